This design comes from an exercise in tuning for small area and a short achievable clock period on the open sky130 flow, not from production work.
Where RTL was checked, it was by simulation tests only, not by an equivalence proof against the original.
The runs stand in the order in which they began. Some may have run side by side, so a run need not build on the results above it, and the first need not be the original design.
Some runs may be left out. An edit can pass the tests and still lose a function that they never use.
Only the layout flow was run in runs 3, 4, 11 to 13, 20, 21, 24 to 26, 29 and 31 to 36; the RTL was not checked for function there.

## run.sh

```bash
#!/bin/bash
# synth_recipe.tcl (not shown) runs the flow's synth.tcl, then flattens the netlist and writes it again
# the make line also repeats each setting of config.mk as NAME=value (left out here)
make -C /OpenROAD-flow-scripts/flow DESIGN_CONFIG=/design/flow/config.mk WORK_HOME=/design/flow/orfs CLKGATE_MAP_FILE= SYNTH_SCRIPT=/design/flow/synth_recipe.tcl finish
```

## constraint.sdc

```tcl
create_clock -name core_clock -period 56.0 [get_ports {clk}]
set_input_delay 11.2000 -clock core_clock [delete_from_list [all_inputs] [get_ports {clk}]]
set_output_delay 11.2000 -clock core_clock [all_outputs]
set_load 0.01 [all_outputs]
```

## design.v

```verilog
module HarmonicMean (
    input wire clk,
    input wire reset,
    input wire [15:0] data1,
    input wire [15:0] data2,
    input wire [15:0] data3,
    input wire [15:0] data4,
    input wire data_valid1,
    input wire data_valid2,
    input wire data_valid3,
    input wire data_valid4,
    output reg [15:0] harmonic_mean,
    output reg data_ready
);
wire [15:0] hm_num = data1 * data2 * data3 * data4;
wire [15:0] hm_den = data1 + data2 + data3 + data4;
always @(posedge clk or posedge reset) begin
    if (reset) begin
        harmonic_mean <= 0;
        data_ready <= 0;
    end else if (data_valid1 && data_valid2 && data_valid3 && data_valid4) begin
        harmonic_mean <= (hm_den == 16'd0) ? 16'hFFFF : hm_num / hm_den;
        data_ready <= 1;
    end else begin
        data_ready <= 0;
    end
end
endmodule
```

## config.mk

```make
export PLATFORM = sky130hd
export DESIGN_NAME = HarmonicMean
export DESIGN_NICKNAME = HarmonicMean
export VERILOG_FILES = /design/flow/design.v
export SDC_FILE = /design/flow/constraint.sdc
export NUM_CORES = 4
export LEC_CHECK = 0
export CAP_MARGIN = 20
export CORE_MARGIN = 2
export CORE_UTILIZATION = 40
export SLEW_MARGIN = 20
```

==> flow_results.xml, run 1 <==
<?xml version="1.0" encoding="UTF-8"?>
<metrics>
  <group name="outcome">
    <metric name="run_status" unit="">finished clean</metric>
  </group>
  <group name="floorplanning">
    <metric name="die_height" unit="um">231</metric>
    <metric name="fp.coreArea" unit="mm2">0.0512</metric>
    <metric name="die_area" unit="mm2">0.0535</metric>
    <metric name="die_width" unit="um">231</metric>
    <metric name="io_pins" unit="">87</metric>
    <metric name="placement_rows" unit="">83</metric>
    <metric name="starting_density_of_the_core" unit="">0.404</metric>
  </group>
  <group name="setup_path">
    <metric name="crit_slowest_cell" unit="">fa_1</metric>
    <metric name="cp_data_arrival_time" unit="ns">54.17</metric>
    <metric name="timing.critical_path.fanout_max" unit="">7</metric>
    <metric name="setup.worst_path.start_class" unit="">primary input</metric>
    <metric name="worst_setup_path_end_kind" unit="">register</metric>
    <metric name="required" unit="ns">56.11</metric>
    <metric name="sum_of_buffers_and_inverters_on_the_critical_path" unit="">18</metric>
    <metric name="worst-setup-path-type" unit="">primary input to register</metric>
    <metric name="path_delay_family" unit="">compound AO/OA/AOI/OAI gates</metric>
    <metric name="critical-path-max-stage-delay" unit="ns">0.56</metric>
    <metric name="critPathMostFrequentCell" unit="">o21a_1</metric>
  </group>
  <group name="global_routing">
    <metric name="first_pass_grt_wire_length" unit="um">101000</metric>
    <metric name="pin_count_of_the_biggest_net_entering_global_routing" unit="">33</metric>
    <metric name="total_overflow_reported_by_the_global_router" unit="">0</metric>
    <metric name="vias_in_the_first_global_route" unit="">19400</metric>
    <metric name="grt_antenna_before_repair" unit="">0</metric>
    <metric name="gr-usage-all-layers" unit="">0.237</metric>
  </group>
  <group name="clock_network">
    <metric name="ctsHoldBuffers" unit="">0</metric>
    <metric name="clock_insertion_delay_at_the_later_pin_of_the_skew_report" unit="ns">0.25</metric>
    <metric name="clockRootBuffer" unit="">clkbuf_16</metric>
    <metric name="cts_tree" unit="">yes</metric>
    <metric name="htree_num_levels" unit="">1</metric>
    <metric name="clkTransAtPathRegs" unit="ns">0.05</metric>
    <metric name="tritoncts_num_sinks" unit="">17</metric>
    <metric name="cts_inserted_buffers" unit="">3</metric>
    <metric name="cts-root-to-sink-buffers" unit="">2</metric>
  </group>
  <group name="synthesis">
    <metric name="synth.ff_latch_count" unit="">17</metric>
    <metric name="synth-warning-count" unit="">1</metric>
    <metric name="yosysUniqueCellTypes" unit="">88</metric>
    <metric name="asyncSetResetFlopFracSynth" unit="">1.00</metric>
    <metric name="average_instance_area_after_synthesis" unit="um2">8.06</metric>
    <metric name="synth.yosys.seq_area_share" unit="">0.0206</metric>
    <metric name="mappedNetlistNets" unit="">3212</metric>
    <metric name="postSynth.topFlopCell" unit="">dfrtp_1</metric>
    <metric name="synth_cells" unit="">2565</metric>
    <metric name="synth.cell_area" unit="mm2">0.0207</metric>
    <metric name="synth_enable_flop_cells" unit="">0</metric>
  </group>
  <group name="timing">
    <metric name="final_critical_path_time_including_i_o_delays_and_setup" unit="ns">54.07</metric>
    <metric name="hold_viol" unit="">0</metric>
    <metric name="final.setup.worst_slack" unit="ns">1.93</metric>
    <metric name="rel_slew_slack" unit="">0.424</metric>
    <metric name="max_clock_freq" unit="MHz">18.5</metric>
    <metric name="finalHoldWorstSlack" unit="ns">0.512</metric>
    <metric name="setup_violations" unit="">0</metric>
    <metric name="finalMaxSlewViolations" unit="">0</metric>
    <metric name="timing.final.crit_share" unit="">0.966</metric>
    <metric name="slew_worst_pin" unit="ns">0.858</metric>
    <metric name="fin_worst_skew" unit="ns">0</metric>
  </group>
  <group name="min_path">
    <metric name="worstHoldPathType" unit="">register to register</metric>
  </group>
  <group name="drt">
    <metric name="detailroute.via_count" unit="">18900</metric>
    <metric name="number_of_detailed_route_iterations_in_the_first_pass" unit="">5</metric>
    <metric name="postRouteAntennaNets" unit="">0</metric>
    <metric name="route.detailed.wl_per_inst" unit="um">18.6</metric>
    <metric name="drc" unit="">0</metric>
    <metric name="initialDrtViolationCount" unit="">1242</metric>
    <metric name="detail_route.wirelength" unit="um">64400</metric>
    <metric name="drt-vias-per-instance" unit="">5.45</metric>
  </group>
  <group name="finish">
    <metric name="syn2layout_area_growth" unit="%">18.5</metric>
    <metric name="fin_area" unit="mm2">0.0245</metric>
    <metric name="share_of_final_layout_standard_cells_stronger_than_drive_strength_1" unit="">0.139</metric>
    <metric name="most_common_cell_after_layout_fill_and_taps_aside" unit="">inv_1</metric>
    <metric name="final_cell_mix" unit="">397 x inv_1, 290 x ha_1, 268 x fa_1, 239 x nand2_1, 219 x and2_1</metric>
    <metric name="layout.nets" unit="">3431</metric>
    <metric name="share_of_the_core_filled_with_cells" unit="">0.479</metric>
  </group>
  <group name="job">
    <metric name="max_cap_violations" unit="">0</metric>
  </group>
  <group name="placement">
    <metric name="globalplace.congestion" unit="">0.979</metric>
    <metric name="preCtsSetupSlack" unit="ns">-1.11</metric>
    <metric name="port_buffers" unit="">86</metric>
    <metric name="placed_instance_area" unit="mm2">0.0231</metric>
    <metric name="dpl.hpwl" unit="um">52000</metric>
  </group>
</metrics>
==> synth_stat cells (32+ instances only) <==
cell | count | share of area
nand2_1 | 245 | 0.044
clkbuf_1 | 68 | 0.012
fa_1 | 270 | 0.26
and2_1 | 223 | 0.067
xnor2_1 | 129 | 0.055
nor2_1 | 164 | 0.030
o21a_1 | 66 | 0.024
xor2_1 | 32 | 0.014
nor3_1 | 73 | 0.018
a21oi_1 | 100 | 0.024
inv_1 | 397 | 0.072
ha_1 | 307 | 0.19
o21ai_0 | 76 | 0.018
==> metrics by stage <==
stage,std cells,TNS (ns)
global route,3463,-0.428
detailed placement,3391,-1.11
finish,3465,0
global placement,3391,0
CTS,3396,0
floorplan,2565,0
==> timing repair <==
action                                  CTS  global route
buffers inserted                          1            66
resized for setup                        15           178
pin swaps                                 1           125
cloned                                    0             1
endpoints found under the setup margin    1             2
endpoints found under the hold margin     0             0
==> metal layers <==
| metal | vias to the layer above | track usage | routed length (um) |
|---|---|---|---|
| li1 | 8896 | - | - |
| met5 | - | 0 | 0 |
| met2 | 664 | 0.412 | 30800 |
| met1 | 9216 | 0.309 | 27900 |
| met4 | 0 | 0.0645 | 1880 |
| met3 | 120 | 0.0277 | 3900 |
==> flip-flops by register name, indices dropped and copies added (netlist names) <==
register	flops
harmonic_mean	16
data_ready	1
==> kinds of logic after synthesis <==
kind of cell    synth area share
xor+xnor                  0.0744
simple gates               0.207
fa+ha+maj                  0.447
mux                       0.0226
buf+inv                   0.0860
compound gates             0.142
flops                     0.0206
==> area by class of cell <==
| type | count | area [um2] |
|---|---|---|
| multi-input cells | 2080 | 19200 |
| fillers | 5016 | 26700 |
| diodes | 2 | 5.00 |
| flip-flops and latches | 17 | 425 |
| well taps | 680 | 851 |
| inverters | 397 | 1490 |
| clock buffers | 4 | 78.8 |
| repair buffers | 285 | 2460 |
==> worst paths after layout <==
kind	slack, ns	cells after the start	endpoint	startpoint
setup / recovery	1.93	210	harmonic_mean[0]	data1[9]
hold / removal	0.51	1	harmonic_mean[8]	harmonic_mean[8]
setup reg to reg	55.20	2	harmonic_mean[5]	harmonic_mean[5]
hold reg to reg	0.51	1	harmonic_mean[8]	harmonic_mean[8]
max in group asynchronous	44.19	2	harmonic_mean[0]	reset
min in group asynchronous	11.36	2	harmonic_mean[13]	reset
Power of run 1 is left out: the tool's default activity adds up to more than one toggle a clock period on the data nets, which glitch-free logic cannot reach.
==> run 2: changes to the inputs <==
==> design.v (replaced) <==
module HarmonicMean (
    input wire clk,
    input wire reset,
    input wire [15:0] data1,
    input wire [15:0] data2,
    input wire [15:0] data3,
    input wire [15:0] data4,
    input wire data_valid1,
    input wire data_valid2,
    input wire data_valid3,
    input wire data_valid4,
    output wire [15:0] harmonic_mean,
    output reg data_ready
);
wire [15:0] p12, p34, hm_num;
hm_mul16lo u_m12 (.a(data1), .b(data2), .p(p12));
hm_mul16lo u_m34 (.a(data3), .b(data4), .p(p34));
hm_mul16lo u_mn (.a(p12), .b(p34), .p(hm_num));
wire [15:0] hm_den = data1 + data2 + data3 + data4;
wire all_valid = data_valid1 & data_valid2 & data_valid3 & data_valid4;
wire [15:0] ra [9:16];
wire [15:9] qa;
assign ra[16] = hm_num;
genvar i;
generate
    for (i = 15; i >= 9; i = i - 1) begin : rowa
        hm_divrow #(.I(i)) u (.r(ra[i+1]), .d(hm_den), .q(qa[i]), .rn(ra[i]));
    end
endgenerate
reg [15:0] rem_q;
reg [15:0] den_q;
reg [15:9] qhi_q;
always @(posedge clk or posedge reset) begin
    if (reset) begin
        rem_q <= 16'd0;
        den_q <= 16'd1;
        qhi_q <= 0;
        data_ready <= 1'b0;
    end else begin
        if (all_valid) begin
            rem_q <= ra[9];
            den_q <= hm_den;
            qhi_q <= qa;
        end
        data_ready <= all_valid;
    end
end
wire [15:0] rb [0:9];
wire [8:0] qb;
assign rb[9] = rem_q;
generate
    for (i = 8; i >= 0; i = i - 1) begin : rowb
        hm_divrow #(.I(i)) u (.r(rb[i+1]), .d(den_q), .q(qb[i]), .rn(rb[i]));
    end
endgenerate
assign harmonic_mean = {qhi_q, qb};
endmodule
module hm_divrow #(parameter I = 0) (
    input wire [15:0] r,
    input wire [15:0] d,
    output wire q,
    output wire [15:0] rn
);
    wire hz;
    wire [16-I:0] diff = {1'b0, r[15:I]} - {1'b0, d[15-I:0]};
    generate
        if (I == 0) begin : g0
            assign hz = 1'b1;
            assign rn = q ? diff[15:0] : r;
        end else begin : gn
            assign hz = ~|d[15:16-I];
            assign rn = q ? {diff[15-I:0], r[I-1:0]} : r;
        end
    endgenerate
    assign q = hz & ~diff[16-I];
endmodule
module hm_mul16lo (input wire [15:0] a, input wire [15:0] b, output wire [15:0] p);
    wire pp_0_0 = a[0] & b[0];
    wire pp_0_1 = a[0] & b[1];
    wire pp_0_2 = a[0] & b[2];
    wire pp_0_3 = a[0] & b[3];
    wire pp_0_4 = a[0] & b[4];
    wire pp_0_5 = a[0] & b[5];
    wire pp_0_6 = a[0] & b[6];
    wire pp_0_7 = a[0] & b[7];
    wire pp_0_8 = a[0] & b[8];
    wire pp_0_9 = a[0] & b[9];
    wire pp_0_10 = a[0] & b[10];
    wire pp_0_11 = a[0] & b[11];
    wire pp_0_12 = a[0] & b[12];
    wire pp_0_13 = a[0] & b[13];
    wire pp_0_14 = a[0] & b[14];
    wire pp_0_15 = a[0] & b[15];
    wire pp_1_0 = a[1] & b[0];
    wire pp_1_1 = a[1] & b[1];
    wire pp_1_2 = a[1] & b[2];
    wire pp_1_3 = a[1] & b[3];
    wire pp_1_4 = a[1] & b[4];
    wire pp_1_5 = a[1] & b[5];
    wire pp_1_6 = a[1] & b[6];
    wire pp_1_7 = a[1] & b[7];
    wire pp_1_8 = a[1] & b[8];
    wire pp_1_9 = a[1] & b[9];
    wire pp_1_10 = a[1] & b[10];
    wire pp_1_11 = a[1] & b[11];
    wire pp_1_12 = a[1] & b[12];
    wire pp_1_13 = a[1] & b[13];
    wire pp_1_14 = a[1] & b[14];
    wire pp_2_0 = a[2] & b[0];
    wire pp_2_1 = a[2] & b[1];
    wire pp_2_2 = a[2] & b[2];
    wire pp_2_3 = a[2] & b[3];
    wire pp_2_4 = a[2] & b[4];
    wire pp_2_5 = a[2] & b[5];
    wire pp_2_6 = a[2] & b[6];
    wire pp_2_7 = a[2] & b[7];
    wire pp_2_8 = a[2] & b[8];
    wire pp_2_9 = a[2] & b[9];
    wire pp_2_10 = a[2] & b[10];
    wire pp_2_11 = a[2] & b[11];
    wire pp_2_12 = a[2] & b[12];
    wire pp_2_13 = a[2] & b[13];
    wire pp_3_0 = a[3] & b[0];
    wire pp_3_1 = a[3] & b[1];
    wire pp_3_2 = a[3] & b[2];
    wire pp_3_3 = a[3] & b[3];
    wire pp_3_4 = a[3] & b[4];
    wire pp_3_5 = a[3] & b[5];
    wire pp_3_6 = a[3] & b[6];
    wire pp_3_7 = a[3] & b[7];
    wire pp_3_8 = a[3] & b[8];
    wire pp_3_9 = a[3] & b[9];
    wire pp_3_10 = a[3] & b[10];
    wire pp_3_11 = a[3] & b[11];
    wire pp_3_12 = a[3] & b[12];
    wire pp_4_0 = a[4] & b[0];
    wire pp_4_1 = a[4] & b[1];
    wire pp_4_2 = a[4] & b[2];
    wire pp_4_3 = a[4] & b[3];
    wire pp_4_4 = a[4] & b[4];
    wire pp_4_5 = a[4] & b[5];
    wire pp_4_6 = a[4] & b[6];
    wire pp_4_7 = a[4] & b[7];
    wire pp_4_8 = a[4] & b[8];
    wire pp_4_9 = a[4] & b[9];
    wire pp_4_10 = a[4] & b[10];
    wire pp_4_11 = a[4] & b[11];
    wire pp_5_0 = a[5] & b[0];
    wire pp_5_1 = a[5] & b[1];
    wire pp_5_2 = a[5] & b[2];
    wire pp_5_3 = a[5] & b[3];
    wire pp_5_4 = a[5] & b[4];
    wire pp_5_5 = a[5] & b[5];
    wire pp_5_6 = a[5] & b[6];
    wire pp_5_7 = a[5] & b[7];
    wire pp_5_8 = a[5] & b[8];
    wire pp_5_9 = a[5] & b[9];
    wire pp_5_10 = a[5] & b[10];
    wire pp_6_0 = a[6] & b[0];
    wire pp_6_1 = a[6] & b[1];
    wire pp_6_2 = a[6] & b[2];
    wire pp_6_3 = a[6] & b[3];
    wire pp_6_4 = a[6] & b[4];
    wire pp_6_5 = a[6] & b[5];
    wire pp_6_6 = a[6] & b[6];
    wire pp_6_7 = a[6] & b[7];
    wire pp_6_8 = a[6] & b[8];
    wire pp_6_9 = a[6] & b[9];
    wire pp_7_0 = a[7] & b[0];
    wire pp_7_1 = a[7] & b[1];
    wire pp_7_2 = a[7] & b[2];
    wire pp_7_3 = a[7] & b[3];
    wire pp_7_4 = a[7] & b[4];
    wire pp_7_5 = a[7] & b[5];
    wire pp_7_6 = a[7] & b[6];
    wire pp_7_7 = a[7] & b[7];
    wire pp_7_8 = a[7] & b[8];
    wire pp_8_0 = a[8] & b[0];
    wire pp_8_1 = a[8] & b[1];
    wire pp_8_2 = a[8] & b[2];
    wire pp_8_3 = a[8] & b[3];
    wire pp_8_4 = a[8] & b[4];
    wire pp_8_5 = a[8] & b[5];
    wire pp_8_6 = a[8] & b[6];
    wire pp_8_7 = a[8] & b[7];
    wire pp_9_0 = a[9] & b[0];
    wire pp_9_1 = a[9] & b[1];
    wire pp_9_2 = a[9] & b[2];
    wire pp_9_3 = a[9] & b[3];
    wire pp_9_4 = a[9] & b[4];
    wire pp_9_5 = a[9] & b[5];
    wire pp_9_6 = a[9] & b[6];
    wire pp_10_0 = a[10] & b[0];
    wire pp_10_1 = a[10] & b[1];
    wire pp_10_2 = a[10] & b[2];
    wire pp_10_3 = a[10] & b[3];
    wire pp_10_4 = a[10] & b[4];
    wire pp_10_5 = a[10] & b[5];
    wire pp_11_0 = a[11] & b[0];
    wire pp_11_1 = a[11] & b[1];
    wire pp_11_2 = a[11] & b[2];
    wire pp_11_3 = a[11] & b[3];
    wire pp_11_4 = a[11] & b[4];
    wire pp_12_0 = a[12] & b[0];
    wire pp_12_1 = a[12] & b[1];
    wire pp_12_2 = a[12] & b[2];
    wire pp_12_3 = a[12] & b[3];
    wire pp_13_0 = a[13] & b[0];
    wire pp_13_1 = a[13] & b[1];
    wire pp_13_2 = a[13] & b[2];
    wire pp_14_0 = a[14] & b[0];
    wire pp_14_1 = a[14] & b[1];
    wire pp_15_0 = a[15] & b[0];
    wire s1 = pp_0_2 ^ pp_1_1 ^ pp_2_0;
    wire c2 = (pp_0_2 & pp_1_1) | (pp_2_0 & (pp_0_2 ^ pp_1_1));
    wire s3 = pp_0_3 ^ pp_1_2 ^ pp_2_1;
    wire c4 = (pp_0_3 & pp_1_2) | (pp_2_1 & (pp_0_3 ^ pp_1_2));
    wire s5 = pp_3_0 ^ c2 ^ s3;
    wire c6 = (pp_3_0 & c2) | (s3 & (pp_3_0 ^ c2));
    wire s7 = pp_0_4 ^ pp_1_3 ^ pp_2_2;
    wire c8 = (pp_0_4 & pp_1_3) | (pp_2_2 & (pp_0_4 ^ pp_1_3));
    wire s9 = pp_3_1 ^ pp_4_0 ^ c4;
    wire c10 = (pp_3_1 & pp_4_0) | (c4 & (pp_3_1 ^ pp_4_0));
    wire s11 = s7 ^ c6 ^ s9;
    wire c12 = (s7 & c6) | (s9 & (s7 ^ c6));
    wire s13 = pp_0_5 ^ pp_1_4 ^ pp_2_3;
    wire c14 = (pp_0_5 & pp_1_4) | (pp_2_3 & (pp_0_5 ^ pp_1_4));
    wire s15 = pp_3_2 ^ pp_4_1 ^ pp_5_0;
    wire c16 = (pp_3_2 & pp_4_1) | (pp_5_0 & (pp_3_2 ^ pp_4_1));
    wire s17 = c8 ^ s13 ^ s15;
    wire c18 = (c8 & s13) | (s15 & (c8 ^ s13));
    wire s19 = c10 ^ s17 ^ c12;
    wire c20 = (c10 & s17) | (c12 & (c10 ^ s17));
    wire s21 = pp_0_6 ^ pp_1_5 ^ pp_2_4;
    wire c22 = (pp_0_6 & pp_1_5) | (pp_2_4 & (pp_0_6 ^ pp_1_5));
    wire s23 = pp_3_3 ^ pp_4_2 ^ pp_5_1;
    wire c24 = (pp_3_3 & pp_4_2) | (pp_5_1 & (pp_3_3 ^ pp_4_2));
    wire s25 = pp_6_0 ^ c14 ^ c16;
    wire c26 = (pp_6_0 & c14) | (c16 & (pp_6_0 ^ c14));
    wire s27 = s21 ^ s23 ^ c18;
    wire c28 = (s21 & s23) | (c18 & (s21 ^ s23));
    wire s29 = s25 ^ s27 ^ c20;
    wire c30 = (s25 & s27) | (c20 & (s25 ^ s27));
    wire s31 = pp_0_7 ^ pp_1_6 ^ pp_2_5;
    wire c32 = (pp_0_7 & pp_1_6) | (pp_2_5 & (pp_0_7 ^ pp_1_6));
    wire s33 = pp_3_4 ^ pp_4_3 ^ pp_5_2;
    wire c34 = (pp_3_4 & pp_4_3) | (pp_5_2 & (pp_3_4 ^ pp_4_3));
    wire s35 = pp_6_1 ^ pp_7_0 ^ c22;
    wire c36 = (pp_6_1 & pp_7_0) | (c22 & (pp_6_1 ^ pp_7_0));
    wire s37 = c24 ^ s31 ^ s33;
    wire c38 = (c24 & s31) | (s33 & (c24 ^ s31));
    wire s39 = c26 ^ s35 ^ s37;
    wire c40 = (c26 & s35) | (s37 & (c26 ^ s35));
    wire s41 = c28 ^ s39 ^ c30;
    wire c42 = (c28 & s39) | (c30 & (c28 ^ s39));
    wire s43 = pp_0_8 ^ pp_1_7 ^ pp_2_6;
    wire c44 = (pp_0_8 & pp_1_7) | (pp_2_6 & (pp_0_8 ^ pp_1_7));
    wire s45 = pp_3_5 ^ pp_4_4 ^ pp_5_3;
    wire c46 = (pp_3_5 & pp_4_4) | (pp_5_3 & (pp_3_5 ^ pp_4_4));
    wire s47 = pp_6_2 ^ pp_7_1 ^ pp_8_0;
    wire c48 = (pp_6_2 & pp_7_1) | (pp_8_0 & (pp_6_2 ^ pp_7_1));
    wire s49 = c32 ^ c34 ^ s43;
    wire c50 = (c32 & c34) | (s43 & (c32 ^ c34));
    wire s51 = s45 ^ s47 ^ c36;
    wire c52 = (s45 & s47) | (c36 & (s45 ^ s47));
    wire s53 = c38 ^ s49 ^ s51;
    wire c54 = (c38 & s49) | (s51 & (c38 ^ s49));
    wire s55 = c40 ^ s53 ^ c42;
    wire c56 = (c40 & s53) | (c42 & (c40 ^ s53));
    wire s57 = pp_0_9 ^ pp_1_8 ^ pp_2_7;
    wire c58 = (pp_0_9 & pp_1_8) | (pp_2_7 & (pp_0_9 ^ pp_1_8));
    wire s59 = pp_3_6 ^ pp_4_5 ^ pp_5_4;
    wire c60 = (pp_3_6 & pp_4_5) | (pp_5_4 & (pp_3_6 ^ pp_4_5));
    wire s61 = pp_6_3 ^ pp_7_2 ^ pp_8_1;
    wire c62 = (pp_6_3 & pp_7_2) | (pp_8_1 & (pp_6_3 ^ pp_7_2));
    wire s63 = pp_9_0 ^ c44 ^ c46;
    wire c64 = (pp_9_0 & c44) | (c46 & (pp_9_0 ^ c44));
    wire s65 = c48 ^ s57 ^ s59;
    wire c66 = (c48 & s57) | (s59 & (c48 ^ s57));
    wire s67 = s61 ^ c50 ^ s63;
    wire c68 = (s61 & c50) | (s63 & (s61 ^ c50));
    wire s69 = s65 ^ c52 ^ s67;
    wire c70 = (s65 & c52) | (s67 & (s65 ^ c52));
    wire s71 = c54 ^ s69 ^ c56;
    wire c72 = (c54 & s69) | (c56 & (c54 ^ s69));
    wire s73 = pp_0_10 ^ pp_10_0 ^ pp_1_9;
    wire c74 = (pp_0_10 & pp_10_0) | (pp_1_9 & (pp_0_10 ^ pp_10_0));
    wire s75 = pp_2_8 ^ pp_3_7 ^ pp_4_6;
    wire c76 = (pp_2_8 & pp_3_7) | (pp_4_6 & (pp_2_8 ^ pp_3_7));
    wire s77 = pp_5_5 ^ pp_6_4 ^ pp_7_3;
    wire c78 = (pp_5_5 & pp_6_4) | (pp_7_3 & (pp_5_5 ^ pp_6_4));
    wire s79 = pp_8_2 ^ pp_9_1 ^ c58;
    wire c80 = (pp_8_2 & pp_9_1) | (c58 & (pp_8_2 ^ pp_9_1));
    wire s81 = c60 ^ c62 ^ s73;
    wire c82 = (c60 & c62) | (s73 & (c60 ^ c62));
    wire s83 = s75 ^ s77 ^ c64;
    wire c84 = (s75 & s77) | (c64 & (s75 ^ s77));
    wire s85 = c66 ^ s79 ^ s81;
    wire c86 = (c66 & s79) | (s81 & (c66 ^ s79));
    wire s87 = s83 ^ c68 ^ s85;
    wire c88 = (s83 & c68) | (s85 & (s83 ^ c68));
    wire s89 = c70 ^ s87 ^ c72;
    wire c90 = (c70 & s87) | (c72 & (c70 ^ s87));
    wire s91 = pp_0_11 ^ pp_10_1 ^ pp_11_0;
    wire c92 = (pp_0_11 & pp_10_1) | (pp_11_0 & (pp_0_11 ^ pp_10_1));
    wire s93 = pp_1_10 ^ pp_2_9 ^ pp_3_8;
    wire c94 = (pp_1_10 & pp_2_9) | (pp_3_8 & (pp_1_10 ^ pp_2_9));
    wire s95 = pp_4_7 ^ pp_5_6 ^ pp_6_5;
    wire c96 = (pp_4_7 & pp_5_6) | (pp_6_5 & (pp_4_7 ^ pp_5_6));
    wire s97 = pp_7_4 ^ pp_8_3 ^ pp_9_2;
    wire c98 = (pp_7_4 & pp_8_3) | (pp_9_2 & (pp_7_4 ^ pp_8_3));
    wire s99 = c74 ^ c76 ^ c78;
    wire c100 = (c74 & c76) | (c78 & (c74 ^ c76));
    wire s101 = s91 ^ s93 ^ s95;
    wire c102 = (s91 & s93) | (s95 & (s91 ^ s93));
    wire s103 = s97 ^ c80 ^ c82;
    wire c104 = (s97 & c80) | (c82 & (s97 ^ c80));
    wire s105 = s99 ^ s101 ^ c84;
    wire c106 = (s99 & s101) | (c84 & (s99 ^ s101));
    wire s107 = c86 ^ s103 ^ s105;
    wire c108 = (c86 & s103) | (s105 & (c86 ^ s103));
    wire s109 = c88 ^ s107 ^ c90;
    wire c110 = (c88 & s107) | (c90 & (c88 ^ s107));
    wire s111 = pp_0_12 ^ pp_10_2 ^ pp_11_1;
    wire c112 = (pp_0_12 & pp_10_2) | (pp_11_1 & (pp_0_12 ^ pp_10_2));
    wire s113 = pp_12_0 ^ pp_1_11 ^ pp_2_10;
    wire c114 = (pp_12_0 & pp_1_11) | (pp_2_10 & (pp_12_0 ^ pp_1_11));
    wire s115 = pp_3_9 ^ pp_4_8 ^ pp_5_7;
    wire c116 = (pp_3_9 & pp_4_8) | (pp_5_7 & (pp_3_9 ^ pp_4_8));
    wire s117 = pp_6_6 ^ pp_7_5 ^ pp_8_4;
    wire c118 = (pp_6_6 & pp_7_5) | (pp_8_4 & (pp_6_6 ^ pp_7_5));
    wire s119 = pp_9_3 ^ c92 ^ c94;
    wire c120 = (pp_9_3 & c92) | (c94 & (pp_9_3 ^ c92));
    wire s121 = c96 ^ c98 ^ s111;
    wire c122 = (c96 & c98) | (s111 & (c96 ^ c98));
    wire s123 = s113 ^ s115 ^ s117;
    wire c124 = (s113 & s115) | (s117 & (s113 ^ s115));
    wire s125 = c100 ^ c102 ^ s119;
    wire c126 = (c100 & c102) | (s119 & (c100 ^ c102));
    wire s127 = s121 ^ s123 ^ c104;
    wire c128 = (s121 & s123) | (c104 & (s121 ^ s123));
    wire s129 = s125 ^ c106 ^ s127;
    wire c130 = (s125 & c106) | (s127 & (s125 ^ c106));
    wire s131 = c108 ^ s129 ^ c110;
    wire c132 = (c108 & s129) | (c110 & (c108 ^ s129));
    wire s133 = pp_0_13 ^ pp_10_3 ^ pp_11_2;
    wire c134 = (pp_0_13 & pp_10_3) | (pp_11_2 & (pp_0_13 ^ pp_10_3));
    wire s135 = pp_12_1 ^ pp_13_0 ^ pp_1_12;
    wire c136 = (pp_12_1 & pp_13_0) | (pp_1_12 & (pp_12_1 ^ pp_13_0));
    wire s137 = pp_2_11 ^ pp_3_10 ^ pp_4_9;
    wire c138 = (pp_2_11 & pp_3_10) | (pp_4_9 & (pp_2_11 ^ pp_3_10));
    wire s139 = pp_5_8 ^ pp_6_7 ^ pp_7_6;
    wire c140 = (pp_5_8 & pp_6_7) | (pp_7_6 & (pp_5_8 ^ pp_6_7));
    wire s141 = pp_8_5 ^ pp_9_4 ^ c112;
    wire c142 = (pp_8_5 & pp_9_4) | (c112 & (pp_8_5 ^ pp_9_4));
    wire s143 = c114 ^ c116 ^ c118;
    wire c144 = (c114 & c116) | (c118 & (c114 ^ c116));
    wire s145 = s133 ^ s135 ^ s137;
    wire c146 = (s133 & s135) | (s137 & (s133 ^ s135));
    wire s147 = s139 ^ c120 ^ c122;
    wire c148 = (s139 & c120) | (c122 & (s139 ^ c120));
    wire s149 = c124 ^ s141 ^ s143;
    wire c150 = (c124 & s141) | (s143 & (c124 ^ s141));
    wire s151 = s145 ^ c126 ^ s147;
    wire c152 = (s145 & c126) | (s147 & (s145 ^ c126));
    wire s153 = s149 ^ c128 ^ s151;
    wire c154 = (s149 & c128) | (s151 & (s149 ^ c128));
    wire s155 = c130 ^ s153 ^ c132;
    wire c156 = (c130 & s153) | (c132 & (c130 ^ s153));
    wire s157 = pp_0_14 ^ pp_10_4 ^ pp_11_3;
    wire c158 = (pp_0_14 & pp_10_4) | (pp_11_3 & (pp_0_14 ^ pp_10_4));
    wire s159 = pp_12_2 ^ pp_13_1 ^ pp_14_0;
    wire c160 = (pp_12_2 & pp_13_1) | (pp_14_0 & (pp_12_2 ^ pp_13_1));
    wire s161 = pp_1_13 ^ pp_2_12 ^ pp_3_11;
    wire c162 = (pp_1_13 & pp_2_12) | (pp_3_11 & (pp_1_13 ^ pp_2_12));
    wire s163 = pp_4_10 ^ pp_5_9 ^ pp_6_8;
    wire c164 = (pp_4_10 & pp_5_9) | (pp_6_8 & (pp_4_10 ^ pp_5_9));
    wire s165 = pp_7_7 ^ pp_8_6 ^ pp_9_5;
    wire c166 = (pp_7_7 & pp_8_6) | (pp_9_5 & (pp_7_7 ^ pp_8_6));
    wire s167 = c134 ^ c136 ^ c138;
    wire c168 = (c134 & c136) | (c138 & (c134 ^ c136));
    wire s169 = c140 ^ s157 ^ s159;
    wire c170 = (c140 & s157) | (s159 & (c140 ^ s157));
    wire s171 = s161 ^ s163 ^ s165;
    wire c172 = (s161 & s163) | (s165 & (s161 ^ s163));
    wire s173 = c142 ^ c144 ^ c146;
    wire c174 = (c142 & c144) | (c146 & (c142 ^ c144));
    wire s175 = s167 ^ s169 ^ s171;
    wire c176 = (s167 & s169) | (s171 & (s167 ^ s169));
    wire s177 = c148 ^ c150 ^ s173;
    wire c178 = (c148 & c150) | (s173 & (c148 ^ c150));
    wire s179 = s175 ^ c152 ^ s177;
    wire c180 = (s175 & c152) | (s177 & (s175 ^ c152));
    wire s181 = c154 ^ s179 ^ c156;
    wire c182 = (c154 & s179) | (c156 & (c154 ^ s179));
    wire s183 = pp_0_15 ^ pp_10_5 ^ pp_11_4;
    wire s184 = pp_12_3 ^ pp_13_2 ^ pp_14_1;
    wire s185 = pp_15_0 ^ pp_1_14 ^ pp_2_13;
    wire s186 = pp_3_12 ^ pp_4_11 ^ pp_5_10;
    wire s187 = pp_6_9 ^ pp_7_8 ^ pp_8_7;
    wire s188 = pp_9_6 ^ c158 ^ c160;
    wire s189 = c162 ^ c164 ^ c166;
    wire s190 = s183 ^ s184 ^ s185;
    wire s191 = s186 ^ s187 ^ c168;
    wire s192 = c170 ^ c172 ^ s188;
    wire s193 = s189 ^ s190 ^ s191;
    wire s194 = c174 ^ c176 ^ s192;
    wire s195 = c178 ^ s193 ^ s194;
    wire s196 = c180 ^ s195 ^ c182;
    wire [15:0] ra = {s196, s181, s155, s131, s109, s89, s71, s55, s41, s29, s19, s11, s5, s1, pp_0_1, pp_0_0};
    wire [15:0] rb = {1'b0, 1'b0, 1'b0, 1'b0, 1'b0, 1'b0, 1'b0, 1'b0, 1'b0, 1'b0, 1'b0, 1'b0, 1'b0, 1'b0, pp_1_0, 1'b0};
    assign p = ra + rb;
endmodule
--- a/config.mk
+++ b/config.mk
@@ -7,2 +7,3 @@
 export LEC_CHECK = 0
+export ABC_AREA = 1
 export CAP_MARGIN = 20
==> flow_results.xml, run 2 <==
<?xml version="1.0" encoding="UTF-8"?>
<metrics>
  <group name="synthesis">
    <metric name="synth.cell_area" unit="mm2">0.0204</metric>
    <metric name="yosysUniqueCellTypes" unit="">53</metric>
    <metric name="postSynth.topFlopCell" unit="">dfrtp_1</metric>
    <metric name="average_instance_area_after_synthesis" unit="um2">6.95</metric>
    <metric name="synth-warning-count" unit="">1</metric>
    <metric name="ys_top_cells_by_area" unit="">fa_1 31%, nand2_1 16%, inv_1 12%</metric>
    <metric name="mappedNetlistNets" unit="">3486</metric>
    <metric name="synth_cells" unit="">2936</metric>
    <metric name="synth_top_cells_by_count" unit="">850 x nand2_1, 655 x inv_1, 317 x fa_1, 163 x ha_1, 144 x nand3_1</metric>
    <metric name="yosysMostFrequentCell" unit="">nand2_1</metric>
    <metric name="yosysTopAreaCellShare" unit="">0.311</metric>
    <metric name="synth.ff_latch_count" unit="">40</metric>
    <metric name="synth_area_leader_cell" unit="">fa_1</metric>
    <metric name="asyncSetResetFlopFracSynth" unit="">1.00</metric>
    <metric name="synth_enable_flop_cells" unit="">0</metric>
    <metric name="synth.yosys.seq_area_share" unit="">0.0492</metric>
  </group>
  <group name="global_routing">
    <metric name="gr-usage-all-layers" unit="">0.221</metric>
    <metric name="grt_antenna_before_repair" unit="">0</metric>
    <metric name="total_overflow_reported_by_the_global_router" unit="">0</metric>
    <metric name="vias_in_the_first_global_route" unit="">19200</metric>
    <metric name="pin_count_of_the_biggest_net_entering_global_routing" unit="">41</metric>
    <metric name="first_pass_grt_wire_length" unit="um">94500</metric>
  </group>
  <group name="clock_network">
    <metric name="clkTransAtPathRegs" unit="ns">0.06</metric>
    <metric name="cts_inserted_buffers" unit="">5</metric>
    <metric name="htree_num_levels" unit="">2</metric>
    <metric name="clock_insertion_delay_at_the_later_pin_of_the_skew_report" unit="ns">0.29</metric>
    <metric name="cts-root-to-sink-buffers" unit="">2</metric>
    <metric name="cts.repair.resized" unit="">0</metric>
    <metric name="post_cts.repair.setup_buffers" unit="">0</metric>
    <metric name="ctsHoldBuffers" unit="">0</metric>
    <metric name="clockRootBuffer" unit="">clkbuf_16</metric>
    <metric name="tritoncts_num_sinks" unit="">40</metric>
    <metric name="cts_tree" unit="">yes</metric>
  </group>
  <group name="setup_path">
    <metric name="crit_slowest_cell" unit="">fa_1</metric>
    <metric name="sum_of_buffers_and_inverters_on_the_critical_path" unit="">9</metric>
    <metric name="worst_setup_path_end_kind" unit="">output port</metric>
    <metric name="cp_data_arrival_time" unit="ns">22.00</metric>
    <metric name="path_delay_family" unit="">compound AO/OA/AOI/OAI gates</metric>
    <metric name="critPathMostFrequentCell" unit="">nand2_1</metric>
    <metric name="worst-setup-path-type" unit="">register to output port</metric>
    <metric name="setup.worst_path.start_class" unit="">register</metric>
    <metric name="timing.critical_path.fanout_max" unit="">27</metric>
    <metric name="critical-path-max-stage-delay" unit="ns">0.57</metric>
    <metric name="required" unit="ns">44.80</metric>
  </group>
  <group name="floorplanning">
    <metric name="die_area" unit="mm2">0.0528</metric>
    <metric name="die_height" unit="um">230</metric>
    <metric name="starting_density_of_the_core" unit="">0.406</metric>
    <metric name="fp.coreArea" unit="mm2">0.0503</metric>
    <metric name="io_pins" unit="">87</metric>
    <metric name="die_width" unit="um">230</metric>
    <metric name="placement_rows" unit="">82</metric>
  </group>
  <group name="placement">
    <metric name="globalplace.congestion" unit="">0.871</metric>
    <metric name="port_buffers" unit="">86</metric>
    <metric name="dpl.hpwl" unit="um">47300</metric>
    <metric name="preCtsSetupSlack" unit="ns">23.25</metric>
  </group>
  <group name="finish">
    <metric name="fill_cells" unit="">5284</metric>
    <metric name="most_common_cell_after_layout_fill_and_taps_aside" unit="">nand2_1</metric>
    <metric name="final_cell_mix" unit="">850 x nand2_1, 654 x inv_1, 317 x fa_1, 163 x ha_1, 144 x nand3_1</metric>
    <metric name="layout_top_registers" unit="">den_q: 16 flops, rem_q: 16 flops, qhi_q: 7 flops</metric>
    <metric name="syn2layout_area_growth" unit="%">7.83</metric>
    <metric name="diodes" unit="">0</metric>
    <metric name="layout.nets" unit="">3521</metric>
    <metric name="share_of_final_layout_standard_cells_stronger_than_drive_strength_1" unit="">0.0464</metric>
  </group>
  <group name="timing">
    <metric name="setup_violations" unit="">0</metric>
    <metric name="rsz0062_at_grt" unit="">false</metric>
    <metric name="finalHoldWorstSlack" unit="ns">0.485</metric>
    <metric name="final_critical_path_time_including_i_o_delays_and_setup" unit="ns">33.20</metric>
    <metric name="timing.final.crit_share" unit="">0.593</metric>
    <metric name="fin_setup_tns" unit="ns">0</metric>
    <metric name="finalMaxSlewViolations" unit="">0</metric>
    <metric name="max_clock_freq" unit="MHz">30.1</metric>
    <metric name="fin_worst_skew" unit="ns">0</metric>
    <metric name="slew_worst_pin" unit="ns">0.927</metric>
    <metric name="hold_viol" unit="">0</metric>
    <metric name="rel_slew_slack" unit="">0.380</metric>
    <metric name="final.setup.worst_slack" unit="ns">22.80</metric>
  </group>
  <group name="drt">
    <metric name="number_of_detailed_route_iterations_in_the_first_pass" unit="">5</metric>
    <metric name="drc" unit="">0</metric>
    <metric name="detailroute.via_count" unit="">18200</metric>
    <metric name="drt-vias-per-instance" unit="">5.00</metric>
    <metric name="route.detailed.wl_per_inst" unit="um">15.8</metric>
    <metric name="detail_route.wirelength" unit="um">57400</metric>
    <metric name="initialDrtViolationCount" unit="">1009</metric>
    <metric name="postRouteAntennaNets" unit="">0</metric>
  </group>
  <group name="outcome">
    <metric name="run_status" unit="">finished clean</metric>
  </group>
  <group name="job">
    <metric name="max_cap_violations" unit="">0</metric>
  </group>
  <group name="min_path">
    <metric name="worstHoldPathType" unit="">register to register</metric>
  </group>
</metrics>
## run 2: layer usage
| metal | track usage | vias up | wire length [um] |
|---|---|---|---|
| met5 | 0 | - | 0 |
| met4 | 0.0665 | 0 | 1650 |
| met1 | 0.270 | 8788 | 24100 |
| met3 | 0.00955 | 99 | 2100 |
| met2 | 0.419 | 406 | 29600 |
| li1 | - | 8909 | - |
## run 2: final timing paths
path	from	endpoint	slack (ns)	cells after the start
worst max-delay path	den_q[1]	harmonic_mean[0]	22.80	121
worst min-delay path	qhi_q[10]	qhi_q[10]	0.49	2
worst max register to register	den_q[8]	den_q[8]	54.85	2
worst min register to register	qhi_q[10]	qhi_q[10]	0.49	2
max in group asynchronous	reset	den_q[13]	44.03	2
min in group asynchronous	reset	qhi_q[10]	11.43	2
## run 2: worst reg2reg max path, stage by stage, from the launching register on
cell,delay (ns)
dfrtp_1,0.36
inv_1,0.47
o21ai_0,0.18
## run 2: cell type report
cell class | count | area (um2) | share of cell area
tap | 672 | 841 | 0.0382
inverter | 671 | 2520 | 0.115
timing repair buffer | 100 | 966 | 0.0439
clock buffer | 7 | 133 | 0.00603
sequential | 40 | 1000 | 0.0456
multi-input combinational | 2153 | 16500 | 0.751
clock inverter | 1 | 5.00 | 0.000228
## run 2: per-stage QoR
stage,instances,area (um2),utilization
after global placement,3636,21800,0.435
after global routing,3644,22000,0.437
final,3644,22000,0.437
after floorplan,2936,20400,-
after detailed placement,3636,21800,0.435
after CTS,3644,22000,0.437
## run 2: kinds of logic after synthesis
kind of cell,synth area share
AOI/OAI and AO/OA,0.0902
xor gates and xnor gates,0.0471
adders and majority gates,0.411
buffers and inverters,0.141
DFF,0.0492
and+or+nand+nor,0.262
Power of run 2 is left out for the same reason.
## Run 3: large edit since run 2, in outline
design.v: 413 -> 1169 lines; modules unchanged: 1
  hm_divrow: edited, 19 -> 694 lines, shown in part
  hm_mul16lo: edited, 337 -> 418 lines, not shown
==> module hm_divrow, changes in run 3, first 43 of 693 lines <==
@@ -7,3 +7,678 @@
     wire hz;
-    wire [16-I:0] diff = {1'b0, r[15:I]} - {1'b0, d[15-I:0]};
+    wire [15-I:0] df;
+    wire bo;
+    generate
+        if (I == 0) begin : w16
+            wire [15:0] a = r[15:0];
+            wire [15:0] b = d[15:0];
+            wire [15:0] g0 = ~a & b;
+            wire [15:0] p0 = ~(a ^ b);
+            wire g1_1 = g0[1] | (p0[1] & g0[0]);
+            wire p1_1 = p0[1] & p0[0];
+            wire g1_3 = g0[3] | (p0[3] & g0[2]);
+            wire p1_3 = p0[3] & p0[2];
+            wire g1_5 = g0[5] | (p0[5] & g0[4]);
+            wire p1_5 = p0[5] & p0[4];
+            wire g1_7 = g0[7] | (p0[7] & g0[6]);
+            wire p1_7 = p0[7] & p0[6];
+            wire g1_9 = g0[9] | (p0[9] & g0[8]);
+            wire p1_9 = p0[9] & p0[8];
+            wire g1_11 = g0[11] | (p0[11] & g0[10]);
+            wire p1_11 = p0[11] & p0[10];
+            wire g1_13 = g0[13] | (p0[13] & g0[12]);
+            wire p1_13 = p0[13] & p0[12];
+            wire g1_15 = g0[15] | (p0[15] & g0[14]);
+            wire p1_15 = p0[15] & p0[14];
+            wire g2_2 = g0[2] | (p0[2] & g1_1);
+            wire p2_2 = p0[2] & p1_1;
+            wire g2_3 = g1_3 | (p1_3 & g1_1);
+            wire p2_3 = p1_3 & p1_1;
+            wire g2_6 = g0[6] | (p0[6] & g1_5);
+            wire p2_6 = p0[6] & p1_5;
+            wire g2_7 = g1_7 | (p1_7 & g1_5);
+            wire p2_7 = p1_7 & p1_5;
+            wire g2_10 = g0[10] | (p0[10] & g1_9);
+            wire p2_10 = p0[10] & p1_9;
+            wire g2_11 = g1_11 | (p1_11 & g1_9);
+            wire p2_11 = p1_11 & p1_9;
+            wire g2_14 = g0[14] | (p0[14] & g1_13);
+            wire p2_14 = p0[14] & p1_13;
+            wire g2_15 = g1_15 | (p1_15 & g1_13);
+            wire p2_15 = p1_15 & p1_13;
--- a/config.mk
+++ b/config.mk
@@ -8,5 +8,5 @@
 export ABC_AREA = 1
-export CAP_MARGIN = 20
+export CAP_MARGIN = 70
 export CORE_MARGIN = 2
 export CORE_UTILIZATION = 40
-export SLEW_MARGIN = 20
+export SLEW_MARGIN = 70
==> flow_results.xml, run 3 <==
<?xml version="1.0" encoding="UTF-8"?>
<metrics>
  <group name="job">
    <metric name="max_cap_violations" unit="">0</metric>
  </group>
  <group name="synthesis">
    <metric name="synth-warning-count" unit="">1</metric>
    <metric name="synth_top_family_by_area" unit="">adder cells</metric>
    <metric name="synth_top_cells_by_count" unit="">822 x nand2_1, 590 x inv_1, 348 x fa_1, 153 x ha_1, 122 x nand3_1</metric>
    <metric name="yosysMostFrequentCell" unit="">nand2_1</metric>
    <metric name="yosysUniqueCellTypes" unit="">55</metric>
    <metric name="simple_logic_cell_fraction_of_the_synthesized_area" unit="">0.239</metric>
    <metric name="yosysTopAreaCellShare" unit="">0.360</metric>
    <metric name="synth_compound_area_frac" unit="">0.0698</metric>
    <metric name="synth.ff_latch_count" unit="">40</metric>
    <metric name="synth_mux_area_frac" unit="">0.00395</metric>
    <metric name="synth_enable_flop_cells" unit="">0</metric>
    <metric name="synth.cell_area" unit="mm2">0.0193</metric>
    <metric name="asyncSetResetFlopFracSynth" unit="">1.00</metric>
    <metric name="arithmetic_cell_share_of_the_synthesized_area_counting_full_adders_half_adders_and_majority_gates" unit="">0.459</metric>
    <metric name="synth_area_leader_cell" unit="">fa_1</metric>
    <metric name="ys_top_cells_by_area" unit="">fa_1 36%, nand2_1 16%, inv_1 11%</metric>
    <metric name="postSynth.topFlopCell" unit="">dfrtp_1</metric>
    <metric name="synth.yosys.seq_area_share" unit="">0.0519</metric>
    <metric name="synth_cells" unit="">2665</metric>
    <metric name="average_instance_area_after_synthesis" unit="um2">7.25</metric>
    <metric name="post_synth_xor_area_fraction" unit="">0.0408</metric>
    <metric name="mappedNetlistNets" unit="">3236</metric>
  </group>
  <group name="setup_path">
    <metric name="critical-path-max-stage-delay" unit="ns">0.65</metric>
    <metric name="crit_slowest_cell" unit="">dfstp_2</metric>
    <metric name="worstSetupStartpoint" unit="">den_q[0]</metric>
    <metric name="r2r_start" unit="">den_q[8]</metric>
    <metric name="worst-setup-path-type" unit="">register to output port</metric>
    <metric name="setup.worst_path.start_class" unit="">register</metric>
    <metric name="critPathMostFrequentCell" unit="">nand2_1</metric>
    <metric name="sum_of_buffers_and_inverters_on_the_critical_path" unit="">20</metric>
    <metric name="path_delay_family" unit="">compound AO/OA/AOI/OAI gates</metric>
    <metric name="cp_data_arrival_time" unit="ns">21.04</metric>
    <metric name="worst_setup_path_end_kind" unit="">output port</metric>
    <metric name="required" unit="ns">44.80</metric>
    <metric name="timing.critical_path.fanout_max" unit="">25</metric>
  </group>
  <group name="drt">
    <metric name="detail_route.wirelength" unit="um">53800</metric>
    <metric name="drt-vias-per-instance" unit="">5.04</metric>
    <metric name="detailroute.via_count" unit="">16800</metric>
    <metric name="drc" unit="">0</metric>
    <metric name="initialDrtViolationCount" unit="">1002</metric>
    <metric name="number_of_detailed_route_iterations_in_the_first_pass" unit="">5</metric>
    <metric name="route.detailed.wl_per_inst" unit="um">16.2</metric>
    <metric name="postRouteAntennaNets" unit="">0</metric>
  </group>
  <group name="timing">
    <metric name="slew_worst_pin" unit="ns">0.440</metric>
    <metric name="finalMaxSlewViolations" unit="">0</metric>
    <metric name="final_critical_path_time_including_i_o_delays_and_setup" unit="ns">32.24</metric>
    <metric name="final.setup.worst_slack" unit="ns">23.76</metric>
    <metric name="fin_worst_skew" unit="ns">0</metric>
    <metric name="finalHoldWorstSlack" unit="ns">0.493</metric>
    <metric name="max_clock_freq" unit="MHz">31.0</metric>
    <metric name="rsz0062_at_grt" unit="">false</metric>
    <metric name="fin_setup_tns" unit="ns">0</metric>
    <metric name="rel_slew_slack" unit="">0.705</metric>
    <metric name="setup_violations" unit="">0</metric>
    <metric name="timing.final.crit_share" unit="">0.576</metric>
    <metric name="hold_viol" unit="">0</metric>
  </group>
  <group name="placement">
    <metric name="port_buffers" unit="">86</metric>
    <metric name="globalplace.congestion" unit="">0.884</metric>
    <metric name="preCtsSetupSlack" unit="ns">23.96</metric>
    <metric name="dpl.hpwl" unit="um">44200</metric>
  </group>
  <group name="global_routing">
    <metric name="pin_count_of_the_biggest_net_entering_global_routing" unit="">42</metric>
    <metric name="vias_in_the_first_global_route" unit="">17600</metric>
    <metric name="gr-usage-all-layers" unit="">0.223</metric>
    <metric name="first_pass_grt_wire_length" unit="um">89300</metric>
    <metric name="total_overflow_reported_by_the_global_router" unit="">0</metric>
    <metric name="grt_antenna_before_repair" unit="">0</metric>
  </group>
  <group name="clock_network">
    <metric name="post_cts.repair.setup_buffers" unit="">0</metric>
    <metric name="clock_insertion_delay_at_the_later_pin_of_the_skew_report" unit="ns">0.28</metric>
    <metric name="cts_tree" unit="">yes</metric>
    <metric name="ctsHoldBuffers" unit="">0</metric>
    <metric name="clkTransAtPathRegs" unit="ns">0.06</metric>
    <metric name="clockRootBuffer" unit="">clkbuf_16</metric>
    <metric name="cts_inserted_buffers" unit="">5</metric>
    <metric name="htree_num_levels" unit="">2</metric>
    <metric name="cts.repair.resized" unit="">0</metric>
    <metric name="tritoncts_num_sinks" unit="">40</metric>
    <metric name="cts-root-to-sink-buffers" unit="">2</metric>
  </group>
  <group name="finish">
    <metric name="final_cell_mix" unit="">821 x nand2_1, 587 x inv_1, 347 x fa_1, 144 x ha_1, 121 x nand3_1</metric>
    <metric name="share_of_final_layout_standard_cells_stronger_than_drive_strength_1" unit="">0.0598</metric>
    <metric name="syn2layout_area_growth" unit="%">8.54</metric>
    <metric name="diodes" unit="">0</metric>
    <metric name="fill_cells" unit="">4806</metric>
    <metric name="layout_top_registers" unit="">den_q: 16 flops, rem_q: 16 flops, qhi_q: 7 flops</metric>
    <metric name="most_common_cell_after_layout_fill_and_taps_aside" unit="">nand2_1</metric>
    <metric name="share_of_the_core_filled_with_cells" unit="">0.439</metric>
    <metric name="layout.nets" unit="">3280</metric>
  </group>
  <group name="floorplanning">
    <metric name="starting_density_of_the_core" unit="">0.405</metric>
    <metric name="io_pins" unit="">87</metric>
    <metric name="placement_rows" unit="">80</metric>
    <metric name="fp.coreArea" unit="mm2">0.0477</metric>
    <metric name="die_height" unit="um">224</metric>
    <metric name="die_width" unit="um">224</metric>
    <metric name="die_area" unit="mm2">0.0501</metric>
  </group>
  <group name="min_path">
    <metric name="hold_start" unit="">rem_q[0]</metric>
    <metric name="worstHoldPathType" unit="">register to register</metric>
  </group>
  <group name="outcome">
    <metric name="run_status" unit="">finished clean</metric>
  </group>
</metrics>
## run 3: cells by family after synthesis
group                      count (synthesis)
and+or+nand+nor                         1127
buffers and inverters                    676
adders and majority gates                501
AOI/OAI and AO/OA                        225
xor gates and xnor gates                  90
DFF                                       40
muxes                                      6
## run 3: worst register-to-register path: cells and delay by family (launching register included)
family	cells	cell delay [ns]
compound gates	1	0.14
buf+inv	2	0.49
flops	1	0.36
## run 3: cell type report
| class | count | area [um2] | share of cell area |
|---|---|---|---|
| Tap cell | 615 | 769 | 0.0367 |
| Timing Repair Buffer | 115 | 953 | 0.0454 |
| Clock inverter | 3 | 42.5 | 0.00203 |
| Sequential cell | 40 | 1010 | 0.0483 |
| Inverter | 598 | 2240 | 0.107 |
| Multi-Input combinational cell | 1949 | 15800 | 0.755 |
| Clock buffer | 5 | 125 | 0.00596 |
## run 3: final timing paths
path                                     to  slack [ns]  cells past startpoint
hold / removal                     rem_q[0]        0.49                      2
setup reg to reg                   den_q[8]       54.90                      3
setup / recovery           harmonic_mean[0]       23.76                    128
max in group asynchronous          den_q[0]       44.40                      3
hold reg to reg                    rem_q[0]        0.49                      2
min in group asynchronous        data_ready       11.28                      3
## run 3: per-layer routing
metal	vias up	wire length (um)	share of wire	global-route usage
li1	8051	-	-	-
met1	8113	23500	0.44	0.296
met2	526	26000	0.48	0.392
met3	77	2820	0.052	0.0198
met4	0	1440	0.027	0.0613
met5	-	0	0	0
## run 3: per-stage QoR
step / cells / instance area [um2]
3_3_place_gp: 3315 / 20800
6_report: 3325 / 21000
2_1_floorplan: 2665 / 19300
5_1_grt: 3325 / 21000
3_5_place_dp: 3316 / 20800
4_1_cts: 3324 / 21000
Power of run 3 is left out for the same reason.
==> run 4: changes to the inputs <==
--- a/config.mk
+++ b/config.mk
@@ -8,5 +8,5 @@
 export ABC_AREA = 1
-export CAP_MARGIN = 70
+export CAP_MARGIN = 20
 export CORE_MARGIN = 2
 export CORE_UTILIZATION = 40
-export SLEW_MARGIN = 70
+export SLEW_MARGIN = 20
==> flow_results.xml, run 4 <==
<?xml version="1.0" encoding="UTF-8"?>
<metrics>
  <group name="setup_path">
    <metric name="reg2reg_slack" unit="ns">54.72</metric>
    <metric name="worstSetupStartpoint" unit="">den_q[2]</metric>
    <metric name="timing.critical_path.fanout_max" unit="">25</metric>
    <metric name="critPathMostFrequentCell" unit="">nand2_1</metric>
    <metric name="critical-path-max-stage-delay" unit="ns">0.93</metric>
    <metric name="worst_setup_path_end_kind" unit="">output port</metric>
    <metric name="regToRegEndpoint" unit="">den_q[8]</metric>
    <metric name="r2r_start" unit="">den_q[8]</metric>
    <metric name="timing.reg2reg.worst_path_depth" unit="">3</metric>
    <metric name="cp_data_arrival_time" unit="ns">21.73</metric>
    <metric name="setup.worst_path.start_class" unit="">register</metric>
    <metric name="critPathCapture" unit="">harmonic_mean[0]</metric>
    <metric name="crit_slowest_cell" unit="">dfrtp_1</metric>
    <metric name="worst-setup-path-type" unit="">register to output port</metric>
    <metric name="required" unit="ns">44.80</metric>
  </group>
  <group name="job">
    <metric name="max_cap_violations" unit="">0</metric>
  </group>
  <group name="clock_network">
    <metric name="clkTransAtPathRegs" unit="ns">0.07</metric>
    <metric name="tritoncts_num_sinks" unit="">40</metric>
    <metric name="clockRootBuffer" unit="">clkbuf_16</metric>
    <metric name="cts_tree" unit="">yes</metric>
    <metric name="ctsHoldBuffers" unit="">0</metric>
    <metric name="cts_inserted_buffers" unit="">5</metric>
    <metric name="post_cts.repair.setup_buffers" unit="">0</metric>
    <metric name="htree_num_levels" unit="">2</metric>
    <metric name="clock_insertion_delay_at_the_later_pin_of_the_skew_report" unit="ns">0.28</metric>
    <metric name="cts.repair.resized" unit="">0</metric>
    <metric name="cts-root-to-sink-buffers" unit="">2</metric>
  </group>
  <group name="synthesis">
    <metric name="synth_enable_flop_cells" unit="">0</metric>
    <metric name="yosysTopAreaCellShare" unit="">0.360</metric>
    <metric name="synth_top_cells_by_count" unit="">822 x nand2_1, 590 x inv_1, 348 x fa_1, 153 x ha_1, 122 x nand3_1</metric>
    <metric name="synth_cells" unit="">2665</metric>
    <metric name="synth.ff_latch_count" unit="">40</metric>
    <metric name="mappedNetlistNets" unit="">3236</metric>
    <metric name="ys_top_cells_by_area" unit="">fa_1 36%, nand2_1 16%, inv_1 11%</metric>
    <metric name="synth-warning-count" unit="">1</metric>
    <metric name="asyncSetResetFlopFracSynth" unit="">1.00</metric>
    <metric name="synth.cell_area" unit="mm2">0.0193</metric>
    <metric name="postSynth.topFlopCell" unit="">dfrtp_1</metric>
    <metric name="synth_area_leader_cell" unit="">fa_1</metric>
    <metric name="average_instance_area_after_synthesis" unit="um2">7.25</metric>
    <metric name="yosysMostFrequentCell" unit="">nand2_1</metric>
    <metric name="yosysUniqueCellTypes" unit="">55</metric>
    <metric name="synth.yosys.seq_area_share" unit="">0.0519</metric>
  </group>
  <group name="placement">
    <metric name="place_inst" unit="">3315</metric>
    <metric name="dpl.hpwl" unit="um">44200</metric>
    <metric name="globalplace.congestion" unit="">0.884</metric>
    <metric name="port_buffers" unit="">86</metric>
  </group>
  <group name="drt">
    <metric name="initialDrtViolationCount" unit="">981</metric>
    <metric name="detailroute.via_count" unit="">16700</metric>
    <metric name="drt-vias-per-instance" unit="">5.03</metric>
    <metric name="detail_route.wirelength" unit="um">53600</metric>
    <metric name="route.detailed.wl_per_inst" unit="um">16.1</metric>
    <metric name="number_of_detailed_route_iterations_in_the_first_pass" unit="">8</metric>
    <metric name="drc" unit="">0</metric>
    <metric name="postRouteAntennaNets" unit="">0</metric>
  </group>
  <group name="global_routing">
    <metric name="gr-usage-all-layers" unit="">0.223</metric>
    <metric name="total_overflow_reported_by_the_global_router" unit="">0</metric>
    <metric name="pin_count_of_the_biggest_net_entering_global_routing" unit="">42</metric>
    <metric name="grt_antenna_before_repair" unit="">0</metric>
    <metric name="first_pass_grt_wire_length" unit="um">89600</metric>
    <metric name="vias_in_the_first_global_route" unit="">17500</metric>
  </group>
  <group name="floorplanning">
    <metric name="starting_density_of_the_core" unit="">0.405</metric>
    <metric name="fp.coreArea" unit="mm2">0.0477</metric>
    <metric name="die_width" unit="um">224</metric>
    <metric name="die_area" unit="mm2">0.0501</metric>
    <metric name="placement_rows" unit="">80</metric>
    <metric name="die_height" unit="um">224</metric>
    <metric name="io_pins" unit="">87</metric>
  </group>
  <group name="timing">
    <metric name="finalMaxSlewViolations" unit="">0</metric>
    <metric name="timing.final.crit_share" unit="">0.588</metric>
    <metric name="rsz0062_at_grt" unit="">false</metric>
    <metric name="rel_slew_slack" unit="">0.295</metric>
    <metric name="hold_viol" unit="">0</metric>
    <metric name="slew_worst_pin" unit="ns">1.05</metric>
    <metric name="fin_setup_tns" unit="ns">0</metric>
    <metric name="max_clock_freq" unit="MHz">30.4</metric>
    <metric name="fin_worst_skew" unit="ns">0</metric>
    <metric name="setup_violations" unit="">0</metric>
    <metric name="final_critical_path_time_including_i_o_delays_and_setup" unit="ns">32.93</metric>
    <metric name="finalHoldWorstSlack" unit="ns">0.490</metric>
  </group>
  <group name="min_path">
    <metric name="holdPathStages" unit="">2</metric>
    <metric name="worstHoldPathType" unit="">register to register</metric>
  </group>
  <group name="finish">
    <metric name="layout.cells.non_filler" unit="">3323</metric>
    <metric name="most_common_cell_after_layout_fill_and_taps_aside" unit="">nand2_1</metric>
    <metric name="layout.nets" unit="">3278</metric>
    <metric name="final_cell_mix" unit="">822 x nand2_1, 589 x inv_1, 348 x fa_1, 153 x ha_1, 122 x nand3_1</metric>
    <metric name="layout_top_registers" unit="">den_q: 16 flops, rem_q: 16 flops, qhi_q: 7 flops</metric>
    <metric name="share_of_final_layout_standard_cells_stronger_than_drive_strength_1" unit="">0.0377</metric>
    <metric name="syn2layout_area_growth" unit="%">8.53</metric>
    <metric name="diodes" unit="">0</metric>
  </group>
  <group name="outcome">
    <metric name="run_status" unit="">finished clean</metric>
  </group>
</metrics>
run 4: cell counts after synthesis:
Identical to the previous run, type by type.
run 4: cell families (layout without fill, tap and decap cells):
kind of cell / Yosys count / after routing / synth area share
and+or+nand+nor: 1127 / 1127 / 0.239
buffers and inverters: 676 / 719 / 0.135
adders and majority gates: 501 / 501 / 0.459
AOI/OAI and AO/OA: 225 / 225 / 0.0698
xor gates and xnor gates: 90 / 90 / 0.0408
DFF: 40 / 40 / 0.0519
muxes: 6 / 6 / 0.00395
run 4: how the worst min path moves through the flow:
stage                   from       end  slack, ns
finish              rem_q[0]  rem_q[0]       0.49
global route        rem_q[0]  rem_q[0]       0.53
CTS                 rem_q[0]  rem_q[0]       0.49
detailed placement  rem_q[0]  rem_q[0]       0.48
global placement    rem_q[0]  rem_q[0]       0.48
floorplan           rem_q[0]  rem_q[0]       0.45
run 4: cell type report:
class	count	area, um2
Clock buffer	5	125
Clock inverter	3	42.5
Fill cell	4818	26800
Inverter	598	2240
Multi-Input combinational cell	1949	15700
Sequential cell	40	1000
Tap cell	615	769
Timing Repair Buffer	113	1060
run 4: per-stage QoR:
step | cell area, um2 | util | setup WS (ns)
after detailed placement | 20800 | 0.436 | 23.30
after floorplan | 19300 | - | 26.91
final | 21000 | 0.439 | 23.07
after global placement | 20800 | 0.436 | 23.71
after CTS | 21000 | 0.439 | 22.96
after global routing | 21000 | 0.439 | 20.59
run 4: per-layer routing:
layer  GRT usage  wire length, um
met5           0                0
met2       0.397            26100
met4      0.0561             1340
met1       0.293            23400
met3      0.0184             2770
run 4: critical path, delay by kind of cell (launching register included):
family	cells	cell delay, ns
and+or+nand+nor	53	6.18
AOI/OAI and AO/OA	43	7.48
adders and majority gates	10	3.29
muxes	1	0.24
buffers and inverters	16	3.28
DFF	1	0.93
Power of run 4 is left out for the same reason.
==> run 5: changes to the inputs <==
--- a/design.v
+++ b/design.v
@@ -14,3 +14,3 @@
 );
-wire [15:0] p12, p34, hm_num;
+wire [15:0] p12, p34, hm_num, hm_den;
 hm_mul16lo u_m12 (.a(data1), .b(data2), .p(p12));
@@ -18,3 +18,3 @@
 hm_mul16lo u_mn (.a(p12), .b(p34), .p(hm_num));
-wire [15:0] hm_den = data1 + data2 + data3 + data4;
+hm_sum4 u_sum (.a(data1), .b(data2), .c(data3), .d(data4), .s(hm_den));
 wire all_valid = data_valid1 & data_valid2 & data_valid3 & data_valid4;
@@ -889,183 +889,183 @@
     wire s1 = pp_0_2 ^ pp_1_1 ^ pp_2_0;
-    wire c2 = (pp_0_2 & pp_1_1) | (pp_2_0 & (pp_0_2 ^ pp_1_1));
+    wire c2 = ~((~pp_0_2 & ~pp_1_1) | (~pp_2_0 & (pp_0_2 ^ pp_1_1)));
     wire s3 = pp_0_3 ^ pp_1_2 ^ pp_2_1;
-    wire c4 = (pp_0_3 & pp_1_2) | (pp_2_1 & (pp_0_3 ^ pp_1_2));
+    wire c4 = ~((~pp_0_3 & ~pp_1_2) | (~pp_2_1 & (pp_0_3 ^ pp_1_2)));
     wire s5 = pp_3_0 ^ c2 ^ s3;
-    wire c6 = (pp_3_0 & c2) | (s3 & (pp_3_0 ^ c2));
+    wire c6 = ~((~pp_3_0 & ~c2) | (~s3 & (pp_3_0 ^ c2)));
     wire s7 = pp_0_4 ^ pp_1_3 ^ pp_2_2;
-    wire c8 = (pp_0_4 & pp_1_3) | (pp_2_2 & (pp_0_4 ^ pp_1_3));
+    wire c8 = ~((~pp_0_4 & ~pp_1_3) | (~pp_2_2 & (pp_0_4 ^ pp_1_3)));
     wire s9 = pp_3_1 ^ pp_4_0 ^ c4;
-    wire c10 = (pp_3_1 & pp_4_0) | (c4 & (pp_3_1 ^ pp_4_0));
+    wire c10 = ~((~pp_3_1 & ~pp_4_0) | (~c4 & (pp_3_1 ^ pp_4_0)));
     wire s11 = s7 ^ c6 ^ s9;
-    wire c12 = (s7 & c6) | (s9 & (s7 ^ c6));
+    wire c12 = ~((~s7 & ~c6) | (~s9 & (s7 ^ c6)));
     wire s13 = pp_0_5 ^ pp_1_4 ^ pp_2_3;
-    wire c14 = (pp_0_5 & pp_1_4) | (pp_2_3 & (pp_0_5 ^ pp_1_4));
+    wire c14 = ~((~pp_0_5 & ~pp_1_4) | (~pp_2_3 & (pp_0_5 ^ pp_1_4)));
     wire s15 = pp_3_2 ^ pp_4_1 ^ pp_5_0;
-    wire c16 = (pp_3_2 & pp_4_1) | (pp_5_0 & (pp_3_2 ^ pp_4_1));
+    wire c16 = ~((~pp_3_2 & ~pp_4_1) | (~pp_5_0 & (pp_3_2 ^ pp_4_1)));
     wire s17 = c8 ^ s13 ^ s15;
-    wire c18 = (c8 & s13) | (s15 & (c8 ^ s13));
+    wire c18 = ~((~c8 & ~s13) | (~s15 & (c8 ^ s13)));
     wire s19 = c10 ^ s17 ^ c12;
-    wire c20 = (c10 & s17) | (c12 & (c10 ^ s17));
+    wire c20 = ~((~c10 & ~s17) | (~c12 & (c10 ^ s17)));
     wire s21 = pp_0_6 ^ pp_1_5 ^ pp_2_4;
-    wire c22 = (pp_0_6 & pp_1_5) | (pp_2_4 & (pp_0_6 ^ pp_1_5));
+    wire c22 = ~((~pp_0_6 & ~pp_1_5) | (~pp_2_4 & (pp_0_6 ^ pp_1_5)));
     wire s23 = pp_3_3 ^ pp_4_2 ^ pp_5_1;
-    wire c24 = (pp_3_3 & pp_4_2) | (pp_5_1 & (pp_3_3 ^ pp_4_2));
+    wire c24 = ~((~pp_3_3 & ~pp_4_2) | (~pp_5_1 & (pp_3_3 ^ pp_4_2)));
     wire s25 = pp_6_0 ^ c14 ^ c16;
-    wire c26 = (pp_6_0 & c14) | (c16 & (pp_6_0 ^ c14));
+    wire c26 = ~((~pp_6_0 & ~c14) | (~c16 & (pp_6_0 ^ c14)));
     wire s27 = s21 ^ s23 ^ c18;
-    wire c28 = (s21 & s23) | (c18 & (s21 ^ s23));
+    wire c28 = ~((~s21 & ~s23) | (~c18 & (s21 ^ s23)));
     wire s29 = s25 ^ s27 ^ c20;
-    wire c30 = (s25 & s27) | (c20 & (s25 ^ s27));
+    wire c30 = ~((~s25 & ~s27) | (~c20 & (s25 ^ s27)));
     wire s31 = pp_0_7 ^ pp_1_6 ^ pp_2_5;
-    wire c32 = (pp_0_7 & pp_1_6) | (pp_2_5 & (pp_0_7 ^ pp_1_6));
+    wire c32 = ~((~pp_0_7 & ~pp_1_6) | (~pp_2_5 & (pp_0_7 ^ pp_1_6)));
     wire s33 = pp_3_4 ^ pp_4_3 ^ pp_5_2;
-    wire c34 = (pp_3_4 & pp_4_3) | (pp_5_2 & (pp_3_4 ^ pp_4_3));
+    wire c34 = ~((~pp_3_4 & ~pp_4_3) | (~pp_5_2 & (pp_3_4 ^ pp_4_3)));
     wire s35 = pp_6_1 ^ pp_7_0 ^ c22;
-    wire c36 = (pp_6_1 & pp_7_0) | (c22 & (pp_6_1 ^ pp_7_0));
+    wire c36 = ~((~pp_6_1 & ~pp_7_0) | (~c22 & (pp_6_1 ^ pp_7_0)));
     wire s37 = c24 ^ s31 ^ s33;
-    wire c38 = (c24 & s31) | (s33 & (c24 ^ s31));
+    wire c38 = ~((~c24 & ~s31) | (~s33 & (c24 ^ s31)));
     wire s39 = c26 ^ s35 ^ s37;
-    wire c40 = (c26 & s35) | (s37 & (c26 ^ s35));
+    wire c40 = ~((~c26 & ~s35) | (~s37 & (c26 ^ s35)));
     wire s41 = c28 ^ s39 ^ c30;
-    wire c42 = (c28 & s39) | (c30 & (c28 ^ s39));
+    wire c42 = ~((~c28 & ~s39) | (~c30 & (c28 ^ s39)));
     wire s43 = pp_0_8 ^ pp_1_7 ^ pp_2_6;
-    wire c44 = (pp_0_8 & pp_1_7) | (pp_2_6 & (pp_0_8 ^ pp_1_7));
+    wire c44 = ~((~pp_0_8 & ~pp_1_7) | (~pp_2_6 & (pp_0_8 ^ pp_1_7)));
     wire s45 = pp_3_5 ^ pp_4_4 ^ pp_5_3;
-    wire c46 = (pp_3_5 & pp_4_4) | (pp_5_3 & (pp_3_5 ^ pp_4_4));
+    wire c46 = ~((~pp_3_5 & ~pp_4_4) | (~pp_5_3 & (pp_3_5 ^ pp_4_4)));
     wire s47 = pp_6_2 ^ pp_7_1 ^ pp_8_0;
-    wire c48 = (pp_6_2 & pp_7_1) | (pp_8_0 & (pp_6_2 ^ pp_7_1));
+    wire c48 = ~((~pp_6_2 & ~pp_7_1) | (~pp_8_0 & (pp_6_2 ^ pp_7_1)));
     wire s49 = c32 ^ c34 ^ s43;
-    wire c50 = (c32 & c34) | (s43 & (c32 ^ c34));
+    wire c50 = ~((~c32 & ~c34) | (~s43 & (c32 ^ c34)));
     wire s51 = s45 ^ s47 ^ c36;
-    wire c52 = (s45 & s47) | (c36 & (s45 ^ s47));
+    wire c52 = ~((~s45 & ~s47) | (~c36 & (s45 ^ s47)));
     wire s53 = c38 ^ s49 ^ s51;
-    wire c54 = (c38 & s49) | (s51 & (c38 ^ s49));
+    wire c54 = ~((~c38 & ~s49) | (~s51 & (c38 ^ s49)));
     wire s55 = c40 ^ s53 ^ c42;
-    wire c56 = (c40 & s53) | (c42 & (c40 ^ s53));
+    wire c56 = ~((~c40 & ~s53) | (~c42 & (c40 ^ s53)));
     wire s57 = pp_0_9 ^ pp_1_8 ^ pp_2_7;
-    wire c58 = (pp_0_9 & pp_1_8) | (pp_2_7 & (pp_0_9 ^ pp_1_8));
+    wire c58 = ~((~pp_0_9 & ~pp_1_8) | (~pp_2_7 & (pp_0_9 ^ pp_1_8)));
     wire s59 = pp_3_6 ^ pp_4_5 ^ pp_5_4;
-    wire c60 = (pp_3_6 & pp_4_5) | (pp_5_4 & (pp_3_6 ^ pp_4_5));
+    wire c60 = ~((~pp_3_6 & ~pp_4_5) | (~pp_5_4 & (pp_3_6 ^ pp_4_5)));
     wire s61 = pp_6_3 ^ pp_7_2 ^ pp_8_1;
-    wire c62 = (pp_6_3 & pp_7_2) | (pp_8_1 & (pp_6_3 ^ pp_7_2));
+    wire c62 = ~((~pp_6_3 & ~pp_7_2) | (~pp_8_1 & (pp_6_3 ^ pp_7_2)));
     wire s63 = pp_9_0 ^ c44 ^ c46;
-    wire c64 = (pp_9_0 & c44) | (c46 & (pp_9_0 ^ c44));
+    wire c64 = ~((~pp_9_0 & ~c44) | (~c46 & (pp_9_0 ^ c44)));
     wire s65 = c48 ^ s57 ^ s59;
-    wire c66 = (c48 & s57) | (s59 & (c48 ^ s57));
+    wire c66 = ~((~c48 & ~s57) | (~s59 & (c48 ^ s57)));
     wire s67 = s61 ^ c50 ^ s63;
-    wire c68 = (s61 & c50) | (s63 & (s61 ^ c50));
+    wire c68 = ~((~s61 & ~c50) | (~s63 & (s61 ^ c50)));
     wire s69 = s65 ^ c52 ^ s67;
-    wire c70 = (s65 & c52) | (s67 & (s65 ^ c52));
+    wire c70 = ~((~s65 & ~c52) | (~s67 & (s65 ^ c52)));
     wire s71 = c54 ^ s69 ^ c56;
-    wire c72 = (c54 & s69) | (c56 & (c54 ^ s69));
+    wire c72 = ~((~c54 & ~s69) | (~c56 & (c54 ^ s69)));
     wire s73 = pp_0_10 ^ pp_10_0 ^ pp_1_9;
-    wire c74 = (pp_0_10 & pp_10_0) | (pp_1_9 & (pp_0_10 ^ pp_10_0));
+    wire c74 = ~((~pp_0_10 & ~pp_10_0) | (~pp_1_9 & (pp_0_10 ^ pp_10_0)));
     wire s75 = pp_2_8 ^ pp_3_7 ^ pp_4_6;
-    wire c76 = (pp_2_8 & pp_3_7) | (pp_4_6 & (pp_2_8 ^ pp_3_7));
+    wire c76 = ~((~pp_2_8 & ~pp_3_7) | (~pp_4_6 & (pp_2_8 ^ pp_3_7)));
     wire s77 = pp_5_5 ^ pp_6_4 ^ pp_7_3;
-    wire c78 = (pp_5_5 & pp_6_4) | (pp_7_3 & (pp_5_5 ^ pp_6_4));
+    wire c78 = ~((~pp_5_5 & ~pp_6_4) | (~pp_7_3 & (pp_5_5 ^ pp_6_4)));
     wire s79 = pp_8_2 ^ pp_9_1 ^ c58;
-    wire c80 = (pp_8_2 & pp_9_1) | (c58 & (pp_8_2 ^ pp_9_1));
+    wire c80 = ~((~pp_8_2 & ~pp_9_1) | (~c58 & (pp_8_2 ^ pp_9_1)));
     wire s81 = c60 ^ c62 ^ s73;
-    wire c82 = (c60 & c62) | (s73 & (c60 ^ c62));
+    wire c82 = ~((~c60 & ~c62) | (~s73 & (c60 ^ c62)));
     wire s83 = s75 ^ s77 ^ c64;
-    wire c84 = (s75 & s77) | (c64 & (s75 ^ s77));
+    wire c84 = ~((~s75 & ~s77) | (~c64 & (s75 ^ s77)));
     wire s85 = c66 ^ s79 ^ s81;
-    wire c86 = (c66 & s79) | (s81 & (c66 ^ s79));
+    wire c86 = ~((~c66 & ~s79) | (~s81 & (c66 ^ s79)));
     wire s87 = s83 ^ c68 ^ s85;
-    wire c88 = (s83 & c68) | (s85 & (s83 ^ c68));
+    wire c88 = ~((~s83 & ~c68) | (~s85 & (s83 ^ c68)));
     wire s89 = c70 ^ s87 ^ c72;
-    wire c90 = (c70 & s87) | (c72 & (c70 ^ s87));
+    wire c90 = ~((~c70 & ~s87) | (~c72 & (c70 ^ s87)));
     wire s91 = pp_0_11 ^ pp_10_1 ^ pp_11_0;
-    wire c92 = (pp_0_11 & pp_10_1) | (pp_11_0 & (pp_0_11 ^ pp_10_1));
+    wire c92 = ~((~pp_0_11 & ~pp_10_1) | (~pp_11_0 & (pp_0_11 ^ pp_10_1)));
     wire s93 = pp_1_10 ^ pp_2_9 ^ pp_3_8;
-    wire c94 = (pp_1_10 & pp_2_9) | (pp_3_8 & (pp_1_10 ^ pp_2_9));
+    wire c94 = ~((~pp_1_10 & ~pp_2_9) | (~pp_3_8 & (pp_1_10 ^ pp_2_9)));
     wire s95 = pp_4_7 ^ pp_5_6 ^ pp_6_5;
-    wire c96 = (pp_4_7 & pp_5_6) | (pp_6_5 & (pp_4_7 ^ pp_5_6));
+    wire c96 = ~((~pp_4_7 & ~pp_5_6) | (~pp_6_5 & (pp_4_7 ^ pp_5_6)));
     wire s97 = pp_7_4 ^ pp_8_3 ^ pp_9_2;
-    wire c98 = (pp_7_4 & pp_8_3) | (pp_9_2 & (pp_7_4 ^ pp_8_3));
+    wire c98 = ~((~pp_7_4 & ~pp_8_3) | (~pp_9_2 & (pp_7_4 ^ pp_8_3)));
     wire s99 = c74 ^ c76 ^ c78;
-    wire c100 = (c74 & c76) | (c78 & (c74 ^ c76));
+    wire c100 = ~((~c74 & ~c76) | (~c78 & (c74 ^ c76)));
     wire s101 = s91 ^ s93 ^ s95;
-    wire c102 = (s91 & s93) | (s95 & (s91 ^ s93));
+    wire c102 = ~((~s91 & ~s93) | (~s95 & (s91 ^ s93)));
     wire s103 = s97 ^ c80 ^ c82;
-    wire c104 = (s97 & c80) | (c82 & (s97 ^ c80));
+    wire c104 = ~((~s97 & ~c80) | (~c82 & (s97 ^ c80)));
     wire s105 = s99 ^ s101 ^ c84;
-    wire c106 = (s99 & s101) | (c84 & (s99 ^ s101));
+    wire c106 = ~((~s99 & ~s101) | (~c84 & (s99 ^ s101)));
     wire s107 = c86 ^ s103 ^ s105;
-    wire c108 = (c86 & s103) | (s105 & (c86 ^ s103));
+    wire c108 = ~((~c86 & ~s103) | (~s105 & (c86 ^ s103)));
     wire s109 = c88 ^ s107 ^ c90;
-    wire c110 = (c88 & s107) | (c90 & (c88 ^ s107));
+    wire c110 = ~((~c88 & ~s107) | (~c90 & (c88 ^ s107)));
     wire s111 = pp_0_12 ^ pp_10_2 ^ pp_11_1;
-    wire c112 = (pp_0_12 & pp_10_2) | (pp_11_1 & (pp_0_12 ^ pp_10_2));
+    wire c112 = ~((~pp_0_12 & ~pp_10_2) | (~pp_11_1 & (pp_0_12 ^ pp_10_2)));
     wire s113 = pp_12_0 ^ pp_1_11 ^ pp_2_10;
-    wire c114 = (pp_12_0 & pp_1_11) | (pp_2_10 & (pp_12_0 ^ pp_1_11));
+    wire c114 = ~((~pp_12_0 & ~pp_1_11) | (~pp_2_10 & (pp_12_0 ^ pp_1_11)));
     wire s115 = pp_3_9 ^ pp_4_8 ^ pp_5_7;
-    wire c116 = (pp_3_9 & pp_4_8) | (pp_5_7 & (pp_3_9 ^ pp_4_8));
+    wire c116 = ~((~pp_3_9 & ~pp_4_8) | (~pp_5_7 & (pp_3_9 ^ pp_4_8)));
     wire s117 = pp_6_6 ^ pp_7_5 ^ pp_8_4;
-    wire c118 = (pp_6_6 & pp_7_5) | (pp_8_4 & (pp_6_6 ^ pp_7_5));
+    wire c118 = ~((~pp_6_6 & ~pp_7_5) | (~pp_8_4 & (pp_6_6 ^ pp_7_5)));
     wire s119 = pp_9_3 ^ c92 ^ c94;
-    wire c120 = (pp_9_3 & c92) | (c94 & (pp_9_3 ^ c92));
+    wire c120 = ~((~pp_9_3 & ~c92) | (~c94 & (pp_9_3 ^ c92)));
     wire s121 = c96 ^ c98 ^ s111;
-    wire c122 = (c96 & c98) | (s111 & (c96 ^ c98));
+    wire c122 = ~((~c96 & ~c98) | (~s111 & (c96 ^ c98)));
     wire s123 = s113 ^ s115 ^ s117;
-    wire c124 = (s113 & s115) | (s117 & (s113 ^ s115));
+    wire c124 = ~((~s113 & ~s115) | (~s117 & (s113 ^ s115)));
     wire s125 = c100 ^ c102 ^ s119;
-    wire c126 = (c100 & c102) | (s119 & (c100 ^ c102));
+    wire c126 = ~((~c100 & ~c102) | (~s119 & (c100 ^ c102)));
     wire s127 = s121 ^ s123 ^ c104;
-    wire c128 = (s121 & s123) | (c104 & (s121 ^ s123));
+    wire c128 = ~((~s121 & ~s123) | (~c104 & (s121 ^ s123)));
     wire s129 = s125 ^ c106 ^ s127;
-    wire c130 = (s125 & c106) | (s127 & (s125 ^ c106));
+    wire c130 = ~((~s125 & ~c106) | (~s127 & (s125 ^ c106)));
     wire s131 = c108 ^ s129 ^ c110;
-    wire c132 = (c108 & s129) | (c110 & (c108 ^ s129));
+    wire c132 = ~((~c108 & ~s129) | (~c110 & (c108 ^ s129)));
     wire s133 = pp_0_13 ^ pp_10_3 ^ pp_11_2;
-    wire c134 = (pp_0_13 & pp_10_3) | (pp_11_2 & (pp_0_13 ^ pp_10_3));
+    wire c134 = ~((~pp_0_13 & ~pp_10_3) | (~pp_11_2 & (pp_0_13 ^ pp_10_3)));
     wire s135 = pp_12_1 ^ pp_13_0 ^ pp_1_12;
-    wire c136 = (pp_12_1 & pp_13_0) | (pp_1_12 & (pp_12_1 ^ pp_13_0));
+    wire c136 = ~((~pp_12_1 & ~pp_13_0) | (~pp_1_12 & (pp_12_1 ^ pp_13_0)));
     wire s137 = pp_2_11 ^ pp_3_10 ^ pp_4_9;
-    wire c138 = (pp_2_11 & pp_3_10) | (pp_4_9 & (pp_2_11 ^ pp_3_10));
+    wire c138 = ~((~pp_2_11 & ~pp_3_10) | (~pp_4_9 & (pp_2_11 ^ pp_3_10)));
     wire s139 = pp_5_8 ^ pp_6_7 ^ pp_7_6;
-    wire c140 = (pp_5_8 & pp_6_7) | (pp_7_6 & (pp_5_8 ^ pp_6_7));
+    wire c140 = ~((~pp_5_8 & ~pp_6_7) | (~pp_7_6 & (pp_5_8 ^ pp_6_7)));
     wire s141 = pp_8_5 ^ pp_9_4 ^ c112;
-    wire c142 = (pp_8_5 & pp_9_4) | (c112 & (pp_8_5 ^ pp_9_4));
+    wire c142 = ~((~pp_8_5 & ~pp_9_4) | (~c112 & (pp_8_5 ^ pp_9_4)));
     wire s143 = c114 ^ c116 ^ c118;
-    wire c144 = (c114 & c116) | (c118 & (c114 ^ c116));
+    wire c144 = ~((~c114 & ~c116) | (~c118 & (c114 ^ c116)));
     wire s145 = s133 ^ s135 ^ s137;
-    wire c146 = (s133 & s135) | (s137 & (s133 ^ s135));
+    wire c146 = ~((~s133 & ~s135) | (~s137 & (s133 ^ s135)));
     wire s147 = s139 ^ c120 ^ c122;
-    wire c148 = (s139 & c120) | (c122 & (s139 ^ c120));
+    wire c148 = ~((~s139 & ~c120) | (~c122 & (s139 ^ c120)));
     wire s149 = c124 ^ s141 ^ s143;
-    wire c150 = (c124 & s141) | (s143 & (c124 ^ s141));
+    wire c150 = ~((~c124 & ~s141) | (~s143 & (c124 ^ s141)));
     wire s151 = s145 ^ c126 ^ s147;
-    wire c152 = (s145 & c126) | (s147 & (s145 ^ c126));
+    wire c152 = ~((~s145 & ~c126) | (~s147 & (s145 ^ c126)));
     wire s153 = s149 ^ c128 ^ s151;
-    wire c154 = (s149 & c128) | (s151 & (s149 ^ c128));
+    wire c154 = ~((~s149 & ~c128) | (~s151 & (s149 ^ c128)));
     wire s155 = c130 ^ s153 ^ c132;
-    wire c156 = (c130 & s153) | (c132 & (c130 ^ s153));
+    wire c156 = ~((~c130 & ~s153) | (~c132 & (c130 ^ s153)));
     wire s157 = pp_0_14 ^ pp_10_4 ^ pp_11_3;
-    wire c158 = (pp_0_14 & pp_10_4) | (pp_11_3 & (pp_0_14 ^ pp_10_4));
+    wire c158 = ~((~pp_0_14 & ~pp_10_4) | (~pp_11_3 & (pp_0_14 ^ pp_10_4)));
     wire s159 = pp_12_2 ^ pp_13_1 ^ pp_14_0;
-    wire c160 = (pp_12_2 & pp_13_1) | (pp_14_0 & (pp_12_2 ^ pp_13_1));
+    wire c160 = ~((~pp_12_2 & ~pp_13_1) | (~pp_14_0 & (pp_12_2 ^ pp_13_1)));
     wire s161 = pp_1_13 ^ pp_2_12 ^ pp_3_11;
-    wire c162 = (pp_1_13 & pp_2_12) | (pp_3_11 & (pp_1_13 ^ pp_2_12));
+    wire c162 = ~((~pp_1_13 & ~pp_2_12) | (~pp_3_11 & (pp_1_13 ^ pp_2_12)));
     wire s163 = pp_4_10 ^ pp_5_9 ^ pp_6_8;
-    wire c164 = (pp_4_10 & pp_5_9) | (pp_6_8 & (pp_4_10 ^ pp_5_9));
+    wire c164 = ~((~pp_4_10 & ~pp_5_9) | (~pp_6_8 & (pp_4_10 ^ pp_5_9)));
     wire s165 = pp_7_7 ^ pp_8_6 ^ pp_9_5;
-    wire c166 = (pp_7_7 & pp_8_6) | (pp_9_5 & (pp_7_7 ^ pp_8_6));
+    wire c166 = ~((~pp_7_7 & ~pp_8_6) | (~pp_9_5 & (pp_7_7 ^ pp_8_6)));
     wire s167 = c134 ^ c136 ^ c138;
-    wire c168 = (c134 & c136) | (c138 & (c134 ^ c136));
+    wire c168 = ~((~c134 & ~c136) | (~c138 & (c134 ^ c136)));
     wire s169 = c140 ^ s157 ^ s159;
-    wire c170 = (c140 & s157) | (s159 & (c140 ^ s157));
+    wire c170 = ~((~c140 & ~s157) | (~s159 & (c140 ^ s157)));
     wire s171 = s161 ^ s163 ^ s165;
-    wire c172 = (s161 & s163) | (s165 & (s161 ^ s163));
+    wire c172 = ~((~s161 & ~s163) | (~s165 & (s161 ^ s163)));
     wire s173 = c142 ^ c144 ^ c146;
-    wire c174 = (c142 & c144) | (c146 & (c142 ^ c144));
+    wire c174 = ~((~c142 & ~c144) | (~c146 & (c142 ^ c144)));
     wire s175 = s167 ^ s169 ^ s171;
-    wire c176 = (s167 & s169) | (s171 & (s167 ^ s169));
+    wire c176 = ~((~s167 & ~s169) | (~s171 & (s167 ^ s169)));
     wire s177 = c148 ^ c150 ^ s173;
-    wire c178 = (c148 & c150) | (s173 & (c148 ^ c150));
+    wire c178 = ~((~c148 & ~c150) | (~s173 & (c148 ^ c150)));
     wire s179 = s175 ^ c152 ^ s177;
-    wire c180 = (s175 & c152) | (s177 & (s175 ^ c152));
+    wire c180 = ~((~s175 & ~c152) | (~s177 & (s175 ^ c152)));
     wire s181 = c154 ^ s179 ^ c156;
-    wire c182 = (c154 & s179) | (c156 & (c154 ^ s179));
+    wire c182 = ~((~c154 & ~s179) | (~c156 & (c154 ^ s179)));
     wire s183 = pp_0_15 ^ pp_10_5 ^ pp_11_4;
@@ -1169 +1169,16 @@
 endmodule
+module hm_sum4 (input wire [15:0] a, input wire [15:0] b, input wire [15:0] c, input wire [15:0] d, output wire [15:0] s);
+    wire [15:0] s1 = a ^ b ^ c;
+    wire [15:0] c1 = {(a[14:0] & b[14:0]) | (c[14:0] & (a[14:0] ^ b[14:0])), 1'b0};
+    wire [15:0] s2 = s1 ^ c1 ^ d;
+    wire [15:0] c2 = {(s1[14:0] & c1[14:0]) | (d[14:0] & (s1[14:0] ^ c1[14:0])), 1'b0};
+    wire [16:0] cy;
+    assign cy[0] = 1'b0;
+    genvar i;
+    generate
+        for (i = 0; i < 16; i = i + 1) begin : rc
+            assign s[i] = s2[i] ^ c2[i] ^ cy[i];
+            assign cy[i+1] = (s2[i] & c2[i]) | (cy[i] & (s2[i] ^ c2[i]));
+        end
+    endgenerate
+endmodule
--- a/config.mk
+++ b/config.mk
@@ -8,5 +8,5 @@
 export ABC_AREA = 1
-export CAP_MARGIN = 20
+export CAP_MARGIN = 70
 export CORE_MARGIN = 2
 export CORE_UTILIZATION = 40
-export SLEW_MARGIN = 20
+export SLEW_MARGIN = 70
==> flow_results.xml, run 5 <==
<?xml version="1.0" encoding="UTF-8"?>
<metrics>
  <group name="global_routing">
    <metric name="first_pass_grt_wire_length" unit="um">88500</metric>
    <metric name="vias_in_the_first_global_route" unit="">17600</metric>
    <metric name="grt_antenna_before_repair" unit="">0</metric>
    <metric name="pin_count_of_the_biggest_net_entering_global_routing" unit="">44</metric>
    <metric name="gr-usage-all-layers" unit="">0.220</metric>
    <metric name="total_overflow_reported_by_the_global_router" unit="">0</metric>
  </group>
  <group name="timing">
    <metric name="rel_slew_slack" unit="">0.709</metric>
    <metric name="finalMaxSlewViolations" unit="">0</metric>
    <metric name="final_critical_path_time_including_i_o_delays_and_setup" unit="ns">31.45</metric>
    <metric name="hold_viol" unit="">0</metric>
    <metric name="rsz0062_at_grt" unit="">false</metric>
    <metric name="timing.final.crit_share" unit="">0.562</metric>
    <metric name="slew_worst_pin" unit="ns">0.437</metric>
    <metric name="final.setup.worst_slack" unit="ns">24.55</metric>
    <metric name="fin_setup_tns" unit="ns">0</metric>
    <metric name="setup_violations" unit="">0</metric>
    <metric name="max_clock_freq" unit="MHz">31.8</metric>
    <metric name="fin_worst_skew" unit="ns">0</metric>
  </group>
  <group name="clock_network">
    <metric name="htree_num_levels" unit="">2</metric>
    <metric name="tritoncts_num_sinks" unit="">40</metric>
    <metric name="cts.repair.resized" unit="">0</metric>
    <metric name="cts_tree" unit="">yes</metric>
    <metric name="cts-root-to-sink-buffers" unit="">2</metric>
    <metric name="post_cts.repair.setup_buffers" unit="">0</metric>
    <metric name="clock_insertion_delay_at_the_later_pin_of_the_skew_report" unit="ns">0.28</metric>
    <metric name="clockRootBuffer" unit="">clkbuf_16</metric>
    <metric name="clkTransAtPathRegs" unit="ns">0.06</metric>
    <metric name="ctsHoldBuffers" unit="">0</metric>
    <metric name="cts_inserted_buffers" unit="">5</metric>
  </group>
  <group name="finish">
    <metric name="layout.cells.non_filler" unit="">3342</metric>
    <metric name="multi_input_comb_area" unit="mm2">0.0156</metric>
    <metric name="syn2layout_area_growth" unit="%">7.77</metric>
    <metric name="sequential_cell_area" unit="mm2">0.00101</metric>
    <metric name="layout.nets" unit="">3296</metric>
    <metric name="share_of_final_layout_standard_cells_stronger_than_drive_strength_1" unit="">0.0572</metric>
    <metric name="layout_top_registers" unit="">den_q: 16 flops, rem_q: 16 flops, qhi_q: 7 flops</metric>
    <metric name="diodes" unit="">0</metric>
    <metric name="most_common_cell_after_layout_fill_and_taps_aside" unit="">nand2_1</metric>
    <metric name="fill_cells" unit="">4806</metric>
    <metric name="final_cell_mix" unit="">786 x nand2_1, 660 x inv_1, 358 x fa_1, 138 x ha_1, 137 x nor2_1</metric>
    <metric name="fin_area" unit="mm2">0.0210</metric>
  </group>
  <group name="drt">
    <metric name="detail_route.wirelength" unit="um">53200</metric>
    <metric name="initialDrtViolationCount" unit="">939</metric>
    <metric name="number_of_detailed_route_iterations_in_the_first_pass" unit="">5</metric>
    <metric name="detailroute.via_count" unit="">16500</metric>
    <metric name="drc" unit="">0</metric>
    <metric name="drt-vias-per-instance" unit="">4.95</metric>
    <metric name="route.detailed.wl_per_inst" unit="um">15.9</metric>
    <metric name="postRouteAntennaNets" unit="">0</metric>
  </group>
  <group name="setup_path">
    <metric name="cp_data_arrival_time" unit="ns">20.25</metric>
    <metric name="setup.worst_path.start_class" unit="">register</metric>
    <metric name="required" unit="ns">44.80</metric>
    <metric name="worst-setup-path-type" unit="">register to output port</metric>
    <metric name="critical-path-max-stage-delay" unit="ns">0.65</metric>
    <metric name="critPathMostFrequentCell" unit="">nand2_1</metric>
    <metric name="crit_slowest_cell" unit="">dfstp_2</metric>
    <metric name="timing.critical_path.fanout_max" unit="">23</metric>
    <metric name="worst_setup_path_end_kind" unit="">output port</metric>
  </group>
  <group name="synthesis">
    <metric name="post_synth_xor_area_fraction" unit="">0.0396</metric>
    <metric name="synth_enable_flop_cells" unit="">0</metric>
    <metric name="arithmetic_cell_share_of_the_synthesized_area_counting_full_adders_half_adders_and_majority_gates" unit="">0.460</metric>
    <metric name="average_instance_area_after_synthesis" unit="um2">7.26</metric>
    <metric name="synth.cell_area" unit="mm2">0.0195</metric>
    <metric name="asyncSetResetFlopFracSynth" unit="">1.00</metric>
    <metric name="synth_top_family_by_area" unit="">adder cells</metric>
    <metric name="simple_logic_cell_fraction_of_the_synthesized_area" unit="">0.229</metric>
    <metric name="postSynth.topFlopCell" unit="">dfrtp_1</metric>
    <metric name="yosysMostFrequentCell" unit="">nand2_1</metric>
    <metric name="synth.yosys.seq_area_share" unit="">0.0514</metric>
    <metric name="synth_top_cells_by_count" unit="">788 x nand2_1, 664 x inv_1, 360 x fa_1, 140 x ha_1, 137 x nor2_1</metric>
    <metric name="synth_compound_area_frac" unit="">0.0658</metric>
    <metric name="yosysTopAreaCellShare" unit="">0.370</metric>
    <metric name="ys_top_cells_by_area" unit="">fa_1 37%, nand2_1 15%, inv_1 13%</metric>
    <metric name="synth_mux_area_frac" unit="">0.00340</metric>
    <metric name="mappedNetlistNets" unit="">3254</metric>
    <metric name="synth.ff_latch_count" unit="">40</metric>
    <metric name="synth-warning-count" unit="">1</metric>
    <metric name="synth_cells" unit="">2684</metric>
    <metric name="yosysUniqueCellTypes" unit="">58</metric>
    <metric name="synth_area_leader_cell" unit="">fa_1</metric>
  </group>
  <group name="placement">
    <metric name="globalplace.congestion" unit="">0.874</metric>
    <metric name="place_inst" unit="">3331</metric>
    <metric name="preCtsSetupSlack" unit="ns">24.92</metric>
    <metric name="port_buffers" unit="">86</metric>
    <metric name="placed_instance_area" unit="mm2">0.0208</metric>
    <metric name="dpl.hpwl" unit="um">44000</metric>
  </group>
  <group name="min_path">
    <metric name="worstHoldPathType" unit="">register to register</metric>
  </group>
  <group name="floorplanning">
    <metric name="io_pins" unit="">87</metric>
    <metric name="die_area" unit="mm2">0.0505</metric>
    <metric name="fp.coreArea" unit="mm2">0.0479</metric>
    <metric name="die_width" unit="um">225</metric>
    <metric name="die_height" unit="um">225</metric>
    <metric name="placement_rows" unit="">80</metric>
    <metric name="starting_density_of_the_core" unit="">0.406</metric>
  </group>
  <group name="outcome">
    <metric name="run_status" unit="">finished clean</metric>
  </group>
  <group name="job">
    <metric name="max_cap_violations" unit="">0</metric>
  </group>
</metrics>
run 5: cell types whose count changed after synthesis, sizes merged, moves of 13 or more:
| cell | previous run | this run |
|---|---|---|
| inv | 595 | 670 |
| nand2 | 826 | 790 |
| nor2 | 108 | 143 |
| a21oi | 63 | 45 |
| nand3 | 125 | 111 |
| ha | 153 | 140 |
run 5: layer usage:
layer | GRT usage | wire [um]
met1 | 0.278 | 22400
met2 | 0.402 | 26700
met3 | 0.0121 | 2260
met4 | 0.0728 | 1910
met5 | 0 | 0
run 5: worst max-delay path, delay by kind of cell, from the launching register on:
kind	cells	cell delay, ns
AOI/OAI and AO/OA	37	6.33
and+or+nand+nor	53	5.34
adders and majority gates	11	3.58
buffers and inverters	22	3.34
muxes	2	0.67
DFF	1	0.65
run 5: cell families (layout without fill, tap and decap cells):
kind of cell | count (synthesis) | in the layout
fa+ha+maj | 500 | 500
simple gates | 1097 | 1097
compound gates | 203 | 203
buf+inv | 751 | 794
flops | 40 | 40
xor+xnor | 88 | 88
mux | 5 | 5
run 5: layout make-up:
type | instances | area share
multi-input combinational | 1893 | 0.744
inverter | 673 | 0.121
clock inverter | 3 | 0.00203
timing repair buffer | 113 | 0.0421
clock buffer | 5 | 0.00596
tap | 615 | 0.0367
sequential | 40 | 0.0481
run 5: worst paths after layout:
check	startpoint	endpoint	slack [ns]	cells after the start
worst min register to register	qhi_q[9]	qhi_q[9]	0.49	1
worst max-delay path	den_q[0]	harmonic_mean[0]	24.55	125
worst min-delay path	qhi_q[9]	qhi_q[9]	0.49	1
min in group asynchronous	reset	data_ready	11.29	3
max in group asynchronous	reset	den_q[0]	44.40	3
worst max register to register	den_q[8]	den_q[8]	54.87	3
run 5: per-stage QoR:
stage	utilization	hold WS, ns
2_1_floorplan	-	0.475
3_3_place_gp	0.435	0.482
3_5_place_dp	0.434	0.483
4_1_cts	0.437	0.496
5_1_grt	0.438	0.534
6_report	0.438	0.492
Power of run 5 is left out for the same reason.
==> run 6: changes to the inputs <==
--- a/config.mk
+++ b/config.mk
@@ -10,3 +10,4 @@
 export CORE_MARGIN = 2
-export CORE_UTILIZATION = 40
+export CORE_UTILIZATION = 65
+export PLACE_DENSITY = 0.75
 export SLEW_MARGIN = 70
==> flow_results.xml, run 6 <==
<?xml version="1.0" encoding="UTF-8"?>
<metrics>
  <group name="floorplanning">
    <metric name="placement_rows" unit="">63</metric>
    <metric name="fp.coreArea" unit="mm2">0.0296</metric>
    <metric name="io_pins" unit="">87</metric>
    <metric name="die_area" unit="mm2">0.0314</metric>
    <metric name="starting_density_of_the_core" unit="">0.659</metric>
    <metric name="die_width" unit="um">177</metric>
    <metric name="die_height" unit="um">177</metric>
  </group>
  <group name="global_routing">
    <metric name="total_overflow_reported_by_the_global_router" unit="">0</metric>
    <metric name="grt_antenna_before_repair" unit="">0</metric>
    <metric name="gr-usage-all-layers" unit="">0.356</metric>
    <metric name="first_pass_grt_wire_length" unit="um">87700</metric>
    <metric name="vias_in_the_first_global_route" unit="">18000</metric>
    <metric name="pin_count_of_the_biggest_net_entering_global_routing" unit="">44</metric>
  </group>
  <group name="synthesis">
    <metric name="yosysUniqueCellTypes" unit="">58</metric>
    <metric name="yosysTopAreaCellShare" unit="">0.370</metric>
    <metric name="ys_top_cells_by_area" unit="">fa_1 37%, nand2_1 15%, inv_1 13%</metric>
    <metric name="synth_top_cells_by_count" unit="">788 x nand2_1, 664 x inv_1, 360 x fa_1, 140 x ha_1, 137 x nor2_1</metric>
    <metric name="yosysMostFrequentCell" unit="">nand2_1</metric>
    <metric name="postSynth.topFlopCell" unit="">dfrtp_1</metric>
    <metric name="synth_area_leader_cell" unit="">fa_1</metric>
    <metric name="synth_enable_flop_cells" unit="">0</metric>
    <metric name="synth.ff_latch_count" unit="">40</metric>
    <metric name="synth_cells" unit="">2684</metric>
    <metric name="synth.yosys.seq_area_share" unit="">0.0514</metric>
    <metric name="asyncSetResetFlopFracSynth" unit="">1.00</metric>
    <metric name="average_instance_area_after_synthesis" unit="um2">7.26</metric>
    <metric name="mappedNetlistNets" unit="">3254</metric>
    <metric name="synth-warning-count" unit="">1</metric>
    <metric name="synth.cell_area" unit="mm2">0.0195</metric>
  </group>
  <group name="placement">
    <metric name="dpl.hpwl" unit="um">43000</metric>
    <metric name="port_buffers" unit="">86</metric>
    <metric name="placed_instance_area" unit="mm2">0.0205</metric>
    <metric name="preCtsSetupSlack" unit="ns">24.53</metric>
    <metric name="globalplace.congestion" unit="">0.969</metric>
  </group>
  <group name="setup_path">
    <metric name="r2r_start" unit="">den_q[8]</metric>
    <metric name="worst-setup-path-type" unit="">register to output port</metric>
    <metric name="setup.worst_path.start_class" unit="">register</metric>
    <metric name="critical-path-max-stage-delay" unit="ns">0.68</metric>
    <metric name="cp_data_arrival_time" unit="ns">20.76</metric>
    <metric name="worst_setup_path_end_kind" unit="">output port</metric>
    <metric name="critPathMostFrequentCell" unit="">nand2_1</metric>
    <metric name="required" unit="ns">44.80</metric>
    <metric name="worstSetupStartpoint" unit="">den_q[0]</metric>
    <metric name="timing.critical_path.fanout_max" unit="">23</metric>
    <metric name="crit_slowest_cell" unit="">dfstp_2</metric>
  </group>
  <group name="timing">
    <metric name="max_clock_freq" unit="MHz">31.3</metric>
    <metric name="final_critical_path_time_including_i_o_delays_and_setup" unit="ns">31.96</metric>
    <metric name="finalMaxSlewViolations" unit="">0</metric>
    <metric name="slew_worst_pin" unit="ns">0.452</metric>
    <metric name="timing.final.crit_share" unit="">0.571</metric>
    <metric name="rel_slew_slack" unit="">0.699</metric>
    <metric name="setup_violations" unit="">0</metric>
    <metric name="final.setup.worst_slack" unit="ns">24.04</metric>
    <metric name="hold_viol" unit="">0</metric>
    <metric name="fin_setup_tns" unit="ns">0</metric>
    <metric name="rsz0062_at_grt" unit="">false</metric>
    <metric name="fin_worst_skew" unit="ns">0</metric>
  </group>
  <group name="clock_network">
    <metric name="post_cts.repair.setup_buffers" unit="">0</metric>
    <metric name="cts_tree" unit="">yes</metric>
    <metric name="cts.repair.resized" unit="">0</metric>
    <metric name="cts_inserted_buffers" unit="">5</metric>
    <metric name="ctsHoldBuffers" unit="">0</metric>
    <metric name="htree_num_levels" unit="">2</metric>
    <metric name="cts-root-to-sink-buffers" unit="">2</metric>
    <metric name="clkTransAtPathRegs" unit="ns">0.06</metric>
    <metric name="clock_insertion_delay_at_the_later_pin_of_the_skew_report" unit="ns">0.28</metric>
    <metric name="clockRootBuffer" unit="">clkbuf_16</metric>
    <metric name="tritoncts_num_sinks" unit="">40</metric>
  </group>
  <group name="finish">
    <metric name="most_common_cell_after_layout_fill_and_taps_aside" unit="">nand2_1</metric>
    <metric name="final_cell_mix" unit="">784 x nand2_1, 661 x inv_1, 358 x fa_1, 137 x nor2_1, 136 x ha_1</metric>
    <metric name="syn2layout_area_growth" unit="%">6.12</metric>
    <metric name="layout.nets" unit="">3284</metric>
    <metric name="layout_top_registers" unit="">den_q: 16 flops, rem_q: 16 flops, qhi_q: 7 flops</metric>
    <metric name="sequential_cell_area" unit="mm2">0.00101</metric>
    <metric name="multi_input_comb_area" unit="mm2">0.0157</metric>
    <metric name="fin_area" unit="mm2">0.0207</metric>
    <metric name="share_of_final_layout_standard_cells_stronger_than_drive_strength_1" unit="">0.0586</metric>
    <metric name="fill_cells" unit="">2517</metric>
    <metric name="share_of_the_core_filled_with_cells" unit="">0.699</metric>
    <metric name="diodes" unit="">0</metric>
  </group>
  <group name="drt">
    <metric name="detail_route.wirelength" unit="um">52500</metric>
    <metric name="initialDrtViolationCount" unit="">1189</metric>
    <metric name="detailroute.via_count" unit="">17000</metric>
    <metric name="number_of_detailed_route_iterations_in_the_first_pass" unit="">5</metric>
    <metric name="route.detailed.wl_per_inst" unit="um">16.9</metric>
    <metric name="postRouteAntennaNets" unit="">0</metric>
    <metric name="drc" unit="">0</metric>
    <metric name="drt-vias-per-instance" unit="">5.48</metric>
  </group>
  <group name="min_path">
    <metric name="worstHoldPathType" unit="">register to register</metric>
    <metric name="hold_start" unit="">qhi_q[13]</metric>
  </group>
  <group name="job">
    <metric name="max_cap_violations" unit="">0</metric>
  </group>
  <group name="outcome">
    <metric name="run_status" unit="">finished clean</metric>
  </group>
</metrics>
## run 6: critical path: cells and delay by family, from the launching register on
family,cells,cell delay (ns)
muxes,1,0.40
AOI/OAI and AO/OA,38,7.00
DFF,1,0.68
buffers and inverters,22,3.45
and+or+nand+nor,54,5.48
adders and majority gates,11,3.45
## run 6: cell type report
class | instances | share of cell area
multi-input combinational | 1893 | 0.758
inverter | 673 | 0.123
sequential | 40 | 0.0490
timing repair buffer | 101 | 0.0383
tap | 390 | 0.0236
clock buffer | 6 | 0.00672
clock inverter | 2 | 0.00188
## run 6: per-stage QoR
stage               cells  hold slack, ns
floorplan            2684           0.475
global placement     3093           0.465
finish               3105           0.494
detailed placement   3097           0.482
CTS                  3105           0.497
global route         3105           0.528
## run 6: final timing paths
path | to | slack, ns | depth (start not counted)
setup reg to reg | den_q[8] | 54.83 | 2
min in group asynchronous | data_ready | 11.31 | 3
hold reg to reg | qhi_q[13] | 0.49 | 2
hold / removal | qhi_q[13] | 0.49 | 2
max in group asynchronous | den_q[0] | 44.38 | 3
setup / recovery | harmonic_mean[0] | 24.04 | 126
## run 6: kinds of logic after synthesis
kind of cell | count (synthesis) | share of synthesized area
buffers and inverters | 751 | 0.151
flip-flops | 40 | 0.0514
adder cells (fa/ha/maj) | 500 | 0.460
multiplexers | 5 | 0.00340
XOR/XNOR | 88 | 0.0396
AND/OR/NAND/NOR | 1097 | 0.229
AO/OA/AOI/OAI | 203 | 0.0658
## run 6: metal layers
layer	GRT usage	wire [um]
met1	0.454	20700
met4	0.158	2630
met2	0.617	25300
met3	0.0335	3860
met5	0	0
Power of run 6 is left out for the same reason.
==> run 7: changes to the inputs <==
==> flow/run.sh (new file) <==
#!/bin/bash
# Standard synthesis, then full-adder polarity clean-up on its netlist, then the
# standard layout from that netlist. Each tool's output goes to its own log here.
set -euo pipefail
R=orfs/results/$FLOW_PLATFORM/HarmonicMean/base
bash standard.sh synth > synth.log 2>&1
cp $R/1_2_yosys.v 1_2_yosys.standard.v
python3 flow/fapol.py 1_2_yosys.standard.v $R/1_2_yosys.v > fapol.log 2>&1
bash standard.sh finish > layout.log 2>&1
==> flow/fapol.py (new file) <==
#!/usr/bin/env python3
"""Flips the polarity of full-adder cells in a Yosys netlist to remove inverters.

A full adder is self-dual: fa(~a, ~b, ~c) = (~cout, ~sum). Flipping one takes the
complements of its inputs (reusing inverters already there) and complements its
outputs (absorbing the inverters on them). A flip is kept when it lowers the
inverter count. usage: fapol.py in.v out.v
"""
import re, sys
from collections import defaultdict

src = open(sys.argv[1]).read()
mod_m = re.search(r'^module\s+(\w+)\s*\((.*?)\);', src, re.S | re.M)
body_start = mod_m.end()
end_idx = src.rindex('endmodule')
body = src[body_start:end_idx]

inst_re = re.compile(r'^\s*(sky130_fd_sc_hd__\w+)\s+(\S+)\s*\((.*?)\);', re.S | re.M)
pin_re = re.compile(r'\.(\w+)\(([^()]*)\)')
insts = {}
order = []
for m in inst_re.finditer(body):
    typ, name, pins = m.group(1), m.group(2), m.group(3)
    insts[name] = {'type': typ, 'pins': {p: n.strip() for p, n in pin_re.findall(pins)}}
    order.append(name)
other = inst_re.sub('', body)  # declarations and assigns
assert 'assign' not in other or True
ports_out = set()
for m in re.finditer(r'^\s*output\s+(\[\d+:\d+\]\s+)?(\S+)\s*;', body, re.M):
    rng, nm = m.group(1), m.group(2)
    if rng:
        a, b = map(int, re.findall(r'\d+', rng))
        for i in range(min(a, b), max(a, b) + 1):
            ports_out.add(f'{nm}[{i}]')
    else:
        ports_out.add(nm)
assigns = re.findall(r'^\s*assign\s+(.*?)\s*=\s*(.*?);', other, re.M)
assign_nets = set()
for l, r in assigns:
    assign_nets.add(l.strip()); assign_nets.add(r.strip())

def is_inv(t): return re.fullmatch(r'sky130_fd_sc_hd__(clk)?inv_\d+', t) is not None
def is_fa(t): return re.fullmatch(r'sky130_fd_sc_hd__fa_\d+', t) is not None
OUTPINS = {'X', 'Y', 'Q', 'Q_N', 'COUT', 'SUM', 'HI', 'LO'}

def norm(n):
    return n.replace(' ', '')

def maps():
    drv, loads = {}, defaultdict(list)
    for nm, ins in insts.items():
        for p, n in ins['pins'].items():
            if not n: continue
            k = norm(n)
            if p in OUTPINS: drv[k] = (nm, p)
            else: loads[k].append((nm, p))
    return drv, loads

cnt = [0]
newwires = []
def fresh():
    cnt[0] += 1
    w = f'fapol_n{cnt[0]}'
    newwires.append(w)
    return w
def new_inv(a, y):
    cnt[0] += 1
    nm = f'fapol_i{cnt[0]}'
    insts[nm] = {'type': 'sky130_fd_sc_hd__inv_1', 'pins': {'A': a, 'Y': y}}
    return nm

def protected(n):
    return norm(n) in ports_out or norm(n) in assign_nets

def delta(f, drv, loads):
    ins = insts[f]['pins']
    d = 0
    seen = set()
    for p in ('A', 'B', 'CIN'):
        n = norm(ins[p])
        if n in seen: continue
        seen.add(n)
        dv = drv.get(n)
        if dv and is_inv(insts[dv[0]]['type']):
            ld = loads[n]
            if all(x[0] == f for x in ld) and not protected(n): d -= 1
        elif any(is_inv(insts[x[0]]['type']) for x in loads[n]):
            pass
        else:
            d += 1
    for p in ('SUM', 'COUT'):
        n = norm(ins.get(p, ''))
        if not n: continue
        ld = loads[n]
        k = [x for x in ld if is_inv(insts[x[0]]['type'])]
        rest = [x for x in ld if not is_inv(insts[x[0]]['type'])]
        d -= len([x for x in k if not protected(insts[x[0]]['pins']['Y'])])
        if rest or protected(n): d += 1
    return d

def flip(f, drv, loads):
    ins = insts[f]['pins']
    comp = {}
    for p in ('A', 'B', 'CIN'):
        n = norm(ins[p])
        if n in comp:
            ins[p] = comp[n]; continue
        dv = drv.get(n)
        if dv and is_inv(insts[dv[0]]['type']):
            c = insts[dv[0]]['pins']['A']
        else:
            invs = [x for x in loads[n] if is_inv(insts[x[0]]['type'])]
            if invs:
                c = insts[invs[0][0]]['pins']['Y']
            else:
                c = fresh(); new_inv(ins[p], c)
        comp[n] = c
        ins[p] = c
    for p in ('SUM', 'COUT'):
        n = ins.get(p, '')
        if not n or not n.strip(): continue
        nn = fresh()
        ins[p] = nn
        new_inv(nn, n)

def cleanup():
    changed = True
    while changed:
        changed = False
        drv, loads = maps()
        for nm in list(insts):
            ins = insts.get(nm)
            if ins is None or not is_inv(ins['type']): continue
            y = norm(ins['pins']['Y'])
            if not loads[y] and not protected(y):
                del insts[nm]; changed = True; continue
            a = norm(ins['pins']['A'])
            dv = drv.get(a)
            if dv and is_inv(insts[dv[0]]['type']) and not protected(y):
                m = insts[dv[0]]['pins']['A']
                for (ln, lp) in loads[y]:
                    insts[ln]['pins'][lp] = m
                del insts[nm]; changed = True
        if changed: continue
        # merge inverters on the same input
        byin = defaultdict(list)
        for nm, ins in insts.items():
            if is_inv(ins['type']): byin[norm(ins['pins']['A'])].append(nm)
        for a, lst in byin.items():
            if len(lst) < 2: continue
            keep = lst[0]
            ky = insts[keep]['pins']['Y']
            for nm in lst[1:]:
                y = norm(insts[nm]['pins']['Y'])
                if protected(y): continue
                for (ln, lp) in loads[y]:
                    insts[ln]['pins'][lp] = ky
                del insts[nm]; changed = True
            if changed: break

def ninv():
    return sum(1 for i in insts.values() if is_inv(i['type']))

cleanup()
before = ninv()
it = 0
while True:
    drv, loads = maps()
    best, bd = None, 0
    for nm, ins in insts.items():
        if is_fa(ins['type']):
            d = delta(nm, drv, loads)
            if d < bd: best, bd = nm, d
    if best is None: break
    flip(best, drv, loads)
    cleanup()
    it += 1
after = ninv()
print(f'fapol: {it} flips, inverters {before} -> {after}', file=sys.stderr)

# write out
def fmt(n):
    n = n.strip()
    return n + ' ' if n.startswith('\\') else n
used = set()
for ins in insts.values():
    for n in ins['pins'].values(): used.add(norm(n))
lines = []
decl = other
wires = ''.join(f'  wire {w};\n' for w in newwires if w in used)
out = src[:body_start] + decl.rstrip('\n') + '\n' + wires
for nm, ins in insts.items():
    pins = ',\n'.join(f'    .{p}({fmt(n)})' for p, n in ins['pins'].items())
    out += f'  {ins["type"]} {nm} (\n{pins}\n  );\n'
out += 'endmodule\n' + src[end_idx + len('endmodule'):].lstrip('\n')
open(sys.argv[2], 'w').write(out)
==> standard.sh (new file) <==
#!/bin/bash
# synth_recipe.tcl (not shown) runs the flow's synth.tcl, then flattens the netlist and writes it again
# the make line also repeats each setting of config.mk as NAME=value (left out here)
make -C /OpenROAD-flow-scripts/flow DESIGN_CONFIG=/design/flow/config.mk WORK_HOME=/design/flow/orfs CLKGATE_MAP_FILE= SYNTH_SCRIPT=/design/flow/synth_recipe.tcl "${@:-finish}"
--- a/config.mk
+++ b/config.mk
@@ -10,4 +10,3 @@
 export CORE_MARGIN = 2
-export CORE_UTILIZATION = 65
-export PLACE_DENSITY = 0.75
+export CORE_UTILIZATION = 40
 export SLEW_MARGIN = 70
removed: run.sh
==> flow_results.xml, run 7 <==
<?xml version="1.0" encoding="UTF-8"?>
<metrics>
  <group name="timing">
    <metric name="fin_setup_tns" unit="ns">0</metric>
    <metric name="max_clock_freq" unit="MHz">31.4</metric>
    <metric name="fin_worst_skew" unit="ns">0</metric>
    <metric name="slew_worst_pin" unit="ns">0.433</metric>
    <metric name="final.setup.worst_slack" unit="ns">24.18</metric>
    <metric name="finalMaxSlewViolations" unit="">0</metric>
    <metric name="final_critical_path_time_including_i_o_delays_and_setup" unit="ns">31.82</metric>
    <metric name="rel_slew_slack" unit="">0.711</metric>
    <metric name="hold_viol" unit="">0</metric>
    <metric name="setup_violations" unit="">0</metric>
    <metric name="timing.final.crit_share" unit="">0.568</metric>
    <metric name="rsz0062_at_grt" unit="">false</metric>
  </group>
  <group name="floorplanning">
    <metric name="starting_density_of_the_core" unit="">0.407</metric>
    <metric name="die_width" unit="um">216</metric>
    <metric name="placement_rows" unit="">77</metric>
    <metric name="die_area" unit="mm2">0.0468</metric>
    <metric name="fp.coreArea" unit="mm2">0.0443</metric>
    <metric name="io_pins" unit="">87</metric>
    <metric name="die_height" unit="um">216</metric>
  </group>
  <group name="setup_path">
    <metric name="regToRegEndpoint" unit="">den_q[8]</metric>
    <metric name="critical-path-max-stage-delay" unit="ns">0.66</metric>
    <metric name="cp_data_arrival_time" unit="ns">20.62</metric>
    <metric name="setup.worst_path.start_class" unit="">register</metric>
    <metric name="timing.reg2reg.worst_path_depth" unit="">3</metric>
    <metric name="timing.critical_path.fanout_max" unit="">23</metric>
    <metric name="crit_slowest_cell" unit="">dfstp_2</metric>
    <metric name="required" unit="ns">44.80</metric>
    <metric name="worst_setup_path_end_kind" unit="">output port</metric>
    <metric name="reg2reg_slack" unit="ns">54.89</metric>
    <metric name="r2r_start" unit="">den_q[8]</metric>
    <metric name="critPathMostFrequentCell" unit="">nand2_1</metric>
    <metric name="worst-setup-path-type" unit="">register to output port</metric>
  </group>
  <group name="clock_network">
    <metric name="clockRootBuffer" unit="">clkbuf_16</metric>
    <metric name="tritoncts_num_sinks" unit="">40</metric>
    <metric name="clock_insertion_delay_at_the_later_pin_of_the_skew_report" unit="ns">0.28</metric>
    <metric name="cts.repair.resized" unit="">0</metric>
    <metric name="cts-root-to-sink-buffers" unit="">2</metric>
    <metric name="post_cts.repair.setup_buffers" unit="">0</metric>
    <metric name="htree_num_levels" unit="">2</metric>
    <metric name="cts_inserted_buffers" unit="">5</metric>
    <metric name="clkTransAtPathRegs" unit="ns">0.06</metric>
    <metric name="ctsHoldBuffers" unit="">0</metric>
    <metric name="cts_tree" unit="">yes</metric>
  </group>
  <group name="finish">
    <metric name="share_of_the_core_filled_with_cells" unit="">0.441</metric>
    <metric name="fill_cells" unit="">4468</metric>
    <metric name="diodes" unit="">0</metric>
    <metric name="share_of_final_layout_standard_cells_stronger_than_drive_strength_1" unit="">0.0654</metric>
    <metric name="final_cell_mix" unit="">785 x nand2_1, 358 x fa_1, 275 x inv_1, 137 x nor2_1, 136 x ha_1</metric>
    <metric name="syn2layout_area_growth" unit="%">8.45</metric>
    <metric name="most_common_cell_after_layout_fill_and_taps_aside" unit="">nand2_1</metric>
    <metric name="layout.nets" unit="">2908</metric>
    <metric name="layout_top_registers" unit="">den_q: 16 flops, rem_q: 16 flops, qhi_q: 7 flops</metric>
  </group>
  <group name="global_routing">
    <metric name="total_overflow_reported_by_the_global_router" unit="">0</metric>
    <metric name="first_pass_grt_wire_length" unit="um">85200</metric>
    <metric name="pin_count_of_the_biggest_net_entering_global_routing" unit="">44</metric>
    <metric name="grt_antenna_before_repair" unit="">0</metric>
    <metric name="vias_in_the_first_global_route" unit="">16500</metric>
    <metric name="gr-usage-all-layers" unit="">0.228</metric>
  </group>
  <group name="outcome">
    <metric name="run_status" unit="">finished clean</metric>
  </group>
  <group name="drt">
    <metric name="route.detailed.wl_per_inst" unit="um">17.5</metric>
    <metric name="drt-vias-per-instance" unit="">5.25</metric>
    <metric name="drc" unit="">0</metric>
    <metric name="initialDrtViolationCount" unit="">928</metric>
    <metric name="number_of_detailed_route_iterations_in_the_first_pass" unit="">5</metric>
    <metric name="detail_route.wirelength" unit="um">51200</metric>
    <metric name="postRouteAntennaNets" unit="">0</metric>
    <metric name="detailroute.via_count" unit="">15400</metric>
  </group>
  <group name="synthesis">
    <metric name="mappedNetlistNets" unit="">2868</metric>
    <metric name="synth_cells" unit="">2298</metric>
    <metric name="synth-warning-count" unit="">1</metric>
    <metric name="synth.cell_area" unit="mm2">0.0180</metric>
    <metric name="average_instance_area_after_synthesis" unit="um2">7.85</metric>
  </group>
  <group name="placement">
    <metric name="globalplace.congestion" unit="">0.919</metric>
    <metric name="preCtsSetupSlack" unit="ns">24.56</metric>
    <metric name="dpl.hpwl" unit="um">42400</metric>
    <metric name="port_buffers" unit="">86</metric>
  </group>
  <group name="min_path">
    <metric name="holdPathStages" unit="">1</metric>
    <metric name="worstHoldPathType" unit="">register to register</metric>
    <metric name="hold_start" unit="">qhi_q[9]</metric>
    <metric name="worstHoldEndpoint" unit="">qhi_q[9]</metric>
  </group>
  <group name="job">
    <metric name="max_cap_violations" unit="">0</metric>
  </group>
</metrics>
run 7: layout make-up:
cell class                 instances  area [um2]  area share
inverter                         287        1090      0.0555
clock inverter                     2        15.0    0.000768
timing repair buffer             111         911      0.0466
tap                              592         741      0.0379
multi-input combinational       1893       15700       0.800
clock buffer                       6         139     0.00710
sequential                        40        1010      0.0518
run 7: worst max-delay path by stage:
stage          startpoint                to  depth (start not counted)  slack (ns)
2_1_floorplan    data3[0]         rem_q[11]                         88       26.61
3_3_place_gp     den_q[4]  harmonic_mean[0]                        112       23.26
3_5_place_dp     den_q[0]  harmonic_mean[0]                        122       24.56
4_1_cts          den_q[0]  harmonic_mean[0]                        121       24.21
5_1_grt          den_q[0]  harmonic_mean[0]                        125       21.92
6_report         den_q[0]  harmonic_mean[0]                        126       24.18
run 7: worst max-delay path, delay by kind of cell, from the launching register on:
family	cells	cell delay, ns
mux	1	0.38
simple gates	55	5.86
flops	1	0.66
fa+ha+maj	11	3.46
compound gates	38	6.46
buf+inv	21	3.45
run 7: layer usage:
| layer | wire (um) | vias to the layer above | global-route usage |
|---|---|---|---|
| met2 | 26100 | 451 | 0.414 |
| met1 | 21800 | 7644 | 0.294 |
| met4 | 1410 | 0 | 0.0669 |
| met3 | 2020 | 88 | 0.0121 |
| met5 | 0 | - | 0 |
| li1 | - | 7207 | - |
run 7: metrics by stage:
stage	instance area, um2	instances	hold WS [ns]
final	19600	2931	0.507
after detailed placement	19400	2923	0.502
after CTS	19500	2931	0.517
after global routing	19600	2931	0.518
after global placement	19400	2919	0.491
after floorplan	18000	2298	0.475
Power of run 7 is left out for the same reason.
==> run 8: changes to the inputs <==
--- a/flow/run.sh
+++ b/flow/run.sh
@@ -8,2 +8,2 @@
 python3 flow/fapol.py 1_2_yosys.standard.v $R/1_2_yosys.v > fapol.log 2>&1
-bash standard.sh finish > layout.log 2>&1
+bash standard.sh finish SETUP_SLACK_MARGIN=31 > layout.log 2>&1
==> flow_results.xml, run 8 <==
<?xml version="1.0" encoding="UTF-8"?>
<metrics>
  <group name="setup_path">
    <metric name="worst_setup_path_end_kind" unit="">register</metric>
    <metric name="timing.reg2reg.worst_path_depth" unit="">3</metric>
    <metric name="worst-setup-path-type" unit="">primary input to register</metric>
    <metric name="setup.worst_path.start_class" unit="">primary input</metric>
    <metric name="critical-path-max-stage-delay" unit="ns">0.61</metric>
    <metric name="reg2reg_slack" unit="ns">54.83</metric>
    <metric name="timing.critical_path.fanout_max" unit="">12</metric>
    <metric name="crit_slowest_cell" unit="">fa_2</metric>
    <metric name="critPathMostFrequentCell" unit="">fa_2</metric>
    <metric name="cp_data_arrival_time" unit="ns">27.99</metric>
    <metric name="required" unit="ns">56.17</metric>
  </group>
  <group name="timing">
    <metric name="setup_violations" unit="">0</metric>
    <metric name="timing.final.crit_share" unit="">0.497</metric>
    <metric name="slew_worst_pin" unit="ns">0.498</metric>
    <metric name="max_clock_freq" unit="MHz">35.9</metric>
    <metric name="fin_worst_skew" unit="ns">0</metric>
    <metric name="finalMaxSlewViolations" unit="">0</metric>
    <metric name="rsz0062_at_grt" unit="">true</metric>
    <metric name="final_critical_path_time_including_i_o_delays_and_setup" unit="ns">27.82</metric>
    <metric name="finalHoldWorstSlack" unit="ns">0.520</metric>
    <metric name="fin_setup_tns" unit="ns">0</metric>
    <metric name="rel_slew_slack" unit="">0.665</metric>
    <metric name="hold_viol" unit="">0</metric>
  </group>
  <group name="clock_network">
    <metric name="tritoncts_num_sinks" unit="">40</metric>
    <metric name="clkTransAtPathRegs" unit="ns">0.06</metric>
    <metric name="clockRootBuffer" unit="">clkbuf_16</metric>
    <metric name="cts-root-to-sink-buffers" unit="">2</metric>
    <metric name="cts_inserted_buffers" unit="">5</metric>
    <metric name="clock_insertion_delay_at_the_later_pin_of_the_skew_report" unit="ns">0.28</metric>
    <metric name="htree_num_levels" unit="">2</metric>
    <metric name="cts_tree" unit="">yes</metric>
  </group>
  <group name="finish">
    <metric name="final_cell_mix" unit="">717 x nand2_1, 305 x fa_1, 247 x inv_1, 213 x buf_4, 120 x nor2_1</metric>
    <metric name="layout_top_registers" unit="">den_q: 16 flops, rem_q: 16 flops, qhi_q: 7 flops</metric>
    <metric name="sequential_cell_area" unit="mm2">0.00102</metric>
    <metric name="syn2layout_area_growth" unit="%">25.9</metric>
    <metric name="share_of_final_layout_standard_cells_stronger_than_drive_strength_1" unit="">0.261</metric>
    <metric name="multi_input_comb_area" unit="mm2">0.0170</metric>
    <metric name="most_common_cell_after_layout_fill_and_taps_aside" unit="">nand2_1</metric>
    <metric name="diodes" unit="">0</metric>
    <metric name="fill_cells" unit="">4133</metric>
    <metric name="layout.nets" unit="">3118</metric>
  </group>
  <group name="drt">
    <metric name="detailroute.via_count" unit="">16600</metric>
    <metric name="drt-vias-per-instance" unit="">5.27</metric>
    <metric name="detail_route.wirelength" unit="um">56500</metric>
    <metric name="route.detailed.wl_per_inst" unit="um">18.0</metric>
    <metric name="initialDrtViolationCount" unit="">1024</metric>
    <metric name="drc" unit="">0</metric>
    <metric name="number_of_detailed_route_iterations_in_the_first_pass" unit="">5</metric>
    <metric name="postRouteAntennaNets" unit="">0</metric>
  </group>
  <group name="global_routing">
    <metric name="gr-usage-all-layers" unit="">0.240</metric>
    <metric name="pin_count_of_the_biggest_net_entering_global_routing" unit="">44</metric>
    <metric name="total_overflow_reported_by_the_global_router" unit="">0</metric>
    <metric name="grt_antenna_before_repair" unit="">0</metric>
    <metric name="first_pass_grt_wire_length" unit="um">89300</metric>
    <metric name="vias_in_the_first_global_route" unit="">17400</metric>
  </group>
  <group name="synthesis">
    <metric name="average_instance_area_after_synthesis" unit="um2">7.85</metric>
    <metric name="synth-warning-count" unit="">1</metric>
    <metric name="synth.cell_area" unit="mm2">0.0180</metric>
    <metric name="mappedNetlistNets" unit="">2868</metric>
    <metric name="synth_cells" unit="">2298</metric>
  </group>
  <group name="min_path">
    <metric name="holdPathStages" unit="">2</metric>
    <metric name="worstHoldPathType" unit="">register to register</metric>
  </group>
  <group name="placement">
    <metric name="dpl.hpwl" unit="um">42200</metric>
    <metric name="port_buffers" unit="">86</metric>
    <metric name="globalplace.congestion" unit="">0.889</metric>
  </group>
  <group name="outcome">
    <metric name="run_status" unit="">finished clean</metric>
  </group>
  <group name="floorplanning">
    <metric name="die_area" unit="mm2">0.0468</metric>
    <metric name="die_width" unit="um">216</metric>
    <metric name="starting_density_of_the_core" unit="">0.407</metric>
    <metric name="placement_rows" unit="">77</metric>
    <metric name="fp.coreArea" unit="mm2">0.0443</metric>
    <metric name="die_height" unit="um">216</metric>
    <metric name="io_pins" unit="">87</metric>
  </group>
  <group name="job">
    <metric name="max_cap_violations" unit="">0</metric>
  </group>
</metrics>
run 8: cell type report:
cell class	instances	area share
Clock buffer	5	0.00551
Multi-Input combinational cell	1895	0.751
Timing Repair inverter	3	0.000827
Timing Repair Buffer	316	0.114
Tap cell	592	0.0326
Sequential cell	40	0.0451
Inverter	287	0.0499
Clock inverter	3	0.00105
run 8: path summary, 6_finish.rpt:
kind,endpoint,from
max,rem_q[14],data4[5]
min,rem_q[15],rem_q[15]
max reg2reg,den_q[8],den_q[8]
min reg2reg,rem_q[15],rem_q[15]
max in group asynchronous,den_q[0],reset
min in group asynchronous,qhi_q[9],reset
run 8: critical path: cells and delay by family:
family                   cells  cell delay [ns]
AO/OA/AOI/OAI               10             1.44
buffers and inverters       14             1.42
XOR/XNOR                     3             0.54
adder cells (fa/ha/maj)     26            10.16
AND/OR/NAND/NOR             30             3.19
run 8: metal layers:
metal  track usage  wire (um)  vias to the layer above
met1         0.293      22000                     8210
met5             0          0                        -
met4        0.0863       2190                        0
li1              -          -                     7633
met3        0.0175       2910                      157
met2         0.443      29400                      559
run 8: stage by stage:
stage	utilization	cells	cell area, um2	setup WS, ns
2_1_floorplan	-	2298	18600	28.61
3_3_place_gp	0.447	2913	19800	25.44
3_5_place_dp	0.446	2916	19800	25.60
4_1_cts	0.489	3080	21700	28.21
5_1_grt	0.512	3141	22700	27.45
6_report	0.512	3141	22700	28.18
run 8: repair_timing:
action | CTS | global route
gates resized for setup | 189 | 124
pin swaps | 135 | 119
hold endpoints to repair | 0 | 0
cloned | 5 | 0
hold buffers | 0 | 0
setup buffers | 151 | 60
setup endpoints to repair | 13 | 13
Power of run 8 is left out for the same reason.
==> run 9: changes to the inputs <==
--- a/flow/run.sh
+++ b/flow/run.sh
@@ -8,2 +8,2 @@
 python3 flow/fapol.py 1_2_yosys.standard.v $R/1_2_yosys.v > fapol.log 2>&1
-bash standard.sh finish SETUP_SLACK_MARGIN=31 > layout.log 2>&1
+bash standard.sh finish SETUP_SLACK_MARGIN=28 > layout.log 2>&1
==> flow_results.xml, run 9 <==
<?xml version="1.0" encoding="UTF-8"?>
<metrics>
  <group name="outcome">
    <metric name="run_status" unit="">finished clean</metric>
  </group>
  <group name="finish">
    <metric name="layout_top_registers" unit="">den_q: 16 flops, rem_q: 16 flops, qhi_q: 7 flops</metric>
    <metric name="syn2layout_area_growth" unit="%">21.4</metric>
    <metric name="share_of_final_layout_standard_cells_stronger_than_drive_strength_1" unit="">0.214</metric>
    <metric name="fill_cells" unit="">4219</metric>
    <metric name="diodes" unit="">0</metric>
    <metric name="most_common_cell_after_layout_fill_and_taps_aside" unit="">nand2_1</metric>
    <metric name="final_cell_mix" unit="">739 x nand2_1, 308 x fa_1, 259 x inv_1, 152 x buf_4, 123 x ha_1</metric>
    <metric name="layout.nets" unit="">3060</metric>
  </group>
  <group name="setup_path">
    <metric name="required" unit="ns">56.16</metric>
    <metric name="worst_setup_path_end_kind" unit="">register</metric>
    <metric name="cp_data_arrival_time" unit="ns">28.33</metric>
    <metric name="crit_slowest_cell" unit="">fa_2</metric>
    <metric name="r2r_start" unit="">den_q[8]</metric>
    <metric name="path_delay_family" unit="">adder cells</metric>
    <metric name="setup.worst_path.start_class" unit="">primary input</metric>
    <metric name="worstSetupStartpoint" unit="">data4[3]</metric>
    <metric name="sum_of_buffers_and_inverters_on_the_critical_path" unit="">14</metric>
    <metric name="worst-setup-path-type" unit="">primary input to register</metric>
    <metric name="critPathMostFrequentCell" unit="">fa_2</metric>
    <metric name="critical-path-max-stage-delay" unit="ns">0.62</metric>
    <metric name="timing.critical_path.fanout_max" unit="">8</metric>
  </group>
  <group name="timing">
    <metric name="rel_slew_slack" unit="">0.695</metric>
    <metric name="timing.final.crit_share" unit="">0.503</metric>
    <metric name="setup_violations" unit="">0</metric>
    <metric name="slew_worst_pin" unit="ns">0.456</metric>
    <metric name="fin_setup_tns" unit="ns">0</metric>
    <metric name="max_clock_freq" unit="MHz">35.5</metric>
    <metric name="final_critical_path_time_including_i_o_delays_and_setup" unit="ns">28.17</metric>
    <metric name="hold_viol" unit="">0</metric>
    <metric name="finalMaxSlewViolations" unit="">0</metric>
    <metric name="rsz0062_at_grt" unit="">true</metric>
    <metric name="fin_worst_skew" unit="ns">0</metric>
  </group>
  <group name="synthesis">
    <metric name="synth.cell_area" unit="mm2">0.0180</metric>
    <metric name="average_instance_area_after_synthesis" unit="um2">7.85</metric>
    <metric name="mappedNetlistNets" unit="">2868</metric>
    <metric name="synth-warning-count" unit="">1</metric>
    <metric name="synth_cells" unit="">2298</metric>
  </group>
  <group name="placement">
    <metric name="port_buffers" unit="">86</metric>
    <metric name="dpl.hpwl" unit="um">41500</metric>
    <metric name="globalplace.congestion" unit="">0.887</metric>
  </group>
  <group name="global_routing">
    <metric name="vias_in_the_first_global_route" unit="">17300</metric>
    <metric name="first_pass_grt_wire_length" unit="um">90000</metric>
    <metric name="gr-usage-all-layers" unit="">0.242</metric>
    <metric name="pin_count_of_the_biggest_net_entering_global_routing" unit="">44</metric>
    <metric name="total_overflow_reported_by_the_global_router" unit="">0</metric>
    <metric name="grt_antenna_before_repair" unit="">0</metric>
  </group>
  <group name="drt">
    <metric name="number_of_detailed_route_iterations_in_the_first_pass" unit="">5</metric>
    <metric name="drt-vias-per-instance" unit="">5.28</metric>
    <metric name="drc" unit="">0</metric>
    <metric name="route.detailed.wl_per_inst" unit="um">18.0</metric>
    <metric name="postRouteAntennaNets" unit="">0</metric>
    <metric name="detailroute.via_count" unit="">16300</metric>
    <metric name="detail_route.wirelength" unit="um">55500</metric>
    <metric name="initialDrtViolationCount" unit="">922</metric>
  </group>
  <group name="clock_network">
    <metric name="clkTransAtPathRegs" unit="ns">0.06</metric>
    <metric name="cts_tree" unit="">yes</metric>
    <metric name="ctsHoldBuffers" unit="">0</metric>
    <metric name="clock_insertion_delay_at_the_later_pin_of_the_skew_report" unit="ns">0.29</metric>
    <metric name="tritoncts_num_sinks" unit="">40</metric>
    <metric name="clockRootBuffer" unit="">clkbuf_16</metric>
    <metric name="htree_num_levels" unit="">2</metric>
    <metric name="cts_inserted_buffers" unit="">5</metric>
    <metric name="cts-root-to-sink-buffers" unit="">2</metric>
  </group>
  <group name="floorplanning">
    <metric name="placement_rows" unit="">77</metric>
    <metric name="starting_density_of_the_core" unit="">0.407</metric>
    <metric name="die_area" unit="mm2">0.0468</metric>
    <metric name="fp.coreArea" unit="mm2">0.0443</metric>
    <metric name="io_pins" unit="">87</metric>
    <metric name="die_width" unit="um">216</metric>
    <metric name="die_height" unit="um">216</metric>
  </group>
  <group name="min_path">
    <metric name="hold_start" unit="">qhi_q[11]</metric>
    <metric name="worstHoldPathType" unit="">register to register</metric>
  </group>
  <group name="job">
    <metric name="max_cap_violations" unit="">0</metric>
  </group>
</metrics>
## run 9: repair_timing
action | 4_1_cts | 5_1_grt
setup endpoints to repair | 11 | 10
pin swaps | 142 | 81
setup buffers | 120 | 33
gates cloned | 5 | 0
resized for setup | 244 | 95
## run 9: final cells by class
class / count / area, um2 / share of cell area
inverter: 287 / 1110 / 0.0508
tap: 592 / 741 / 0.0338
clock buffer: 5 / 125 / 0.00571
multi-input combinational: 1896 / 16700 / 0.761
sequential: 40 / 1020 / 0.0465
timing repair buffer: 259 / 2190 / 0.0998
timing repair inverter: 1 / 8.76 / 0.000400
clock inverter: 3 / 46.3 / 0.00211
## run 9: worst register-to-register path: stages (launching register included)
cell,delay (ns)
dfrtp_1,0.41
buf_4,0.30
inv_2,0.19
o21ai_0,0.19
## run 9: metal layers
| metal | wire [um] | part of all wire | GRT usage |
|---|---|---|---|
| met1 | 22600 | 0.41 | 0.305 |
| met2 | 28300 | 0.51 | 0.445 |
| met3 | 2870 | 0.052 | 0.0164 |
| met4 | 1740 | 0.031 | 0.0696 |
| met5 | 0 | 0 | 0 |
## run 9: worst paths after layout
check / endpoint / slack, ns / cells after the start
worst max-delay path: rem_q[13] / 27.83 / 82
worst min-delay path: qhi_q[11] / 0.49 / 2
worst max register to register: den_q[8] / 54.84 / 3
worst min register to register: qhi_q[11] / 0.49 / 2
max in group asynchronous: den_q[0] / 44.41 / 3
min in group asynchronous: qhi_q[10] / 11.29 / 3
## run 9: through the flow
stage | std cells | instance area (um2) | util | hold slack, ns | setup WS, ns
global placement | 2917 | 19400 | 0.439 | 0.467 | 24.57
finish | 3083 | 21900 | 0.494 | 0.493 | 27.83
global route | 3083 | 21900 | 0.494 | 0.526 | 26.73
detailed placement | 2917 | 19300 | 0.436 | 0.476 | 25.18
floorplan | 2298 | 18100 | - | 0.475 | 28.00
CTS | 3050 | 21200 | 0.478 | 0.491 | 27.76
Power of run 9 is left out for the same reason.
==> run 10: changes to the inputs <==
--- a/flow/run.sh
+++ b/flow/run.sh
@@ -8,2 +8,2 @@
 python3 flow/fapol.py 1_2_yosys.standard.v $R/1_2_yosys.v > fapol.log 2>&1
-bash standard.sh finish SETUP_SLACK_MARGIN=28 > layout.log 2>&1
+bash standard.sh finish SETUP_SLACK_MARGIN=26 > layout.log 2>&1
--- a/config.mk
+++ b/config.mk
@@ -8,5 +8,5 @@
 export ABC_AREA = 1
-export CAP_MARGIN = 70
+export CAP_MARGIN = 20
 export CORE_MARGIN = 2
 export CORE_UTILIZATION = 40
-export SLEW_MARGIN = 70
+export SLEW_MARGIN = 20
==> flow_results.xml, run 10 <==
<?xml version="1.0" encoding="UTF-8"?>
<metrics>
  <group name="timing">
    <metric name="rel_slew_slack" unit="">0.399</metric>
    <metric name="timing.final.crit_share" unit="">0.521</metric>
    <metric name="finalHoldWorstSlack" unit="ns">0.504</metric>
    <metric name="fin_setup_tns" unit="ns">0</metric>
    <metric name="hold_viol" unit="">0</metric>
    <metric name="rsz0062_at_grt" unit="">false</metric>
    <metric name="finalMaxSlewViolations" unit="">0</metric>
    <metric name="fin_worst_skew" unit="ns">0</metric>
    <metric name="slew_worst_pin" unit="ns">0.896</metric>
    <metric name="setup_violations" unit="">0</metric>
    <metric name="max_clock_freq" unit="MHz">34.3</metric>
    <metric name="final_critical_path_time_including_i_o_delays_and_setup" unit="ns">29.18</metric>
  </group>
  <group name="drt">
    <metric name="route.detailed.wl_per_inst" unit="um">17.6</metric>
    <metric name="drt-vias-per-instance" unit="">5.24</metric>
    <metric name="postRouteAntennaNets" unit="">0</metric>
    <metric name="detail_route.wirelength" unit="um">52800</metric>
    <metric name="initialDrtViolationCount" unit="">884</metric>
    <metric name="number_of_detailed_route_iterations_in_the_first_pass" unit="">6</metric>
    <metric name="detailroute.via_count" unit="">15700</metric>
    <metric name="drc" unit="">0</metric>
  </group>
  <group name="clock_network">
    <metric name="tritoncts_num_sinks" unit="">40</metric>
    <metric name="clockRootBuffer" unit="">clkbuf_16</metric>
    <metric name="cts_inserted_buffers" unit="">5</metric>
    <metric name="ctsHoldBuffers" unit="">0</metric>
    <metric name="cts_tree" unit="">yes</metric>
    <metric name="clkTransAtPathRegs" unit="ns">0.06</metric>
    <metric name="htree_num_levels" unit="">2</metric>
    <metric name="cts-root-to-sink-buffers" unit="">2</metric>
    <metric name="clock_insertion_delay_at_the_later_pin_of_the_skew_report" unit="ns">0.28</metric>
  </group>
  <group name="synthesis">
    <metric name="synth.cell_area" unit="mm2">0.0180</metric>
    <metric name="average_instance_area_after_synthesis" unit="um2">7.85</metric>
    <metric name="synth-warning-count" unit="">1</metric>
    <metric name="synth_cells" unit="">2298</metric>
    <metric name="mappedNetlistNets" unit="">2868</metric>
  </group>
  <group name="setup_path">
    <metric name="critPathCapture" unit="">rem_q[15]</metric>
    <metric name="critical_path_stages" unit="">88</metric>
    <metric name="timing.critical_path.fanout_max" unit="">7</metric>
    <metric name="crit_slowest_cell" unit="">fa_1</metric>
    <metric name="worst-setup-path-type" unit="">primary input to register</metric>
    <metric name="worst_setup_path_end_kind" unit="">register</metric>
    <metric name="timing.reg2reg.worst_path_depth" unit="">3</metric>
    <metric name="setup.worst_path.start_class" unit="">primary input</metric>
    <metric name="critPathMostFrequentCell" unit="">fa_1</metric>
    <metric name="r2r_start" unit="">den_q[8]</metric>
    <metric name="regToRegEndpoint" unit="">den_q[8]</metric>
    <metric name="required" unit="ns">56.22</metric>
    <metric name="critical-path-max-stage-delay" unit="ns">0.62</metric>
    <metric name="path_delay_family" unit="">adder cells</metric>
    <metric name="worstSetupStartpoint" unit="">data4[3]</metric>
    <metric name="sum_of_buffers_and_inverters_on_the_critical_path" unit="">15</metric>
    <metric name="reg2reg_slack" unit="ns">54.66</metric>
    <metric name="cp_data_arrival_time" unit="ns">29.40</metric>
  </group>
  <group name="floorplanning">
    <metric name="fp.coreArea" unit="mm2">0.0443</metric>
    <metric name="die_area" unit="mm2">0.0468</metric>
    <metric name="placement_rows" unit="">77</metric>
    <metric name="die_width" unit="um">216</metric>
    <metric name="die_height" unit="um">216</metric>
    <metric name="starting_density_of_the_core" unit="">0.407</metric>
    <metric name="io_pins" unit="">87</metric>
  </group>
  <group name="finish">
    <metric name="syn2layout_area_growth" unit="%">14.6</metric>
    <metric name="share_of_final_layout_standard_cells_stronger_than_drive_strength_1" unit="">0.114</metric>
    <metric name="diodes" unit="">0</metric>
    <metric name="layout_top_registers" unit="">den_q: 16 flops, rem_q: 16 flops, qhi_q: 7 flops</metric>
    <metric name="fill_cells" unit="">4314</metric>
    <metric name="layout.nets" unit="">2983</metric>
    <metric name="layout.cells.non_filler" unit="">3005</metric>
    <metric name="most_common_cell_after_layout_fill_and_taps_aside" unit="">nand2_1</metric>
    <metric name="final_cell_mix" unit="">778 x nand2_1, 333 x fa_1, 268 x inv_1, 139 x ha_1, 127 x nor2_1</metric>
  </group>
  <group name="placement">
    <metric name="globalplace.congestion" unit="">0.919</metric>
    <metric name="place_inst" unit="">2919</metric>
    <metric name="dpl.hpwl" unit="um">42300</metric>
    <metric name="port_buffers" unit="">86</metric>
  </group>
  <group name="outcome">
    <metric name="run_status" unit="">finished clean</metric>
  </group>
  <group name="global_routing">
    <metric name="first_pass_grt_wire_length" unit="um">85100</metric>
    <metric name="pin_count_of_the_biggest_net_entering_global_routing" unit="">44</metric>
    <metric name="gr-usage-all-layers" unit="">0.228</metric>
    <metric name="vias_in_the_first_global_route" unit="">16200</metric>
    <metric name="grt_antenna_before_repair" unit="">0</metric>
    <metric name="total_overflow_reported_by_the_global_router" unit="">0</metric>
  </group>
  <group name="job">
    <metric name="max_cap_violations" unit="">0</metric>
  </group>
  <group name="min_path">
    <metric name="worstHoldPathType" unit="">register to register</metric>
  </group>
</metrics>
## run 10: how the worst min path moves through the flow
| stage | from | to | cells past startpoint |
|---|---|---|---|
| 2_1_floorplan | rem_q[3] | rem_q[3] | 2 |
| 3_3_place_gp | qhi_q[9] | qhi_q[9] | 1 |
| 3_5_place_dp | qhi_q[9] | qhi_q[9] | 1 |
| 4_1_cts | qhi_q[9] | qhi_q[9] | 1 |
| 5_1_grt | qhi_q[9] | qhi_q[9] | 1 |
| 6_report | den_q[0] | den_q[0] | 2 |
## run 10: layout make-up
cell class | instances | area [um2] | area share
clock buffers | 5 | 125 | 0.00606
clock inverters | 2 | 60.1 | 0.00291
inverters | 287 | 1100 | 0.0534
multi-input cells | 1899 | 16000 | 0.772
flip-flops and latches | 40 | 1010 | 0.0487
well taps | 592 | 741 | 0.0358
repair buffers | 177 | 1650 | 0.0797
repair inverters | 3 | 17.5 | 0.000848
## run 10: worst reg2reg max path, stage by stage, from the launching register on
cell	delay, ns
dfrtp_1	0.40
buf_4	0.22
inv_1	0.40
o21ai_0	0.17
## run 10: metal layers
layer,share of wire,track usage,routed length [um],up-vias
met5,0,0,0,-
met4,0.033,0.0703,1760,0
met3,0.053,0.0146,2780,111
met2,0.51,0.414,26700,526
met1,0.41,0.291,21600,7736
li1,-,-,-,7359
## run 10: timing repair
action | CTS | global route
cloned | 3 | 6
buffers inserted | 12 | 58
pin swaps | 7 | 35
resized for setup | 40 | 134
endpoints found under the setup margin | 10 | 9
## run 10: stage by stage
step / utilization / setup slack (ns) / instance area, um2
2_1_floorplan: - / 26.61 / 18000
3_3_place_gp: 0.437 / 23.26 / 19400
3_5_place_dp: 0.437 / 22.95 / 19400
4_1_cts: 0.447 / 26.00 / 19800
5_1_grt: 0.466 / 25.82 / 20700
6_report: 0.466 / 26.82 / 20700
Power of run 10 is left out for the same reason.
==> run 11: changes to the inputs <==
--- a/design.v
+++ b/design.v
@@ -20,4 +20,4 @@
 wire all_valid = data_valid1 & data_valid2 & data_valid3 & data_valid4;
-wire [15:0] ra [9:16];
-wire [15:9] qa;
+wire [15:0] ra [10:16];
+wire [15:10] qa;
 assign ra[16] = hm_num;
@@ -25,3 +25,3 @@
 generate
-    for (i = 15; i >= 9; i = i - 1) begin : rowa
+    for (i = 15; i >= 10; i = i - 1) begin : rowa
         hm_divrow #(.I(i)) u (.r(ra[i+1]), .d(hm_den), .q(qa[i]), .rn(ra[i]));
@@ -31,3 +31,3 @@
 reg [15:0] den_q;
-reg [15:9] qhi_q;
+reg [15:10] qhi_q;
 always @(posedge clk or posedge reset) begin
@@ -40,3 +40,3 @@
         if (all_valid) begin
-            rem_q <= ra[9];
+            rem_q <= ra[10];
             den_q <= hm_den;
@@ -47,7 +47,7 @@
 end
-wire [15:0] rb [0:9];
-wire [8:0] qb;
-assign rb[9] = rem_q;
+wire [15:0] rb [0:10];
+wire [9:0] qb;
+assign rb[10] = rem_q;
 generate
-    for (i = 8; i >= 0; i = i - 1) begin : rowb
+    for (i = 9; i >= 0; i = i - 1) begin : rowb
         hm_divrow #(.I(i)) u (.r(rb[i+1]), .d(den_q), .q(qb[i]), .rn(rb[i]));
--- a/config.mk
+++ b/config.mk
@@ -8,5 +8,5 @@
 export ABC_AREA = 1
-export CAP_MARGIN = 20
+export CAP_MARGIN = 70
 export CORE_MARGIN = 2
 export CORE_UTILIZATION = 40
-export SLEW_MARGIN = 20
+export SLEW_MARGIN = 70
==> flow_results.xml, run 11 <==
<?xml version="1.0" encoding="UTF-8"?>
<metrics>
  <group name="clock_network">
    <metric name="tritoncts_num_sinks" unit="">39</metric>
    <metric name="clock_insertion_delay_at_the_later_pin_of_the_skew_report" unit="ns">0.29</metric>
    <metric name="clockRootBuffer" unit="">clkbuf_16</metric>
    <metric name="cts-root-to-sink-buffers" unit="">2</metric>
    <metric name="clkTransAtPathRegs" unit="ns">0.06</metric>
    <metric name="cts_inserted_buffers" unit="">5</metric>
    <metric name="cts_tree" unit="">yes</metric>
    <metric name="ctsHoldBuffers" unit="">0</metric>
    <metric name="htree_num_levels" unit="">2</metric>
  </group>
  <group name="timing">
    <metric name="timing.final.crit_share" unit="">0.523</metric>
    <metric name="slew_worst_pin" unit="ns">0.515</metric>
    <metric name="hold_viol" unit="">0</metric>
    <metric name="fin_worst_skew" unit="ns">0</metric>
    <metric name="finalMaxSlewViolations" unit="">0</metric>
    <metric name="fin_setup_tns" unit="ns">0</metric>
    <metric name="setup_violations" unit="">0</metric>
    <metric name="max_clock_freq" unit="MHz">34.1</metric>
    <metric name="finalHoldWorstSlack" unit="ns">0.488</metric>
    <metric name="rsz0062_at_grt" unit="">true</metric>
    <metric name="rel_slew_slack" unit="">0.657</metric>
    <metric name="final_critical_path_time_including_i_o_delays_and_setup" unit="ns">29.31</metric>
  </group>
  <group name="floorplanning">
    <metric name="die_area" unit="mm2">0.0471</metric>
    <metric name="die_height" unit="um">217</metric>
    <metric name="fp.coreArea" unit="mm2">0.0451</metric>
    <metric name="placement_rows" unit="">78</metric>
    <metric name="io_pins" unit="">87</metric>
    <metric name="starting_density_of_the_core" unit="">0.403</metric>
    <metric name="die_width" unit="um">217</metric>
  </group>
  <group name="setup_path">
    <metric name="regToRegEndpoint" unit="">den_q[8]</metric>
    <metric name="worst_setup_path_end_kind" unit="">output port</metric>
    <metric name="critical-path-max-stage-delay" unit="ns">0.55</metric>
    <metric name="worst-setup-path-type" unit="">register to output port</metric>
    <metric name="critPathMostFrequentCell" unit="">nand2_2</metric>
    <metric name="required" unit="ns">44.80</metric>
    <metric name="reg2reg_slack" unit="ns">54.83</metric>
    <metric name="worstSetupStartpoint" unit="">den_q[0]</metric>
    <metric name="path_delay_family" unit="">compound AO/OA/AOI/OAI gates</metric>
    <metric name="setup.worst_path.start_class" unit="">register</metric>
    <metric name="r2r_start" unit="">den_q[8]</metric>
    <metric name="cp_data_arrival_time" unit="ns">18.11</metric>
    <metric name="timing.critical_path.fanout_max" unit="">7</metric>
    <metric name="critPathCapture" unit="">harmonic_mean[0]</metric>
    <metric name="timing.reg2reg.worst_path_depth" unit="">3</metric>
    <metric name="critical_path_stages" unit="">130</metric>
    <metric name="sum_of_buffers_and_inverters_on_the_critical_path" unit="">18</metric>
    <metric name="crit_slowest_cell" unit="">dfstp_2</metric>
  </group>
  <group name="placement">
    <metric name="port_buffers" unit="">86</metric>
    <metric name="dpl.hpwl" unit="um">41900</metric>
    <metric name="globalplace.congestion" unit="">0.906</metric>
  </group>
  <group name="global_routing">
    <metric name="total_overflow_reported_by_the_global_router" unit="">0</metric>
    <metric name="pin_count_of_the_biggest_net_entering_global_routing" unit="">49</metric>
    <metric name="gr-usage-all-layers" unit="">0.227</metric>
    <metric name="first_pass_grt_wire_length" unit="um">84500</metric>
    <metric name="vias_in_the_first_global_route" unit="">16500</metric>
    <metric name="grt_antenna_before_repair" unit="">0</metric>
  </group>
  <group name="drt">
    <metric name="drc" unit="">0</metric>
    <metric name="route.detailed.wl_per_inst" unit="um">17.6</metric>
    <metric name="detail_route.wirelength" unit="um">54100</metric>
    <metric name="number_of_detailed_route_iterations_in_the_first_pass" unit="">5</metric>
    <metric name="drt-vias-per-instance" unit="">5.22</metric>
    <metric name="detailroute.via_count" unit="">16000</metric>
    <metric name="initialDrtViolationCount" unit="">892</metric>
    <metric name="postRouteAntennaNets" unit="">0</metric>
  </group>
  <group name="synthesis">
    <metric name="synth-warning-count" unit="">1</metric>
    <metric name="synth_cells" unit="">2333</metric>
    <metric name="synth.cell_area" unit="mm2">0.0182</metric>
    <metric name="mappedNetlistNets" unit="">2903</metric>
    <metric name="average_instance_area_after_synthesis" unit="um2">7.78</metric>
  </group>
  <group name="job">
    <metric name="max_cap_violations" unit="">0</metric>
  </group>
  <group name="finish">
    <metric name="share_of_final_layout_standard_cells_stronger_than_drive_strength_1" unit="">0.168</metric>
    <metric name="layout_top_registers" unit="">den_q: 16 flops, rem_q: 16 flops, qhi_q: 6 flops</metric>
    <metric name="layout.nets" unit="">3040</metric>
    <metric name="final_cell_mix" unit="">727 x nand2_1, 349 x fa_1, 286 x inv_1, 149 x nor2_1, 126 x ha_1</metric>
    <metric name="most_common_cell_after_layout_fill_and_taps_aside" unit="">nand2_1</metric>
    <metric name="diodes" unit="">0</metric>
    <metric name="syn2layout_area_growth" unit="%">16.6</metric>
  </group>
  <group name="outcome">
    <metric name="run_status" unit="">finished clean</metric>
  </group>
  <group name="min_path">
    <metric name="worstHoldPathType" unit="">register to register</metric>
  </group>
</metrics>
run 11: worst min-delay path by stage:
stage | startpoint | to | slack (ns) | cells past startpoint
floorplan | rem_q[15] | rem_q[15] | 0.45 | 2
global placement | rem_q[15] | rem_q[15] | 0.47 | 2
detailed placement | rem_q[15] | rem_q[15] | 0.48 | 2
CTS | rem_q[15] | rem_q[15] | 0.49 | 2
global route | rem_q[0] | rem_q[0] | 0.57 | 2
finish | rem_q[15] | rem_q[15] | 0.49 | 2
run 11: metal layers:
metal	track usage	share of wire
met1	0.286	0.41
met2	0.404	0.50
met3	0.0200	0.047
met4	0.0881	0.042
met5	0	0
run 11: worst min-delay path, cell delays in order (launching register included):
cell,delay (ns)
dfrtp_1,0.35
nand2_1,0.05
nand2_1,0.06
run 11: layout make-up:
cell class	count	area, um2
fill	4420	23900
timing repair inverter	1	6.26
multi-input combinational	1902	16400
clock inverter	3	46.3
tap	600	751
sequential	39	985
timing repair buffer	206	1660
inverter	315	1200
clock buffer	5	125
run 11: timing repair:
action,CTS,global route
pin swaps,11,88
buffers inserted,26,71
setup endpoints to repair,2,9
gates cloned,2,4
resized for setup,33,150
run 11: through the flow:
stage                     utilization  std cells  worst slack [ns]  cell area (um2)
after floorplan                     -       2333             26.97            18200
after global placement          0.433       2956             22.66            19500
after detailed placement        0.431       2959             23.97            19400
after CTS                       0.442       2995             26.02            19900
after global routing            0.469       3071             25.61            21200
final                           0.469       3071             26.69            21200
Power of run 11 is left out for the same reason.
==> run 12: changes to the inputs <==
--- a/design.v
+++ b/design.v
@@ -20,4 +20,4 @@
 wire all_valid = data_valid1 & data_valid2 & data_valid3 & data_valid4;
-wire [15:0] ra [10:16];
-wire [15:10] qa;
+wire [15:0] ra [11:16];
+wire [15:11] qa;
 assign ra[16] = hm_num;
@@ -25,3 +25,3 @@
 generate
-    for (i = 15; i >= 10; i = i - 1) begin : rowa
+    for (i = 15; i >= 11; i = i - 1) begin : rowa
         hm_divrow #(.I(i)) u (.r(ra[i+1]), .d(hm_den), .q(qa[i]), .rn(ra[i]));
@@ -31,3 +31,3 @@
 reg [15:0] den_q;
-reg [15:10] qhi_q;
+reg [15:11] qhi_q;
 always @(posedge clk or posedge reset) begin
@@ -40,3 +40,3 @@
         if (all_valid) begin
-            rem_q <= ra[10];
+            rem_q <= ra[11];
             den_q <= hm_den;
@@ -47,7 +47,7 @@
 end
-wire [15:0] rb [0:10];
-wire [9:0] qb;
-assign rb[10] = rem_q;
+wire [15:0] rb [0:11];
+wire [10:0] qb;
+assign rb[11] = rem_q;
 generate
-    for (i = 9; i >= 0; i = i - 1) begin : rowb
+    for (i = 10; i >= 0; i = i - 1) begin : rowb
         hm_divrow #(.I(i)) u (.r(rb[i+1]), .d(den_q), .q(qb[i]), .rn(rb[i]));
@@ -888,200 +888,200 @@
     wire pp_15_0 = a[15] & b[0];
-    wire s1 = pp_0_2 ^ pp_1_1 ^ pp_2_0;
-    wire c2 = ~((~pp_0_2 & ~pp_1_1) | (~pp_2_0 & (pp_0_2 ^ pp_1_1)));
-    wire s3 = pp_0_3 ^ pp_1_2 ^ pp_2_1;
-    wire c4 = ~((~pp_0_3 & ~pp_1_2) | (~pp_2_1 & (pp_0_3 ^ pp_1_2)));
-    wire s5 = pp_3_0 ^ c2 ^ s3;
-    wire c6 = ~((~pp_3_0 & ~c2) | (~s3 & (pp_3_0 ^ c2)));
-    wire s7 = pp_0_4 ^ pp_1_3 ^ pp_2_2;
-    wire c8 = ~((~pp_0_4 & ~pp_1_3) | (~pp_2_2 & (pp_0_4 ^ pp_1_3)));
-    wire s9 = pp_3_1 ^ pp_4_0 ^ c4;
-    wire c10 = ~((~pp_3_1 & ~pp_4_0) | (~c4 & (pp_3_1 ^ pp_4_0)));
-    wire s11 = s7 ^ c6 ^ s9;
-    wire c12 = ~((~s7 & ~c6) | (~s9 & (s7 ^ c6)));
-    wire s13 = pp_0_5 ^ pp_1_4 ^ pp_2_3;
-    wire c14 = ~((~pp_0_5 & ~pp_1_4) | (~pp_2_3 & (pp_0_5 ^ pp_1_4)));
-    wire s15 = pp_3_2 ^ pp_4_1 ^ pp_5_0;
-    wire c16 = ~((~pp_3_2 & ~pp_4_1) | (~pp_5_0 & (pp_3_2 ^ pp_4_1)));
-    wire s17 = c8 ^ s13 ^ s15;
-    wire c18 = ~((~c8 & ~s13) | (~s15 & (c8 ^ s13)));
-    wire s19 = c10 ^ s17 ^ c12;
-    wire c20 = ~((~c10 & ~s17) | (~c12 & (c10 ^ s17)));
-    wire s21 = pp_0_6 ^ pp_1_5 ^ pp_2_4;
-    wire c22 = ~((~pp_0_6 & ~pp_1_5) | (~pp_2_4 & (pp_0_6 ^ pp_1_5)));
-    wire s23 = pp_3_3 ^ pp_4_2 ^ pp_5_1;
-    wire c24 = ~((~pp_3_3 & ~pp_4_2) | (~pp_5_1 & (pp_3_3 ^ pp_4_2)));
-    wire s25 = pp_6_0 ^ c14 ^ c16;
-    wire c26 = ~((~pp_6_0 & ~c14) | (~c16 & (pp_6_0 ^ c14)));
-    wire s27 = s21 ^ s23 ^ c18;
-    wire c28 = ~((~s21 & ~s23) | (~c18 & (s21 ^ s23)));
-    wire s29 = s25 ^ s27 ^ c20;
-    wire c30 = ~((~s25 & ~s27) | (~c20 & (s25 ^ s27)));
-    wire s31 = pp_0_7 ^ pp_1_6 ^ pp_2_5;
-    wire c32 = ~((~pp_0_7 & ~pp_1_6) | (~pp_2_5 & (pp_0_7 ^ pp_1_6)));
-    wire s33 = pp_3_4 ^ pp_4_3 ^ pp_5_2;
-    wire c34 = ~((~pp_3_4 & ~pp_4_3) | (~pp_5_2 & (pp_3_4 ^ pp_4_3)));
-    wire s35 = pp_6_1 ^ pp_7_0 ^ c22;
-    wire c36 = ~((~pp_6_1 & ~pp_7_0) | (~c22 & (pp_6_1 ^ pp_7_0)));
-    wire s37 = c24 ^ s31 ^ s33;
-    wire c38 = ~((~c24 & ~s31) | (~s33 & (c24 ^ s31)));
-    wire s39 = c26 ^ s35 ^ s37;
-    wire c40 = ~((~c26 & ~s35) | (~s37 & (c26 ^ s35)));
-    wire s41 = c28 ^ s39 ^ c30;
-    wire c42 = ~((~c28 & ~s39) | (~c30 & (c28 ^ s39)));
-    wire s43 = pp_0_8 ^ pp_1_7 ^ pp_2_6;
-    wire c44 = ~((~pp_0_8 & ~pp_1_7) | (~pp_2_6 & (pp_0_8 ^ pp_1_7)));
-    wire s45 = pp_3_5 ^ pp_4_4 ^ pp_5_3;
-    wire c46 = ~((~pp_3_5 & ~pp_4_4) | (~pp_5_3 & (pp_3_5 ^ pp_4_4)));
-    wire s47 = pp_6_2 ^ pp_7_1 ^ pp_8_0;
-    wire c48 = ~((~pp_6_2 & ~pp_7_1) | (~pp_8_0 & (pp_6_2 ^ pp_7_1)));
-    wire s49 = c32 ^ c34 ^ s43;
-    wire c50 = ~((~c32 & ~c34) | (~s43 & (c32 ^ c34)));
-    wire s51 = s45 ^ s47 ^ c36;
-    wire c52 = ~((~s45 & ~s47) | (~c36 & (s45 ^ s47)));
-    wire s53 = c38 ^ s49 ^ s51;
-    wire c54 = ~((~c38 & ~s49) | (~s51 & (c38 ^ s49)));
-    wire s55 = c40 ^ s53 ^ c42;
-    wire c56 = ~((~c40 & ~s53) | (~c42 & (c40 ^ s53)));
-    wire s57 = pp_0_9 ^ pp_1_8 ^ pp_2_7;
-    wire c58 = ~((~pp_0_9 & ~pp_1_8) | (~pp_2_7 & (pp_0_9 ^ pp_1_8)));
-    wire s59 = pp_3_6 ^ pp_4_5 ^ pp_5_4;
-    wire c60 = ~((~pp_3_6 & ~pp_4_5) | (~pp_5_4 & (pp_3_6 ^ pp_4_5)));
-    wire s61 = pp_6_3 ^ pp_7_2 ^ pp_8_1;
-    wire c62 = ~((~pp_6_3 & ~pp_7_2) | (~pp_8_1 & (pp_6_3 ^ pp_7_2)));
-    wire s63 = pp_9_0 ^ c44 ^ c46;
-    wire c64 = ~((~pp_9_0 & ~c44) | (~c46 & (pp_9_0 ^ c44)));
-    wire s65 = c48 ^ s57 ^ s59;
-    wire c66 = ~((~c48 & ~s57) | (~s59 & (c48 ^ s57)));
-    wire s67 = s61 ^ c50 ^ s63;
-    wire c68 = ~((~s61 & ~c50) | (~s63 & (s61 ^ c50)));
-    wire s69 = s65 ^ c52 ^ s67;
-    wire c70 = ~((~s65 & ~c52) | (~s67 & (s65 ^ c52)));
-    wire s71 = c54 ^ s69 ^ c56;
-    wire c72 = ~((~c54 & ~s69) | (~c56 & (c54 ^ s69)));
-    wire s73 = pp_0_10 ^ pp_10_0 ^ pp_1_9;
-    wire c74 = ~((~pp_0_10 & ~pp_10_0) | (~pp_1_9 & (pp_0_10 ^ pp_10_0)));
-    wire s75 = pp_2_8 ^ pp_3_7 ^ pp_4_6;
-    wire c76 = ~((~pp_2_8 & ~pp_3_7) | (~pp_4_6 & (pp_2_8 ^ pp_3_7)));
-    wire s77 = pp_5_5 ^ pp_6_4 ^ pp_7_3;
-    wire c78 = ~((~pp_5_5 & ~pp_6_4) | (~pp_7_3 & (pp_5_5 ^ pp_6_4)));
-    wire s79 = pp_8_2 ^ pp_9_1 ^ c58;
-    wire c80 = ~((~pp_8_2 & ~pp_9_1) | (~c58 & (pp_8_2 ^ pp_9_1)));
-    wire s81 = c60 ^ c62 ^ s73;
-    wire c82 = ~((~c60 & ~c62) | (~s73 & (c60 ^ c62)));
-    wire s83 = s75 ^ s77 ^ c64;
-    wire c84 = ~((~s75 & ~s77) | (~c64 & (s75 ^ s77)));
-    wire s85 = c66 ^ s79 ^ s81;
-    wire c86 = ~((~c66 & ~s79) | (~s81 & (c66 ^ s79)));
-    wire s87 = s83 ^ c68 ^ s85;
-    wire c88 = ~((~s83 & ~c68) | (~s85 & (s83 ^ c68)));
-    wire s89 = c70 ^ s87 ^ c72;
-    wire c90 = ~((~c70 & ~s87) | (~c72 & (c70 ^ s87)));
-    wire s91 = pp_0_11 ^ pp_10_1 ^ pp_11_0;
-    wire c92 = ~((~pp_0_11 & ~pp_10_1) | (~pp_11_0 & (pp_0_11 ^ pp_10_1)));
-    wire s93 = pp_1_10 ^ pp_2_9 ^ pp_3_8;
-    wire c94 = ~((~pp_1_10 & ~pp_2_9) | (~pp_3_8 & (pp_1_10 ^ pp_2_9)));
-    wire s95 = pp_4_7 ^ pp_5_6 ^ pp_6_5;
-    wire c96 = ~((~pp_4_7 & ~pp_5_6) | (~pp_6_5 & (pp_4_7 ^ pp_5_6)));
-    wire s97 = pp_7_4 ^ pp_8_3 ^ pp_9_2;
-    wire c98 = ~((~pp_7_4 & ~pp_8_3) | (~pp_9_2 & (pp_7_4 ^ pp_8_3)));
-    wire s99 = c74 ^ c76 ^ c78;
-    wire c100 = ~((~c74 & ~c76) | (~c78 & (c74 ^ c76)));
-    wire s101 = s91 ^ s93 ^ s95;
-    wire c102 = ~((~s91 & ~s93) | (~s95 & (s91 ^ s93)));
-    wire s103 = s97 ^ c80 ^ c82;
-    wire c104 = ~((~s97 & ~c80) | (~c82 & (s97 ^ c80)));
-    wire s105 = s99 ^ s101 ^ c84;
-    wire c106 = ~((~s99 & ~s101) | (~c84 & (s99 ^ s101)));
-    wire s107 = c86 ^ s103 ^ s105;
-    wire c108 = ~((~c86 & ~s103) | (~s105 & (c86 ^ s103)));
-    wire s109 = c88 ^ s107 ^ c90;
-    wire c110 = ~((~c88 & ~s107) | (~c90 & (c88 ^ s107)));
-    wire s111 = pp_0_12 ^ pp_10_2 ^ pp_11_1;
-    wire c112 = ~((~pp_0_12 & ~pp_10_2) | (~pp_11_1 & (pp_0_12 ^ pp_10_2)));
-    wire s113 = pp_12_0 ^ pp_1_11 ^ pp_2_10;
-    wire c114 = ~((~pp_12_0 & ~pp_1_11) | (~pp_2_10 & (pp_12_0 ^ pp_1_11)));
-    wire s115 = pp_3_9 ^ pp_4_8 ^ pp_5_7;
-    wire c116 = ~((~pp_3_9 & ~pp_4_8) | (~pp_5_7 & (pp_3_9 ^ pp_4_8)));
-    wire s117 = pp_6_6 ^ pp_7_5 ^ pp_8_4;
-    wire c118 = ~((~pp_6_6 & ~pp_7_5) | (~pp_8_4 & (pp_6_6 ^ pp_7_5)));
-    wire s119 = pp_9_3 ^ c92 ^ c94;
-    wire c120 = ~((~pp_9_3 & ~c92) | (~c94 & (pp_9_3 ^ c92)));
-    wire s121 = c96 ^ c98 ^ s111;
-    wire c122 = ~((~c96 & ~c98) | (~s111 & (c96 ^ c98)));
-    wire s123 = s113 ^ s115 ^ s117;
-    wire c124 = ~((~s113 & ~s115) | (~s117 & (s113 ^ s115)));
-    wire s125 = c100 ^ c102 ^ s119;
-    wire c126 = ~((~c100 & ~c102) | (~s119 & (c100 ^ c102)));
-    wire s127 = s121 ^ s123 ^ c104;
-    wire c128 = ~((~s121 & ~s123) | (~c104 & (s121 ^ s123)));
-    wire s129 = s125 ^ c106 ^ s127;
-    wire c130 = ~((~s125 & ~c106) | (~s127 & (s125 ^ c106)));
-    wire s131 = c108 ^ s129 ^ c110;
-    wire c132 = ~((~c108 & ~s129) | (~c110 & (c108 ^ s129)));
-    wire s133 = pp_0_13 ^ pp_10_3 ^ pp_11_2;
-    wire c134 = ~((~pp_0_13 & ~pp_10_3) | (~pp_11_2 & (pp_0_13 ^ pp_10_3)));
-    wire s135 = pp_12_1 ^ pp_13_0 ^ pp_1_12;
-    wire c136 = ~((~pp_12_1 & ~pp_13_0) | (~pp_1_12 & (pp_12_1 ^ pp_13_0)));
-    wire s137 = pp_2_11 ^ pp_3_10 ^ pp_4_9;
-    wire c138 = ~((~pp_2_11 & ~pp_3_10) | (~pp_4_9 & (pp_2_11 ^ pp_3_10)));
-    wire s139 = pp_5_8 ^ pp_6_7 ^ pp_7_6;
-    wire c140 = ~((~pp_5_8 & ~pp_6_7) | (~pp_7_6 & (pp_5_8 ^ pp_6_7)));
-    wire s141 = pp_8_5 ^ pp_9_4 ^ c112;
-    wire c142 = ~((~pp_8_5 & ~pp_9_4) | (~c112 & (pp_8_5 ^ pp_9_4)));
-    wire s143 = c114 ^ c116 ^ c118;
-    wire c144 = ~((~c114 & ~c116) | (~c118 & (c114 ^ c116)));
-    wire s145 = s133 ^ s135 ^ s137;
-    wire c146 = ~((~s133 & ~s135) | (~s137 & (s133 ^ s135)));
-    wire s147 = s139 ^ c120 ^ c122;
-    wire c148 = ~((~s139 & ~c120) | (~c122 & (s139 ^ c120)));
-    wire s149 = c124 ^ s141 ^ s143;
-    wire c150 = ~((~c124 & ~s141) | (~s143 & (c124 ^ s141)));
-    wire s151 = s145 ^ c126 ^ s147;
-    wire c152 = ~((~s145 & ~c126) | (~s147 & (s145 ^ c126)));
-    wire s153 = s149 ^ c128 ^ s151;
-    wire c154 = ~((~s149 & ~c128) | (~s151 & (s149 ^ c128)));
-    wire s155 = c130 ^ s153 ^ c132;
-    wire c156 = ~((~c130 & ~s153) | (~c132 & (c130 ^ s153)));
-    wire s157 = pp_0_14 ^ pp_10_4 ^ pp_11_3;
-    wire c158 = ~((~pp_0_14 & ~pp_10_4) | (~pp_11_3 & (pp_0_14 ^ pp_10_4)));
-    wire s159 = pp_12_2 ^ pp_13_1 ^ pp_14_0;
-    wire c160 = ~((~pp_12_2 & ~pp_13_1) | (~pp_14_0 & (pp_12_2 ^ pp_13_1)));
-    wire s161 = pp_1_13 ^ pp_2_12 ^ pp_3_11;
-    wire c162 = ~((~pp_1_13 & ~pp_2_12) | (~pp_3_11 & (pp_1_13 ^ pp_2_12)));
-    wire s163 = pp_4_10 ^ pp_5_9 ^ pp_6_8;
-    wire c164 = ~((~pp_4_10 & ~pp_5_9) | (~pp_6_8 & (pp_4_10 ^ pp_5_9)));
-    wire s165 = pp_7_7 ^ pp_8_6 ^ pp_9_5;
-    wire c166 = ~((~pp_7_7 & ~pp_8_6) | (~pp_9_5 & (pp_7_7 ^ pp_8_6)));
-    wire s167 = c134 ^ c136 ^ c138;
-    wire c168 = ~((~c134 & ~c136) | (~c138 & (c134 ^ c136)));
-    wire s169 = c140 ^ s157 ^ s159;
-    wire c170 = ~((~c140 & ~s157) | (~s159 & (c140 ^ s157)));
-    wire s171 = s161 ^ s163 ^ s165;
-    wire c172 = ~((~s161 & ~s163) | (~s165 & (s161 ^ s163)));
-    wire s173 = c142 ^ c144 ^ c146;
-    wire c174 = ~((~c142 & ~c144) | (~c146 & (c142 ^ c144)));
-    wire s175 = s167 ^ s169 ^ s171;
-    wire c176 = ~((~s167 & ~s169) | (~s171 & (s167 ^ s169)));
-    wire s177 = c148 ^ c150 ^ s173;
-    wire c178 = ~((~c148 & ~c150) | (~s173 & (c148 ^ c150)));
-    wire s179 = s175 ^ c152 ^ s177;
-    wire c180 = ~((~s175 & ~c152) | (~s177 & (s175 ^ c152)));
-    wire s181 = c154 ^ s179 ^ c156;
-    wire c182 = ~((~c154 & ~s179) | (~c156 & (c154 ^ s179)));
-    wire s183 = pp_0_15 ^ pp_10_5 ^ pp_11_4;
-    wire s184 = pp_12_3 ^ pp_13_2 ^ pp_14_1;
-    wire s185 = pp_15_0 ^ pp_1_14 ^ pp_2_13;
-    wire s186 = pp_3_12 ^ pp_4_11 ^ pp_5_10;
-    wire s187 = pp_6_9 ^ pp_7_8 ^ pp_8_7;
-    wire s188 = pp_9_6 ^ c158 ^ c160;
-    wire s189 = c162 ^ c164 ^ c166;
-    wire s190 = s183 ^ s184 ^ s185;
-    wire s191 = s186 ^ s187 ^ c168;
-    wire s192 = c170 ^ c172 ^ s188;
-    wire s193 = s189 ^ s190 ^ s191;
-    wire s194 = c174 ^ c176 ^ s192;
-    wire s195 = c178 ^ s193 ^ s194;
-    wire s196 = c180 ^ s195 ^ c182;
-    wire [15:0] ra = {s196, s181, s155, s131, s109, s89, s71, s55, s41, s29, s19, s11, s5, s1, pp_0_1, pp_0_0};
-    wire [15:0] rb = {1'b0, 1'b0, 1'b0, 1'b0, 1'b0, 1'b0, 1'b0, 1'b0, 1'b0, 1'b0, 1'b0, 1'b0, 1'b0, 1'b0, pp_1_0, 1'b0};
+    wire s1 = pp_0_13 ^ pp_1_12;
+    wire c2 = pp_0_13 & pp_1_12;
+    wire s3 = pp_0_14 ^ pp_1_13 ^ pp_2_12;
+    wire c4 = ~((~pp_0_14 & ~pp_1_13) | (~pp_2_12 & (pp_0_14 ^ pp_1_13)));
+    wire s5 = pp_3_11 ^ pp_4_10;
+    wire c6 = pp_3_11 & pp_4_10;
+    wire s7 = pp_0_15 ^ pp_1_14 ^ pp_2_13;
+    wire s8 = pp_3_12 ^ pp_4_11 ^ pp_5_10;
+    wire s9 = pp_6_9 ^ pp_7_8;
+    wire s10 = pp_0_9 ^ pp_1_8;
+    wire c11 = pp_0_9 & pp_1_8;
+    wire s12 = pp_0_10 ^ pp_1_9 ^ pp_2_8;
+    wire c13 = ~((~pp_0_10 & ~pp_1_9) | (~pp_2_8 & (pp_0_10 ^ pp_1_9)));
+    wire s14 = pp_3_7 ^ pp_4_6;
+    wire c15 = pp_3_7 & pp_4_6;
+    wire s16 = pp_0_11 ^ pp_1_10 ^ pp_2_9;
+    wire c17 = ~((~pp_0_11 & ~pp_1_10) | (~pp_2_9 & (pp_0_11 ^ pp_1_10)));
+    wire s18 = pp_3_8 ^ pp_4_7 ^ pp_5_6;
+    wire c19 = ~((~pp_3_8 & ~pp_4_7) | (~pp_5_6 & (pp_3_8 ^ pp_4_7)));
+    wire s20 = pp_6_5 ^ pp_7_4;
+    wire c21 = pp_6_5 & pp_7_4;
+    wire s22 = pp_0_12 ^ pp_1_11 ^ pp_2_10;
+    wire c23 = ~((~pp_0_12 & ~pp_1_11) | (~pp_2_10 & (pp_0_12 ^ pp_1_11)));
+    wire s24 = pp_3_9 ^ pp_4_8 ^ pp_5_7;
+    wire c25 = ~((~pp_3_9 & ~pp_4_8) | (~pp_5_7 & (pp_3_9 ^ pp_4_8)));
+    wire s26 = pp_6_6 ^ pp_7_5 ^ pp_8_4;
+    wire c27 = ~((~pp_6_6 & ~pp_7_5) | (~pp_8_4 & (pp_6_6 ^ pp_7_5)));
+    wire s28 = pp_9_3 ^ pp_10_2;
+    wire c29 = pp_9_3 & pp_10_2;
+    wire s30 = pp_2_11 ^ pp_3_10 ^ pp_4_9;
+    wire c31 = ~((~pp_2_11 & ~pp_3_10) | (~pp_4_9 & (pp_2_11 ^ pp_3_10)));
+    wire s32 = pp_5_8 ^ pp_6_7 ^ pp_7_6;
+    wire c33 = ~((~pp_5_8 & ~pp_6_7) | (~pp_7_6 & (pp_5_8 ^ pp_6_7)));
+    wire s34 = pp_8_5 ^ pp_9_4 ^ pp_10_3;
+    wire c35 = ~((~pp_8_5 & ~pp_9_4) | (~pp_10_3 & (pp_8_5 ^ pp_9_4)));
+    wire s36 = pp_11_2 ^ pp_12_1 ^ pp_13_0;
+    wire c37 = ~((~pp_11_2 & ~pp_12_1) | (~pp_13_0 & (pp_11_2 ^ pp_12_1)));
+    wire s38 = c2 ^ pp_5_9 ^ pp_6_8;
+    wire c39 = ~((~c2 & ~pp_5_9) | (~pp_6_8 & (c2 ^ pp_5_9)));
+    wire s40 = pp_7_7 ^ pp_8_6 ^ pp_9_5;
+    wire c41 = ~((~pp_7_7 & ~pp_8_6) | (~pp_9_5 & (pp_7_7 ^ pp_8_6)));
+    wire s42 = pp_10_4 ^ pp_11_3 ^ pp_12_2;
+    wire c43 = ~((~pp_10_4 & ~pp_11_3) | (~pp_12_2 & (pp_10_4 ^ pp_11_3)));
+    wire s44 = pp_13_1 ^ pp_14_0 ^ s3;
+    wire c45 = ~((~pp_13_1 & ~pp_14_0) | (~s3 & (pp_13_1 ^ pp_14_0)));
+    wire s46 = c4 ^ c6 ^ pp_8_7;
+    wire s47 = pp_9_6 ^ pp_10_5 ^ pp_11_4;
+    wire s48 = pp_12_3 ^ pp_13_2 ^ pp_14_1;
+    wire s49 = pp_15_0 ^ s7 ^ s8;
+    wire s50 = pp_0_6 ^ pp_1_5;
+    wire c51 = pp_0_6 & pp_1_5;
+    wire s52 = pp_0_7 ^ pp_1_6 ^ pp_2_5;
+    wire c53 = ~((~pp_0_7 & ~pp_1_6) | (~pp_2_5 & (pp_0_7 ^ pp_1_6)));
+    wire s54 = pp_3_4 ^ pp_4_3;
+    wire c55 = pp_3_4 & pp_4_3;
+    wire s56 = pp_0_8 ^ pp_1_7 ^ pp_2_6;
+    wire c57 = ~((~pp_0_8 & ~pp_1_7) | (~pp_2_6 & (pp_0_8 ^ pp_1_7)));
+    wire s58 = pp_3_5 ^ pp_4_4 ^ pp_5_3;
+    wire c59 = ~((~pp_3_5 & ~pp_4_4) | (~pp_5_3 & (pp_3_5 ^ pp_4_4)));
+    wire s60 = pp_6_2 ^ pp_7_1;
+    wire c61 = pp_6_2 & pp_7_1;
+    wire s62 = pp_2_7 ^ pp_3_6 ^ pp_4_5;
+    wire c63 = ~((~pp_2_7 & ~pp_3_6) | (~pp_4_5 & (pp_2_7 ^ pp_3_6)));
+    wire s64 = pp_5_4 ^ pp_6_3 ^ pp_7_2;
+    wire c65 = ~((~pp_5_4 & ~pp_6_3) | (~pp_7_2 & (pp_5_4 ^ pp_6_3)));
+    wire s66 = pp_8_1 ^ pp_9_0 ^ s10;
+    wire c67 = ~((~pp_8_1 & ~pp_9_0) | (~s10 & (pp_8_1 ^ pp_9_0)));
+    wire s68 = c11 ^ pp_5_5 ^ pp_6_4;
+    wire c69 = ~((~c11 & ~pp_5_5) | (~pp_6_4 & (c11 ^ pp_5_5)));
+    wire s70 = pp_7_3 ^ pp_8_2 ^ pp_9_1;
+    wire c71 = ~((~pp_7_3 & ~pp_8_2) | (~pp_9_1 & (pp_7_3 ^ pp_8_2)));
+    wire s72 = pp_10_0 ^ s12 ^ s14;
+    wire c73 = ~((~pp_10_0 & ~s12) | (~s14 & (pp_10_0 ^ s12)));
+    wire s74 = c13 ^ c15 ^ pp_8_3;
+    wire c75 = ~((~c13 & ~c15) | (~pp_8_3 & (c13 ^ c15)));
+    wire s76 = pp_9_2 ^ pp_10_1 ^ pp_11_0;
+    wire c77 = ~((~pp_9_2 & ~pp_10_1) | (~pp_11_0 & (pp_9_2 ^ pp_10_1)));
+    wire s78 = s16 ^ s18 ^ s20;
+    wire c79 = ~((~s16 & ~s18) | (~s20 & (s16 ^ s18)));
+    wire s80 = c17 ^ c19 ^ c21;
+    wire c81 = ~((~c17 & ~c19) | (~c21 & (c17 ^ c19)));
+    wire s82 = pp_11_1 ^ pp_12_0 ^ s22;
+    wire c83 = ~((~pp_11_1 & ~pp_12_0) | (~s22 & (pp_11_1 ^ pp_12_0)));
+    wire s84 = s24 ^ s26 ^ s28;
+    wire c85 = ~((~s24 & ~s26) | (~s28 & (s24 ^ s26)));
+    wire s86 = c23 ^ c25 ^ c27;
+    wire c87 = ~((~c23 & ~c25) | (~c27 & (c23 ^ c25)));
+    wire s88 = c29 ^ s1 ^ s30;
+    wire c89 = ~((~c29 & ~s1) | (~s30 & (c29 ^ s1)));
+    wire s90 = s32 ^ s34 ^ s36;
+    wire c91 = ~((~s32 & ~s34) | (~s36 & (s32 ^ s34)));
+    wire s92 = c31 ^ c33 ^ c35;
+    wire c93 = ~((~c31 & ~c33) | (~c35 & (c31 ^ c33)));
+    wire s94 = c37 ^ s5 ^ s38;
+    wire c95 = ~((~c37 & ~s5) | (~s38 & (c37 ^ s5)));
+    wire s96 = s40 ^ s42 ^ s44;
+    wire c97 = ~((~s40 & ~s42) | (~s44 & (s40 ^ s42)));
+    wire s98 = c39 ^ c41 ^ c43;
+    wire s99 = c45 ^ s9 ^ s46;
+    wire s100 = s47 ^ s48 ^ s49;
+    wire s101 = pp_0_4 ^ pp_1_3;
+    wire c102 = pp_0_4 & pp_1_3;
+    wire s103 = pp_0_5 ^ pp_1_4 ^ pp_2_3;
+    wire c104 = ~((~pp_0_5 & ~pp_1_4) | (~pp_2_3 & (pp_0_5 ^ pp_1_4)));
+    wire s105 = pp_3_2 ^ pp_4_1;
+    wire c106 = pp_3_2 & pp_4_1;
+    wire s107 = pp_2_4 ^ pp_3_3 ^ pp_4_2;
+    wire c108 = ~((~pp_2_4 & ~pp_3_3) | (~pp_4_2 & (pp_2_4 ^ pp_3_3)));
+    wire s109 = pp_5_1 ^ pp_6_0 ^ s50;
+    wire c110 = ~((~pp_5_1 & ~pp_6_0) | (~s50 & (pp_5_1 ^ pp_6_0)));
+    wire s111 = c51 ^ pp_5_2 ^ pp_6_1;
+    wire c112 = ~((~c51 & ~pp_5_2) | (~pp_6_1 & (c51 ^ pp_5_2)));
+    wire s113 = pp_7_0 ^ s52 ^ s54;
+    wire c114 = ~((~pp_7_0 & ~s52) | (~s54 & (pp_7_0 ^ s52)));
+    wire s115 = c53 ^ c55 ^ pp_8_0;
+    wire c116 = ~((~c53 & ~c55) | (~pp_8_0 & (c53 ^ c55)));
+    wire s117 = s56 ^ s58 ^ s60;
+    wire c118 = ~((~s56 & ~s58) | (~s60 & (s56 ^ s58)));
+    wire s119 = c57 ^ c59 ^ c61;
+    wire c120 = ~((~c57 & ~c59) | (~c61 & (c57 ^ c59)));
+    wire s121 = s62 ^ s64 ^ s66;
+    wire c122 = ~((~s62 & ~s64) | (~s66 & (s62 ^ s64)));
+    wire s123 = c63 ^ c65 ^ c67;
+    wire c124 = ~((~c63 & ~c65) | (~c67 & (c63 ^ c65)));
+    wire s125 = s68 ^ s70 ^ s72;
+    wire c126 = ~((~s68 & ~s70) | (~s72 & (s68 ^ s70)));
+    wire s127 = c69 ^ c71 ^ c73;
+    wire c128 = ~((~c69 & ~c71) | (~c73 & (c69 ^ c71)));
+    wire s129 = s74 ^ s76 ^ s78;
+    wire c130 = ~((~s74 & ~s76) | (~s78 & (s74 ^ s76)));
+    wire s131 = c75 ^ c77 ^ c79;
+    wire c132 = ~((~c75 & ~c77) | (~c79 & (c75 ^ c77)));
+    wire s133 = s80 ^ s82 ^ s84;
+    wire c134 = ~((~s80 & ~s82) | (~s84 & (s80 ^ s82)));
+    wire s135 = c81 ^ c83 ^ c85;
+    wire c136 = ~((~c81 & ~c83) | (~c85 & (c81 ^ c83)));
+    wire s137 = s86 ^ s88 ^ s90;
+    wire c138 = ~((~s86 & ~s88) | (~s90 & (s86 ^ s88)));
+    wire s139 = c87 ^ c89 ^ c91;
+    wire c140 = ~((~c87 & ~c89) | (~c91 & (c87 ^ c89)));
+    wire s141 = s92 ^ s94 ^ s96;
+    wire c142 = ~((~s92 & ~s94) | (~s96 & (s92 ^ s94)));
+    wire s143 = c93 ^ c95 ^ c97;
+    wire s144 = s98 ^ s99 ^ s100;
+    wire s145 = pp_0_3 ^ pp_1_2;
+    wire c146 = pp_0_3 & pp_1_2;
+    wire s147 = pp_2_2 ^ pp_3_1 ^ pp_4_0;
+    wire c148 = ~((~pp_2_2 & ~pp_3_1) | (~pp_4_0 & (pp_2_2 ^ pp_3_1)));
+    wire s149 = c102 ^ pp_5_0 ^ s103;
+    wire c150 = ~((~c102 & ~pp_5_0) | (~s103 & (c102 ^ pp_5_0)));
+    wire s151 = c104 ^ c106 ^ s107;
+    wire c152 = ~((~c104 & ~c106) | (~s107 & (c104 ^ c106)));
+    wire s153 = c108 ^ c110 ^ s111;
+    wire c154 = ~((~c108 & ~c110) | (~s111 & (c108 ^ c110)));
+    wire s155 = c112 ^ c114 ^ s115;
+    wire c156 = ~((~c112 & ~c114) | (~s115 & (c112 ^ c114)));
+    wire s157 = c116 ^ c118 ^ s119;
+    wire c158 = ~((~c116 & ~c118) | (~s119 & (c116 ^ c118)));
+    wire s159 = c120 ^ c122 ^ s123;
+    wire c160 = ~((~c120 & ~c122) | (~s123 & (c120 ^ c122)));
+    wire s161 = c124 ^ c126 ^ s127;
+    wire c162 = ~((~c124 & ~c126) | (~s127 & (c124 ^ c126)));
+    wire s163 = c128 ^ c130 ^ s131;
+    wire c164 = ~((~c128 & ~c130) | (~s131 & (c128 ^ c130)));
+    wire s165 = c132 ^ c134 ^ s135;
+    wire c166 = ~((~c132 & ~c134) | (~s135 & (c132 ^ c134)));
+    wire s167 = c136 ^ c138 ^ s139;
+    wire c168 = ~((~c136 & ~c138) | (~s139 & (c136 ^ c138)));
+    wire s169 = c140 ^ c142 ^ s143;
+    wire s170 = pp_0_2 ^ pp_1_1;
+    wire c171 = pp_0_2 & pp_1_1;
+    wire s172 = pp_2_1 ^ pp_3_0 ^ s145;
+    wire c173 = ~((~pp_2_1 & ~pp_3_0) | (~s145 & (pp_2_1 ^ pp_3_0)));
+    wire s174 = c146 ^ s101 ^ s147;
+    wire c175 = ~((~c146 & ~s101) | (~s147 & (c146 ^ s101)));
+    wire s176 = c148 ^ s105 ^ s149;
+    wire c177 = ~((~c148 & ~s105) | (~s149 & (c148 ^ s105)));
+    wire s178 = c150 ^ s109 ^ s151;
+    wire c179 = ~((~c150 & ~s109) | (~s151 & (c150 ^ s109)));
+    wire s180 = c152 ^ s113 ^ s153;
+    wire c181 = ~((~c152 & ~s113) | (~s153 & (c152 ^ s113)));
+    wire s182 = c154 ^ s117 ^ s155;
+    wire c183 = ~((~c154 & ~s117) | (~s155 & (c154 ^ s117)));
+    wire s184 = c156 ^ s121 ^ s157;
+    wire c185 = ~((~c156 & ~s121) | (~s157 & (c156 ^ s121)));
+    wire s186 = c158 ^ s125 ^ s159;
+    wire c187 = ~((~c158 & ~s125) | (~s159 & (c158 ^ s125)));
+    wire s188 = c160 ^ s129 ^ s161;
+    wire c189 = ~((~c160 & ~s129) | (~s161 & (c160 ^ s129)));
+    wire s190 = c162 ^ s133 ^ s163;
+    wire c191 = ~((~c162 & ~s133) | (~s163 & (c162 ^ s133)));
+    wire s192 = c164 ^ s137 ^ s165;
+    wire c193 = ~((~c164 & ~s137) | (~s165 & (c164 ^ s137)));
+    wire s194 = c166 ^ s141 ^ s167;
+    wire c195 = ~((~c166 & ~s141) | (~s167 & (c166 ^ s141)));
+    wire s196 = c168 ^ s144 ^ s169;
+    wire [15:0] ra = {c195, c193, c191, c189, c187, c185, c183, c181, c179, c177, c175, c173, c171, pp_2_0, pp_0_1, pp_0_0};
+    wire [15:0] rb = {s196, s194, s192, s190, s188, s186, s184, s182, s180, s178, s176, s174, s172, s170, pp_1_0, 1'b0};
     wire [15:0] fg0 = ra & rb;
==> flow_results.xml, run 12 <==
<?xml version="1.0" encoding="UTF-8"?>
<metrics>
  <group name="finish">
    <metric name="final_cell_mix" unit="">739 x nand2_1, 392 x inv_1, 317 x fa_1, 186 x ha_1, 141 x nor2_1</metric>
    <metric name="syn2layout_area_growth" unit="%">17.2</metric>
    <metric name="most_common_cell_after_layout_fill_and_taps_aside" unit="">nand2_1</metric>
    <metric name="fill_cells" unit="">4618</metric>
    <metric name="share_of_final_layout_standard_cells_stronger_than_drive_strength_1" unit="">0.163</metric>
    <metric name="share_of_the_core_filled_with_cells" unit="">0.473</metric>
    <metric name="layout.nets" unit="">3297</metric>
    <metric name="layout_top_registers" unit="">den_q: 16 flops, rem_q: 16 flops, qhi_q: 5 flops</metric>
  </group>
  <group name="clock_network">
    <metric name="clock_insertion_delay_at_the_later_pin_of_the_skew_report" unit="ns">0.27</metric>
    <metric name="htree_num_levels" unit="">2</metric>
    <metric name="cts_inserted_buffers" unit="">5</metric>
    <metric name="cts-root-to-sink-buffers" unit="">2</metric>
    <metric name="tritoncts_num_sinks" unit="">38</metric>
    <metric name="clockRootBuffer" unit="">clkbuf_16</metric>
    <metric name="cts_tree" unit="">yes</metric>
    <metric name="clkTransAtPathRegs" unit="ns">0.06</metric>
  </group>
  <group name="floorplanning">
    <metric name="die_area" unit="mm2">0.0499</metric>
    <metric name="die_width" unit="um">223</metric>
    <metric name="starting_density_of_the_core" unit="">0.404</metric>
    <metric name="placement_rows" unit="">80</metric>
    <metric name="die_height" unit="um">223</metric>
    <metric name="io_pins" unit="">87</metric>
    <metric name="fp.coreArea" unit="mm2">0.0476</metric>
  </group>
  <group name="drt">
    <metric name="route.detailed.wl_per_inst" unit="um">17.1</metric>
    <metric name="initialDrtViolationCount" unit="">967</metric>
    <metric name="drc" unit="">0</metric>
    <metric name="number_of_detailed_route_iterations_in_the_first_pass" unit="">5</metric>
    <metric name="detailroute.via_count" unit="">17200</metric>
    <metric name="postRouteAntennaNets" unit="">0</metric>
    <metric name="drt-vias-per-instance" unit="">5.21</metric>
    <metric name="detail_route.wirelength" unit="um">56500</metric>
  </group>
  <group name="placement">
    <metric name="preCtsSetupSlack" unit="ns">22.81</metric>
    <metric name="dpl.hpwl" unit="um">43400</metric>
    <metric name="globalplace.congestion" unit="">0.866</metric>
    <metric name="port_buffers" unit="">86</metric>
  </group>
  <group name="min_path">
    <metric name="hold_start" unit="">qhi_q[14]</metric>
    <metric name="holdPathStages" unit="">2</metric>
    <metric name="worstHoldPathType" unit="">register to register</metric>
    <metric name="worstHoldEndpoint" unit="">qhi_q[14]</metric>
  </group>
  <group name="setup_path">
    <metric name="required" unit="ns">44.80</metric>
    <metric name="cp_data_arrival_time" unit="ns">18.14</metric>
    <metric name="timing.critical_path.fanout_max" unit="">8</metric>
    <metric name="r2r_start" unit="">den_q[8]</metric>
    <metric name="timing.reg2reg.worst_path_depth" unit="">2</metric>
    <metric name="setup.worst_path.start_class" unit="">register</metric>
    <metric name="worst_setup_path_end_kind" unit="">output port</metric>
    <metric name="regToRegEndpoint" unit="">den_q[8]</metric>
    <metric name="worst-setup-path-type" unit="">register to output port</metric>
    <metric name="critical-path-max-stage-delay" unit="ns">0.56</metric>
    <metric name="reg2reg_slack" unit="ns">54.78</metric>
    <metric name="crit_slowest_cell" unit="">dfstp_2</metric>
  </group>
  <group name="synthesis">
    <metric name="mappedNetlistNets" unit="">3155</metric>
    <metric name="synth-warning-count" unit="">1</metric>
    <metric name="synth_cells" unit="">2546</metric>
    <metric name="synth.cell_area" unit="mm2">0.0192</metric>
    <metric name="average_instance_area_after_synthesis" unit="um2">7.55</metric>
  </group>
  <group name="timing">
    <metric name="slew_worst_pin" unit="ns">0.466</metric>
    <metric name="rsz0062_at_grt" unit="">false</metric>
    <metric name="max_clock_freq" unit="MHz">34.1</metric>
    <metric name="fin_worst_skew" unit="ns">0</metric>
    <metric name="rel_slew_slack" unit="">0.689</metric>
    <metric name="setup_violations" unit="">0</metric>
    <metric name="fin_setup_tns" unit="ns">0</metric>
    <metric name="final_critical_path_time_including_i_o_delays_and_setup" unit="ns">29.34</metric>
    <metric name="hold_viol" unit="">0</metric>
    <metric name="finalMaxSlewViolations" unit="">0</metric>
    <metric name="final.setup.worst_slack" unit="ns">26.66</metric>
    <metric name="timing.final.crit_share" unit="">0.524</metric>
  </group>
  <group name="outcome">
    <metric name="run_status" unit="">finished clean</metric>
  </group>
  <group name="global_routing">
    <metric name="gr-usage-all-layers" unit="">0.225</metric>
    <metric name="pin_count_of_the_biggest_net_entering_global_routing" unit="">43</metric>
    <metric name="vias_in_the_first_global_route" unit="">17900</metric>
    <metric name="grt_antenna_before_repair" unit="">1</metric>
    <metric name="total_overflow_reported_by_the_global_router" unit="">0</metric>
    <metric name="first_pass_grt_wire_length" unit="um">90400</metric>
  </group>
  <group name="job">
    <metric name="max_cap_violations" unit="">0</metric>
  </group>
</metrics>
run 12: cell types whose count changed in the layout (fill, tap and decap cells not counted), moves of 12 or more:
cell and change:
or2_2 +12, inv_1 +106, a21oi_1 +20, o21ai_2 -18, nand2_1 +12, fa_1 -32
nand3_1 +19, ha_1 +60, xor2_1 +20
run 12: final cells by class:
class	instances	area (um2)	share of cell area
diodes	1	2.50	0.000111
multi-input cells	2012	17400	0.770
repair inverters	1	5.00	0.000222
flip-flops and latches	38	970	0.0430
well taps	615	769	0.0341
clock inverters	2	13.8	0.000610
clock buffers	6	129	0.00572
repair buffers	210	1690	0.0751
inverters	420	1610	0.0713
run 12: critical path: cells and delay by family, from the launching register on:
kind | cells | cell delay, ns
compound gates | 41 | 6.40
simple gates | 49 | 4.58
fa+ha+maj | 13 | 3.97
buf+inv | 18 | 1.78
flops | 1 | 0.56
mux | 2 | 0.52
run 12: how the worst max path moves through the flow:
stage | from | to | slack [ns] | cells past startpoint
finish | den_q[0] | harmonic_mean[0] | 26.66 | 123
global route | rem_q[10] | harmonic_mean[0] | 25.62 | 131
CTS | rem_q[10] | harmonic_mean[0] | 26.02 | 135
detailed placement | den_q[0] | harmonic_mean[0] | 22.81 | 134
global placement | den_q[1] | harmonic_mean[0] | 22.47 | 134
floorplan | den_q[2] | harmonic_mean[0] | 26.43 | 132
run 12: layer usage:
layer	vias to the layer above	track usage	wire length [um]
li1	8104	-	-
met1	8459	0.295	24000
met2	531	0.405	28200
met3	113	0.0100	2580
met4	0	0.0632	1640
met5	-	0	0
run 12: per-stage QoR:
step                area (um2)  hold slack, ns  cells
floorplan                19200           0.475   2546
global placement         20600           0.516   3182
detailed placement       20500           0.509   3185
CTS                      21500           0.524   3256
global route             22500           0.536   3305
finish                   22500           0.521   3305
run 12: what timing repair did:
item | 4_1_cts | 5_1_grt
hold buffers | 0 | 0
setup buffers | 58 | 44
pin swaps | 41 | 83
gates cloned | 5 | 3
resized for setup | 93 | 129
endpoints found under the setup margin | 2 | 2
Power of run 12 is left out for the same reason.
==> run 13: changes to the inputs <==
--- a/design.v
+++ b/design.v
@@ -20,4 +20,4 @@
 wire all_valid = data_valid1 & data_valid2 & data_valid3 & data_valid4;
-wire [15:0] ra [11:16];
-wire [15:11] qa;
+wire [15:0] ra [12:16];
+wire [15:12] qa;
 assign ra[16] = hm_num;
@@ -25,3 +25,3 @@
 generate
-    for (i = 15; i >= 11; i = i - 1) begin : rowa
+    for (i = 15; i >= 12; i = i - 1) begin : rowa
         hm_divrow #(.I(i)) u (.r(ra[i+1]), .d(hm_den), .q(qa[i]), .rn(ra[i]));
@@ -31,3 +31,3 @@
 reg [15:0] den_q;
-reg [15:11] qhi_q;
+reg [15:12] qhi_q;
 always @(posedge clk or posedge reset) begin
@@ -40,3 +40,3 @@
         if (all_valid) begin
-            rem_q <= ra[11];
+            rem_q <= ra[12];
             den_q <= hm_den;
@@ -47,7 +47,7 @@
 end
-wire [15:0] rb [0:11];
-wire [10:0] qb;
-assign rb[11] = rem_q;
+wire [15:0] rb [0:12];
+wire [11:0] qb;
+assign rb[12] = rem_q;
 generate
-    for (i = 10; i >= 0; i = i - 1) begin : rowb
+    for (i = 11; i >= 0; i = i - 1) begin : rowb
         hm_divrow #(.I(i)) u (.r(rb[i+1]), .d(den_q), .q(qb[i]), .rn(rb[i]));
==> flow_results.xml, run 13 <==
<?xml version="1.0" encoding="UTF-8"?>
<metrics>
  <group name="drt">
    <metric name="detail_route.wirelength" unit="um">60500</metric>
    <metric name="number_of_detailed_route_iterations_in_the_first_pass" unit="">7</metric>
    <metric name="postRouteAntennaNets" unit="">0</metric>
    <metric name="route.detailed.wl_per_inst" unit="um">18.1</metric>
    <metric name="initialDrtViolationCount" unit="">1154</metric>
    <metric name="detailroute.via_count" unit="">17400</metric>
    <metric name="drc" unit="">0</metric>
    <metric name="drt-vias-per-instance" unit="">5.23</metric>
  </group>
  <group name="finish">
    <metric name="diodes" unit="">0</metric>
    <metric name="layout.nets" unit="">3334</metric>
    <metric name="syn2layout_area_growth" unit="%">23.2</metric>
    <metric name="layout_top_registers" unit="">den_q: 16 flops, rem_q: 16 flops, qhi_q: 4 flops</metric>
    <metric name="final_cell_mix" unit="">674 x nand2_1, 376 x inv_1, 314 x fa_1, 197 x buf_4, 175 x ha_1</metric>
    <metric name="most_common_cell_after_layout_fill_and_taps_aside" unit="">nand2_1</metric>
    <metric name="fill_cells" unit="">4273</metric>
    <metric name="sequential_cell_area" unit="um2">950</metric>
    <metric name="share_of_final_layout_standard_cells_stronger_than_drive_strength_1" unit="">0.218</metric>
    <metric name="multi_input_comb_area" unit="mm2">0.0175</metric>
  </group>
  <group name="setup_path">
    <metric name="setup.worst_path.start_class" unit="">register</metric>
    <metric name="worst-setup-path-type" unit="">register to output port</metric>
    <metric name="path_delay_family" unit="">compound AO/OA/AOI/OAI gates</metric>
    <metric name="critPathMostFrequentCell" unit="">buf_4</metric>
    <metric name="timing.critical_path.fanout_max" unit="">8</metric>
    <metric name="sum_of_buffers_and_inverters_on_the_critical_path" unit="">37</metric>
    <metric name="required" unit="ns">44.80</metric>
    <metric name="crit_slowest_cell" unit="">dfstp_2</metric>
    <metric name="critical-path-max-stage-delay" unit="ns">0.55</metric>
    <metric name="reg2reg_slack" unit="ns">54.30</metric>
    <metric name="cp_data_arrival_time" unit="ns">19.79</metric>
    <metric name="worst_setup_path_end_kind" unit="">output port</metric>
  </group>
  <group name="floorplanning">
    <metric name="placement_rows" unit="">79</metric>
    <metric name="starting_density_of_the_core" unit="">0.407</metric>
    <metric name="io_pins" unit="">87</metric>
    <metric name="die_height" unit="um">222</metric>
    <metric name="die_width" unit="um">222</metric>
    <metric name="die_area" unit="mm2">0.0494</metric>
    <metric name="fp.coreArea" unit="mm2">0.0468</metric>
  </group>
  <group name="timing">
    <metric name="timing.final.crit_share" unit="">0.553</metric>
    <metric name="final_critical_path_time_including_i_o_delays_and_setup" unit="ns">30.99</metric>
    <metric name="rsz0062_at_grt" unit="">true</metric>
    <metric name="max_clock_freq" unit="MHz">32.3</metric>
    <metric name="hold_viol" unit="">0</metric>
    <metric name="fin_setup_tns" unit="ns">0</metric>
    <metric name="slew_worst_pin" unit="ns">0.464</metric>
    <metric name="finalMaxSlewViolations" unit="">0</metric>
    <metric name="rel_slew_slack" unit="">0.688</metric>
    <metric name="fin_worst_skew" unit="ns">0</metric>
    <metric name="setup_violations" unit="">0</metric>
  </group>
  <group name="global_routing">
    <metric name="total_overflow_reported_by_the_global_router" unit="">0</metric>
    <metric name="vias_in_the_first_global_route" unit="">18500</metric>
    <metric name="pin_count_of_the_biggest_net_entering_global_routing" unit="">42</metric>
    <metric name="grt_antenna_before_repair" unit="">0</metric>
    <metric name="gr-usage-all-layers" unit="">0.237</metric>
    <metric name="first_pass_grt_wire_length" unit="um">93500</metric>
  </group>
  <group name="clock_network">
    <metric name="cts-root-to-sink-buffers" unit="">2</metric>
    <metric name="clockRootBuffer" unit="">clkbuf_16</metric>
    <metric name="cts_inserted_buffers" unit="">5</metric>
    <metric name="tritoncts_num_sinks" unit="">37</metric>
    <metric name="clock_insertion_delay_at_the_later_pin_of_the_skew_report" unit="ns">0.28</metric>
    <metric name="clkTransAtPathRegs" unit="ns">0.06</metric>
    <metric name="htree_num_levels" unit="">2</metric>
    <metric name="cts_tree" unit="">yes</metric>
  </group>
  <group name="outcome">
    <metric name="run_status" unit="">finished clean</metric>
  </group>
  <group name="placement">
    <metric name="dpl.hpwl" unit="um">43100</metric>
    <metric name="port_buffers" unit="">86</metric>
    <metric name="globalplace.congestion" unit="">0.854</metric>
  </group>
  <group name="synthesis">
    <metric name="average_instance_area_after_synthesis" unit="um2">7.63</metric>
    <metric name="synth-warning-count" unit="">1</metric>
    <metric name="mappedNetlistNets" unit="">3104</metric>
    <metric name="synth.cell_area" unit="mm2">0.0190</metric>
    <metric name="synth_cells" unit="">2495</metric>
  </group>
  <group name="job">
    <metric name="max_cap_violations" unit="">0</metric>
  </group>
  <group name="min_path">
    <metric name="worstHoldPathType" unit="">register to register</metric>
  </group>
</metrics>
## run 13: metal layers
metal  global-route usage  part of all wire  vias up
met2                0.429              0.50      615
met4               0.0942             0.044        0
li1                     -                 -     8103
met5                    0                 0        -
met1                0.290              0.40     8561
met3               0.0209             0.051      169
## run 13: worst paths after layout
check                           cells past startpoint  startpoint               end
worst max register to register                      3    den_q[4]          den_q[4]
max in group asynchronous                           3       reset          den_q[0]
min in group asynchronous                           3       reset         den_q[15]
worst min register to register                      2   rem_q[15]         rem_q[15]
worst min-delay path                                2   rem_q[15]         rem_q[15]
worst max-delay path                              141    den_q[0]  harmonic_mean[0]
## run 13: layout make-up
cell class / count / share of cell area
repair buffers: 303 / 0.104
repair inverters: 2 / 0.000640
flip-flops and latches: 37 / 0.0405
clock buffers: 5 / 0.00533
well taps: 607 / 0.0324
multi-input cells: 1957 / 0.747
inverters: 419 / 0.0695
clock inverters: 3 / 0.000747
## run 13: tightest hold or removal path, cell delays in order (launching register included)
cell and delay (ns):
dfrtp_1 0.36, nand2_1 0.06, nand2_1 0.06
## run 13: stage by stage
step	util	cells	setup WS (ns)	hold WS (ns)	cell area, um2
finish	0.502	3333	25.01	0.516	23500
global route	0.502	3333	23.93	0.554	23500
CTS	0.484	3288	25.48	0.516	22600
detailed placement	0.435	3121	21.90	0.488	20400
global placement	0.437	3118	22.44	0.471	20400
floorplan	-	2495	26.01	0.449	19100
## run 13: what timing repair did
action                                  in CTS  in global routing
gates resized for setup                    194                107
endpoints found under the hold margin        0                  0
buffers inserted                           154                 44
hold buffers                                 0                  0
endpoints found under the setup margin       3                  2
gates cloned                                 5                  1
pin swaps                                  113                115
Power of run 13 is left out for the same reason.
==> run 14: changes to the inputs <==
==> design.v: back to that of run 5 <==
==> flow_results.xml, run 14 <==
<?xml version="1.0" encoding="UTF-8"?>
<metrics>
  <group name="setup_path">
    <metric name="reg2reg_slack" unit="ns">54.89</metric>
    <metric name="crit_slowest_cell" unit="">fa_2</metric>
    <metric name="worst-setup-path-type" unit="">primary input to register</metric>
    <metric name="cp_data_arrival_time" unit="ns">29.26</metric>
    <metric name="regToRegEndpoint" unit="">den_q[8]</metric>
    <metric name="critPathMostFrequentCell" unit="">nand2_1</metric>
    <metric name="critPathCapture" unit="">rem_q[15]</metric>
    <metric name="required" unit="ns">56.22</metric>
    <metric name="worstSetupStartpoint" unit="">data2[3]</metric>
    <metric name="timing.reg2reg.worst_path_depth" unit="">3</metric>
    <metric name="r2r_start" unit="">den_q[8]</metric>
    <metric name="worst_setup_path_end_kind" unit="">register</metric>
    <metric name="setup.worst_path.start_class" unit="">primary input</metric>
    <metric name="critical-path-max-stage-delay" unit="ns">0.61</metric>
    <metric name="timing.critical_path.fanout_max" unit="">14</metric>
  </group>
  <group name="placement">
    <metric name="port_buffers" unit="">86</metric>
    <metric name="dpl.hpwl" unit="um">42400</metric>
    <metric name="globalplace.congestion" unit="">0.919</metric>
  </group>
  <group name="outcome">
    <metric name="run_status" unit="">finished clean</metric>
  </group>
  <group name="synthesis">
    <metric name="synth-warning-count" unit="">1</metric>
    <metric name="average_instance_area_after_synthesis" unit="um2">7.85</metric>
    <metric name="mappedNetlistNets" unit="">2868</metric>
    <metric name="synth_cells" unit="">2298</metric>
    <metric name="synth.cell_area" unit="mm2">0.0180</metric>
  </group>
  <group name="timing">
    <metric name="rsz0062_at_grt" unit="">true</metric>
    <metric name="fin_setup_tns" unit="ns">0</metric>
    <metric name="max_clock_freq" unit="MHz">34.4</metric>
    <metric name="fin_worst_skew" unit="ns">0</metric>
    <metric name="hold_viol" unit="">0</metric>
    <metric name="setup_violations" unit="">0</metric>
    <metric name="finalMaxSlewViolations" unit="">0</metric>
    <metric name="final_critical_path_time_including_i_o_delays_and_setup" unit="ns">29.05</metric>
    <metric name="rel_slew_slack" unit="">0.659</metric>
    <metric name="slew_worst_pin" unit="ns">0.510</metric>
    <metric name="timing.final.crit_share" unit="">0.519</metric>
  </group>
  <group name="drt">
    <metric name="number_of_detailed_route_iterations_in_the_first_pass" unit="">5</metric>
    <metric name="drt-vias-per-instance" unit="">5.26</metric>
    <metric name="initialDrtViolationCount" unit="">926</metric>
    <metric name="detail_route.wirelength" unit="um">52800</metric>
    <metric name="drc" unit="">0</metric>
    <metric name="postRouteAntennaNets" unit="">0</metric>
    <metric name="route.detailed.wl_per_inst" unit="um">17.6</metric>
    <metric name="detailroute.via_count" unit="">15800</metric>
  </group>
  <group name="clock_network">
    <metric name="clkTransAtPathRegs" unit="ns">0.06</metric>
    <metric name="clockRootBuffer" unit="">clkbuf_16</metric>
    <metric name="tritoncts_num_sinks" unit="">40</metric>
    <metric name="htree_num_levels" unit="">2</metric>
    <metric name="clock_insertion_delay_at_the_later_pin_of_the_skew_report" unit="ns">0.28</metric>
    <metric name="cts_tree" unit="">yes</metric>
    <metric name="cts-root-to-sink-buffers" unit="">2</metric>
    <metric name="cts_inserted_buffers" unit="">5</metric>
  </group>
  <group name="global_routing">
    <metric name="pin_count_of_the_biggest_net_entering_global_routing" unit="">44</metric>
    <metric name="gr-usage-all-layers" unit="">0.229</metric>
    <metric name="grt_antenna_before_repair" unit="">0</metric>
    <metric name="total_overflow_reported_by_the_global_router" unit="">0</metric>
    <metric name="first_pass_grt_wire_length" unit="um">85700</metric>
    <metric name="vias_in_the_first_global_route" unit="">16600</metric>
  </group>
  <group name="finish">
    <metric name="fill_cells" unit="">4398</metric>
    <metric name="syn2layout_area_growth" unit="%">13.8</metric>
    <metric name="most_common_cell_after_layout_fill_and_taps_aside" unit="">nand2_1</metric>
    <metric name="layout_top_registers" unit="">den_q: 16 flops, rem_q: 16 flops, qhi_q: 7 flops</metric>
    <metric name="diodes" unit="">0</metric>
    <metric name="share_of_final_layout_standard_cells_stronger_than_drive_strength_1" unit="">0.128</metric>
    <metric name="final_cell_mix" unit="">775 x nand2_1, 331 x fa_1, 268 x inv_1, 133 x ha_1, 129 x nor2_1</metric>
    <metric name="layout.nets" unit="">2972</metric>
  </group>
  <group name="floorplanning">
    <metric name="die_area" unit="mm2">0.0468</metric>
    <metric name="fp.coreArea" unit="mm2">0.0443</metric>
    <metric name="io_pins" unit="">87</metric>
    <metric name="starting_density_of_the_core" unit="">0.407</metric>
    <metric name="die_width" unit="um">216</metric>
    <metric name="placement_rows" unit="">77</metric>
    <metric name="die_height" unit="um">216</metric>
  </group>
  <group name="job">
    <metric name="max_cap_violations" unit="">0</metric>
  </group>
  <group name="min_path">
    <metric name="holdPathStages" unit="">1</metric>
    <metric name="worstHoldPathType" unit="">register to register</metric>
  </group>
</metrics>
==> run 14: cell types whose count changed in the layout (fill, tap and decap cells not counted), moves of 15 or more <==
cell / delta
buf_4: -129
fa_1: +17
ha_1: -42
ha_4: -28
inv_1: -108
inv_2: -20
nand2_1: +101
nand2_2: -47
nand2_4: -15
nand3_2: -15
nor2_1: -15
o21ai_2: +24
o21ai_4: -20
xor2_1: -21
==> run 14: critical path, delay by kind of cell <==
kind	cells	cell delay (ns)
buffers and inverters	14	1.60
AND/OR/NAND/NOR	34	3.57
adder cells (fa/ha/maj)	27	10.77
AO/OA/AOI/OAI	10	1.58
XOR/XNOR	3	0.51
==> run 14: worst min-delay path by stage <==
stage / startpoint / to
6_report: qhi_q[9] / qhi_q[9]
5_1_grt: qhi_q[9] / qhi_q[9]
4_1_cts: qhi_q[9] / qhi_q[9]
3_5_place_dp: qhi_q[9] / qhi_q[9]
3_3_place_gp: qhi_q[9] / qhi_q[9]
2_1_floorplan: rem_q[3] / rem_q[3]
==> run 14: cell type report <==
type	instances	area, um2	share of cell area
Multi-Input combinational cell	1896	16100	0.782
Clock buffer	6	139	0.00677
Sequential cell	40	1010	0.0494
Timing Repair Buffer	171	1450	0.0706
Timing Repair inverter	1	5.00	0.000244
Inverter	287	1110	0.0540
Clock inverter	2	15.0	0.000732
Tap cell	592	741	0.0361
==> run 14: timing repair <==
item                       CTS  global route
pin swaps                    5            38
gates resized for setup     30           121
setup endpoints to repair   10            10
buffers inserted            11            49
gates cloned                 2             2
hold buffers                 0             0
==> run 14: metal layers <==
| layer | vias to the layer above | GRT usage | wire length [um] |
|---|---|---|---|
| met4 | 0 | 0.0705 | 1770 |
| met1 | 7762 | 0.295 | 21600 |
| li1 | 7337 | - | - |
| met5 | - | 0 | 0 |
| met3 | 114 | 0.0122 | 2650 |
| met2 | 543 | 0.414 | 26700 |
==> run 14: stage by stage <==
step	utilization	hold WS [ns]	setup slack (ns)	instance area, um2	std cells
4_1_cts	0.445	0.517	26.03	19700	2944
5_1_grt	0.463	0.518	25.83	20500	2995
3_3_place_gp	0.437	0.491	23.26	19400	2919
3_5_place_dp	0.437	0.502	24.56	19400	2923
2_1_floorplan	-	0.475	26.61	18000	2298
6_report	0.463	0.510	26.95	20500	2995
Power of run 14 is left out for the same reason.
==> run 15: changes to the inputs <==
--- a/config.mk
+++ b/config.mk
@@ -7,3 +7,3 @@
 export LEC_CHECK = 0
-export ABC_AREA = 1
+export ABC_AREA = 0
 export CAP_MARGIN = 70
==> flow_results.xml, run 15 <==
<?xml version="1.0" encoding="UTF-8"?>
<metrics>
  <group name="setup_path">
    <metric name="crit_slowest_cell" unit="">or4_2</metric>
    <metric name="cp_data_arrival_time" unit="ns">19.13</metric>
    <metric name="path_delay_family" unit="">compound AO/OA/AOI/OAI gates</metric>
    <metric name="sum_of_buffers_and_inverters_on_the_critical_path" unit="">28</metric>
    <metric name="timing.reg2reg.worst_path_depth" unit="">3</metric>
    <metric name="timing.critical_path.fanout_max" unit="">6</metric>
    <metric name="critical-path-max-stage-delay" unit="ns">0.67</metric>
    <metric name="worst_setup_path_end_kind" unit="">output port</metric>
    <metric name="worst-setup-path-type" unit="">register to output port</metric>
    <metric name="r2r_start" unit="">den_q[8]</metric>
    <metric name="critPathMostFrequentCell" unit="">buf_6</metric>
    <metric name="critical_path_stages" unit="">114</metric>
    <metric name="reg2reg_slack" unit="ns">54.75</metric>
    <metric name="regToRegEndpoint" unit="">den_q[8]</metric>
    <metric name="setup.worst_path.start_class" unit="">register</metric>
    <metric name="required" unit="ns">44.80</metric>
  </group>
  <group name="timing">
    <metric name="setup_violations" unit="">0</metric>
    <metric name="timing.final.crit_share" unit="">0.542</metric>
    <metric name="hold_viol" unit="">0</metric>
    <metric name="rel_slew_slack" unit="">0.665</metric>
    <metric name="max_clock_freq" unit="MHz">33.0</metric>
    <metric name="slew_worst_pin" unit="ns">0.502</metric>
    <metric name="final_critical_path_time_including_i_o_delays_and_setup" unit="ns">30.33</metric>
    <metric name="fin_worst_skew" unit="ns">0</metric>
    <metric name="fin_setup_tns" unit="ns">0</metric>
    <metric name="rsz0062_at_grt" unit="">true</metric>
    <metric name="finalMaxSlewViolations" unit="">0</metric>
    <metric name="finalHoldWorstSlack" unit="ns">0.476</metric>
  </group>
  <group name="floorplanning">
    <metric name="die_width" unit="um">216</metric>
    <metric name="fp.coreArea" unit="mm2">0.0443</metric>
    <metric name="io_pins" unit="">87</metric>
    <metric name="placement_rows" unit="">77</metric>
    <metric name="die_height" unit="um">216</metric>
    <metric name="die_area" unit="mm2">0.0466</metric>
    <metric name="starting_density_of_the_core" unit="">0.405</metric>
  </group>
  <group name="drt">
    <metric name="detailroute.via_count" unit="">14500</metric>
    <metric name="number_of_detailed_route_iterations_in_the_first_pass" unit="">5</metric>
    <metric name="drt-vias-per-instance" unit="">5.34</metric>
    <metric name="route.detailed.wl_per_inst" unit="um">19.0</metric>
    <metric name="detail_route.wirelength" unit="um">51600</metric>
    <metric name="postRouteAntennaNets" unit="">0</metric>
    <metric name="initialDrtViolationCount" unit="">717</metric>
    <metric name="drc" unit="">0</metric>
  </group>
  <group name="finish">
    <metric name="layout_top_registers" unit="">den_q: 16 flops, rem_q: 16 flops, qhi_q: 7 flops</metric>
    <metric name="most_common_cell_after_layout_fill_and_taps_aside" unit="">fa_1</metric>
    <metric name="final_cell_mix" unit="">317 x fa_1, 263 x and2_1, 199 x nand2_1, 182 x buf_4, 135 x inv_1</metric>
    <metric name="diodes" unit="">0</metric>
    <metric name="share_of_the_core_filled_with_cells" unit="">0.502</metric>
    <metric name="fill_cells" unit="">4034</metric>
    <metric name="layout.nets" unit="">2690</metric>
    <metric name="syn2layout_area_growth" unit="%">23.9</metric>
    <metric name="share_of_final_layout_standard_cells_stronger_than_drive_strength_1" unit="">0.252</metric>
    <metric name="layout.cells.non_filler" unit="">2713</metric>
  </group>
  <group name="global_routing">
    <metric name="total_overflow_reported_by_the_global_router" unit="">0</metric>
    <metric name="first_pass_grt_wire_length" unit="um">82300</metric>
    <metric name="gr-usage-all-layers" unit="">0.221</metric>
    <metric name="pin_count_of_the_biggest_net_entering_global_routing" unit="">43</metric>
    <metric name="grt_antenna_before_repair" unit="">0</metric>
    <metric name="vias_in_the_first_global_route" unit="">15700</metric>
  </group>
  <group name="min_path">
    <metric name="hold_start" unit="">qhi_q[12]</metric>
    <metric name="worstHoldPathType" unit="">register to register</metric>
    <metric name="worstHoldEndpoint" unit="">qhi_q[12]</metric>
    <metric name="holdPathStages" unit="">2</metric>
  </group>
  <group name="clock_network">
    <metric name="tritoncts_num_sinks" unit="">40</metric>
    <metric name="ctsHoldBuffers" unit="">0</metric>
    <metric name="htree_num_levels" unit="">2</metric>
    <metric name="cts-root-to-sink-buffers" unit="">2</metric>
    <metric name="clkTransAtPathRegs" unit="ns">0.06</metric>
    <metric name="cts_inserted_buffers" unit="">5</metric>
    <metric name="clock_insertion_delay_at_the_later_pin_of_the_skew_report" unit="ns">0.29</metric>
    <metric name="clockRootBuffer" unit="">clkbuf_16</metric>
    <metric name="cts_tree" unit="">yes</metric>
  </group>
  <group name="synthesis">
    <metric name="mappedNetlistNets" unit="">2448</metric>
    <metric name="synth_cells" unit="">1878</metric>
    <metric name="synth.cell_area" unit="mm2">0.0180</metric>
    <metric name="average_instance_area_after_synthesis" unit="um2">9.56</metric>
    <metric name="synth-warning-count" unit="">1</metric>
  </group>
  <group name="placement">
    <metric name="place_inst" unit="">2511</metric>
    <metric name="dpl.hpwl" unit="um">38700</metric>
    <metric name="globalplace.congestion" unit="">0.877</metric>
    <metric name="port_buffers" unit="">86</metric>
  </group>
  <group name="outcome">
    <metric name="run_status" unit="">finished clean</metric>
  </group>
  <group name="job">
    <metric name="max_cap_violations" unit="">0</metric>
  </group>
</metrics>
[run 15: timing repair]
item,in CTS,in global routing
resized for setup,142,154
setup buffers,133,58
setup endpoints to repair,10,10
cloned,1,2
pin swaps,97,143
[run 15: area by class of cell]
class | instances | area [um2] | area share
clock inverter | 3 | 46.3 | 0.00208
tap | 592 | 741 | 0.0333
inverter | 152 | 598 | 0.0269
clock buffer | 5 | 125 | 0.00562
timing repair buffer | 297 | 2500 | 0.112
sequential | 40 | 1020 | 0.0458
multi-input combinational | 1624 | 17200 | 0.774
[run 15: worst max path at each step]
stage / from / to / slack (ns)
3_3_place_gp: den_q[15] / harmonic_mean[0] / 21.85
6_report: den_q[12] / harmonic_mean[0] / 25.67
2_1_floorplan: den_q[15] / harmonic_mean[0] / 25.98
4_1_cts: den_q[14] / harmonic_mean[0] / 25.31
5_1_grt: den_q[12] / harmonic_mean[0] / 24.72
3_5_place_dp: den_q[15] / harmonic_mean[0] / 21.80
[run 15: worst register-to-register path, delay by kind of cell, from the launching register on]
kind                   cells  cell delay [ns]
buffers and inverters      2             0.54
flip-flops                 1             0.44
AO/OA/AOI/OAI              1             0.14
[run 15: routing by layer]
metal,track usage,vias up,share of wire,routed length (um)
met5,0,-,0,0
met4,0.0578,0,0.025,1290
met3,0.0258,87,0.047,2450
met2,0.384,418,0.50,25600
met1,0.292,7429,0.43,22300
li1,-,6552,-,-
[run 15: through the flow]
stage | instance area, um2 | setup WS [ns]
after floorplan | 18100 | 25.98
after global placement | 19500 | 21.85
after detailed placement | 19600 | 21.80
after CTS | 21100 | 25.31
after global routing | 22300 | 24.72
final | 22300 | 25.67
Power of run 15 is left out for the same reason.
==> run 16: changes to the inputs <==
--- a/flow/run.sh
+++ b/flow/run.sh
@@ -8,2 +8,2 @@
 python3 flow/fapol.py 1_2_yosys.standard.v $R/1_2_yosys.v > fapol.log 2>&1
-bash standard.sh finish SETUP_SLACK_MARGIN=26 > layout.log 2>&1
+bash standard.sh finish SETUP_SLACK_MARGIN=26 "BUFFER_PORTS_ARGS=-buffer_cell sky130_fd_sc_hd__buf_2" > layout.log 2>&1
--- a/config.mk
+++ b/config.mk
@@ -7,3 +7,3 @@
 export LEC_CHECK = 0
-export ABC_AREA = 0
+export ABC_AREA = 1
 export CAP_MARGIN = 70
==> flow_results.xml, run 16 <==
<?xml version="1.0" encoding="UTF-8"?>
<metrics>
  <group name="floorplanning">
    <metric name="die_area" unit="mm2">0.0468</metric>
    <metric name="die_width" unit="um">216</metric>
    <metric name="placement_rows" unit="">77</metric>
    <metric name="io_pins" unit="">87</metric>
    <metric name="fp.coreArea" unit="mm2">0.0443</metric>
    <metric name="starting_density_of_the_core" unit="">0.407</metric>
    <metric name="die_height" unit="um">216</metric>
  </group>
  <group name="clock_network">
    <metric name="tritoncts_num_sinks" unit="">40</metric>
    <metric name="cts_inserted_buffers" unit="">5</metric>
    <metric name="clock_insertion_delay_at_the_later_pin_of_the_skew_report" unit="ns">0.28</metric>
    <metric name="clkTransAtPathRegs" unit="ns">0.06</metric>
    <metric name="cts_tree" unit="">yes</metric>
    <metric name="cts-root-to-sink-buffers" unit="">2</metric>
    <metric name="clockRootBuffer" unit="">clkbuf_16</metric>
    <metric name="htree_num_levels" unit="">2</metric>
    <metric name="ctsHoldBuffers" unit="">0</metric>
  </group>
  <group name="global_routing">
    <metric name="first_pass_grt_wire_length" unit="um">82300</metric>
    <metric name="total_overflow_reported_by_the_global_router" unit="">0</metric>
    <metric name="vias_in_the_first_global_route" unit="">16000</metric>
    <metric name="pin_count_of_the_biggest_net_entering_global_routing" unit="">44</metric>
    <metric name="gr-usage-all-layers" unit="">0.220</metric>
    <metric name="grt_antenna_before_repair" unit="">0</metric>
  </group>
  <group name="timing">
    <metric name="slew_worst_pin" unit="ns">0.520</metric>
    <metric name="rel_slew_slack" unit="">0.652</metric>
    <metric name="setup_violations" unit="">0</metric>
    <metric name="hold_viol" unit="">0</metric>
    <metric name="fin_setup_tns" unit="ns">0</metric>
    <metric name="fin_worst_skew" unit="ns">0</metric>
    <metric name="rsz0062_at_grt" unit="">true</metric>
    <metric name="max_clock_freq" unit="MHz">34.3</metric>
    <metric name="timing.final.crit_share" unit="">0.520</metric>
    <metric name="final_critical_path_time_including_i_o_delays_and_setup" unit="ns">29.11</metric>
    <metric name="finalMaxSlewViolations" unit="">0</metric>
  </group>
  <group name="finish">
    <metric name="sequential_cell_area" unit="mm2">0.00102</metric>
    <metric name="fill_cells" unit="">4398</metric>
    <metric name="layout.cells.non_filler" unit="">2998</metric>
    <metric name="diodes" unit="">0</metric>
    <metric name="layout_top_registers" unit="">den_q: 16 flops, rem_q: 16 flops, qhi_q: 7 flops</metric>
    <metric name="most_common_cell_after_layout_fill_and_taps_aside" unit="">nand2_1</metric>
    <metric name="layout.nets" unit="">2975</metric>
    <metric name="multi_input_comb_area" unit="mm2">0.0161</metric>
    <metric name="share_of_final_layout_standard_cells_stronger_than_drive_strength_1" unit="">0.147</metric>
    <metric name="syn2layout_area_growth" unit="%">12.6</metric>
    <metric name="final_cell_mix" unit="">776 x nand2_1, 342 x fa_1, 269 x inv_1, 131 x ha_1, 129 x nor2_1</metric>
  </group>
  <group name="setup_path">
    <metric name="required" unit="ns">56.16</metric>
    <metric name="path_delay_family" unit="">adder cells</metric>
    <metric name="critical-path-max-stage-delay" unit="ns">0.56</metric>
    <metric name="crit_slowest_cell" unit="">fa_1</metric>
    <metric name="timing.critical_path.fanout_max" unit="">14</metric>
    <metric name="cp_data_arrival_time" unit="ns">29.28</metric>
    <metric name="worst-setup-path-type" unit="">primary input to register</metric>
    <metric name="sum_of_buffers_and_inverters_on_the_critical_path" unit="">13</metric>
    <metric name="setup.worst_path.start_class" unit="">primary input</metric>
    <metric name="worst_setup_path_end_kind" unit="">register</metric>
    <metric name="critPathMostFrequentCell" unit="">fa_1</metric>
  </group>
  <group name="placement">
    <metric name="dpl.hpwl" unit="um">41200</metric>
    <metric name="port_buffers" unit="">86</metric>
    <metric name="globalplace.congestion" unit="">0.924</metric>
    <metric name="place_inst" unit="">2910</metric>
  </group>
  <group name="drt">
    <metric name="detailroute.via_count" unit="">15700</metric>
    <metric name="drt-vias-per-instance" unit="">5.23</metric>
    <metric name="route.detailed.wl_per_inst" unit="um">17.3</metric>
    <metric name="number_of_detailed_route_iterations_in_the_first_pass" unit="">5</metric>
    <metric name="drc" unit="">0</metric>
    <metric name="initialDrtViolationCount" unit="">958</metric>
    <metric name="postRouteAntennaNets" unit="">0</metric>
    <metric name="detail_route.wirelength" unit="um">51700</metric>
  </group>
  <group name="synthesis">
    <metric name="synth.cell_area" unit="mm2">0.0180</metric>
    <metric name="mappedNetlistNets" unit="">2868</metric>
    <metric name="synth_cells" unit="">2298</metric>
    <metric name="average_instance_area_after_synthesis" unit="um2">7.85</metric>
    <metric name="synth-warning-count" unit="">1</metric>
  </group>
  <group name="min_path">
    <metric name="worstHoldPathType" unit="">register to register</metric>
  </group>
  <group name="job">
    <metric name="max_cap_violations" unit="">0</metric>
  </group>
  <group name="outcome">
    <metric name="run_status" unit="">finished clean</metric>
  </group>
</metrics>
[run 16: changes by cell type in the layout (fill, tap and decap cells not counted), sizes merged, moves of 38 or more]
cell	change
nand2	+585
and2	-268
inv	+133
nand3	+96
buf	-75
nor2	+55
clkdlybuf4s50	-47
xnor2	-38
[run 16: layer usage]
metal	up-vias	track usage	part of all wire
li1	7348	-	-
met1	7731	0.289	0.42
met2	511	0.390	0.50
met3	100	0.00968	0.047
met4	0	0.0696	0.032
met5	-	0	0
[run 16: area by class of cell]
class                      count  share of cell area
inverter                     287              0.0546
timing repair inverter         2            0.000493
clock buffer                   6             0.00635
clock inverter                 2            0.000801
timing repair buffer         171              0.0601
tap                          592              0.0365
sequential                    40              0.0502
multi-input combinational   1898               0.791
[run 16: worst paths after layout]
| kind | startpoint | depth (start not counted) | endpoint | slack (ns) |
|---|---|---|---|---|
| max | data4[3] | 86 | rem_q[14] | 26.89 |
| min | den_q[0] | 2 | den_q[0] | 0.48 |
| max reg2reg | den_q[8] | 3 | den_q[8] | 54.87 |
| min reg2reg | den_q[0] | 2 | den_q[0] | 0.48 |
| max in group asynchronous | reset | 3 | den_q[0] | 44.72 |
| min in group asynchronous | reset | 3 | qhi_q[9] | 10.96 |
[run 16: timing repair]
action | CTS | global route
setup endpoints to repair | 9 | 10
gates cloned | 1 | 7
setup buffers | 2 | 69
resized for setup | 17 | 141
pin swaps | 3 | 29
[run 16: worst reg2reg max path, cell delays in order (launching register included)]
cell and delay (ns):
dfrtp_1 0.40, buf_4 0.22, inv_2 0.26, o21ai_0 0.13
[run 16: stage by stage]
step,cell area [um2],setup WS (ns),utilization,hold WS [ns]
after floorplan,18000,26.61,-,0.475
after global placement,18900,24.08,0.426,0.493
after detailed placement,19000,25.27,0.428,0.493
after CTS,19200,26.02,0.433,0.507
after global routing,20300,25.79,0.458,0.498
final,20300,26.89,0.458,0.483
Power of run 16 is left out for the same reason.
==> run 17: changes to the inputs <==
--- a/flow/run.sh
+++ b/flow/run.sh
@@ -8,2 +8,2 @@
 python3 flow/fapol.py 1_2_yosys.standard.v $R/1_2_yosys.v > fapol.log 2>&1
-bash standard.sh finish SETUP_SLACK_MARGIN=26 "BUFFER_PORTS_ARGS=-buffer_cell sky130_fd_sc_hd__buf_2" > layout.log 2>&1
+bash standard.sh finish SETUP_SLACK_MARGIN=24 > layout.log 2>&1
==> flow_results.xml, run 17 <==
<?xml version="1.0" encoding="UTF-8"?>
<metrics>
  <group name="global_routing">
    <metric name="total_overflow_reported_by_the_global_router" unit="">0</metric>
    <metric name="pin_count_of_the_biggest_net_entering_global_routing" unit="">44</metric>
    <metric name="first_pass_grt_wire_length" unit="um">85200</metric>
    <metric name="vias_in_the_first_global_route" unit="">16500</metric>
    <metric name="grt_antenna_before_repair" unit="">0</metric>
    <metric name="gr-usage-all-layers" unit="">0.228</metric>
  </group>
  <group name="timing">
    <metric name="final.setup.worst_slack" unit="ns">25.56</metric>
    <metric name="setup_violations" unit="">0</metric>
    <metric name="hold_viol" unit="">0</metric>
    <metric name="timing.final.crit_share" unit="">0.544</metric>
    <metric name="fin_worst_skew" unit="ns">0</metric>
    <metric name="slew_worst_pin" unit="ns">0.554</metric>
    <metric name="rsz0062_at_grt" unit="">true</metric>
    <metric name="max_clock_freq" unit="MHz">32.8</metric>
    <metric name="final_critical_path_time_including_i_o_delays_and_setup" unit="ns">30.45</metric>
    <metric name="rel_slew_slack" unit="">0.630</metric>
    <metric name="finalMaxSlewViolations" unit="">0</metric>
    <metric name="fin_setup_tns" unit="ns">0</metric>
  </group>
  <group name="finish">
    <metric name="share_of_final_layout_standard_cells_stronger_than_drive_strength_1" unit="">0.0809</metric>
    <metric name="diodes" unit="">0</metric>
    <metric name="layout.nets" unit="">2930</metric>
    <metric name="layout_top_registers" unit="">den_q: 16 flops, rem_q: 16 flops, qhi_q: 7 flops</metric>
    <metric name="final_cell_mix" unit="">784 x nand2_1, 358 x fa_1, 274 x inv_1, 136 x ha_1, 135 x nor2_1</metric>
    <metric name="most_common_cell_after_layout_fill_and_taps_aside" unit="">nand2_1</metric>
    <metric name="syn2layout_area_growth" unit="%">9.80</metric>
  </group>
  <group name="setup_path">
    <metric name="worst-setup-path-type" unit="">primary input to register</metric>
    <metric name="worst_setup_path_end_kind" unit="">register</metric>
    <metric name="critPathMostFrequentCell" unit="">fa_1</metric>
    <metric name="crit_slowest_cell" unit="">fa_1</metric>
    <metric name="timing.critical_path.fanout_max" unit="">17</metric>
    <metric name="critical-path-max-stage-delay" unit="ns">0.55</metric>
    <metric name="setup.worst_path.start_class" unit="">primary input</metric>
    <metric name="cp_data_arrival_time" unit="ns">30.61</metric>
    <metric name="required" unit="ns">56.16</metric>
  </group>
  <group name="clock_network">
    <metric name="cts-root-to-sink-buffers" unit="">2</metric>
    <metric name="clock_insertion_delay_at_the_later_pin_of_the_skew_report" unit="ns">0.28</metric>
    <metric name="clockRootBuffer" unit="">clkbuf_16</metric>
    <metric name="htree_num_levels" unit="">2</metric>
    <metric name="clkTransAtPathRegs" unit="ns">0.06</metric>
    <metric name="tritoncts_num_sinks" unit="">40</metric>
    <metric name="cts_tree" unit="">yes</metric>
    <metric name="cts_inserted_buffers" unit="">5</metric>
  </group>
  <group name="placement">
    <metric name="preCtsSetupSlack" unit="ns">24.56</metric>
    <metric name="globalplace.congestion" unit="">0.919</metric>
    <metric name="dpl.hpwl" unit="um">42400</metric>
    <metric name="port_buffers" unit="">86</metric>
  </group>
  <group name="floorplanning">
    <metric name="fp.coreArea" unit="mm2">0.0443</metric>
    <metric name="die_area" unit="mm2">0.0468</metric>
    <metric name="starting_density_of_the_core" unit="">0.407</metric>
    <metric name="io_pins" unit="">87</metric>
    <metric name="placement_rows" unit="">77</metric>
    <metric name="die_height" unit="um">216</metric>
    <metric name="die_width" unit="um">216</metric>
  </group>
  <group name="synthesis">
    <metric name="synth.cell_area" unit="mm2">0.0180</metric>
    <metric name="synth_cells" unit="">2298</metric>
    <metric name="synth-warning-count" unit="">1</metric>
    <metric name="average_instance_area_after_synthesis" unit="um2">7.85</metric>
    <metric name="mappedNetlistNets" unit="">2868</metric>
  </group>
  <group name="drt">
    <metric name="m1WireLength" unit="um">21600</metric>
    <metric name="met2WireLength" unit="um">26300</metric>
    <metric name="drt-vias-per-instance" unit="">5.25</metric>
    <metric name="initialDrtViolationCount" unit="">896</metric>
    <metric name="postRouteAntennaNets" unit="">0</metric>
    <metric name="detail_route.wirelength" unit="um">51800</metric>
    <metric name="number_of_detailed_route_iterations_in_the_first_pass" unit="">6</metric>
    <metric name="topRoutingLayerUsed" unit="">met4</metric>
    <metric name="route.met3.wl" unit="um">2430</metric>
    <metric name="route.detailed.wl_per_inst" unit="um">17.5</metric>
    <metric name="detailroute.via_count" unit="">15500</metric>
    <metric name="drc" unit="">0</metric>
  </group>
  <group name="min_path">
    <metric name="worstHoldPathType" unit="">register to register</metric>
  </group>
  <group name="job">
    <metric name="max_cap_violations" unit="">0</metric>
  </group>
  <group name="outcome">
    <metric name="run_status" unit="">finished clean</metric>
  </group>
</metrics>
-- run 17: cell types whose count changed in the layout (fill, tap and decap cells not counted), sizes merged --
cell / change
clkdlybuf4s50: +57
clkbuf: -4
dlymetal6s2s: -1
clkinvlp: +1
nand2: -2
inv: +3
nand3: -1
clkinv: -6
buf: -92
-- run 17: final timing paths --
path	from	to	slack, ns	depth (start not counted)
worst max-delay path	data2[1]	rem_q[14]	25.56	85
worst min-delay path	den_q[0]	den_q[0]	0.49	2
worst max register to register	den_q[8]	den_q[8]	54.90	3
worst min register to register	den_q[0]	den_q[0]	0.49	2
max in group asynchronous	reset	den_q[0]	44.40	3
min in group asynchronous	reset	rem_q[14]	11.29	3
-- run 17: repair_timing --
item / CTS / global route
hold buffers: 0 / 0
endpoints found under the setup margin: 0 / 9
buffers inserted: 0 / 20
resized for setup: 0 / 27
-- run 17: routing by layer --
layer | GRT usage | up-vias
li1 | - | 7249
met4 | 0.0669 | 0
met5 | 0 | -
met3 | 0.0121 | 103
met1 | 0.294 | 7626
met2 | 0.414 | 512
-- run 17: critical path, delay by kind of cell --
kind,cells,cell delay (ns)
buffers and inverters,13,1.76
and+or+nand+nor,30,3.95
adders and majority gates,28,11.30
AOI/OAI and AO/OA,11,1.86
xor gates and xnor gates,3,0.53
-- run 17: layout make-up --
type / instances / area (um2)
fill: 4469 / 24500
timing repair buffer: 131 / 1060
clock buffer: 6 / 139
clock inverter: 2 / 15.0
inverter: 287 / 1090
sequential: 40 / 1010
tap: 592 / 741
multi-input combinational: 1895 / 15700
-- run 17: stage by stage --
stage          area (um2)   util  hold WS (ns)  instances
3_5_place_dp        19400  0.437         0.502       2923
6_report            19800  0.447         0.487       2953
5_1_grt             19800  0.447         0.518       2953
4_1_cts             19500  0.441         0.517       2931
3_3_place_gp        19400  0.437         0.491       2919
2_1_floorplan       18000      -         0.475       2298
Power of run 17 is left out for the same reason.
==> run 18: changes to the inputs <==
--- a/flow/run.sh
+++ b/flow/run.sh
@@ -8,2 +8,2 @@
 python3 flow/fapol.py 1_2_yosys.standard.v $R/1_2_yosys.v > fapol.log 2>&1
-bash standard.sh finish SETUP_SLACK_MARGIN=24 > layout.log 2>&1
+bash standard.sh finish SETUP_SLACK_MARGIN=26 "BUFFER_PORTS_ARGS=-buffer_cell sky130_fd_sc_hd__buf_2" > layout.log 2>&1
--- a/config.mk
+++ b/config.mk
@@ -8,5 +8,5 @@
 export ABC_AREA = 1
-export CAP_MARGIN = 70
+export CAP_MARGIN = 20
 export CORE_MARGIN = 2
 export CORE_UTILIZATION = 40
-export SLEW_MARGIN = 70
+export SLEW_MARGIN = 20
==> flow_results.xml, run 18 <==
<?xml version="1.0" encoding="UTF-8"?>
<metrics>
  <group name="synthesis">
    <metric name="mappedNetlistNets" unit="">2868</metric>
    <metric name="synth_cells" unit="">2298</metric>
    <metric name="synth-warning-count" unit="">1</metric>
    <metric name="average_instance_area_after_synthesis" unit="um2">7.85</metric>
    <metric name="synth.cell_area" unit="mm2">0.0180</metric>
  </group>
  <group name="drt">
    <metric name="postRouteAntennaNets" unit="">0</metric>
    <metric name="number_of_detailed_route_iterations_in_the_first_pass" unit="">6</metric>
    <metric name="route.detailed.wl_per_inst" unit="um">17.2</metric>
    <metric name="detailroute.via_count" unit="">15600</metric>
    <metric name="initialDrtViolationCount" unit="">954</metric>
    <metric name="drt-vias-per-instance" unit="">5.24</metric>
    <metric name="detail_route.wirelength" unit="um">51100</metric>
    <metric name="drc" unit="">0</metric>
  </group>
  <group name="global_routing">
    <metric name="gr-usage-all-layers" unit="">0.221</metric>
    <metric name="first_pass_grt_wire_length" unit="um">82800</metric>
    <metric name="grt_use_met1" unit="">0.286</metric>
    <metric name="gr-usage-met3" unit="">0.0147</metric>
    <metric name="grt_antenna_before_repair" unit="">0</metric>
    <metric name="total_overflow_reported_by_the_global_router" unit="">0</metric>
    <metric name="pin_count_of_the_biggest_net_entering_global_routing" unit="">44</metric>
    <metric name="grt-busiest-layer" unit="">met2</metric>
    <metric name="global_route.usage.met2" unit="">0.392</metric>
    <metric name="vias_in_the_first_global_route" unit="">16000</metric>
  </group>
  <group name="setup_path">
    <metric name="timing.critical_path.fanout_max" unit="">18</metric>
    <metric name="critPathMostFrequentCell" unit="">fa_1</metric>
    <metric name="crit_slowest_cell" unit="">fa_1</metric>
    <metric name="cp_data_arrival_time" unit="ns">29.25</metric>
    <metric name="worst-setup-path-type" unit="">primary input to register</metric>
    <metric name="worst_setup_path_end_kind" unit="">register</metric>
    <metric name="required" unit="ns">56.15</metric>
    <metric name="critical-path-max-stage-delay" unit="ns">0.54</metric>
    <metric name="setup.worst_path.start_class" unit="">primary input</metric>
  </group>
  <group name="floorplanning">
    <metric name="fp.coreArea" unit="mm2">0.0443</metric>
    <metric name="die_height" unit="um">216</metric>
    <metric name="die_area" unit="mm2">0.0468</metric>
    <metric name="starting_density_of_the_core" unit="">0.407</metric>
    <metric name="io_pins" unit="">87</metric>
    <metric name="die_width" unit="um">216</metric>
    <metric name="placement_rows" unit="">77</metric>
  </group>
  <group name="finish">
    <metric name="layout.nets" unit="">2947</metric>
    <metric name="most_common_cell_after_layout_fill_and_taps_aside" unit="">nand2_1</metric>
    <metric name="diodes" unit="">0</metric>
    <metric name="layout.cells.non_filler" unit="">2970</metric>
    <metric name="syn2layout_area_growth" unit="%">10.2</metric>
    <metric name="sequential_cell_area" unit="mm2">0.00101</metric>
    <metric name="layout_top_registers" unit="">den_q: 16 flops, rem_q: 16 flops, qhi_q: 7 flops</metric>
    <metric name="multi_input_comb_area" unit="mm2">0.0159</metric>
    <metric name="fill_cells" unit="">4412</metric>
    <metric name="final_cell_mix" unit="">779 x nand2_1, 343 x fa_1, 269 x inv_1, 139 x ha_1, 127 x nor2_1</metric>
    <metric name="share_of_the_core_filled_with_cells" unit="">0.448</metric>
    <metric name="share_of_final_layout_standard_cells_stronger_than_drive_strength_1" unit="">0.127</metric>
  </group>
  <group name="placement">
    <metric name="globalplace.congestion" unit="">0.924</metric>
    <metric name="port_buffers" unit="">86</metric>
    <metric name="place_inst" unit="">2908</metric>
    <metric name="dpl.hpwl" unit="um">41100</metric>
  </group>
  <group name="clock_network">
    <metric name="cts_inserted_buffers" unit="">5</metric>
    <metric name="clkTransAtPathRegs" unit="ns">0.06</metric>
    <metric name="tritoncts_num_sinks" unit="">40</metric>
    <metric name="htree_num_levels" unit="">2</metric>
    <metric name="clockRootBuffer" unit="">clkbuf_16</metric>
    <metric name="clock_insertion_delay_at_the_later_pin_of_the_skew_report" unit="ns">0.28</metric>
    <metric name="cts-root-to-sink-buffers" unit="">2</metric>
    <metric name="ctsHoldBuffers" unit="">0</metric>
    <metric name="cts_tree" unit="">yes</metric>
  </group>
  <group name="timing">
    <metric name="hold_viol" unit="">0</metric>
    <metric name="rel_slew_slack" unit="">0.379</metric>
    <metric name="slew_worst_pin" unit="ns">0.926</metric>
    <metric name="timing.final.crit_share" unit="">0.520</metric>
    <metric name="finalMaxSlewViolations" unit="">0</metric>
    <metric name="fin_worst_skew" unit="ns">0</metric>
    <metric name="rsz0062_at_grt" unit="">true</metric>
    <metric name="setup_violations" unit="">0</metric>
    <metric name="fin_setup_tns" unit="ns">0</metric>
    <metric name="max_clock_freq" unit="MHz">34.4</metric>
    <metric name="finalHoldWorstSlack" unit="ns">0.483</metric>
    <metric name="final_critical_path_time_including_i_o_delays_and_setup" unit="ns">29.10</metric>
  </group>
  <group name="outcome">
    <metric name="run_status" unit="">finished clean</metric>
  </group>
  <group name="min_path">
    <metric name="worstHoldPathType" unit="">register to register</metric>
  </group>
  <group name="job">
    <metric name="max_cap_violations" unit="">0</metric>
  </group>
</metrics>
-- run 18: worst max-delay path: cells and delay by family --
kind            cells  cell delay, ns
fa+ha+maj          27           11.04
simple gates       33            3.73
compound gates     10            1.64
buf+inv            13            1.14
xor+xnor            3            0.52
-- run 18: layout make-up --
type                    instances  area share
clock buffers                   6     0.00649
clock inverters                 2    0.000819
inverters                     287      0.0554
multi-input cells            1897       0.799
flip-flops and latches         40      0.0508
well taps                     592      0.0373
repair buffers                145      0.0493
repair inverters                1    0.000378
-- run 18: per-stage QoR --
step                      setup WS [ns]  instance area (um2)
after floorplan                   26.61                18000
after global placement            24.08                18900
after detailed placement          23.86                18900
after CTS                         25.97                19200
after global routing              25.83                19900
final                             26.90                19900
-- run 18: worst paths after layout --
path | from | to | cells past startpoint | slack (ns)
hold reg to reg | den_q[0] | den_q[0] | 2 | 0.48
min in group asynchronous | reset | data_ready | 3 | 11.01
hold / removal | den_q[0] | den_q[0] | 2 | 0.48
max in group asynchronous | reset | den_q[2] | 3 | 44.58
setup / recovery | data1[0] | rem_q[14] | 86 | 26.90
setup reg to reg | den_q[8] | den_q[8] | 3 | 54.71
-- run 18: metal layers --
layer | part of all wire | vias up
met5 | 0 | -
met4 | 0.033 | 0
met3 | 0.048 | 98
met2 | 0.50 | 507
met1 | 0.42 | 7670
li1 | - | 7291
-- run 18: timing repair --
| item | 4_1_cts | 5_1_grt |
|---|---|---|
| cloned | 1 | 5 |
| pin swaps | 3 | 33 |
| resized for setup | 33 | 104 |
| buffers inserted | 8 | 40 |
| endpoints found under the setup margin | 10 | 10 |
Power of run 18 is left out for the same reason.
==> run 19: changes to the inputs <==
--- a/config.mk
+++ b/config.mk
@@ -8,5 +8,6 @@
 export ABC_AREA = 1
-export CAP_MARGIN = 20
+export CAP_MARGIN = 70
 export CORE_MARGIN = 2
-export CORE_UTILIZATION = 40
-export SLEW_MARGIN = 20
+export CORE_UTILIZATION = 60
+export PLACE_DENSITY = 0.7
+export SLEW_MARGIN = 70
==> flow_results.xml, run 19 <==
<?xml version="1.0" encoding="UTF-8"?>
<metrics>
  <group name="outcome">
    <metric name="run_status" unit="">finished clean</metric>
  </group>
  <group name="timing">
    <metric name="fin_worst_skew" unit="ns">0</metric>
    <metric name="fin_setup_tns" unit="ns">0</metric>
    <metric name="setup_violations" unit="">0</metric>
    <metric name="final_critical_path_time_including_i_o_delays_and_setup" unit="ns">29.21</metric>
    <metric name="hold_viol" unit="">0</metric>
    <metric name="rsz0062_at_grt" unit="">true</metric>
    <metric name="max_clock_freq" unit="MHz">34.2</metric>
    <metric name="final.setup.worst_slack" unit="ns">26.79</metric>
    <metric name="slew_worst_pin" unit="ns">0.640</metric>
    <metric name="finalMaxSlewViolations" unit="">0</metric>
    <metric name="rel_slew_slack" unit="">0.571</metric>
    <metric name="timing.final.crit_share" unit="">0.522</metric>
  </group>
  <group name="global_routing">
    <metric name="vias_in_the_first_global_route" unit="">16100</metric>
    <metric name="grt_antenna_before_repair" unit="">0</metric>
    <metric name="global_route.usage.met2" unit="">0.587</metric>
    <metric name="total_overflow_reported_by_the_global_router" unit="">0</metric>
    <metric name="grt_use_met1" unit="">0.394</metric>
    <metric name="pin_count_of_the_biggest_net_entering_global_routing" unit="">44</metric>
    <metric name="gr-usage-met3" unit="">0.0360</metric>
    <metric name="grt-busiest-layer" unit="">met2</metric>
    <metric name="first_pass_grt_wire_length" unit="um">80500</metric>
    <metric name="gr-usage-all-layers" unit="">0.327</metric>
  </group>
  <group name="setup_path">
    <metric name="critical-path-max-stage-delay" unit="ns">0.63</metric>
    <metric name="regToRegEndpoint" unit="">den_q[8]</metric>
    <metric name="timing.reg2reg.worst_path_depth" unit="">2</metric>
    <metric name="reg2reg_slack" unit="ns">54.84</metric>
    <metric name="cp_data_arrival_time" unit="ns">29.41</metric>
    <metric name="timing.critical_path.fanout_max" unit="">14</metric>
    <metric name="crit_slowest_cell" unit="">fa_1</metric>
    <metric name="sum_of_buffers_and_inverters_on_the_critical_path" unit="">13</metric>
    <metric name="setup.worst_path.start_class" unit="">primary input</metric>
    <metric name="r2r_start" unit="">den_q[8]</metric>
    <metric name="worst-setup-path-type" unit="">primary input to register</metric>
    <metric name="critPathMostFrequentCell" unit="">fa_1</metric>
    <metric name="path_delay_family" unit="">adder cells</metric>
    <metric name="required" unit="ns">56.20</metric>
    <metric name="worst_setup_path_end_kind" unit="">register</metric>
  </group>
  <group name="min_path">
    <metric name="holdPathStages" unit="">1</metric>
    <metric name="hold_start" unit="">qhi_q[9]</metric>
    <metric name="worstHoldEndpoint" unit="">qhi_q[9]</metric>
    <metric name="worstHoldPathType" unit="">register to register</metric>
  </group>
  <group name="floorplanning">
    <metric name="die_height" unit="um">177</metric>
    <metric name="die_width" unit="um">177</metric>
    <metric name="starting_density_of_the_core" unit="">0.608</metric>
    <metric name="die_area" unit="mm2">0.0315</metric>
    <metric name="fp.coreArea" unit="mm2">0.0296</metric>
    <metric name="placement_rows" unit="">63</metric>
    <metric name="io_pins" unit="">87</metric>
  </group>
  <group name="finish">
    <metric name="final_cell_mix" unit="">777 x nand2_1, 343 x fa_1, 270 x inv_1, 136 x ha_1, 131 x nor2_1</metric>
    <metric name="syn2layout_area_growth" unit="%">8.79</metric>
    <metric name="share_of_final_layout_standard_cells_stronger_than_drive_strength_1" unit="">0.133</metric>
    <metric name="layout.nets" unit="">2941</metric>
    <metric name="layout.cells.non_filler" unit="">2762</metric>
    <metric name="most_common_cell_after_layout_fill_and_taps_aside" unit="">nand2_1</metric>
    <metric name="diodes" unit="">0</metric>
    <metric name="fin_area" unit="mm2">0.0196</metric>
    <metric name="layout_top_registers" unit="">den_q: 16 flops, rem_q: 16 flops, qhi_q: 7 flops</metric>
  </group>
  <group name="drt">
    <metric name="route.detailed.wl_per_inst" unit="um">18.1</metric>
    <metric name="initialDrtViolationCount" unit="">1067</metric>
    <metric name="number_of_detailed_route_iterations_in_the_first_pass" unit="">5</metric>
    <metric name="drt-vias-per-instance" unit="">5.73</metric>
    <metric name="postRouteAntennaNets" unit="">0</metric>
    <metric name="drc" unit="">0</metric>
    <metric name="detailroute.via_count" unit="">15800</metric>
    <metric name="detail_route.wirelength" unit="um">49900</metric>
  </group>
  <group name="placement">
    <metric name="globalplace.congestion" unit="">0.914</metric>
    <metric name="placed_instance_area" unit="mm2">0.0187</metric>
    <metric name="place_inst" unit="">2704</metric>
    <metric name="dpl.hpwl" unit="um">40100</metric>
    <metric name="port_buffers" unit="">86</metric>
    <metric name="preCtsSetupSlack" unit="ns">25.25</metric>
  </group>
  <group name="clock_network">
    <metric name="clockRootBuffer" unit="">clkbuf_16</metric>
    <metric name="cts_tree" unit="">yes</metric>
    <metric name="clkTransAtPathRegs" unit="ns">0.06</metric>
    <metric name="cts-root-to-sink-buffers" unit="">2</metric>
    <metric name="cts_inserted_buffers" unit="">5</metric>
    <metric name="htree_num_levels" unit="">2</metric>
    <metric name="clock_insertion_delay_at_the_later_pin_of_the_skew_report" unit="ns">0.28</metric>
    <metric name="tritoncts_num_sinks" unit="">40</metric>
  </group>
  <group name="synthesis">
    <metric name="synth.cell_area" unit="mm2">0.0180</metric>
    <metric name="synth-warning-count" unit="">1</metric>
    <metric name="average_instance_area_after_synthesis" unit="um2">7.85</metric>
    <metric name="synth_cells" unit="">2298</metric>
    <metric name="mappedNetlistNets" unit="">2868</metric>
  </group>
  <group name="job">
    <metric name="max_cap_violations" unit="">0</metric>
  </group>
</metrics>
## run 19: cell count changes in the layout (fill, tap and decap cells not counted), sizes merged
cell,previous run,this run
buf,142,134
clkbuf,9,10
clkinv,5,7
clkinvlp,4,0
inv,281,284
## run 19: routing by layer
layer	vias up	routed length [um]
met5	-	0
met4	0	2620
met3	185	3230
met2	666	25200
met1	7694	18800
li1	7290	-
## run 19: worst max path at each step
stage / start / endpoint / slack [ns] / cells after the start
final: data4[3] / rem_q[15] / 26.79 / 86
after global routing: den_q[0] / harmonic_mean[0] / 25.82 / 124
after CTS: den_q[0] / harmonic_mean[0] / 25.95 / 123
after detailed placement: den_q[0] / harmonic_mean[0] / 25.25 / 122
after global placement: den_q[2] / harmonic_mean[0] / 23.82 / 118
after floorplan: data3[0] / rem_q[11] / 26.61 / 88
## run 19: worst reg2reg max path: stages, from the launching register on
cell and delay, ns:
dfrtp_2 0.62, inv_2 0.23, o21ai_0 0.22
## run 19: repair_timing
item / 4_1_cts / 5_1_grt
pin swaps: 2 / 21
gates cloned: 0 / 5
setup buffers: 4 / 40
hold buffers: 0 / 0
resized for setup: 26 / 99
setup endpoints to repair: 9 / 10
## run 19: cell type report
| type | instances | area, um2 |
|---|---|---|
| clock buffers | 5 | 125 |
| clock inverters | 3 | 18.8 |
| fillers | 2594 | 10000 |
| inverters | 287 | 1100 |
| multi-input cells | 1897 | 15900 |
| flip-flops and latches | 40 | 1020 |
| well taps | 390 | 488 |
| repair buffers | 139 | 917 |
| repair inverters | 1 | 5.00 |
## run 19: metrics by stage
step | hold WS, ns | utilization
after CTS | 0.489 | 0.639
after global placement | 0.474 | 0.627
after floorplan | 0.475 | -
final | 0.488 | 0.662
after global routing | 0.531 | 0.662
after detailed placement | 0.476 | 0.631
Power of run 19 is left out for the same reason.
==> run 20: too many edits to list; what changed since run 19 <==
design.v: 1184 -> 2295 lines; modules unchanged: 3
  HarmonicMean: edited, 57 -> 64 lines, not shown
  hm_divpair0: new, 262 lines, shown in part
  hm_divpair2: new, 216 lines, not shown
  hm_divpair4: new, 180 lines, not shown
  hm_divpair6: new, 146 lines, not shown
  hm_divpair8: new, 120 lines, not shown
  hm_divpair10: new, 86 lines, not shown
  hm_times3: new, 94 lines, not shown
==> module hm_divpair0 as of run 20, first 50 of 262 lines <==
module hm_divpair0 (
    input wire [15:0] r,
    input wire [15:0] d,
    input wire [17:0] d3,
    output wire q1,
    output wire q0,
    output wire [15:0] rn
);
    wire [15:0] a = r[15:0];
    wire [15:0] b1 = d[15:0];
    wire [14:0] a2 = r[15:1];
    wire [14:0] b2 = d[14:0];
    wire [15:0] b3 = d3[15:0];
    wire [15:0] xg0 = ~a & b1;
    wire [15:0] xp0 = ~(a ^ b1);
    wire xg1_1 = xg0[1] | (xp0[1] & xg0[0]);
    wire xp1_1 = xp0[1] & xp0[0];
    wire xg1_3 = xg0[3] | (xp0[3] & xg0[2]);
    wire xp1_3 = xp0[3] & xp0[2];
    wire xg1_5 = xg0[5] | (xp0[5] & xg0[4]);
    wire xp1_5 = xp0[5] & xp0[4];
    wire xg1_7 = xg0[7] | (xp0[7] & xg0[6]);
    wire xp1_7 = xp0[7] & xp0[6];
    wire xg1_9 = xg0[9] | (xp0[9] & xg0[8]);
    wire xp1_9 = xp0[9] & xp0[8];
    wire xg1_11 = xg0[11] | (xp0[11] & xg0[10]);
    wire xp1_11 = xp0[11] & xp0[10];
    wire xg1_13 = xg0[13] | (xp0[13] & xg0[12]);
    wire xp1_13 = xp0[13] & xp0[12];
    wire xg1_15 = xg0[15] | (xp0[15] & xg0[14]);
    wire xp1_15 = xp0[15] & xp0[14];
    wire xg2_2 = xg0[2] | (xp0[2] & xg1_1);
    wire xp2_2 = xp0[2] & xp1_1;
    wire xg2_3 = xg1_3 | (xp1_3 & xg1_1);
    wire xp2_3 = xp1_3 & xp1_1;
    wire xg2_6 = xg0[6] | (xp0[6] & xg1_5);
    wire xp2_6 = xp0[6] & xp1_5;
    wire xg2_7 = xg1_7 | (xp1_7 & xg1_5);
    wire xp2_7 = xp1_7 & xp1_5;
    wire xg2_10 = xg0[10] | (xp0[10] & xg1_9);
    wire xp2_10 = xp0[10] & xp1_9;
    wire xg2_11 = xg1_11 | (xp1_11 & xg1_9);
    wire xp2_11 = xp1_11 & xp1_9;
    wire xg2_14 = xg0[14] | (xp0[14] & xg1_13);
    wire xp2_14 = xp0[14] & xp1_13;
    wire xg2_15 = xg1_15 | (xp1_15 & xg1_13);
    wire xp2_15 = xp1_15 & xp1_13;
    wire xg3_4 = xg0[4] | (xp0[4] & xg2_3);
    wire xp3_4 = xp0[4] & xp2_3;
    wire xg3_5 = xg1_5 | (xp1_5 & xg2_3);
--- a/flow/run.sh
+++ b/flow/run.sh
@@ -8,2 +8,2 @@
 python3 flow/fapol.py 1_2_yosys.standard.v $R/1_2_yosys.v > fapol.log 2>&1
-bash standard.sh finish SETUP_SLACK_MARGIN=26 "BUFFER_PORTS_ARGS=-buffer_cell sky130_fd_sc_hd__buf_2" > layout.log 2>&1
+bash standard.sh finish SETUP_SLACK_MARGIN=28 "BUFFER_PORTS_ARGS=-buffer_cell sky130_fd_sc_hd__buf_2" > layout.log 2>&1
--- a/config.mk
+++ b/config.mk
@@ -8,6 +8,5 @@
 export ABC_AREA = 1
-export CAP_MARGIN = 70
+export CAP_MARGIN = 20
 export CORE_MARGIN = 2
-export CORE_UTILIZATION = 60
-export PLACE_DENSITY = 0.7
-export SLEW_MARGIN = 70
+export CORE_UTILIZATION = 40
+export SLEW_MARGIN = 20
==> flow_results.xml, run 20 <==
<?xml version="1.0" encoding="UTF-8"?>
<metrics>
  <group name="global_routing">
    <metric name="vias_in_the_first_global_route" unit="">19100</metric>
    <metric name="pin_count_of_the_biggest_net_entering_global_routing" unit="">38</metric>
    <metric name="first_pass_grt_wire_length" unit="um">102000</metric>
    <metric name="gr-usage-all-layers" unit="">0.242</metric>
    <metric name="grt_antenna_before_repair" unit="">0</metric>
    <metric name="total_overflow_reported_by_the_global_router" unit="">0</metric>
  </group>
  <group name="clock_network">
    <metric name="cts_inserted_buffers" unit="">5</metric>
    <metric name="cts_tree" unit="">yes</metric>
    <metric name="cts-root-to-sink-buffers" unit="">2</metric>
    <metric name="clock_insertion_delay_at_the_later_pin_of_the_skew_report" unit="ns">0.28</metric>
    <metric name="ctsHoldBuffers" unit="">0</metric>
    <metric name="clockRootBuffer" unit="">clkbuf_16</metric>
    <metric name="clkTransAtPathRegs" unit="ns">0.06</metric>
    <metric name="tritoncts_num_sinks" unit="">37</metric>
    <metric name="htree_num_levels" unit="">2</metric>
  </group>
  <group name="floorplanning">
    <metric name="die_area" unit="mm2">0.0537</metric>
    <metric name="io_pins" unit="">87</metric>
    <metric name="die_height" unit="um">232</metric>
    <metric name="starting_density_of_the_core" unit="">0.405</metric>
    <metric name="fp.coreArea" unit="mm2">0.0513</metric>
    <metric name="die_width" unit="um">232</metric>
    <metric name="placement_rows" unit="">83</metric>
  </group>
  <group name="drt">
    <metric name="route.detailed.wl_per_inst" unit="um">18.6</metric>
    <metric name="detailroute.via_count" unit="">18700</metric>
    <metric name="postRouteAntennaNets" unit="">0</metric>
    <metric name="initialDrtViolationCount" unit="">1303</metric>
    <metric name="number_of_detailed_route_iterations_in_the_first_pass" unit="">7</metric>
    <metric name="detail_route.wirelength" unit="um">64400</metric>
    <metric name="drc" unit="">0</metric>
    <metric name="drt-vias-per-instance" unit="">5.37</metric>
  </group>
  <group name="setup_path">
    <metric name="worst_setup_path_end_kind" unit="">output port</metric>
    <metric name="timing.critical_path.fanout_max" unit="">23</metric>
    <metric name="timing.reg2reg.worst_path_depth" unit="">3</metric>
    <metric name="required" unit="ns">44.80</metric>
    <metric name="critical-path-max-stage-delay" unit="ns">0.57</metric>
    <metric name="critPathMostFrequentCell" unit="">nand2_1</metric>
    <metric name="cp_data_arrival_time" unit="ns">15.57</metric>
    <metric name="setup.worst_path.start_class" unit="">register</metric>
    <metric name="worst-setup-path-type" unit="">register to output port</metric>
    <metric name="crit_slowest_cell" unit="">xor2_1</metric>
  </group>
  <group name="finish">
    <metric name="layout.cells.non_filler" unit="">3471</metric>
    <metric name="final_cell_mix" unit="">833 x nand2_1, 373 x fa_1, 330 x inv_1, 218 x ha_1, 182 x nor2_1</metric>
    <metric name="layout_top_registers" unit="">den_q: 16 flops, rem_q: 16 flops, qhi_q: 4 flops</metric>
    <metric name="share_of_final_layout_standard_cells_stronger_than_drive_strength_1" unit="">0.0949</metric>
    <metric name="diodes" unit="">0</metric>
    <metric name="syn2layout_area_growth" unit="%">8.86</metric>
    <metric name="share_of_the_core_filled_with_cells" unit="">0.441</metric>
    <metric name="most_common_cell_after_layout_fill_and_taps_aside" unit="">nand2_1</metric>
    <metric name="layout.nets" unit="">3457</metric>
  </group>
  <group name="timing">
    <metric name="setup_violations" unit="">0</metric>
    <metric name="rsz0062_at_grt" unit="">false</metric>
    <metric name="hold_viol" unit="">0</metric>
    <metric name="rel_slew_slack" unit="">0.463</metric>
    <metric name="fin_setup_tns" unit="ns">0</metric>
    <metric name="finalHoldWorstSlack" unit="ns">0.526</metric>
    <metric name="fin_worst_skew" unit="ns">0</metric>
    <metric name="finalMaxSlewViolations" unit="">0</metric>
    <metric name="timing.final.crit_share" unit="">0.478</metric>
    <metric name="slew_worst_pin" unit="ns">0.799</metric>
    <metric name="final_critical_path_time_including_i_o_delays_and_setup" unit="ns">26.77</metric>
    <metric name="max_clock_freq" unit="MHz">37.4</metric>
  </group>
  <group name="synthesis">
    <metric name="synth.cell_area" unit="mm2">0.0208</metric>
    <metric name="average_instance_area_after_synthesis" unit="um2">7.63</metric>
    <metric name="synth_cells" unit="">2720</metric>
    <metric name="mappedNetlistNets" unit="">3387</metric>
    <metric name="synth-warning-count" unit="">1</metric>
  </group>
  <group name="placement">
    <metric name="globalplace.congestion" unit="">0.943</metric>
    <metric name="place_inst" unit="">3415</metric>
    <metric name="dpl.hpwl" unit="um">51600</metric>
    <metric name="port_buffers" unit="">86</metric>
  </group>
  <group name="min_path">
    <metric name="holdPathStages" unit="">2</metric>
    <metric name="worstHoldPathType" unit="">register to register</metric>
  </group>
  <group name="job">
    <metric name="max_cap_violations" unit="">0</metric>
  </group>
  <group name="outcome">
    <metric name="run_status" unit="">finished clean</metric>
  </group>
</metrics>
[run 20: per-layer routing]
layer / part of all wire / vias up / global-route usage
met5: 0 / - / 0
met4: 0.041 / 0 / 0.0925
met3: 0.058 / 131 / 0.0223
met2: 0.48 / 688 / 0.415
met1: 0.42 / 9160 / 0.315
li1: - / 8672 / -
[run 20: timing repair]
action,CTS,global route
buffers inserted,10,31
gates cloned,2,5
hold endpoints to repair,0,0
pin swaps,6,19
endpoints found under the setup margin,3,2
resized for setup,34,42
[run 20: worst max-delay path: cells and delay by family, from the launching register on]
family	cells	cell delay, ns
buffers and inverters	14	1.84
and+or+nand+nor	60	7.01
adders and majority gates	8	2.60
DFF	1	0.47
xor gates and xnor gates	1	0.57
AOI/OAI and AO/OA	14	2.75
[run 20: per-stage QoR]
stage          setup slack (ns)  area [um2]
2_1_floorplan             30.64       20800
3_3_place_gp              25.99       21700
3_5_place_dp              25.33       21700
4_1_cts                   28.04       22200
5_1_grt                   27.96       22600
6_report                  29.23       22600
[run 20: worst paths after layout]
kind	start	to	slack, ns
worst min register to register	rem_q[12]	rem_q[12]	0.53
worst max-delay path	den_q[2]	harmonic_mean[0]	29.23
worst min-delay path	rem_q[12]	rem_q[12]	0.53
min in group asynchronous	reset	rem_q[5]	11.04
worst max register to register	den_q[1]	den_q[1]	54.82
max in group asynchronous	reset	den_q[7]	44.59
[run 20: final cells by class]
class	instances	area (um2)
Sequential cell	37	947
Multi-Input combinational cell	2249	18400
Inverter	352	1330
Timing Repair Buffer	145	912
Clock buffer	5	125
Tap cell	680	851
Fill cell	5145	28700
Clock inverter	3	68.8
Power of run 20 is left out for the same reason.
==> run 21: changes to the inputs <==
--- a/flow/run.sh
+++ b/flow/run.sh
@@ -8,2 +8,2 @@
 python3 flow/fapol.py 1_2_yosys.standard.v $R/1_2_yosys.v > fapol.log 2>&1
-bash standard.sh finish SETUP_SLACK_MARGIN=28 "BUFFER_PORTS_ARGS=-buffer_cell sky130_fd_sc_hd__buf_2" > layout.log 2>&1
+bash standard.sh finish SETUP_SLACK_MARGIN=30 "BUFFER_PORTS_ARGS=-buffer_cell sky130_fd_sc_hd__buf_2" > layout.log 2>&1
==> flow_results.xml, run 21 <==
<?xml version="1.0" encoding="UTF-8"?>
<metrics>
  <group name="outcome">
    <metric name="run_status" unit="">finished clean</metric>
  </group>
  <group name="timing">
    <metric name="rel_slew_slack" unit="">0.468</metric>
    <metric name="fin_worst_skew" unit="ns">0</metric>
    <metric name="fin_setup_tns" unit="ns">0</metric>
    <metric name="max_clock_freq" unit="MHz">39.1</metric>
    <metric name="finalMaxSlewViolations" unit="">0</metric>
    <metric name="slew_worst_pin" unit="ns">0.792</metric>
    <metric name="hold_viol" unit="">0</metric>
    <metric name="setup_violations" unit="">0</metric>
    <metric name="final_critical_path_time_including_i_o_delays_and_setup" unit="ns">25.56</metric>
    <metric name="final.setup.worst_slack" unit="ns">30.44</metric>
    <metric name="finalHoldWorstSlack" unit="ns">0.544</metric>
    <metric name="rsz0062_at_grt" unit="">true</metric>
    <metric name="timing.final.crit_share" unit="">0.457</metric>
  </group>
  <group name="setup_path">
    <metric name="timing.critical_path.fanout_max" unit="">13</metric>
    <metric name="critical-path-max-stage-delay" unit="ns">0.49</metric>
    <metric name="timing.reg2reg.worst_path_depth" unit="">4</metric>
    <metric name="required" unit="ns">44.80</metric>
    <metric name="crit_slowest_cell" unit="">a2111o_1</metric>
    <metric name="worst-setup-path-type" unit="">register to output port</metric>
    <metric name="worst_setup_path_end_kind" unit="">output port</metric>
    <metric name="setup.worst_path.start_class" unit="">register</metric>
    <metric name="cp_data_arrival_time" unit="ns">14.36</metric>
    <metric name="critPathMostFrequentCell" unit="">nand2_1</metric>
  </group>
  <group name="global_routing">
    <metric name="vias_in_the_first_global_route" unit="">19500</metric>
    <metric name="pin_count_of_the_biggest_net_entering_global_routing" unit="">38</metric>
    <metric name="total_overflow_reported_by_the_global_router" unit="">0</metric>
    <metric name="grt_antenna_before_repair" unit="">0</metric>
    <metric name="gr-usage-all-layers" unit="">0.248</metric>
    <metric name="first_pass_grt_wire_length" unit="um">104000</metric>
  </group>
  <group name="drt">
    <metric name="detailroute.via_count" unit="">19300</metric>
    <metric name="drt-vias-per-instance" unit="">5.41</metric>
    <metric name="initialDrtViolationCount" unit="">1327</metric>
    <metric name="detail_route.wirelength" unit="um">67400</metric>
    <metric name="postRouteAntennaNets" unit="">0</metric>
    <metric name="number_of_detailed_route_iterations_in_the_first_pass" unit="">5</metric>
    <metric name="route.detailed.wl_per_inst" unit="um">18.9</metric>
    <metric name="drc" unit="">0</metric>
  </group>
  <group name="finish">
    <metric name="layout_top_registers" unit="">den_q: 16 flops, rem_q: 16 flops, qhi_q: 4 flops</metric>
    <metric name="diodes" unit="">0</metric>
    <metric name="syn2layout_area_growth" unit="%">16.9</metric>
    <metric name="layout.nets" unit="">3550</metric>
    <metric name="share_of_final_layout_standard_cells_stronger_than_drive_strength_1" unit="">0.167</metric>
    <metric name="most_common_cell_after_layout_fill_and_taps_aside" unit="">nand2_1</metric>
    <metric name="fin_area" unit="mm2">0.0243</metric>
    <metric name="final_cell_mix" unit="">800 x nand2_1, 368 x fa_1, 320 x inv_1, 193 x ha_1, 179 x nor2_1</metric>
  </group>
  <group name="clock_network">
    <metric name="clkTransAtPathRegs" unit="ns">0.06</metric>
    <metric name="cts_tree" unit="">yes</metric>
    <metric name="tritoncts_num_sinks" unit="">37</metric>
    <metric name="cts_inserted_buffers" unit="">5</metric>
    <metric name="cts-root-to-sink-buffers" unit="">2</metric>
    <metric name="clockRootBuffer" unit="">clkbuf_16</metric>
    <metric name="ctsHoldBuffers" unit="">0</metric>
    <metric name="htree_num_levels" unit="">2</metric>
    <metric name="clock_insertion_delay_at_the_later_pin_of_the_skew_report" unit="ns">0.29</metric>
  </group>
  <group name="floorplanning">
    <metric name="die_width" unit="um">232</metric>
    <metric name="starting_density_of_the_core" unit="">0.405</metric>
    <metric name="die_height" unit="um">232</metric>
    <metric name="die_area" unit="mm2">0.0537</metric>
    <metric name="io_pins" unit="">87</metric>
    <metric name="fp.coreArea" unit="mm2">0.0513</metric>
    <metric name="placement_rows" unit="">83</metric>
  </group>
  <group name="synthesis">
    <metric name="synth_cells" unit="">2720</metric>
    <metric name="synth.cell_area" unit="mm2">0.0208</metric>
    <metric name="average_instance_area_after_synthesis" unit="um2">7.63</metric>
    <metric name="mappedNetlistNets" unit="">3387</metric>
    <metric name="synth-warning-count" unit="">1</metric>
  </group>
  <group name="placement">
    <metric name="preCtsSetupSlack" unit="ns">25.33</metric>
    <metric name="port_buffers" unit="">86</metric>
    <metric name="dpl.hpwl" unit="um">51600</metric>
    <metric name="globalplace.congestion" unit="">0.943</metric>
    <metric name="placed_instance_area" unit="mm2">0.0217</metric>
  </group>
  <group name="min_path">
    <metric name="holdPathStages" unit="">2</metric>
    <metric name="worstHoldPathType" unit="">register to register</metric>
  </group>
  <group name="job">
    <metric name="max_cap_violations" unit="">0</metric>
  </group>
</metrics>
## run 21: routing by layer
layer	part of all wire	vias to the layer above	wire [um]	global-route usage
li1	-	8865	-	-
met1	0.41	9480	27400	0.322
met2	0.48	778	32300	0.424
met3	0.063	174	4280	0.0211
met4	0.050	0	3350	0.103
met5	0	-	0	0
## run 21: worst paths after layout
kind | from | end | slack (ns)
setup / recovery | den_q[4] | harmonic_mean[0] | 30.44
hold / removal | rem_q[12] | rem_q[12] | 0.54
setup reg to reg | den_q[2] | den_q[2] | 54.85
hold reg to reg | rem_q[12] | rem_q[12] | 0.54
max in group asynchronous | reset | den_q[6] | 44.60
min in group asynchronous | reset | rem_q[5] | 11.04
## run 21: area by class of cell
class / instances / area (um2)
Fill cell: 4977 / 27000
Multi-Input combinational cell: 2248 / 19200
Timing Repair Buffer: 238 / 1750
Inverter: 352 / 1370
Sequential cell: 37 / 953
Tap cell: 680 / 851
Clock buffer: 5 / 125
Clock inverter: 3 / 68.8
Timing Repair inverter: 1 / 8.76
## run 21: metrics by stage
stage	utilization	std cells
final	0.473	3564
after global routing	0.473	3564
after CTS	0.445	3485
after detailed placement	0.424	3415
after global placement	0.424	3415
after floorplan	-	2720
## run 21: critical path: cells and delay by family (launching register included)
kind	cells	cell delay, ns
AOI/OAI and AO/OA	21	3.78
buffers and inverters	17	2.27
DFF	1	0.43
adders and majority gates	8	2.23
and+or+nand+nor	46	5.10
xor gates and xnor gates	1	0.20
## run 21: timing repair
item / CTS / global route
pin swaps: 29 / 80
resized for setup: 99 / 185
buffers inserted: 56 / 76
gates cloned: 6 / 3
endpoints found under the setup margin: 4 / 7
Power of run 21 is left out for the same reason.
==> run 22: changes to the inputs <==
==> design.v: back to that of run 5 <==
--- a/flow/run.sh
+++ b/flow/run.sh
@@ -8,2 +8,2 @@
 python3 flow/fapol.py 1_2_yosys.standard.v $R/1_2_yosys.v > fapol.log 2>&1
-bash standard.sh finish SETUP_SLACK_MARGIN=30 "BUFFER_PORTS_ARGS=-buffer_cell sky130_fd_sc_hd__buf_2" > layout.log 2>&1
+bash standard.sh finish SETUP_SLACK_MARGIN=26 "BUFFER_PORTS_ARGS=-buffer_cell sky130_fd_sc_hd__buf_2" > layout.log 2>&1
--- a/config.mk
+++ b/config.mk
@@ -10,3 +10,4 @@
 export CORE_MARGIN = 2
-export CORE_UTILIZATION = 40
+export CORE_UTILIZATION = 70
+export PLACE_DENSITY = 0.8
 export SLEW_MARGIN = 20
==> flow_results.xml, run 22 <==
<?xml version="1.0" encoding="UTF-8"?>
<metrics>
  <group name="timing">
    <metric name="finalMaxSlewViolations" unit="">0</metric>
    <metric name="fin_worst_skew" unit="ns">0</metric>
    <metric name="slew_worst_pin" unit="ns">0.906</metric>
    <metric name="rsz0062_at_grt" unit="">true</metric>
    <metric name="setup_violations" unit="">0</metric>
    <metric name="final_critical_path_time_including_i_o_delays_and_setup" unit="ns">29.28</metric>
    <metric name="fin_setup_tns" unit="ns">0</metric>
    <metric name="max_clock_freq" unit="MHz">34.2</metric>
    <metric name="hold_viol" unit="">0</metric>
    <metric name="rel_slew_slack" unit="">0.392</metric>
    <metric name="timing.final.crit_share" unit="">0.523</metric>
  </group>
  <group name="placement">
    <metric name="port_buffers" unit="">86</metric>
    <metric name="globalplace.congestion" unit="">0.999</metric>
    <metric name="dpl.hpwl" unit="um">40600</metric>
  </group>
  <group name="finish">
    <metric name="layout.nets" unit="">2949</metric>
    <metric name="share_of_final_layout_standard_cells_stronger_than_drive_strength_1" unit="">0.125</metric>
    <metric name="most_common_cell_after_layout_fill_and_taps_aside" unit="">nand2_1</metric>
    <metric name="syn2layout_area_growth" unit="%">8.42</metric>
    <metric name="fill_cells" unit="">1855</metric>
    <metric name="diodes" unit="">0</metric>
    <metric name="final_cell_mix" unit="">780 x nand2_1, 349 x fa_1, 271 x inv_1, 139 x ha_1, 130 x nor2_1</metric>
    <metric name="layout_top_registers" unit="">den_q: 16 flops, rem_q: 16 flops, qhi_q: 7 flops</metric>
  </group>
  <group name="setup_path">
    <metric name="worst-setup-path-type" unit="">register to output port</metric>
    <metric name="cp_data_arrival_time" unit="ns">18.08</metric>
    <metric name="required" unit="ns">44.80</metric>
    <metric name="reg2reg_slack" unit="ns">54.71</metric>
    <metric name="path_delay_family" unit="">compound AO/OA/AOI/OAI gates</metric>
    <metric name="timing.critical_path.fanout_max" unit="">9</metric>
    <metric name="worst_setup_path_end_kind" unit="">output port</metric>
    <metric name="crit_slowest_cell" unit="">dfrtp_1</metric>
    <metric name="critical-path-max-stage-delay" unit="ns">0.48</metric>
    <metric name="critPathMostFrequentCell" unit="">nand2_1</metric>
    <metric name="sum_of_buffers_and_inverters_on_the_critical_path" unit="">17</metric>
    <metric name="setup.worst_path.start_class" unit="">register</metric>
  </group>
  <group name="global_routing">
    <metric name="grt_antenna_before_repair" unit="">0</metric>
    <metric name="vias_in_the_first_global_route" unit="">16700</metric>
    <metric name="first_pass_grt_wire_length" unit="um">81200</metric>
    <metric name="gr-usage-all-layers" unit="">0.386</metric>
    <metric name="total_overflow_reported_by_the_global_router" unit="">0</metric>
    <metric name="pin_count_of_the_biggest_net_entering_global_routing" unit="">44</metric>
  </group>
  <group name="drt">
    <metric name="drt-vias-per-instance" unit="">6.00</metric>
    <metric name="drc" unit="">0</metric>
    <metric name="route.detailed.wl_per_inst" unit="um">18.9</metric>
    <metric name="postRouteAntennaNets" unit="">0</metric>
    <metric name="initialDrtViolationCount" unit="">1385</metric>
    <metric name="detailroute.via_count" unit="">16300</metric>
    <metric name="detail_route.wirelength" unit="um">51300</metric>
    <metric name="number_of_detailed_route_iterations_in_the_first_pass" unit="">6</metric>
  </group>
  <group name="clock_network">
    <metric name="cts_inserted_buffers" unit="">5</metric>
    <metric name="cts-root-to-sink-buffers" unit="">2</metric>
    <metric name="clock_insertion_delay_at_the_later_pin_of_the_skew_report" unit="ns">0.28</metric>
    <metric name="ctsHoldBuffers" unit="">0</metric>
    <metric name="clockRootBuffer" unit="">clkbuf_16</metric>
    <metric name="tritoncts_num_sinks" unit="">40</metric>
    <metric name="clkTransAtPathRegs" unit="ns">0.06</metric>
    <metric name="cts_tree" unit="">yes</metric>
    <metric name="htree_num_levels" unit="">2</metric>
  </group>
  <group name="floorplanning">
    <metric name="die_height" unit="um">164</metric>
    <metric name="die_width" unit="um">164</metric>
    <metric name="io_pins" unit="">87</metric>
    <metric name="starting_density_of_the_core" unit="">0.714</metric>
    <metric name="placement_rows" unit="">58</metric>
    <metric name="die_area" unit="mm2">0.0271</metric>
    <metric name="fp.coreArea" unit="mm2">0.0253</metric>
  </group>
  <group name="min_path">
    <metric name="worstHoldPathType" unit="">register to register</metric>
  </group>
  <group name="synthesis">
    <metric name="synth.cell_area" unit="mm2">0.0180</metric>
    <metric name="average_instance_area_after_synthesis" unit="um2">7.85</metric>
    <metric name="synth_cells" unit="">2298</metric>
    <metric name="mappedNetlistNets" unit="">2868</metric>
    <metric name="synth-warning-count" unit="">1</metric>
  </group>
  <group name="job">
    <metric name="max_cap_violations" unit="">0</metric>
  </group>
  <group name="outcome">
    <metric name="run_status" unit="">finished clean</metric>
  </group>
</metrics>
-- run 22: path summary, 6_finish.rpt --
path / start / endpoint / cells past startpoint
hold / removal: qhi_q[9] / qhi_q[9] / 1
hold reg to reg: qhi_q[9] / qhi_q[9] / 1
min in group asynchronous: reset / data_ready / 3
setup reg to reg: den_q[8] / den_q[8] / 3
setup / recovery: den_q[15] / harmonic_mean[0] / 120
max in group asynchronous: reset / den_q[2] / 3
-- run 22: what timing repair did --
action	CTS	global route
pin swaps	5	26
endpoints found under the hold margin	0	0
setup endpoints to repair	10	10
buffers inserted	10	42
gates cloned	2	5
resized for setup	32	99
-- run 22: stage by stage --
| stage | setup slack [ns] | utilization | instance area [um2] | hold WS (ns) | cells |
|---|---|---|---|---|---|
| 6_report | 26.72 | 0.774 | 19500 | 0.516 | 2710 |
| 4_1_cts | 25.93 | 0.748 | 18900 | 0.516 | 2663 |
| 3_5_place_dp | 23.38 | 0.733 | 18500 | 0.502 | 2643 |
| 3_3_place_gp | 23.84 | 0.733 | 18500 | 0.491 | 2643 |
| 5_1_grt | 25.39 | 0.774 | 19500 | 0.536 | 2710 |
| 2_1_floorplan | 26.61 | - | 18000 | 0.475 | 2298 |
-- run 22: layer usage --
layer,GRT usage,routed length (um)
met5,0,0
met1,0.467,18400
met4,0.202,2970
met3,0.0568,4630
met2,0.671,25400
-- run 22: layout make-up --
type	count	area [um2]	area share
Clock buffer	6	139	0.00710
Clock inverter	2	38.8	0.00198
Inverter	287	1100	0.0563
Multi-Input combinational cell	1898	15900	0.813
Sequential cell	40	1010	0.0517
Tap cell	330	413	0.0211
Timing Repair Buffer	145	946	0.0484
Timing Repair inverter	2	12.5	0.000640
Power of run 22 is left out for the same reason.
==> run 23: changes to the inputs <==
--- a/config.mk
+++ b/config.mk
@@ -10,4 +10,5 @@
 export CORE_MARGIN = 2
-export CORE_UTILIZATION = 70
-export PLACE_DENSITY = 0.8
+export CORE_UTILIZATION = 60
+export CTS_BUF_LIST = sky130_fd_sc_hd__clkbuf_4 sky130_fd_sc_hd__clkbuf_8
+export PLACE_DENSITY = 0.7
 export SLEW_MARGIN = 20
==> flow_results.xml, run 23 <==
<?xml version="1.0" encoding="UTF-8"?>
<metrics>
  <group name="clock_network">
    <metric name="clkTransAtPathRegs" unit="ns">0.08</metric>
    <metric name="htree_num_levels" unit="">2</metric>
    <metric name="clock_insertion_delay_at_the_later_pin_of_the_skew_report" unit="ns">0.30</metric>
    <metric name="cts_tree" unit="">yes</metric>
    <metric name="ctsHoldBuffers" unit="">0</metric>
    <metric name="cts_inserted_buffers" unit="">5</metric>
    <metric name="clockRootBuffer" unit="">clkbuf_8</metric>
    <metric name="cts-root-to-sink-buffers" unit="">2</metric>
    <metric name="tritoncts_num_sinks" unit="">40</metric>
  </group>
  <group name="drt">
    <metric name="detail_route.wirelength" unit="um">50600</metric>
    <metric name="drc" unit="">0</metric>
    <metric name="initialDrtViolationCount" unit="">1127</metric>
    <metric name="number_of_detailed_route_iterations_in_the_first_pass" unit="">5</metric>
    <metric name="detailroute.via_count" unit="">15900</metric>
    <metric name="drt-vias-per-instance" unit="">5.78</metric>
    <metric name="postRouteAntennaNets" unit="">0</metric>
    <metric name="route.detailed.wl_per_inst" unit="um">18.4</metric>
  </group>
  <group name="finish">
    <metric name="most_common_cell_after_layout_fill_and_taps_aside" unit="">nand2_1</metric>
    <metric name="layout.nets" unit="">2937</metric>
    <metric name="fill_cells" unit="">2631</metric>
    <metric name="multi_input_comb_area" unit="mm2">0.0159</metric>
    <metric name="layout_top_registers" unit="">den_q: 16 flops, rem_q: 16 flops, qhi_q: 7 flops</metric>
    <metric name="final_cell_mix" unit="">781 x nand2_1, 348 x fa_1, 271 x inv_1, 139 x ha_1, 127 x nor2_1</metric>
    <metric name="syn2layout_area_growth" unit="%">8.00</metric>
    <metric name="sequential_cell_area" unit="mm2">0.00101</metric>
    <metric name="share_of_final_layout_standard_cells_stronger_than_drive_strength_1" unit="">0.125</metric>
    <metric name="share_of_the_core_filled_with_cells" unit="">0.657</metric>
    <metric name="diodes" unit="">0</metric>
  </group>
  <group name="timing">
    <metric name="rsz0062_at_grt" unit="">true</metric>
    <metric name="slew_worst_pin" unit="ns">0.954</metric>
    <metric name="final.setup.worst_slack" unit="ns">26.57</metric>
    <metric name="max_clock_freq" unit="MHz">34.0</metric>
    <metric name="rel_slew_slack" unit="">0.360</metric>
    <metric name="finalMaxSlewViolations" unit="">0</metric>
    <metric name="timing.final.crit_share" unit="">0.526</metric>
    <metric name="setup_violations" unit="">0</metric>
    <metric name="fin_worst_skew" unit="ns">0</metric>
    <metric name="finalHoldWorstSlack" unit="ns">0.492</metric>
    <metric name="fin_setup_tns" unit="ns">0</metric>
    <metric name="final_critical_path_time_including_i_o_delays_and_setup" unit="ns">29.43</metric>
    <metric name="hold_viol" unit="">0</metric>
  </group>
  <group name="placement">
    <metric name="globalplace.congestion" unit="">0.914</metric>
    <metric name="dpl.hpwl" unit="um">40100</metric>
    <metric name="preCtsSetupSlack" unit="ns">23.32</metric>
    <metric name="port_buffers" unit="">86</metric>
  </group>
  <group name="synthesis">
    <metric name="synth_cells" unit="">2298</metric>
    <metric name="synth-warning-count" unit="">1</metric>
    <metric name="synth.cell_area" unit="mm2">0.0180</metric>
    <metric name="average_instance_area_after_synthesis" unit="um2">7.85</metric>
    <metric name="mappedNetlistNets" unit="">2868</metric>
  </group>
  <group name="min_path">
    <metric name="holdPathStages" unit="">1</metric>
    <metric name="worstHoldPathType" unit="">register to register</metric>
  </group>
  <group name="setup_path">
    <metric name="path_delay_family" unit="">adder cells</metric>
    <metric name="sum_of_buffers_and_inverters_on_the_critical_path" unit="">12</metric>
    <metric name="setup.worst_path.start_class" unit="">primary input</metric>
    <metric name="worst-setup-path-type" unit="">primary input to register</metric>
    <metric name="worst_setup_path_end_kind" unit="">register</metric>
    <metric name="crit_slowest_cell" unit="">fa_1</metric>
    <metric name="timing.reg2reg.worst_path_depth" unit="">2</metric>
    <metric name="critPathMostFrequentCell" unit="">fa_1</metric>
    <metric name="critical_path_stages" unit="">85</metric>
    <metric name="cp_data_arrival_time" unit="ns">29.58</metric>
    <metric name="required" unit="ns">56.15</metric>
    <metric name="critical-path-max-stage-delay" unit="ns">0.64</metric>
    <metric name="timing.critical_path.fanout_max" unit="">17</metric>
  </group>
  <group name="global_routing">
    <metric name="grt_antenna_before_repair" unit="">0</metric>
    <metric name="total_overflow_reported_by_the_global_router" unit="">0</metric>
    <metric name="pin_count_of_the_biggest_net_entering_global_routing" unit="">44</metric>
    <metric name="vias_in_the_first_global_route" unit="">16400</metric>
    <metric name="gr-usage-all-layers" unit="">0.331</metric>
    <metric name="first_pass_grt_wire_length" unit="um">81500</metric>
  </group>
  <group name="job">
    <metric name="max_cap_violations" unit="">0</metric>
  </group>
  <group name="floorplanning">
    <metric name="die_height" unit="um">177</metric>
    <metric name="die_area" unit="mm2">0.0315</metric>
    <metric name="starting_density_of_the_core" unit="">0.608</metric>
    <metric name="die_width" unit="um">177</metric>
    <metric name="io_pins" unit="">87</metric>
    <metric name="fp.coreArea" unit="mm2">0.0296</metric>
    <metric name="placement_rows" unit="">63</metric>
  </group>
  <group name="outcome">
    <metric name="run_status" unit="">finished clean</metric>
  </group>
</metrics>
-- run 23: what timing repair did --
item                                    in CTS  in global routing
pin swaps                                    4                 23
gates resized for setup                     36                105
endpoints found under the setup margin      10                 10
gates cloned                                 2                  5
endpoints found under the hold margin        0                  0
setup buffers                                8                 35
-- run 23: worst paths after layout --
| check | startpoint | to | slack, ns |
|---|---|---|---|
| worst max-delay path | data3[0] | rem_q[9] | 26.57 |
| worst min-delay path | qhi_q[9] | qhi_q[9] | 0.49 |
| worst max register to register | den_q[8] | den_q[8] | 54.32 |
| worst min register to register | qhi_q[9] | qhi_q[9] | 0.49 |
| max in group asynchronous | reset | den_q[2] | 44.59 |
| min in group asynchronous | reset | qhi_q[12] | 11.02 |
-- run 23: layout make-up --
class,instances,area share
multi-input cells,1898,0.817
clock inverters,3,0.000964
flip-flops and latches,40,0.0520
well taps,390,0.0251
clock buffers,5,0.00353
repair buffers,133,0.0447
repair inverters,2,0.000643
inverters,287,0.0564
-- run 23: stage by stage --
step	instances	area (um2)
floorplan	2298	18000
finish	2758	19500
CTS	2718	18900
detailed placement	2700	18600
global route	2758	19500
global placement	2700	18600
-- run 23: layer usage --
metal	vias to the layer above	wire length (um)	track usage
li1	7274	-	-
met1	7801	18800	0.393
met2	655	25700	0.595
met3	199	3220	0.0368
met4	0	2900	0.169
met5	-	0	0
Power of run 23 is left out for the same reason.
==> run 24: changes to the inputs <==
--- a/design.v
+++ b/design.v
@@ -20,14 +20,12 @@
 wire all_valid = data_valid1 & data_valid2 & data_valid3 & data_valid4;
-wire [15:0] ra [9:16];
-wire [15:9] qa;
-assign ra[16] = hm_num;
-genvar i;
-generate
-    for (i = 15; i >= 9; i = i - 1) begin : rowa
-        hm_divrow #(.I(i)) u (.r(ra[i+1]), .d(hm_den), .q(qa[i]), .rn(ra[i]));
-    end
-endgenerate
+wire [15:13] qa;
+wire [15:0] a_r15;
+hm_divrow #(.I(15)) u_a_row15 (.r(hm_num), .d(hm_den), .q(qa[15]), .rn(a_r15));
+wire [15:0] a_r14;
+hm_divrow #(.I(14)) u_a_row14 (.r(a_r15), .d(hm_den), .q(qa[14]), .rn(a_r14));
+wire [15:0] a_r13;
+hm_divrow #(.I(13)) u_a_row13 (.r(a_r14), .d(hm_den), .q(qa[13]), .rn(a_r13));
 reg [15:0] rem_q;
 reg [15:0] den_q;
-reg [15:9] qhi_q;
+reg [15:13] qhi_q;
 always @(posedge clk or posedge reset) begin
@@ -40,3 +38,3 @@
         if (all_valid) begin
-            rem_q <= ra[9];
+            rem_q <= a_r13;
             den_q <= hm_den;
@@ -47,10 +45,29 @@
 end
-wire [15:0] rb [0:9];
-wire [8:0] qb;
-assign rb[9] = rem_q;
-generate
-    for (i = 8; i >= 0; i = i - 1) begin : rowb
-        hm_divrow #(.I(i)) u (.r(rb[i+1]), .d(den_q), .q(qb[i]), .rn(rb[i]));
-    end
-endgenerate
+wire [12:0] qb;
+wire [15:0] b_r12;
+hm_divrow #(.I(12)) u_b_row12 (.r(rem_q), .d(den_q), .q(qb[12]), .rn(b_r12));
+wire [15:0] b_r11;
+hm_divrow #(.I(11)) u_b_row11 (.r(b_r12), .d(den_q), .q(qb[11]), .rn(b_r11));
+wire [15:0] b_r10;
+hm_divrow #(.I(10)) u_b_row10 (.r(b_r11), .d(den_q), .q(qb[10]), .rn(b_r10));
+wire [15:0] b_r9;
+hm_divrow #(.I(9)) u_b_row9 (.r(b_r10), .d(den_q), .q(qb[9]), .rn(b_r9));
+wire [15:0] b_r8;
+hm_divrow #(.I(8)) u_b_row8 (.r(b_r9), .d(den_q), .q(qb[8]), .rn(b_r8));
+wire [15:0] b_r7;
+hm_divrow #(.I(7)) u_b_row7 (.r(b_r8), .d(den_q), .q(qb[7]), .rn(b_r7));
+wire [15:0] b_r6;
+hm_divrow #(.I(6)) u_b_row6 (.r(b_r7), .d(den_q), .q(qb[6]), .rn(b_r6));
+wire [15:0] b_r5;
+hm_divrow #(.I(5)) u_b_row5 (.r(b_r6), .d(den_q), .q(qb[5]), .rn(b_r5));
+wire [15:0] b_r4;
+hm_divrow #(.I(4)) u_b_row4 (.r(b_r5), .d(den_q), .q(qb[4]), .rn(b_r4));
+wire [15:0] b_r3;
+hm_divrow #(.I(3)) u_b_row3 (.r(b_r4), .d(den_q), .q(qb[3]), .rn(b_r3));
+wire [15:0] b_r2;
+hm_divrow #(.I(2)) u_b_row2 (.r(b_r3), .d(den_q), .q(qb[2]), .rn(b_r2));
+wire [15:0] b_r1;
+hm_divrow #(.I(1)) u_b_row1 (.r(b_r2), .d(den_q), .q(qb[1]), .rn(b_r1));
+wire [15:0] b_r0;
+hm_divrow #(.I(0)) u_b_row0 (.r(b_r1), .d(den_q), .q(qb[0]), .rn(b_r0));
 assign harmonic_mean = {qhi_q, qb};
@@ -71,3 +88,3 @@
             wire [15:0] g0 = ~a & b;
-            wire [15:0] p0 = ~(a ^ b);
+            wire [15:0] p0 = ~a | b;
             wire g1_1 = g0[1] | (p0[1] & g0[0]);
@@ -136,18 +153,18 @@
             wire p4_15 = p3_15 & p3_7;
-            assign df[0] = a[0] ^ b[0] ^ 1'b0;
-            assign df[1] = a[1] ^ b[1] ^ g0[0];
-            assign df[2] = a[2] ^ b[2] ^ g1_1;
-            assign df[3] = a[3] ^ b[3] ^ g2_2;
-            assign df[4] = a[4] ^ b[4] ^ g2_3;
-            assign df[5] = a[5] ^ b[5] ^ g3_4;
-            assign df[6] = a[6] ^ b[6] ^ g3_5;
-            assign df[7] = a[7] ^ b[7] ^ g3_6;
-            assign df[8] = a[8] ^ b[8] ^ g3_7;
-            assign df[9] = a[9] ^ b[9] ^ g4_8;
-            assign df[10] = a[10] ^ b[10] ^ g4_9;
-            assign df[11] = a[11] ^ b[11] ^ g4_10;
-            assign df[12] = a[12] ^ b[12] ^ g4_11;
-            assign df[13] = a[13] ^ b[13] ^ g4_12;
-            assign df[14] = a[14] ^ b[14] ^ g4_13;
-            assign df[15] = a[15] ^ b[15] ^ g4_14;
+            assign df[0] = b[0] ^ 1'b0;
+            assign df[1] = b[1] ^ g0[0];
+            assign df[2] = b[2] ^ g1_1;
+            assign df[3] = b[3] ^ g2_2;
+            assign df[4] = b[4] ^ g2_3;
+            assign df[5] = b[5] ^ g3_4;
+            assign df[6] = b[6] ^ g3_5;
+            assign df[7] = b[7] ^ g3_6;
+            assign df[8] = b[8] ^ g3_7;
+            assign df[9] = b[9] ^ g4_8;
+            assign df[10] = b[10] ^ g4_9;
+            assign df[11] = b[11] ^ g4_10;
+            assign df[12] = b[12] ^ g4_11;
+            assign df[13] = b[13] ^ g4_12;
+            assign df[14] = b[14] ^ g4_13;
+            assign df[15] = b[15] ^ g4_14;
             assign bo = g4_15;
@@ -158,3 +175,3 @@
             wire [14:0] g0 = ~a & b;
-            wire [14:0] p0 = ~(a ^ b);
+            wire [14:0] p0 = ~a | b;
             wire g1_1 = g0[1] | (p0[1] & g0[0]);
@@ -215,17 +232,17 @@
             wire p4_14 = p3_14 & p3_7;
-            assign df[0] = a[0] ^ b[0] ^ 1'b0;
-            assign df[1] = a[1] ^ b[1] ^ g0[0];
-            assign df[2] = a[2] ^ b[2] ^ g1_1;
-            assign df[3] = a[3] ^ b[3] ^ g2_2;
-            assign df[4] = a[4] ^ b[4] ^ g2_3;
-            assign df[5] = a[5] ^ b[5] ^ g3_4;
-            assign df[6] = a[6] ^ b[6] ^ g3_5;
-            assign df[7] = a[7] ^ b[7] ^ g3_6;
-            assign df[8] = a[8] ^ b[8] ^ g3_7;
-            assign df[9] = a[9] ^ b[9] ^ g4_8;
-            assign df[10] = a[10] ^ b[10] ^ g4_9;
-            assign df[11] = a[11] ^ b[11] ^ g4_10;
-            assign df[12] = a[12] ^ b[12] ^ g4_11;
-            assign df[13] = a[13] ^ b[13] ^ g4_12;
-            assign df[14] = a[14] ^ b[14] ^ g4_13;
+            assign df[0] = b[0] ^ 1'b0;
+            assign df[1] = b[1] ^ g0[0];
+            assign df[2] = b[2] ^ g1_1;
+            assign df[3] = b[3] ^ g2_2;
+            assign df[4] = b[4] ^ g2_3;
+            assign df[5] = b[5] ^ g3_4;
+            assign df[6] = b[6] ^ g3_5;
+            assign df[7] = b[7] ^ g3_6;
+            assign df[8] = b[8] ^ g3_7;
+            assign df[9] = b[9] ^ g4_8;
+            assign df[10] = b[10] ^ g4_9;
+            assign df[11] = b[11] ^ g4_10;
+            assign df[12] = b[12] ^ g4_11;
+            assign df[13] = b[13] ^ g4_12;
+            assign df[14] = b[14] ^ g4_13;
             assign bo = g4_14;
@@ -236,3 +253,3 @@
             wire [13:0] g0 = ~a & b;
-            wire [13:0] p0 = ~(a ^ b);
+            wire [13:0] p0 = ~a | b;
             wire g1_1 = g0[1] | (p0[1] & g0[0]);
@@ -287,16 +304,16 @@
             wire p4_13 = p3_13 & p3_7;
-            assign df[0] = a[0] ^ b[0] ^ 1'b0;
-            assign df[1] = a[1] ^ b[1] ^ g0[0];
-            assign df[2] = a[2] ^ b[2] ^ g1_1;
-            assign df[3] = a[3] ^ b[3] ^ g2_2;
-            assign df[4] = a[4] ^ b[4] ^ g2_3;
-            assign df[5] = a[5] ^ b[5] ^ g3_4;
-            assign df[6] = a[6] ^ b[6] ^ g3_5;
-            assign df[7] = a[7] ^ b[7] ^ g3_6;
-            assign df[8] = a[8] ^ b[8] ^ g3_7;
-            assign df[9] = a[9] ^ b[9] ^ g4_8;
-            assign df[10] = a[10] ^ b[10] ^ g4_9;
-            assign df[11] = a[11] ^ b[11] ^ g4_10;
-            assign df[12] = a[12] ^ b[12] ^ g4_11;
-            assign df[13] = a[13] ^ b[13] ^ g4_12;
+            assign df[0] = b[0] ^ 1'b0;
+            assign df[1] = b[1] ^ g0[0];
+            assign df[2] = b[2] ^ g1_1;
+            assign df[3] = b[3] ^ g2_2;
+            assign df[4] = b[4] ^ g2_3;
+            assign df[5] = b[5] ^ g3_4;
+            assign df[6] = b[6] ^ g3_5;
+            assign df[7] = b[7] ^ g3_6;
+            assign df[8] = b[8] ^ g3_7;
+            assign df[9] = b[9] ^ g4_8;
+            assign df[10] = b[10] ^ g4_9;
+            assign df[11] = b[11] ^ g4_10;
+            assign df[12] = b[12] ^ g4_11;
+            assign df[13] = b[13] ^ g4_12;
             assign bo = g4_13;
@@ -307,3 +324,3 @@
             wire [12:0] g0 = ~a & b;
-            wire [12:0] p0 = ~(a ^ b);
+            wire [12:0] p0 = ~a | b;
             wire g1_1 = g0[1] | (p0[1] & g0[0]);
@@ -352,15 +369,15 @@
             wire p4_12 = p3_12 & p3_7;
-            assign df[0] = a[0] ^ b[0] ^ 1'b0;
-            assign df[1] = a[1] ^ b[1] ^ g0[0];
-            assign df[2] = a[2] ^ b[2] ^ g1_1;
-            assign df[3] = a[3] ^ b[3] ^ g2_2;
-            assign df[4] = a[4] ^ b[4] ^ g2_3;
-            assign df[5] = a[5] ^ b[5] ^ g3_4;
-            assign df[6] = a[6] ^ b[6] ^ g3_5;
-            assign df[7] = a[7] ^ b[7] ^ g3_6;
-            assign df[8] = a[8] ^ b[8] ^ g3_7;
-            assign df[9] = a[9] ^ b[9] ^ g4_8;
-            assign df[10] = a[10] ^ b[10] ^ g4_9;
-            assign df[11] = a[11] ^ b[11] ^ g4_10;
-            assign df[12] = a[12] ^ b[12] ^ g4_11;
+            assign df[0] = b[0] ^ 1'b0;
+            assign df[1] = b[1] ^ g0[0];
+            assign df[2] = b[2] ^ g1_1;
+            assign df[3] = b[3] ^ g2_2;
+            assign df[4] = b[4] ^ g2_3;
+            assign df[5] = b[5] ^ g3_4;
+            assign df[6] = b[6] ^ g3_5;
+            assign df[7] = b[7] ^ g3_6;
+            assign df[8] = b[8] ^ g3_7;
+            assign df[9] = b[9] ^ g4_8;
+            assign df[10] = b[10] ^ g4_9;
+            assign df[11] = b[11] ^ g4_10;
+            assign df[12] = b[12] ^ g4_11;
             assign bo = g4_12;
@@ -371,3 +388,3 @@
             wire [11:0] g0 = ~a & b;
-            wire [11:0] p0 = ~(a ^ b);
+            wire [11:0] p0 = ~a | b;
             wire g1_1 = g0[1] | (p0[1] & g0[0]);
@@ -412,14 +429,14 @@
             wire p4_11 = p2_11 & p3_7;
-            assign df[0] = a[0] ^ b[0] ^ 1'b0;
-            assign df[1] = a[1] ^ b[1] ^ g0[0];
-            assign df[2] = a[2] ^ b[2] ^ g1_1;
-            assign df[3] = a[3] ^ b[3] ^ g2_2;
-            assign df[4] = a[4] ^ b[4] ^ g2_3;
-            assign df[5] = a[5] ^ b[5] ^ g3_4;
-            assign df[6] = a[6] ^ b[6] ^ g3_5;
-            assign df[7] = a[7] ^ b[7] ^ g3_6;
-            assign df[8] = a[8] ^ b[8] ^ g3_7;
-            assign df[9] = a[9] ^ b[9] ^ g4_8;
-            assign df[10] = a[10] ^ b[10] ^ g4_9;
-            assign df[11] = a[11] ^ b[11] ^ g4_10;
+            assign df[0] = b[0] ^ 1'b0;
+            assign df[1] = b[1] ^ g0[0];
+            assign df[2] = b[2] ^ g1_1;
+            assign df[3] = b[3] ^ g2_2;
+            assign df[4] = b[4] ^ g2_3;
+            assign df[5] = b[5] ^ g3_4;
+            assign df[6] = b[6] ^ g3_5;
+            assign df[7] = b[7] ^ g3_6;
+            assign df[8] = b[8] ^ g3_7;
+            assign df[9] = b[9] ^ g4_8;
+            assign df[10] = b[10] ^ g4_9;
+            assign df[11] = b[11] ^ g4_10;
             assign bo = g4_11;
@@ -430,3 +447,3 @@
             wire [10:0] g0 = ~a & b;
-            wire [10:0] p0 = ~(a ^ b);
+            wire [10:0] p0 = ~a | b;
             wire g1_1 = g0[1] | (p0[1] & g0[0]);
@@ -465,13 +482,13 @@
             wire p4_10 = p2_10 & p3_7;
-            assign df[0] = a[0] ^ b[0] ^ 1'b0;
-            assign df[1] = a[1] ^ b[1] ^ g0[0];
-            assign df[2] = a[2] ^ b[2] ^ g1_1;
-            assign df[3] = a[3] ^ b[3] ^ g2_2;
-            assign df[4] = a[4] ^ b[4] ^ g2_3;
-            assign df[5] = a[5] ^ b[5] ^ g3_4;
-            assign df[6] = a[6] ^ b[6] ^ g3_5;
-            assign df[7] = a[7] ^ b[7] ^ g3_6;
-            assign df[8] = a[8] ^ b[8] ^ g3_7;
-            assign df[9] = a[9] ^ b[9] ^ g4_8;
-            assign df[10] = a[10] ^ b[10] ^ g4_9;
+            assign df[0] = b[0] ^ 1'b0;
+            assign df[1] = b[1] ^ g0[0];
+            assign df[2] = b[2] ^ g1_1;
+            assign df[3] = b[3] ^ g2_2;
+            assign df[4] = b[4] ^ g2_3;
+            assign df[5] = b[5] ^ g3_4;
+            assign df[6] = b[6] ^ g3_5;
+            assign df[7] = b[7] ^ g3_6;
+            assign df[8] = b[8] ^ g3_7;
+            assign df[9] = b[9] ^ g4_8;
+            assign df[10] = b[10] ^ g4_9;
             assign bo = g4_10;
@@ -482,3 +499,3 @@
             wire [9:0] g0 = ~a & b;
-            wire [9:0] p0 = ~(a ^ b);
+            wire [9:0] p0 = ~a | b;
             wire g1_1 = g0[1] | (p0[1] & g0[0]);
@@ -513,12 +530,12 @@
             wire p4_9 = p1_9 & p3_7;
-            assign df[0] = a[0] ^ b[0] ^ 1'b0;
-            assign df[1] = a[1] ^ b[1] ^ g0[0];
-            assign df[2] = a[2] ^ b[2] ^ g1_1;
-            assign df[3] = a[3] ^ b[3] ^ g2_2;
-            assign df[4] = a[4] ^ b[4] ^ g2_3;
-            assign df[5] = a[5] ^ b[5] ^ g3_4;
-            assign df[6] = a[6] ^ b[6] ^ g3_5;
-            assign df[7] = a[7] ^ b[7] ^ g3_6;
-            assign df[8] = a[8] ^ b[8] ^ g3_7;
-            assign df[9] = a[9] ^ b[9] ^ g4_8;
+            assign df[0] = b[0] ^ 1'b0;
+            assign df[1] = b[1] ^ g0[0];
+            assign df[2] = b[2] ^ g1_1;
+            assign df[3] = b[3] ^ g2_2;
+            assign df[4] = b[4] ^ g2_3;
+            assign df[5] = b[5] ^ g3_4;
+            assign df[6] = b[6] ^ g3_5;
+            assign df[7] = b[7] ^ g3_6;
+            assign df[8] = b[8] ^ g3_7;
+            assign df[9] = b[9] ^ g4_8;
             assign bo = g4_9;
@@ -529,3 +546,3 @@
             wire [8:0] g0 = ~a & b;
-            wire [8:0] p0 = ~(a ^ b);
+            wire [8:0] p0 = ~a | b;
             wire g1_1 = g0[1] | (p0[1] & g0[0]);
@@ -556,11 +573,11 @@
             wire p4_8 = p0[8] & p3_7;
-            assign df[0] = a[0] ^ b[0] ^ 1'b0;
-            assign df[1] = a[1] ^ b[1] ^ g0[0];
-            assign df[2] = a[2] ^ b[2] ^ g1_1;
-            assign df[3] = a[3] ^ b[3] ^ g2_2;
-            assign df[4] = a[4] ^ b[4] ^ g2_3;
-            assign df[5] = a[5] ^ b[5] ^ g3_4;
-            assign df[6] = a[6] ^ b[6] ^ g3_5;
-            assign df[7] = a[7] ^ b[7] ^ g3_6;
-            assign df[8] = a[8] ^ b[8] ^ g3_7;
+            assign df[0] = b[0] ^ 1'b0;
+            assign df[1] = b[1] ^ g0[0];
+            assign df[2] = b[2] ^ g1_1;
+            assign df[3] = b[3] ^ g2_2;
+            assign df[4] = b[4] ^ g2_3;
+            assign df[5] = b[5] ^ g3_4;
+            assign df[6] = b[6] ^ g3_5;
+            assign df[7] = b[7] ^ g3_6;
+            assign df[8] = b[8] ^ g3_7;
             assign bo = g4_8;
@@ -571,3 +588,3 @@
             wire [7:0] g0 = ~a & b;
-            wire [7:0] p0 = ~(a ^ b);
+            wire [7:0] p0 = ~a | b;
             wire g1_1 = g0[1] | (p0[1] & g0[0]);
@@ -596,10 +613,10 @@
             wire p3_7 = p2_7 & p2_3;
-            assign df[0] = a[0] ^ b[0] ^ 1'b0;
-            assign df[1] = a[1] ^ b[1] ^ g0[0];
-            assign df[2] = a[2] ^ b[2] ^ g1_1;
-            assign df[3] = a[3] ^ b[3] ^ g2_2;
-            assign df[4] = a[4] ^ b[4] ^ g2_3;
-            assign df[5] = a[5] ^ b[5] ^ g3_4;
-            assign df[6] = a[6] ^ b[6] ^ g3_5;
-            assign df[7] = a[7] ^ b[7] ^ g3_6;
+            assign df[0] = b[0] ^ 1'b0;
+            assign df[1] = b[1] ^ g0[0];
+            assign df[2] = b[2] ^ g1_1;
+            assign df[3] = b[3] ^ g2_2;
+            assign df[4] = b[4] ^ g2_3;
+            assign df[5] = b[5] ^ g3_4;
+            assign df[6] = b[6] ^ g3_5;
+            assign df[7] = b[7] ^ g3_6;
             assign bo = g3_7;
@@ -610,3 +627,3 @@
             wire [6:0] g0 = ~a & b;
-            wire [6:0] p0 = ~(a ^ b);
+            wire [6:0] p0 = ~a | b;
             wire g1_1 = g0[1] | (p0[1] & g0[0]);
@@ -629,9 +646,9 @@
             wire p3_6 = p2_6 & p2_3;
-            assign df[0] = a[0] ^ b[0] ^ 1'b0;
-            assign df[1] = a[1] ^ b[1] ^ g0[0];
-            assign df[2] = a[2] ^ b[2] ^ g1_1;
-            assign df[3] = a[3] ^ b[3] ^ g2_2;
-            assign df[4] = a[4] ^ b[4] ^ g2_3;
-            assign df[5] = a[5] ^ b[5] ^ g3_4;
-            assign df[6] = a[6] ^ b[6] ^ g3_5;
+            assign df[0] = b[0] ^ 1'b0;
+            assign df[1] = b[1] ^ g0[0];
+            assign df[2] = b[2] ^ g1_1;
+            assign df[3] = b[3] ^ g2_2;
+            assign df[4] = b[4] ^ g2_3;
+            assign df[5] = b[5] ^ g3_4;
+            assign df[6] = b[6] ^ g3_5;
             assign bo = g3_6;
@@ -642,3 +659,3 @@
             wire [5:0] g0 = ~a & b;
-            wire [5:0] p0 = ~(a ^ b);
+            wire [5:0] p0 = ~a | b;
             wire g1_1 = g0[1] | (p0[1] & g0[0]);
@@ -657,8 +674,8 @@
             wire p3_5 = p1_5 & p2_3;
-            assign df[0] = a[0] ^ b[0] ^ 1'b0;
-            assign df[1] = a[1] ^ b[1] ^ g0[0];
-            assign df[2] = a[2] ^ b[2] ^ g1_1;
-            assign df[3] = a[3] ^ b[3] ^ g2_2;
-            assign df[4] = a[4] ^ b[4] ^ g2_3;
-            assign df[5] = a[5] ^ b[5] ^ g3_4;
+            assign df[0] = b[0] ^ 1'b0;
+            assign df[1] = b[1] ^ g0[0];
+            assign df[2] = b[2] ^ g1_1;
+            assign df[3] = b[3] ^ g2_2;
+            assign df[4] = b[4] ^ g2_3;
+            assign df[5] = b[5] ^ g3_4;
             assign bo = g3_5;
@@ -669,3 +686,3 @@
             wire [4:0] g0 = ~a & b;
-            wire [4:0] p0 = ~(a ^ b);
+            wire [4:0] p0 = ~a | b;
             wire g1_1 = g0[1] | (p0[1] & g0[0]);
@@ -680,7 +697,7 @@
             wire p3_4 = p0[4] & p2_3;
-            assign df[0] = a[0] ^ b[0] ^ 1'b0;
-            assign df[1] = a[1] ^ b[1] ^ g0[0];
-            assign df[2] = a[2] ^ b[2] ^ g1_1;
-            assign df[3] = a[3] ^ b[3] ^ g2_2;
-            assign df[4] = a[4] ^ b[4] ^ g2_3;
+            assign df[0] = b[0] ^ 1'b0;
+            assign df[1] = b[1] ^ g0[0];
+            assign df[2] = b[2] ^ g1_1;
+            assign df[3] = b[3] ^ g2_2;
+            assign df[4] = b[4] ^ g2_3;
             assign bo = g3_4;
@@ -691,3 +708,3 @@
             wire [3:0] g0 = ~a & b;
-            wire [3:0] p0 = ~(a ^ b);
+            wire [3:0] p0 = ~a | b;
             wire g1_1 = g0[1] | (p0[1] & g0[0]);
@@ -700,6 +717,6 @@
             wire p2_3 = p1_3 & p1_1;
-            assign df[0] = a[0] ^ b[0] ^ 1'b0;
-            assign df[1] = a[1] ^ b[1] ^ g0[0];
-            assign df[2] = a[2] ^ b[2] ^ g1_1;
-            assign df[3] = a[3] ^ b[3] ^ g2_2;
+            assign df[0] = b[0] ^ 1'b0;
+            assign df[1] = b[1] ^ g0[0];
+            assign df[2] = b[2] ^ g1_1;
+            assign df[3] = b[3] ^ g2_2;
             assign bo = g2_3;
@@ -710,3 +727,3 @@
             wire [2:0] g0 = ~a & b;
-            wire [2:0] p0 = ~(a ^ b);
+            wire [2:0] p0 = ~a | b;
             wire g1_1 = g0[1] | (p0[1] & g0[0]);
@@ -715,5 +732,5 @@
             wire p2_2 = p0[2] & p1_1;
-            assign df[0] = a[0] ^ b[0] ^ 1'b0;
-            assign df[1] = a[1] ^ b[1] ^ g0[0];
-            assign df[2] = a[2] ^ b[2] ^ g1_1;
+            assign df[0] = b[0] ^ 1'b0;
+            assign df[1] = b[1] ^ g0[0];
+            assign df[2] = b[2] ^ g1_1;
             assign bo = g2_2;
@@ -724,7 +741,7 @@
             wire [1:0] g0 = ~a & b;
-            wire [1:0] p0 = ~(a ^ b);
+            wire [1:0] p0 = ~a | b;
             wire g1_1 = g0[1] | (p0[1] & g0[0]);
             wire p1_1 = p0[1] & p0[0];
-            assign df[0] = a[0] ^ b[0] ^ 1'b0;
-            assign df[1] = a[1] ^ b[1] ^ g0[0];
+            assign df[0] = b[0] ^ 1'b0;
+            assign df[1] = b[1] ^ g0[0];
             assign bo = g1_1;
@@ -735,4 +752,4 @@
             wire [0:0] g0 = ~a & b;
-            wire [0:0] p0 = ~(a ^ b);
-            assign df[0] = a[0] ^ b[0] ^ 1'b0;
+            wire [0:0] p0 = ~a | b;
+            assign df[0] = b[0] ^ 1'b0;
             assign bo = g0[0];
@@ -743,6 +760,6 @@
             assign hz = 1'b1;
-            assign rn = q ? df : r;
+            assign rn = r ^ ({16{q}} & df);
         end else begin : gn
             assign hz = ~|d[15:16-I];
-            assign rn = q ? {df, r[I-1:0]} : r;
+            assign rn = {r[15:I] ^ ({(16-I){q}} & df), r[I-1:0]};
         end
--- a/flow/run.sh
+++ b/flow/run.sh
@@ -8,2 +8,2 @@
 python3 flow/fapol.py 1_2_yosys.standard.v $R/1_2_yosys.v > fapol.log 2>&1
-bash standard.sh finish SETUP_SLACK_MARGIN=26 "BUFFER_PORTS_ARGS=-buffer_cell sky130_fd_sc_hd__buf_2" > layout.log 2>&1
+bash standard.sh finish SETUP_SLACK_MARGIN=30 "BUFFER_PORTS_ARGS=-buffer_cell sky130_fd_sc_hd__buf_2" > layout.log 2>&1
--- a/config.mk
+++ b/config.mk
@@ -10,5 +10,3 @@
 export CORE_MARGIN = 2
-export CORE_UTILIZATION = 60
-export CTS_BUF_LIST = sky130_fd_sc_hd__clkbuf_4 sky130_fd_sc_hd__clkbuf_8
-export PLACE_DENSITY = 0.7
+export CORE_UTILIZATION = 40
 export SLEW_MARGIN = 20
==> flow_results.xml, run 24 <==
<?xml version="1.0" encoding="UTF-8"?>
<metrics>
  <group name="clock_network">
    <metric name="clkTransAtPathRegs" unit="ns">0.06</metric>
    <metric name="tritoncts_num_sinks" unit="">36</metric>
    <metric name="clockRootBuffer" unit="">clkbuf_16</metric>
    <metric name="ctsHoldBuffers" unit="">0</metric>
    <metric name="cts_inserted_buffers" unit="">5</metric>
    <metric name="cts_tree" unit="">yes</metric>
    <metric name="clock_insertion_delay_at_the_later_pin_of_the_skew_report" unit="ns">0.28</metric>
    <metric name="cts-root-to-sink-buffers" unit="">2</metric>
    <metric name="htree_num_levels" unit="">2</metric>
  </group>
  <group name="drt">
    <metric name="detailroute.via_count" unit="">19500</metric>
    <metric name="number_of_detailed_route_iterations_in_the_first_pass" unit="">6</metric>
    <metric name="route.detailed.wl_per_inst" unit="um">16.4</metric>
    <metric name="detail_route.wirelength" unit="um">60400</metric>
    <metric name="drt-vias-per-instance" unit="">5.31</metric>
    <metric name="drc" unit="">0</metric>
    <metric name="postRouteAntennaNets" unit="">0</metric>
    <metric name="initialDrtViolationCount" unit="">1345</metric>
  </group>
  <group name="timing">
    <metric name="fin_worst_skew" unit="ns">0</metric>
    <metric name="finalMaxSlewViolations" unit="">0</metric>
    <metric name="setup_violations" unit="">0</metric>
    <metric name="final_critical_path_time_including_i_o_delays_and_setup" unit="ns">24.55</metric>
    <metric name="slew_worst_pin" unit="ns">0.726</metric>
    <metric name="rel_slew_slack" unit="">0.513</metric>
    <metric name="fin_setup_tns" unit="ns">0</metric>
    <metric name="rsz0062_at_grt" unit="">false</metric>
    <metric name="timing.final.crit_share" unit="">0.438</metric>
    <metric name="hold_viol" unit="">0</metric>
    <metric name="max_clock_freq" unit="MHz">40.7</metric>
  </group>
  <group name="setup_path">
    <metric name="critical-path-max-stage-delay" unit="ns">0.75</metric>
    <metric name="worst-setup-path-type" unit="">register to output port</metric>
    <metric name="worst_setup_path_end_kind" unit="">output port</metric>
    <metric name="timing.reg2reg.worst_path_depth" unit="">3</metric>
    <metric name="critPathMostFrequentCell" unit="">nand2_1</metric>
    <metric name="timing.critical_path.fanout_max" unit="">17</metric>
    <metric name="required" unit="ns">44.80</metric>
    <metric name="crit_slowest_cell" unit="">dfstp_4</metric>
    <metric name="setup.worst_path.start_class" unit="">register</metric>
    <metric name="cp_data_arrival_time" unit="ns">13.35</metric>
  </group>
  <group name="global_routing">
    <metric name="gr-usage-all-layers" unit="">0.239</metric>
    <metric name="total_overflow_reported_by_the_global_router" unit="">0</metric>
    <metric name="first_pass_grt_wire_length" unit="um">98700</metric>
    <metric name="pin_count_of_the_biggest_net_entering_global_routing" unit="">37</metric>
    <metric name="grt_antenna_before_repair" unit="">0</metric>
    <metric name="vias_in_the_first_global_route" unit="">19600</metric>
  </group>
  <group name="placement">
    <metric name="port_buffers" unit="">86</metric>
    <metric name="dpl.hpwl" unit="um">47000</metric>
    <metric name="globalplace.congestion" unit="">0.905</metric>
  </group>
  <group name="floorplanning">
    <metric name="starting_density_of_the_core" unit="">0.406</metric>
    <metric name="die_width" unit="um">227</metric>
    <metric name="die_area" unit="mm2">0.0515</metric>
    <metric name="die_height" unit="um">227</metric>
    <metric name="fp.coreArea" unit="mm2">0.0490</metric>
    <metric name="io_pins" unit="">87</metric>
    <metric name="placement_rows" unit="">81</metric>
  </group>
  <group name="finish">
    <metric name="most_common_cell_after_layout_fill_and_taps_aside" unit="">nand2_1</metric>
    <metric name="diodes" unit="">0</metric>
    <metric name="layout.nets" unit="">3417</metric>
    <metric name="layout_top_registers" unit="">den_q: 16 flops, rem_q: 16 flops, qhi_q: 3 flops</metric>
    <metric name="final_cell_mix" unit="">1058 x nand2_1, 370 x nand3_1, 315 x fa_1, 313 x inv_1, 202 x nor2_1</metric>
    <metric name="fill_cells" unit="">5108</metric>
    <metric name="syn2layout_area_growth" unit="%">6.32</metric>
    <metric name="share_of_final_layout_standard_cells_stronger_than_drive_strength_1" unit="">0.116</metric>
  </group>
  <group name="outcome">
    <metric name="run_status" unit="">finished clean</metric>
  </group>
  <group name="synthesis">
    <metric name="mappedNetlistNets" unit="">3402</metric>
    <metric name="synth_cells" unit="">2995</metric>
    <metric name="average_instance_area_after_synthesis" unit="um2">6.63</metric>
    <metric name="synth.cell_area" unit="mm2">0.0199</metric>
    <metric name="synth-warning-count" unit="">1</metric>
  </group>
  <group name="job">
    <metric name="max_cap_violations" unit="">0</metric>
  </group>
  <group name="min_path">
    <metric name="worstHoldPathType" unit="">register to register</metric>
    <metric name="holdPathStages" unit="">2</metric>
  </group>
</metrics>
-- run 24: cell count changes in the layout (fill, tap and decap cells not counted), moves of 26 or more --
cell     previous run  this run
nand3_2             4        50
nand2_2            10        40
nand2_1           781      1058
ha_1              139        22
fa_1              348       315
nor2_1            127       202
o21ai_2            41         2
inv_2               8        43
nand4_1            21        90
nand3_1           107       370
xor2_1             28        54
inv_1             271       313
-- run 24: cell type report --
| class | count | area [um2] | area share |
|---|---|---|---|
| Clock buffer | 7 | 143 | 0.00675 |
| Clock inverter | 1 | 7.51 | 0.000355 |
| Tap cell | 664 | 831 | 0.0393 |
| Timing Repair inverter | 1 | 5.00 | 0.000237 |
| Inverter | 381 | 1460 | 0.0689 |
| Multi-Input combinational cell | 2461 | 17000 | 0.804 |
| Sequential cell | 36 | 907 | 0.0429 |
| Timing Repair Buffer | 124 | 787 | 0.0373 |
-- run 24: per-stage QoR --
step | cell area [um2] | instances | hold WS (ns) | setup slack (ns) | utilization
6_report | 21100 | 3675 | 0.488 | 31.45 | 0.432
5_1_grt | 21100 | 3675 | 0.524 | 30.00 | 0.432
4_1_cts | 20800 | 3648 | 0.488 | 30.11 | 0.424
3_5_place_dp | 20600 | 3640 | 0.474 | 30.45 | 0.421
3_3_place_gp | 20600 | 3639 | 0.463 | 30.93 | 0.421
2_1_floorplan | 19900 | 2995 | 0.488 | 33.66 | -
-- run 24: final timing paths --
path	startpoint	to	slack [ns]
max in group asynchronous	reset	den_q[0]	44.60
min reg2reg	qhi_q[13]	qhi_q[13]	0.49
max reg2reg	den_q[8]	den_q[8]	54.29
min in group asynchronous	reset	den_q[13]	11.01
min	qhi_q[13]	qhi_q[13]	0.49
max	den_q[0]	harmonic_mean[0]	31.45
-- run 24: timing repair --
action                     4_1_cts  5_1_grt
buffers inserted                 0       21
setup endpoints to repair        0        2
gates resized for setup          0       27
-- run 24: per-layer routing --
metal | track usage | part of all wire | vias up
met2 | 0.430 | 0.50 | 654
met5 | 0 | 0 | -
met4 | 0.0768 | 0.026 | 0
li1 | - | - | 9334
met1 | 0.303 | 0.42 | 9415
met3 | 0.0167 | 0.054 | 96
-- run 24: critical path, delay by kind of cell, from the launching register on --
| family | cells | cell delay, ns |
|---|---|---|
| and+or+nand+nor | 80 | 8.53 |
| buffers and inverters | 17 | 1.86 |
| AOI/OAI and AO/OA | 9 | 1.85 |
| DFF | 1 | 0.75 |
Power of run 24 is left out for the same reason.
==> run 25: changes to the inputs <==
--- a/flow/run.sh
+++ b/flow/run.sh
@@ -8,2 +8,2 @@
 python3 flow/fapol.py 1_2_yosys.standard.v $R/1_2_yosys.v > fapol.log 2>&1
-bash standard.sh finish SETUP_SLACK_MARGIN=30 "BUFFER_PORTS_ARGS=-buffer_cell sky130_fd_sc_hd__buf_2" > layout.log 2>&1
+bash standard.sh finish SETUP_SLACK_MARGIN=32 "BUFFER_PORTS_ARGS=-buffer_cell sky130_fd_sc_hd__buf_2" > layout.log 2>&1
==> flow_results.xml, run 25 <==
<?xml version="1.0" encoding="UTF-8"?>
<metrics>
  <group name="floorplanning">
    <metric name="placement_rows" unit="">81</metric>
    <metric name="die_width" unit="um">227</metric>
    <metric name="fp.coreArea" unit="mm2">0.0490</metric>
    <metric name="die_height" unit="um">227</metric>
    <metric name="die_area" unit="mm2">0.0515</metric>
    <metric name="starting_density_of_the_core" unit="">0.406</metric>
    <metric name="io_pins" unit="">87</metric>
  </group>
  <group name="timing">
    <metric name="timing.final.crit_share" unit="">0.423</metric>
    <metric name="rel_slew_slack" unit="">0.395</metric>
    <metric name="rsz0062_at_grt" unit="">true</metric>
    <metric name="finalMaxSlewViolations" unit="">0</metric>
    <metric name="hold_viol" unit="">0</metric>
    <metric name="setup_violations" unit="">0</metric>
    <metric name="fin_setup_tns" unit="ns">0</metric>
    <metric name="final_critical_path_time_including_i_o_delays_and_setup" unit="ns">23.66</metric>
    <metric name="fin_worst_skew" unit="ns">0</metric>
    <metric name="max_clock_freq" unit="MHz">42.3</metric>
    <metric name="finalHoldWorstSlack" unit="ns">0.484</metric>
    <metric name="slew_worst_pin" unit="ns">0.898</metric>
  </group>
  <group name="setup_path">
    <metric name="worst_setup_path_end_kind" unit="">output port</metric>
    <metric name="reg2reg_slack" unit="ns">54.18</metric>
    <metric name="setup.worst_path.start_class" unit="">register</metric>
    <metric name="critical-path-max-stage-delay" unit="ns">0.37</metric>
    <metric name="cp_data_arrival_time" unit="ns">12.46</metric>
    <metric name="required" unit="ns">44.80</metric>
    <metric name="critPathMostFrequentCell" unit="">nand2_1</metric>
    <metric name="timing.critical_path.fanout_max" unit="">12</metric>
    <metric name="crit_slowest_cell" unit="">dfrtp_1</metric>
    <metric name="worst-setup-path-type" unit="">register to output port</metric>
  </group>
  <group name="outcome">
    <metric name="run_status" unit="">finished clean</metric>
  </group>
  <group name="global_routing">
    <metric name="gr-usage-all-layers" unit="">0.244</metric>
    <metric name="vias_in_the_first_global_route" unit="">19900</metric>
    <metric name="grt_antenna_before_repair" unit="">0</metric>
    <metric name="first_pass_grt_wire_length" unit="um">101000</metric>
    <metric name="pin_count_of_the_biggest_net_entering_global_routing" unit="">37</metric>
    <metric name="total_overflow_reported_by_the_global_router" unit="">0</metric>
  </group>
  <group name="drt">
    <metric name="detailroute.via_count" unit="">20300</metric>
    <metric name="drt-vias-per-instance" unit="">5.37</metric>
    <metric name="postRouteAntennaNets" unit="">0</metric>
    <metric name="drc" unit="">0</metric>
    <metric name="number_of_detailed_route_iterations_in_the_first_pass" unit="">7</metric>
    <metric name="initialDrtViolationCount" unit="">1402</metric>
    <metric name="route.detailed.wl_per_inst" unit="um">17.0</metric>
    <metric name="detail_route.wirelength" unit="um">64300</metric>
  </group>
  <group name="synthesis">
    <metric name="mappedNetlistNets" unit="">3402</metric>
    <metric name="synth_cells" unit="">2995</metric>
    <metric name="average_instance_area_after_synthesis" unit="um2">6.63</metric>
    <metric name="synth.cell_area" unit="mm2">0.0199</metric>
    <metric name="synth-warning-count" unit="">1</metric>
  </group>
  <group name="finish">
    <metric name="sequential_cell_area" unit="um2">917</metric>
    <metric name="layout.nets" unit="">3515</metric>
    <metric name="fill_cells" unit="">4916</metric>
    <metric name="share_of_the_core_filled_with_cells" unit="">0.477</metric>
    <metric name="diodes" unit="">0</metric>
    <metric name="fin_area" unit="mm2">0.0233</metric>
    <metric name="multi_input_comb_area" unit="mm2">0.0183</metric>
    <metric name="syn2layout_area_growth" unit="%">17.5</metric>
    <metric name="most_common_cell_after_layout_fill_and_taps_aside" unit="">nand2_1</metric>
    <metric name="layout_top_registers" unit="">den_q: 16 flops, rem_q: 16 flops, qhi_q: 3 flops</metric>
    <metric name="share_of_final_layout_standard_cells_stronger_than_drive_strength_1" unit="">0.216</metric>
    <metric name="final_cell_mix" unit="">948 x nand2_1, 315 x fa_1, 311 x inv_1, 302 x nand3_1, 174 x nor2_1</metric>
  </group>
  <group name="clock_network">
    <metric name="cts_inserted_buffers" unit="">5</metric>
    <metric name="htree_num_levels" unit="">2</metric>
    <metric name="tritoncts_num_sinks" unit="">36</metric>
    <metric name="clkTransAtPathRegs" unit="ns">0.06</metric>
    <metric name="clockRootBuffer" unit="">clkbuf_16</metric>
    <metric name="clock_insertion_delay_at_the_later_pin_of_the_skew_report" unit="ns">0.28</metric>
    <metric name="cts_tree" unit="">yes</metric>
    <metric name="cts-root-to-sink-buffers" unit="">2</metric>
  </group>
  <group name="min_path">
    <metric name="worstHoldPathType" unit="">register to register</metric>
  </group>
  <group name="placement">
    <metric name="globalplace.congestion" unit="">0.905</metric>
    <metric name="port_buffers" unit="">86</metric>
    <metric name="dpl.hpwl" unit="um">47000</metric>
    <metric name="placed_instance_area" unit="mm2">0.0206</metric>
  </group>
  <group name="job">
    <metric name="max_cap_violations" unit="">0</metric>
  </group>
</metrics>
-- run 25: layer usage --
| metal | share of wire | GRT usage | up-vias |
|---|---|---|---|
| met5 | 0 | 0 | - |
| met4 | 0.030 | 0.0730 | 0 |
| met3 | 0.058 | 0.0167 | 127 |
| li1 | - | - | 9548 |
| met2 | 0.50 | 0.443 | 719 |
| met1 | 0.41 | 0.309 | 9883 |
-- run 25: timing repair --
item / CTS / global route
gates cloned: 9 / 15
hold buffers: 0 / 0
setup buffers: 19 / 82
gates resized for setup: 41 / 339
pin swaps: 14 / 147
setup endpoints to repair: 2 / 2
-- run 25: final timing paths --
check                           from          endpoint  depth (start not counted)
min                        qhi_q[13]         qhi_q[13]                          2
min reg2reg                qhi_q[13]         qhi_q[13]                          2
max                        den_q[10]  harmonic_mean[0]                        111
max reg2reg                 den_q[8]          den_q[8]                          4
max in group asynchronous      reset          den_q[3]                          3
min in group asynchronous      reset         den_q[13]                          3
-- run 25: critical path, delay by kind of cell, from the launching register on --
family,cells,cell delay (ns)
AO/OA/AOI/OAI,3,0.58
buffers and inverters,12,1.38
flip-flops,1,0.37
AND/OR/NAND/NOR,96,9.73
-- run 25: layout make-up --
| cell class | count | area share |
|---|---|---|
| multi-input cells | 2470 | 0.782 |
| repair buffers | 208 | 0.0690 |
| inverters | 381 | 0.0654 |
| flip-flops and latches | 36 | 0.0393 |
| well taps | 664 | 0.0356 |
| clock buffers | 7 | 0.00611 |
| repair inverters | 6 | 0.00193 |
| clock inverters | 1 | 0.000322 |
-- run 25: metrics by stage --
stage,cells,setup slack [ns]
5_1_grt,3773,31.37
2_1_floorplan,2995,33.66
4_1_cts,3676,32.01
6_report,3773,32.34
3_5_place_dp,3640,30.45
3_3_place_gp,3639,30.93
Power of run 25 is left out for the same reason.
## Run 26: large edit since run 25, in outline
design.v: 1201 -> 1455 lines; modules unchanged: 2
  HarmonicMean: edited, 74 -> 74 lines
  hm_divrow: edited, 694 -> 948 lines, shown in part
==> module HarmonicMean, changes in run 26 <==
@@ -20,3 +20,3 @@
 wire all_valid = data_valid1 & data_valid2 & data_valid3 & data_valid4;
-wire [15:13] qa;
+wire [15:12] qa;
 wire [15:0] a_r15;
@@ -27,5 +27,7 @@
 hm_divrow #(.I(13)) u_a_row13 (.r(a_r14), .d(hm_den), .q(qa[13]), .rn(a_r13));
+wire [15:0] a_r12;
+hm_divrow #(.I(12)) u_a_row12 (.r(a_r13), .d(hm_den), .q(qa[12]), .rn(a_r12));
 reg [15:0] rem_q;
 reg [15:0] den_q;
-reg [15:13] qhi_q;
+reg [15:12] qhi_q;
 always @(posedge clk or posedge reset) begin
@@ -38,3 +40,3 @@
         if (all_valid) begin
-            rem_q <= a_r13;
+            rem_q <= a_r12;
             den_q <= hm_den;
@@ -45,7 +47,5 @@
 end
-wire [12:0] qb;
-wire [15:0] b_r12;
-hm_divrow #(.I(12)) u_b_row12 (.r(rem_q), .d(den_q), .q(qb[12]), .rn(b_r12));
+wire [11:0] qb;
 wire [15:0] b_r11;
-hm_divrow #(.I(11)) u_b_row11 (.r(b_r12), .d(den_q), .q(qb[11]), .rn(b_r11));
+hm_divrow #(.I(11)) u_b_row11 (.r(rem_q), .d(den_q), .q(qb[11]), .rn(b_r11));
 wire [15:0] b_r10;
==> module hm_divrow as of run 26, first 47 of 948 lines <==
module hm_divrow #(parameter I = 0) (
    input wire [15:0] r,
    input wire [15:0] d,
    output wire q,
    output wire [15:0] rn
);
    wire hz;
    wire [15-I:0] df;
    wire bo;
    generate
        if (I == 0) begin : w16
            wire [15:0] a = r[15:0];
            wire [15:0] b = d[15:0];
            wire [15:0] g0 = ~a & b;
            wire [15:0] p0 = ~a | b;
            wire g1_1 = g0[1] | (p0[1] & g0[0]);
            wire p1_1 = p0[1] & p0[0];
            wire g1_2 = g0[2] | (p0[2] & g1_1);
            wire p1_2 = p0[2] & p1_1;
            wire g1_3 = g0[3] | (p0[3] & g1_2);
            wire p1_3 = p0[3] & p1_2;
            wire g1_4 = g0[4] | (p0[4] & g1_3);
            wire p1_4 = p0[4] & p1_3;
            wire g1_5 = g0[5] | (p0[5] & g1_4);
            wire p1_5 = p0[5] & p1_4;
            wire g1_6 = g0[6] | (p0[6] & g1_5);
            wire p1_6 = p0[6] & p1_5;
            wire g1_7 = g0[7] | (p0[7] & g1_6);
            wire p1_7 = p0[7] & p1_6;
            wire g1_8 = g0[8] | (p0[8] & g1_7);
            wire p1_8 = p0[8] & p1_7;
            wire g1_9 = g0[9] | (p0[9] & g1_8);
            wire p1_9 = p0[9] & p1_8;
            wire g1_10 = g0[10] | (p0[10] & g1_9);
            wire p1_10 = p0[10] & p1_9;
            wire g1_11 = g0[11] | (p0[11] & g1_10);
            wire p1_11 = p0[11] & p1_10;
            wire g1_12 = g0[12] | (p0[12] & g1_11);
            wire p1_12 = p0[12] & p1_11;
            wire g1_13 = g0[13] | (p0[13] & g1_12);
            wire p1_13 = p0[13] & p1_12;
            wire g1_14 = g0[14] | (p0[14] & g1_13);
            wire p1_14 = p0[14] & p1_13;
            wire g1_15 = g0[15] | (p0[15] & g1_14);
            wire p1_15 = p0[15] & p1_14;
            wire g2_2 = g1_2 | (p1_2 & g0[0]);
            wire p2_2 = p1_2 & p0[0];
--- a/flow/run.sh
+++ b/flow/run.sh
@@ -8,2 +8,2 @@
 python3 flow/fapol.py 1_2_yosys.standard.v $R/1_2_yosys.v > fapol.log 2>&1
-bash standard.sh finish SETUP_SLACK_MARGIN=32 "BUFFER_PORTS_ARGS=-buffer_cell sky130_fd_sc_hd__buf_2" > layout.log 2>&1
+bash standard.sh finish SETUP_SLACK_MARGIN=30 "BUFFER_PORTS_ARGS=-buffer_cell sky130_fd_sc_hd__buf_2" > layout.log 2>&1
==> flow_results.xml, run 26 <==
<?xml version="1.0" encoding="UTF-8"?>
<metrics>
  <group name="setup_path">
    <metric name="timing.critical_path.fanout_max" unit="">8</metric>
    <metric name="critical_path_stages" unit="">139</metric>
    <metric name="required" unit="ns">44.80</metric>
    <metric name="timing.reg2reg.worst_path_depth" unit="">5</metric>
    <metric name="cp_data_arrival_time" unit="ns">14.88</metric>
    <metric name="critical-path-max-stage-delay" unit="ns">0.65</metric>
    <metric name="setup.worst_path.start_class" unit="">register</metric>
    <metric name="regToRegEndpoint" unit="">den_q[11]</metric>
    <metric name="path_delay_family" unit="">simple AND/OR/NAND/NOR gates</metric>
    <metric name="worst-setup-path-type" unit="">register to output port</metric>
    <metric name="worst_setup_path_end_kind" unit="">output port</metric>
    <metric name="crit_slowest_cell" unit="">dfstp_4</metric>
    <metric name="sum_of_buffers_and_inverters_on_the_critical_path" unit="">9</metric>
    <metric name="r2r_start" unit="">den_q[11]</metric>
    <metric name="reg2reg_slack" unit="ns">54.80</metric>
  </group>
  <group name="placement">
    <metric name="globalplace.congestion" unit="">0.881</metric>
    <metric name="port_buffers" unit="">86</metric>
    <metric name="dpl.hpwl" unit="um">40300</metric>
  </group>
  <group name="timing">
    <metric name="rsz0062_at_grt" unit="">true</metric>
    <metric name="rel_slew_slack" unit="">0.419</metric>
    <metric name="finalMaxSlewViolations" unit="">0</metric>
    <metric name="slew_worst_pin" unit="ns">0.867</metric>
    <metric name="setup_violations" unit="">0</metric>
    <metric name="hold_viol" unit="">0</metric>
    <metric name="fin_setup_tns" unit="ns">0</metric>
    <metric name="timing.final.crit_share" unit="">0.466</metric>
    <metric name="final_critical_path_time_including_i_o_delays_and_setup" unit="ns">26.08</metric>
    <metric name="fin_worst_skew" unit="ns">0</metric>
    <metric name="max_clock_freq" unit="MHz">38.3</metric>
  </group>
  <group name="clock_network">
    <metric name="clockRootBuffer" unit="">clkbuf_16</metric>
    <metric name="clock_insertion_delay_at_the_later_pin_of_the_skew_report" unit="ns">0.28</metric>
    <metric name="htree_num_levels" unit="">2</metric>
    <metric name="cts_tree" unit="">yes</metric>
    <metric name="clkTransAtPathRegs" unit="ns">0.06</metric>
    <metric name="tritoncts_num_sinks" unit="">37</metric>
    <metric name="ctsHoldBuffers" unit="">0</metric>
    <metric name="cts_inserted_buffers" unit="">5</metric>
    <metric name="cts-root-to-sink-buffers" unit="">2</metric>
  </group>
  <group name="floorplanning">
    <metric name="die_area" unit="mm2">0.0461</metric>
    <metric name="fp.coreArea" unit="mm2">0.0440</metric>
    <metric name="die_width" unit="um">215</metric>
    <metric name="placement_rows" unit="">77</metric>
    <metric name="starting_density_of_the_core" unit="">0.403</metric>
    <metric name="die_height" unit="um">215</metric>
    <metric name="io_pins" unit="">87</metric>
  </group>
  <group name="synthesis">
    <metric name="synth.cell_area" unit="mm2">0.0177</metric>
    <metric name="average_instance_area_after_synthesis" unit="um2">7.34</metric>
    <metric name="mappedNetlistNets" unit="">2826</metric>
    <metric name="synth_cells" unit="">2419</metric>
    <metric name="synth-warning-count" unit="">1</metric>
  </group>
  <group name="global_routing">
    <metric name="total_overflow_reported_by_the_global_router" unit="">0</metric>
    <metric name="first_pass_grt_wire_length" unit="um">85100</metric>
    <metric name="grt_antenna_before_repair" unit="">0</metric>
    <metric name="vias_in_the_first_global_route" unit="">16500</metric>
    <metric name="pin_count_of_the_biggest_net_entering_global_routing" unit="">39</metric>
    <metric name="gr-usage-all-layers" unit="">0.230</metric>
  </group>
  <group name="finish">
    <metric name="most_common_cell_after_layout_fill_and_taps_aside" unit="">nand2_1</metric>
    <metric name="final_cell_mix" unit="">700 x nand2_1, 315 x fa_1, 243 x inv_1, 208 x nor2_1, 142 x nand3_1</metric>
    <metric name="fill_cells" unit="">4348</metric>
    <metric name="sequential_cell_area" unit="um2">940</metric>
    <metric name="multi_input_comb_area" unit="mm2">0.0163</metric>
    <metric name="layout_top_registers" unit="">den_q: 16 flops, rem_q: 16 flops, qhi_q: 4 flops</metric>
    <metric name="layout.nets" unit="">2949</metric>
    <metric name="diodes" unit="">0</metric>
    <metric name="syn2layout_area_growth" unit="%">17.4</metric>
    <metric name="share_of_final_layout_standard_cells_stronger_than_drive_strength_1" unit="">0.235</metric>
  </group>
  <group name="min_path">
    <metric name="worstHoldEndpoint" unit="">rem_q[0]</metric>
    <metric name="worstHoldPathType" unit="">register to register</metric>
    <metric name="holdPathStages" unit="">2</metric>
    <metric name="hold_start" unit="">rem_q[0]</metric>
  </group>
  <group name="drt">
    <metric name="number_of_detailed_route_iterations_in_the_first_pass" unit="">5</metric>
    <metric name="detailroute.via_count" unit="">16300</metric>
    <metric name="initialDrtViolationCount" unit="">1052</metric>
    <metric name="postRouteAntennaNets" unit="">0</metric>
    <metric name="drt-vias-per-instance" unit="">5.21</metric>
    <metric name="detail_route.wirelength" unit="um">54100</metric>
    <metric name="drc" unit="">0</metric>
    <metric name="route.detailed.wl_per_inst" unit="um">17.3</metric>
  </group>
  <group name="job">
    <metric name="max_cap_violations" unit="">0</metric>
  </group>
  <group name="outcome">
    <metric name="run_status" unit="">finished clean</metric>
  </group>
</metrics>
[run 26: tightest hold or removal path: stages (launching register included)]
cell and delay [ns]:
dfrtp_1 0.34, nand2_1 0.06, o31ai_1 0.05
[run 26: metal layers]
metal / up-vias / part of all wire / GRT usage
met5: - / 0 / 0
met4: 0 / 0.045 / 0.0891
met3: 129 / 0.057 / 0.0123
met2: 608 / 0.50 / 0.412
met1: 8007 / 0.40 / 0.292
li1: 7574 / - / -
[run 26: stage by stage]
| stage | hold WS, ns | utilization | instances | setup slack, ns | area, um2 |
|---|---|---|---|---|---|
| 2_1_floorplan | 0.452 | - | 2419 | 31.94 | 17700 |
| 3_3_place_gp | 0.476 | 0.420 | 3018 | 29.66 | 18500 |
| 3_5_place_dp | 0.476 | 0.420 | 3018 | 29.13 | 18500 |
| 4_1_cts | 0.492 | 0.441 | 3069 | 30.01 | 19400 |
| 5_1_grt | 0.527 | 0.473 | 3135 | 28.75 | 20800 |
| 6_report | 0.492 | 0.473 | 3135 | 29.92 | 20800 |
[run 26: what timing repair did]
item                       4_1_cts  5_1_grt
setup endpoints to repair        1        2
cloned                           0        1
gates resized for setup         99      194
pin swaps                       33      106
buffers inserted                43       65
[run 26: cell type report]
cell class / count / share of cell area
clock buffer: 5 / 0.00600
clock inverter: 3 / 0.00330
inverter: 307 / 0.0604
multi-input combinational: 1977 / 0.781
sequential: 37 / 0.0451
tap: 592 / 0.0355
timing repair buffer: 213 / 0.0684
timing repair inverter: 1 / 0.000240
[run 26: worst max path at each step]
stage,start,to,slack [ns]
after floorplan,den_q[12],harmonic_mean[0],31.94
after global placement,den_q[4],harmonic_mean[0],29.66
after detailed placement,den_q[4],harmonic_mean[0],29.13
after CTS,den_q[11],harmonic_mean[0],30.01
after global routing,den_q[2],harmonic_mean[0],28.75
final,den_q[0],harmonic_mean[0],29.92
Power of run 26 is left out for the same reason.
## Run 27: large edit since run 26, in outline
design.v: 1455 -> 1147 lines; modules unchanged: 2
  HarmonicMean: edited, 74 -> 74 lines
  hm_divrow: edited, 948 -> 640 lines, shown in part
==> module HarmonicMean, changes in run 27 <==
@@ -20,3 +20,3 @@
 wire all_valid = data_valid1 & data_valid2 & data_valid3 & data_valid4;
-wire [15:12] qa;
+wire [15:13] qa;
 wire [15:0] a_r15;
@@ -27,7 +27,5 @@
 hm_divrow #(.I(13)) u_a_row13 (.r(a_r14), .d(hm_den), .q(qa[13]), .rn(a_r13));
-wire [15:0] a_r12;
-hm_divrow #(.I(12)) u_a_row12 (.r(a_r13), .d(hm_den), .q(qa[12]), .rn(a_r12));
 reg [15:0] rem_q;
 reg [15:0] den_q;
-reg [15:12] qhi_q;
+reg [15:13] qhi_q;
 always @(posedge clk or posedge reset) begin
@@ -40,3 +38,3 @@
         if (all_valid) begin
-            rem_q <= a_r12;
+            rem_q <= a_r13;
             den_q <= hm_den;
@@ -47,5 +45,7 @@
 end
-wire [11:0] qb;
+wire [12:0] qb;
+wire [15:0] b_r12;
+hm_divrow #(.I(12)) u_b_row12 (.r(rem_q), .d(den_q), .q(qb[12]), .rn(b_r12));
 wire [15:0] b_r11;
-hm_divrow #(.I(11)) u_b_row11 (.r(rem_q), .d(den_q), .q(qb[11]), .rn(b_r11));
+hm_divrow #(.I(11)) u_b_row11 (.r(b_r12), .d(den_q), .q(qb[11]), .rn(b_r11));
 wire [15:0] b_r10;
==> module hm_divrow as of run 27, first 47 of 640 lines <==
module hm_divrow #(parameter I = 0) (
    input wire [15:0] r,
    input wire [15:0] d,
    output wire q,
    output wire [15:0] rn
);
    wire hz;
    wire [15-I:0] df;
    wire bo;
    generate
        if (I == 0) begin : w16
            wire [15:0] a = r[15:0];
            wire [15:0] b = d[15:0];
            wire [15:0] g0 = ~a & b;
            wire [15:0] p0 = ~a | b;
            wire g1_1 = g0[1] | (p0[1] & g0[0]);
            wire p1_1 = p0[1] & p0[0];
            wire g1_3 = g0[3] | (p0[3] & g0[2]);
            wire p1_3 = p0[3] & p0[2];
            wire g1_5 = g0[5] | (p0[5] & g0[4]);
            wire p1_5 = p0[5] & p0[4];
            wire g1_7 = g0[7] | (p0[7] & g0[6]);
            wire p1_7 = p0[7] & p0[6];
            wire g1_9 = g0[9] | (p0[9] & g0[8]);
            wire p1_9 = p0[9] & p0[8];
            wire g1_11 = g0[11] | (p0[11] & g0[10]);
            wire p1_11 = p0[11] & p0[10];
            wire g1_13 = g0[13] | (p0[13] & g0[12]);
            wire p1_13 = p0[13] & p0[12];
            wire g1_15 = g0[15] | (p0[15] & g0[14]);
            wire p1_15 = p0[15] & p0[14];
            wire g2_3 = g1_3 | (p1_3 & g1_1);
            wire p2_3 = p1_3 & p1_1;
            wire g2_7 = g1_7 | (p1_7 & g1_5);
            wire p2_7 = p1_7 & p1_5;
            wire g2_11 = g1_11 | (p1_11 & g1_9);
            wire p2_11 = p1_11 & p1_9;
            wire g2_15 = g1_15 | (p1_15 & g1_13);
            wire p2_15 = p1_15 & p1_13;
            wire g3_7 = g2_7 | (p2_7 & g2_3);
            wire p3_7 = p2_7 & p2_3;
            wire g3_15 = g2_15 | (p2_15 & g2_11);
            wire p3_15 = p2_15 & p2_11;
            wire g4_15 = g3_15 | (p3_15 & g3_7);
            wire p4_15 = p3_15 & p3_7;
            wire g5_11 = g2_11 | (p2_11 & g3_7);
            wire p5_11 = p2_11 & p3_7;
==> flow_results.xml, run 27 <==
<?xml version="1.0" encoding="UTF-8"?>
<metrics>
  <group name="global_routing">
    <metric name="gr-usage-met3" unit="">0.0178</metric>
    <metric name="first_pass_grt_wire_length" unit="um">96600</metric>
    <metric name="grt_use_met1" unit="">0.282</metric>
    <metric name="global_route.usage.met2" unit="">0.414</metric>
    <metric name="gr-usage-all-layers" unit="">0.226</metric>
    <metric name="grt-busiest-layer" unit="">met2</metric>
    <metric name="vias_in_the_first_global_route" unit="">19200</metric>
    <metric name="pin_count_of_the_biggest_net_entering_global_routing" unit="">41</metric>
    <metric name="grt_antenna_before_repair" unit="">0</metric>
    <metric name="total_overflow_reported_by_the_global_router" unit="">0</metric>
  </group>
  <group name="setup_path">
    <metric name="crit_slowest_cell" unit="">nor3b_4</metric>
    <metric name="required" unit="ns">44.80</metric>
    <metric name="cp_data_arrival_time" unit="ns">13.39</metric>
    <metric name="timing.critical_path.fanout_max" unit="">23</metric>
    <metric name="worst_setup_path_end_kind" unit="">output port</metric>
    <metric name="critical-path-max-stage-delay" unit="ns">0.42</metric>
    <metric name="worst-setup-path-type" unit="">register to output port</metric>
    <metric name="setup.worst_path.start_class" unit="">register</metric>
    <metric name="critPathMostFrequentCell" unit="">nand2_1</metric>
  </group>
  <group name="timing">
    <metric name="final_critical_path_time_including_i_o_delays_and_setup" unit="ns">24.59</metric>
    <metric name="rsz0062_at_grt" unit="">false</metric>
    <metric name="timing.final.crit_share" unit="">0.439</metric>
    <metric name="rel_slew_slack" unit="">0.404</metric>
    <metric name="fin_worst_skew" unit="ns">0</metric>
    <metric name="finalMaxSlewViolations" unit="">0</metric>
    <metric name="slew_worst_pin" unit="ns">0.889</metric>
    <metric name="max_clock_freq" unit="MHz">40.7</metric>
    <metric name="fin_setup_tns" unit="ns">0</metric>
    <metric name="setup_violations" unit="">0</metric>
    <metric name="hold_viol" unit="">0</metric>
  </group>
  <group name="job">
    <metric name="max_cap_violations" unit="">0</metric>
  </group>
  <group name="clock_network">
    <metric name="clockRootBuffer" unit="">clkbuf_16</metric>
    <metric name="tritoncts_num_sinks" unit="">36</metric>
    <metric name="cts-root-to-sink-buffers" unit="">2</metric>
    <metric name="cts_tree" unit="">yes</metric>
    <metric name="clkTransAtPathRegs" unit="ns">0.06</metric>
    <metric name="htree_num_levels" unit="">2</metric>
    <metric name="cts_inserted_buffers" unit="">5</metric>
    <metric name="clock_insertion_delay_at_the_later_pin_of_the_skew_report" unit="ns">0.27</metric>
    <metric name="ctsHoldBuffers" unit="">0</metric>
  </group>
  <group name="finish">
    <metric name="layout.nets" unit="">3311</metric>
    <metric name="layout_top_registers" unit="">den_q: 16 flops, rem_q: 16 flops, qhi_q: 3 flops</metric>
    <metric name="fill_cells" unit="">5166</metric>
    <metric name="share_of_final_layout_standard_cells_stronger_than_drive_strength_1" unit="">0.138</metric>
    <metric name="share_of_the_core_filled_with_cells" unit="">0.422</metric>
    <metric name="multi_input_comb_area" unit="mm2">0.0170</metric>
    <metric name="sequential_cell_area" unit="um2">913</metric>
    <metric name="most_common_cell_after_layout_fill_and_taps_aside" unit="">nand2_1</metric>
    <metric name="final_cell_mix" unit="">932 x nand2_1, 327 x nand3_1, 315 x fa_1, 307 x inv_1, 202 x nor2_1</metric>
    <metric name="syn2layout_area_growth" unit="%">4.83</metric>
  </group>
  <group name="synthesis">
    <metric name="synth-warning-count" unit="">1</metric>
    <metric name="synth_cells" unit="">2900</metric>
    <metric name="average_instance_area_after_synthesis" unit="um2">6.94</metric>
    <metric name="mappedNetlistNets" unit="">3307</metric>
    <metric name="synth.cell_area" unit="mm2">0.0201</metric>
  </group>
  <group name="drt">
    <metric name="detail_route.wirelength" unit="um">59500</metric>
    <metric name="initialDrtViolationCount" unit="">1225</metric>
    <metric name="number_of_detailed_route_iterations_in_the_first_pass" unit="">6</metric>
    <metric name="detailroute.via_count" unit="">19000</metric>
    <metric name="drt-vias-per-instance" unit="">5.31</metric>
    <metric name="route.detailed.wl_per_inst" unit="um">16.6</metric>
    <metric name="postRouteAntennaNets" unit="">0</metric>
    <metric name="drc" unit="">0</metric>
  </group>
  <group name="placement">
    <metric name="dpl.hpwl" unit="um">47100</metric>
    <metric name="port_buffers" unit="">86</metric>
    <metric name="globalplace.congestion" unit="">0.879</metric>
  </group>
  <group name="floorplanning">
    <metric name="die_width" unit="um">228</metric>
    <metric name="die_area" unit="mm2">0.0522</metric>
    <metric name="die_height" unit="um">228</metric>
    <metric name="starting_density_of_the_core" unit="">0.403</metric>
    <metric name="fp.coreArea" unit="mm2">0.0500</metric>
    <metric name="placement_rows" unit="">82</metric>
    <metric name="io_pins" unit="">87</metric>
  </group>
  <group name="outcome">
    <metric name="run_status" unit="">finished clean</metric>
  </group>
  <group name="min_path">
    <metric name="worstHoldPathType" unit="">register to register</metric>
  </group>
</metrics>
==> run 27: per-layer routing <==
metal / vias up / share of wire
li1: 9040 / -
met1: 9248 / 0.42
met2: 619 / 0.50
met3: 110 / 0.052
met4: 0 / 0.028
met5: - / 0
==> run 27: per-stage QoR <==
step           setup slack, ns  instances  area, um2  hold WS, ns
4_1_cts                  30.23       3565      20800        0.509
2_1_floorplan            33.74       2900      20100        0.468
6_report                 31.41       3578      21100        0.512
3_3_place_gp             30.81       3557      20700        0.474
5_1_grt                  29.96       3577      21100        0.538
3_5_place_dp             30.57       3557      20700        0.494
==> run 27: repair_timing <==
action                                  CTS  global route
resized for setup                         0            51
setup buffers                             0            10
hold endpoints to repair                  0             0
endpoints found under the setup margin    0             2
==> run 27: worst paths after layout <==
check                                   endpoint  cells after the start  slack (ns)      start
worst max-delay path            harmonic_mean[0]                    114       31.41  den_q[10]
max in group asynchronous               den_q[1]                      3       44.60      reset
min in group asynchronous               rem_q[7]                      3       11.02      reset
worst max register to register          den_q[5]                      4       54.65   den_q[5]
worst min register to register         qhi_q[15]                      2        0.51  qhi_q[15]
worst min-delay path                   qhi_q[15]                      2        0.51  qhi_q[15]
==> run 27: area by class of cell <==
| type | instances | area share |
|---|---|---|
| inverters | 372 | 0.0704 |
| repair buffers | 117 | 0.0321 |
| flip-flops and latches | 36 | 0.0433 |
| well taps | 672 | 0.0398 |
| clock buffers | 7 | 0.00723 |
| diodes | 1 | 0.000119 |
| multi-input cells | 2372 | 0.806 |
| clock inverters | 1 | 0.00142 |
==> run 27: critical path: cells and delay by family, from the launching register on <==
family	cells	cell delay (ns)
buf+inv	10	1.19
compound gates	6	1.09
flops	1	0.37
simple gates	98	10.39
Power of run 27 is left out for the same reason.
==> run 28: changes to the inputs <==
--- a/flow/run.sh
+++ b/flow/run.sh
@@ -8,2 +8,2 @@
 python3 flow/fapol.py 1_2_yosys.standard.v $R/1_2_yosys.v > fapol.log 2>&1
-bash standard.sh finish SETUP_SLACK_MARGIN=30 "BUFFER_PORTS_ARGS=-buffer_cell sky130_fd_sc_hd__buf_2" > layout.log 2>&1
+bash standard.sh finish SETUP_SLACK_MARGIN=28 "BUFFER_PORTS_ARGS=-buffer_cell sky130_fd_sc_hd__buf_2" > layout.log 2>&1
==> flow_results.xml, run 28 <==
<?xml version="1.0" encoding="UTF-8"?>
<metrics>
  <group name="placement">
    <metric name="port_buffers" unit="">86</metric>
    <metric name="place_inst" unit="">3557</metric>
    <metric name="globalplace.congestion" unit="">0.879</metric>
    <metric name="preCtsSetupSlack" unit="ns">30.57</metric>
    <metric name="dpl.hpwl" unit="um">47100</metric>
  </group>
  <group name="drt">
    <metric name="detail_route.wirelength" unit="um">58900</metric>
    <metric name="drt-vias-per-instance" unit="">5.30</metric>
    <metric name="postRouteAntennaNets" unit="">0</metric>
    <metric name="number_of_detailed_route_iterations_in_the_first_pass" unit="">7</metric>
    <metric name="drc" unit="">0</metric>
    <metric name="detailroute.via_count" unit="">18900</metric>
    <metric name="route.detailed.wl_per_inst" unit="um">16.5</metric>
    <metric name="initialDrtViolationCount" unit="">1298</metric>
  </group>
  <group name="setup_path">
    <metric name="worst_setup_path_end_kind" unit="">output port</metric>
    <metric name="cp_data_arrival_time" unit="ns">14.66</metric>
    <metric name="setup.worst_path.start_class" unit="">register</metric>
    <metric name="critical-path-max-stage-delay" unit="ns">0.97</metric>
    <metric name="required" unit="ns">44.80</metric>
    <metric name="worst-setup-path-type" unit="">register to output port</metric>
    <metric name="critPathMostFrequentCell" unit="">nand2_2</metric>
    <metric name="crit_slowest_cell" unit="">dfstp_2</metric>
    <metric name="timing.critical_path.fanout_max" unit="">32</metric>
  </group>
  <group name="clock_network">
    <metric name="clockRootBuffer" unit="">clkbuf_16</metric>
    <metric name="htree_num_levels" unit="">2</metric>
    <metric name="clkTransAtPathRegs" unit="ns">0.06</metric>
    <metric name="cts_inserted_buffers" unit="">5</metric>
    <metric name="clock_insertion_delay_at_the_later_pin_of_the_skew_report" unit="ns">0.27</metric>
    <metric name="tritoncts_num_sinks" unit="">36</metric>
    <metric name="cts.repair.resized" unit="">0</metric>
    <metric name="post_cts.repair.setup_buffers" unit="">0</metric>
    <metric name="ctsHoldBuffers" unit="">0</metric>
    <metric name="cts-root-to-sink-buffers" unit="">2</metric>
    <metric name="cts_tree" unit="">yes</metric>
  </group>
  <group name="timing">
    <metric name="rsz0062_at_grt" unit="">false</metric>
    <metric name="hold_viol" unit="">0</metric>
    <metric name="max_clock_freq" unit="MHz">38.7</metric>
    <metric name="slew_worst_pin" unit="ns">1.08</metric>
    <metric name="final.setup.worst_slack" unit="ns">30.14</metric>
    <metric name="timing.final.crit_share" unit="">0.462</metric>
    <metric name="fin_worst_skew" unit="ns">0</metric>
    <metric name="setup_violations" unit="">0</metric>
    <metric name="finalMaxSlewViolations" unit="">0</metric>
    <metric name="fin_setup_tns" unit="ns">0</metric>
    <metric name="rel_slew_slack" unit="">0.277</metric>
    <metric name="finalHoldWorstSlack" unit="ns">0.504</metric>
    <metric name="final_critical_path_time_including_i_o_delays_and_setup" unit="ns">25.86</metric>
  </group>
  <group name="synthesis">
    <metric name="average_instance_area_after_synthesis" unit="um2">6.94</metric>
    <metric name="mappedNetlistNets" unit="">3307</metric>
    <metric name="synth-warning-count" unit="">1</metric>
    <metric name="synth.cell_area" unit="mm2">0.0201</metric>
    <metric name="synth_cells" unit="">2900</metric>
  </group>
  <group name="floorplanning">
    <metric name="die_height" unit="um">228</metric>
    <metric name="die_width" unit="um">228</metric>
    <metric name="starting_density_of_the_core" unit="">0.403</metric>
    <metric name="die_area" unit="mm2">0.0522</metric>
    <metric name="io_pins" unit="">87</metric>
    <metric name="fp.coreArea" unit="mm2">0.0500</metric>
    <metric name="placement_rows" unit="">82</metric>
  </group>
  <group name="global_routing">
    <metric name="total_overflow_reported_by_the_global_router" unit="">0</metric>
    <metric name="pin_count_of_the_biggest_net_entering_global_routing" unit="">41</metric>
    <metric name="vias_in_the_first_global_route" unit="">19200</metric>
    <metric name="grt_antenna_before_repair" unit="">0</metric>
    <metric name="first_pass_grt_wire_length" unit="um">96600</metric>
    <metric name="gr-usage-all-layers" unit="">0.226</metric>
  </group>
  <group name="job">
    <metric name="max_cap_violations" unit="">0</metric>
  </group>
  <group name="outcome">
    <metric name="run_status" unit="">finished clean</metric>
  </group>
  <group name="finish">
    <metric name="syn2layout_area_growth" unit="%">3.49</metric>
    <metric name="multi_input_comb_area" unit="mm2">0.0169</metric>
    <metric name="layout.nets" unit="">3299</metric>
    <metric name="final_cell_mix" unit="">934 x nand2_1, 329 x nand3_1, 315 x fa_1, 307 x inv_1, 204 x nor2_1</metric>
    <metric name="fill_cells" unit="">5185</metric>
    <metric name="share_of_final_layout_standard_cells_stronger_than_drive_strength_1" unit="">0.129</metric>
    <metric name="sequential_cell_area" unit="um2">902</metric>
    <metric name="layout.cells.non_filler" unit="">3566</metric>
    <metric name="most_common_cell_after_layout_fill_and_taps_aside" unit="">nand2_1</metric>
    <metric name="layout_top_registers" unit="">den_q: 16 flops, rem_q: 16 flops, qhi_q: 3 flops</metric>
  </group>
  <group name="min_path">
    <metric name="worstHoldPathType" unit="">register to register</metric>
  </group>
</metrics>
-- run 28: per-stage QoR --
step | area [um2] | util
2_1_floorplan | 20100 | -
5_1_grt | 20800 | 0.417
3_5_place_dp | 20700 | 0.413
3_3_place_gp | 20700 | 0.413
4_1_cts | 20800 | 0.417
6_report | 20800 | 0.417
-- run 28: final cells by class --
| cell class | count | area share |
|---|---|---|
| antenna | 1 | 0.000120 |
| clock buffer | 7 | 0.00733 |
| clock inverter | 1 | 0.00144 |
| inverter | 372 | 0.0696 |
| multi-input combinational | 2370 | 0.810 |
| sequential | 36 | 0.0433 |
| tap | 672 | 0.0403 |
| timing repair buffer | 107 | 0.0282 |
-- run 28: worst paths after layout --
check / from / to / slack, ns / cells past startpoint
worst max-delay path: den_q[0] / harmonic_mean[0] / 30.14 / 105
worst min-delay path: qhi_q[15] / qhi_q[15] / 0.50 / 2
worst max register to register: den_q[5] / den_q[5] / 54.65 / 4
worst min register to register: qhi_q[15] / qhi_q[15] / 0.50 / 2
max in group asynchronous: reset / den_q[0] / 44.60 / 3
min in group asynchronous: reset / rem_q[7] / 11.03 / 3
-- run 28: layer usage --
metal / track usage / part of all wire
met1: 0.282 / 0.42
met4: 0.0684 / 0.029
met2: 0.414 / 0.50
met5: 0 / 0
met3: 0.0178 / 0.049
-- run 28: worst max-delay path: cells and delay by family (launching register included) --
family,cells,cell delay [ns]
AOI/OAI and AO/OA,9,1.92
xor gates and xnor gates,4,1.14
buffers and inverters,12,1.39
DFF,1,0.97
and+or+nand+nor,80,8.86
Power of run 28 is left out for the same reason.
==> run 29: changes to the inputs <==
--- a/design.v
+++ b/design.v
@@ -20,3 +20,3 @@
 wire all_valid = data_valid1 & data_valid2 & data_valid3 & data_valid4;
-wire [15:13] qa;
+wire [15:12] qa;
 wire [15:0] a_r15;
@@ -27,5 +27,7 @@
 hm_divrow #(.I(13)) u_a_row13 (.r(a_r14), .d(hm_den), .q(qa[13]), .rn(a_r13));
+wire [15:0] a_r12;
+hm_divrow #(.I(12)) u_a_row12 (.r(a_r13), .d(hm_den), .q(qa[12]), .rn(a_r12));
 reg [15:0] rem_q;
 reg [15:0] den_q;
-reg [15:13] qhi_q;
+reg [15:12] qhi_q;
 always @(posedge clk or posedge reset) begin
@@ -38,3 +40,3 @@
         if (all_valid) begin
-            rem_q <= a_r13;
+            rem_q <= a_r12;
             den_q <= hm_den;
@@ -45,7 +47,5 @@
 end
-wire [12:0] qb;
-wire [15:0] b_r12;
-hm_divrow #(.I(12)) u_b_row12 (.r(rem_q), .d(den_q), .q(qb[12]), .rn(b_r12));
+wire [11:0] qb;
 wire [15:0] b_r11;
-hm_divrow #(.I(11)) u_b_row11 (.r(b_r12), .d(den_q), .q(qb[11]), .rn(b_r11));
+hm_divrow #(.I(11)) u_b_row11 (.r(rem_q), .d(den_q), .q(qb[11]), .rn(b_r11));
 wire [15:0] b_r10;
==> flow/run.sh (replaced) <==
#!/bin/bash
# Synthesis: the standard script (synth_recipe.tcl's steps) with one change,
# ABC's mapping script (flow/abc_map.script). Then full-adder polarity clean-up
# on its netlist, then the standard layout from that netlist, with timing repair
# aimed past the required slack. Each tool's output goes to its own log here.
set -euo pipefail
R=orfs/results/$FLOW_PLATFORM/HarmonicMean/base
export MY_ABC_SCRIPT=$PWD/flow/abc_map.script
bash standard.sh synth SYNTH_SCRIPT=$PWD/flow/synth.tcl > synth.log 2>&1
cp $R/1_2_yosys.v 1_2_yosys.synth.v
python3 flow/fapol.py 1_2_yosys.synth.v $R/1_2_yosys.v > fapol.log 2>&1
bash standard.sh finish SETUP_SLACK_MARGIN=30 "BUFFER_PORTS_ARGS=-buffer_cell sky130_fd_sc_hd__buf_2" > layout.log 2>&1
==> flow/abc_map.script (new file) <==
strash
dch
map -a
topo
stime -c
buffer -c
upsize -c
dnsize -c
==> flow/synth.tcl (new file) <==
proc synth {args} { yosys synth -nofsm -noshare {*}$args }
proc abc {args} {
  set i [lsearch -exact $args -script]
  if {$i >= 0 && [info exists ::env(MY_ABC_SCRIPT)] && $::env(MY_ABC_SCRIPT) ne ""} {
    lset args [expr {$i + 1}] $::env(MY_ABC_SCRIPT)
  }
  yosys abc {*}$args
}
source $::env(SCRIPTS_DIR)/synth.tcl
# left out here: clear keep_hierarchy, flatten, clean up, hide names made inside functions, write 1_2_yosys.v
==> flow_results.xml, run 29 <==
<?xml version="1.0" encoding="UTF-8"?>
<metrics>
  <group name="placement">
    <metric name="globalplace.congestion" unit="">0.916</metric>
    <metric name="dpl.hpwl" unit="um">39300</metric>
    <metric name="place_inst" unit="">2776</metric>
    <metric name="port_buffers" unit="">86</metric>
  </group>
  <group name="outcome">
    <metric name="run_status" unit="">finished clean</metric>
  </group>
  <group name="min_path">
    <metric name="worstHoldEndpoint" unit="">rem_q[0]</metric>
    <metric name="worstHoldPathType" unit="">register to register</metric>
    <metric name="holdPathStages" unit="">2</metric>
    <metric name="hold_start" unit="">rem_q[0]</metric>
  </group>
  <group name="setup_path">
    <metric name="cp_data_arrival_time" unit="ns">16.97</metric>
    <metric name="critical-path-max-stage-delay" unit="ns">0.54</metric>
    <metric name="required" unit="ns">44.80</metric>
    <metric name="timing.reg2reg.worst_path_depth" unit="">2</metric>
    <metric name="timing.critical_path.fanout_max" unit="">7</metric>
    <metric name="r2r_start" unit="">den_q[9]</metric>
    <metric name="reg2reg_slack" unit="ns">54.42</metric>
    <metric name="crit_slowest_cell" unit="">dfrtp_1</metric>
    <metric name="critPathMostFrequentCell" unit="">nand2_2</metric>
    <metric name="path_delay_family" unit="">compound AO/OA/AOI/OAI gates</metric>
    <metric name="worst_setup_path_end_kind" unit="">output port</metric>
    <metric name="critical_path_stages" unit="">126</metric>
    <metric name="regToRegEndpoint" unit="">den_q[9]</metric>
    <metric name="sum_of_buffers_and_inverters_on_the_critical_path" unit="">30</metric>
    <metric name="worst-setup-path-type" unit="">register to output port</metric>
    <metric name="worstSetupStartpoint" unit="">den_q[13]</metric>
    <metric name="setup.worst_path.start_class" unit="">register</metric>
  </group>
  <group name="timing">
    <metric name="rel_slew_slack" unit="">0.473</metric>
    <metric name="rsz0062_at_grt" unit="">true</metric>
    <metric name="final_critical_path_time_including_i_o_delays_and_setup" unit="ns">28.17</metric>
    <metric name="setup_violations" unit="">0</metric>
    <metric name="slew_worst_pin" unit="ns">0.784</metric>
    <metric name="hold_viol" unit="">0</metric>
    <metric name="finalHoldWorstSlack" unit="ns">0.504</metric>
    <metric name="fin_setup_tns" unit="ns">0</metric>
    <metric name="fin_worst_skew" unit="ns">0</metric>
    <metric name="max_clock_freq" unit="MHz">35.5</metric>
    <metric name="timing.final.crit_share" unit="">0.503</metric>
    <metric name="finalMaxSlewViolations" unit="">0</metric>
  </group>
  <group name="finish">
    <metric name="most_common_cell_after_layout_fill_and_taps_aside" unit="">nor2_1</metric>
    <metric name="syn2layout_area_growth" unit="%">18.7</metric>
    <metric name="diodes" unit="">0</metric>
    <metric name="layout_top_registers" unit="">den_q: 16 flops, rem_q: 16 flops, qhi_q: 4 flops</metric>
    <metric name="layout.nets" unit="">2758</metric>
    <metric name="final_cell_mix" unit="">471 x nor2_1, 315 x fa_1, 281 x nand2_1, 211 x inv_1, 151 x buf_4</metric>
    <metric name="share_of_final_layout_standard_cells_stronger_than_drive_strength_1" unit="">0.260</metric>
    <metric name="layout.cells.non_filler" unit="">2937</metric>
  </group>
  <group name="clock_network">
    <metric name="clkTransAtPathRegs" unit="ns">0.06</metric>
    <metric name="tritoncts_num_sinks" unit="">37</metric>
    <metric name="cts-root-to-sink-buffers" unit="">2</metric>
    <metric name="htree_num_levels" unit="">2</metric>
    <metric name="clockRootBuffer" unit="">clkbuf_16</metric>
    <metric name="cts_inserted_buffers" unit="">5</metric>
    <metric name="cts_tree" unit="">yes</metric>
    <metric name="clock_insertion_delay_at_the_later_pin_of_the_skew_report" unit="ns">0.28</metric>
  </group>
  <group name="global_routing">
    <metric name="grt_antenna_before_repair" unit="">0</metric>
    <metric name="gr-usage-all-layers" unit="">0.231</metric>
    <metric name="first_pass_grt_wire_length" unit="um">81800</metric>
    <metric name="vias_in_the_first_global_route" unit="">15900</metric>
    <metric name="pin_count_of_the_biggest_net_entering_global_routing" unit="">69</metric>
    <metric name="total_overflow_reported_by_the_global_router" unit="">0</metric>
  </group>
  <group name="synthesis">
    <metric name="synth.cell_area" unit="mm2">0.0173</metric>
    <metric name="synth-warning-count" unit="">1</metric>
    <metric name="synth_cells" unit="">2179</metric>
    <metric name="mappedNetlistNets" unit="">2586</metric>
    <metric name="average_instance_area_after_synthesis" unit="um2">7.96</metric>
  </group>
  <group name="floorplanning">
    <metric name="io_pins" unit="">87</metric>
    <metric name="die_width" unit="um">212</metric>
    <metric name="die_height" unit="um">212</metric>
    <metric name="die_area" unit="mm2">0.0450</metric>
    <metric name="fp.coreArea" unit="mm2">0.0429</metric>
    <metric name="placement_rows" unit="">76</metric>
    <metric name="starting_density_of_the_core" unit="">0.404</metric>
  </group>
  <group name="drt">
    <metric name="detail_route.wirelength" unit="um">52300</metric>
    <metric name="drt-vias-per-instance" unit="">5.20</metric>
    <metric name="initialDrtViolationCount" unit="">864</metric>
    <metric name="postRouteAntennaNets" unit="">0</metric>
    <metric name="detailroute.via_count" unit="">15300</metric>
    <metric name="number_of_detailed_route_iterations_in_the_first_pass" unit="">5</metric>
    <metric name="route.detailed.wl_per_inst" unit="um">17.8</metric>
    <metric name="drc" unit="">0</metric>
  </group>
  <group name="job">
    <metric name="max_cap_violations" unit="">0</metric>
  </group>
</metrics>
## run 29: routing by layer
metal / global-route usage / share of wire
met5: 0 / 0
met3: 0.0229 / 0.058
met2: 0.410 / 0.50
met1: 0.294 / 0.40
met4: 0.0797 / 0.037
## run 29: stage by stage
stage               instance area [um2]  setup WS [ns]  utilization
floorplan                         17300          29.76            -
global placement                  17900          26.38        0.417
detailed placement                17900          25.67        0.417
CTS                               19300          27.81        0.450
global route                      20600          26.72        0.480
finish                            20600          27.83        0.480
## run 29: worst max-delay path by stage
stage                            end
floorplan           harmonic_mean[0]
global placement    harmonic_mean[0]
detailed placement  harmonic_mean[0]
CTS                 harmonic_mean[0]
global route        harmonic_mean[0]
finish              harmonic_mean[0]
## run 29: layout make-up
class	instances	area, um2
repair inverters	2	13.8
inverters	276	1140
well taps	585	732
fillers	4047	22300
multi-input cells	1780	15800
clock buffers	6	139
clock inverters	2	37.5
flip-flops and latches	37	945
repair buffers	249	1740
## run 29: timing repair
action                                  CTS  global route
pin swaps                                51           115
hold buffers                              0             0
cloned                                    2             2
setup buffers                            78            71
hold endpoints to repair                  0             0
resized for setup                       114           148
endpoints found under the setup margin    3             3
## run 29: tightest hold or removal path, delay by kind of cell (launching register included)
| kind | cells | cell delay (ns) |
|---|---|---|
| simple gates | 1 | 0.06 |
| flops | 1 | 0.35 |
| compound gates | 1 | 0.06 |
Power of run 29 is left out for the same reason.
==> run 30: changes to the inputs <==
--- a/design.v
+++ b/design.v
@@ -20,3 +20,3 @@
 wire all_valid = data_valid1 & data_valid2 & data_valid3 & data_valid4;
-wire [15:12] qa;
+wire [15:13] qa;
 wire [15:0] a_r15;
@@ -27,7 +27,5 @@
 hm_divrow #(.I(13)) u_a_row13 (.r(a_r14), .d(hm_den), .q(qa[13]), .rn(a_r13));
-wire [15:0] a_r12;
-hm_divrow #(.I(12)) u_a_row12 (.r(a_r13), .d(hm_den), .q(qa[12]), .rn(a_r12));
 reg [15:0] rem_q;
 reg [15:0] den_q;
-reg [15:12] qhi_q;
+reg [15:13] qhi_q;
 always @(posedge clk or posedge reset) begin
@@ -40,3 +38,3 @@
         if (all_valid) begin
-            rem_q <= a_r12;
+            rem_q <= a_r13;
             den_q <= hm_den;
@@ -47,5 +45,7 @@
 end
-wire [11:0] qb;
+wire [12:0] qb;
+wire [15:0] b_r12;
+hm_divrow #(.I(12)) u_b_row12 (.r(rem_q), .d(den_q), .q(qb[12]), .rn(b_r12));
 wire [15:0] b_r11;
-hm_divrow #(.I(11)) u_b_row11 (.r(rem_q), .d(den_q), .q(qb[11]), .rn(b_r11));
+hm_divrow #(.I(11)) u_b_row11 (.r(b_r12), .d(den_q), .q(qb[11]), .rn(b_r11));
 wire [15:0] b_r10;
==> flow/run.sh (replaced) <==
#!/bin/bash
# Standard synthesis, then full-adder polarity clean-up on its netlist, then the
# standard layout from that netlist. Each tool's output goes to its own log here.
set -euo pipefail
R=orfs/results/$FLOW_PLATFORM/HarmonicMean/base
bash standard.sh synth > synth.log 2>&1
cp $R/1_2_yosys.v 1_2_yosys.standard.v
python3 flow/fapol.py 1_2_yosys.standard.v $R/1_2_yosys.v > fapol.log 2>&1
bash standard.sh finish SETUP_SLACK_MARGIN=31 "BUFFER_PORTS_ARGS=-buffer_cell sky130_fd_sc_hd__buf_2" > layout.log 2>&1
removed: flow/abc_map.script
removed: flow/synth.tcl
==> flow_results.xml, run 30 <==
<?xml version="1.0" encoding="UTF-8"?>
<metrics>
  <group name="synthesis">
    <metric name="synth_cells" unit="">2900</metric>
    <metric name="mappedNetlistNets" unit="">3307</metric>
    <metric name="synth-warning-count" unit="">1</metric>
    <metric name="average_instance_area_after_synthesis" unit="um2">6.94</metric>
    <metric name="synth.cell_area" unit="mm2">0.0201</metric>
  </group>
  <group name="setup_path">
    <metric name="r2r_start" unit="">den_q[5]</metric>
    <metric name="critPathMostFrequentCell" unit="">nand2_1</metric>
    <metric name="required" unit="ns">44.80</metric>
    <metric name="critical-path-max-stage-delay" unit="ns">0.38</metric>
    <metric name="timing.critical_path.fanout_max" unit="">15</metric>
    <metric name="worst_setup_path_end_kind" unit="">output port</metric>
    <metric name="cp_data_arrival_time" unit="ns">13.06</metric>
    <metric name="worstSetupStartpoint" unit="">den_q[10]</metric>
    <metric name="setup.worst_path.start_class" unit="">register</metric>
    <metric name="crit_slowest_cell" unit="">dfrtp_1</metric>
    <metric name="worst-setup-path-type" unit="">register to output port</metric>
  </group>
  <group name="floorplanning">
    <metric name="io_pins" unit="">87</metric>
    <metric name="placement_rows" unit="">82</metric>
    <metric name="fp.coreArea" unit="mm2">0.0500</metric>
    <metric name="die_height" unit="um">228</metric>
    <metric name="die_width" unit="um">228</metric>
    <metric name="starting_density_of_the_core" unit="">0.403</metric>
    <metric name="die_area" unit="mm2">0.0522</metric>
  </group>
  <group name="placement">
    <metric name="dpl.hpwl" unit="um">47100</metric>
    <metric name="port_buffers" unit="">86</metric>
    <metric name="place_inst" unit="">3557</metric>
    <metric name="globalplace.congestion" unit="">0.879</metric>
  </group>
  <group name="timing">
    <metric name="rel_slew_slack" unit="">0.486</metric>
    <metric name="rsz0062_at_grt" unit="">false</metric>
    <metric name="finalHoldWorstSlack" unit="ns">0.512</metric>
    <metric name="timing.final.crit_share" unit="">0.433</metric>
    <metric name="finalMaxSlewViolations" unit="">0</metric>
    <metric name="setup_violations" unit="">0</metric>
    <metric name="fin_worst_skew" unit="ns">0</metric>
    <metric name="hold_viol" unit="">0</metric>
    <metric name="final_critical_path_time_including_i_o_delays_and_setup" unit="ns">24.26</metric>
    <metric name="slew_worst_pin" unit="ns">0.768</metric>
    <metric name="fin_setup_tns" unit="ns">0</metric>
    <metric name="max_clock_freq" unit="MHz">41.2</metric>
  </group>
  <group name="finish">
    <metric name="diodes" unit="">0</metric>
    <metric name="share_of_final_layout_standard_cells_stronger_than_drive_strength_1" unit="">0.188</metric>
    <metric name="layout.cells.non_filler" unit="">3660</metric>
    <metric name="most_common_cell_after_layout_fill_and_taps_aside" unit="">nand2_1</metric>
    <metric name="final_cell_mix" unit="">910 x nand2_1, 315 x fa_1, 305 x inv_1, 305 x nand3_1, 188 x nor2_1</metric>
    <metric name="layout.nets" unit="">3394</metric>
    <metric name="syn2layout_area_growth" unit="%">10.9</metric>
    <metric name="layout_top_registers" unit="">den_q: 16 flops, rem_q: 16 flops, qhi_q: 3 flops</metric>
  </group>
  <group name="clock_network">
    <metric name="cts_inserted_buffers" unit="">5</metric>
    <metric name="cts_tree" unit="">yes</metric>
    <metric name="htree_num_levels" unit="">2</metric>
    <metric name="ctsHoldBuffers" unit="">0</metric>
    <metric name="clock_insertion_delay_at_the_later_pin_of_the_skew_report" unit="ns">0.27</metric>
    <metric name="clockRootBuffer" unit="">clkbuf_16</metric>
    <metric name="clkTransAtPathRegs" unit="ns">0.06</metric>
    <metric name="tritoncts_num_sinks" unit="">36</metric>
    <metric name="cts-root-to-sink-buffers" unit="">2</metric>
  </group>
  <group name="drt">
    <metric name="detailroute.via_count" unit="">19500</metric>
    <metric name="postRouteAntennaNets" unit="">0</metric>
    <metric name="detail_route.wirelength" unit="um">61600</metric>
    <metric name="drt-vias-per-instance" unit="">5.32</metric>
    <metric name="initialDrtViolationCount" unit="">1254</metric>
    <metric name="route.detailed.wl_per_inst" unit="um">16.8</metric>
    <metric name="number_of_detailed_route_iterations_in_the_first_pass" unit="">6</metric>
    <metric name="drc" unit="">0</metric>
  </group>
  <group name="global_routing">
    <metric name="pin_count_of_the_biggest_net_entering_global_routing" unit="">41</metric>
    <metric name="total_overflow_reported_by_the_global_router" unit="">0</metric>
    <metric name="grt_antenna_before_repair" unit="">0</metric>
    <metric name="first_pass_grt_wire_length" unit="um">96900</metric>
    <metric name="gr-usage-all-layers" unit="">0.227</metric>
    <metric name="vias_in_the_first_global_route" unit="">19200</metric>
  </group>
  <group name="job">
    <metric name="max_cap_violations" unit="">0</metric>
  </group>
  <group name="min_path">
    <metric name="worstHoldPathType" unit="">register to register</metric>
    <metric name="hold_start" unit="">qhi_q[15]</metric>
  </group>
  <group name="outcome">
    <metric name="run_status" unit="">finished clean</metric>
  </group>
</metrics>
==> run 30: timing repair <==
action                     4_1_cts  5_1_grt
pin swaps                        0       57
gates cloned                     1       12
buffers inserted                 3       79
resized for setup               16      185
setup endpoints to repair        2        2
==> run 30: cell type report <==
class	count	area, um2
clock buffers	7	153
clock inverters	1	30.0
fillers	5099	27600
inverters	372	1530
multi-input cells	2381	17600
flip-flops and latches	36	918
well taps	672	841
repair buffers	189	1270
repair inverters	2	17.5
==> run 30: path summary, 6_finish.rpt <==
check / cells after the start / to / slack, ns
worst max-delay path: 108 / harmonic_mean[0] / 31.74
worst max register to register: 4 / den_q[5] / 54.61
max in group asynchronous: 3 / den_q[1] / 44.58
min in group asynchronous: 3 / rem_q[7] / 11.03
worst min-delay path: 2 / qhi_q[15] / 0.51
worst min register to register: 2 / qhi_q[15] / 0.51
==> run 30: metrics by stage <==
step | instance area [um2] | util | worst slack [ns]
6_report | 22300 | 0.447 | 31.74
5_1_grt | 22300 | 0.447 | 30.80
2_1_floorplan | 20100 | - | 33.74
3_3_place_gp | 20700 | 0.413 | 30.81
3_5_place_dp | 20700 | 0.413 | 30.57
4_1_cts | 20900 | 0.419 | 31.03
==> run 30: metal layers <==
layer	track usage	routed length (um)	vias to the layer above
met3	0.0176	3410	115
met2	0.416	30900	641
li1	-	-	9219
met1	0.284	25800	9496
met4	0.0682	1570	0
met5	0	0	-
==> run 30: worst max-delay path: cells and delay by family (launching register included) <==
| family | cells | cell delay, ns |
|---|---|---|
| AO/OA/AOI/OAI | 6 | 1.21 |
| XOR/XNOR | 2 | 0.40 |
| buffers and inverters | 14 | 1.67 |
| flip-flops | 1 | 0.38 |
| AND/OR/NAND/NOR | 86 | 9.02 |
Power of run 30 is left out for the same reason.
--- run 31: outline of the changes from run 30 ---
design.v: 1147 -> 1147 lines; modules unchanged: 2
  HarmonicMean: edited, 74 -> 74 lines
  hm_mul16lo: edited, 418 -> 418 lines, shown in part
==> module HarmonicMean, changes in run 31 <==
@@ -20,3 +20,3 @@
 wire all_valid = data_valid1 & data_valid2 & data_valid3 & data_valid4;
-wire [15:13] qa;
+wire [15:12] qa;
 wire [15:0] a_r15;
@@ -27,5 +27,7 @@
 hm_divrow #(.I(13)) u_a_row13 (.r(a_r14), .d(hm_den), .q(qa[13]), .rn(a_r13));
+wire [15:0] a_r12;
+hm_divrow #(.I(12)) u_a_row12 (.r(a_r13), .d(hm_den), .q(qa[12]), .rn(a_r12));
 reg [15:0] rem_q;
 reg [15:0] den_q;
-reg [15:13] qhi_q;
+reg [15:12] qhi_q;
 always @(posedge clk or posedge reset) begin
@@ -38,3 +40,3 @@
         if (all_valid) begin
-            rem_q <= a_r13;
+            rem_q <= a_r12;
             den_q <= hm_den;
@@ -45,7 +47,5 @@
 end
-wire [12:0] qb;
-wire [15:0] b_r12;
-hm_divrow #(.I(12)) u_b_row12 (.r(rem_q), .d(den_q), .q(qb[12]), .rn(b_r12));
+wire [11:0] qb;
 wire [15:0] b_r11;
-hm_divrow #(.I(11)) u_b_row11 (.r(b_r12), .d(den_q), .q(qb[11]), .rn(b_r11));
+hm_divrow #(.I(11)) u_b_row11 (.r(rem_q), .d(den_q), .q(qb[11]), .rn(b_r11));
 wire [15:0] b_r10;
==> module hm_mul16lo as of run 31, first 55 of 418 lines <==
module hm_mul16lo (input wire [15:0] a, input wire [15:0] b, output wire [15:0] p);
    wire pp_0_0 = a[0] & b[0];
    wire pp_0_1 = a[0] & b[1];
    wire pp_0_2 = a[0] & b[2];
    wire pp_0_3 = a[0] & b[3];
    wire pp_0_4 = a[0] & b[4];
    wire pp_0_5 = a[0] & b[5];
    wire pp_0_6 = a[0] & b[6];
    wire pp_0_7 = a[0] & b[7];
    wire pp_0_8 = a[0] & b[8];
    wire pp_0_9 = a[0] & b[9];
    wire pp_0_10 = a[0] & b[10];
    wire pp_0_11 = a[0] & b[11];
    wire pp_0_12 = a[0] & b[12];
    wire pp_0_13 = a[0] & b[13];
    wire pp_0_14 = a[0] & b[14];
    wire pp_0_15 = a[0] & b[15];
    wire pp_1_0 = a[1] & b[0];
    wire pp_1_1 = a[1] & b[1];
    wire pp_1_2 = a[1] & b[2];
    wire pp_1_3 = a[1] & b[3];
    wire pp_1_4 = a[1] & b[4];
    wire pp_1_5 = a[1] & b[5];
    wire pp_1_6 = a[1] & b[6];
    wire pp_1_7 = a[1] & b[7];
    wire pp_1_8 = a[1] & b[8];
    wire pp_1_9 = a[1] & b[9];
    wire pp_1_10 = a[1] & b[10];
    wire pp_1_11 = a[1] & b[11];
    wire pp_1_12 = a[1] & b[12];
    wire pp_1_13 = a[1] & b[13];
    wire pp_1_14 = a[1] & b[14];
    wire pp_2_0 = a[2] & b[0];
    wire pp_2_1 = a[2] & b[1];
    wire pp_2_2 = a[2] & b[2];
    wire pp_2_3 = a[2] & b[3];
    wire pp_2_4 = a[2] & b[4];
    wire pp_2_5 = a[2] & b[5];
    wire pp_2_6 = a[2] & b[6];
    wire pp_2_7 = a[2] & b[7];
    wire pp_2_8 = a[2] & b[8];
    wire pp_2_9 = a[2] & b[9];
    wire pp_2_10 = a[2] & b[10];
    wire pp_2_11 = a[2] & b[11];
    wire pp_2_12 = a[2] & b[12];
    wire pp_2_13 = a[2] & b[13];
    wire pp_3_0 = a[3] & b[0];
    wire pp_3_1 = a[3] & b[1];
    wire pp_3_2 = a[3] & b[2];
    wire pp_3_3 = a[3] & b[3];
    wire pp_3_4 = a[3] & b[4];
    wire pp_3_5 = a[3] & b[5];
    wire pp_3_6 = a[3] & b[6];
    wire pp_3_7 = a[3] & b[7];
    wire pp_3_8 = a[3] & b[8];
--- a/flow/run.sh
+++ b/flow/run.sh
@@ -8,2 +8,2 @@
 python3 flow/fapol.py 1_2_yosys.standard.v $R/1_2_yosys.v > fapol.log 2>&1
-bash standard.sh finish SETUP_SLACK_MARGIN=31 "BUFFER_PORTS_ARGS=-buffer_cell sky130_fd_sc_hd__buf_2" > layout.log 2>&1
+bash standard.sh finish SETUP_SLACK_MARGIN=30 "BUFFER_PORTS_ARGS=-buffer_cell sky130_fd_sc_hd__buf_2" > layout.log 2>&1
==> flow_results.xml, run 31 <==
<?xml version="1.0" encoding="UTF-8"?>
<metrics>
  <group name="clock_network">
    <metric name="cts_tree" unit="">yes</metric>
    <metric name="ctsHoldBuffers" unit="">0</metric>
    <metric name="clkTransAtPathRegs" unit="ns">0.06</metric>
    <metric name="clockRootBuffer" unit="">clkbuf_16</metric>
    <metric name="tritoncts_num_sinks" unit="">37</metric>
    <metric name="cts-root-to-sink-buffers" unit="">2</metric>
    <metric name="cts_inserted_buffers" unit="">5</metric>
    <metric name="clock_insertion_delay_at_the_later_pin_of_the_skew_report" unit="ns">0.28</metric>
    <metric name="htree_num_levels" unit="">2</metric>
  </group>
  <group name="global_routing">
    <metric name="pin_count_of_the_biggest_net_entering_global_routing" unit="">44</metric>
    <metric name="grt_antenna_before_repair" unit="">0</metric>
    <metric name="gr-usage-all-layers" unit="">0.229</metric>
    <metric name="vias_in_the_first_global_route" unit="">19500</metric>
    <metric name="total_overflow_reported_by_the_global_router" unit="">0</metric>
    <metric name="first_pass_grt_wire_length" unit="um">98200</metric>
  </group>
  <group name="synthesis">
    <metric name="synth.cell_area" unit="mm2">0.0202</metric>
    <metric name="average_instance_area_after_synthesis" unit="um2">6.66</metric>
    <metric name="mappedNetlistNets" unit="">3473</metric>
    <metric name="synth-warning-count" unit="">1</metric>
    <metric name="synth_cells" unit="">3027</metric>
  </group>
  <group name="setup_path">
    <metric name="sum_of_buffers_and_inverters_on_the_critical_path" unit="">5</metric>
    <metric name="required" unit="ns">44.80</metric>
    <metric name="critical-path-max-stage-delay" unit="ns">0.63</metric>
    <metric name="worst_setup_path_end_kind" unit="">output port</metric>
    <metric name="crit_slowest_cell" unit="">dfrtp_2</metric>
    <metric name="path_delay_family" unit="">simple AND/OR/NAND/NOR gates</metric>
    <metric name="timing.critical_path.fanout_max" unit="">23</metric>
    <metric name="worst-setup-path-type" unit="">register to output port</metric>
    <metric name="critPathMostFrequentCell" unit="">nand2_1</metric>
    <metric name="cp_data_arrival_time" unit="ns">13.16</metric>
    <metric name="setup.worst_path.start_class" unit="">register</metric>
  </group>
  <group name="floorplanning">
    <metric name="die_area" unit="mm2">0.0522</metric>
    <metric name="die_height" unit="um">229</metric>
    <metric name="io_pins" unit="">87</metric>
    <metric name="fp.coreArea" unit="mm2">0.0500</metric>
    <metric name="starting_density_of_the_core" unit="">0.404</metric>
    <metric name="die_width" unit="um">229</metric>
    <metric name="placement_rows" unit="">82</metric>
  </group>
  <group name="timing">
    <metric name="fin_setup_tns" unit="ns">0</metric>
    <metric name="max_clock_freq" unit="MHz">41.0</metric>
    <metric name="slew_worst_pin" unit="ns">0.940</metric>
    <metric name="final_critical_path_time_including_i_o_delays_and_setup" unit="ns">24.36</metric>
    <metric name="timing.final.crit_share" unit="">0.435</metric>
    <metric name="finalMaxSlewViolations" unit="">0</metric>
    <metric name="setup_violations" unit="">0</metric>
    <metric name="rsz0062_at_grt" unit="">false</metric>
    <metric name="hold_viol" unit="">0</metric>
    <metric name="rel_slew_slack" unit="">0.369</metric>
    <metric name="fin_worst_skew" unit="ns">0</metric>
  </group>
  <group name="finish">
    <metric name="most_common_cell_after_layout_fill_and_taps_aside" unit="">nand2_1</metric>
    <metric name="multi_input_comb_area" unit="mm2">0.0168</metric>
    <metric name="final_cell_mix" unit="">972 x nand2_1, 433 x inv_1, 318 x nand3_1, 285 x fa_1, 179 x nor2_1</metric>
    <metric name="sequential_cell_area" unit="um2">932</metric>
    <metric name="fill_cells" unit="">5298</metric>
    <metric name="layout_top_registers" unit="">den_q: 16 flops, rem_q: 16 flops, qhi_q: 4 flops</metric>
    <metric name="share_of_final_layout_standard_cells_stronger_than_drive_strength_1" unit="">0.0964</metric>
    <metric name="layout.cells.non_filler" unit="">3690</metric>
    <metric name="fin_area" unit="mm2">0.0212</metric>
    <metric name="layout.nets" unit="">3463</metric>
    <metric name="diodes" unit="">0</metric>
    <metric name="syn2layout_area_growth" unit="%">5.08</metric>
  </group>
  <group name="drt">
    <metric name="detail_route.wirelength" unit="um">59200</metric>
    <metric name="drt-vias-per-instance" unit="">5.22</metric>
    <metric name="number_of_detailed_route_iterations_in_the_first_pass" unit="">5</metric>
    <metric name="route.detailed.wl_per_inst" unit="um">16.1</metric>
    <metric name="initialDrtViolationCount" unit="">1094</metric>
    <metric name="postRouteAntennaNets" unit="">0</metric>
    <metric name="detailroute.via_count" unit="">19200</metric>
    <metric name="drc" unit="">0</metric>
  </group>
  <group name="min_path">
    <metric name="worstHoldPathType" unit="">register to register</metric>
  </group>
  <group name="placement">
    <metric name="globalplace.congestion" unit="">0.863</metric>
    <metric name="placed_instance_area" unit="mm2">0.0209</metric>
    <metric name="place_inst" unit="">3679</metric>
    <metric name="port_buffers" unit="">86</metric>
    <metric name="dpl.hpwl" unit="um">46800</metric>
  </group>
  <group name="job">
    <metric name="max_cap_violations" unit="">0</metric>
  </group>
  <group name="outcome">
    <metric name="run_status" unit="">finished clean</metric>
  </group>
</metrics>
==> run 31: cell type report <==
type,count,share of cell area
sequential,37,0.0440
clock buffer,7,0.00673
tap,672,0.0397
multi-input combinational,2382,0.793
timing repair buffer,108,0.0283
inverter,483,0.0865
clock inverter,1,0.00142
==> run 31: timing repair <==
action                                  CTS  global route
gates resized for setup                   0            14
endpoints found under the setup margin    0             2
setup buffers                             0             3
==> run 31: worst min-delay path, cell delays in order, from the launching register on <==
cell and delay, ns:
dfrtp_1 0.35, nand2_1 0.06, o31ai_1 0.05
==> run 31: path summary, 6_finish.rpt <==
kind | from | endpoint | slack [ns] | cells past startpoint
min in group asynchronous | reset | rem_q[5] | 11.05 | 3
max in group asynchronous | reset | den_q[3] | 44.58 | 3
max reg2reg | den_q[10] | den_q[10] | 54.15 | 2
max | den_q[3] | harmonic_mean[0] | 31.64 | 106
min | qhi_q[15] | qhi_q[15] | 0.49 | 2
min reg2reg | qhi_q[15] | qhi_q[15] | 0.49 | 2
==> run 31: layer usage <==
layer	global-route usage	routed length, um	vias to the layer above
met5	0	0	-
met4	0.0737	1590	0
li1	-	-	9304
met2	0.400	28300	622
met3	0.0142	3250	101
met1	0.302	26100	9218
==> run 31: per-stage QoR <==
| stage | hold WS [ns] | setup slack (ns) | util |
|---|---|---|---|
| finish | 0.495 | 31.64 | 0.424 |
| detailed placement | 0.498 | 31.00 | 0.419 |
| global placement | 0.500 | 31.43 | 0.419 |
| floorplan | 0.465 | 34.75 | - |
| global route | 0.527 | 30.01 | 0.424 |
| CTS | 0.513 | 30.64 | 0.423 |
Power of run 31 is left out for the same reason.
## Run 32: large edit since run 31, in outline
design.v: 1147 -> 1147 lines; modules unchanged: 2
  HarmonicMean: edited, 74 -> 74 lines
  hm_mul16lo: edited, 418 -> 418 lines, shown in part
==> module HarmonicMean, changes in run 32 <==
@@ -20,3 +20,3 @@
 wire all_valid = data_valid1 & data_valid2 & data_valid3 & data_valid4;
-wire [15:12] qa;
+wire [15:14] qa;
 wire [15:0] a_r15;
@@ -25,9 +25,5 @@
 hm_divrow #(.I(14)) u_a_row14 (.r(a_r15), .d(hm_den), .q(qa[14]), .rn(a_r14));
-wire [15:0] a_r13;
-hm_divrow #(.I(13)) u_a_row13 (.r(a_r14), .d(hm_den), .q(qa[13]), .rn(a_r13));
-wire [15:0] a_r12;
-hm_divrow #(.I(12)) u_a_row12 (.r(a_r13), .d(hm_den), .q(qa[12]), .rn(a_r12));
 reg [15:0] rem_q;
 reg [15:0] den_q;
-reg [15:12] qhi_q;
+reg [15:14] qhi_q;
 always @(posedge clk or posedge reset) begin
@@ -40,3 +36,3 @@
         if (all_valid) begin
-            rem_q <= a_r12;
+            rem_q <= a_r14;
             den_q <= hm_den;
@@ -47,5 +43,9 @@
 end
-wire [11:0] qb;
+wire [13:0] qb;
+wire [15:0] b_r13;
+hm_divrow #(.I(13)) u_b_row13 (.r(rem_q), .d(den_q), .q(qb[13]), .rn(b_r13));
+wire [15:0] b_r12;
+hm_divrow #(.I(12)) u_b_row12 (.r(b_r13), .d(den_q), .q(qb[12]), .rn(b_r12));
 wire [15:0] b_r11;
-hm_divrow #(.I(11)) u_b_row11 (.r(rem_q), .d(den_q), .q(qb[11]), .rn(b_r11));
+hm_divrow #(.I(11)) u_b_row11 (.r(b_r12), .d(den_q), .q(qb[11]), .rn(b_r11));
 wire [15:0] b_r10;
==> module hm_mul16lo as of run 32, first 55 of 418 lines <==
module hm_mul16lo (input wire [15:0] a, input wire [15:0] b, output wire [15:0] p);
    wire pp_0_0 = a[0] & b[0];
    wire pp_0_1 = a[0] & b[1];
    wire pp_0_2 = a[0] & b[2];
    wire pp_0_3 = a[0] & b[3];
    wire pp_0_4 = a[0] & b[4];
    wire pp_0_5 = a[0] & b[5];
    wire pp_0_6 = a[0] & b[6];
    wire pp_0_7 = a[0] & b[7];
    wire pp_0_8 = a[0] & b[8];
    wire pp_0_9 = a[0] & b[9];
    wire pp_0_10 = a[0] & b[10];
    wire pp_0_11 = a[0] & b[11];
    wire pp_0_12 = a[0] & b[12];
    wire pp_0_13 = a[0] & b[13];
    wire pp_0_14 = a[0] & b[14];
    wire pp_0_15 = a[0] & b[15];
    wire pp_1_0 = a[1] & b[0];
    wire pp_1_1 = a[1] & b[1];
    wire pp_1_2 = a[1] & b[2];
    wire pp_1_3 = a[1] & b[3];
    wire pp_1_4 = a[1] & b[4];
    wire pp_1_5 = a[1] & b[5];
    wire pp_1_6 = a[1] & b[6];
    wire pp_1_7 = a[1] & b[7];
    wire pp_1_8 = a[1] & b[8];
    wire pp_1_9 = a[1] & b[9];
    wire pp_1_10 = a[1] & b[10];
    wire pp_1_11 = a[1] & b[11];
    wire pp_1_12 = a[1] & b[12];
    wire pp_1_13 = a[1] & b[13];
    wire pp_1_14 = a[1] & b[14];
    wire pp_2_0 = a[2] & b[0];
    wire pp_2_1 = a[2] & b[1];
    wire pp_2_2 = a[2] & b[2];
    wire pp_2_3 = a[2] & b[3];
    wire pp_2_4 = a[2] & b[4];
    wire pp_2_5 = a[2] & b[5];
    wire pp_2_6 = a[2] & b[6];
    wire pp_2_7 = a[2] & b[7];
    wire pp_2_8 = a[2] & b[8];
    wire pp_2_9 = a[2] & b[9];
    wire pp_2_10 = a[2] & b[10];
    wire pp_2_11 = a[2] & b[11];
    wire pp_2_12 = a[2] & b[12];
    wire pp_2_13 = a[2] & b[13];
    wire pp_3_0 = a[3] & b[0];
    wire pp_3_1 = a[3] & b[1];
    wire pp_3_2 = a[3] & b[2];
    wire pp_3_3 = a[3] & b[3];
    wire pp_3_4 = a[3] & b[4];
    wire pp_3_5 = a[3] & b[5];
    wire pp_3_6 = a[3] & b[6];
    wire pp_3_7 = a[3] & b[7];
    wire pp_3_8 = a[3] & b[8];
==> flow_results.xml, run 32 <==
<?xml version="1.0" encoding="UTF-8"?>
<metrics>
  <group name="timing">
    <metric name="hold_viol" unit="">0</metric>
    <metric name="slew_worst_pin" unit="ns">0.954</metric>
    <metric name="fin_setup_tns" unit="ns">0</metric>
    <metric name="final_critical_path_time_including_i_o_delays_and_setup" unit="ns">24.99</metric>
    <metric name="fin_worst_skew" unit="ns">0</metric>
    <metric name="timing.final.crit_share" unit="">0.446</metric>
    <metric name="rel_slew_slack" unit="">0.362</metric>
    <metric name="setup_violations" unit="">0</metric>
    <metric name="max_clock_freq" unit="MHz">40.0</metric>
    <metric name="rsz0062_at_grt" unit="">false</metric>
    <metric name="finalMaxSlewViolations" unit="">0</metric>
  </group>
  <group name="setup_path">
    <metric name="critPathCapture" unit="">harmonic_mean[0]</metric>
    <metric name="cp_data_arrival_time" unit="ns">13.79</metric>
    <metric name="critical-path-max-stage-delay" unit="ns">0.46</metric>
    <metric name="setup.worst_path.start_class" unit="">register</metric>
    <metric name="timing.critical_path.fanout_max" unit="">9</metric>
    <metric name="worstSetupStartpoint" unit="">den_q[15]</metric>
    <metric name="worst_setup_path_end_kind" unit="">output port</metric>
    <metric name="critical_path_stages" unit="">110</metric>
    <metric name="regToRegEndpoint" unit="">den_q[9]</metric>
    <metric name="worst-setup-path-type" unit="">register to output port</metric>
    <metric name="timing.reg2reg.worst_path_depth" unit="">3</metric>
    <metric name="crit_slowest_cell" unit="">dfrtp_2</metric>
    <metric name="r2r_start" unit="">den_q[9]</metric>
    <metric name="reg2reg_slack" unit="ns">54.46</metric>
    <metric name="required" unit="ns">44.80</metric>
    <metric name="critPathMostFrequentCell" unit="">nand2_1</metric>
    <metric name="sum_of_buffers_and_inverters_on_the_critical_path" unit="">9</metric>
    <metric name="path_delay_family" unit="">simple AND/OR/NAND/NOR gates</metric>
  </group>
  <group name="floorplanning">
    <metric name="placement_rows" unit="">81</metric>
    <metric name="fp.coreArea" unit="mm2">0.0488</metric>
    <metric name="die_height" unit="um">226</metric>
    <metric name="die_area" unit="mm2">0.0512</metric>
    <metric name="die_width" unit="um">226</metric>
    <metric name="starting_density_of_the_core" unit="">0.404</metric>
    <metric name="io_pins" unit="">87</metric>
  </group>
  <group name="placement">
    <metric name="port_buffers" unit="">86</metric>
    <metric name="globalplace.congestion" unit="">0.921</metric>
    <metric name="dpl.hpwl" unit="um">45900</metric>
  </group>
  <group name="clock_network">
    <metric name="cts_inserted_buffers" unit="">5</metric>
    <metric name="clock_insertion_delay_at_the_later_pin_of_the_skew_report" unit="ns">0.29</metric>
    <metric name="htree_num_levels" unit="">2</metric>
    <metric name="cts_tree" unit="">yes</metric>
    <metric name="clkTransAtPathRegs" unit="ns">0.06</metric>
    <metric name="tritoncts_num_sinks" unit="">35</metric>
    <metric name="cts-root-to-sink-buffers" unit="">2</metric>
    <metric name="ctsHoldBuffers" unit="">0</metric>
    <metric name="clockRootBuffer" unit="">clkbuf_16</metric>
  </group>
  <group name="global_routing">
    <metric name="grt_antenna_before_repair" unit="">2</metric>
    <metric name="first_pass_grt_wire_length" unit="um">95600</metric>
    <metric name="total_overflow_reported_by_the_global_router" unit="">0</metric>
    <metric name="gr-usage-all-layers" unit="">0.232</metric>
    <metric name="vias_in_the_first_global_route" unit="">19000</metric>
    <metric name="pin_count_of_the_biggest_net_entering_global_routing" unit="">40</metric>
  </group>
  <group name="job">
    <metric name="max_cap_violations" unit="">0</metric>
  </group>
  <group name="finish">
    <metric name="syn2layout_area_growth" unit="%">8.72</metric>
    <metric name="fill_cells" unit="">5058</metric>
    <metric name="final_cell_mix" unit="">919 x nand2_1, 316 x inv_1, 315 x fa_1, 297 x nand3_1, 184 x nor2_1</metric>
    <metric name="share_of_final_layout_standard_cells_stronger_than_drive_strength_1" unit="">0.155</metric>
    <metric name="multi_input_comb_area" unit="mm2">0.0172</metric>
    <metric name="sequential_cell_area" unit="um2">885</metric>
    <metric name="layout.nets" unit="">3315</metric>
    <metric name="layout_top_registers" unit="">den_q: 16 flops, rem_q: 16 flops, qhi_q: 2 flops</metric>
    <metric name="diodes" unit="">0</metric>
    <metric name="most_common_cell_after_layout_fill_and_taps_aside" unit="">nand2_1</metric>
  </group>
  <group name="synthesis">
    <metric name="synth-warning-count" unit="">1</metric>
    <metric name="average_instance_area_after_synthesis" unit="um2">6.90</metric>
    <metric name="synth.cell_area" unit="mm2">0.0198</metric>
    <metric name="mappedNetlistNets" unit="">3269</metric>
    <metric name="synth_cells" unit="">2862</metric>
  </group>
  <group name="outcome">
    <metric name="run_status" unit="">finished clean</metric>
  </group>
  <group name="drt">
    <metric name="initialDrtViolationCount" unit="">1319</metric>
    <metric name="postRouteAntennaNets" unit="">0</metric>
    <metric name="drt-vias-per-instance" unit="">5.32</metric>
    <metric name="route.detailed.wl_per_inst" unit="um">16.7</metric>
    <metric name="detailroute.via_count" unit="">19000</metric>
    <metric name="drc" unit="">0</metric>
    <metric name="number_of_detailed_route_iterations_in_the_first_pass" unit="">5</metric>
    <metric name="detail_route.wirelength" unit="um">59700</metric>
  </group>
  <group name="min_path">
    <metric name="worstHoldPathType" unit="">register to register</metric>
  </group>
</metrics>
==> run 32: per-layer routing <==
layer / up-vias / wire length, um / global-route usage
met5: - / 8 / 0
met2: 641 / 30000 / 0.418
met4: 2 / 1430 / 0.0669
met3: 106 / 3200 / 0.0185
met1: 9237 / 25100 / 0.297
li1: 9007 / - / -
==> run 32: final cells by class <==
type | count | share of cell area
Timing Repair Buffer | 151 | 0.0439
Multi-Input combinational cell | 2351 | 0.803
Clock buffer | 5 | 0.00583
Inverter | 364 | 0.0655
Sequential cell | 35 | 0.0412
Clock inverter | 3 | 0.00221
Tap cell | 664 | 0.0387
==> run 32: repair_timing <==
| item | CTS | global route |
|---|---|---|
| endpoints found under the setup margin | 1 | 2 |
| gates resized for setup | 3 | 130 |
| pin swaps | 0 | 54 |
| cloned | 0 | 9 |
| setup buffers | 0 | 45 |
==> run 32: worst min-delay path by stage <==
| stage | from | end | slack (ns) | cells after the start |
|---|---|---|---|---|
| 2_1_floorplan | rem_q[1] | rem_q[1] | 0.48 | 2 |
| 3_3_place_gp | qhi_q[15] | qhi_q[15] | 0.49 | 2 |
| 3_5_place_dp | qhi_q[15] | qhi_q[15] | 0.50 | 2 |
| 4_1_cts | qhi_q[15] | qhi_q[15] | 0.52 | 2 |
| 5_1_grt | qhi_q[15] | qhi_q[15] | 0.59 | 2 |
| 6_report | qhi_q[15] | qhi_q[15] | 0.51 | 2 |
==> run 32: stage by stage <==
step | util | area [um2] | setup WS, ns | std cells | hold slack (ns)
detailed placement | 0.415 | 20300 | 29.91 | 3511 | 0.501
global placement | 0.415 | 20300 | 30.30 | 3511 | 0.491
floorplan | - | 19800 | 33.76 | 2862 | 0.481
CTS | 0.419 | 20500 | 30.02 | 3519 | 0.516
global route | 0.440 | 21500 | 29.85 | 3573 | 0.587
finish | 0.440 | 21500 | 31.01 | 3573 | 0.506
==> run 32: tightest hold or removal path: stages (launching register included) <==
cell and delay (ns):
dfrtp_1 0.34, nor2_1 0.05, nor2_1 0.08
Power of run 32 is left out for the same reason.
--- run 33: outline of the changes from run 32 ---
design.v: 1147 -> 1201 lines; modules unchanged: 3
  hm_divrow: edited, 640 -> 694 lines, shown in part
==> module hm_divrow, changes in run 33, first 40 of 691 lines <==
@@ -31,38 +31,50 @@
             wire p1_15 = p0[15] & p0[14];
+            wire g2_2 = g0[2] | (p0[2] & g1_1);
+            wire p2_2 = p0[2] & p1_1;
             wire g2_3 = g1_3 | (p1_3 & g1_1);
             wire p2_3 = p1_3 & p1_1;
+            wire g2_6 = g0[6] | (p0[6] & g1_5);
+            wire p2_6 = p0[6] & p1_5;
             wire g2_7 = g1_7 | (p1_7 & g1_5);
             wire p2_7 = p1_7 & p1_5;
+            wire g2_10 = g0[10] | (p0[10] & g1_9);
+            wire p2_10 = p0[10] & p1_9;
             wire g2_11 = g1_11 | (p1_11 & g1_9);
             wire p2_11 = p1_11 & p1_9;
+            wire g2_14 = g0[14] | (p0[14] & g1_13);
+            wire p2_14 = p0[14] & p1_13;
             wire g2_15 = g1_15 | (p1_15 & g1_13);
             wire p2_15 = p1_15 & p1_13;
+            wire g3_4 = g0[4] | (p0[4] & g2_3);
+            wire p3_4 = p0[4] & p2_3;
+            wire g3_5 = g1_5 | (p1_5 & g2_3);
+            wire p3_5 = p1_5 & p2_3;
+            wire g3_6 = g2_6 | (p2_6 & g2_3);
+            wire p3_6 = p2_6 & p2_3;
             wire g3_7 = g2_7 | (p2_7 & g2_3);
             wire p3_7 = p2_7 & p2_3;
+            wire g3_12 = g0[12] | (p0[12] & g2_11);
+            wire p3_12 = p0[12] & p2_11;
+            wire g3_13 = g1_13 | (p1_13 & g2_11);
+            wire p3_13 = p1_13 & p2_11;
+            wire g3_14 = g2_14 | (p2_14 & g2_11);
+            wire p3_14 = p2_14 & p2_11;
             wire g3_15 = g2_15 | (p2_15 & g2_11);
             wire p3_15 = p2_15 & p2_11;
+            wire g4_8 = g0[8] | (p0[8] & g3_7);
+            wire p4_8 = p0[8] & p3_7;
+            wire g4_9 = g1_9 | (p1_9 & g3_7);
+            wire p4_9 = p1_9 & p3_7;
+            wire g4_10 = g2_10 | (p2_10 & g3_7);
+            wire p4_10 = p2_10 & p3_7;
==> flow_results.xml, run 33 <==
<?xml version="1.0" encoding="UTF-8"?>
<metrics>
  <group name="global_routing">
    <metric name="first_pass_grt_wire_length" unit="um">98500</metric>
    <metric name="total_overflow_reported_by_the_global_router" unit="">0</metric>
    <metric name="pin_count_of_the_biggest_net_entering_global_routing" unit="">43</metric>
    <metric name="grt_antenna_before_repair" unit="">0</metric>
    <metric name="gr-usage-all-layers" unit="">0.225</metric>
    <metric name="vias_in_the_first_global_route" unit="">18800</metric>
  </group>
  <group name="drt">
    <metric name="postRouteAntennaNets" unit="">0</metric>
    <metric name="route.detailed.wl_per_inst" unit="um">16.6</metric>
    <metric name="detail_route.wirelength" unit="um">61500</metric>
    <metric name="number_of_detailed_route_iterations_in_the_first_pass" unit="">7</metric>
    <metric name="initialDrtViolationCount" unit="">1321</metric>
    <metric name="detailroute.via_count" unit="">19200</metric>
    <metric name="drt-vias-per-instance" unit="">5.18</metric>
    <metric name="drc" unit="">0</metric>
  </group>
  <group name="clock_network">
    <metric name="clkTransAtPathRegs" unit="ns">0.06</metric>
    <metric name="cts-root-to-sink-buffers" unit="">2</metric>
    <metric name="htree_num_levels" unit="">2</metric>
    <metric name="clockRootBuffer" unit="">clkbuf_16</metric>
    <metric name="clock_insertion_delay_at_the_later_pin_of_the_skew_report" unit="ns">0.28</metric>
    <metric name="ctsHoldBuffers" unit="">0</metric>
    <metric name="cts_tree" unit="">yes</metric>
    <metric name="cts_inserted_buffers" unit="">5</metric>
    <metric name="tritoncts_num_sinks" unit="">35</metric>
  </group>
  <group name="finish">
    <metric name="diodes" unit="">0</metric>
    <metric name="sequential_cell_area" unit="um2">888</metric>
    <metric name="layout.nets" unit="">3431</metric>
    <metric name="layout.cells.non_filler" unit="">3713</metric>
    <metric name="multi_input_comb_area" unit="mm2">0.0179</metric>
    <metric name="fin_area" unit="mm2">0.0224</metric>
    <metric name="most_common_cell_after_layout_fill_and_taps_aside" unit="">nand2_1</metric>
    <metric name="final_cell_mix" unit="">932 x nand2_1, 325 x inv_1, 318 x nand3_1, 315 x fa_1, 175 x nor2_1</metric>
    <metric name="syn2layout_area_growth" unit="%">5.86</metric>
    <metric name="layout_top_registers" unit="">den_q: 16 flops, rem_q: 16 flops, qhi_q: 2 flops</metric>
    <metric name="share_of_final_layout_standard_cells_stronger_than_drive_strength_1" unit="">0.187</metric>
    <metric name="fill_cells" unit="">5549</metric>
  </group>
  <group name="setup_path">
    <metric name="cp_data_arrival_time" unit="ns">13.50</metric>
    <metric name="required" unit="ns">44.80</metric>
    <metric name="critical_path_stages" unit="">116</metric>
    <metric name="sum_of_buffers_and_inverters_on_the_critical_path" unit="">18</metric>
    <metric name="setup.worst_path.start_class" unit="">register</metric>
    <metric name="worst-setup-path-type" unit="">register to output port</metric>
    <metric name="crit_slowest_cell" unit="">dfrtp_1</metric>
    <metric name="worst_setup_path_end_kind" unit="">output port</metric>
    <metric name="timing.reg2reg.worst_path_depth" unit="">3</metric>
    <metric name="critical-path-max-stage-delay" unit="ns">0.39</metric>
    <metric name="critPathMostFrequentCell" unit="">nand2_1</metric>
    <metric name="timing.critical_path.fanout_max" unit="">15</metric>
    <metric name="path_delay_family" unit="">simple AND/OR/NAND/NOR gates</metric>
  </group>
  <group name="timing">
    <metric name="fin_worst_skew" unit="ns">0</metric>
    <metric name="max_clock_freq" unit="MHz">40.5</metric>
    <metric name="rsz0062_at_grt" unit="">false</metric>
    <metric name="final.setup.worst_slack" unit="ns">31.30</metric>
    <metric name="finalMaxSlewViolations" unit="">0</metric>
    <metric name="timing.final.crit_share" unit="">0.441</metric>
    <metric name="rel_slew_slack" unit="">0.288</metric>
    <metric name="fin_setup_tns" unit="ns">0</metric>
    <metric name="slew_worst_pin" unit="ns">1.07</metric>
    <metric name="final_critical_path_time_including_i_o_delays_and_setup" unit="ns">24.70</metric>
    <metric name="hold_viol" unit="">0</metric>
    <metric name="setup_violations" unit="">0</metric>
  </group>
  <group name="floorplanning">
    <metric name="placement_rows" unit="">84</metric>
    <metric name="die_height" unit="um">234</metric>
    <metric name="fp.coreArea" unit="mm2">0.0523</metric>
    <metric name="starting_density_of_the_core" unit="">0.404</metric>
    <metric name="die_width" unit="um">234</metric>
    <metric name="io_pins" unit="">87</metric>
    <metric name="die_area" unit="mm2">0.0547</metric>
  </group>
  <group name="synthesis">
    <metric name="synth-warning-count" unit="">1</metric>
    <metric name="synth_cells" unit="">2986</metric>
    <metric name="mappedNetlistNets" unit="">3393</metric>
    <metric name="synth.cell_area" unit="mm2">0.0211</metric>
    <metric name="average_instance_area_after_synthesis" unit="um2">7.07</metric>
  </group>
  <group name="min_path">
    <metric name="holdPathStages" unit="">2</metric>
    <metric name="worstHoldPathType" unit="">register to register</metric>
  </group>
  <group name="placement">
    <metric name="port_buffers" unit="">86</metric>
    <metric name="placed_instance_area" unit="mm2">0.0215</metric>
    <metric name="globalplace.congestion" unit="">0.855</metric>
    <metric name="preCtsSetupSlack" unit="ns">30.33</metric>
    <metric name="dpl.hpwl" unit="um">47600</metric>
    <metric name="place_inst" unit="">3655</metric>
  </group>
  <group name="outcome">
    <metric name="run_status" unit="">finished clean</metric>
  </group>
  <group name="job">
    <metric name="max_cap_violations" unit="">0</metric>
  </group>
</metrics>
-- run 33: path summary, 6_finish.rpt --
kind	slack [ns]	endpoint	startpoint
min in group asynchronous	11.06	data_ready	reset
setup / recovery	31.30	harmonic_mean[0]	den_q[8]
max in group asynchronous	44.57	den_q[9]	reset
hold / removal	0.56	rem_q[0]	rem_q[0]
setup reg to reg	54.10	den_q[5]	den_q[5]
hold reg to reg	0.56	rem_q[0]	rem_q[0]
-- run 33: what timing repair did --
item	4_1_cts	5_1_grt
pin swaps	0	26
buffers inserted	0	42
resized for setup	1	53
setup endpoints to repair	1	2
cloned	0	7
hold endpoints to repair	0	0
-- run 33: layout make-up --
class                      count  share of cell area
multi-input combinational   2445               0.802
inverter                     390              0.0679
timing repair buffer         147              0.0441
sequential                    35              0.0397
tap                          688              0.0385
clock buffer                   6             0.00621
clock inverter                 2             0.00157
-- run 33: metal layers --
layer  track usage  vias up  share of wire  wire length (um)
li1              -     9393              -                 -
met1         0.311     9173           0.45             27400
met2         0.389      589           0.48             29700
met3        0.0114       74          0.055              3410
met4        0.0441        0          0.017              1030
met5             0        -              0                 0
-- run 33: worst register-to-register path, delay by kind of cell (launching register included) --
kind            cells  cell delay [ns]
buf+inv             2             1.09
flops               1             0.42
compound gates      1             0.23
-- run 33: metrics by stage --
stage	utilization	hold slack [ns]
floorplan	-	0.490
global placement	0.411	0.537
detailed placement	0.411	0.538
CTS	0.414	0.552
global route	0.427	0.586
finish	0.427	0.556
Power of run 33 is left out for the same reason.
--- run 34: outline of the changes from run 33 ---
design.v: 1201 -> 1147 lines; modules unchanged: 1
  HarmonicMean: edited, 74 -> 74 lines
  hm_divrow: edited, 694 -> 640 lines, shown in part
  hm_mul16lo: edited, 418 -> 418 lines, not shown
==> module HarmonicMean, changes in run 34 <==
@@ -20,3 +20,3 @@
 wire all_valid = data_valid1 & data_valid2 & data_valid3 & data_valid4;
-wire [15:14] qa;
+wire [15:13] qa;
 wire [15:0] a_r15;
@@ -25,5 +25,7 @@
 hm_divrow #(.I(14)) u_a_row14 (.r(a_r15), .d(hm_den), .q(qa[14]), .rn(a_r14));
+wire [15:0] a_r13;
+hm_divrow #(.I(13)) u_a_row13 (.r(a_r14), .d(hm_den), .q(qa[13]), .rn(a_r13));
 reg [15:0] rem_q;
 reg [15:0] den_q;
-reg [15:14] qhi_q;
+reg [15:13] qhi_q;
 always @(posedge clk or posedge reset) begin
@@ -36,3 +38,3 @@
         if (all_valid) begin
-            rem_q <= a_r14;
+            rem_q <= a_r13;
             den_q <= hm_den;
@@ -43,7 +45,5 @@
 end
-wire [13:0] qb;
-wire [15:0] b_r13;
-hm_divrow #(.I(13)) u_b_row13 (.r(rem_q), .d(den_q), .q(qb[13]), .rn(b_r13));
+wire [12:0] qb;
 wire [15:0] b_r12;
-hm_divrow #(.I(12)) u_b_row12 (.r(b_r13), .d(den_q), .q(qb[12]), .rn(b_r12));
+hm_divrow #(.I(12)) u_b_row12 (.r(rem_q), .d(den_q), .q(qb[12]), .rn(b_r12));
 wire [15:0] b_r11;
==> module hm_divrow as of run 34, first 47 of 640 lines <==
module hm_divrow #(parameter I = 0) (
    input wire [15:0] r,
    input wire [15:0] d,
    output wire q,
    output wire [15:0] rn
);
    wire hz;
    wire [15-I:0] df;
    wire bo;
    generate
        if (I == 0) begin : w16
            wire [15:0] a = r[15:0];
            wire [15:0] b = d[15:0];
            wire [15:0] g0 = ~a & b;
            wire [15:0] p0 = ~a | b;
            wire g1_1 = g0[1] | (p0[1] & g0[0]);
            wire p1_1 = p0[1] & p0[0];
            wire g1_3 = g0[3] | (p0[3] & g0[2]);
            wire p1_3 = p0[3] & p0[2];
            wire g1_5 = g0[5] | (p0[5] & g0[4]);
            wire p1_5 = p0[5] & p0[4];
            wire g1_7 = g0[7] | (p0[7] & g0[6]);
            wire p1_7 = p0[7] & p0[6];
            wire g1_9 = g0[9] | (p0[9] & g0[8]);
            wire p1_9 = p0[9] & p0[8];
            wire g1_11 = g0[11] | (p0[11] & g0[10]);
            wire p1_11 = p0[11] & p0[10];
            wire g1_13 = g0[13] | (p0[13] & g0[12]);
            wire p1_13 = p0[13] & p0[12];
            wire g1_15 = g0[15] | (p0[15] & g0[14]);
            wire p1_15 = p0[15] & p0[14];
            wire g2_3 = g1_3 | (p1_3 & g1_1);
            wire p2_3 = p1_3 & p1_1;
            wire g2_7 = g1_7 | (p1_7 & g1_5);
            wire p2_7 = p1_7 & p1_5;
            wire g2_11 = g1_11 | (p1_11 & g1_9);
            wire p2_11 = p1_11 & p1_9;
            wire g2_15 = g1_15 | (p1_15 & g1_13);
            wire p2_15 = p1_15 & p1_13;
            wire g3_7 = g2_7 | (p2_7 & g2_3);
            wire p3_7 = p2_7 & p2_3;
            wire g3_15 = g2_15 | (p2_15 & g2_11);
            wire p3_15 = p2_15 & p2_11;
            wire g4_15 = g3_15 | (p3_15 & g3_7);
            wire p4_15 = p3_15 & p3_7;
            wire g5_11 = g2_11 | (p2_11 & g3_7);
            wire p5_11 = p2_11 & p3_7;
==> flow_results.xml, run 34 <==
<?xml version="1.0" encoding="UTF-8"?>
<metrics>
  <group name="outcome">
    <metric name="run_status" unit="">finished clean</metric>
  </group>
  <group name="timing">
    <metric name="hold_viol" unit="">0</metric>
    <metric name="finalMaxSlewViolations" unit="">0</metric>
    <metric name="setup_violations" unit="">0</metric>
    <metric name="timing.final.crit_share" unit="">0.439</metric>
    <metric name="max_clock_freq" unit="MHz">40.6</metric>
    <metric name="rel_slew_slack" unit="">0.366</metric>
    <metric name="final_critical_path_time_including_i_o_delays_and_setup" unit="ns">24.60</metric>
    <metric name="fin_worst_skew" unit="ns">0</metric>
    <metric name="fin_setup_tns" unit="ns">0</metric>
    <metric name="rsz0062_at_grt" unit="">false</metric>
    <metric name="slew_worst_pin" unit="ns">0.951</metric>
  </group>
  <group name="setup_path">
    <metric name="r2r_start" unit="">den_q[9]</metric>
    <metric name="sum_of_buffers_and_inverters_on_the_critical_path" unit="">13</metric>
    <metric name="timing.critical_path.fanout_max" unit="">21</metric>
    <metric name="critical-path-max-stage-delay" unit="ns">0.48</metric>
    <metric name="cp_data_arrival_time" unit="ns">13.40</metric>
    <metric name="required" unit="ns">44.80</metric>
    <metric name="reg2reg_slack" unit="ns">54.52</metric>
    <metric name="worst-setup-path-type" unit="">register to output port</metric>
    <metric name="path_delay_family" unit="">simple AND/OR/NAND/NOR gates</metric>
    <metric name="crit_slowest_cell" unit="">dfrtp_1</metric>
    <metric name="setup.worst_path.start_class" unit="">register</metric>
    <metric name="worst_setup_path_end_kind" unit="">output port</metric>
    <metric name="regToRegEndpoint" unit="">den_q[9]</metric>
    <metric name="critPathMostFrequentCell" unit="">nand2_1</metric>
    <metric name="timing.reg2reg.worst_path_depth" unit="">3</metric>
  </group>
  <group name="floorplanning">
    <metric name="die_area" unit="mm2">0.0521</metric>
    <metric name="placement_rows" unit="">82</metric>
    <metric name="fp.coreArea" unit="mm2">0.0499</metric>
    <metric name="starting_density_of_the_core" unit="">0.403</metric>
    <metric name="die_width" unit="um">228</metric>
    <metric name="die_height" unit="um">228</metric>
    <metric name="io_pins" unit="">87</metric>
  </group>
  <group name="clock_network">
    <metric name="cts-root-to-sink-buffers" unit="">2</metric>
    <metric name="clkTransAtPathRegs" unit="ns">0.05</metric>
    <metric name="cts_tree" unit="">yes</metric>
    <metric name="clockRootBuffer" unit="">clkbuf_16</metric>
    <metric name="cts_inserted_buffers" unit="">5</metric>
    <metric name="htree_num_levels" unit="">2</metric>
    <metric name="clock_insertion_delay_at_the_later_pin_of_the_skew_report" unit="ns">0.28</metric>
    <metric name="tritoncts_num_sinks" unit="">36</metric>
  </group>
  <group name="drt">
    <metric name="number_of_detailed_route_iterations_in_the_first_pass" unit="">6</metric>
    <metric name="detail_route.wirelength" unit="um">58900</metric>
    <metric name="postRouteAntennaNets" unit="">0</metric>
    <metric name="detailroute.via_count" unit="">19300</metric>
    <metric name="route.detailed.wl_per_inst" unit="um">15.9</metric>
    <metric name="drc" unit="">0</metric>
    <metric name="drt-vias-per-instance" unit="">5.21</metric>
    <metric name="initialDrtViolationCount" unit="">1320</metric>
  </group>
  <group name="min_path">
    <metric name="worstHoldEndpoint" unit="">qhi_q[14]</metric>
    <metric name="hold_start" unit="">qhi_q[14]</metric>
    <metric name="holdPathStages" unit="">2</metric>
    <metric name="worstHoldPathType" unit="">register to register</metric>
  </group>
  <group name="placement">
    <metric name="dpl.hpwl" unit="um">45800</metric>
    <metric name="place_inst" unit="">3681</metric>
    <metric name="globalplace.congestion" unit="">0.887</metric>
    <metric name="port_buffers" unit="">86</metric>
  </group>
  <group name="global_routing">
    <metric name="grt_use_met1" unit="">0.295</metric>
    <metric name="pin_count_of_the_biggest_net_entering_global_routing" unit="">40</metric>
    <metric name="grt_antenna_before_repair" unit="">0</metric>
    <metric name="total_overflow_reported_by_the_global_router" unit="">0</metric>
    <metric name="first_pass_grt_wire_length" unit="um">96900</metric>
    <metric name="vias_in_the_first_global_route" unit="">19400</metric>
    <metric name="gr-usage-all-layers" unit="">0.226</metric>
    <metric name="global_route.usage.met2" unit="">0.399</metric>
    <metric name="grt-busiest-layer" unit="">met2</metric>
    <metric name="gr-usage-met3" unit="">0.0178</metric>
  </group>
  <group name="finish">
    <metric name="layout.cells.non_filler" unit="">3703</metric>
    <metric name="final_cell_mix" unit="">975 x nand2_1, 435 x inv_1, 315 x nand3_1, 285 x fa_1, 180 x nor2_1</metric>
    <metric name="diodes" unit="">0</metric>
    <metric name="share_of_final_layout_standard_cells_stronger_than_drive_strength_1" unit="">0.104</metric>
    <metric name="layout.nets" unit="">3476</metric>
    <metric name="syn2layout_area_growth" unit="%">5.60</metric>
    <metric name="fill_cells" unit="">5237</metric>
    <metric name="most_common_cell_after_layout_fill_and_taps_aside" unit="">nand2_1</metric>
    <metric name="layout_top_registers" unit="">den_q: 16 flops, rem_q: 16 flops, qhi_q: 3 flops</metric>
  </group>
  <group name="synthesis">
    <metric name="synth.cell_area" unit="mm2">0.0201</metric>
    <metric name="synth-warning-count" unit="">1</metric>
    <metric name="synth_cells" unit="">3031</metric>
    <metric name="mappedNetlistNets" unit="">3477</metric>
    <metric name="average_instance_area_after_synthesis" unit="um2">6.64</metric>
  </group>
  <group name="job">
    <metric name="max_cap_violations" unit="">0</metric>
  </group>
</metrics>
==> run 34: cell type report <==
cell class / instances / area [um2] / area share
Clock buffer: 7 / 143 / 0.00671
Clock inverter: 1 / 7.51 / 0.000353
Inverter: 488 / 1880 / 0.0887
Multi-Input combinational cell: 2382 / 16800 / 0.790
Sequential cell: 36 / 912 / 0.0429
Tap cell: 672 / 841 / 0.0396
Timing Repair Buffer: 114 / 661 / 0.0311
Timing Repair inverter: 3 / 21.3 / 0.00100
==> run 34: worst max path at each step <==
stage | from | to | cells past startpoint
after CTS | den_q[0] | harmonic_mean[0] | 94
final | den_q[14] | harmonic_mean[0] | 112
after detailed placement | den_q[0] | harmonic_mean[0] | 96
after floorplan | den_q[0] | harmonic_mean[0] | 115
after global routing | den_q[2] | harmonic_mean[0] | 121
after global placement | den_q[0] | harmonic_mean[0] | 102
==> run 34: metal layers <==
metal,routed length [um],vias up
li1,-,9338
met1,25700,9307
met2,28500,571
met3,3210,88
met4,1460,0
met5,0,-
==> run 34: metrics by stage <==
step	setup WS [ns]	utilization	hold WS, ns	instance area (um2)
floorplan	34.32	-	0.491	20100
global placement	31.11	0.418	0.516	20800
detailed placement	30.64	0.418	0.523	20800
CTS	30.31	0.421	0.535	21000
global route	29.97	0.426	0.573	21200
finish	31.40	0.426	0.535	21200
==> run 34: what timing repair did <==
item | 4_1_cts | 5_1_grt
setup endpoints to repair | 0 | 2
resized for setup | 0 | 46
buffers inserted | 0 | 9
hold buffers | 0 | 0
==> run 34: worst register-to-register path, cell delays in order, from the launching register on <==
cell and delay (ns):
dfrtp_1 0.36, buf_4 0.23, inv_1 0.55, o21ai_0 0.19
Power of run 34 is left out for the same reason.
==> run 35: changes to the inputs <==
--- a/design.v
+++ b/design.v
@@ -20,3 +20,3 @@
 wire all_valid = data_valid1 & data_valid2 & data_valid3 & data_valid4;
-wire [15:13] qa;
+wire [15:10] qa;
 wire [15:0] a_r15;
@@ -27,5 +27,11 @@
 hm_divrow #(.I(13)) u_a_row13 (.r(a_r14), .d(hm_den), .q(qa[13]), .rn(a_r13));
+wire [15:0] a_r12;
+hm_divrow #(.I(12)) u_a_row12 (.r(a_r13), .d(hm_den), .q(qa[12]), .rn(a_r12));
+wire [15:0] a_r11;
+hm_divrow #(.I(11)) u_a_row11 (.r(a_r12), .d(hm_den), .q(qa[11]), .rn(a_r11));
+wire [15:0] a_r10;
+hm_divrow #(.I(10)) u_a_row10 (.r(a_r11), .d(hm_den), .q(qa[10]), .rn(a_r10));
 reg [15:0] rem_q;
 reg [15:0] den_q;
-reg [15:13] qhi_q;
+reg [15:10] qhi_q;
 always @(posedge clk or posedge reset) begin
@@ -38,3 +44,3 @@
         if (all_valid) begin
-            rem_q <= a_r13;
+            rem_q <= a_r10;
             den_q <= hm_den;
@@ -45,11 +51,5 @@
 end
-wire [12:0] qb;
-wire [15:0] b_r12;
-hm_divrow #(.I(12)) u_b_row12 (.r(rem_q), .d(den_q), .q(qb[12]), .rn(b_r12));
-wire [15:0] b_r11;
-hm_divrow #(.I(11)) u_b_row11 (.r(b_r12), .d(den_q), .q(qb[11]), .rn(b_r11));
-wire [15:0] b_r10;
-hm_divrow #(.I(10)) u_b_row10 (.r(b_r11), .d(den_q), .q(qb[10]), .rn(b_r10));
+wire [9:0] qb;
 wire [15:0] b_r9;
-hm_divrow #(.I(9)) u_b_row9 (.r(b_r10), .d(den_q), .q(qb[9]), .rn(b_r9));
+hm_divrow #(.I(9)) u_b_row9 (.r(rem_q), .d(den_q), .q(qb[9]), .rn(b_r9));
 wire [15:0] b_r8;
==> flow_results.xml, run 35 <==
<?xml version="1.0" encoding="UTF-8"?>
<metrics>
  <group name="finish">
    <metric name="layout.cells.non_filler" unit="">3630</metric>
    <metric name="final_cell_mix" unit="">895 x nand2_1, 422 x inv_1, 285 x fa_1, 236 x nand3_1, 177 x nor2_1</metric>
    <metric name="syn2layout_area_growth" unit="%">2.88</metric>
    <metric name="most_common_cell_after_layout_fill_and_taps_aside" unit="">nand2_1</metric>
    <metric name="layout_top_registers" unit="">den_q: 16 flops, rem_q: 16 flops, qhi_q: 6 flops</metric>
    <metric name="share_of_final_layout_standard_cells_stronger_than_drive_strength_1" unit="">0.137</metric>
    <metric name="layout.nets" unit="">3395</metric>
    <metric name="diodes" unit="">0</metric>
    <metric name="fill_cells" unit="">5334</metric>
  </group>
  <group name="synthesis">
    <metric name="mappedNetlistNets" unit="">3409</metric>
    <metric name="synth.cell_area" unit="mm2">0.0208</metric>
    <metric name="synth_cells" unit="">2963</metric>
    <metric name="average_instance_area_after_synthesis" unit="um2">7.03</metric>
    <metric name="synth-warning-count" unit="">1</metric>
  </group>
  <group name="job">
    <metric name="max_cap_violations" unit="">0</metric>
  </group>
  <group name="drt">
    <metric name="detail_route.wirelength" unit="um">58700</metric>
    <metric name="detailroute.via_count" unit="">18700</metric>
    <metric name="drt-vias-per-instance" unit="">5.15</metric>
    <metric name="drc" unit="">0</metric>
    <metric name="number_of_detailed_route_iterations_in_the_first_pass" unit="">6</metric>
    <metric name="postRouteAntennaNets" unit="">0</metric>
    <metric name="initialDrtViolationCount" unit="">1166</metric>
    <metric name="route.detailed.wl_per_inst" unit="um">16.2</metric>
  </group>
  <group name="floorplanning">
    <metric name="placement_rows" unit="">83</metric>
    <metric name="die_height" unit="um">232</metric>
    <metric name="die_area" unit="mm2">0.0539</metric>
    <metric name="die_width" unit="um">232</metric>
    <metric name="io_pins" unit="">87</metric>
    <metric name="starting_density_of_the_core" unit="">0.405</metric>
    <metric name="fp.coreArea" unit="mm2">0.0514</metric>
  </group>
  <group name="clock_network">
    <metric name="clockRootBuffer" unit="">clkbuf_16</metric>
    <metric name="cts-root-to-sink-buffers" unit="">2</metric>
    <metric name="tritoncts_num_sinks" unit="">39</metric>
    <metric name="clock_insertion_delay_at_the_later_pin_of_the_skew_report" unit="ns">0.29</metric>
    <metric name="cts_tree" unit="">yes</metric>
    <metric name="post_cts.repair.setup_buffers" unit="">0</metric>
    <metric name="clkTransAtPathRegs" unit="ns">0.07</metric>
    <metric name="htree_num_levels" unit="">2</metric>
    <metric name="cts_inserted_buffers" unit="">5</metric>
  </group>
  <group name="global_routing">
    <metric name="pin_count_of_the_biggest_net_entering_global_routing" unit="">46</metric>
    <metric name="total_overflow_reported_by_the_global_router" unit="">0</metric>
    <metric name="vias_in_the_first_global_route" unit="">18800</metric>
    <metric name="gr-usage-all-layers" unit="">0.223</metric>
    <metric name="first_pass_grt_wire_length" unit="um">96300</metric>
    <metric name="grt_antenna_before_repair" unit="">0</metric>
  </group>
  <group name="timing">
    <metric name="timing.final.crit_share" unit="">0.443</metric>
    <metric name="fin_worst_skew" unit="ns">0</metric>
    <metric name="slew_worst_pin" unit="ns">1.10</metric>
    <metric name="rsz0062_at_grt" unit="">false</metric>
    <metric name="rel_slew_slack" unit="">0.262</metric>
    <metric name="finalMaxSlewViolations" unit="">0</metric>
    <metric name="fin_setup_tns" unit="ns">0</metric>
    <metric name="final_critical_path_time_including_i_o_delays_and_setup" unit="ns">24.78</metric>
    <metric name="max_clock_freq" unit="MHz">40.3</metric>
    <metric name="setup_violations" unit="">0</metric>
    <metric name="hold_viol" unit="">0</metric>
  </group>
  <group name="setup_path">
    <metric name="crit_slowest_cell" unit="">fa_1</metric>
    <metric name="worst-setup-path-type" unit="">primary input to register</metric>
    <metric name="critPathMostFrequentCell" unit="">fa_1</metric>
    <metric name="required" unit="ns">56.17</metric>
    <metric name="setup.worst_path.start_class" unit="">primary input</metric>
    <metric name="worst_setup_path_end_kind" unit="">register</metric>
    <metric name="cp_data_arrival_time" unit="ns">24.95</metric>
    <metric name="timing.critical_path.fanout_max" unit="">16</metric>
    <metric name="critical-path-max-stage-delay" unit="ns">0.53</metric>
  </group>
  <group name="min_path">
    <metric name="worstHoldPathType" unit="">register to register</metric>
  </group>
  <group name="placement">
    <metric name="port_buffers" unit="">86</metric>
    <metric name="place_inst" unit="">3622</metric>
    <metric name="dpl.hpwl" unit="um">47300</metric>
    <metric name="globalplace.congestion" unit="">0.917</metric>
  </group>
  <group name="outcome">
    <metric name="run_status" unit="">finished clean</metric>
  </group>
</metrics>
-- run 35: cell count changes in the layout (fill, tap and decap cells not counted), moves of 11 or more --
cell	change
buf_4	-11
inv_1	-13
inv_2	-13
nand2_1	-80
nand2_2	+38
nand2_4	+15
nand3_1	-79
nand3_2	+51
nand4_1	-20
nor2_2	+14
o21ai_0	+11
-- run 35: worst paths after layout --
kind                            from   endpoint  slack [ns]  depth (start not counted)
setup / recovery            data1[1]  rem_q[13]       31.22                         67
hold / removal             qhi_q[15]  qhi_q[15]        0.49                          2
setup reg to reg            den_q[7]   den_q[7]       54.21                          2
hold reg to reg            qhi_q[15]  qhi_q[15]        0.49                          2
max in group asynchronous      reset  rem_q[15]       44.33                          2
min in group asynchronous      reset  den_q[11]       11.12                          2
-- run 35: area by class of cell --
class                           count  area (um2)  share of cell area
Tap cell                          680         851              0.0397
Clock buffer                        5         125             0.00584
Sequential cell                    39         977              0.0456
Inverter                          464        1770              0.0828
Multi-Input combinational cell   2339       17100               0.798
Timing Repair Buffer              100         543              0.0254
Clock inverter                      3        47.5             0.00222
-- run 35: metal layers --
metal  part of all wire  vias up  global-route usage
li1                   -     9087                   -
met2               0.50      544               0.403
met5                  0        -                   0
met3              0.052       84              0.0165
met1               0.42     8970               0.283
met4              0.027        0              0.0665
-- run 35: what timing repair did --
action / CTS / global route
setup endpoints to repair: 0 / 6
resized for setup: 0 / 6
hold buffers: 0 / 0
hold endpoints to repair: 0 / 0
-- run 35: stage by stage --
step / setup WS [ns] / area (um2) / hold WS, ns / util
2_1_floorplan: 32.44 / 20800 / 0.481 / -
5_1_grt: 30.04 / 21400 / 0.532 / 0.417
3_3_place_gp: 31.24 / 21200 / 0.477 / 0.413
4_1_cts: 30.99 / 21400 / 0.489 / 0.416
3_5_place_dp: 30.71 / 21200 / 0.473 / 0.413
6_report: 31.22 / 21400 / 0.494 / 0.417
-- run 35: critical path, delay by kind of cell --
| kind | cells | cell delay [ns] |
|---|---|---|
| buffers and inverters | 7 | 0.69 |
| adders and majority gates | 16 | 6.41 |
| xor gates and xnor gates | 2 | 0.40 |
| and+or+nand+nor | 24 | 3.32 |
| AOI/OAI and AO/OA | 18 | 2.90 |
Power of run 35 is left out for the same reason.
==> run 36: changes to the inputs <==
--- a/design.v
+++ b/design.v
@@ -20,3 +20,3 @@
 wire all_valid = data_valid1 & data_valid2 & data_valid3 & data_valid4;
-wire [15:10] qa;
+wire [15:9] qa;
 wire [15:0] a_r15;
@@ -33,5 +33,7 @@
 hm_divrow #(.I(10)) u_a_row10 (.r(a_r11), .d(hm_den), .q(qa[10]), .rn(a_r10));
+wire [15:0] a_r9;
+hm_divrow #(.I(9)) u_a_row9 (.r(a_r10), .d(hm_den), .q(qa[9]), .rn(a_r9));
 reg [15:0] rem_q;
 reg [15:0] den_q;
-reg [15:10] qhi_q;
+reg [15:9] qhi_q;
 always @(posedge clk or posedge reset) begin
@@ -44,3 +46,3 @@
         if (all_valid) begin
-            rem_q <= a_r10;
+            rem_q <= a_r9;
             den_q <= hm_den;
@@ -51,7 +53,5 @@
 end
-wire [9:0] qb;
-wire [15:0] b_r9;
-hm_divrow #(.I(9)) u_b_row9 (.r(rem_q), .d(den_q), .q(qb[9]), .rn(b_r9));
+wire [8:0] qb;
 wire [15:0] b_r8;
-hm_divrow #(.I(8)) u_b_row8 (.r(b_r9), .d(den_q), .q(qb[8]), .rn(b_r8));
+hm_divrow #(.I(8)) u_b_row8 (.r(rem_q), .d(den_q), .q(qb[8]), .rn(b_r8));
 wire [15:0] b_r7;
==> flow_results.xml, run 36 <==
<?xml version="1.0" encoding="UTF-8"?>
<metrics>
  <group name="outcome">
    <metric name="run_status" unit="">finished clean</metric>
  </group>
  <group name="timing">
    <metric name="rel_slew_slack" unit="">0.376</metric>
    <metric name="setup_violations" unit="">0</metric>
    <metric name="fin_worst_skew" unit="ns">0</metric>
    <metric name="finalMaxSlewViolations" unit="">0</metric>
    <metric name="slew_worst_pin" unit="ns">0.936</metric>
    <metric name="max_clock_freq" unit="MHz">40.3</metric>
    <metric name="hold_viol" unit="">0</metric>
    <metric name="rsz0062_at_grt" unit="">false</metric>
    <metric name="timing.final.crit_share" unit="">0.443</metric>
    <metric name="final_critical_path_time_including_i_o_delays_and_setup" unit="ns">24.81</metric>
    <metric name="fin_setup_tns" unit="ns">0</metric>
  </group>
  <group name="global_routing">
    <metric name="first_pass_grt_wire_length" unit="um">98400</metric>
    <metric name="grt_antenna_before_repair" unit="">0</metric>
    <metric name="total_overflow_reported_by_the_global_router" unit="">0</metric>
    <metric name="vias_in_the_first_global_route" unit="">19600</metric>
    <metric name="gr-usage-all-layers" unit="">0.229</metric>
    <metric name="pin_count_of_the_biggest_net_entering_global_routing" unit="">47</metric>
  </group>
  <group name="floorplanning">
    <metric name="fp.coreArea" unit="mm2">0.0499</metric>
    <metric name="io_pins" unit="">87</metric>
    <metric name="die_area" unit="mm2">0.0519</metric>
    <metric name="die_width" unit="um">228</metric>
    <metric name="placement_rows" unit="">82</metric>
    <metric name="die_height" unit="um">228</metric>
    <metric name="starting_density_of_the_core" unit="">0.402</metric>
  </group>
  <group name="synthesis">
    <metric name="synth_cells" unit="">3021</metric>
    <metric name="mappedNetlistNets" unit="">3467</metric>
    <metric name="average_instance_area_after_synthesis" unit="um2">6.64</metric>
    <metric name="synth-warning-count" unit="">1</metric>
    <metric name="synth.cell_area" unit="mm2">0.0201</metric>
  </group>
  <group name="setup_path">
    <metric name="worst-setup-path-type" unit="">primary input to register</metric>
    <metric name="cp_data_arrival_time" unit="ns">24.99</metric>
    <metric name="critical-path-max-stage-delay" unit="ns">0.54</metric>
    <metric name="worst_setup_path_end_kind" unit="">register</metric>
    <metric name="timing.critical_path.fanout_max" unit="">16</metric>
    <metric name="setup.worst_path.start_class" unit="">primary input</metric>
    <metric name="required" unit="ns">56.18</metric>
    <metric name="critPathMostFrequentCell" unit="">nand2_1</metric>
    <metric name="crit_slowest_cell" unit="">fa_1</metric>
  </group>
  <group name="placement">
    <metric name="dpl.hpwl" unit="um">48000</metric>
    <metric name="globalplace.congestion" unit="">0.887</metric>
    <metric name="placed_instance_area" unit="mm2">0.0208</metric>
    <metric name="port_buffers" unit="">86</metric>
  </group>
  <group name="finish">
    <metric name="syn2layout_area_growth" unit="%">4.90</metric>
    <metric name="most_common_cell_after_layout_fill_and_taps_aside" unit="">nand2_1</metric>
    <metric name="layout_top_registers" unit="">den_q: 16 flops, rem_q: 16 flops, qhi_q: 7 flops</metric>
    <metric name="share_of_final_layout_standard_cells_stronger_than_drive_strength_1" unit="">0.0899</metric>
    <metric name="layout.nets" unit="">3458</metric>
    <metric name="final_cell_mix" unit="">969 x nand2_1, 453 x inv_1, 290 x nand3_1, 285 x fa_1, 200 x nor2_1</metric>
    <metric name="fin_area" unit="mm2">0.0210</metric>
    <metric name="diodes" unit="">0</metric>
  </group>
  <group name="clock_network">
    <metric name="clkTransAtPathRegs" unit="ns">0.07</metric>
    <metric name="cts-root-to-sink-buffers" unit="">2</metric>
    <metric name="cts_inserted_buffers" unit="">5</metric>
    <metric name="tritoncts_num_sinks" unit="">40</metric>
    <metric name="clockRootBuffer" unit="">clkbuf_16</metric>
    <metric name="htree_num_levels" unit="">2</metric>
    <metric name="clock_insertion_delay_at_the_later_pin_of_the_skew_report" unit="ns">0.29</metric>
    <metric name="cts_tree" unit="">yes</metric>
  </group>
  <group name="drt">
    <metric name="route.detailed.wl_per_inst" unit="um">15.9</metric>
    <metric name="drc" unit="">0</metric>
    <metric name="drt-vias-per-instance" unit="">5.17</metric>
    <metric name="postRouteAntennaNets" unit="">0</metric>
    <metric name="detailroute.via_count" unit="">19100</metric>
    <metric name="detail_route.wirelength" unit="um">58700</metric>
    <metric name="number_of_detailed_route_iterations_in_the_first_pass" unit="">5</metric>
    <metric name="initialDrtViolationCount" unit="">1183</metric>
  </group>
  <group name="min_path">
    <metric name="worstHoldPathType" unit="">register to register</metric>
  </group>
  <group name="job">
    <metric name="max_cap_violations" unit="">0</metric>
  </group>
</metrics>
-- run 36: final cells by class --
class	instances	area [um2]
Multi-Input combinational cell	2368	16600
Fill cell	5295	28800
Inverter	494	1860
Sequential cell	40	1000
Clock buffer	5	125
Tap cell	672	841
Timing Repair Buffer	103	566
Clock inverter	3	46.3
-- run 36: critical path: cells and delay by family --
| kind | cells | cell delay, ns |
|---|---|---|
| buffers and inverters | 7 | 0.81 |
| xor gates and xnor gates | 2 | 0.41 |
| AOI/OAI and AO/OA | 8 | 1.49 |
| and+or+nand+nor | 41 | 4.65 |
| adders and majority gates | 16 | 6.41 |
-- run 36: timing repair --
action / 4_1_cts / 5_1_grt
gates resized for setup: 0 / 12
setup buffers: 0 / 2
hold endpoints to repair: 0 / 0
hold buffers: 0 / 0
setup endpoints to repair: 0 / 8
-- run 36: layer usage --
layer | global-route usage | share of wire | vias to the layer above
li1 | - | - | 9272
met1 | 0.288 | 0.43 | 9147
met2 | 0.417 | 0.49 | 521
met3 | 0.0144 | 0.047 | 117
met4 | 0.0788 | 0.034 | 0
met5 | 0 | 0 | -
-- run 36: path summary, 6_finish.rpt --
check / end / depth (start not counted) / slack [ns] / start
max: rem_q[12] / 74 / 31.19 / data1[1]
min: qhi_q[10] / 2 / 0.48 / qhi_q[10]
max reg2reg: den_q[8] / 4 / 54.70 / den_q[8]
min reg2reg: qhi_q[10] / 2 / 0.48 / qhi_q[10]
max in group asynchronous: den_q[13] / 3 / 44.59 / reset
min in group asynchronous: qhi_q[10] / 3 / 11.02 / reset
-- run 36: stage by stage --
step | hold WS, ns | worst slack (ns) | cells | utilization
5_1_grt | 0.525 | 30.06 | 3685 | 0.422
4_1_cts | 0.486 | 30.40 | 3683 | 0.421
6_report | 0.481 | 31.19 | 3685 | 0.422
3_5_place_dp | 0.469 | 30.14 | 3675 | 0.417
2_1_floorplan | 0.491 | 32.31 | 3021 | -
3_3_place_gp | 0.469 | 30.58 | 3674 | 0.417
Power of run 36 is left out for the same reason.
==> run 37: changes to the inputs <==
--- a/design.v
+++ b/design.v
@@ -20,3 +20,3 @@
 wire all_valid = data_valid1 & data_valid2 & data_valid3 & data_valid4;
-wire [15:9] qa;
+wire [15:11] qa;
 wire [15:0] a_r15;
@@ -31,9 +31,5 @@
 hm_divrow #(.I(11)) u_a_row11 (.r(a_r12), .d(hm_den), .q(qa[11]), .rn(a_r11));
-wire [15:0] a_r10;
-hm_divrow #(.I(10)) u_a_row10 (.r(a_r11), .d(hm_den), .q(qa[10]), .rn(a_r10));
-wire [15:0] a_r9;
-hm_divrow #(.I(9)) u_a_row9 (.r(a_r10), .d(hm_den), .q(qa[9]), .rn(a_r9));
 reg [15:0] rem_q;
 reg [15:0] den_q;
-reg [15:9] qhi_q;
+reg [15:11] qhi_q;
 always @(posedge clk or posedge reset) begin
@@ -46,3 +42,3 @@
         if (all_valid) begin
-            rem_q <= a_r9;
+            rem_q <= a_r11;
             den_q <= hm_den;
@@ -53,5 +49,9 @@
 end
-wire [8:0] qb;
+wire [10:0] qb;
+wire [15:0] b_r10;
+hm_divrow #(.I(10)) u_b_row10 (.r(rem_q), .d(den_q), .q(qb[10]), .rn(b_r10));
+wire [15:0] b_r9;
+hm_divrow #(.I(9)) u_b_row9 (.r(b_r10), .d(den_q), .q(qb[9]), .rn(b_r9));
 wire [15:0] b_r8;
-hm_divrow #(.I(8)) u_b_row8 (.r(rem_q), .d(den_q), .q(qb[8]), .rn(b_r8));
+hm_divrow #(.I(8)) u_b_row8 (.r(b_r9), .d(den_q), .q(qb[8]), .rn(b_r8));
 wire [15:0] b_r7;
==> flow_results.xml, run 37 <==
<?xml version="1.0" encoding="UTF-8"?>
<metrics>
  <group name="floorplanning">
    <metric name="fp.coreArea" unit="mm2">0.0499</metric>
    <metric name="die_height" unit="um">228</metric>
    <metric name="die_area" unit="mm2">0.0520</metric>
    <metric name="starting_density_of_the_core" unit="">0.403</metric>
    <metric name="die_width" unit="um">228</metric>
    <metric name="placement_rows" unit="">82</metric>
    <metric name="io_pins" unit="">87</metric>
  </group>
  <group name="clock_network">
    <metric name="htree_num_levels" unit="">2</metric>
    <metric name="cts_inserted_buffers" unit="">5</metric>
    <metric name="post_cts.repair.setup_buffers" unit="">0</metric>
    <metric name="cts-root-to-sink-buffers" unit="">2</metric>
    <metric name="cts.repair.resized" unit="">0</metric>
    <metric name="ctsHoldBuffers" unit="">0</metric>
    <metric name="cts_tree" unit="">yes</metric>
    <metric name="clockRootBuffer" unit="">clkbuf_16</metric>
    <metric name="clkTransAtPathRegs" unit="ns">0.06</metric>
    <metric name="tritoncts_num_sinks" unit="">38</metric>
    <metric name="clock_insertion_delay_at_the_later_pin_of_the_skew_report" unit="ns">0.28</metric>
  </group>
  <group name="drt">
    <metric name="postRouteAntennaNets" unit="">0</metric>
    <metric name="route.detailed.wl_per_inst" unit="um">16.3</metric>
    <metric name="drc" unit="">0</metric>
    <metric name="initialDrtViolationCount" unit="">1286</metric>
    <metric name="number_of_detailed_route_iterations_in_the_first_pass" unit="">6</metric>
    <metric name="detail_route.wirelength" unit="um">59500</metric>
    <metric name="detailroute.via_count" unit="">19100</metric>
    <metric name="drt-vias-per-instance" unit="">5.22</metric>
  </group>
  <group name="finish">
    <metric name="diodes" unit="">0</metric>
    <metric name="layout_top_registers" unit="">den_q: 16 flops, rem_q: 16 flops, qhi_q: 5 flops</metric>
    <metric name="syn2layout_area_growth" unit="%">4.48</metric>
    <metric name="most_common_cell_after_layout_fill_and_taps_aside" unit="">nand2_1</metric>
    <metric name="final_cell_mix" unit="">961 x nand2_1, 416 x inv_1, 285 x fa_1, 280 x nand3_1, 197 x nor2_1</metric>
    <metric name="layout.cells.non_filler" unit="">3649</metric>
    <metric name="share_of_the_core_filled_with_cells" unit="">0.421</metric>
    <metric name="share_of_final_layout_standard_cells_stronger_than_drive_strength_1" unit="">0.103</metric>
    <metric name="layout.nets" unit="">3422</metric>
  </group>
  <group name="setup_path">
    <metric name="regToRegEndpoint" unit="">den_q[10]</metric>
    <metric name="r2r_start" unit="">den_q[10]</metric>
    <metric name="timing.critical_path.fanout_max" unit="">22</metric>
    <metric name="crit_slowest_cell" unit="">dfrtp_2</metric>
    <metric name="critPathCapture" unit="">harmonic_mean[0]</metric>
    <metric name="critPathMostFrequentCell" unit="">nand2_1</metric>
    <metric name="worstSetupStartpoint" unit="">den_q[4]</metric>
    <metric name="critical-path-max-stage-delay" unit="ns">0.63</metric>
    <metric name="cp_data_arrival_time" unit="ns">13.19</metric>
    <metric name="reg2reg_slack" unit="ns">54.26</metric>
    <metric name="setup.worst_path.start_class" unit="">register</metric>
    <metric name="required" unit="ns">44.80</metric>
    <metric name="worst-setup-path-type" unit="">register to output port</metric>
    <metric name="timing.reg2reg.worst_path_depth" unit="">2</metric>
    <metric name="worst_setup_path_end_kind" unit="">output port</metric>
  </group>
  <group name="timing">
    <metric name="rel_slew_slack" unit="">0.242</metric>
    <metric name="finalMaxSlewViolations" unit="">0</metric>
    <metric name="fin_setup_tns" unit="ns">0</metric>
    <metric name="timing.final.crit_share" unit="">0.436</metric>
    <metric name="final_critical_path_time_including_i_o_delays_and_setup" unit="ns">24.39</metric>
    <metric name="final.setup.worst_slack" unit="ns">31.61</metric>
    <metric name="hold_viol" unit="">0</metric>
    <metric name="fin_worst_skew" unit="ns">0</metric>
    <metric name="slew_worst_pin" unit="ns">1.13</metric>
    <metric name="max_clock_freq" unit="MHz">41.0</metric>
    <metric name="setup_violations" unit="">0</metric>
    <metric name="rsz0062_at_grt" unit="">false</metric>
  </group>
  <group name="placement">
    <metric name="dpl.hpwl" unit="um">47300</metric>
    <metric name="preCtsSetupSlack" unit="ns">31.45</metric>
    <metric name="globalplace.congestion" unit="">0.918</metric>
    <metric name="place_inst" unit="">3641</metric>
    <metric name="port_buffers" unit="">86</metric>
  </group>
  <group name="synthesis">
    <metric name="mappedNetlistNets" unit="">3432</metric>
    <metric name="synth-warning-count" unit="">1</metric>
    <metric name="average_instance_area_after_synthesis" unit="um2">6.72</metric>
    <metric name="synth.cell_area" unit="mm2">0.0201</metric>
    <metric name="synth_cells" unit="">2986</metric>
  </group>
  <group name="min_path">
    <metric name="worstHoldPathType" unit="">register to register</metric>
  </group>
  <group name="global_routing">
    <metric name="gr-usage-all-layers" unit="">0.229</metric>
    <metric name="grt_antenna_before_repair" unit="">0</metric>
    <metric name="total_overflow_reported_by_the_global_router" unit="">0</metric>
    <metric name="pin_count_of_the_biggest_net_entering_global_routing" unit="">40</metric>
    <metric name="vias_in_the_first_global_route" unit="">19200</metric>
    <metric name="first_pass_grt_wire_length" unit="um">97600</metric>
  </group>
  <group name="outcome">
    <metric name="run_status" unit="">finished clean</metric>
  </group>
  <group name="job">
    <metric name="max_cap_violations" unit="">0</metric>
  </group>
</metrics>
## run 37: area by class of cell
class | count | area, um2
Inverter | 468 | 1760
Timing Repair Buffer | 102 | 551
Fill cell | 5265 | 28900
Sequential cell | 38 | 953
Tap cell | 672 | 841
Clock buffer | 7 | 143
Multi-Input combinational cell | 2361 | 16700
Clock inverter | 1 | 5.00
## run 37: worst min path at each step
stage / slack, ns / from / end / cells after the start
6_report: 0.54 / rem_q[4] / rem_q[4] / 2
5_1_grt: 0.58 / qhi_q[15] / qhi_q[15] / 2
4_1_cts: 0.54 / rem_q[4] / rem_q[4] / 2
3_5_place_dp: 0.52 / rem_q[4] / rem_q[4] / 2
3_3_place_gp: 0.53 / rem_q[4] / rem_q[4] / 2
2_1_floorplan: 0.48 / rem_q[1] / rem_q[1] / 2
## run 37: worst max-delay path, delay by kind of cell (launching register included)
family          cells  cell delay, ns
flops               1            0.63
xor+xnor            3            0.60
simple gates       71            7.23
buf+inv             7            1.12
compound gates     11            3.27
## run 37: metal layers
metal  share of wire  track usage
met5               0            0
met4           0.025       0.0705
met3           0.048       0.0121
met2            0.49        0.411
met1            0.44        0.296
## run 37: metrics by stage
stage	cell area, um2	hold WS, ns
floorplan	20100	0.484
global placement	20800	0.528
detailed placement	20800	0.525
CTS	21000	0.539
global route	21000	0.581
finish	21000	0.540
Power of run 37 is left out for the same reason.
==> run 38: changes to the inputs <==
--- a/config.mk
+++ b/config.mk
@@ -10,3 +10,4 @@
 export CORE_MARGIN = 2
-export CORE_UTILIZATION = 40
+export CORE_UTILIZATION = 60
+export PLACE_DENSITY = 0.7
 export SLEW_MARGIN = 20
==> flow_results.xml, run 38 <==
<?xml version="1.0" encoding="UTF-8"?>
<metrics>
  <group name="finish">
    <metric name="diodes" unit="">0</metric>
    <metric name="share_of_final_layout_standard_cells_stronger_than_drive_strength_1" unit="">0.104</metric>
    <metric name="final_cell_mix" unit="">961 x nand2_1, 417 x inv_1, 285 x fa_1, 280 x nand3_1, 197 x nor2_1</metric>
    <metric name="layout_top_registers" unit="">den_q: 16 flops, rem_q: 16 flops, qhi_q: 5 flops</metric>
    <metric name="share_of_the_core_filled_with_cells" unit="">0.633</metric>
    <metric name="most_common_cell_after_layout_fill_and_taps_aside" unit="">nand2_1</metric>
    <metric name="syn2layout_area_growth" unit="%">3.10</metric>
    <metric name="layout.nets" unit="">3423</metric>
  </group>
  <group name="job">
    <metric name="max_cap_violations" unit="">0</metric>
  </group>
  <group name="setup_path">
    <metric name="r2r_start" unit="">den_q[10]</metric>
    <metric name="required" unit="ns">44.80</metric>
    <metric name="critPathMostFrequentCell" unit="">nand2_1</metric>
    <metric name="critical-path-max-stage-delay" unit="ns">0.94</metric>
    <metric name="path_delay_family" unit="">simple AND/OR/NAND/NOR gates</metric>
    <metric name="timing.reg2reg.worst_path_depth" unit="">2</metric>
    <metric name="setup.worst_path.start_class" unit="">register</metric>
    <metric name="crit_slowest_cell" unit="">dfstp_2</metric>
    <metric name="reg2reg_slack" unit="ns">54.19</metric>
    <metric name="worst-setup-path-type" unit="">register to output port</metric>
    <metric name="sum_of_buffers_and_inverters_on_the_critical_path" unit="">8</metric>
    <metric name="worst_setup_path_end_kind" unit="">output port</metric>
    <metric name="timing.critical_path.fanout_max" unit="">26</metric>
    <metric name="regToRegEndpoint" unit="">den_q[10]</metric>
    <metric name="cp_data_arrival_time" unit="ns">13.25</metric>
  </group>
  <group name="placement">
    <metric name="port_buffers" unit="">86</metric>
    <metric name="globalplace.congestion" unit="">0.914</metric>
    <metric name="dpl.hpwl" unit="um">45300</metric>
  </group>
  <group name="drt">
    <metric name="number_of_detailed_route_iterations_in_the_first_pass" unit="">6</metric>
    <metric name="initialDrtViolationCount" unit="">1312</metric>
    <metric name="route.detailed.wl_per_inst" unit="um">16.6</metric>
    <metric name="postRouteAntennaNets" unit="">0</metric>
    <metric name="drc" unit="">0</metric>
    <metric name="detail_route.wirelength" unit="um">56700</metric>
    <metric name="detailroute.via_count" unit="">19200</metric>
    <metric name="drt-vias-per-instance" unit="">5.61</metric>
  </group>
  <group name="timing">
    <metric name="final_critical_path_time_including_i_o_delays_and_setup" unit="ns">24.45</metric>
    <metric name="slew_worst_pin" unit="ns">0.986</metric>
    <metric name="finalMaxSlewViolations" unit="">0</metric>
    <metric name="fin_worst_skew" unit="ns">0</metric>
    <metric name="max_clock_freq" unit="MHz">40.9</metric>
    <metric name="timing.final.crit_share" unit="">0.437</metric>
    <metric name="setup_violations" unit="">0</metric>
    <metric name="hold_viol" unit="">0</metric>
    <metric name="rel_slew_slack" unit="">0.338</metric>
    <metric name="rsz0062_at_grt" unit="">false</metric>
    <metric name="fin_setup_tns" unit="ns">0</metric>
  </group>
  <group name="synthesis">
    <metric name="mappedNetlistNets" unit="">3432</metric>
    <metric name="synth.cell_area" unit="mm2">0.0201</metric>
    <metric name="synth_cells" unit="">2986</metric>
    <metric name="average_instance_area_after_synthesis" unit="um2">6.72</metric>
    <metric name="synth-warning-count" unit="">1</metric>
  </group>
  <group name="global_routing">
    <metric name="total_overflow_reported_by_the_global_router" unit="">0</metric>
    <metric name="vias_in_the_first_global_route" unit="">19400</metric>
    <metric name="grt_antenna_before_repair" unit="">0</metric>
    <metric name="gr-usage-all-layers" unit="">0.330</metric>
    <metric name="first_pass_grt_wire_length" unit="um">94700</metric>
    <metric name="pin_count_of_the_biggest_net_entering_global_routing" unit="">40</metric>
  </group>
  <group name="floorplanning">
    <metric name="die_area" unit="mm2">0.0349</metric>
    <metric name="io_pins" unit="">87</metric>
    <metric name="fp.coreArea" unit="mm2">0.0327</metric>
    <metric name="die_height" unit="um">187</metric>
    <metric name="starting_density_of_the_core" unit="">0.614</metric>
    <metric name="placement_rows" unit="">66</metric>
    <metric name="die_width" unit="um">187</metric>
  </group>
  <group name="clock_network">
    <metric name="tritoncts_num_sinks" unit="">38</metric>
    <metric name="clkTransAtPathRegs" unit="ns">0.06</metric>
    <metric name="cts-root-to-sink-buffers" unit="">2</metric>
    <metric name="post_cts.repair.setup_buffers" unit="">0</metric>
    <metric name="htree_num_levels" unit="">2</metric>
    <metric name="cts_inserted_buffers" unit="">5</metric>
    <metric name="ctsHoldBuffers" unit="">0</metric>
    <metric name="cts_tree" unit="">yes</metric>
    <metric name="clock_insertion_delay_at_the_later_pin_of_the_skew_report" unit="ns">0.28</metric>
    <metric name="clockRootBuffer" unit="">clkbuf_16</metric>
    <metric name="cts.repair.resized" unit="">0</metric>
  </group>
  <group name="outcome">
    <metric name="run_status" unit="">finished clean</metric>
  </group>
  <group name="min_path">
    <metric name="holdPathStages" unit="">2</metric>
    <metric name="worstHoldPathType" unit="">register to register</metric>
    <metric name="worstHoldEndpoint" unit="">qhi_q[15]</metric>
    <metric name="hold_start" unit="">qhi_q[15]</metric>
  </group>
</metrics>
==> run 38: worst max-delay path by stage <==
| stage | start | to | slack, ns | depth (start not counted) |
|---|---|---|---|---|
| 2_1_floorplan | data3[0] | rem_q[14] | 34.02 | 65 |
| 3_3_place_gp | den_q[3] | harmonic_mean[0] | 32.19 | 89 |
| 3_5_place_dp | den_q[3] | harmonic_mean[0] | 31.67 | 94 |
| 4_1_cts | den_q[3] | harmonic_mean[0] | 31.34 | 94 |
| 5_1_grt | den_q[0] | harmonic_mean[0] | 30.13 | 98 |
| 6_report | den_q[0] | harmonic_mean[0] | 31.55 | 95 |
==> run 38: worst min-delay path, stage by stage, from the launching register on <==
cell	delay (ns)
dfrtp_1	0.34
nand2_1	0.05
nand2_1	0.06
==> run 38: routing by layer <==
| layer | part of all wire | routed length, um | vias to the layer above | track usage |
|---|---|---|---|---|
| li1 | - | - | 9163 | - |
| met1 | 0.40 | 22800 | 9206 | 0.411 |
| met2 | 0.51 | 28700 | 678 | 0.602 |
| met3 | 0.057 | 3240 | 133 | 0.0221 |
| met4 | 0.035 | 1970 | 0 | 0.123 |
| met5 | 0 | 0 | - | 0 |
==> run 38: cell type report <==
| cell class | instances | area (um2) |
|---|---|---|
| inverters | 468 | 1760 |
| repair buffers | 103 | 558 |
| clock buffers | 6 | 139 |
| multi-input cells | 2361 | 16700 |
| well taps | 442 | 553 |
| flip-flops and latches | 38 | 952 |
| fillers | 3072 | 12000 |
| clock inverters | 2 | 12.5 |
==> run 38: through the flow <==
stage          area (um2)  std cells  worst slack, ns  hold WS (ns)
3_3_place_gp        20500       3412            32.19         0.461
5_1_grt             20700       3420            30.13         0.519
2_1_floorplan       20100       2986            34.02         0.484
4_1_cts             20700       3420            31.34         0.486
3_5_place_dp        20500       3412            31.67         0.470
6_report            20700       3420            31.55         0.479
Power of run 38 is left out for the same reason.
==> run 39: changes to the inputs <==
--- a/config.mk
+++ b/config.mk
@@ -10,4 +10,4 @@
 export CORE_MARGIN = 2
-export CORE_UTILIZATION = 60
-export PLACE_DENSITY = 0.7
+export CORE_UTILIZATION = 50
+export PLACE_DENSITY = 0.6
 export SLEW_MARGIN = 20
==> flow_results.xml, run 39 <==
<?xml version="1.0" encoding="UTF-8"?>
<metrics>
  <group name="floorplanning">
    <metric name="die_area" unit="mm2">0.0418</metric>
    <metric name="placement_rows" unit="">73</metric>
    <metric name="die_height" unit="um">204</metric>
    <metric name="fp.coreArea" unit="mm2">0.0396</metric>
    <metric name="starting_density_of_the_core" unit="">0.506</metric>
    <metric name="die_width" unit="um">204</metric>
    <metric name="io_pins" unit="">87</metric>
  </group>
  <group name="timing">
    <metric name="finalHoldWorstSlack" unit="ns">0.486</metric>
    <metric name="rel_slew_slack" unit="">0.397</metric>
    <metric name="fin_worst_skew" unit="ns">0</metric>
    <metric name="max_clock_freq" unit="MHz">41.5</metric>
    <metric name="finalMaxSlewViolations" unit="">0</metric>
    <metric name="final_critical_path_time_including_i_o_delays_and_setup" unit="ns">24.12</metric>
    <metric name="rsz0062_at_grt" unit="">false</metric>
    <metric name="hold_viol" unit="">0</metric>
    <metric name="slew_worst_pin" unit="ns">0.902</metric>
    <metric name="timing.final.crit_share" unit="">0.431</metric>
    <metric name="fin_setup_tns" unit="ns">0</metric>
    <metric name="setup_violations" unit="">0</metric>
  </group>
  <group name="setup_path">
    <metric name="setup.worst_path.start_class" unit="">register</metric>
    <metric name="worst_setup_path_end_kind" unit="">output port</metric>
    <metric name="cp_data_arrival_time" unit="ns">12.92</metric>
    <metric name="sum_of_buffers_and_inverters_on_the_critical_path" unit="">6</metric>
    <metric name="timing.critical_path.fanout_max" unit="">22</metric>
    <metric name="path_delay_family" unit="">simple AND/OR/NAND/NOR gates</metric>
    <metric name="critPathMostFrequentCell" unit="">nand2_1</metric>
    <metric name="crit_slowest_cell" unit="">dfrtp_2</metric>
    <metric name="required" unit="ns">44.80</metric>
    <metric name="critical-path-max-stage-delay" unit="ns">0.61</metric>
    <metric name="worst-setup-path-type" unit="">register to output port</metric>
  </group>
  <group name="placement">
    <metric name="globalplace.congestion" unit="">0.876</metric>
    <metric name="dpl.hpwl" unit="um">46400</metric>
    <metric name="port_buffers" unit="">86</metric>
  </group>
  <group name="drt">
    <metric name="postRouteAntennaNets" unit="">0</metric>
    <metric name="drt-vias-per-instance" unit="">5.38</metric>
    <metric name="detail_route.wirelength" unit="um">58200</metric>
    <metric name="detailroute.via_count" unit="">18900</metric>
    <metric name="drc" unit="">0</metric>
    <metric name="initialDrtViolationCount" unit="">1127</metric>
    <metric name="number_of_detailed_route_iterations_in_the_first_pass" unit="">5</metric>
    <metric name="route.detailed.wl_per_inst" unit="um">16.6</metric>
  </group>
  <group name="clock_network">
    <metric name="ctsHoldBuffers" unit="">0</metric>
    <metric name="htree_num_levels" unit="">2</metric>
    <metric name="tritoncts_num_sinks" unit="">38</metric>
    <metric name="clock_insertion_delay_at_the_later_pin_of_the_skew_report" unit="ns">0.28</metric>
    <metric name="cts-root-to-sink-buffers" unit="">2</metric>
    <metric name="clockRootBuffer" unit="">clkbuf_16</metric>
    <metric name="cts_tree" unit="">yes</metric>
    <metric name="clkTransAtPathRegs" unit="ns">0.06</metric>
    <metric name="cts_inserted_buffers" unit="">5</metric>
  </group>
  <group name="global_routing">
    <metric name="grt_antenna_before_repair" unit="">0</metric>
    <metric name="first_pass_grt_wire_length" unit="um">97500</metric>
    <metric name="vias_in_the_first_global_route" unit="">19100</metric>
    <metric name="pin_count_of_the_biggest_net_entering_global_routing" unit="">40</metric>
    <metric name="total_overflow_reported_by_the_global_router" unit="">0</metric>
    <metric name="gr-usage-all-layers" unit="">0.291</metric>
  </group>
  <group name="synthesis">
    <metric name="synth.cell_area" unit="mm2">0.0201</metric>
    <metric name="mappedNetlistNets" unit="">3432</metric>
    <metric name="average_instance_area_after_synthesis" unit="um2">6.72</metric>
    <metric name="synth_cells" unit="">2986</metric>
    <metric name="synth-warning-count" unit="">1</metric>
  </group>
  <group name="finish">
    <metric name="fill_cells" unit="">4085</metric>
    <metric name="final_cell_mix" unit="">961 x nand2_1, 417 x inv_1, 285 x fa_1, 280 x nand3_1, 197 x nor2_1</metric>
    <metric name="most_common_cell_after_layout_fill_and_taps_aside" unit="">nand2_1</metric>
    <metric name="syn2layout_area_growth" unit="%">3.72</metric>
    <metric name="sequential_cell_area" unit="um2">953</metric>
    <metric name="share_of_final_layout_standard_cells_stronger_than_drive_strength_1" unit="">0.104</metric>
    <metric name="layout.nets" unit="">3425</metric>
    <metric name="layout_top_registers" unit="">den_q: 16 flops, rem_q: 16 flops, qhi_q: 5 flops</metric>
    <metric name="diodes" unit="">0</metric>
    <metric name="multi_input_comb_area" unit="mm2">0.0167</metric>
  </group>
  <group name="min_path">
    <metric name="worstHoldPathType" unit="">register to register</metric>
  </group>
  <group name="job">
    <metric name="max_cap_violations" unit="">0</metric>
  </group>
  <group name="outcome">
    <metric name="run_status" unit="">finished clean</metric>
  </group>
</metrics>
[run 39: through the flow]
step           instances  area [um2]  worst slack (ns)  utilization
3_3_place_gp        3497       20700             32.04        0.521
2_1_floorplan       2986       20100             34.02            -
4_1_cts             3505       20800             31.13        0.525
6_report            3505       20800             31.88        0.525
3_5_place_dp        3497       20700             31.47        0.521
5_1_grt             3505       20800             30.13        0.525
[run 39: layout make-up]
type,count,area share
Clock buffer,7,0.00637
Timing Repair Buffer,105,0.0275
Clock inverter,1,0.000361
Multi-Input combinational cell,2361,0.804
Tap cell,525,0.0316
Inverter,468,0.0846
Sequential cell,38,0.0458
[run 39: routing by layer]
metal | track usage | vias to the layer above | share of wire
li1 | - | 9166 | -
met1 | 0.362 | 9001 | 0.41
met2 | 0.526 | 576 | 0.50
met3 | 0.0217 | 119 | 0.052
met4 | 0.106 | 0 | 0.033
met5 | 0 | - | 0
[run 39: worst register-to-register path: stages (launching register included)]
cell and delay [ns]:
dfrtp_1 0.62, clkinv_1 0.72, o21ai_0 0.36
[run 39: worst paths after layout]
| path | startpoint | end | slack, ns | cells after the start |
|---|---|---|---|---|
| min in group asynchronous | reset | rem_q[8] | 11.05 | 3 |
| min reg2reg | qhi_q[15] | qhi_q[15] | 0.49 | 2 |
| max reg2reg | den_q[10] | den_q[10] | 54.21 | 2 |
| max | den_q[4] | harmonic_mean[0] | 31.88 | 91 |
| min | qhi_q[15] | qhi_q[15] | 0.49 | 2 |
| max in group asynchronous | reset | den_q[4] | 44.57 | 3 |
[run 39: repair_timing]
action / in CTS / in global routing
setup buffers: 0 / 0
endpoints found under the setup margin: 0 / 1
resized for setup: 0 / 4
Power of run 39 is left out for the same reason.

## re-timing with driven ports
The results above use ideal ports. As a check the final layouts listed here were re-extracted and re-timed, cells and wires unchanged.
Step 1 (the two cells are an assumption about what drives the block):
set clk [get_ports {clk}]
set_driving_cell -lib_cell sky130_fd_sc_hd__clkbuf_16 $clk
set_driving_cell -lib_cell sky130_fd_sc_hd__buf_2 [delete_from_list [all_inputs] $clk]
Step 2 adds t to the input delays and takes it off the output delays; t is the mean of the earliest and latest rising clock arrival at the registers after step 1. Input paths then give back, and output paths get back, about the clock's delay inside the block.
a / b / c = ideal ports / drivers / drivers and shift; a / b = the first two.
run	shift t [ns]	slack for setup (ns)	latest minus earliest clock arrival (ns)
run 1	0.283	1.931 / 1.939 / 1.656	0.008 / 0.007
run 2	0.327	22.804 / 22.765 / 23.092	0.009 / 0.009
run 3	0.322	23.764 / 23.728 / 24.049	0.004 / 0.005
run 4	0.325	23.069 / 23.032 / 23.357	0.012 / 0.011
run 5	0.324	24.550 / 24.508 / 24.832	0.004 / 0.004
run 6	0.326	24.044 / 24.002 / 24.328	0.012 / 0.012
run 7	0.320	24.177 / 24.139 / 24.459	0.008 / 0.008
run 8	0.326	28.177 / 28.195 / 27.869	0.007 / 0.007
run 9	0.323	27.828 / 27.786 / 27.463	0.006 / 0.007
run 10	0.326	26.819 / 26.836 / 26.510	0.005 / 0.006
run 11	0.332	26.686 / 26.639 / 26.841	0.012 / 0.013
run 12	0.319	26.665 / 26.621 / 26.940	0.004 / 0.004
run 13	0.321	25.014 / 24.975 / 25.296	0.008 / 0.008
run 14	0.321	26.955 / 26.968 / 26.647	0.009 / 0.008
run 15	0.332	25.671 / 25.633 / 25.965	0.007 / 0.007
run 16	0.323	26.886 / 26.883 / 26.560	0.007 / 0.006
run 17	0.321	25.555 / 25.567 / 25.246	0.008 / 0.008
run 18	0.326	26.902 / 26.896 / 26.570	0.008 / 0.007
run 19	0.310	26.791 / 26.772 / 26.462	0.006 / 0.006
run 20	0.328	29.233 / 29.185 / 29.513	0.009 / 0.009
run 21	0.328	30.435 / 30.389 / 30.456	0.009 / 0.009
run 22	0.320	26.721 / 26.685 / 26.511	0.008 / 0.008
run 23	0.327	26.566 / 26.540 / 26.213	0.005 / 0.005
run 24	0.324	31.447 / 31.400 / 31.724	0.008 / 0.009
run 25	0.329	32.339 / 32.290 / 32.470	0.007 / 0.007
run 26	0.319	29.921 / 29.884 / 30.203	0.006 / 0.006
run 27	0.321	31.408 / 31.361 / 31.682	0.008 / 0.007
run 28	0.320	30.144 / 30.098 / 30.418	0.007 / 0.008
run 29	0.323	27.827 / 27.785 / 28.108	0.006 / 0.006
run 30	0.320	31.740 / 31.694 / 32.014	0.007 / 0.006
run 31	0.328	31.637 / 31.591 / 31.918	0.007 / 0.007
run 32	0.331	31.012 / 30.968 / 31.298	0.010 / 0.011
run 33	0.328	31.302 / 31.255 / 31.583	0.004 / 0.004
run 34	0.319	31.396 / 31.353 / 31.672	0.004 / 0.004
run 35	0.336	31.216 / 31.243 / 30.907	0.011 / 0.012
run 36	0.321	31.190 / 31.207 / 30.886	0.007 / 0.008
run 37	0.329	31.605 / 31.558 / 31.887	0.003 / 0.004
run 38	0.317	31.547 / 31.509 / 31.826	0.006 / 0.006
run 39	0.323	31.883 / 31.842 / 32.165	0.005 / 0.004
After both steps setup and hold are still met in every run listed. For run 9, which loses most, drivers alone change the setup slack by -0.042 ns; drivers and shift together by -0.365 ns.
